Background: an optimization exercise with open tools, aiming at small area and a short achievable clock period. Do not read the settings as production practice. At most, simulation tests tie the RTL to the original design; equivalence was not proved. The runs stand in the order in which they began. Some may have run side by side, so a run need not build on the results above it, and the first need not be the original design. Not every run is shown, and edits may drop behaviour that the tests do not exercise. The RTL of runs 5 to 8 and 10 to 13 was laid out without a check of its function. Power is estimated from default activity; no workload was simulated.

## flow/design.v

```verilog
module riscv_core_ref (
input clk,
input rstn,
output [31:0] instr_mem_addr,
input  [31:0] instr_mem_rdata,
output [31:0] data_mem_addr,
output        data_mem_write,
output [31:0] data_mem_wdata,
input  [31:0] data_mem_rdata
);
localparam BEQ   = 6'h00;
localparam BNE   = 6'h01;
localparam BLT   = 6'h02;
localparam BGE   = 6'h03;
localparam BLTU  = 6'h04;
localparam BGEU  = 6'h05;
localparam JALR  = 6'h06;
localparam JAL   = 6'h07;
localparam LUI   = 6'h08;
localparam AUIPC = 6'h09;
localparam ADDI  = 6'h0A;
localparam SLTI  = 6'h0B;
localparam SLTIU = 6'h0C;
localparam XORI  = 6'h0D;
localparam ORI   = 6'h0E;
localparam ANDI  = 6'h0F;
localparam SLLI  = 6'h10;
localparam SRLI  = 6'h11;
localparam SRAI  = 6'h12;
localparam ADD   = 6'h13;
localparam SUB   = 6'h14;
localparam OR    = 6'h15;
localparam XOR   = 6'h16;
localparam AND   = 6'h17;
localparam SLT   = 6'h18;
localparam SLTU  = 6'h19;
localparam SLL   = 6'h1A;
localparam SRL   = 6'h1B;
localparam SRA   = 6'h1C;
localparam LB    = 6'h1D;
localparam LH    = 6'h1E;
localparam LW    = 6'h1F;
localparam LBU   = 6'h20;
localparam LHU   = 6'h21;
localparam SB    = 6'h22;
localparam SH    = 6'h23;
localparam SW    = 6'h24;
localparam ILLEGAL = 6'h3F;
reg [31:0] rf [0:31];
reg [31:0] pc_ff;
reg [31:0] data_mem_wdata_l;
wire [31:0] instr_raw;
reg  [5:0] instr_e;
reg        illegal_instr;
wire [31:0] i_im;
wire [31:0] s_im;
wire [31:0] b_im;
wire [31:0] u_im;
wire [31:0] j_im;
wire        sign;
wire [4:0]  rsj_sel;
wire [4:0]  rsk_sel;
wire [4:0]  rsd_sel;
wire [31:0] rsj; 
wire [31:0] rsk;
reg  [31:0] pc_nxt;
reg  [31:0] rf_wdata;
reg  [31:0] d_addr;
reg  [31:0] d_wdata;
reg  [3:0]  d_wmask;
reg         d_write;
reg         take_branch;
reg         alu_op;
reg         load_op;
wire [31:0] ld_wsh;
wire [7:0]  ld_byte;
wire [15:0] ld_half;
assign rsd_sel = instr_raw[11:7];
assign rsj_sel = instr_raw[19:15];
assign rsk_sel = instr_raw[24:20];
assign sign    = instr_raw[31];
assign i_im = {{21{sign}}, instr_raw[30:20]};
assign s_im = {{21{sign}}, instr_raw[30:25], instr_raw[11:7]};
assign b_im = {{20{sign}}, instr_raw[7], instr_raw[30:25], instr_raw[11:8], 1'b0};
assign u_im = {sign, instr_raw[30:12], 12'b0};
assign j_im = {{12{sign}}, instr_raw[19:12], instr_raw[20], instr_raw[30:21], 1'b0};
assign rsj = (rsj_sel == 5'd0) ? 32'b0 : rf[rsj_sel];
assign rsk = (rsk_sel == 5'd0) ? 32'b0 : rf[rsk_sel];
assign instr_mem_addr = pc_ff;
assign instr_raw = instr_mem_rdata;
always @ (*) begin
    illegal_instr = 1'b0;
    instr_e = ILLEGAL;
    casez (instr_raw) 
        32'b?????????????????000?????1100011: instr_e = BEQ;
        32'b?????????????????001?????1100011: instr_e = BNE;
        32'b?????????????????100?????1100011: instr_e = BLT;
        32'b?????????????????101?????1100011: instr_e = BGE;
        32'b?????????????????110?????1100011: instr_e = BLTU;
        32'b?????????????????111?????1100011: instr_e = BGEU;
        32'b?????????????????000?????1100111: instr_e = JALR;
        32'b?????????????????????????1101111: instr_e = JAL;
        32'b?????????????????????????0110111: instr_e = LUI;
        32'b?????????????????????????0010111: instr_e = AUIPC;
        32'b?????????????????000?????0010011: instr_e = ADDI;
        32'b?????????????????010?????0010011: instr_e = SLTI;
        32'b?????????????????011?????0010011: instr_e = SLTIU;
        32'b?????????????????100?????0010011: instr_e = XORI;
        32'b?????????????????110?????0010011: instr_e = ORI;
        32'b?????????????????111?????0010011: instr_e = ANDI;
        32'b000000???????????001?????0010011: instr_e = SLLI;
        32'b000000???????????101?????0010011: instr_e = SRLI;
        32'b010000???????????101?????0010011: instr_e = SRAI;
        32'b0000000??????????000?????0110011: instr_e = ADD;
        32'b0100000??????????000?????0110011: instr_e = SUB;
        32'b0000000??????????110?????0110011: instr_e = OR;
        32'b0000000??????????100?????0110011: instr_e = XOR;
        32'b0000000??????????111?????0110011: instr_e = AND;
        32'b0000000??????????010?????0110011: instr_e = SLT;
        32'b0000000??????????011?????0110011: instr_e = SLTU;
        32'b0000000??????????001?????0110011: instr_e = SLL;
        32'b0000000??????????101?????0110011: instr_e = SRL;
        32'b0100000??????????101?????0110011: instr_e = SRA;
        32'b?????????????????000?????0000011: instr_e = LB;
        32'b?????????????????001?????0000011: instr_e = LH;
        32'b?????????????????010?????0000011: instr_e = LW;
        32'b?????????????????100?????0000011: instr_e = LBU;
        32'b?????????????????101?????0000011: instr_e = LHU;
        32'b?????????????????000?????0100011: instr_e = SB;
        32'b?????????????????001?????0100011: instr_e = SH;
        32'b?????????????????010?????0100011: instr_e = SW;
        default                               illegal_instr = 1'b1;
    endcase
end
always @ (*) begin
    case (instr_e) 
        BEQ:     take_branch = (rsj == rsk) ? 1'b1 : 1'b0;
        BNE:     take_branch = (rsj != rsk) ? 1'b1 : 1'b0;
        BLT:     take_branch = ($signed(rsj) < $signed(rsk)) ? 1'b1 : 1'b0;
        BGE:     take_branch = ($signed(rsj) >= $signed(rsk)) ? 1'b1 : 1'b0;
        BLTU:    take_branch = (rsj < rsk) ? 1'b1 : 1'b0;
        BGEU:    take_branch = (rsj >= rsk) ? 1'b1 : 1'b0;
        JALR,    
        JAL:     take_branch = 1'b1;
        default  take_branch = 1'b0;
    endcase 
end
always @ (*) begin
    if (take_branch) begin
        case (instr_e) 
            BEQ,
            BNE,
            BLT,
            BGE,
            BLTU,
            BGEU:    pc_nxt = pc_ff + b_im;
            JALR:    pc_nxt = (rsj + i_im) & 32'hFFFFFFFE;
            JAL:     pc_nxt = pc_ff + j_im;
            default  pc_nxt = pc_ff + 4;
        endcase
    end
    else begin
        pc_nxt = pc_ff + 4;
    end
end
always @ (*) begin
    alu_op = 1'b1;
    load_op = 1'b0;
    rf_wdata = 32'b0;
    case (instr_e) 
        JALR,    
        JAL:   rf_wdata = pc_ff + 4;
        LUI:   rf_wdata = {u_im[31:12], 12'b0};
        AUIPC: rf_wdata = pc_ff + u_im;
        ADDI:  rf_wdata = rsj + i_im;
        SLTI:  rf_wdata = ($signed(rsj) < $signed(i_im)) ? 1 : 0;
        SLTIU: rf_wdata = (rsj < i_im) ? 1 : 0;
        XORI:  rf_wdata = rsj ^ i_im;
        ORI:   rf_wdata = rsj | i_im;
        ANDI:  rf_wdata = rsj & i_im;
        SLLI:  rf_wdata = rsj << (i_im & 'h1F);
        SRLI:  rf_wdata = rsj >> (i_im & 'h1F);
        SRAI:  rf_wdata = $signed(rsj) >>> (i_im & 'h1F);
        ADD:   rf_wdata = rsj + rsk;
        SUB:   rf_wdata = rsj - rsk;
        OR:    rf_wdata = rsj | rsk;
        XOR:   rf_wdata = rsj ^ rsk;
        AND:   rf_wdata = rsj & rsk;
        SLT:   rf_wdata = ($signed(rsj) < $signed(rsk)) ? 1 : 0;
        SLTU:  rf_wdata = (rsj < rsk) ? 1 : 0;
        SLL:   rf_wdata = rsj << (rsk & 'h1F);
        SRL:   rf_wdata = rsj >> (rsk & 'h1F);
        SRA:   rf_wdata = $signed(rsj) >>> (rsk & 'h1F);
        LBU : begin alu_op = 1'b0; load_op = 1'b1; rf_wdata = {24'b0, ld_byte}; end
        LHU : begin alu_op = 1'b0; load_op = 1'b1; rf_wdata = {16'b0, ld_half}; end
        LW  : begin alu_op = 1'b0; load_op = 1'b1; rf_wdata = data_mem_rdata; end
        LB  : begin alu_op = 1'b0; load_op = 1'b1; rf_wdata = {{24{ld_byte[7]}},  ld_byte}; end
        LH  : begin alu_op = 1'b0; load_op = 1'b1; rf_wdata = {{16{ld_half[15]}}, ld_half}; end
        default alu_op = 1'b0;
    endcase
end
assign data_mem_addr = {d_addr[31:2], 2'b00};
assign data_mem_wdata = data_mem_wdata_l;
assign data_mem_write = d_write;
always @ (*) begin
    d_write = 1;
    d_wdata = 0;
    d_wmask = 0;
    d_addr = i_im + rsj;
    case (instr_e) 
        SB: begin
            d_addr  = s_im + rsj;
            d_wdata = {4{rsk[7:0]}};
            d_wmask = 4'h1 << d_addr[1:0];
        end
        SH: begin
            d_addr  = s_im + rsj;
            d_wdata = {2{rsk[15:0]}};
            d_wmask = (d_addr[1]) ? 4'hC : 4'h3;
        end
        SW: begin
            d_addr  = s_im + rsj;
            d_wdata = rsk;
            d_wmask = 4'hF;
        end
        default d_write = 0;
    endcase
end
always @ (*) begin
    begin
      data_mem_wdata_l[7:0]   = (d_wmask[0]) ? d_wdata[7:0]   : data_mem_rdata[7:0]; 
      data_mem_wdata_l[15:8]  = (d_wmask[1]) ? d_wdata[15:8]  : data_mem_rdata[15:8];
      data_mem_wdata_l[23:16] = (d_wmask[2]) ? d_wdata[23:16] : data_mem_rdata[23:16];
      data_mem_wdata_l[31:24] = (d_wmask[3]) ? d_wdata[31:24] : data_mem_rdata[31:24];
    end
end
assign ld_wsh   = data_mem_rdata >> {d_addr[1:0], 3'b000};
assign ld_byte = ld_wsh[7:0];
assign ld_half = (d_addr[1]) ? data_mem_rdata[31:16] : data_mem_rdata[15:0];
integer i;
always @ (posedge clk, negedge rstn) begin
    if (~rstn) begin
        for (i = 0 ; i < 32; i = i + 1) begin
            rf[i] <= 0;
        end
        pc_ff <= 0;
    end
    else begin
        pc_ff <= pc_nxt;
        if ((alu_op || load_op) && (rsd_sel != 5'd0)) begin
            rf[rsd_sel] <= rf_wdata;
        end
    end
end
endmodule
```

## flow/run.sh

```bash
#!/bin/bash
# synth_recipe.tcl (not shown) runs the flow's synth.tcl, then flattens the netlist and writes it again
# the make line also repeats each setting of config.mk as NAME=value (left out here)
make -C /OpenROAD-flow-scripts/flow DESIGN_CONFIG=/design/flow/config.mk WORK_HOME=/design/flow/orfs CLKGATE_MAP_FILE= SYNTH_SCRIPT=/design/flow/synth_recipe.tcl finish
```

## flow/config.mk

```make
export PLATFORM = sky130hd
export DESIGN_NAME = riscv_core_ref
export DESIGN_NICKNAME = riscv_core_ref
export VERILOG_FILES = /design/flow/design.v
export SDC_FILE = /design/flow/constraint.sdc
export NUM_CORES = 4
export LEC_CHECK = 0
export CAP_MARGIN = 20
export CORE_MARGIN = 2
export CORE_UTILIZATION = 30
export PLACE_DENSITY = 0.45
export SLEW_MARGIN = 20
```

## flow/constraint.sdc

```tcl
create_clock -name core_clock -period 12.0 [get_ports {clk}]
set_input_delay 2.4000 -clock core_clock [delete_from_list [all_inputs] [get_ports {clk}]]
set_output_delay 2.4000 -clock core_clock [all_outputs]
set_load 0.01 [all_outputs]
```

==> metrics.md, run 1 <==
| Metric | Value |
|---|---|
| Total congestion overflow | 0 |
| HPWL reported at the end of detailed placement | 442000 um |
| DRC errors left | 0 |
| First-pass detailed-route iteration total | 7 |
| Worst-case setup margin in the final layout | 0.238 ns |
| Area share of and/or/nand/nor cells after synthesis | 21.7% |
| Max H-tree Level | 3 |
| Iteration-0 DRC Markers | 13278 |
| Fraction of registers with async set/reset | 100% |
| Total cell area at the placement stage | 82500 um^2 |
| Vias after detailed routing | 86717 |
| Worst Skew | 0.0739 ns |
| Total of fill cells in the finished design | 24986 |
| Result of the run | no timing/DRC/antenna violations |
| Core area | 240000 um^2 |
| Worst-case setup slack after placement | 0.337 ns |
| Via-to-Cell Ratio | 6.91 |
| Max rail drop VDD | 0.135 mV |
| XOR/XNOR Fraction of Synth Area | 1.96% |
| Area of the die | 245000 um^2 |
| Fraction of the mapped netlist area in compound gates | 28.3% |
| Number of register bits inferred by synthesis | 1023 |
| Total wire length after detailed routing | 603000 um |
| Worst path buffer plus inverter count | 7 |
| Synth unique cells | 117 |
| Actual transition at the worst max-transition pin | 1.41 ns |
| Kind of start point of the critical path | input pin |
| Final non-filler cell area | 86900 um^2 |
| Layout area overhead | 20.0% |
| Number of antenna violations at the first check in global routing | 75 |
| Headroom to the max-slew limit | 5.15% |
| Cell repeated most along the worst path | a21oi_1 |
| Row count | 180 |
| Most common library cell in the layout ignoring fill and taps | a21oi_1 |
| Total negative slack for setup checks | 0 ns |
| CP Capture Type | output port |
| Post-Syn Area per Cell | 8.04 um^2 |
| Worst path top cell family by delay | compound AO/OA/AOI/OAI gates |
| Combinational family with the most area after synthesis | compound AO/OA/AOI/OAI gates |
| Total power consumption of the routed design | 11.5 mW |
| Critical path class | in2out |
| # setup viols final | 0 |
| Share of the core filled with cells in the final layout | 36.2% |
| Final slew viol count | 0 |
| First-pass GRT wire length | 788000 um |
| Die Wd | 495 um |
| Share of the clock period used by the worst path after layout | 98.0% |
| Part of the Yosys area used for sequential elements | 35.3% |
| Net total in the final layout | 9468 |
| Post-synth EDFFs | 0 |
| TritonCTS Sinks | 1023 |
| Multiplexer share of the synthesized area | 3.74% |
| Clock edge transition at the registers on the reported setup and hold paths | 0.06 ns |
| Class of the most critical hold timing path | reg2reg |
| Count of buffers inserted at the top-level ports | 159 |
| Number of global-route vias before repair | 80921 |
| CTS Buffer Depth | 3 |
| Worst endpoint required time | 9.60 ns |
| Clock tree from TritonCTS | done |
| Time the worst path needs with I/O delays and setup | 11.76 ns |
| Root buffer cell | clkbuf_16 |
| Setup repair after global routing missed its margin | false |
| Leak | 37.7 nW |
| All-layer global routing usage | 47.7% |
| Slowest cell on the critical path | a21oi_1 |
| Synthesized instance count | 9006 |
| Final antenna-violating net count | 0 |
| Cell area after synthesis | 72400 um^2 |
| Die span in y | 495 um |
| Detail-routed net length per standard cell | 48.0 um |
| GPL Wtd Cong | 1.07 |
| Most instantiated flip-flop cell in the synthesis netlist | dfrtp_1 |
| Arrival @ worst endpoint | 9.36 ns |
| Delay of the slowest cell on the worst path | 0.83 ns |
| # IOs | 163 |
| Adder-Cell Fraction of Synth Area | 3.34% |
| Maximum net fanout on the critical path | 22 |
| Warnings, synthesis | 2 |
| Number of buffers created by CTS | 120 |
| Max Clock Freq | 85.0 MHz |
| Endpoints failing hold | 0 |
| Share of layout cells above drive strength 1 | 14.2% |
| Max-cap viol count | 0 |
| Maximum number of pins on one net before global-route repair | 157 |
| Clk latency of the worst-skew pair | 0.84 ns |
| Initial core utilization | 30.1% |
| Power density over the cells | 132 nW/um^2 |
| Commonest cells after routing, fill and taps aside | 1328 x a21oi_1, 1261 x nor2_1, 1023 x dfrtp_1, 641 x buf_4, 472 x a22oi_1 |
==> cell type report <==
class	count	area, um^2	area share, %
Clock buffer	173	3480	4.01
Inverter	162	608	0.699
Tap cell	3185	3990	4.58
Timing Repair Buffer	895	8330	9.58
Multi-Input combinational cell	7010	44100	50.7
Clock inverter	49	724	0.833
Antenna cell	52	130	0.150
Sequential cell	1023	25600	29.4
==> what timing repair did <==
item | in CTS | in global routing
buffers inserted | 0 | 0
hold buffers | 0 | 0
setup endpoints to repair | 0 | 2
resized for setup | 0 | 1
==> worst min-delay path, stage by stage, from the launching register on <==
cell and delay (ns):
dfrtp_1 0.37, nand2_1 0.05, o21ai_1 0.07
==> sequential cells by signal, indices dropped and copies added (netlist names) <==
name / flops
pc_ff: 31
rf: 992
==> cells by family after synthesis <==
| family | Yosys count |
|---|---|
| simple gates | 3235 |
| compound gates | 3173 |
| flops | 1023 |
| buf+inv | 975 |
| mux | 247 |
| fa+ha+maj | 190 |
| xor+xnor | 162 |
| other cells | 1 |
==> worst paths after layout <==
check,from,to,slack [ns],cells past startpoint
worst max-delay path,instr_mem_rdata[16],data_mem_addr[28],0.24,26
worst min-delay path,rf[20][10]$_DFFE_PN0P_,rf[20][10]$_DFFE_PN0P_,0.52,2
worst max register to register,rf[13][7]$_DFFE_PN0P_,rf[27][20]$_DFFE_PN0P_,3.82,23
worst min register to register,rf[20][10]$_DFFE_PN0P_,rf[20][10]$_DFFE_PN0P_,0.52,2
max in group asynchronous,rstn,rf[15][17]$_DFFE_PN0P_,7.79,3
min in group asynchronous,rstn,rf[23][6]$_DFFE_PN0P_,1.58,1
==> stage by stage <==
stage | std cells | hold slack, ns
after global placement | 12270 | 0.486
final | 12549 | 0.522
after global routing | 12504 | 0.548
after CTS | 12492 | 0.516
after floorplan | 9008 | 0.464
after detailed placement | 12270 | 0.500
==> cells in the mapped netlist, drive strengths merged (158+ instances only) <==
| master | number | area, um^2 |
|---|---|---|
| mux2i | 163 | 1630 |
| nor3 | 158 | 976 |
| nand3 | 434 | 2180 |
| buf | 310 | 1560 |
| dfrtp | 1023 | 25600 |
| nand4 | 199 | 1260 |
| a22oi | 472 | 3540 |
| o21ai | 332 | 1670 |
| clkbuf | 503 | 1890 |
| nor2 | 1329 | 5010 |
| a21oi | 1371 | 6910 |
| ha | 184 | 2300 |
| nand2 | 439 | 1650 |
| and3 | 262 | 1640 |
==> power by group <==
group / total (mW) / switching (mW) / internal, mW
registers: 4.07 / 0.373 / 3.70
logic: 3.39 / 2.38 / 1.01
clock network: 4.00 / 1.72 / 2.28
==> metal layers <==
metal	vias up	wire length [um]	GRT usage, %
li1	33964	-	-
met1	42911	210000	52.6
met2	7156	257000	71.5
met3	2648	62000	15.0
met4	38	73800	47.5
met5	-	290	0
==> inputs of run 2 (changes only) <==
==> flow/design.v (replaced) <==
module riscv_core_ref (
input clk,
input rstn,
output [31:0] instr_mem_addr,
input  [31:0] instr_mem_rdata,
output [31:0] data_mem_addr,
output        data_mem_write,
output [31:0] data_mem_wdata,
input  [31:0] data_mem_rdata
);
wire [31:0] ins = instr_mem_rdata;
wire [6:0]  op  = ins[6:0];
wire [2:0]  f3  = ins[14:12];
wire [4:0]  rd  = ins[11:7];
wire [4:0]  ra  = ins[19:15];
wire [4:0]  rb  = ins[24:20];
wire        sg  = ins[31];
wire op_lui   = (op == 7'b0110111);
wire op_auipc = (op == 7'b0010111);
wire op_jal   = (op == 7'b1101111);
wire op_jalr  = (op == 7'b1100111) & (f3 == 3'b000);
wire op_br    = (op == 7'b1100011) & (f3[2:1] != 2'b01);
wire op_imm   = (op == 7'b0010011) &
                ((f3 == 3'b001) ? (ins[31:26] == 6'b000000) :
                 (f3 == 3'b101) ? ((ins[31:26] == 6'b000000) | (ins[31:26] == 6'b010000)) :
                 1'b1);
wire op_reg   = (op == 7'b0110011) &
                ((ins[31:25] == 7'b0000000) |
                 ((ins[31:25] == 7'b0100000) & ((f3 == 3'b000) | (f3 == 3'b101))));
wire op_load  = (op == 7'b0000011) & (f3 != 3'b011) & (f3[2:1] != 2'b11);
wire op_store = (op == 7'b0100011) & (f3[2] == 1'b0) & (f3[1:0] != 2'b11);
wire op_link  = op_jal | op_jalr;
wire rf_we    = (op_lui | op_auipc | op_link | op_imm | op_reg | op_load) & (rd != 5'd0);
wire [31:0] i_im = {{21{sg}}, ins[30:20]};
wire [31:0] s_im = {{21{sg}}, ins[30:25], ins[11:7]};
wire [31:0] b_im = {{20{sg}}, ins[7], ins[30:25], ins[11:8], 1'b0};
wire [31:0] u_im = {ins[31:12], 12'b0};
wire [31:0] j_im = {{12{sg}}, ins[19:12], ins[20], ins[30:21], 1'b0};
reg  [31:0] rf [1:31];
reg  [31:1] vld;
wire [31:0] wd;
wire [31:0] sel_a, sel_b;
assign sel_a[0] = 1'b0;
assign sel_b[0] = 1'b0;
genvar gi;
generate
for (gi = 1; gi < 32; gi = gi + 1) begin : g_rf
    assign sel_a[gi] = vld[gi] & (ra == gi);
    assign sel_b[gi] = vld[gi] & (rb == gi);
    always @(posedge clk) begin
        if (rf_we && rd == gi) rf[gi] <= wd;
    end
end
endgenerate
always @(posedge clk or negedge rstn) begin
    if (!rstn) vld <= 31'b0;
    else if (rf_we) vld[rd] <= 1'b1;
end
reg [31:0] rsa, rsb;
integer k;
always @(*) begin
    rsa = 32'b0;
    rsb = 32'b0;
    for (k = 1; k < 32; k = k + 1) begin
        rsa = rsa | ({32{sel_a[k]}} & rf[k]);
        rsb = rsb | ({32{sel_b[k]}} & rf[k]);
    end
end
reg  [31:1] pc;
wire [31:0] pc_w   = {pc, 1'b0};
wire [31:0] pc4    = pc_w + 32'd4;
wire [31:0] pc_imm = ins[3] ? j_im : (ins[2] ? u_im : b_im);
wire [31:0] pc_sum = pc_w + pc_imm;
wire [31:0] ag_im = op_store ? s_im : i_im;
wire [31:0] ag    = rsa + ag_im;
wire        use_imm = ~ins[5];                   
wire [31:0] opb     = use_imm ? i_im : rsb;
wire        do_sub  = ins[6] | (f3[2:1] == 2'b01) | (ins[5] & ins[30] & (f3 == 3'b000));
wire [32:0] diff    = {1'b0, rsa} + {1'b0, opb ^ {32{do_sub}}} + {32'b0, do_sub};
wire [31:0] sum     = diff[31:0];
wire        ltu     = ~diff[32];
wire        lt      = (rsa[31] ^ opb[31]) ? rsa[31] : sum[31];
wire        eq      = (rsa == rsb);
wire [4:0]  shamt   = opb[4:0];
wire        sh_left = ~f3[2];
wire        sh_fill = ins[30] & rsa[31];
reg  [31:0] sh_in;
integer m;
always @(*) for (m = 0; m < 32; m = m + 1) sh_in[m] = sh_left ? rsa[31-m] : rsa[m];
wire [31:0] sh_r    = $signed({sh_fill & ~sh_left, sh_in}) >>> shamt;
reg  [31:0] sh_out;
always @(*) for (m = 0; m < 32; m = m + 1) sh_out[m] = sh_left ? sh_r[31-m] : sh_r[m];
reg [31:0] alu;
always @(*) begin
    case (f3)
        3'b000: alu = sum;
        3'b001: alu = sh_out;
        3'b010: alu = {31'b0, lt};
        3'b011: alu = {31'b0, ltu};
        3'b100: alu = rsa ^ opb;
        3'b101: alu = sh_out;
        3'b110: alu = rsa | opb;
        default: alu = rsa & opb;
    endcase
end
wire br_c  = f3[2] ? (f3[1] ? ltu : lt) : eq;
wire taken = op_jal | (op_br & (br_c ^ f3[0]));
wire [31:1] pc_nxt = op_jalr ? ag[31:1] : taken ? pc_sum[31:1] : pc4[31:1];
always @(posedge clk or negedge rstn) begin
    if (!rstn) pc <= 31'b0;
    else       pc <= pc_nxt;
end
wire [1:0]  ab  = ag[1:0];
wire [15:0] ldh = ab[1] ? data_mem_rdata[31:16] : data_mem_rdata[15:0];
wire [7:0]  ldb = ab[0] ? ldh[15:8] : ldh[7:0];
reg  [31:0] ld;
always @(*) begin
    case (f3[1:0])
        2'b00:   ld = {{24{ldb[7] & ~f3[2]}}, ldb};
        2'b01:   ld = {{16{ldh[15] & ~f3[2]}}, ldh};
        default: ld = data_mem_rdata;
    endcase
end
assign wd = op_load  ? ld :
            op_lui   ? u_im :
            op_auipc ? pc_sum :
            op_link  ? pc4 :
                       alu;
reg [3:0] wm;
always @(*) begin
    wm = 4'b0000;
    if (op_store) begin
        case (f3[1:0])
            2'b00:   wm = 4'b0001 << ab;
            2'b01:   wm = ab[1] ? 4'b1100 : 4'b0011;
            default: wm = 4'b1111;
        endcase
    end
end
wire [31:0] st = f3[1] ? rsb : f3[0] ? {2{rsb[15:0]}} : {4{rsb[7:0]}};
assign data_mem_wdata[7:0]   = wm[0] ? st[7:0]   : data_mem_rdata[7:0];
assign data_mem_wdata[15:8]  = wm[1] ? st[15:8]  : data_mem_rdata[15:8];
assign data_mem_wdata[23:16] = wm[2] ? st[23:16] : data_mem_rdata[23:16];
assign data_mem_wdata[31:24] = wm[3] ? st[31:24] : data_mem_rdata[31:24];
assign data_mem_write = op_store;
assign data_mem_addr  = {ag[31:2], 2'b00};
assign instr_mem_addr = pc_w;
endmodule
==> metrics.md, run 2 <==
| Metric | Value |
|---|---|
| Setup repair after global routing missed its margin | false |
| Total negative slack for setup checks | 0 ns (unchanged) |
| Initial core utilization | 30.2% (+0.034 points) |
| Combinational group share of total power | 19.7% (-9.8 points) |
| Post-cts resize count | 0 (unchanged) |
| Headroom to the max-slew limit | 11.5% (+6.3 points) |
| Fraction of registers with async set/reset | 5.88% (-94 points) |
| Total cell area at the placement stage | 68200 um^2 (-17%) |
| DRC errors left | 0 (unchanged) |
| Library cell with the highest instance count after synthesis | edfxtp_1 |
| Area contributors post-synth | edfxtp_1 49%, nand3_1 7.8%, a22oi_1 3.8% |
| Class of the most critical hold timing path | reg2reg |
| Delay of the slowest cell on the worst path | 0.65 ns (-0.18 ns) |
| Ranking of synthesized cells by instance count | 992 x edfxtp_1, 949 x nand3_1, 340 x clkbuf_1, 312 x a22oi_1, 297 x nor2_1 |
| Core area | 202000 um^2 (-16%) |
| Final non-filler cell area | 72300 um^2 (-17%) |
| Result of the run | no timing/DRC/antenna violations |
| Final antenna-violating net count | 0 (unchanged) |
| Synthesized instance count | 5774 (-36%) |
| Iteration-0 DRC Markers | 12271 (-7.6%) |
| Kind of start point of the critical path | input pin |
| Critical-path cell list | clkdlybuf4s50_1, buf_4, and3b_4, and2_0, a22o_1, nor4_1, nand3_1, ha_1, nor3_1, o21ai_0, a21oi_1, o21a_1, o211ai_1, a221o_1, a2111oi_0, nor3_1, o41ai_1, buf_4, o21ai_0, xor2_1, clkdlybuf4s50_1 |
| Total congestion overflow | 0 (unchanged) |
| Power density over the cells | 140 nW/um^2 (+6.5%) |
| # setup viols final | 0 (unchanged) |
| Area of the die | 207000 um^2 (-16%) |
| Final slew viol count | 0 (unchanged) |
| GPL Wtd Cong | 1.01 (-5.7%) |
| Flip-flop count of the largest register after layout | 992 (unchanged) |
| Post-synth EDFFs | 992 (+992) |
| Max H-tree Level | 3 (unchanged) |
| Synth unique cells | 100 (-15%) |
| Clock tree from TritonCTS | done |
| Commonest cells after routing, fill and taps aside | 992 x edfxtp_1, 948 x nand3_1, 389 x buf_4, 312 x a22oi_1, 274 x nand4_1 |
| Detail-routed net length per standard cell | 47.7 um (-0.70%) |
| Yosys top cell area share | 48.8% (+13 points) |
| Part of the Yosys area used for sequential elements | 51.4% (+16 points) |
| Leak | 25.8 nW (-32%) |
| All-layer global routing usage | 39.3% (-8.4 points) |
| Number of hold-repair buffers added at the cts stage | 0 (unchanged) |
| Endpoints failing hold | 0 (unchanged) |
| First-pass GRT wire length | 548000 um (-30%) |
| R2r worst-path depth | 27 (+17%) |
| Design internal power | 6.93 mW (-0.86%) |
| Number of buffers created by CTS | 119 (-0.83%) |
| Register-to-register path setup slack | 2.68 ns (-1.14 ns) |
| First-pass detailed-route iteration total | 13 (+6) |
| CP Capture Type | output port |
| Share of layout cells above drive strength 1 | 13.9% (-0.24 points) |
| Start of the worst register-to-register path | vld[31]$_DFFE_PN0P_ |
| Number of buffers inserted to repair setup after CTS | 0 (unchanged) |
| Net switching power figure | 3.22 mW (-28%) |
| Number of register bits inferred by synthesis | 1054 (+3.0%) |
| Maximum net fanout on the critical path | 13 (-41%) |
| Vias after detailed routing | 62101 (-28%) |
| Die Wd | 455 um (-8.2%) |
| Via-to-Cell Ratio | 7.06 (+2.1%) |
| Root buffer cell | clkbuf_16 |
| R2r endpoint | pc[26]$_DFF_PN0_ |
| Worst hold slack | 0.566 ns (+0.0431 ns) |
| HPWL reported at the end of detailed placement | 286000 um (-35%) |
| Most common library cell in the layout ignoring fill and taps | edfxtp_1 |
| Share of total power in sequential cells | 42.3% (+6.8 points) |
| Max-cap viol count | 0 (unchanged) |
| Share of the clock period used by the worst path after layout | 98.7% (+0.71 points) |
| # IOs | 163 (unchanged) |
| Critical path class | in2out |
| CTS Buffer Depth | 3 (unchanged) |
| Count of buffers inserted at the top-level ports | 159 (unchanged) |
| Most area-hungry cell type in the Yosys netlist | edfxtp_1 |
| Portion of total power attributed to the clock network | 38.0% (+3.1 points) |
| Number of antenna violations at the first check in global routing | 26 (-65%) |
| Row count | 165 (-8.3%) |
| Warnings, synthesis | 2 (unchanged) |
| Max rail drop VDD | 0.134 mV (-0.31%) |
| Number of global-route vias before repair | 57838 (-29%) |
| Worst endpoint required time | 9.60 ns (about the same) |
| Register bank with the most flops | rf |
| Clk latency of the worst-skew pair | 0.84 ns (about the same) |
| Layout area overhead | 18.5% |
| Arrival @ worst endpoint | 9.45 ns (+0.09 ns) |
| Slowest cell on the critical path | and2_0 |
| TritonCTS Sinks | 1054 (+3.0%) |
| Largest registers in the final layout | rf (992), pc (31), vld (31) |
| Total wire length after detailed routing | 420000 um (-30%) |
| Time the worst path needs with I/O delays and setup | 11.85 ns (+0.0856 ns) |
| Final cell count without fillers | 8802 (-30%) |
| Worst setup path end | data_mem_addr[30] |
| Post-Syn Area per Cell | 10.6 um^2 (+31%) |
| Share of total power consumed by net switching | 31.7% (-7.3 points) |
| Die span in y | 455 um (-8.2%) |
| Worst Skew | 0.0562 ns (-0.0177 ns) |
| Maximum number of pins on one net before global-route repair | 89 (-43%) |
| Crit path launch | instr_mem_rdata[18] |
| Net total in the final layout | 6244 (-34%) |
| Actual transition at the worst max-transition pin | 1.33 ns (-0.0799 ns) |
| Max Clock Freq | 84.4 MHz (-0.72%) |
| Cell area after synthesis | 61000 um^2 (-16%) |
| Cell count after placement | 8556 (-30%) |
| Most instantiated flip-flop cell in the synthesis netlist | edfxtp_1 |
| Clock edge transition at the registers on the reported setup and hold paths | 0.06 ns (about the same) |
[run 2: cell types whose count changed after synthesis, sizes merged, moves of 97 or more]
cell,previous run,this run
a21oi,1371,250
nand3,434,949
dfrtp,1023,62
nor2,1329,297
nor3,158,61
nand2,439,263
a22oi,472,312
o21ai,332,193
buf,310,132
and3,262,134
clkbuf,503,340
edfxtp,0,992
[run 2: per-layer routing]
metal / global-route usage, % / part of all wire [%] / vias to the layer above
li1: - / - / 23283
met1: 48.0 / 36 / 30967
met2: 57.2 / 41 / 5997
met3: 13.6 / 13 / 1826
met4: 29.1 / 9.3 / 28
met5: 0.827 / 0.11 / -
[run 2: power by group through the flow]
stage                     sequential [mW]  clock, mW  combinational (mW)
after floorplan                      4.33          0               0.966
after global placement               4.37          0                1.94
after detailed placement             4.36          0                1.93
after CTS                            4.29       3.85                1.94
after global routing                 4.29       3.99                2.06
final                                4.29       3.85                2.00
[run 2: how the worst min path moves through the flow]
| stage | from | end | slack (ns) | cells past startpoint |
|---|---|---|---|---|
| floorplan | vld[8]$_DFFE_PN0P_ | vld[8]$_DFFE_PN0P_ | 0.45 | 1 |
| global placement | vld[5]$_DFFE_PN0P_ | vld[5]$_DFFE_PN0P_ | 0.56 | 1 |
| detailed placement | vld[5]$_DFFE_PN0P_ | vld[5]$_DFFE_PN0P_ | 0.55 | 1 |
| CTS | vld[5]$_DFFE_PN0P_ | vld[5]$_DFFE_PN0P_ | 0.57 | 1 |
| global route | vld[5]$_DFFE_PN0P_ | vld[5]$_DFFE_PN0P_ | 0.60 | 1 |
| finish | vld[5]$_DFFE_PN0P_ | vld[5]$_DFFE_PN0P_ | 0.57 | 1 |
[run 2: stage by stage]
| step | utilization, % | power [mW] | setup slack, ns |
|---|---|---|---|
| finish | 35.8 | 10.1 | 0.153 |
| global route | 35.7 | 10.3 | 0.0434 |
| CTS | 35.7 | 10.1 | 0.533 |
| detailed placement | 33.7 | 6.30 | 0.561 |
| global placement | 33.7 | 6.30 | 0.441 |
| floorplan | - | 5.29 | 2.27 |
[run 2: kinds of logic (layout without fill, tap and decap cells)]
logic type / Yosys count / after routing / synth area share (%)
compound gates: 1305 / 1305 / 15.3
xor+xnor: 179 / 179 / 2.57
fa+ha+maj: 172 / 172 / 3.57
buf+inv: 571 / 903 / 3.81
flops: 1054 / 1054 / 51.4
mux: 145 / 145 / 3.12
other cells: 1 / 25 / 0.00615
simple gates: 2347 / 2347 / 20.3
[run 2: cell type report]
cell class	instances	area [um^2]
fill	20056	130000
sequential	1054	31300
multi-input combinational	4151	28000
timing repair buffer	581	5140
tap	2672	3340
clock buffer	140	3140
clock inverter	83	881
inverter	99	374
antenna	22	55.1
[run 2: worst max-delay path, delay by kind of cell]
family | cells | cell delay, ns
AO/OA/AOI/OAI | 9 | 2.49
XOR/XNOR | 1 | 0.19
adder cells (fa/ha/maj) | 1 | 0.39
buffers and inverters | 4 | 1.64
AND/OR/NAND/NOR | 6 | 2.31
==> inputs of run 3 (changes only) <==
--- a/flow/design.v
+++ b/flow/design.v
@@ -40,14 +40,25 @@
 reg  [31:1] vld;
 wire [31:0] wd;
-wire [31:0] sel_a, sel_b;
-assign sel_a[0] = 1'b0;
-assign sel_b[0] = 1'b0;
-genvar gi;
+wire [31:0] wdn = ~wd;
+wire [3:0] pa_lo, pb_lo;
+wire [7:0] pa_hi, pb_hi;
+genvar gi, gj;
+generate
+for (gi = 0; gi < 4; gi = gi + 1) begin : g_plo
+    assign pa_lo[gi] = (ra[1:0] == gi);
+    assign pb_lo[gi] = (rb[1:0] == gi);
+end
+for (gi = 0; gi < 8; gi = gi + 1) begin : g_phi
+    assign pa_hi[gi] = (ra[4:2] == gi);
+    assign pb_hi[gi] = (rb[4:2] == gi);
+end
+endgenerate
+wire [31:1] sna, snb;
 generate
 for (gi = 1; gi < 32; gi = gi + 1) begin : g_rf
-    assign sel_a[gi] = vld[gi] & (ra == gi);
-    assign sel_b[gi] = vld[gi] & (rb == gi);
+    c_nand3 u_sa (.a(vld[gi]), .b(pa_lo[gi % 4]), .c(pa_hi[gi / 4]), .y(sna[gi]));
+    c_nand3 u_sb (.a(vld[gi]), .b(pb_lo[gi % 4]), .c(pb_hi[gi / 4]), .y(snb[gi]));
     always @(posedge clk) begin
-        if (rf_we && rd == gi) rf[gi] <= wd;
+        if (rf_we && rd == gi) rf[gi] <= wdn;
     end
 end
@@ -57,14 +68,17 @@
     else if (rf_we) vld[rd] <= 1'b1;
 end
-reg [31:0] rsa, rsb;
-integer k;
-always @(*) begin
-    rsa = 32'b0;
-    rsb = 32'b0;
-    for (k = 1; k < 32; k = k + 1) begin
-        rsa = rsa | ({32{sel_a[k]}} & rf[k]);
-        rsb = rsb | ({32{sel_b[k]}} & rf[k]);
+wire [31:0] rsa_n, rsb_n;
+generate
+for (gj = 0; gj < 32; gj = gj + 1) begin : g_rd
+    wire [31:1] qn;
+    for (gi = 1; gi < 32; gi = gi + 1) begin : g_q
+        assign qn[gi] = rf[gi][gj];
     end
+    rf_rd_bit u_a (.qn(qn), .sn(sna), .yn(rsa_n[gj]));
+    rf_rd_bit u_b (.qn(qn), .sn(snb), .yn(rsb_n[gj]));
 end
+endgenerate
+wire [31:0] rsa = ~rsa_n;
+wire [31:0] rsb = ~rsb_n;
 reg  [31:1] pc;
 wire [31:0] pc_w   = {pc, 1'b0};
@@ -73,5 +87,6 @@
 wire [31:0] pc_sum = pc_w + pc_imm;
 wire [31:0] ag_im = op_store ? s_im : i_im;
-wire [31:0] ag    = rsa + ag_im;
+wire [31:0] ag;
+agu_add u_agu (.an(rsa_n), .bn(~ag_im), .s(ag));
 wire        use_imm = ~ins[5];                   
 wire [31:0] opb     = use_imm ? i_im : rsb;
@@ -127,15 +142,23 @@
             op_link  ? pc4 :
                        alu;
-reg [3:0] wm;
+reg [3:0] wm_tt [0:3];
+integer v, kk;
+reg [1:0] abv;
 always @(*) begin
-    wm = 4'b0000;
-    if (op_store) begin
-        case (f3[1:0])
-            2'b00:   wm = 4'b0001 << ab;
-            2'b01:   wm = ab[1] ? 4'b1100 : 4'b0011;
-            default: wm = 4'b1111;
-        endcase
+    for (kk = 0; kk < 4; kk = kk + 1) begin
+        for (v = 0; v < 4; v = v + 1) begin
+            abv = v[1:0] + s_im[1:0];
+            wm_tt[kk][v] = op_store & (f3[1] | (f3[0] ? (abv[1] == kk[1]) : (abv == kk[1:0])));
+        end
     end
 end
+wire [3:0] wm;
+genvar gk;
+generate
+for (gk = 0; gk < 4; gk = gk + 1) begin : g_wm
+    c_mux4 u_wm (.d0(wm_tt[gk][3]), .d1(wm_tt[gk][2]), .d2(wm_tt[gk][1]), .d3(wm_tt[gk][0]),
+                 .s0(rsa_n[0]), .s1(rsa_n[1]), .y(wm[gk]));
+end
+endgenerate
 wire [31:0] st = f3[1] ? rsb : f3[0] ? {2{rsb[15:0]}} : {4{rsb[7:0]}};
 assign data_mem_wdata[7:0]   = wm[0] ? st[7:0]   : data_mem_rdata[7:0];
@@ -147,2 +170,810 @@
 assign instr_mem_addr = pc_w;
 endmodule
+module rf_rd_bit (input [31:1] qn, input [31:1] sn, output yn);
+wire [15:0] p;
+wire [7:0]  q;
+wire [1:0]  r;
+c_nor2 u_p0 (.a(qn[1]), .b(sn[1]), .y(p[0]));
+genvar i;
+generate
+for (i = 1; i < 16; i = i + 1) begin : g_p
+    c_o22ai u_p (.a1(qn[2*i]), .a2(sn[2*i]), .b1(qn[2*i+1]), .b2(sn[2*i+1]), .y(p[i]));
+end
+for (i = 0; i < 8; i = i + 1) begin : g_q
+    c_nor2 u_q (.a(p[2*i]), .b(p[2*i+1]), .y(q[i]));
+end
+for (i = 0; i < 2; i = i + 1) begin : g_r
+    c_nand4 u_r (.a(q[4*i]), .b(q[4*i+1]), .c(q[4*i+2]), .d(q[4*i+3]), .y(r[i]));
+end
+endgenerate
+c_nor2 u_y (.a(r[0]), .b(r[1]), .y(yn));
+endmodule
+module agu_add (input [31:0] an, input [31:0] bn, output [31:0] s);
+wire n1;
+wire n2;
+wire n3;
+wire n4;
+wire n5;
+wire n6;
+wire n7;
+wire n8;
+wire n9;
+wire n10;
+wire n11;
+wire n12;
+wire n13;
+wire n14;
+wire n15;
+wire n16;
+wire n17;
+wire n18;
+wire n19;
+wire n20;
+wire n21;
+wire n22;
+wire n23;
+wire n24;
+wire n25;
+wire n26;
+wire n27;
+wire n28;
+wire n29;
+wire n30;
+wire n31;
+wire n32;
+wire n33;
+wire n34;
+wire n35;
+wire n36;
+wire n37;
+wire n38;
+wire n39;
+wire n40;
+wire n41;
+wire n42;
+wire n43;
+wire n44;
+wire n45;
+wire n46;
+wire n47;
+wire n48;
+wire n49;
+wire n50;
+wire n51;
+wire n52;
+wire n53;
+wire n54;
+wire n55;
+wire n56;
+wire n57;
+wire n58;
+wire n59;
+wire n60;
+wire n61;
+wire n62;
+wire n63;
+wire n64;
+wire n65;
+wire n66;
+wire n67;
+wire n68;
+wire n69;
+wire n70;
+wire n71;
+wire n72;
+wire n73;
+wire n74;
+wire n75;
+wire n76;
+wire n77;
+wire n78;
+wire n79;
+wire n80;
+wire n81;
+wire n82;
+wire n83;
+wire n84;
+wire n85;
+wire n86;
+wire n87;
+wire n88;
+wire n89;
+wire n90;
+wire n91;
+wire n92;
+wire n93;
+wire n94;
+wire n95;
+wire n96;
+wire n97;
+wire n98;
+wire n99;
+wire n100;
+wire n101;
+wire n102;
+wire n103;
+wire n104;
+wire n105;
+wire n106;
+wire n107;
+wire n108;
+wire n109;
+wire n110;
+wire n111;
+wire n112;
+wire n113;
+wire n114;
+wire n115;
+wire n116;
+wire n117;
+wire n118;
+wire n119;
+wire n120;
+wire n121;
+wire n122;
+wire n123;
+wire n124;
+wire n125;
+wire n126;
+wire n127;
+wire n128;
+wire n129;
+wire n130;
+wire n131;
+wire n132;
+wire n133;
+wire n134;
+wire n135;
+wire n136;
+wire n137;
+wire n138;
+wire n139;
+wire n140;
+wire n141;
+wire n142;
+wire n143;
+wire n144;
+wire n145;
+wire n146;
+wire n147;
+wire n148;
+wire n149;
+wire n150;
+wire n151;
+wire n152;
+wire n153;
+wire n154;
+wire n155;
+wire n156;
+wire n157;
+wire n158;
+wire n159;
+wire n160;
+wire n161;
+wire n162;
+wire n163;
+wire n164;
+wire n165;
+wire n166;
+wire n167;
+wire n168;
+wire n169;
+wire n170;
+wire n171;
+wire n172;
+wire n173;
+wire n174;
+wire n175;
+wire n176;
+wire n177;
+wire n178;
+wire n179;
+wire n180;
+wire n181;
+wire n182;
+wire n183;
+wire n184;
+wire n185;
+wire n186;
+wire n187;
+wire n188;
+wire n189;
+wire n190;
+wire n191;
+wire n192;
+wire n193;
+wire n194;
+wire n195;
+wire n196;
+wire n197;
+wire n198;
+wire n199;
+wire n200;
+wire n201;
+wire n202;
+wire n203;
+wire n204;
+wire n205;
+wire n206;
+wire n207;
+wire n208;
+wire n209;
+wire n210;
+wire n211;
+wire n212;
+wire n213;
+wire n214;
+wire n215;
+wire n216;
+wire n217;
+wire n218;
+wire n219;
+wire n220;
+wire n221;
+wire n222;
+wire n223;
+wire n224;
+wire n225;
+wire n226;
+wire n227;
+wire n228;
+wire n229;
+wire n230;
+wire n231;
+wire n232;
+wire n233;
+wire n234;
+wire n235;
+wire n236;
+wire n237;
+wire n238;
+wire n239;
+wire n240;
+wire n241;
+wire n242;
+wire n243;
+wire n244;
+wire n245;
+wire n246;
+wire n247;
+wire n248;
+wire n249;
+wire n250;
+wire n251;
+wire n252;
+wire n253;
+wire n254;
+wire n255;
+wire n256;
+wire n257;
+wire n258;
+wire n259;
+wire n260;
+wire n261;
+wire n262;
+wire n263;
+wire n264;
+wire n265;
+wire n266;
+wire n267;
+wire n268;
+wire n269;
+wire n270;
+wire n271;
+wire n272;
+wire n273;
+wire n274;
+wire n275;
+wire n276;
+wire n277;
+wire n278;
+wire n279;
+wire n280;
+wire n281;
+wire n282;
+wire n283;
+wire n284;
+wire n285;
+wire n286;
+wire n287;
+wire n288;
+wire n289;
+wire n290;
+wire n291;
+wire n292;
+wire n293;
+wire n294;
+wire n295;
+wire n296;
+wire n297;
+wire n298;
+wire n299;
+wire n300;
+wire n301;
+wire n302;
+wire n303;
+wire n304;
+wire n305;
+wire n306;
+wire n307;
+wire n308;
+wire n309;
+wire n310;
+wire n311;
+wire n312;
+wire n313;
+wire n314;
+wire n315;
+wire n316;
+wire n317;
+wire n318;
+wire n319;
+wire n320;
+wire n321;
+wire n322;
+wire n323;
+wire n324;
+wire n325;
+wire n326;
+wire n327;
+wire n328;
+wire n329;
+wire n330;
+wire s331;
+wire s332;
+wire s333;
+wire s334;
+wire s335;
+wire s336;
+wire s337;
+wire s338;
+wire s339;
+wire s340;
+wire s341;
+wire s342;
+wire s343;
+wire s344;
+wire s345;
+wire s346;
+wire s347;
+wire s348;
+wire s349;
+wire s350;
+wire s351;
+wire s352;
+wire s353;
+wire s354;
+wire s355;
+wire s356;
+wire s357;
+wire s358;
+wire s359;
+wire s360;
+wire s361;
+c_nor2 u0 (.a(an[0]), .b(bn[0]), .y(n1));
+c_xor2 u1 (.a(an[0]), .b(bn[0]), .y(n2));
+c_nor2 u2 (.a(an[1]), .b(bn[1]), .y(n3));
+c_nand2 u3 (.a(an[1]), .b(bn[1]), .y(n4));
+c_xor2 u4 (.a(an[1]), .b(bn[1]), .y(n5));
+c_nor2 u5 (.a(an[2]), .b(bn[2]), .y(n6));
+c_nand2 u6 (.a(an[2]), .b(bn[2]), .y(n7));
+c_xor2 u7 (.a(an[2]), .b(bn[2]), .y(n8));
+c_nor2 u8 (.a(an[3]), .b(bn[3]), .y(n9));
+c_nand2 u9 (.a(an[3]), .b(bn[3]), .y(n10));
+c_xor2 u10 (.a(an[3]), .b(bn[3]), .y(n11));
+c_nor2 u11 (.a(an[4]), .b(bn[4]), .y(n12));
+c_nand2 u12 (.a(an[4]), .b(bn[4]), .y(n13));
+c_xor2 u13 (.a(an[4]), .b(bn[4]), .y(n14));
+c_nor2 u14 (.a(an[5]), .b(bn[5]), .y(n15));
+c_nand2 u15 (.a(an[5]), .b(bn[5]), .y(n16));
+c_xor2 u16 (.a(an[5]), .b(bn[5]), .y(n17));
+c_nor2 u17 (.a(an[6]), .b(bn[6]), .y(n18));
+c_nand2 u18 (.a(an[6]), .b(bn[6]), .y(n19));
+c_xor2 u19 (.a(an[6]), .b(bn[6]), .y(n20));
+c_nor2 u20 (.a(an[7]), .b(bn[7]), .y(n21));
+c_nand2 u21 (.a(an[7]), .b(bn[7]), .y(n22));
+c_xor2 u22 (.a(an[7]), .b(bn[7]), .y(n23));
+c_nor2 u23 (.a(an[8]), .b(bn[8]), .y(n24));
+c_nand2 u24 (.a(an[8]), .b(bn[8]), .y(n25));
+c_xor2 u25 (.a(an[8]), .b(bn[8]), .y(n26));
+c_nor2 u26 (.a(an[9]), .b(bn[9]), .y(n27));
+c_nand2 u27 (.a(an[9]), .b(bn[9]), .y(n28));
+c_xor2 u28 (.a(an[9]), .b(bn[9]), .y(n29));
+c_nor2 u29 (.a(an[10]), .b(bn[10]), .y(n30));
+c_nand2 u30 (.a(an[10]), .b(bn[10]), .y(n31));
+c_xor2 u31 (.a(an[10]), .b(bn[10]), .y(n32));
+c_nor2 u32 (.a(an[11]), .b(bn[11]), .y(n33));
+c_nand2 u33 (.a(an[11]), .b(bn[11]), .y(n34));
+c_xor2 u34 (.a(an[11]), .b(bn[11]), .y(n35));
+c_nor2 u35 (.a(an[12]), .b(bn[12]), .y(n36));
+c_nand2 u36 (.a(an[12]), .b(bn[12]), .y(n37));
+c_xor2 u37 (.a(an[12]), .b(bn[12]), .y(n38));
+c_nor2 u38 (.a(an[13]), .b(bn[13]), .y(n39));
+c_nand2 u39 (.a(an[13]), .b(bn[13]), .y(n40));
+c_xor2 u40 (.a(an[13]), .b(bn[13]), .y(n41));
+c_nor2 u41 (.a(an[14]), .b(bn[14]), .y(n42));
+c_nand2 u42 (.a(an[14]), .b(bn[14]), .y(n43));
+c_xor2 u43 (.a(an[14]), .b(bn[14]), .y(n44));
+c_nor2 u44 (.a(an[15]), .b(bn[15]), .y(n45));
+c_nand2 u45 (.a(an[15]), .b(bn[15]), .y(n46));
+c_xor2 u46 (.a(an[15]), .b(bn[15]), .y(n47));
+c_nor2 u47 (.a(an[16]), .b(bn[16]), .y(n48));
+c_nand2 u48 (.a(an[16]), .b(bn[16]), .y(n49));
+c_xor2 u49 (.a(an[16]), .b(bn[16]), .y(n50));
+c_nor2 u50 (.a(an[17]), .b(bn[17]), .y(n51));
+c_nand2 u51 (.a(an[17]), .b(bn[17]), .y(n52));
+c_xor2 u52 (.a(an[17]), .b(bn[17]), .y(n53));
+c_nor2 u53 (.a(an[18]), .b(bn[18]), .y(n54));
+c_nand2 u54 (.a(an[18]), .b(bn[18]), .y(n55));
+c_xor2 u55 (.a(an[18]), .b(bn[18]), .y(n56));
+c_nor2 u56 (.a(an[19]), .b(bn[19]), .y(n57));
+c_nand2 u57 (.a(an[19]), .b(bn[19]), .y(n58));
+c_xor2 u58 (.a(an[19]), .b(bn[19]), .y(n59));
+c_nor2 u59 (.a(an[20]), .b(bn[20]), .y(n60));
+c_nand2 u60 (.a(an[20]), .b(bn[20]), .y(n61));
+c_xor2 u61 (.a(an[20]), .b(bn[20]), .y(n62));
+c_nor2 u62 (.a(an[21]), .b(bn[21]), .y(n63));
+c_nand2 u63 (.a(an[21]), .b(bn[21]), .y(n64));
+c_xor2 u64 (.a(an[21]), .b(bn[21]), .y(n65));
+c_nor2 u65 (.a(an[22]), .b(bn[22]), .y(n66));
+c_nand2 u66 (.a(an[22]), .b(bn[22]), .y(n67));
+c_xor2 u67 (.a(an[22]), .b(bn[22]), .y(n68));
+c_nor2 u68 (.a(an[23]), .b(bn[23]), .y(n69));
+c_nand2 u69 (.a(an[23]), .b(bn[23]), .y(n70));
+c_xor2 u70 (.a(an[23]), .b(bn[23]), .y(n71));
+c_nor2 u71 (.a(an[24]), .b(bn[24]), .y(n72));
+c_nand2 u72 (.a(an[24]), .b(bn[24]), .y(n73));
+c_xor2 u73 (.a(an[24]), .b(bn[24]), .y(n74));
+c_nor2 u74 (.a(an[25]), .b(bn[25]), .y(n75));
+c_nand2 u75 (.a(an[25]), .b(bn[25]), .y(n76));
+c_xor2 u76 (.a(an[25]), .b(bn[25]), .y(n77));
+c_nor2 u77 (.a(an[26]), .b(bn[26]), .y(n78));
+c_nand2 u78 (.a(an[26]), .b(bn[26]), .y(n79));
+c_xor2 u79 (.a(an[26]), .b(bn[26]), .y(n80));
+c_nor2 u80 (.a(an[27]), .b(bn[27]), .y(n81));
+c_nand2 u81 (.a(an[27]), .b(bn[27]), .y(n82));
+c_xor2 u82 (.a(an[27]), .b(bn[27]), .y(n83));
+c_nor2 u83 (.a(an[28]), .b(bn[28]), .y(n84));
+c_nand2 u84 (.a(an[28]), .b(bn[28]), .y(n85));
+c_xor2 u85 (.a(an[28]), .b(bn[28]), .y(n86));
+c_nor2 u86 (.a(an[29]), .b(bn[29]), .y(n87));
+c_nand2 u87 (.a(an[29]), .b(bn[29]), .y(n88));
+c_xor2 u88 (.a(an[29]), .b(bn[29]), .y(n89));
+c_nor2 u89 (.a(an[30]), .b(bn[30]), .y(n90));
+c_nand2 u90 (.a(an[30]), .b(bn[30]), .y(n91));
+c_xor2 u91 (.a(an[30]), .b(bn[30]), .y(n92));
+c_nor2 u92 (.a(an[31]), .b(bn[31]), .y(n93));
+c_nand2 u93 (.a(an[31]), .b(bn[31]), .y(n94));
+c_xor2 u94 (.a(an[31]), .b(bn[31]), .y(n95));
+c_a21oi u95 (.a1(n4), .a2(n1), .b1(n3), .y(n96));
+c_a21oi u96 (.a1(n7), .a2(n3), .b1(n6), .y(n97));
+c_nand2 u97 (.a(n7), .b(n4), .y(n98));
+c_a21oi u98 (.a1(n10), .a2(n6), .b1(n9), .y(n99));
+c_nand2 u99 (.a(n10), .b(n7), .y(n100));
+c_a21oi u100 (.a1(n13), .a2(n9), .b1(n12), .y(n101));
+c_nand2 u101 (.a(n13), .b(n10), .y(n102));
+c_a21oi u102 (.a1(n16), .a2(n12), .b1(n15), .y(n103));
+c_nand2 u103 (.a(n16), .b(n13), .y(n104));
+c_a21oi u104 (.a1(n19), .a2(n15), .b1(n18), .y(n105));
+c_nand2 u105 (.a(n19), .b(n16), .y(n106));
+c_a21oi u106 (.a1(n22), .a2(n18), .b1(n21), .y(n107));
+c_nand2 u107 (.a(n22), .b(n19), .y(n108));
+c_a21oi u108 (.a1(n25), .a2(n21), .b1(n24), .y(n109));
+c_nand2 u109 (.a(n25), .b(n22), .y(n110));
+c_a21oi u110 (.a1(n28), .a2(n24), .b1(n27), .y(n111));
+c_nand2 u111 (.a(n28), .b(n25), .y(n112));
+c_a21oi u112 (.a1(n31), .a2(n27), .b1(n30), .y(n113));
+c_nand2 u113 (.a(n31), .b(n28), .y(n114));
+c_a21oi u114 (.a1(n34), .a2(n30), .b1(n33), .y(n115));
+c_nand2 u115 (.a(n34), .b(n31), .y(n116));
+c_a21oi u116 (.a1(n37), .a2(n33), .b1(n36), .y(n117));
+c_nand2 u117 (.a(n37), .b(n34), .y(n118));
+c_a21oi u118 (.a1(n40), .a2(n36), .b1(n39), .y(n119));
+c_nand2 u119 (.a(n40), .b(n37), .y(n120));
+c_a21oi u120 (.a1(n43), .a2(n39), .b1(n42), .y(n121));
+c_nand2 u121 (.a(n43), .b(n40), .y(n122));
+c_a21oi u122 (.a1(n46), .a2(n42), .b1(n45), .y(n123));
+c_nand2 u123 (.a(n46), .b(n43), .y(n124));
+c_a21oi u124 (.a1(n49), .a2(n45), .b1(n48), .y(n125));
+c_nand2 u125 (.a(n49), .b(n46), .y(n126));
+c_a21oi u126 (.a1(n52), .a2(n48), .b1(n51), .y(n127));
+c_nand2 u127 (.a(n52), .b(n49), .y(n128));
+c_a21oi u128 (.a1(n55), .a2(n51), .b1(n54), .y(n129));
+c_nand2 u129 (.a(n55), .b(n52), .y(n130));
+c_a21oi u130 (.a1(n58), .a2(n54), .b1(n57), .y(n131));
+c_nand2 u131 (.a(n58), .b(n55), .y(n132));
+c_a21oi u132 (.a1(n61), .a2(n57), .b1(n60), .y(n133));
+c_nand2 u133 (.a(n61), .b(n58), .y(n134));
+c_a21oi u134 (.a1(n64), .a2(n60), .b1(n63), .y(n135));
+c_nand2 u135 (.a(n64), .b(n61), .y(n136));
+c_a21oi u136 (.a1(n67), .a2(n63), .b1(n66), .y(n137));
+c_nand2 u137 (.a(n67), .b(n64), .y(n138));
+c_a21oi u138 (.a1(n70), .a2(n66), .b1(n69), .y(n139));
+c_nand2 u139 (.a(n70), .b(n67), .y(n140));
+c_a21oi u140 (.a1(n73), .a2(n69), .b1(n72), .y(n141));
+c_nand2 u141 (.a(n73), .b(n70), .y(n142));
+c_a21oi u142 (.a1(n76), .a2(n72), .b1(n75), .y(n143));
+c_nand2 u143 (.a(n76), .b(n73), .y(n144));
+c_a21oi u144 (.a1(n79), .a2(n75), .b1(n78), .y(n145));
+c_nand2 u145 (.a(n79), .b(n76), .y(n146));
+c_a21oi u146 (.a1(n82), .a2(n78), .b1(n81), .y(n147));
+c_nand2 u147 (.a(n82), .b(n79), .y(n148));
+c_a21oi u148 (.a1(n85), .a2(n81), .b1(n84), .y(n149));
+c_nand2 u149 (.a(n85), .b(n82), .y(n150));
+c_a21oi u150 (.a1(n88), .a2(n84), .b1(n87), .y(n151));
+c_nand2 u151 (.a(n88), .b(n85), .y(n152));
+c_a21oi u152 (.a1(n91), .a2(n87), .b1(n90), .y(n153));
+c_nand2 u153 (.a(n91), .b(n88), .y(n154));
+c_a21oi u154 (.a1(n94), .a2(n90), .b1(n93), .y(n155));
+c_nand2 u155 (.a(n94), .b(n91), .y(n156));
+c_inv u156 (.a(n1), .y(n157));
+c_o21ai u157 (.a1(n98), .a2(n157), .b1(n97), .y(n158));
+c_o21ai u158 (.a1(n100), .a2(n96), .b1(n99), .y(n159));
+c_o21ai u159 (.a1(n102), .a2(n97), .b1(n101), .y(n160));
+c_nor2 u160 (.a(n102), .b(n98), .y(n161));
+c_o21ai u161 (.a1(n104), .a2(n99), .b1(n103), .y(n162));
+c_nor2 u162 (.a(n104), .b(n100), .y(n163));
+c_o21ai u163 (.a1(n106), .a2(n101), .b1(n105), .y(n164));
+c_nor2 u164 (.a(n106), .b(n102), .y(n165));
+c_o21ai u165 (.a1(n108), .a2(n103), .b1(n107), .y(n166));
+c_nor2 u166 (.a(n108), .b(n104), .y(n167));
+c_o21ai u167 (.a1(n110), .a2(n105), .b1(n109), .y(n168));
+c_nor2 u168 (.a(n110), .b(n106), .y(n169));
+c_o21ai u169 (.a1(n112), .a2(n107), .b1(n111), .y(n170));
+c_nor2 u170 (.a(n112), .b(n108), .y(n171));
+c_o21ai u171 (.a1(n114), .a2(n109), .b1(n113), .y(n172));
+c_nor2 u172 (.a(n114), .b(n110), .y(n173));
+c_o21ai u173 (.a1(n116), .a2(n111), .b1(n115), .y(n174));
+c_nor2 u174 (.a(n116), .b(n112), .y(n175));
+c_o21ai u175 (.a1(n118), .a2(n113), .b1(n117), .y(n176));
+c_nor2 u176 (.a(n118), .b(n114), .y(n177));
+c_o21ai u177 (.a1(n120), .a2(n115), .b1(n119), .y(n178));
+c_nor2 u178 (.a(n120), .b(n116), .y(n179));
+c_o21ai u179 (.a1(n122), .a2(n117), .b1(n121), .y(n180));
+c_nor2 u180 (.a(n122), .b(n118), .y(n181));
+c_o21ai u181 (.a1(n124), .a2(n119), .b1(n123), .y(n182));
+c_nor2 u182 (.a(n124), .b(n120), .y(n183));
+c_o21ai u183 (.a1(n126), .a2(n121), .b1(n125), .y(n184));
+c_nor2 u184 (.a(n126), .b(n122), .y(n185));
+c_o21ai u185 (.a1(n128), .a2(n123), .b1(n127), .y(n186));
+c_nor2 u186 (.a(n128), .b(n124), .y(n187));
+c_o21ai u187 (.a1(n130), .a2(n125), .b1(n129), .y(n188));
+c_nor2 u188 (.a(n130), .b(n126), .y(n189));
+c_o21ai u189 (.a1(n132), .a2(n127), .b1(n131), .y(n190));
+c_nor2 u190 (.a(n132), .b(n128), .y(n191));
+c_o21ai u191 (.a1(n134), .a2(n129), .b1(n133), .y(n192));
+c_nor2 u192 (.a(n134), .b(n130), .y(n193));
+c_o21ai u193 (.a1(n136), .a2(n131), .b1(n135), .y(n194));
+c_nor2 u194 (.a(n136), .b(n132), .y(n195));
+c_o21ai u195 (.a1(n138), .a2(n133), .b1(n137), .y(n196));
+c_nor2 u196 (.a(n138), .b(n134), .y(n197));
+c_o21ai u197 (.a1(n140), .a2(n135), .b1(n139), .y(n198));
+c_nor2 u198 (.a(n140), .b(n136), .y(n199));
+c_o21ai u199 (.a1(n142), .a2(n137), .b1(n141), .y(n200));
+c_nor2 u200 (.a(n142), .b(n138), .y(n201));
+c_o21ai u201 (.a1(n144), .a2(n139), .b1(n143), .y(n202));
+c_nor2 u202 (.a(n144), .b(n140), .y(n203));
+c_o21ai u203 (.a1(n146), .a2(n141), .b1(n145), .y(n204));
+c_nor2 u204 (.a(n146), .b(n142), .y(n205));
+c_o21ai u205 (.a1(n148), .a2(n143), .b1(n147), .y(n206));
+c_nor2 u206 (.a(n148), .b(n144), .y(n207));
+c_o21ai u207 (.a1(n150), .a2(n145), .b1(n149), .y(n208));
+c_nor2 u208 (.a(n150), .b(n146), .y(n209));
+c_o21ai u209 (.a1(n152), .a2(n147), .b1(n151), .y(n210));
+c_nor2 u210 (.a(n152), .b(n148), .y(n211));
+c_o21ai u211 (.a1(n154), .a2(n149), .b1(n153), .y(n212));
+c_nor2 u212 (.a(n154), .b(n150), .y(n213));
+c_o21ai u213 (.a1(n156), .a2(n151), .b1(n155), .y(n214));
+c_nor2 u214 (.a(n156), .b(n152), .y(n215));
+c_a21oi u215 (.a1(n161), .a2(n1), .b1(n160), .y(n216));
+c_inv u216 (.a(n96), .y(n217));
+c_a21oi u217 (.a1(n163), .a2(n217), .b1(n162), .y(n218));
+c_a21oi u218 (.a1(n165), .a2(n158), .b1(n164), .y(n219));
+c_a21oi u219 (.a1(n167), .a2(n159), .b1(n166), .y(n220));
+c_a21oi u220 (.a1(n169), .a2(n160), .b1(n168), .y(n221));
+c_nand2 u221 (.a(n169), .b(n161), .y(n222));
+c_a21oi u222 (.a1(n171), .a2(n162), .b1(n170), .y(n223));
+c_nand2 u223 (.a(n171), .b(n163), .y(n224));
+c_a21oi u224 (.a1(n173), .a2(n164), .b1(n172), .y(n225));
+c_nand2 u225 (.a(n173), .b(n165), .y(n226));
+c_a21oi u226 (.a1(n175), .a2(n166), .b1(n174), .y(n227));
+c_nand2 u227 (.a(n175), .b(n167), .y(n228));
+c_a21oi u228 (.a1(n177), .a2(n168), .b1(n176), .y(n229));
+c_nand2 u229 (.a(n177), .b(n169), .y(n230));
+c_a21oi u230 (.a1(n179), .a2(n170), .b1(n178), .y(n231));
+c_nand2 u231 (.a(n179), .b(n171), .y(n232));
+c_a21oi u232 (.a1(n181), .a2(n172), .b1(n180), .y(n233));
+c_nand2 u233 (.a(n181), .b(n173), .y(n234));
+c_a21oi u234 (.a1(n183), .a2(n174), .b1(n182), .y(n235));
+c_nand2 u235 (.a(n183), .b(n175), .y(n236));
+c_a21oi u236 (.a1(n185), .a2(n176), .b1(n184), .y(n237));
+c_nand2 u237 (.a(n185), .b(n177), .y(n238));
+c_a21oi u238 (.a1(n187), .a2(n178), .b1(n186), .y(n239));
+c_nand2 u239 (.a(n187), .b(n179), .y(n240));
+c_a21oi u240 (.a1(n189), .a2(n180), .b1(n188), .y(n241));
+c_nand2 u241 (.a(n189), .b(n181), .y(n242));
+c_a21oi u242 (.a1(n191), .a2(n182), .b1(n190), .y(n243));
+c_nand2 u243 (.a(n191), .b(n183), .y(n244));
+c_a21oi u244 (.a1(n193), .a2(n184), .b1(n192), .y(n245));
+c_nand2 u245 (.a(n193), .b(n185), .y(n246));
+c_a21oi u246 (.a1(n195), .a2(n186), .b1(n194), .y(n247));
+c_nand2 u247 (.a(n195), .b(n187), .y(n248));
+c_a21oi u248 (.a1(n197), .a2(n188), .b1(n196), .y(n249));
+c_nand2 u249 (.a(n197), .b(n189), .y(n250));
+c_a21oi u250 (.a1(n199), .a2(n190), .b1(n198), .y(n251));
+c_nand2 u251 (.a(n199), .b(n191), .y(n252));
+c_a21oi u252 (.a1(n201), .a2(n192), .b1(n200), .y(n253));
+c_nand2 u253 (.a(n201), .b(n193), .y(n254));
+c_a21oi u254 (.a1(n203), .a2(n194), .b1(n202), .y(n255));
+c_nand2 u255 (.a(n203), .b(n195), .y(n256));
+c_a21oi u256 (.a1(n205), .a2(n196), .b1(n204), .y(n257));
+c_nand2 u257 (.a(n205), .b(n197), .y(n258));
+c_a21oi u258 (.a1(n207), .a2(n198), .b1(n206), .y(n259));
+c_nand2 u259 (.a(n207), .b(n199), .y(n260));
+c_a21oi u260 (.a1(n209), .a2(n200), .b1(n208), .y(n261));
+c_nand2 u261 (.a(n209), .b(n201), .y(n262));
+c_a21oi u262 (.a1(n211), .a2(n202), .b1(n210), .y(n263));
+c_nand2 u263 (.a(n211), .b(n203), .y(n264));
+c_a21oi u264 (.a1(n213), .a2(n204), .b1(n212), .y(n265));
+c_nand2 u265 (.a(n213), .b(n205), .y(n266));
+c_a21oi u266 (.a1(n215), .a2(n206), .b1(n214), .y(n267));
+c_nand2 u267 (.a(n215), .b(n207), .y(n268));
+c_o21ai u268 (.a1(n222), .a2(n157), .b1(n221), .y(n269));
+c_o21ai u269 (.a1(n224), .a2(n96), .b1(n223), .y(n270));
+c_inv u270 (.a(n158), .y(n271));
+c_o21ai u271 (.a1(n226), .a2(n271), .b1(n225), .y(n272));
+c_inv u272 (.a(n159), .y(n273));
+c_o21ai u273 (.a1(n228), .a2(n273), .b1(n227), .y(n274));
+c_o21ai u274 (.a1(n230), .a2(n216), .b1(n229), .y(n275));
+c_o21ai u275 (.a1(n232), .a2(n218), .b1(n231), .y(n276));
+c_o21ai u276 (.a1(n234), .a2(n219), .b1(n233), .y(n277));
+c_o21ai u277 (.a1(n236), .a2(n220), .b1(n235), .y(n278));
+c_o21ai u278 (.a1(n238), .a2(n221), .b1(n237), .y(n279));
+c_nor2 u279 (.a(n238), .b(n222), .y(n280));
+c_o21ai u280 (.a1(n240), .a2(n223), .b1(n239), .y(n281));
+c_nor2 u281 (.a(n240), .b(n224), .y(n282));
+c_o21ai u282 (.a1(n242), .a2(n225), .b1(n241), .y(n283));
+c_nor2 u283 (.a(n242), .b(n226), .y(n284));
+c_o21ai u284 (.a1(n244), .a2(n227), .b1(n243), .y(n285));
+c_nor2 u285 (.a(n244), .b(n228), .y(n286));
+c_o21ai u286 (.a1(n246), .a2(n229), .b1(n245), .y(n287));
+c_nor2 u287 (.a(n246), .b(n230), .y(n288));
+c_o21ai u288 (.a1(n248), .a2(n231), .b1(n247), .y(n289));
+c_nor2 u289 (.a(n248), .b(n232), .y(n290));
+c_o21ai u290 (.a1(n250), .a2(n233), .b1(n249), .y(n291));
+c_nor2 u291 (.a(n250), .b(n234), .y(n292));
+c_o21ai u292 (.a1(n252), .a2(n235), .b1(n251), .y(n293));
+c_nor2 u293 (.a(n252), .b(n236), .y(n294));
+c_o21ai u294 (.a1(n254), .a2(n237), .b1(n253), .y(n295));
+c_nor2 u295 (.a(n254), .b(n238), .y(n296));
+c_o21ai u296 (.a1(n256), .a2(n239), .b1(n255), .y(n297));
+c_nor2 u297 (.a(n256), .b(n240), .y(n298));
+c_o21ai u298 (.a1(n258), .a2(n241), .b1(n257), .y(n299));
+c_nor2 u299 (.a(n258), .b(n242), .y(n300));
+c_o21ai u300 (.a1(n260), .a2(n243), .b1(n259), .y(n301));
+c_nor2 u301 (.a(n260), .b(n244), .y(n302));
+c_o21ai u302 (.a1(n262), .a2(n245), .b1(n261), .y(n303));
+c_nor2 u303 (.a(n262), .b(n246), .y(n304));
+c_o21ai u304 (.a1(n264), .a2(n247), .b1(n263), .y(n305));
+c_nor2 u305 (.a(n264), .b(n248), .y(n306));
+c_o21ai u306 (.a1(n266), .a2(n249), .b1(n265), .y(n307));
+c_nor2 u307 (.a(n266), .b(n250), .y(n308));
+c_o21ai u308 (.a1(n268), .a2(n251), .b1(n267), .y(n309));
+c_nor2 u309 (.a(n268), .b(n252), .y(n310));
+c_a21oi u310 (.a1(n280), .a2(n1), .b1(n279), .y(n311));
+c_a21oi u311 (.a1(n282), .a2(n217), .b1(n281), .y(n312));
+c_a21oi u312 (.a1(n284), .a2(n158), .b1(n283), .y(n313));
+c_a21oi u313 (.a1(n286), .a2(n159), .b1(n285), .y(n314));
+c_inv u314 (.a(n216), .y(n315));
+c_a21oi u315 (.a1(n288), .a2(n315), .b1(n287), .y(n316));
+c_inv u316 (.a(n218), .y(n317));
+c_a21oi u317 (.a1(n290), .a2(n317), .b1(n289), .y(n318));
+c_inv u318 (.a(n219), .y(n319));
+c_a21oi u319 (.a1(n292), .a2(n319), .b1(n291), .y(n320));
+c_inv u320 (.a(n220), .y(n321));
+c_a21oi u321 (.a1(n294), .a2(n321), .b1(n293), .y(n322));
+c_a21oi u322 (.a1(n296), .a2(n269), .b1(n295), .y(n323));
+c_a21oi u323 (.a1(n298), .a2(n270), .b1(n297), .y(n324));
+c_a21oi u324 (.a1(n300), .a2(n272), .b1(n299), .y(n325));
+c_a21oi u325 (.a1(n302), .a2(n274), .b1(n301), .y(n326));
+c_a21oi u326 (.a1(n304), .a2(n275), .b1(n303), .y(n327));
+c_a21oi u327 (.a1(n306), .a2(n276), .b1(n305), .y(n328));
+c_a21oi u328 (.a1(n308), .a2(n277), .b1(n307), .y(n329));
+c_a21oi u329 (.a1(n310), .a2(n278), .b1(n309), .y(n330));
+c_xor2 u330 (.a(n5), .b(n1), .y(s331));
+c_xnor2 u331 (.a(n8), .b(n96), .y(s332));
+c_xor2 u332 (.a(n11), .b(n158), .y(s333));
+c_xor2 u333 (.a(n14), .b(n159), .y(s334));
+c_xnor2 u334 (.a(n17), .b(n216), .y(s335));
+c_xnor2 u335 (.a(n20), .b(n218), .y(s336));
+c_xnor2 u336 (.a(n23), .b(n219), .y(s337));
+c_xnor2 u337 (.a(n26), .b(n220), .y(s338));
+c_xor2 u338 (.a(n29), .b(n269), .y(s339));
+c_xor2 u339 (.a(n32), .b(n270), .y(s340));
+c_xor2 u340 (.a(n35), .b(n272), .y(s341));
+c_xor2 u341 (.a(n38), .b(n274), .y(s342));
+c_xor2 u342 (.a(n41), .b(n275), .y(s343));
+c_xor2 u343 (.a(n44), .b(n276), .y(s344));
+c_xor2 u344 (.a(n47), .b(n277), .y(s345));
+c_xor2 u345 (.a(n50), .b(n278), .y(s346));
+c_xnor2 u346 (.a(n53), .b(n311), .y(s347));
+c_xnor2 u347 (.a(n56), .b(n312), .y(s348));
+c_xnor2 u348 (.a(n59), .b(n313), .y(s349));
+c_xnor2 u349 (.a(n62), .b(n314), .y(s350));
+c_xnor2 u350 (.a(n65), .b(n316), .y(s351));
+c_xnor2 u351 (.a(n68), .b(n318), .y(s352));
+c_xnor2 u352 (.a(n71), .b(n320), .y(s353));
+c_xnor2 u353 (.a(n74), .b(n322), .y(s354));
+c_xnor2 u354 (.a(n77), .b(n323), .y(s355));
+c_xnor2 u355 (.a(n80), .b(n324), .y(s356));
+c_xnor2 u356 (.a(n83), .b(n325), .y(s357));
+c_xnor2 u357 (.a(n86), .b(n326), .y(s358));
+c_xnor2 u358 (.a(n89), .b(n327), .y(s359));
+c_xnor2 u359 (.a(n92), .b(n328), .y(s360));
+c_xnor2 u360 (.a(n95), .b(n329), .y(s361));
+assign s[0] = n2;
+assign s[1] = s331;
+assign s[2] = s332;
+assign s[3] = s333;
+assign s[4] = s334;
+assign s[5] = s335;
+assign s[6] = s336;
+assign s[7] = s337;
+assign s[8] = s338;
+assign s[9] = s339;
+assign s[10] = s340;
+assign s[11] = s341;
+assign s[12] = s342;
+assign s[13] = s343;
+assign s[14] = s344;
+assign s[15] = s345;
+assign s[16] = s346;
+assign s[17] = s347;
+assign s[18] = s348;
+assign s[19] = s349;
+assign s[20] = s350;
+assign s[21] = s351;
+assign s[22] = s352;
+assign s[23] = s353;
+assign s[24] = s354;
+assign s[25] = s355;
+assign s[26] = s356;
+assign s[27] = s357;
+assign s[28] = s358;
+assign s[29] = s359;
+assign s[30] = s360;
+assign s[31] = s361;
+endmodule
+module c_inv (input a, output y);
+assign y = ~a;
+endmodule
+module c_nand2 (input a, input b, output y);
+assign y = ~(a & b);
+endmodule
+module c_nor2 (input a, input b, output y);
+assign y = ~(a | b);
+endmodule
+module c_nand3 (input a, input b, input c, output y);
+assign y = ~(a & b & c);
+endmodule
+module c_nand4 (input a, input b, input c, input d, output y);
+assign y = ~(a & b & c & d);
+endmodule
+module c_a21oi (input a1, input a2, input b1, output y);
+assign y = ~((a1 & a2) | b1);
+endmodule
+module c_o21ai (input a1, input a2, input b1, output y);
+assign y = ~((a1 | a2) & b1);
+endmodule
+module c_o22ai (input a1, input a2, input b1, input b2, output y);
+assign y = ~((a1 | a2) & (b1 | b2));
+endmodule
+module c_xor2 (input a, input b, output y);
+assign y = a ^ b;
+endmodule
+module c_mux4 (input d0, input d1, input d2, input d3, input s0, input s1, output y);
+assign y = s1 ? (s0 ? d3 : d2) : (s0 ? d1 : d0);
+endmodule
+module c_xnor2 (input a, input b, output y);
+assign y = ~(a ^ b);
+endmodule
--- a/flow/config.mk
+++ b/flow/config.mk
@@ -8,5 +8,8 @@
 export CAP_MARGIN = 20
 export CORE_MARGIN = 2
-export CORE_UTILIZATION = 30
-export PLACE_DENSITY = 0.45
+export CORE_UTILIZATION = 55
+export CTS_BUF_LIST = sky130_fd_sc_hd__clkbuf_8
+export PLACE_DENSITY = 0.7
+export SETUP_SLACK_MARGIN = 5
 export SLEW_MARGIN = 20
+export SYNTH_HIERARCHICAL = 1
==> metrics.md, run 3 <==
| Metric | Value |
|---|---|
| CTS Buffer Depth | 3 (unchanged) |
| Most area-hungry cell type in the Yosys netlist | edfxtp_1 |
| GPL Wtd Cong | 1.14 (+13%) |
| Worst-case setup slack after placement | 1.31 ns (+0.750 ns) |
| Cell area after synthesis | 57100 um^2 (-6.5%) |
| Root buffer cell | clkbuf_8 |
| Fraction of registers with async set/reset | 5.88% (unchanged) |
| Initial core utilization | 55.3% (+25 points) |
| HPWL reported at the end of detailed placement | 181000 um (-37%) |
| Total congestion overflow | 9 |
| Exit stage | global routing |
| Most instantiated flip-flop cell in the synthesis netlist | edfxtp_1 |
| Library cell with the highest instance count after synthesis | edfxtp_1 |
| Number of buffers created by CTS | 165 (+39%) |
| Post-Syn Area per Cell | 10.7 um^2 (+0.82%) |
| Max H-tree Level | 4 (+1) |
| TritonCTS Sinks | 1054 (unchanged) |
| Ranking of synthesized cells by instance count | 992 x edfxtp_1, 975 x o22ai_1, 908 x nor2_1, 273 x nand2_1, 219 x a21oi_1 |
| Post-synth EDFFs | 992 (unchanged) |
| All-layer global routing usage | 74.8% |
| Die span in y | 326 um (-28%) |
| Maximum number of pins on one net before global-route repair | 63 |
| Row count | 118 (-28%) |
| Tool error | [ERROR GRT-0232] Routing congestion too high. Check the congestion heatmap in the GUI. |
| Synthesized instance count | 5357 (-7.2%) |
| Synth unique cells | 83 (-17%) |
| Area contributors post-synth | edfxtp_1 52%, o22ai_1 11%, nor2_1 6.0% |
| Result of the run | did not finish |
| Total cell area at the placement stage | 63200 um^2 (-7.3%) |
| Warnings, synthesis | 11 (+9) |
| Number of register bits inferred by synthesis | 1054 (unchanged) |
| Yosys top cell area share | 52.2% (+3.4 points) |
| Part of the Yosys area used for sequential elements | 54.9% (+3.5 points) |
| Die Wd | 326 um (-28%) |
| # IOs | 163 (unchanged) |
| Cell count after placement | 6881 (-20%) |
| Count of buffers inserted at the top-level ports | 159 (unchanged) |
## run 3: cell families after synthesis
family	share of synthesized area [%]
AND/OR/NAND/NOR	12.5
XOR/XNOR	3.27
multiplexers	3.58
buffers and inverters	2.38
AO/OA/AOI/OAI	20.3
other	0.00657
adder cells (fa/ha/maj)	3.12
flip-flops	54.9
## run 3: per-layer routing
layer | overflow | track usage, %
met1 | 1 | 76.2
met2 | 2 | 87.4
met3 | 0 | 64.2
met4 | 6 | 69.0
met5 | 0 | 41.9
## run 3: through the flow
| step | hold slack [ns] | power [mW] |
|---|---|---|
| floorplan | 0.575 | 5.36 |
| global placement | 0.595 | 6.14 |
| detailed placement | 0.604 | 6.15 |
| CTS | 0.658 | 9.34 |
## run 3: worst max-delay path by stage
stage                                       to
after detailed placement      pc[12]$_DFF_PN0_
after global placement        pc[12]$_DFF_PN0_
after floorplan           rf[10][26]$_DFFE_PP_
after CTS                    data_mem_addr[23]
## run 3: power groups by stage
| stage | Combinational, mW | Sequential [mW] | Clock [mW] |
|---|---|---|---|
| after floorplan | 1.02 | 4.33 | 0 |
| after global placement | 1.79 | 4.35 | 0 |
| after detailed placement | 1.80 | 4.36 | 0 |
| after CTS | 2.16 | 4.29 | 2.89 |
## run 3: what timing repair did
item                       in CTS
setup endpoints to repair    1086
pin swaps                     341
buffers inserted              674
hold buffers                    0
cloned                         90
resized for setup             995
## run 3: modules after synthesis, one instance, submodules excluded, a selection
module / times used / flip-flops and latches
agu_add: 1 / 0
c_inv: 8 / 0
c_xor2: 43 / 0
c_nand3: 62 / 0
riscv_core_ref: 1 / 1054
c_nand2: 82 / 0
c_o22ai: 960 / 0
c_nand4: 128 / 0
c_xnor2: 20 / 0
c_a21oi: 72 / 0
c_mux4: 4 / 0
==> inputs of run 4 (changes only) <==
--- a/flow/config.mk
+++ b/flow/config.mk
@@ -11,5 +11,5 @@
 export CTS_BUF_LIST = sky130_fd_sc_hd__clkbuf_8
 export PLACE_DENSITY = 0.7
-export SETUP_SLACK_MARGIN = 5
+export SETUP_SLACK_MARGIN = 3.5
 export SLEW_MARGIN = 20
 export SYNTH_HIERARCHICAL = 1
==> metrics.md, run 4 <==
| Metric | Value |
|---|---|
| All-layer global routing usage | 51.0% |
| R2r endpoint | rf[22][29]$_DFFE_PP_ |
| Actual transition at the worst max-transition pin | 1.46 ns |
| Vias after detailed routing | 56035 |
| Result of the run | no timing/DRC/antenna violations |
| Die Wd | 326 um (unchanged) |
| Max H-tree Level | 4 (unchanged) |
| Final cell count without fillers | 7461 |
| DRC errors left | 0 |
| Headroom to the max-slew limit | 2.63% |
| HPWL reported at the end of detailed placement | 184000 um (+1.9%) |
| Layout area overhead | 22.1% |
| Power density over the cells | 133 nW/um^2 |
| Clock tree from TritonCTS | done |
| Clk latency of the worst-skew pair | 0.94 ns |
| CP Capture Type | output port |
| Yosys top cell area share | 52.2% (unchanged) |
| Leak | 24.9 nW |
| Worst endpoint required time | 9.60 ns |
| Most instantiated flip-flop cell in the synthesis netlist | edfxtp_1 |
| Total wire length after detailed routing | 286000 um |
| Number of register bits inferred by synthesis | 1054 (unchanged) |
| # IOs | 163 (unchanged) |
| Net total in the final layout | 6150 |
| Most area-hungry cell type in the Yosys netlist | edfxtp_1 |
| Worst Skew | 0.0895 ns |
| Register bank with the most flops | rf |
| Arrival @ worst endpoint | 6.42 ns |
| Post-synth EDFFs | 992 (unchanged) |
| Synthesized instance count | 5357 (unchanged) |
| Ranking of synthesized cells by instance count | 992 x edfxtp_1, 975 x o22ai_1, 908 x nor2_1, 273 x nand2_1, 219 x a21oi_1 |
| Number of global-route vias before repair | 51181 |
| Worst setup path end | data_mem_wdata[25] |
| Fraction of registers with async set/reset | 5.88% (unchanged) |
| Final slew viol count | 0 |
| Share of layout cells above drive strength 1 | 18.5% |
| Iteration-0 DRC Markers | 10256 |
| Worst hold slack | 0.562 ns |
| Final antenna-violating net count | 0 |
| Initial core utilization | 55.3% (unchanged) |
| Max-cap viol count | 0 |
| Number of antenna violations at the first check in global routing | 17 |
| Total congestion overflow | 0 |
| Die span in y | 326 um (unchanged) |
| Max Clock Freq | 113 MHz |
| Part of the Yosys area used for sequential elements | 54.9% (unchanged) |
| Kind of start point of the critical path | input pin |
| Count of buffers inserted at the top-level ports | 159 (unchanged) |
| Commonest cells after routing, fill and taps aside | 992 x edfxtp_1, 972 x o22ai_1, 797 x nor2_1, 302 x buf_4, 265 x nand2_1 |
| Crit path launch | instr_mem_rdata[21] |
| Class of the most critical hold timing path | reg2reg |
| Library cell with the highest instance count after synthesis | edfxtp_1 |
| Total negative slack for setup checks | 0 ns |
| Number of hold-repair buffers added at the cts stage | 0 (unchanged) |
| Flip-flop count of the largest register after layout | 992 |
| Via-to-Cell Ratio | 7.51 |
| Total of fill cells in the finished design | 7759 |
| Detail-routed net length per standard cell | 38.3 um |
| Worst-case setup margin in the final layout | 3.18 ns |
| Time the worst path needs with I/O delays and setup | 8.82 ns |
| Core area | 103000 um^2 |
| Register-to-register path setup slack | 4.90 ns |
| First-pass detailed-route iteration total | 9 |
| Row count | 118 (unchanged) |
| Number of buffers created by CTS | 167 (+1.2%) |
| Cell area after synthesis | 57100 um^2 (unchanged) |
| Maximum number of pins on one net before global-route repair | 63 |
| Share of the clock period used by the worst path after layout | 73.5% |
| Area of the die | 106000 um^2 |
| Maximum net fanout on the critical path | 31 |
| Setup repair after global routing missed its margin | true |
| Warnings, synthesis | 11 (unchanged) |
| Max rail drop VDD | 0.150 mV |
| Post-Syn Area per Cell | 10.7 um^2 (unchanged) |
| CTS Buffer Depth | 3 (unchanged) |
| Synth unique cells | 83 (unchanged) |
| Worst-case setup slack after placement | 1.33 ns (+0.0220 ns) |
| Area contributors post-synth | edfxtp_1 52%, o22ai_1 11%, nor2_1 6.0% |
| TritonCTS Sinks | 1054 (unchanged) |
| Clock edge transition at the registers on the reported setup and hold paths | 0.07 ns |
| Most common library cell in the layout ignoring fill and taps | edfxtp_1 |
| Start of the worst register-to-register path | vld[8]$_DFFE_PN0P_ |
| Share of the core filled with cells in the final layout | 67.5% |
| Endpoints failing hold | 0 |
| R2r worst-path depth | 18 |
| # setup viols final | 0 |
| Root buffer cell | clkbuf_8 |
| Cell count after placement | 6952 (+1.0%) |
| First-pass GRT wire length | 382000 um |
| Largest registers in the final layout | rf (992), pc (31), vld (31) |
| GPL Wtd Cong | 1.15 (+1.1%) |
| Critical path class | in2out |
run 4: cell counts after synthesis:
No cell type changed its count.
run 4: repair_timing:
| item | in CTS | in global routing |
|---|---|---|
| buffers inserted | 82 | 86 |
| endpoints found under the setup margin | 930 | 665 |
| cloned | 10 | 20 |
| pin swaps | 56 | 74 |
| gates resized for setup | 318 | 192 |
run 4: power breakdown:
| part | total (mW) | switching, mW | internal, mW |
|---|---|---|---|
| clock | 2.93 | 1.52 | 1.41 |
| sequential | 4.29 | 0.122 | 4.17 |
| combinational | 2.03 | 1.38 | 0.654 |
| total | 9.25 | 3.02 | 6.24 |
run 4: critical path, cell delays in order:
cell and delay [ns]:
clkdlybuf4s50_1 0.41, buf_4 0.21, nor2_4 0.63, nand3_2 0.26, buf_8 0.29, o22ai_1 0.21, nor2_1 0.08, nand4_1 0.29
nor2_1 0.12, buf_4 0.23, mux2i_1 0.14, o21ai_0 0.14, a21oi_4 0.34, clkdlybuf4s50_1 0.60
run 4: final cells by class:
type | count | area [um^2] | area share, %
multi-input combinational | 4002 | 26900 | 38.7
sequential | 1054 | 31300 | 45.0
clock inverter | 127 | 738 | 1.06
tap | 1380 | 1730 | 2.48
clock buffer | 171 | 2350 | 3.38
inverter | 130 | 502 | 0.720
timing repair buffer | 587 | 6030 | 8.65
timing repair inverter | 1 | 7.51 | 0.0108
antenna | 9 | 22.5 | 0.0323
run 4: worst min path at each step:
stage,cells past startpoint,slack (ns),start,end
finish,1,0.56,vld[30]$_DFFE_PN0P_,vld[30]$_DFFE_PN0P_
global route,1,0.60,vld[30]$_DFFE_PN0P_,vld[30]$_DFFE_PN0P_
CTS,1,0.56,vld[30]$_DFFE_PN0P_,vld[30]$_DFFE_PN0P_
detailed placement,1,0.54,vld[24]$_DFFE_PN0P_,vld[24]$_DFFE_PN0P_
global placement,1,0.54,vld[20]$_DFFE_PN0P_,vld[20]$_DFFE_PN0P_
floorplan,1,0.47,vld[10]$_DFFE_PN0P_,vld[10]$_DFFE_PN0P_
run 4: Yosys stat by module, one instance, submodules excluded, a selection:
module / cells / times used
c_nand4: 1 / 128
riscv_core_ref: 3181 / 1
c_xnor2: 1 / 20
agu_add: 32 / 1
c_a21oi: 1 / 72
c_nor2: 1 / 713
c_o21ai: 1 / 52
c_mux4: 1 / 4
c_nand3: 1 / 62
c_inv: 1 / 8
c_nand2: 1 / 82
c_xor2: 1 / 43
c_o22ai: 1 / 960
run 4: cell families after synthesis:
family | count (synthesis) | synth area share [%]
AND/OR/NAND/NOR | 1634 | 12.5
AO/OA/AOI/OAI | 1823 | 20.3
flip-flops | 1054 | 54.9
multiplexers | 174 | 3.58
adder cells (fa/ha/maj) | 141 | 3.12
XOR/XNOR | 213 | 3.27
other | 1 | 0.00657
buffers and inverters | 317 | 2.38
run 4: per-layer routing:
metal | vias to the layer above | GRT usage [%] | wire length (um)
li1 | 22311 | - | -
met1 | 26434 | 59.9 | 88500
met2 | 5626 | 75.0 | 118000
met3 | 1640 | 19.1 | 46600
met4 | 24 | 41.2 | 32500
met5 | - | 0 | 301
run 4: metrics by stage:
| stage | instance area, um^2 | power [mW] |
|---|---|---|
| 2_1_floorplan | 57100 | 5.28 |
| 3_3_place_gp | 62200 | 6.13 |
| 3_5_place_dp | 62200 | 6.13 |
| 4_1_cts | 67600 | 9.02 |
| 5_1_grt | 69600 | 9.43 |
| 6_report | 69700 | 9.25 |
==> inputs of run 5 (changes only) <==
--- a/flow/design.v
+++ b/flow/design.v
@@ -85,5 +85,7 @@
 wire [31:0] pc4    = pc_w + 32'd4;
 wire [31:0] pc_imm = ins[3] ? j_im : (ins[2] ? u_im : b_im);
-wire [31:0] pc_sum = pc_w + pc_imm;
+wire [31:0] pc_sum;
+assign pc_sum[0] = 1'b0;
+pc_add u_pca (.a(pc), .b(pc_imm[31:1]), .s(pc_sum[31:1]));
 wire [31:0] ag_im = op_store ? s_im : i_im;
 wire [31:0] ag;
@@ -92,7 +94,16 @@
 wire [31:0] opb     = use_imm ? i_im : rsb;
 wire        do_sub  = ins[6] | (f3[2:1] == 2'b01) | (ins[5] & ins[30] & (f3 == 3'b000));
-wire [32:0] diff    = {1'b0, rsa} + {1'b0, opb ^ {32{do_sub}}} + {32'b0, do_sub};
-wire [31:0] sum     = diff[31:0];
-wire        ltu     = ~diff[32];
+wire [31:0] sum;
+wire        alu_co;
+wire [31:0] bn_imm = ~(i_im ^ {32{do_sub}});
+wire [31:0] bn_reg, alu_bn;
+generate
+for (gj = 0; gj < 32; gj = gj + 1) begin : g_bn
+    c_xor2 u_x (.a(rsb_n[gj]), .b(do_sub), .y(bn_reg[gj]));
+    c_mux2 u_m (.d0(bn_reg[gj]), .d1(bn_imm[gj]), .s(use_imm), .y(alu_bn[gj]));
+end
+endgenerate
+alu_add u_alu (.an(rsa_n), .bn(alu_bn), .ci(do_sub), .s(sum), .co(alu_co));
+wire        ltu     = ~alu_co;
 wire        lt      = (rsa[31] ^ opb[31]) ? rsa[31] : sum[31];
 wire        eq      = (rsa == rsb);
@@ -945,4 +956,1228 @@
 assign s[31] = s361;
 endmodule
+module alu_add (input [31:0] an, input [31:0] bn, input ci, output [31:0] s, output co);
+wire n1;
+wire n2;
+wire n3;
+wire n4;
+wire n5;
+wire n6;
+wire n7;
+wire n8;
+wire n9;
+wire n10;
+wire n11;
+wire n12;
+wire n13;
+wire n14;
+wire n15;
+wire n16;
+wire n17;
+wire n18;
+wire n19;
+wire n20;
+wire n21;
+wire n22;
+wire n23;
+wire n24;
+wire n25;
+wire n26;
+wire n27;
+wire n28;
+wire n29;
+wire n30;
+wire n31;
+wire n32;
+wire n33;
+wire n34;
+wire n35;
+wire n36;
+wire n37;
+wire n38;
+wire n39;
+wire n40;
+wire n41;
+wire n42;
+wire n43;
+wire n44;
+wire n45;
+wire n46;
+wire n47;
+wire n48;
+wire n49;
+wire n50;
+wire n51;
+wire n52;
+wire n53;
+wire n54;
+wire n55;
+wire n56;
+wire n57;
+wire n58;
+wire n59;
+wire n60;
+wire n61;
+wire n62;
+wire n63;
+wire n64;
+wire n65;
+wire n66;
+wire n67;
+wire n68;
+wire n69;
+wire n70;
+wire n71;
+wire n72;
+wire n73;
+wire n74;
+wire n75;
+wire n76;
+wire n77;
+wire n78;
+wire n79;
+wire n80;
+wire n81;
+wire n82;
+wire n83;
+wire n84;
+wire n85;
+wire n86;
+wire n87;
+wire n88;
+wire n89;
+wire n90;
+wire n91;
+wire n92;
+wire n93;
+wire n94;
+wire n95;
+wire n96;
+wire n97;
+wire n98;
+wire n99;
+wire n100;
+wire n101;
+wire n102;
+wire n103;
+wire n104;
+wire n105;
+wire n106;
+wire n107;
+wire n108;
+wire n109;
+wire n110;
+wire n111;
+wire n112;
+wire n113;
+wire n114;
+wire n115;
+wire n116;
+wire n117;
+wire n118;
+wire n119;
+wire n120;
+wire n121;
+wire n122;
+wire n123;
+wire n124;
+wire n125;
+wire n126;
+wire n127;
+wire n128;
+wire n129;
+wire n130;
+wire n131;
+wire n132;
+wire n133;
+wire n134;
+wire n135;
+wire n136;
+wire n137;
+wire n138;
+wire n139;
+wire n140;
+wire n141;
+wire n142;
+wire n143;
+wire n144;
+wire n145;
+wire n146;
+wire n147;
+wire n148;
+wire n149;
+wire n150;
+wire n151;
+wire n152;
+wire n153;
+wire n154;
+wire n155;
+wire n156;
+wire n157;
+wire n158;
+wire n159;
+wire n160;
+wire n161;
+wire n162;
+wire n163;
+wire n164;
+wire n165;
+wire n166;
+wire n167;
+wire n168;
+wire n169;
+wire n170;
+wire n171;
+wire n172;
+wire n173;
+wire n174;
+wire n175;
+wire n176;
+wire n177;
+wire n178;
+wire n179;
+wire n180;
+wire n181;
+wire n182;
+wire n183;
+wire n184;
+wire n185;
+wire n186;
+wire n187;
+wire n188;
+wire n189;
+wire n190;
+wire n191;
+wire n192;
+wire n193;
+wire n194;
+wire n195;
+wire n196;
+wire n197;
+wire n198;
+wire n199;
+wire n200;
+wire n201;
+wire n202;
+wire n203;
+wire n204;
+wire n205;
+wire n206;
+wire n207;
+wire n208;
+wire n209;
+wire n210;
+wire n211;
+wire n212;
+wire n213;
+wire n214;
+wire n215;
+wire n216;
+wire n217;
+wire n218;
+wire n219;
+wire n220;
+wire n221;
+wire n222;
+wire n223;
+wire n224;
+wire n225;
+wire n226;
+wire n227;
+wire n228;
+wire n229;
+wire n230;
+wire n231;
+wire n232;
+wire n233;
+wire n234;
+wire n235;
+wire n236;
+wire n237;
+wire n238;
+wire n239;
+wire n240;
+wire n241;
+wire n242;
+wire n243;
+wire n244;
+wire n245;
+wire n246;
+wire n247;
+wire n248;
+wire n249;
+wire n250;
+wire n251;
+wire n252;
+wire n253;
+wire n254;
+wire n255;
+wire n256;
+wire n257;
+wire n258;
+wire n259;
+wire n260;
+wire n261;
+wire n262;
+wire n263;
+wire n264;
+wire n265;
+wire n266;
+wire n267;
+wire n268;
+wire n269;
+wire n270;
+wire n271;
+wire n272;
+wire n273;
+wire n274;
+wire n275;
+wire n276;
+wire n277;
+wire n278;
+wire n279;
+wire n280;
+wire n281;
+wire n282;
+wire n283;
+wire n284;
+wire n285;
+wire n286;
+wire n287;
+wire n288;
+wire n289;
+wire n290;
+wire n291;
+wire n292;
+wire n293;
+wire n294;
+wire n295;
+wire n296;
+wire n297;
+wire n298;
+wire n299;
+wire n300;
+wire n301;
+wire n302;
+wire n303;
+wire n304;
+wire n305;
+wire n306;
+wire n307;
+wire n308;
+wire n309;
+wire n310;
+wire n311;
+wire n312;
+wire n313;
+wire n314;
+wire n315;
+wire n316;
+wire n317;
+wire n318;
+wire n319;
+wire n320;
+wire n321;
+wire n322;
+wire n323;
+wire n324;
+wire n325;
+wire n326;
+wire n327;
+wire n328;
+wire n329;
+wire n330;
+wire n331;
+wire n332;
+wire n333;
+wire n334;
+wire n335;
+wire n336;
+wire n337;
+wire n338;
+wire n339;
+wire n340;
+wire n341;
+wire n342;
+wire s343;
+wire s344;
+wire s345;
+wire s346;
+wire s347;
+wire s348;
+wire s349;
+wire s350;
+wire s351;
+wire s352;
+wire s353;
+wire s354;
+wire s355;
+wire s356;
+wire s357;
+wire s358;
+wire s359;
+wire s360;
+wire s361;
+wire s362;
+wire s363;
+wire s364;
+wire s365;
+wire s366;
+wire s367;
+wire s368;
+wire s369;
+wire s370;
+wire s371;
+wire s372;
+wire s373;
+wire s374;
+c_nor2 u0 (.a(an[0]), .b(bn[0]), .y(n1));
+c_nand2 u1 (.a(an[0]), .b(bn[0]), .y(n2));
+c_xor2 u2 (.a(an[0]), .b(bn[0]), .y(n3));
+c_nor2 u3 (.a(an[1]), .b(bn[1]), .y(n4));
+c_nand2 u4 (.a(an[1]), .b(bn[1]), .y(n5));
+c_xor2 u5 (.a(an[1]), .b(bn[1]), .y(n6));
+c_nor2 u6 (.a(an[2]), .b(bn[2]), .y(n7));
+c_nand2 u7 (.a(an[2]), .b(bn[2]), .y(n8));
+c_xor2 u8 (.a(an[2]), .b(bn[2]), .y(n9));
+c_nor2 u9 (.a(an[3]), .b(bn[3]), .y(n10));
+c_nand2 u10 (.a(an[3]), .b(bn[3]), .y(n11));
+c_xor2 u11 (.a(an[3]), .b(bn[3]), .y(n12));
+c_nor2 u12 (.a(an[4]), .b(bn[4]), .y(n13));
+c_nand2 u13 (.a(an[4]), .b(bn[4]), .y(n14));
+c_xor2 u14 (.a(an[4]), .b(bn[4]), .y(n15));
+c_nor2 u15 (.a(an[5]), .b(bn[5]), .y(n16));
+c_nand2 u16 (.a(an[5]), .b(bn[5]), .y(n17));
+c_xor2 u17 (.a(an[5]), .b(bn[5]), .y(n18));
+c_nor2 u18 (.a(an[6]), .b(bn[6]), .y(n19));
+c_nand2 u19 (.a(an[6]), .b(bn[6]), .y(n20));
+c_xor2 u20 (.a(an[6]), .b(bn[6]), .y(n21));
+c_nor2 u21 (.a(an[7]), .b(bn[7]), .y(n22));
+c_nand2 u22 (.a(an[7]), .b(bn[7]), .y(n23));
+c_xor2 u23 (.a(an[7]), .b(bn[7]), .y(n24));
+c_nor2 u24 (.a(an[8]), .b(bn[8]), .y(n25));
+c_nand2 u25 (.a(an[8]), .b(bn[8]), .y(n26));
+c_xor2 u26 (.a(an[8]), .b(bn[8]), .y(n27));
+c_nor2 u27 (.a(an[9]), .b(bn[9]), .y(n28));
+c_nand2 u28 (.a(an[9]), .b(bn[9]), .y(n29));
+c_xor2 u29 (.a(an[9]), .b(bn[9]), .y(n30));
+c_nor2 u30 (.a(an[10]), .b(bn[10]), .y(n31));
+c_nand2 u31 (.a(an[10]), .b(bn[10]), .y(n32));
+c_xor2 u32 (.a(an[10]), .b(bn[10]), .y(n33));
+c_nor2 u33 (.a(an[11]), .b(bn[11]), .y(n34));
+c_nand2 u34 (.a(an[11]), .b(bn[11]), .y(n35));
+c_xor2 u35 (.a(an[11]), .b(bn[11]), .y(n36));
+c_nor2 u36 (.a(an[12]), .b(bn[12]), .y(n37));
+c_nand2 u37 (.a(an[12]), .b(bn[12]), .y(n38));
+c_xor2 u38 (.a(an[12]), .b(bn[12]), .y(n39));
+c_nor2 u39 (.a(an[13]), .b(bn[13]), .y(n40));
+c_nand2 u40 (.a(an[13]), .b(bn[13]), .y(n41));
+c_xor2 u41 (.a(an[13]), .b(bn[13]), .y(n42));
+c_nor2 u42 (.a(an[14]), .b(bn[14]), .y(n43));
+c_nand2 u43 (.a(an[14]), .b(bn[14]), .y(n44));
+c_xor2 u44 (.a(an[14]), .b(bn[14]), .y(n45));
+c_nor2 u45 (.a(an[15]), .b(bn[15]), .y(n46));
+c_nand2 u46 (.a(an[15]), .b(bn[15]), .y(n47));
+c_xor2 u47 (.a(an[15]), .b(bn[15]), .y(n48));
+c_nor2 u48 (.a(an[16]), .b(bn[16]), .y(n49));
+c_nand2 u49 (.a(an[16]), .b(bn[16]), .y(n50));
+c_xor2 u50 (.a(an[16]), .b(bn[16]), .y(n51));
+c_nor2 u51 (.a(an[17]), .b(bn[17]), .y(n52));
+c_nand2 u52 (.a(an[17]), .b(bn[17]), .y(n53));
+c_xor2 u53 (.a(an[17]), .b(bn[17]), .y(n54));
+c_nor2 u54 (.a(an[18]), .b(bn[18]), .y(n55));
+c_nand2 u55 (.a(an[18]), .b(bn[18]), .y(n56));
+c_xor2 u56 (.a(an[18]), .b(bn[18]), .y(n57));
+c_nor2 u57 (.a(an[19]), .b(bn[19]), .y(n58));
+c_nand2 u58 (.a(an[19]), .b(bn[19]), .y(n59));
+c_xor2 u59 (.a(an[19]), .b(bn[19]), .y(n60));
+c_nor2 u60 (.a(an[20]), .b(bn[20]), .y(n61));
+c_nand2 u61 (.a(an[20]), .b(bn[20]), .y(n62));
+c_xor2 u62 (.a(an[20]), .b(bn[20]), .y(n63));
+c_nor2 u63 (.a(an[21]), .b(bn[21]), .y(n64));
+c_nand2 u64 (.a(an[21]), .b(bn[21]), .y(n65));
+c_xor2 u65 (.a(an[21]), .b(bn[21]), .y(n66));
+c_nor2 u66 (.a(an[22]), .b(bn[22]), .y(n67));
+c_nand2 u67 (.a(an[22]), .b(bn[22]), .y(n68));
+c_xor2 u68 (.a(an[22]), .b(bn[22]), .y(n69));
+c_nor2 u69 (.a(an[23]), .b(bn[23]), .y(n70));
+c_nand2 u70 (.a(an[23]), .b(bn[23]), .y(n71));
+c_xor2 u71 (.a(an[23]), .b(bn[23]), .y(n72));
+c_nor2 u72 (.a(an[24]), .b(bn[24]), .y(n73));
+c_nand2 u73 (.a(an[24]), .b(bn[24]), .y(n74));
+c_xor2 u74 (.a(an[24]), .b(bn[24]), .y(n75));
+c_nor2 u75 (.a(an[25]), .b(bn[25]), .y(n76));
+c_nand2 u76 (.a(an[25]), .b(bn[25]), .y(n77));
+c_xor2 u77 (.a(an[25]), .b(bn[25]), .y(n78));
+c_nor2 u78 (.a(an[26]), .b(bn[26]), .y(n79));
+c_nand2 u79 (.a(an[26]), .b(bn[26]), .y(n80));
+c_xor2 u80 (.a(an[26]), .b(bn[26]), .y(n81));
+c_nor2 u81 (.a(an[27]), .b(bn[27]), .y(n82));
+c_nand2 u82 (.a(an[27]), .b(bn[27]), .y(n83));
+c_xor2 u83 (.a(an[27]), .b(bn[27]), .y(n84));
+c_nor2 u84 (.a(an[28]), .b(bn[28]), .y(n85));
+c_nand2 u85 (.a(an[28]), .b(bn[28]), .y(n86));
+c_xor2 u86 (.a(an[28]), .b(bn[28]), .y(n87));
+c_nor2 u87 (.a(an[29]), .b(bn[29]), .y(n88));
+c_nand2 u88 (.a(an[29]), .b(bn[29]), .y(n89));
+c_xor2 u89 (.a(an[29]), .b(bn[29]), .y(n90));
+c_nor2 u90 (.a(an[30]), .b(bn[30]), .y(n91));
+c_nand2 u91 (.a(an[30]), .b(bn[30]), .y(n92));
+c_xor2 u92 (.a(an[30]), .b(bn[30]), .y(n93));
+c_nor2 u93 (.a(an[31]), .b(bn[31]), .y(n94));
+c_nand2 u94 (.a(an[31]), .b(bn[31]), .y(n95));
+c_xor2 u95 (.a(an[31]), .b(bn[31]), .y(n96));
+c_a21oi u96 (.a1(n2), .a2(ci), .b1(n1), .y(n97));
+c_a21oi u97 (.a1(n5), .a2(n1), .b1(n4), .y(n98));
+c_nand2 u98 (.a(n5), .b(n2), .y(n99));
+c_a21oi u99 (.a1(n8), .a2(n4), .b1(n7), .y(n100));
+c_nand2 u100 (.a(n8), .b(n5), .y(n101));
+c_a21oi u101 (.a1(n11), .a2(n7), .b1(n10), .y(n102));
+c_nand2 u102 (.a(n11), .b(n8), .y(n103));
+c_a21oi u103 (.a1(n14), .a2(n10), .b1(n13), .y(n104));
+c_nand2 u104 (.a(n14), .b(n11), .y(n105));
+c_a21oi u105 (.a1(n17), .a2(n13), .b1(n16), .y(n106));
+c_nand2 u106 (.a(n17), .b(n14), .y(n107));
+c_a21oi u107 (.a1(n20), .a2(n16), .b1(n19), .y(n108));
+c_nand2 u108 (.a(n20), .b(n17), .y(n109));
+c_a21oi u109 (.a1(n23), .a2(n19), .b1(n22), .y(n110));
+c_nand2 u110 (.a(n23), .b(n20), .y(n111));
+c_a21oi u111 (.a1(n26), .a2(n22), .b1(n25), .y(n112));
+c_nand2 u112 (.a(n26), .b(n23), .y(n113));
+c_a21oi u113 (.a1(n29), .a2(n25), .b1(n28), .y(n114));
+c_nand2 u114 (.a(n29), .b(n26), .y(n115));
+c_a21oi u115 (.a1(n32), .a2(n28), .b1(n31), .y(n116));
+c_nand2 u116 (.a(n32), .b(n29), .y(n117));
+c_a21oi u117 (.a1(n35), .a2(n31), .b1(n34), .y(n118));
+c_nand2 u118 (.a(n35), .b(n32), .y(n119));
+c_a21oi u119 (.a1(n38), .a2(n34), .b1(n37), .y(n120));
+c_nand2 u120 (.a(n38), .b(n35), .y(n121));
+c_a21oi u121 (.a1(n41), .a2(n37), .b1(n40), .y(n122));
+c_nand2 u122 (.a(n41), .b(n38), .y(n123));
+c_a21oi u123 (.a1(n44), .a2(n40), .b1(n43), .y(n124));
+c_nand2 u124 (.a(n44), .b(n41), .y(n125));
+c_a21oi u125 (.a1(n47), .a2(n43), .b1(n46), .y(n126));
+c_nand2 u126 (.a(n47), .b(n44), .y(n127));
+c_a21oi u127 (.a1(n50), .a2(n46), .b1(n49), .y(n128));
+c_nand2 u128 (.a(n50), .b(n47), .y(n129));
+c_a21oi u129 (.a1(n53), .a2(n49), .b1(n52), .y(n130));
+c_nand2 u130 (.a(n53), .b(n50), .y(n131));
+c_a21oi u131 (.a1(n56), .a2(n52), .b1(n55), .y(n132));
+c_nand2 u132 (.a(n56), .b(n53), .y(n133));
+c_a21oi u133 (.a1(n59), .a2(n55), .b1(n58), .y(n134));
+c_nand2 u134 (.a(n59), .b(n56), .y(n135));
+c_a21oi u135 (.a1(n62), .a2(n58), .b1(n61), .y(n136));
+c_nand2 u136 (.a(n62), .b(n59), .y(n137));
+c_a21oi u137 (.a1(n65), .a2(n61), .b1(n64), .y(n138));
+c_nand2 u138 (.a(n65), .b(n62), .y(n139));
+c_a21oi u139 (.a1(n68), .a2(n64), .b1(n67), .y(n140));
+c_nand2 u140 (.a(n68), .b(n65), .y(n141));
+c_a21oi u141 (.a1(n71), .a2(n67), .b1(n70), .y(n142));
+c_nand2 u142 (.a(n71), .b(n68), .y(n143));
+c_a21oi u143 (.a1(n74), .a2(n70), .b1(n73), .y(n144));
+c_nand2 u144 (.a(n74), .b(n71), .y(n145));
+c_a21oi u145 (.a1(n77), .a2(n73), .b1(n76), .y(n146));
+c_nand2 u146 (.a(n77), .b(n74), .y(n147));
+c_a21oi u147 (.a1(n80), .a2(n76), .b1(n79), .y(n148));
+c_nand2 u148 (.a(n80), .b(n77), .y(n149));
+c_a21oi u149 (.a1(n83), .a2(n79), .b1(n82), .y(n150));
+c_nand2 u150 (.a(n83), .b(n80), .y(n151));
+c_a21oi u151 (.a1(n86), .a2(n82), .b1(n85), .y(n152));
+c_nand2 u152 (.a(n86), .b(n83), .y(n153));
+c_a21oi u153 (.a1(n89), .a2(n85), .b1(n88), .y(n154));
+c_nand2 u154 (.a(n89), .b(n86), .y(n155));
+c_a21oi u155 (.a1(n92), .a2(n88), .b1(n91), .y(n156));
+c_nand2 u156 (.a(n92), .b(n89), .y(n157));
+c_a21oi u157 (.a1(n95), .a2(n91), .b1(n94), .y(n158));
+c_nand2 u158 (.a(n95), .b(n92), .y(n159));
+c_inv u159 (.a(ci), .y(n160));
+c_o21ai u160 (.a1(n99), .a2(n160), .b1(n98), .y(n161));
+c_o21ai u161 (.a1(n101), .a2(n97), .b1(n100), .y(n162));
+c_o21ai u162 (.a1(n103), .a2(n98), .b1(n102), .y(n163));
+c_nor2 u163 (.a(n103), .b(n99), .y(n164));
+c_o21ai u164 (.a1(n105), .a2(n100), .b1(n104), .y(n165));
+c_nor2 u165 (.a(n105), .b(n101), .y(n166));
+c_o21ai u166 (.a1(n107), .a2(n102), .b1(n106), .y(n167));
+c_nor2 u167 (.a(n107), .b(n103), .y(n168));
+c_o21ai u168 (.a1(n109), .a2(n104), .b1(n108), .y(n169));
+c_nor2 u169 (.a(n109), .b(n105), .y(n170));
+c_o21ai u170 (.a1(n111), .a2(n106), .b1(n110), .y(n171));
+c_nor2 u171 (.a(n111), .b(n107), .y(n172));
+c_o21ai u172 (.a1(n113), .a2(n108), .b1(n112), .y(n173));
+c_nor2 u173 (.a(n113), .b(n109), .y(n174));
+c_o21ai u174 (.a1(n115), .a2(n110), .b1(n114), .y(n175));
+c_nor2 u175 (.a(n115), .b(n111), .y(n176));
+c_o21ai u176 (.a1(n117), .a2(n112), .b1(n116), .y(n177));
+c_nor2 u177 (.a(n117), .b(n113), .y(n178));
+c_o21ai u178 (.a1(n119), .a2(n114), .b1(n118), .y(n179));
+c_nor2 u179 (.a(n119), .b(n115), .y(n180));
+c_o21ai u180 (.a1(n121), .a2(n116), .b1(n120), .y(n181));
+c_nor2 u181 (.a(n121), .b(n117), .y(n182));
+c_o21ai u182 (.a1(n123), .a2(n118), .b1(n122), .y(n183));
+c_nor2 u183 (.a(n123), .b(n119), .y(n184));
+c_o21ai u184 (.a1(n125), .a2(n120), .b1(n124), .y(n185));
+c_nor2 u185 (.a(n125), .b(n121), .y(n186));
+c_o21ai u186 (.a1(n127), .a2(n122), .b1(n126), .y(n187));
+c_nor2 u187 (.a(n127), .b(n123), .y(n188));
+c_o21ai u188 (.a1(n129), .a2(n124), .b1(n128), .y(n189));
+c_nor2 u189 (.a(n129), .b(n125), .y(n190));
+c_o21ai u190 (.a1(n131), .a2(n126), .b1(n130), .y(n191));
+c_nor2 u191 (.a(n131), .b(n127), .y(n192));
+c_o21ai u192 (.a1(n133), .a2(n128), .b1(n132), .y(n193));
+c_nor2 u193 (.a(n133), .b(n129), .y(n194));
+c_o21ai u194 (.a1(n135), .a2(n130), .b1(n134), .y(n195));
+c_nor2 u195 (.a(n135), .b(n131), .y(n196));
+c_o21ai u196 (.a1(n137), .a2(n132), .b1(n136), .y(n197));
+c_nor2 u197 (.a(n137), .b(n133), .y(n198));
+c_o21ai u198 (.a1(n139), .a2(n134), .b1(n138), .y(n199));
+c_nor2 u199 (.a(n139), .b(n135), .y(n200));
+c_o21ai u200 (.a1(n141), .a2(n136), .b1(n140), .y(n201));
+c_nor2 u201 (.a(n141), .b(n137), .y(n202));
+c_o21ai u202 (.a1(n143), .a2(n138), .b1(n142), .y(n203));
+c_nor2 u203 (.a(n143), .b(n139), .y(n204));
+c_o21ai u204 (.a1(n145), .a2(n140), .b1(n144), .y(n205));
+c_nor2 u205 (.a(n145), .b(n141), .y(n206));
+c_o21ai u206 (.a1(n147), .a2(n142), .b1(n146), .y(n207));
+c_nor2 u207 (.a(n147), .b(n143), .y(n208));
+c_o21ai u208 (.a1(n149), .a2(n144), .b1(n148), .y(n209));
+c_nor2 u209 (.a(n149), .b(n145), .y(n210));
+c_o21ai u210 (.a1(n151), .a2(n146), .b1(n150), .y(n211));
+c_nor2 u211 (.a(n151), .b(n147), .y(n212));
+c_o21ai u212 (.a1(n153), .a2(n148), .b1(n152), .y(n213));
+c_nor2 u213 (.a(n153), .b(n149), .y(n214));
+c_o21ai u214 (.a1(n155), .a2(n150), .b1(n154), .y(n215));
+c_nor2 u215 (.a(n155), .b(n151), .y(n216));
+c_o21ai u216 (.a1(n157), .a2(n152), .b1(n156), .y(n217));
+c_nor2 u217 (.a(n157), .b(n153), .y(n218));
+c_o21ai u218 (.a1(n159), .a2(n154), .b1(n158), .y(n219));
+c_nor2 u219 (.a(n159), .b(n155), .y(n220));
+c_a21oi u220 (.a1(n164), .a2(ci), .b1(n163), .y(n221));
+c_inv u221 (.a(n97), .y(n222));
+c_a21oi u222 (.a1(n166), .a2(n222), .b1(n165), .y(n223));
+c_a21oi u223 (.a1(n168), .a2(n161), .b1(n167), .y(n224));
+c_a21oi u224 (.a1(n170), .a2(n162), .b1(n169), .y(n225));
+c_a21oi u225 (.a1(n172), .a2(n163), .b1(n171), .y(n226));
+c_nand2 u226 (.a(n172), .b(n164), .y(n227));
+c_a21oi u227 (.a1(n174), .a2(n165), .b1(n173), .y(n228));
+c_nand2 u228 (.a(n174), .b(n166), .y(n229));
+c_a21oi u229 (.a1(n176), .a2(n167), .b1(n175), .y(n230));
+c_nand2 u230 (.a(n176), .b(n168), .y(n231));
+c_a21oi u231 (.a1(n178), .a2(n169), .b1(n177), .y(n232));
+c_nand2 u232 (.a(n178), .b(n170), .y(n233));
+c_a21oi u233 (.a1(n180), .a2(n171), .b1(n179), .y(n234));
+c_nand2 u234 (.a(n180), .b(n172), .y(n235));
+c_a21oi u235 (.a1(n182), .a2(n173), .b1(n181), .y(n236));
+c_nand2 u236 (.a(n182), .b(n174), .y(n237));
+c_a21oi u237 (.a1(n184), .a2(n175), .b1(n183), .y(n238));
+c_nand2 u238 (.a(n184), .b(n176), .y(n239));
+c_a21oi u239 (.a1(n186), .a2(n177), .b1(n185), .y(n240));
+c_nand2 u240 (.a(n186), .b(n178), .y(n241));
+c_a21oi u241 (.a1(n188), .a2(n179), .b1(n187), .y(n242));
+c_nand2 u242 (.a(n188), .b(n180), .y(n243));
+c_a21oi u243 (.a1(n190), .a2(n181), .b1(n189), .y(n244));
+c_nand2 u244 (.a(n190), .b(n182), .y(n245));
+c_a21oi u245 (.a1(n192), .a2(n183), .b1(n191), .y(n246));
+c_nand2 u246 (.a(n192), .b(n184), .y(n247));
+c_a21oi u247 (.a1(n194), .a2(n185), .b1(n193), .y(n248));
+c_nand2 u248 (.a(n194), .b(n186), .y(n249));
+c_a21oi u249 (.a1(n196), .a2(n187), .b1(n195), .y(n250));
+c_nand2 u250 (.a(n196), .b(n188), .y(n251));
+c_a21oi u251 (.a1(n198), .a2(n189), .b1(n197), .y(n252));
+c_nand2 u252 (.a(n198), .b(n190), .y(n253));
+c_a21oi u253 (.a1(n200), .a2(n191), .b1(n199), .y(n254));
+c_nand2 u254 (.a(n200), .b(n192), .y(n255));
+c_a21oi u255 (.a1(n202), .a2(n193), .b1(n201), .y(n256));
+c_nand2 u256 (.a(n202), .b(n194), .y(n257));
+c_a21oi u257 (.a1(n204), .a2(n195), .b1(n203), .y(n258));
+c_nand2 u258 (.a(n204), .b(n196), .y(n259));
+c_a21oi u259 (.a1(n206), .a2(n197), .b1(n205), .y(n260));
+c_nand2 u260 (.a(n206), .b(n198), .y(n261));
+c_a21oi u261 (.a1(n208), .a2(n199), .b1(n207), .y(n262));
+c_nand2 u262 (.a(n208), .b(n200), .y(n263));
+c_a21oi u263 (.a1(n210), .a2(n201), .b1(n209), .y(n264));
+c_nand2 u264 (.a(n210), .b(n202), .y(n265));
+c_a21oi u265 (.a1(n212), .a2(n203), .b1(n211), .y(n266));
+c_nand2 u266 (.a(n212), .b(n204), .y(n267));
+c_a21oi u267 (.a1(n214), .a2(n205), .b1(n213), .y(n268));
+c_nand2 u268 (.a(n214), .b(n206), .y(n269));
+c_a21oi u269 (.a1(n216), .a2(n207), .b1(n215), .y(n270));
+c_nand2 u270 (.a(n216), .b(n208), .y(n271));
+c_a21oi u271 (.a1(n218), .a2(n209), .b1(n217), .y(n272));
+c_nand2 u272 (.a(n218), .b(n210), .y(n273));
+c_a21oi u273 (.a1(n220), .a2(n211), .b1(n219), .y(n274));
+c_nand2 u274 (.a(n220), .b(n212), .y(n275));
+c_o21ai u275 (.a1(n227), .a2(n160), .b1(n226), .y(n276));
+c_o21ai u276 (.a1(n229), .a2(n97), .b1(n228), .y(n277));
+c_inv u277 (.a(n161), .y(n278));
+c_o21ai u278 (.a1(n231), .a2(n278), .b1(n230), .y(n279));
+c_inv u279 (.a(n162), .y(n280));
+c_o21ai u280 (.a1(n233), .a2(n280), .b1(n232), .y(n281));
+c_o21ai u281 (.a1(n235), .a2(n221), .b1(n234), .y(n282));
+c_o21ai u282 (.a1(n237), .a2(n223), .b1(n236), .y(n283));
+c_o21ai u283 (.a1(n239), .a2(n224), .b1(n238), .y(n284));
+c_o21ai u284 (.a1(n241), .a2(n225), .b1(n240), .y(n285));
+c_o21ai u285 (.a1(n243), .a2(n226), .b1(n242), .y(n286));
+c_nor2 u286 (.a(n243), .b(n227), .y(n287));
+c_o21ai u287 (.a1(n245), .a2(n228), .b1(n244), .y(n288));
+c_nor2 u288 (.a(n245), .b(n229), .y(n289));
+c_o21ai u289 (.a1(n247), .a2(n230), .b1(n246), .y(n290));
+c_nor2 u290 (.a(n247), .b(n231), .y(n291));
+c_o21ai u291 (.a1(n249), .a2(n232), .b1(n248), .y(n292));
+c_nor2 u292 (.a(n249), .b(n233), .y(n293));
+c_o21ai u293 (.a1(n251), .a2(n234), .b1(n250), .y(n294));
+c_nor2 u294 (.a(n251), .b(n235), .y(n295));
+c_o21ai u295 (.a1(n253), .a2(n236), .b1(n252), .y(n296));
+c_nor2 u296 (.a(n253), .b(n237), .y(n297));
+c_o21ai u297 (.a1(n255), .a2(n238), .b1(n254), .y(n298));
+c_nor2 u298 (.a(n255), .b(n239), .y(n299));
+c_o21ai u299 (.a1(n257), .a2(n240), .b1(n256), .y(n300));
+c_nor2 u300 (.a(n257), .b(n241), .y(n301));
+c_o21ai u301 (.a1(n259), .a2(n242), .b1(n258), .y(n302));
+c_nor2 u302 (.a(n259), .b(n243), .y(n303));
+c_o21ai u303 (.a1(n261), .a2(n244), .b1(n260), .y(n304));
+c_nor2 u304 (.a(n261), .b(n245), .y(n305));
+c_o21ai u305 (.a1(n263), .a2(n246), .b1(n262), .y(n306));
+c_nor2 u306 (.a(n263), .b(n247), .y(n307));
+c_o21ai u307 (.a1(n265), .a2(n248), .b1(n264), .y(n308));
+c_nor2 u308 (.a(n265), .b(n249), .y(n309));
+c_o21ai u309 (.a1(n267), .a2(n250), .b1(n266), .y(n310));
+c_nor2 u310 (.a(n267), .b(n251), .y(n311));
+c_o21ai u311 (.a1(n269), .a2(n252), .b1(n268), .y(n312));
+c_nor2 u312 (.a(n269), .b(n253), .y(n313));
+c_o21ai u313 (.a1(n271), .a2(n254), .b1(n270), .y(n314));
+c_nor2 u314 (.a(n271), .b(n255), .y(n315));
+c_o21ai u315 (.a1(n273), .a2(n256), .b1(n272), .y(n316));
+c_nor2 u316 (.a(n273), .b(n257), .y(n317));
+c_o21ai u317 (.a1(n275), .a2(n258), .b1(n274), .y(n318));
+c_nor2 u318 (.a(n275), .b(n259), .y(n319));
+c_a21oi u319 (.a1(n287), .a2(ci), .b1(n286), .y(n320));
+c_a21oi u320 (.a1(n289), .a2(n222), .b1(n288), .y(n321));
+c_a21oi u321 (.a1(n291), .a2(n161), .b1(n290), .y(n322));
+c_a21oi u322 (.a1(n293), .a2(n162), .b1(n292), .y(n323));
+c_inv u323 (.a(n221), .y(n324));
+c_a21oi u324 (.a1(n295), .a2(n324), .b1(n294), .y(n325));
+c_inv u325 (.a(n223), .y(n326));
+c_a21oi u326 (.a1(n297), .a2(n326), .b1(n296), .y(n327));
+c_inv u327 (.a(n224), .y(n328));
+c_a21oi u328 (.a1(n299), .a2(n328), .b1(n298), .y(n329));
+c_inv u329 (.a(n225), .y(n330));
+c_a21oi u330 (.a1(n301), .a2(n330), .b1(n300), .y(n331));
+c_a21oi u331 (.a1(n303), .a2(n276), .b1(n302), .y(n332));
+c_a21oi u332 (.a1(n305), .a2(n277), .b1(n304), .y(n333));
+c_a21oi u333 (.a1(n307), .a2(n279), .b1(n306), .y(n334));
+c_a21oi u334 (.a1(n309), .a2(n281), .b1(n308), .y(n335));
+c_a21oi u335 (.a1(n311), .a2(n282), .b1(n310), .y(n336));
+c_a21oi u336 (.a1(n313), .a2(n283), .b1(n312), .y(n337));
+c_a21oi u337 (.a1(n315), .a2(n284), .b1(n314), .y(n338));
+c_a21oi u338 (.a1(n317), .a2(n285), .b1(n316), .y(n339));
+c_a21oi u339 (.a1(n319), .a2(n286), .b1(n318), .y(n340));
+c_nand2 u340 (.a(n319), .b(n287), .y(n341));
+c_o21ai u341 (.a1(n341), .a2(n160), .b1(n340), .y(n342));
+c_xor2 u342 (.a(n3), .b(ci), .y(s343));
+c_xnor2 u343 (.a(n6), .b(n97), .y(s344));
+c_xor2 u344 (.a(n9), .b(n161), .y(s345));
+c_xor2 u345 (.a(n12), .b(n162), .y(s346));
+c_xnor2 u346 (.a(n15), .b(n221), .y(s347));
+c_xnor2 u347 (.a(n18), .b(n223), .y(s348));
+c_xnor2 u348 (.a(n21), .b(n224), .y(s349));
+c_xnor2 u349 (.a(n24), .b(n225), .y(s350));
+c_xor2 u350 (.a(n27), .b(n276), .y(s351));
+c_xor2 u351 (.a(n30), .b(n277), .y(s352));
+c_xor2 u352 (.a(n33), .b(n279), .y(s353));
+c_xor2 u353 (.a(n36), .b(n281), .y(s354));
+c_xor2 u354 (.a(n39), .b(n282), .y(s355));
+c_xor2 u355 (.a(n42), .b(n283), .y(s356));
+c_xor2 u356 (.a(n45), .b(n284), .y(s357));
+c_xor2 u357 (.a(n48), .b(n285), .y(s358));
+c_xnor2 u358 (.a(n51), .b(n320), .y(s359));
+c_xnor2 u359 (.a(n54), .b(n321), .y(s360));
+c_xnor2 u360 (.a(n57), .b(n322), .y(s361));
+c_xnor2 u361 (.a(n60), .b(n323), .y(s362));
+c_xnor2 u362 (.a(n63), .b(n325), .y(s363));
+c_xnor2 u363 (.a(n66), .b(n327), .y(s364));
+c_xnor2 u364 (.a(n69), .b(n329), .y(s365));
+c_xnor2 u365 (.a(n72), .b(n331), .y(s366));
+c_xnor2 u366 (.a(n75), .b(n332), .y(s367));
+c_xnor2 u367 (.a(n78), .b(n333), .y(s368));
+c_xnor2 u368 (.a(n81), .b(n334), .y(s369));
+c_xnor2 u369 (.a(n84), .b(n335), .y(s370));
+c_xnor2 u370 (.a(n87), .b(n336), .y(s371));
+c_xnor2 u371 (.a(n90), .b(n337), .y(s372));
+c_xnor2 u372 (.a(n93), .b(n338), .y(s373));
+c_xnor2 u373 (.a(n96), .b(n339), .y(s374));
+assign s[0] = s343;
+assign s[1] = s344;
+assign s[2] = s345;
+assign s[3] = s346;
+assign s[4] = s347;
+assign s[5] = s348;
+assign s[6] = s349;
+assign s[7] = s350;
+assign s[8] = s351;
+assign s[9] = s352;
+assign s[10] = s353;
+assign s[11] = s354;
+assign s[12] = s355;
+assign s[13] = s356;
+assign s[14] = s357;
+assign s[15] = s358;
+assign s[16] = s359;
+assign s[17] = s360;
+assign s[18] = s361;
+assign s[19] = s362;
+assign s[20] = s363;
+assign s[21] = s364;
+assign s[22] = s365;
+assign s[23] = s366;
+assign s[24] = s367;
+assign s[25] = s368;
+assign s[26] = s369;
+assign s[27] = s370;
+assign s[28] = s371;
+assign s[29] = s372;
+assign s[30] = s373;
+assign s[31] = s374;
+assign co = n342;
+endmodule
+module pc_add (input [30:0] a, input [30:0] b, output [30:0] s);
+wire n1;
+wire n2;
+wire n3;
+wire n4;
+wire n5;
+wire n6;
+wire n7;
+wire n8;
+wire n9;
+wire n10;
+wire n11;
+wire n12;
+wire n13;
+wire n14;
+wire n15;
+wire n16;
+wire n17;
+wire n18;
+wire n19;
+wire n20;
+wire n21;
+wire n22;
+wire n23;
+wire n24;
+wire n25;
+wire n26;
+wire n27;
+wire n28;
+wire n29;
+wire n30;
+wire n31;
+wire n32;
+wire n33;
+wire n34;
+wire n35;
+wire n36;
+wire n37;
+wire n38;
+wire n39;
+wire n40;
+wire n41;
+wire n42;
+wire n43;
+wire n44;
+wire n45;
+wire n46;
+wire n47;
+wire n48;
+wire n49;
+wire n50;
+wire n51;
+wire n52;
+wire n53;
+wire n54;
+wire n55;
+wire n56;
+wire n57;
+wire n58;
+wire n59;
+wire n60;
+wire n61;
+wire n62;
+wire n63;
+wire n64;
+wire n65;
+wire n66;
+wire n67;
+wire n68;
+wire n69;
+wire n70;
+wire n71;
+wire n72;
+wire n73;
+wire n74;
+wire n75;
+wire n76;
+wire n77;
+wire n78;
+wire n79;
+wire n80;
+wire n81;
+wire n82;
+wire n83;
+wire n84;
+wire n85;
+wire n86;
+wire n87;
+wire n88;
+wire n89;
+wire n90;
+wire n91;
+wire n92;
+wire n93;
+wire n94;
+wire n95;
+wire n96;
+wire n97;
+wire n98;
+wire n99;
+wire n100;
+wire n101;
+wire n102;
+wire n103;
+wire n104;
+wire n105;
+wire n106;
+wire n107;
+wire n108;
+wire n109;
+wire n110;
+wire n111;
+wire n112;
+wire n113;
+wire n114;
+wire n115;
+wire n116;
+wire n117;
+wire n118;
+wire n119;
+wire n120;
+wire n121;
+wire n122;
+wire n123;
+wire n124;
+wire n125;
+wire n126;
+wire n127;
+wire n128;
+wire n129;
+wire n130;
+wire n131;
+wire n132;
+wire n133;
+wire n134;
+wire n135;
+wire n136;
+wire n137;
+wire n138;
+wire n139;
+wire n140;
+wire n141;
+wire n142;
+wire n143;
+wire n144;
+wire n145;
+wire n146;
+wire n147;
+wire n148;
+wire n149;
+wire n150;
+wire n151;
+wire n152;
+wire n153;
+wire n154;
+wire n155;
+wire n156;
+wire n157;
+wire n158;
+wire n159;
+wire n160;
+wire n161;
+wire n162;
+wire n163;
+wire n164;
+wire n165;
+wire n166;
+wire n167;
+wire n168;
+wire n169;
+wire n170;
+wire n171;
+wire n172;
+wire n173;
+wire n174;
+wire s175;
+wire s176;
+wire s177;
+wire s178;
+wire s179;
+wire s180;
+wire s181;
+wire s182;
+wire s183;
+wire s184;
+wire s185;
+wire s186;
+wire s187;
+wire s188;
+wire s189;
+wire s190;
+wire s191;
+wire s192;
+wire s193;
+wire s194;
+wire s195;
+wire s196;
+wire s197;
+wire s198;
+wire s199;
+wire s200;
+wire s201;
+wire s202;
+wire s203;
+wire s204;
+c_nand2 u0 (.a(a[0]), .b(b[0]), .y(n1));
+c_xor2 u1 (.a(a[0]), .b(b[0]), .y(n2));
+c_nand2 u2 (.a(a[1]), .b(b[1]), .y(n3));
+c_nor2 u3 (.a(a[1]), .b(b[1]), .y(n4));
+c_xor2 u4 (.a(a[1]), .b(b[1]), .y(n5));
+c_nand2 u5 (.a(a[2]), .b(b[2]), .y(n6));
+c_nor2 u6 (.a(a[2]), .b(b[2]), .y(n7));
+c_xor2 u7 (.a(a[2]), .b(b[2]), .y(n8));
+c_nand2 u8 (.a(a[3]), .b(b[3]), .y(n9));
+c_nor2 u9 (.a(a[3]), .b(b[3]), .y(n10));
+c_xor2 u10 (.a(a[3]), .b(b[3]), .y(n11));
+c_nand2 u11 (.a(a[4]), .b(b[4]), .y(n12));
+c_nor2 u12 (.a(a[4]), .b(b[4]), .y(n13));
+c_xor2 u13 (.a(a[4]), .b(b[4]), .y(n14));
+c_nand2 u14 (.a(a[5]), .b(b[5]), .y(n15));
+c_nor2 u15 (.a(a[5]), .b(b[5]), .y(n16));
+c_xor2 u16 (.a(a[5]), .b(b[5]), .y(n17));
+c_nand2 u17 (.a(a[6]), .b(b[6]), .y(n18));
+c_nor2 u18 (.a(a[6]), .b(b[6]), .y(n19));
+c_xor2 u19 (.a(a[6]), .b(b[6]), .y(n20));
+c_nand2 u20 (.a(a[7]), .b(b[7]), .y(n21));
+c_nor2 u21 (.a(a[7]), .b(b[7]), .y(n22));
+c_xor2 u22 (.a(a[7]), .b(b[7]), .y(n23));
+c_nand2 u23 (.a(a[8]), .b(b[8]), .y(n24));
+c_nor2 u24 (.a(a[8]), .b(b[8]), .y(n25));
+c_xor2 u25 (.a(a[8]), .b(b[8]), .y(n26));
+c_nand2 u26 (.a(a[9]), .b(b[9]), .y(n27));
+c_nor2 u27 (.a(a[9]), .b(b[9]), .y(n28));
+c_xor2 u28 (.a(a[9]), .b(b[9]), .y(n29));
+c_nand2 u29 (.a(a[10]), .b(b[10]), .y(n30));
+c_nor2 u30 (.a(a[10]), .b(b[10]), .y(n31));
+c_xor2 u31 (.a(a[10]), .b(b[10]), .y(n32));
+c_nand2 u32 (.a(a[11]), .b(b[11]), .y(n33));
+c_nor2 u33 (.a(a[11]), .b(b[11]), .y(n34));
+c_xor2 u34 (.a(a[11]), .b(b[11]), .y(n35));
+c_nand2 u35 (.a(a[12]), .b(b[12]), .y(n36));
+c_nor2 u36 (.a(a[12]), .b(b[12]), .y(n37));
+c_xor2 u37 (.a(a[12]), .b(b[12]), .y(n38));
+c_nand2 u38 (.a(a[13]), .b(b[13]), .y(n39));
+c_nor2 u39 (.a(a[13]), .b(b[13]), .y(n40));
+c_xor2 u40 (.a(a[13]), .b(b[13]), .y(n41));
+c_nand2 u41 (.a(a[14]), .b(b[14]), .y(n42));
+c_nor2 u42 (.a(a[14]), .b(b[14]), .y(n43));
+c_xor2 u43 (.a(a[14]), .b(b[14]), .y(n44));
+c_nand2 u44 (.a(a[15]), .b(b[15]), .y(n45));
+c_nor2 u45 (.a(a[15]), .b(b[15]), .y(n46));
+c_xor2 u46 (.a(a[15]), .b(b[15]), .y(n47));
+c_nand2 u47 (.a(a[16]), .b(b[16]), .y(n48));
+c_nor2 u48 (.a(a[16]), .b(b[16]), .y(n49));
+c_xor2 u49 (.a(a[16]), .b(b[16]), .y(n50));
+c_nand2 u50 (.a(a[17]), .b(b[17]), .y(n51));
+c_nor2 u51 (.a(a[17]), .b(b[17]), .y(n52));
+c_xor2 u52 (.a(a[17]), .b(b[17]), .y(n53));
+c_nand2 u53 (.a(a[18]), .b(b[18]), .y(n54));
+c_nor2 u54 (.a(a[18]), .b(b[18]), .y(n55));
+c_xor2 u55 (.a(a[18]), .b(b[18]), .y(n56));
+c_nand2 u56 (.a(a[19]), .b(b[19]), .y(n57));
+c_nor2 u57 (.a(a[19]), .b(b[19]), .y(n58));
+c_xor2 u58 (.a(a[19]), .b(b[19]), .y(n59));
+c_nand2 u59 (.a(a[20]), .b(b[20]), .y(n60));
+c_nor2 u60 (.a(a[20]), .b(b[20]), .y(n61));
+c_xor2 u61 (.a(a[20]), .b(b[20]), .y(n62));
+c_nand2 u62 (.a(a[21]), .b(b[21]), .y(n63));
+c_nor2 u63 (.a(a[21]), .b(b[21]), .y(n64));
+c_xor2 u64 (.a(a[21]), .b(b[21]), .y(n65));
+c_nand2 u65 (.a(a[22]), .b(b[22]), .y(n66));
+c_nor2 u66 (.a(a[22]), .b(b[22]), .y(n67));
+c_xor2 u67 (.a(a[22]), .b(b[22]), .y(n68));
+c_nand2 u68 (.a(a[23]), .b(b[23]), .y(n69));
+c_nor2 u69 (.a(a[23]), .b(b[23]), .y(n70));
+c_xor2 u70 (.a(a[23]), .b(b[23]), .y(n71));
+c_nand2 u71 (.a(a[24]), .b(b[24]), .y(n72));
+c_nor2 u72 (.a(a[24]), .b(b[24]), .y(n73));
+c_xor2 u73 (.a(a[24]), .b(b[24]), .y(n74));
+c_nand2 u74 (.a(a[25]), .b(b[25]), .y(n75));
+c_nor2 u75 (.a(a[25]), .b(b[25]), .y(n76));
+c_xor2 u76 (.a(a[25]), .b(b[25]), .y(n77));
+c_nand2 u77 (.a(a[26]), .b(b[26]), .y(n78));
+c_nor2 u78 (.a(a[26]), .b(b[26]), .y(n79));
+c_xor2 u79 (.a(a[26]), .b(b[26]), .y(n80));
+c_nand2 u80 (.a(a[27]), .b(b[27]), .y(n81));
+c_nor2 u81 (.a(a[27]), .b(b[27]), .y(n82));
+c_xor2 u82 (.a(a[27]), .b(b[27]), .y(n83));
+c_nand2 u83 (.a(a[28]), .b(b[28]), .y(n84));
+c_nor2 u84 (.a(a[28]), .b(b[28]), .y(n85));
+c_xor2 u85 (.a(a[28]), .b(b[28]), .y(n86));
+c_nand2 u86 (.a(a[29]), .b(b[29]), .y(n87));
+c_nor2 u87 (.a(a[29]), .b(b[29]), .y(n88));
+c_xor2 u88 (.a(a[29]), .b(b[29]), .y(n89));
+c_nand2 u89 (.a(a[30]), .b(b[30]), .y(n90));
+c_nor2 u90 (.a(a[30]), .b(b[30]), .y(n91));
+c_xor2 u91 (.a(a[30]), .b(b[30]), .y(n92));
+c_o21ai u92 (.a1(n4), .a2(n1), .b1(n3), .y(n93));
+c_o21ai u93 (.a1(n10), .a2(n6), .b1(n9), .y(n94));
+c_nor2 u94 (.a(n10), .b(n7), .y(n95));
+c_o21ai u95 (.a1(n16), .a2(n12), .b1(n15), .y(n96));
+c_nor2 u96 (.a(n16), .b(n13), .y(n97));
+c_o21ai u97 (.a1(n22), .a2(n18), .b1(n21), .y(n98));
+c_nor2 u98 (.a(n22), .b(n19), .y(n99));
+c_o21ai u99 (.a1(n28), .a2(n24), .b1(n27), .y(n100));
+c_nor2 u100 (.a(n28), .b(n25), .y(n101));
+c_o21ai u101 (.a1(n34), .a2(n30), .b1(n33), .y(n102));
+c_nor2 u102 (.a(n34), .b(n31), .y(n103));
+c_o21ai u103 (.a1(n40), .a2(n36), .b1(n39), .y(n104));
+c_nor2 u104 (.a(n40), .b(n37), .y(n105));
+c_o21ai u105 (.a1(n46), .a2(n42), .b1(n45), .y(n106));
+c_nor2 u106 (.a(n46), .b(n43), .y(n107));
+c_o21ai u107 (.a1(n52), .a2(n48), .b1(n51), .y(n108));
+c_nor2 u108 (.a(n52), .b(n49), .y(n109));
+c_o21ai u109 (.a1(n58), .a2(n54), .b1(n57), .y(n110));
+c_nor2 u110 (.a(n58), .b(n55), .y(n111));
+c_o21ai u111 (.a1(n64), .a2(n60), .b1(n63), .y(n112));
+c_nor2 u112 (.a(n64), .b(n61), .y(n113));
+c_o21ai u113 (.a1(n70), .a2(n66), .b1(n69), .y(n114));
+c_nor2 u114 (.a(n70), .b(n67), .y(n115));
+c_o21ai u115 (.a1(n76), .a2(n72), .b1(n75), .y(n116));
+c_nor2 u116 (.a(n76), .b(n73), .y(n117));
+c_o21ai u117 (.a1(n82), .a2(n78), .b1(n81), .y(n118));
+c_nor2 u118 (.a(n82), .b(n79), .y(n119));
+c_o21ai u119 (.a1(n88), .a2(n84), .b1(n87), .y(n120));
+c_nor2 u120 (.a(n88), .b(n85), .y(n121));
+c_a21oi u121 (.a1(n95), .a2(n93), .b1(n94), .y(n122));
+c_a21oi u122 (.a1(n99), .a2(n96), .b1(n98), .y(n123));
+c_nand2 u123 (.a(n99), .b(n97), .y(n124));
+c_a21oi u124 (.a1(n103), .a2(n100), .b1(n102), .y(n125));
+c_nand2 u125 (.a(n103), .b(n101), .y(n126));
+c_a21oi u126 (.a1(n107), .a2(n104), .b1(n106), .y(n127));
+c_nand2 u127 (.a(n107), .b(n105), .y(n128));
+c_a21oi u128 (.a1(n111), .a2(n108), .b1(n110), .y(n129));
+c_nand2 u129 (.a(n111), .b(n109), .y(n130));
+c_a21oi u130 (.a1(n115), .a2(n112), .b1(n114), .y(n131));
+c_nand2 u131 (.a(n115), .b(n113), .y(n132));
+c_a21oi u132 (.a1(n119), .a2(n116), .b1(n118), .y(n133));
+c_nand2 u133 (.a(n119), .b(n117), .y(n134));
+c_o21ai u134 (.a1(n124), .a2(n122), .b1(n123), .y(n135));
+c_o21ai u135 (.a1(n128), .a2(n125), .b1(n127), .y(n136));
+c_nor2 u136 (.a(n128), .b(n126), .y(n137));
+c_o21ai u137 (.a1(n132), .a2(n129), .b1(n131), .y(n138));
+c_nor2 u138 (.a(n132), .b(n130), .y(n139));
+c_a21oi u139 (.a1(n137), .a2(n135), .b1(n136), .y(n140));
+c_inv u140 (.a(n140), .y(n141));
+c_a21oi u141 (.a1(n139), .a2(n141), .b1(n138), .y(n142));
+c_inv u142 (.a(n135), .y(n143));
+c_o21ai u143 (.a1(n126), .a2(n143), .b1(n125), .y(n144));
+c_o21ai u144 (.a1(n130), .a2(n140), .b1(n129), .y(n145));
+c_o21ai u145 (.a1(n134), .a2(n142), .b1(n133), .y(n146));
+c_inv u146 (.a(n122), .y(n147));
+c_a21oi u147 (.a1(n97), .a2(n147), .b1(n96), .y(n148));
+c_a21oi u148 (.a1(n101), .a2(n135), .b1(n100), .y(n149));
+c_a21oi u149 (.a1(n105), .a2(n144), .b1(n104), .y(n150));
+c_a21oi u150 (.a1(n109), .a2(n141), .b1(n108), .y(n151));
+c_a21oi u151 (.a1(n113), .a2(n145), .b1(n112), .y(n152));
+c_inv u152 (.a(n142), .y(n153));
+c_a21oi u153 (.a1(n117), .a2(n153), .b1(n116), .y(n154));
+c_a21oi u154 (.a1(n121), .a2(n146), .b1(n120), .y(n155));
+c_inv u155 (.a(n93), .y(n156));
+c_o21ai u156 (.a1(n7), .a2(n156), .b1(n6), .y(n157));
+c_o21ai u157 (.a1(n13), .a2(n122), .b1(n12), .y(n158));
+c_o21ai u158 (.a1(n19), .a2(n148), .b1(n18), .y(n159));
+c_o21ai u159 (.a1(n25), .a2(n143), .b1(n24), .y(n160));
+c_o21ai u160 (.a1(n31), .a2(n149), .b1(n30), .y(n161));
+c_inv u161 (.a(n144), .y(n162));
+c_o21ai u162 (.a1(n37), .a2(n162), .b1(n36), .y(n163));
+c_o21ai u163 (.a1(n43), .a2(n150), .b1(n42), .y(n164));
+c_o21ai u164 (.a1(n49), .a2(n140), .b1(n48), .y(n165));
+c_o21ai u165 (.a1(n55), .a2(n151), .b1(n54), .y(n166));
+c_inv u166 (.a(n145), .y(n167));
+c_o21ai u167 (.a1(n61), .a2(n167), .b1(n60), .y(n168));
+c_o21ai u168 (.a1(n67), .a2(n152), .b1(n66), .y(n169));
+c_o21ai u169 (.a1(n73), .a2(n142), .b1(n72), .y(n170));
+c_o21ai u170 (.a1(n79), .a2(n154), .b1(n78), .y(n171));
+c_inv u171 (.a(n146), .y(n172));
+c_o21ai u172 (.a1(n85), .a2(n172), .b1(n84), .y(n173));
+c_o21ai u173 (.a1(n91), .a2(n155), .b1(n90), .y(n174));
+c_xnor2 u174 (.a(n5), .b(n1), .y(s175));
+c_xor2 u175 (.a(n8), .b(n93), .y(s176));
+c_xor2 u176 (.a(n11), .b(n157), .y(s177));
+c_xnor2 u177 (.a(n14), .b(n122), .y(s178));
+c_xor2 u178 (.a(n17), .b(n158), .y(s179));
+c_xnor2 u179 (.a(n20), .b(n148), .y(s180));
+c_xor2 u180 (.a(n23), .b(n159), .y(s181));
+c_xor2 u181 (.a(n26), .b(n135), .y(s182));
+c_xor2 u182 (.a(n29), .b(n160), .y(s183));
+c_xnor2 u183 (.a(n32), .b(n149), .y(s184));
+c_xor2 u184 (.a(n35), .b(n161), .y(s185));
+c_xor2 u185 (.a(n38), .b(n144), .y(s186));
+c_xor2 u186 (.a(n41), .b(n163), .y(s187));
+c_xnor2 u187 (.a(n44), .b(n150), .y(s188));
+c_xor2 u188 (.a(n47), .b(n164), .y(s189));
+c_xnor2 u189 (.a(n50), .b(n140), .y(s190));
+c_xor2 u190 (.a(n53), .b(n165), .y(s191));
+c_xnor2 u191 (.a(n56), .b(n151), .y(s192));
+c_xor2 u192 (.a(n59), .b(n166), .y(s193));
+c_xor2 u193 (.a(n62), .b(n145), .y(s194));
+c_xor2 u194 (.a(n65), .b(n168), .y(s195));
+c_xnor2 u195 (.a(n68), .b(n152), .y(s196));
+c_xor2 u196 (.a(n71), .b(n169), .y(s197));
+c_xnor2 u197 (.a(n74), .b(n142), .y(s198));
+c_xor2 u198 (.a(n77), .b(n170), .y(s199));
+c_xnor2 u199 (.a(n80), .b(n154), .y(s200));
+c_xor2 u200 (.a(n83), .b(n171), .y(s201));
+c_xor2 u201 (.a(n86), .b(n146), .y(s202));
+c_xor2 u202 (.a(n89), .b(n173), .y(s203));
+c_xnor2 u203 (.a(n92), .b(n155), .y(s204));
+assign s[0] = n2;
+assign s[1] = s175;
+assign s[2] = s176;
+assign s[3] = s177;
+assign s[4] = s178;
+assign s[5] = s179;
+assign s[6] = s180;
+assign s[7] = s181;
+assign s[8] = s182;
+assign s[9] = s183;
+assign s[10] = s184;
+assign s[11] = s185;
+assign s[12] = s186;
+assign s[13] = s187;
+assign s[14] = s188;
+assign s[15] = s189;
+assign s[16] = s190;
+assign s[17] = s191;
+assign s[18] = s192;
+assign s[19] = s193;
+assign s[20] = s194;
+assign s[21] = s195;
+assign s[22] = s196;
+assign s[23] = s197;
+assign s[24] = s198;
+assign s[25] = s199;
+assign s[26] = s200;
+assign s[27] = s201;
+assign s[28] = s202;
+assign s[29] = s203;
+assign s[30] = s204;
+endmodule
 module c_inv (input a, output y);
 assign y = ~a;
@@ -972,4 +2207,7 @@
 assign y = a ^ b;
 endmodule
+module c_mux2 (input d0, input d1, input s, output y);
+assign y = s ? d1 : d0;
+endmodule
 module c_mux4 (input d0, input d1, input d2, input d3, input s0, input s1, output y);
 assign y = s1 ? (s0 ? d3 : d2) : (s0 ? d1 : d0);
==> flow/flow/run.sh (new file) <==
#!/bin/bash
# Own layout flow: the standard synthesis unchanged, then the standard ORFS
# layout with the I/O port buffers made from buf_4 and the delay cells kept
# out of the resizer's choices.  Each step's output goes to its own log here.
set -euo pipefail
DU="sky130_fd_sc_hd__probe_p_8 sky130_fd_sc_hd__probec_p_8 sky130_fd_sc_hd__lpflow_bleeder_1 sky130_fd_sc_hd__lpflow_clkbufkapwr_1 sky130_fd_sc_hd__lpflow_clkbufkapwr_16 sky130_fd_sc_hd__lpflow_clkbufkapwr_2 sky130_fd_sc_hd__lpflow_clkbufkapwr_4 sky130_fd_sc_hd__lpflow_clkbufkapwr_8 sky130_fd_sc_hd__lpflow_clkinvkapwr_1 sky130_fd_sc_hd__lpflow_clkinvkapwr_16 sky130_fd_sc_hd__lpflow_clkinvkapwr_2 sky130_fd_sc_hd__lpflow_clkinvkapwr_4 sky130_fd_sc_hd__lpflow_clkinvkapwr_8 sky130_fd_sc_hd__lpflow_decapkapwr_12 sky130_fd_sc_hd__lpflow_decapkapwr_3 sky130_fd_sc_hd__lpflow_decapkapwr_4 sky130_fd_sc_hd__lpflow_decapkapwr_6 sky130_fd_sc_hd__lpflow_decapkapwr_8 sky130_fd_sc_hd__lpflow_inputiso0n_1 sky130_fd_sc_hd__lpflow_inputiso0p_1 sky130_fd_sc_hd__lpflow_inputiso1n_1 sky130_fd_sc_hd__lpflow_inputiso1p_1 sky130_fd_sc_hd__lpflow_inputisolatch_1 sky130_fd_sc_hd__lpflow_isobufsrc_1 sky130_fd_sc_hd__lpflow_isobufsrc_16 sky130_fd_sc_hd__lpflow_isobufsrc_2 sky130_fd_sc_hd__lpflow_isobufsrc_4 sky130_fd_sc_hd__lpflow_isobufsrc_8 sky130_fd_sc_hd__lpflow_isobufsrckapwr_16 sky130_fd_sc_hd__lpflow_lsbuf_lh_hl_isowell_tap_1 sky130_fd_sc_hd__lpflow_lsbuf_lh_hl_isowell_tap_2 sky130_fd_sc_hd__lpflow_lsbuf_lh_hl_isowell_tap_4 sky130_fd_sc_hd__lpflow_lsbuf_lh_isowell_4 sky130_fd_sc_hd__lpflow_lsbuf_lh_isowell_tap_1 sky130_fd_sc_hd__lpflow_lsbuf_lh_isowell_tap_2 sky130_fd_sc_hd__lpflow_lsbuf_lh_isowell_tap_4"
DU="$DU sky130_fd_sc_hd__clkdlybuf4s15_1 sky130_fd_sc_hd__clkdlybuf4s15_2 sky130_fd_sc_hd__clkdlybuf4s18_1 sky130_fd_sc_hd__clkdlybuf4s18_2 sky130_fd_sc_hd__clkdlybuf4s25_1 sky130_fd_sc_hd__clkdlybuf4s25_2 sky130_fd_sc_hd__clkdlybuf4s50_1 sky130_fd_sc_hd__clkdlybuf4s50_2 sky130_fd_sc_hd__dlygate4sd1_1 sky130_fd_sc_hd__dlygate4sd2_1 sky130_fd_sc_hd__dlygate4sd3_1 sky130_fd_sc_hd__dlymetal6s2s_1 sky130_fd_sc_hd__dlymetal6s4s_1 sky130_fd_sc_hd__dlymetal6s6s_1"
bash standard.sh synth > std_synth.log 2>&1
bash standard.sh "DONT_USE_CELLS=$DU" "BUFFER_PORTS_ARGS=-buffer_cell sky130_fd_sc_hd__buf_4" finish > std_layout.log 2>&1
==> flow/standard.sh (new file) <==
#!/bin/bash
# synth_recipe.tcl (not shown) runs the flow's synth.tcl, then flattens the netlist and writes it again
# the make line also repeats each setting of config.mk as NAME=value (left out here)
make -C /OpenROAD-flow-scripts/flow DESIGN_CONFIG=/design/flow/config.mk WORK_HOME=/design/flow/orfs CLKGATE_MAP_FILE= SYNTH_SCRIPT=/design/flow/synth_recipe.tcl "${@:-finish}"
--- a/flow/config.mk
+++ b/flow/config.mk
@@ -8,7 +8,6 @@
 export CAP_MARGIN = 20
 export CORE_MARGIN = 2
-export CORE_UTILIZATION = 55
-export CTS_BUF_LIST = sky130_fd_sc_hd__clkbuf_8
-export PLACE_DENSITY = 0.7
+export CORE_UTILIZATION = 45
+export PLACE_DENSITY = 0.6
 export SETUP_SLACK_MARGIN = 3.5
 export SLEW_MARGIN = 20
removed: flow/run.sh
==> metrics.md, run 5 <==
| Metric | Value |
|---|---|
| Worst hold slack | 0.590 ns (+0.0285 ns) |
| Post-synth EDFFs | 992 (unchanged) |
| Most instantiated flip-flop cell in the synthesis netlist | edfxtp_1 |
| Total of fill cells in the finished design | 11488 (+48%) |
| Critical-path cell list | buf_4, and3_1, nand3_2, buf_2, o22ai_1, nor2_1, nand4_1, nor2_1, buf_1, mux2i_1, o21ai_0, a21oi_4, buf_4 |
| Post-Syn Area per Cell | 10.3 um^2 (-2.9%) |
| Number of hold-repair buffers added at the cts stage | 0 (unchanged) |
| Warnings, synthesis | 11 (unchanged) |
| Count of buffers inserted at the top-level ports | 159 (unchanged) |
| Register-to-register path setup slack | 4.91 ns (about the same) |
| Max-cap viol count | 0 (unchanged) |
| Yosys top cell area share | 50.1% (-2.1 points) |
| Net total in the final layout | 6428 (+4.5%) |
| All-layer global routing usage | 43.7% (-7.3 points) |
| CTS Buffer Depth | 3 (unchanged) |
| Max H-tree Level | 3 (-1) |
| Commonest cells after routing, fill and taps aside | 992 x edfxtp_1, 973 x o22ai_1, 922 x nor2_1, 374 x nand2_1, 206 x xor2_1 |
| Share of layout cells above drive strength 1 | 18.8% (+0.30 points) |
| Area of the die | 135000 um^2 (+27%) |
| R2r worst-path depth | 20 (+2) |
| Row count | 133 (+13%) |
| Total congestion overflow | 0 (unchanged) |
| Max rail drop VDD | 0.125 mV (-17%) |
| Clk latency of the worst-skew pair | 0.79 ns (-0.15 ns) |
| Area contributors post-synth | edfxtp_1 50%, o22ai_1 10%, nor2_1 6.4% |
| Headroom to the max-slew limit | 16.6% (+14 points) |
| TritonCTS Sinks | 1054 (unchanged) |
| Power density over the cells | 140 nW/um^2 (+5.1%) |
| Leak | 24.6 nW (-0.97%) |
| Total power consumption of the routed design | 9.84 mW (+6.3%) |
| Synth unique cells | 100 (+20%) |
| Most area-hungry cell type in the Yosys netlist | edfxtp_1 |
| Synthesized instance count | 5752 (+7.4%) |
| Number of register bits inferred by synthesis | 1054 (unchanged) |
| Endpoints failing hold | 0 (unchanged) |
| Maximum number of pins on one net before global-route repair | 68 (+7.9%) |
| First-pass detailed-route iteration total | 14 (+5) |
| Cell area after synthesis | 59500 um^2 (+4.3%) |
| HPWL reported at the end of detailed placement | 203000 um (+10%) |
| Final antenna-violating net count | 0 (unchanged) |
| Ranking of synthesized cells by instance count | 1009 x nor2_1, 992 x edfxtp_1, 980 x o22ai_1, 378 x nand2_1, 216 x xor2_1 |
| Final slew viol count | 0 (unchanged) |
| DRC errors left | 0 (unchanged) |
| Die Wd | 368 um (+13%) |
| Fraction of registers with async set/reset | 5.88% (unchanged) |
| Flip-flop count of the largest register after layout | 992 (unchanged) |
| Min-Delay Startpoint | vld[25]$_DFFE_PN0P_ |
| GPL Wtd Cong | 1.10 (-4.4%) |
| Class of the most critical hold timing path | reg2reg |
| # IOs | 163 (unchanged) |
| Kind of start point of the critical path | input pin |
| Worst Skew | 0.0701 ns (-0.0195 ns) |
| Slowest cell on the critical path | nand3_2 |
| Part of the Yosys area used for sequential elements | 52.7% (-2.2 points) |
| Layout area overhead | 18.5% |
| Core area | 131000 um^2 (+27%) |
| Start of the worst register-to-register path | vld[26]$_DFFE_PN0P_ |
| Root buffer cell | clkbuf_16 |
| Register bank with the most flops | rf |
| Number of global-route vias before repair | 52462 (+2.5%) |
| CP Capture Type | output port |
| Most common library cell in the layout ignoring fill and taps | edfxtp_1 |
| Number of antenna violations at the first check in global routing | 12 (-5) |
| Critical path class | in2out |
| Delay of the slowest cell on the worst path | 0.58 ns (-0.05 ns) |
| Actual transition at the worst max-transition pin | 1.24 ns (-0.223 ns) |
| Setup repair after global routing missed its margin | true |
| Clock edge transition at the registers on the reported setup and hold paths | 0.07 ns (about the same) |
| R2r endpoint | rf[9][13]$_DFFE_PP_ |
| Total wire length after detailed routing | 307000 um (+7.3%) |
| # setup viols final | 0 (unchanged) |
| Worst endpoint required time | 9.60 ns (about the same) |
| Number of cells on the worst hold path | 1 (unchanged) |
| Share of the clock period used by the worst path after layout | 72.8% (-0.63 points) |
| Via-to-Cell Ratio | 7.16 (-4.7%) |
| Time the worst path needs with I/O delays and setup | 8.74 ns (-0.0752 ns) |
| Initial core utilization | 45.3% (-10 points) |
| Maximum net fanout on the critical path | 16 (-48%) |
| Clock tree from TritonCTS | done |
| Hold path endpoint | vld[25]$_DFFE_PN0P_ |
| Library cell with the highest instance count after synthesis | nor2_1 |
| Max Clock Freq | 114 MHz (+0.86%) |
| Detail-routed net length per standard cell | 37.7 um (-1.6%) |
| Arrival @ worst endpoint | 6.34 ns (-0.08 ns) |
| Iteration-0 DRC Markers | 11025 (+7.5%) |
| Number of buffers created by CTS | 109 (-35%) |
| Vias after detailed routing | 58185 (+3.8%) |
| Die span in y | 368 um (+13%) |
| Result of the run | no timing/DRC/antenna violations |
| Largest registers in the final layout | rf (992), pc (31), vld (31) |
| First-pass GRT wire length | 414000 um (+8.3%) |
| Total negative slack for setup checks | 0 ns (unchanged) |
| Share of the core filled with cells in the final layout | 53.7% (-14 points) |
run 5: cell types whose count changed after synthesis, moves of 60 or more:
cell     change
xor2_1     +112
buf_4       +67
a21oi_2     +95
ha_1        -60
a21oi_1     -74
nand2_1    +105
o21ai_1    +104
nor2_1     +101
run 5: repair_timing:
item | 4_1_cts | 5_1_grt
resized for setup | 224 | 177
pin swaps | 58 | 71
setup buffers | 124 | 131
setup endpoints to repair | 1003 | 456
cloned | 25 | 2
run 5: layout make-up:
type / instances / area (um^2) / share of cell area (%)
Clock inverter: 71 / 714 / 1.01
Sequential cell: 1054 / 31300 / 44.5
Clock buffer: 130 / 2830 / 4.01
Multi-Input combinational cell: 4349 / 28600 / 40.6
Antenna cell: 3 / 7.51 / 0.0107
Timing Repair Buffer: 647 / 4310 / 6.12
Inverter: 122 / 464 / 0.659
Tap cell: 1755 / 2200 / 3.12
run 5: worst max-delay path by stage:
stage / start / to / slack [ns] / cells after the start
6_report: instr_mem_rdata[23] / data_mem_wdata[29] / 3.26 / 13
3_3_place_gp: instr_mem_rdata[16] / rf[4][21]$_DFFE_PP_ / 1.82 / 18
5_1_grt: instr_mem_rdata[15] / data_mem_addr[29] / 3.35 / 19
2_1_floorplan: instr_mem_rdata[12] / rf[10][16]$_DFFE_PP_ / 3.53 / 24
4_1_cts: instr_mem_rdata[15] / data_mem_addr[31] / 3.38 / 19
3_5_place_dp: instr_mem_rdata[16] / rf[26][29]$_DFFE_PP_ / 1.72 / 19
run 5: logic make-up after synthesis:
| kind of cell | Yosys count | synth area share, % |
|---|---|---|
| AOI/OAI and AO/OA | 1946 | 21.4 |
| buffers and inverters | 377 | 3.22 |
| other | 1 | 0.00630 |
| and+or+nand+nor | 1873 | 13.8 |
| adders and majority gates | 79 | 1.66 |
| muxes | 125 | 2.87 |
| DFF | 1054 | 52.7 |
| xor gates and xnor gates | 297 | 4.39 |
run 5: power breakdown:
part / internal [mW] / switching (mW)
logic: 0.621 / 1.49
registers: 4.18 / 0.139
clock network: 1.89 / 1.52
run 5: critical path: cells and delay by family:
kind            cells  cell delay, ns
simple gates        5            1.60
buf+inv             4            1.26
compound gates      3            0.81
mux                 1            0.22
run 5: metal layers:
layer  track usage (%)  share of wire, %  vias up
met5                 0             0.052        -
met4              35.1                10       12
met3              15.8                16     1375
met2              61.6                40     5366
met1              53.7                34    28011
li1                  -                 -    23421
run 5: Yosys stat by module, one instance, submodules excluded, excerpt:
module / copies in the design / area (um^2)
c_nand4: 128 / 6.26
agu_add: 1 / 240
c_o21ai: 144 / 5.00
c_a21oi: 166 / 8.76
pc_add: 1 / 233
c_xor2: 168 / 8.76
c_nand3: 62 / 5.00
run 5: per-stage QoR:
stage               cells  cell area [um^2]  setup slack (ns)
finish               8131             70500              3.26
CTS                  7991             69000              3.38
global route         8128             70500              3.35
floorplan            5754             59500              3.53
detailed placement   7641             63300              1.72
global placement     7639             63300              1.82
==> inputs of run 6 (changes only) <==
--- a/flow/design.v
+++ b/flow/design.v
@@ -69,4 +69,5 @@
 end
 wire [31:0] rsa_n, rsb_n;
+wire [31:0] rsa_r0, rsa_r1;
 generate
 for (gj = 0; gj < 32; gj = gj + 1) begin : g_rd
@@ -75,6 +76,6 @@
         assign qn[gi] = rf[gi][gj];
     end
-    rf_rd_bit u_a (.qn(qn), .sn(sna), .yn(rsa_n[gj]));
-    rf_rd_bit u_b (.qn(qn), .sn(snb), .yn(rsb_n[gj]));
+    rf_rd_bit u_a (.qn(qn), .sn(sna), .yn(rsa_n[gj]), .r({rsa_r1[gj], rsa_r0[gj]}));
+    rf_rd_bit u_b (.qn(qn), .sn(snb), .yn(rsb_n[gj]), .r());
 end
 endgenerate
@@ -90,5 +91,5 @@
 wire [31:0] ag_im = op_store ? s_im : i_im;
 wire [31:0] ag;
-agu_add u_agu (.an(rsa_n), .bn(~ag_im), .s(ag));
+agu_add u_agu (.an(rsa_n), .bn(~ag_im), .r0(rsa_r0), .r1(rsa_r1), .b(ag_im), .s(ag));
 wire        use_imm = ~ins[5];                   
 wire [31:0] opb     = use_imm ? i_im : rsb;
@@ -104,8 +105,10 @@
 end
 endgenerate
-alu_add u_alu (.an(rsa_n), .bn(alu_bn), .ci(do_sub), .s(sum), .co(alu_co));
+wire [31:0] x_and, x_or, x_xor;
+alu_add u_alu (.an(rsa_n), .bn(alu_bn), .ci(do_sub), .s(sum), .co(alu_co),
+               .xg(x_and), .xt(x_or), .xp(x_xor));
 wire        ltu     = ~alu_co;
 wire        lt      = (rsa[31] ^ opb[31]) ? rsa[31] : sum[31];
-wire        eq      = (rsa == rsb);
+wire        eq      = &x_xor;
 wire [4:0]  shamt   = opb[4:0];
 wire        sh_left = ~f3[2];
@@ -124,8 +127,8 @@
         3'b010: alu = {31'b0, lt};
         3'b011: alu = {31'b0, ltu};
-        3'b100: alu = rsa ^ opb;
+        3'b100: alu = x_xor;
         3'b101: alu = sh_out;
-        3'b110: alu = rsa | opb;
-        default: alu = rsa & opb;
+        3'b110: alu = x_or;
+        default: alu = x_and;
     endcase
 end
@@ -181,8 +184,7 @@
 assign instr_mem_addr = pc_w;
 endmodule
-module rf_rd_bit (input [31:1] qn, input [31:1] sn, output yn);
+module rf_rd_bit (input [31:1] qn, input [31:1] sn, output yn, output [1:0] r);
 wire [15:0] p;
 wire [7:0]  q;
-wire [1:0]  r;
 c_nor2 u_p0 (.a(qn[1]), .b(sn[1]), .y(p[0]));
 genvar i;
@@ -200,5 +202,5 @@
 c_nor2 u_y (.a(r[0]), .b(r[1]), .y(yn));
 endmodule
-module agu_add (input [31:0] an, input [31:0] bn, output [31:0] s);
+module agu_add (input [31:0] an, input [31:0] bn, input [31:0] r0, input [31:0] r1, input [31:0] b, output [31:0] s);
 wire n1;
 wire n2;
@@ -562,365 +564,365 @@
 wire s360;
 wire s361;
-c_nor2 u0 (.a(an[0]), .b(bn[0]), .y(n1));
+c_o21ai u0 (.a1(r0[0]), .a2(r1[0]), .b1(b[0]), .y(n1));
 c_xor2 u1 (.a(an[0]), .b(bn[0]), .y(n2));
-c_nor2 u2 (.a(an[1]), .b(bn[1]), .y(n3));
-c_nand2 u3 (.a(an[1]), .b(bn[1]), .y(n4));
+c_o21ai u2 (.a1(r0[1]), .a2(r1[1]), .b1(b[1]), .y(n3));
+c_nor3 u3 (.a(r0[1]), .b(r1[1]), .c(b[1]), .y(n4));
 c_xor2 u4 (.a(an[1]), .b(bn[1]), .y(n5));
-c_nor2 u5 (.a(an[2]), .b(bn[2]), .y(n6));
-c_nand2 u6 (.a(an[2]), .b(bn[2]), .y(n7));
+c_o21ai u5 (.a1(r0[2]), .a2(r1[2]), .b1(b[2]), .y(n6));
+c_nor3 u6 (.a(r0[2]), .b(r1[2]), .c(b[2]), .y(n7));
 c_xor2 u7 (.a(an[2]), .b(bn[2]), .y(n8));
-c_nor2 u8 (.a(an[3]), .b(bn[3]), .y(n9));
-c_nand2 u9 (.a(an[3]), .b(bn[3]), .y(n10));
+c_o21ai u8 (.a1(r0[3]), .a2(r1[3]), .b1(b[3]), .y(n9));
+c_nor3 u9 (.a(r0[3]), .b(r1[3]), .c(b[3]), .y(n10));
 c_xor2 u10 (.a(an[3]), .b(bn[3]), .y(n11));
-c_nor2 u11 (.a(an[4]), .b(bn[4]), .y(n12));
-c_nand2 u12 (.a(an[4]), .b(bn[4]), .y(n13));
+c_o21ai u11 (.a1(r0[4]), .a2(r1[4]), .b1(b[4]), .y(n12));
+c_nor3 u12 (.a(r0[4]), .b(r1[4]), .c(b[4]), .y(n13));
 c_xor2 u13 (.a(an[4]), .b(bn[4]), .y(n14));
-c_nor2 u14 (.a(an[5]), .b(bn[5]), .y(n15));
-c_nand2 u15 (.a(an[5]), .b(bn[5]), .y(n16));
+c_o21ai u14 (.a1(r0[5]), .a2(r1[5]), .b1(b[5]), .y(n15));
+c_nor3 u15 (.a(r0[5]), .b(r1[5]), .c(b[5]), .y(n16));
 c_xor2 u16 (.a(an[5]), .b(bn[5]), .y(n17));
-c_nor2 u17 (.a(an[6]), .b(bn[6]), .y(n18));
-c_nand2 u18 (.a(an[6]), .b(bn[6]), .y(n19));
+c_o21ai u17 (.a1(r0[6]), .a2(r1[6]), .b1(b[6]), .y(n18));
+c_nor3 u18 (.a(r0[6]), .b(r1[6]), .c(b[6]), .y(n19));
 c_xor2 u19 (.a(an[6]), .b(bn[6]), .y(n20));
-c_nor2 u20 (.a(an[7]), .b(bn[7]), .y(n21));
-c_nand2 u21 (.a(an[7]), .b(bn[7]), .y(n22));
+c_o21ai u20 (.a1(r0[7]), .a2(r1[7]), .b1(b[7]), .y(n21));
+c_nor3 u21 (.a(r0[7]), .b(r1[7]), .c(b[7]), .y(n22));
 c_xor2 u22 (.a(an[7]), .b(bn[7]), .y(n23));
-c_nor2 u23 (.a(an[8]), .b(bn[8]), .y(n24));
-c_nand2 u24 (.a(an[8]), .b(bn[8]), .y(n25));
+c_o21ai u23 (.a1(r0[8]), .a2(r1[8]), .b1(b[8]), .y(n24));
+c_nor3 u24 (.a(r0[8]), .b(r1[8]), .c(b[8]), .y(n25));
 c_xor2 u25 (.a(an[8]), .b(bn[8]), .y(n26));
-c_nor2 u26 (.a(an[9]), .b(bn[9]), .y(n27));
-c_nand2 u27 (.a(an[9]), .b(bn[9]), .y(n28));
+c_o21ai u26 (.a1(r0[9]), .a2(r1[9]), .b1(b[9]), .y(n27));
+c_nor3 u27 (.a(r0[9]), .b(r1[9]), .c(b[9]), .y(n28));
 c_xor2 u28 (.a(an[9]), .b(bn[9]), .y(n29));
-c_nor2 u29 (.a(an[10]), .b(bn[10]), .y(n30));
-c_nand2 u30 (.a(an[10]), .b(bn[10]), .y(n31));
+c_o21ai u29 (.a1(r0[10]), .a2(r1[10]), .b1(b[10]), .y(n30));
+c_nor3 u30 (.a(r0[10]), .b(r1[10]), .c(b[10]), .y(n31));
 c_xor2 u31 (.a(an[10]), .b(bn[10]), .y(n32));
-c_nor2 u32 (.a(an[11]), .b(bn[11]), .y(n33));
-c_nand2 u33 (.a(an[11]), .b(bn[11]), .y(n34));
+c_o21ai u32 (.a1(r0[11]), .a2(r1[11]), .b1(b[11]), .y(n33));
+c_nor3 u33 (.a(r0[11]), .b(r1[11]), .c(b[11]), .y(n34));
 c_xor2 u34 (.a(an[11]), .b(bn[11]), .y(n35));
-c_nor2 u35 (.a(an[12]), .b(bn[12]), .y(n36));
-c_nand2 u36 (.a(an[12]), .b(bn[12]), .y(n37));
+c_o21ai u35 (.a1(r0[12]), .a2(r1[12]), .b1(b[12]), .y(n36));
+c_nor3 u36 (.a(r0[12]), .b(r1[12]), .c(b[12]), .y(n37));
 c_xor2 u37 (.a(an[12]), .b(bn[12]), .y(n38));
-c_nor2 u38 (.a(an[13]), .b(bn[13]), .y(n39));
-c_nand2 u39 (.a(an[13]), .b(bn[13]), .y(n40));
+c_o21ai u38 (.a1(r0[13]), .a2(r1[13]), .b1(b[13]), .y(n39));
+c_nor3 u39 (.a(r0[13]), .b(r1[13]), .c(b[13]), .y(n40));
 c_xor2 u40 (.a(an[13]), .b(bn[13]), .y(n41));
-c_nor2 u41 (.a(an[14]), .b(bn[14]), .y(n42));
-c_nand2 u42 (.a(an[14]), .b(bn[14]), .y(n43));
+c_o21ai u41 (.a1(r0[14]), .a2(r1[14]), .b1(b[14]), .y(n42));
+c_nor3 u42 (.a(r0[14]), .b(r1[14]), .c(b[14]), .y(n43));
 c_xor2 u43 (.a(an[14]), .b(bn[14]), .y(n44));
-c_nor2 u44 (.a(an[15]), .b(bn[15]), .y(n45));
-c_nand2 u45 (.a(an[15]), .b(bn[15]), .y(n46));
+c_o21ai u44 (.a1(r0[15]), .a2(r1[15]), .b1(b[15]), .y(n45));
+c_nor3 u45 (.a(r0[15]), .b(r1[15]), .c(b[15]), .y(n46));
 c_xor2 u46 (.a(an[15]), .b(bn[15]), .y(n47));
-c_nor2 u47 (.a(an[16]), .b(bn[16]), .y(n48));
-c_nand2 u48 (.a(an[16]), .b(bn[16]), .y(n49));
+c_o21ai u47 (.a1(r0[16]), .a2(r1[16]), .b1(b[16]), .y(n48));
+c_nor3 u48 (.a(r0[16]), .b(r1[16]), .c(b[16]), .y(n49));
 c_xor2 u49 (.a(an[16]), .b(bn[16]), .y(n50));
-c_nor2 u50 (.a(an[17]), .b(bn[17]), .y(n51));
-c_nand2 u51 (.a(an[17]), .b(bn[17]), .y(n52));
+c_o21ai u50 (.a1(r0[17]), .a2(r1[17]), .b1(b[17]), .y(n51));
+c_nor3 u51 (.a(r0[17]), .b(r1[17]), .c(b[17]), .y(n52));
 c_xor2 u52 (.a(an[17]), .b(bn[17]), .y(n53));
-c_nor2 u53 (.a(an[18]), .b(bn[18]), .y(n54));
-c_nand2 u54 (.a(an[18]), .b(bn[18]), .y(n55));
+c_o21ai u53 (.a1(r0[18]), .a2(r1[18]), .b1(b[18]), .y(n54));
+c_nor3 u54 (.a(r0[18]), .b(r1[18]), .c(b[18]), .y(n55));
 c_xor2 u55 (.a(an[18]), .b(bn[18]), .y(n56));
-c_nor2 u56 (.a(an[19]), .b(bn[19]), .y(n57));
-c_nand2 u57 (.a(an[19]), .b(bn[19]), .y(n58));
+c_o21ai u56 (.a1(r0[19]), .a2(r1[19]), .b1(b[19]), .y(n57));
+c_nor3 u57 (.a(r0[19]), .b(r1[19]), .c(b[19]), .y(n58));
 c_xor2 u58 (.a(an[19]), .b(bn[19]), .y(n59));
-c_nor2 u59 (.a(an[20]), .b(bn[20]), .y(n60));
-c_nand2 u60 (.a(an[20]), .b(bn[20]), .y(n61));
+c_o21ai u59 (.a1(r0[20]), .a2(r1[20]), .b1(b[20]), .y(n60));
+c_nor3 u60 (.a(r0[20]), .b(r1[20]), .c(b[20]), .y(n61));
 c_xor2 u61 (.a(an[20]), .b(bn[20]), .y(n62));
-c_nor2 u62 (.a(an[21]), .b(bn[21]), .y(n63));
-c_nand2 u63 (.a(an[21]), .b(bn[21]), .y(n64));
+c_o21ai u62 (.a1(r0[21]), .a2(r1[21]), .b1(b[21]), .y(n63));
+c_nor3 u63 (.a(r0[21]), .b(r1[21]), .c(b[21]), .y(n64));
 c_xor2 u64 (.a(an[21]), .b(bn[21]), .y(n65));
-c_nor2 u65 (.a(an[22]), .b(bn[22]), .y(n66));
-c_nand2 u66 (.a(an[22]), .b(bn[22]), .y(n67));
+c_o21ai u65 (.a1(r0[22]), .a2(r1[22]), .b1(b[22]), .y(n66));
+c_nor3 u66 (.a(r0[22]), .b(r1[22]), .c(b[22]), .y(n67));
 c_xor2 u67 (.a(an[22]), .b(bn[22]), .y(n68));
-c_nor2 u68 (.a(an[23]), .b(bn[23]), .y(n69));
-c_nand2 u69 (.a(an[23]), .b(bn[23]), .y(n70));
+c_o21ai u68 (.a1(r0[23]), .a2(r1[23]), .b1(b[23]), .y(n69));
+c_nor3 u69 (.a(r0[23]), .b(r1[23]), .c(b[23]), .y(n70));
 c_xor2 u70 (.a(an[23]), .b(bn[23]), .y(n71));
-c_nor2 u71 (.a(an[24]), .b(bn[24]), .y(n72));
-c_nand2 u72 (.a(an[24]), .b(bn[24]), .y(n73));
+c_o21ai u71 (.a1(r0[24]), .a2(r1[24]), .b1(b[24]), .y(n72));
+c_nor3 u72 (.a(r0[24]), .b(r1[24]), .c(b[24]), .y(n73));
 c_xor2 u73 (.a(an[24]), .b(bn[24]), .y(n74));
-c_nor2 u74 (.a(an[25]), .b(bn[25]), .y(n75));
-c_nand2 u75 (.a(an[25]), .b(bn[25]), .y(n76));
+c_o21ai u74 (.a1(r0[25]), .a2(r1[25]), .b1(b[25]), .y(n75));
+c_nor3 u75 (.a(r0[25]), .b(r1[25]), .c(b[25]), .y(n76));
 c_xor2 u76 (.a(an[25]), .b(bn[25]), .y(n77));
-c_nor2 u77 (.a(an[26]), .b(bn[26]), .y(n78));
-c_nand2 u78 (.a(an[26]), .b(bn[26]), .y(n79));
+c_o21ai u77 (.a1(r0[26]), .a2(r1[26]), .b1(b[26]), .y(n78));
+c_nor3 u78 (.a(r0[26]), .b(r1[26]), .c(b[26]), .y(n79));
 c_xor2 u79 (.a(an[26]), .b(bn[26]), .y(n80));
-c_nor2 u80 (.a(an[27]), .b(bn[27]), .y(n81));
-c_nand2 u81 (.a(an[27]), .b(bn[27]), .y(n82));
+c_o21ai u80 (.a1(r0[27]), .a2(r1[27]), .b1(b[27]), .y(n81));
+c_nor3 u81 (.a(r0[27]), .b(r1[27]), .c(b[27]), .y(n82));
 c_xor2 u82 (.a(an[27]), .b(bn[27]), .y(n83));
-c_nor2 u83 (.a(an[28]), .b(bn[28]), .y(n84));
-c_nand2 u84 (.a(an[28]), .b(bn[28]), .y(n85));
+c_o21ai u83 (.a1(r0[28]), .a2(r1[28]), .b1(b[28]), .y(n84));
+c_nor3 u84 (.a(r0[28]), .b(r1[28]), .c(b[28]), .y(n85));
 c_xor2 u85 (.a(an[28]), .b(bn[28]), .y(n86));
-c_nor2 u86 (.a(an[29]), .b(bn[29]), .y(n87));
-c_nand2 u87 (.a(an[29]), .b(bn[29]), .y(n88));
+c_o21ai u86 (.a1(r0[29]), .a2(r1[29]), .b1(b[29]), .y(n87));
+c_nor3 u87 (.a(r0[29]), .b(r1[29]), .c(b[29]), .y(n88));
 c_xor2 u88 (.a(an[29]), .b(bn[29]), .y(n89));
-c_nor2 u89 (.a(an[30]), .b(bn[30]), .y(n90));
-c_nand2 u90 (.a(an[30]), .b(bn[30]), .y(n91));
+c_o21ai u89 (.a1(r0[30]), .a2(r1[30]), .b1(b[30]), .y(n90));
+c_nor3 u90 (.a(r0[30]), .b(r1[30]), .c(b[30]), .y(n91));
 c_xor2 u91 (.a(an[30]), .b(bn[30]), .y(n92));
-c_nor2 u92 (.a(an[31]), .b(bn[31]), .y(n93));
-c_nand2 u93 (.a(an[31]), .b(bn[31]), .y(n94));
+c_o21ai u92 (.a1(r0[31]), .a2(r1[31]), .b1(b[31]), .y(n93));
+c_nor3 u93 (.a(r0[31]), .b(r1[31]), .c(b[31]), .y(n94));
 c_xor2 u94 (.a(an[31]), .b(bn[31]), .y(n95));
-c_a21oi u95 (.a1(n4), .a2(n1), .b1(n3), .y(n96));
-c_a21oi u96 (.a1(n7), .a2(n3), .b1(n6), .y(n97));
-c_nand2 u97 (.a(n7), .b(n4), .y(n98));
-c_a21oi u98 (.a1(n10), .a2(n6), .b1(n9), .y(n99));
-c_nand2 u99 (.a(n10), .b(n7), .y(n100));
-c_a21oi u100 (.a1(n13), .a2(n9), .b1(n12), .y(n101));
-c_nand2 u101 (.a(n13), .b(n10), .y(n102));
-c_a21oi u102 (.a1(n16), .a2(n12), .b1(n15), .y(n103));
-c_nand2 u103 (.a(n16), .b(n13), .y(n104));
-c_a21oi u104 (.a1(n19), .a2(n15), .b1(n18), .y(n105));
-c_nand2 u105 (.a(n19), .b(n16), .y(n106));
-c_a21oi u106 (.a1(n22), .a2(n18), .b1(n21), .y(n107));
-c_nand2 u107 (.a(n22), .b(n19), .y(n108));
-c_a21oi u108 (.a1(n25), .a2(n21), .b1(n24), .y(n109));
-c_nand2 u109 (.a(n25), .b(n22), .y(n110));
-c_a21oi u110 (.a1(n28), .a2(n24), .b1(n27), .y(n111));
-c_nand2 u111 (.a(n28), .b(n25), .y(n112));
-c_a21oi u112 (.a1(n31), .a2(n27), .b1(n30), .y(n113));
-c_nand2 u113 (.a(n31), .b(n28), .y(n114));
-c_a21oi u114 (.a1(n34), .a2(n30), .b1(n33), .y(n115));
-c_nand2 u115 (.a(n34), .b(n31), .y(n116));
-c_a21oi u116 (.a1(n37), .a2(n33), .b1(n36), .y(n117));
-c_nand2 u117 (.a(n37), .b(n34), .y(n118));
-c_a21oi u118 (.a1(n40), .a2(n36), .b1(n39), .y(n119));
-c_nand2 u119 (.a(n40), .b(n37), .y(n120));
-c_a21oi u120 (.a1(n43), .a2(n39), .b1(n42), .y(n121));
-c_nand2 u121 (.a(n43), .b(n40), .y(n122));
-c_a21oi u122 (.a1(n46), .a2(n42), .b1(n45), .y(n123));
-c_nand2 u123 (.a(n46), .b(n43), .y(n124));
-c_a21oi u124 (.a1(n49), .a2(n45), .b1(n48), .y(n125));
-c_nand2 u125 (.a(n49), .b(n46), .y(n126));
-c_a21oi u126 (.a1(n52), .a2(n48), .b1(n51), .y(n127));
-c_nand2 u127 (.a(n52), .b(n49), .y(n128));
-c_a21oi u128 (.a1(n55), .a2(n51), .b1(n54), .y(n129));
-c_nand2 u129 (.a(n55), .b(n52), .y(n130));
-c_a21oi u130 (.a1(n58), .a2(n54), .b1(n57), .y(n131));
-c_nand2 u131 (.a(n58), .b(n55), .y(n132));
-c_a21oi u132 (.a1(n61), .a2(n57), .b1(n60), .y(n133));
-c_nand2 u133 (.a(n61), .b(n58), .y(n134));
-c_a21oi u134 (.a1(n64), .a2(n60), .b1(n63), .y(n135));
-c_nand2 u135 (.a(n64), .b(n61), .y(n136));
-c_a21oi u136 (.a1(n67), .a2(n63), .b1(n66), .y(n137));
-c_nand2 u137 (.a(n67), .b(n64), .y(n138));
-c_a21oi u138 (.a1(n70), .a2(n66), .b1(n69), .y(n139));
-c_nand2 u139 (.a(n70), .b(n67), .y(n140));
-c_a21oi u140 (.a1(n73), .a2(n69), .b1(n72), .y(n141));
-c_nand2 u141 (.a(n73), .b(n70), .y(n142));
-c_a21oi u142 (.a1(n76), .a2(n72), .b1(n75), .y(n143));
-c_nand2 u143 (.a(n76), .b(n73), .y(n144));
-c_a21oi u144 (.a1(n79), .a2(n75), .b1(n78), .y(n145));
-c_nand2 u145 (.a(n79), .b(n76), .y(n146));
-c_a21oi u146 (.a1(n82), .a2(n78), .b1(n81), .y(n147));
-c_nand2 u147 (.a(n82), .b(n79), .y(n148));
-c_a21oi u148 (.a1(n85), .a2(n81), .b1(n84), .y(n149));
-c_nand2 u149 (.a(n85), .b(n82), .y(n150));
-c_a21oi u150 (.a1(n88), .a2(n84), .b1(n87), .y(n151));
-c_nand2 u151 (.a(n88), .b(n85), .y(n152));
-c_a21oi u152 (.a1(n91), .a2(n87), .b1(n90), .y(n153));
-c_nand2 u153 (.a(n91), .b(n88), .y(n154));
-c_a21oi u154 (.a1(n94), .a2(n90), .b1(n93), .y(n155));
-c_nand2 u155 (.a(n94), .b(n91), .y(n156));
+c_o21ai u95 (.a1(n4), .a2(n1), .b1(n3), .y(n96));
+c_o21ai u96 (.a1(n7), .a2(n3), .b1(n6), .y(n97));
+c_nor2 u97 (.a(n7), .b(n4), .y(n98));
+c_o21ai u98 (.a1(n10), .a2(n6), .b1(n9), .y(n99));
+c_nor2 u99 (.a(n10), .b(n7), .y(n100));
+c_o21ai u100 (.a1(n13), .a2(n9), .b1(n12), .y(n101));
+c_nor2 u101 (.a(n13), .b(n10), .y(n102));
+c_o21ai u102 (.a1(n16), .a2(n12), .b1(n15), .y(n103));
+c_nor2 u103 (.a(n16), .b(n13), .y(n104));
+c_o21ai u104 (.a1(n19), .a2(n15), .b1(n18), .y(n105));
+c_nor2 u105 (.a(n19), .b(n16), .y(n106));
+c_o21ai u106 (.a1(n22), .a2(n18), .b1(n21), .y(n107));
+c_nor2 u107 (.a(n22), .b(n19), .y(n108));
+c_o21ai u108 (.a1(n25), .a2(n21), .b1(n24), .y(n109));
+c_nor2 u109 (.a(n25), .b(n22), .y(n110));
+c_o21ai u110 (.a1(n28), .a2(n24), .b1(n27), .y(n111));
+c_nor2 u111 (.a(n28), .b(n25), .y(n112));
+c_o21ai u112 (.a1(n31), .a2(n27), .b1(n30), .y(n113));
+c_nor2 u113 (.a(n31), .b(n28), .y(n114));
+c_o21ai u114 (.a1(n34), .a2(n30), .b1(n33), .y(n115));
+c_nor2 u115 (.a(n34), .b(n31), .y(n116));
+c_o21ai u116 (.a1(n37), .a2(n33), .b1(n36), .y(n117));
+c_nor2 u117 (.a(n37), .b(n34), .y(n118));
+c_o21ai u118 (.a1(n40), .a2(n36), .b1(n39), .y(n119));
+c_nor2 u119 (.a(n40), .b(n37), .y(n120));
+c_o21ai u120 (.a1(n43), .a2(n39), .b1(n42), .y(n121));
+c_nor2 u121 (.a(n43), .b(n40), .y(n122));
+c_o21ai u122 (.a1(n46), .a2(n42), .b1(n45), .y(n123));
+c_nor2 u123 (.a(n46), .b(n43), .y(n124));
+c_o21ai u124 (.a1(n49), .a2(n45), .b1(n48), .y(n125));
+c_nor2 u125 (.a(n49), .b(n46), .y(n126));
+c_o21ai u126 (.a1(n52), .a2(n48), .b1(n51), .y(n127));
+c_nor2 u127 (.a(n52), .b(n49), .y(n128));
+c_o21ai u128 (.a1(n55), .a2(n51), .b1(n54), .y(n129));
+c_nor2 u129 (.a(n55), .b(n52), .y(n130));
+c_o21ai u130 (.a1(n58), .a2(n54), .b1(n57), .y(n131));
+c_nor2 u131 (.a(n58), .b(n55), .y(n132));
+c_o21ai u132 (.a1(n61), .a2(n57), .b1(n60), .y(n133));
+c_nor2 u133 (.a(n61), .b(n58), .y(n134));
+c_o21ai u134 (.a1(n64), .a2(n60), .b1(n63), .y(n135));
+c_nor2 u135 (.a(n64), .b(n61), .y(n136));
+c_o21ai u136 (.a1(n67), .a2(n63), .b1(n66), .y(n137));
+c_nor2 u137 (.a(n67), .b(n64), .y(n138));
+c_o21ai u138 (.a1(n70), .a2(n66), .b1(n69), .y(n139));
+c_nor2 u139 (.a(n70), .b(n67), .y(n140));
+c_o21ai u140 (.a1(n73), .a2(n69), .b1(n72), .y(n141));
+c_nor2 u141 (.a(n73), .b(n70), .y(n142));
+c_o21ai u142 (.a1(n76), .a2(n72), .b1(n75), .y(n143));
+c_nor2 u143 (.a(n76), .b(n73), .y(n144));
+c_o21ai u144 (.a1(n79), .a2(n75), .b1(n78), .y(n145));
+c_nor2 u145 (.a(n79), .b(n76), .y(n146));
+c_o21ai u146 (.a1(n82), .a2(n78), .b1(n81), .y(n147));
+c_nor2 u147 (.a(n82), .b(n79), .y(n148));
+c_o21ai u148 (.a1(n85), .a2(n81), .b1(n84), .y(n149));
+c_nor2 u149 (.a(n85), .b(n82), .y(n150));
+c_o21ai u150 (.a1(n88), .a2(n84), .b1(n87), .y(n151));
+c_nor2 u151 (.a(n88), .b(n85), .y(n152));
+c_o21ai u152 (.a1(n91), .a2(n87), .b1(n90), .y(n153));
+c_nor2 u153 (.a(n91), .b(n88), .y(n154));
+c_o21ai u154 (.a1(n94), .a2(n90), .b1(n93), .y(n155));
+c_nor2 u155 (.a(n94), .b(n91), .y(n156));
 c_inv u156 (.a(n1), .y(n157));
-c_o21ai u157 (.a1(n98), .a2(n157), .b1(n97), .y(n158));
-c_o21ai u158 (.a1(n100), .a2(n96), .b1(n99), .y(n159));
-c_o21ai u159 (.a1(n102), .a2(n97), .b1(n101), .y(n160));
-c_nor2 u160 (.a(n102), .b(n98), .y(n161));
-c_o21ai u161 (.a1(n104), .a2(n99), .b1(n103), .y(n162));
-c_nor2 u162 (.a(n104), .b(n100), .y(n163));
-c_o21ai u163 (.a1(n106), .a2(n101), .b1(n105), .y(n164));
-c_nor2 u164 (.a(n106), .b(n102), .y(n165));
-c_o21ai u165 (.a1(n108), .a2(n103), .b1(n107), .y(n166));
-c_nor2 u166 (.a(n108), .b(n104), .y(n167));
-c_o21ai u167 (.a1(n110), .a2(n105), .b1(n109), .y(n168));
-c_nor2 u168 (.a(n110), .b(n106), .y(n169));
-c_o21ai u169 (.a1(n112), .a2(n107), .b1(n111), .y(n170));
-c_nor2 u170 (.a(n112), .b(n108), .y(n171));
-c_o21ai u171 (.a1(n114), .a2(n109), .b1(n113), .y(n172));
-c_nor2 u172 (.a(n114), .b(n110), .y(n173));
-c_o21ai u173 (.a1(n116), .a2(n111), .b1(n115), .y(n174));
-c_nor2 u174 (.a(n116), .b(n112), .y(n175));
-c_o21ai u175 (.a1(n118), .a2(n113), .b1(n117), .y(n176));
-c_nor2 u176 (.a(n118), .b(n114), .y(n177));
-c_o21ai u177 (.a1(n120), .a2(n115), .b1(n119), .y(n178));
-c_nor2 u178 (.a(n120), .b(n116), .y(n179));
-c_o21ai u179 (.a1(n122), .a2(n117), .b1(n121), .y(n180));
-c_nor2 u180 (.a(n122), .b(n118), .y(n181));
-c_o21ai u181 (.a1(n124), .a2(n119), .b1(n123), .y(n182));
-c_nor2 u182 (.a(n124), .b(n120), .y(n183));
-c_o21ai u183 (.a1(n126), .a2(n121), .b1(n125), .y(n184));
-c_nor2 u184 (.a(n126), .b(n122), .y(n185));
-c_o21ai u185 (.a1(n128), .a2(n123), .b1(n127), .y(n186));
-c_nor2 u186 (.a(n128), .b(n124), .y(n187));
-c_o21ai u187 (.a1(n130), .a2(n125), .b1(n129), .y(n188));
-c_nor2 u188 (.a(n130), .b(n126), .y(n189));
-c_o21ai u189 (.a1(n132), .a2(n127), .b1(n131), .y(n190));
-c_nor2 u190 (.a(n132), .b(n128), .y(n191));
-c_o21ai u191 (.a1(n134), .a2(n129), .b1(n133), .y(n192));
-c_nor2 u192 (.a(n134), .b(n130), .y(n193));
-c_o21ai u193 (.a1(n136), .a2(n131), .b1(n135), .y(n194));
-c_nor2 u194 (.a(n136), .b(n132), .y(n195));
-c_o21ai u195 (.a1(n138), .a2(n133), .b1(n137), .y(n196));
-c_nor2 u196 (.a(n138), .b(n134), .y(n197));
-c_o21ai u197 (.a1(n140), .a2(n135), .b1(n139), .y(n198));
-c_nor2 u198 (.a(n140), .b(n136), .y(n199));
-c_o21ai u199 (.a1(n142), .a2(n137), .b1(n141), .y(n200));
-c_nor2 u200 (.a(n142), .b(n138), .y(n201));
-c_o21ai u201 (.a1(n144), .a2(n139), .b1(n143), .y(n202));
-c_nor2 u202 (.a(n144), .b(n140), .y(n203));
-c_o21ai u203 (.a1(n146), .a2(n141), .b1(n145), .y(n204));
-c_nor2 u204 (.a(n146), .b(n142), .y(n205));
-c_o21ai u205 (.a1(n148), .a2(n143), .b1(n147), .y(n206));
-c_nor2 u206 (.a(n148), .b(n144), .y(n207));
-c_o21ai u207 (.a1(n150), .a2(n145), .b1(n149), .y(n208));
-c_nor2 u208 (.a(n150), .b(n146), .y(n209));
-c_o21ai u209 (.a1(n152), .a2(n147), .b1(n151), .y(n210));
-c_nor2 u210 (.a(n152), .b(n148), .y(n211));
-c_o21ai u211 (.a1(n154), .a2(n149), .b1(n153), .y(n212));
-c_nor2 u212 (.a(n154), .b(n150), .y(n213));
-c_o21ai u213 (.a1(n156), .a2(n151), .b1(n155), .y(n214));
-c_nor2 u214 (.a(n156), .b(n152), .y(n215));
-c_a21oi u215 (.a1(n161), .a2(n1), .b1(n160), .y(n216));
+c_a21oi u157 (.a1(n98), .a2(n157), .b1(n97), .y(n158));
+c_a21oi u158 (.a1(n100), .a2(n96), .b1(n99), .y(n159));
+c_a21oi u159 (.a1(n102), .a2(n97), .b1(n101), .y(n160));
+c_nand2 u160 (.a(n102), .b(n98), .y(n161));
+c_a21oi u161 (.a1(n104), .a2(n99), .b1(n103), .y(n162));
+c_nand2 u162 (.a(n104), .b(n100), .y(n163));
+c_a21oi u163 (.a1(n106), .a2(n101), .b1(n105), .y(n164));
+c_nand2 u164 (.a(n106), .b(n102), .y(n165));
+c_a21oi u165 (.a1(n108), .a2(n103), .b1(n107), .y(n166));
+c_nand2 u166 (.a(n108), .b(n104), .y(n167));
+c_a21oi u167 (.a1(n110), .a2(n105), .b1(n109), .y(n168));
+c_nand2 u168 (.a(n110), .b(n106), .y(n169));
+c_a21oi u169 (.a1(n112), .a2(n107), .b1(n111), .y(n170));
+c_nand2 u170 (.a(n112), .b(n108), .y(n171));
+c_a21oi u171 (.a1(n114), .a2(n109), .b1(n113), .y(n172));
+c_nand2 u172 (.a(n114), .b(n110), .y(n173));
+c_a21oi u173 (.a1(n116), .a2(n111), .b1(n115), .y(n174));
+c_nand2 u174 (.a(n116), .b(n112), .y(n175));
+c_a21oi u175 (.a1(n118), .a2(n113), .b1(n117), .y(n176));
+c_nand2 u176 (.a(n118), .b(n114), .y(n177));
+c_a21oi u177 (.a1(n120), .a2(n115), .b1(n119), .y(n178));
+c_nand2 u178 (.a(n120), .b(n116), .y(n179));
+c_a21oi u179 (.a1(n122), .a2(n117), .b1(n121), .y(n180));
+c_nand2 u180 (.a(n122), .b(n118), .y(n181));
+c_a21oi u181 (.a1(n124), .a2(n119), .b1(n123), .y(n182));
+c_nand2 u182 (.a(n124), .b(n120), .y(n183));
+c_a21oi u183 (.a1(n126), .a2(n121), .b1(n125), .y(n184));
+c_nand2 u184 (.a(n126), .b(n122), .y(n185));
+c_a21oi u185 (.a1(n128), .a2(n123), .b1(n127), .y(n186));
+c_nand2 u186 (.a(n128), .b(n124), .y(n187));
+c_a21oi u187 (.a1(n130), .a2(n125), .b1(n129), .y(n188));
+c_nand2 u188 (.a(n130), .b(n126), .y(n189));
+c_a21oi u189 (.a1(n132), .a2(n127), .b1(n131), .y(n190));
+c_nand2 u190 (.a(n132), .b(n128), .y(n191));
+c_a21oi u191 (.a1(n134), .a2(n129), .b1(n133), .y(n192));
+c_nand2 u192 (.a(n134), .b(n130), .y(n193));
+c_a21oi u193 (.a1(n136), .a2(n131), .b1(n135), .y(n194));
+c_nand2 u194 (.a(n136), .b(n132), .y(n195));
+c_a21oi u195 (.a1(n138), .a2(n133), .b1(n137), .y(n196));
+c_nand2 u196 (.a(n138), .b(n134), .y(n197));
+c_a21oi u197 (.a1(n140), .a2(n135), .b1(n139), .y(n198));
+c_nand2 u198 (.a(n140), .b(n136), .y(n199));
+c_a21oi u199 (.a1(n142), .a2(n137), .b1(n141), .y(n200));
+c_nand2 u200 (.a(n142), .b(n138), .y(n201));
+c_a21oi u201 (.a1(n144), .a2(n139), .b1(n143), .y(n202));
+c_nand2 u202 (.a(n144), .b(n140), .y(n203));
+c_a21oi u203 (.a1(n146), .a2(n141), .b1(n145), .y(n204));
+c_nand2 u204 (.a(n146), .b(n142), .y(n205));
+c_a21oi u205 (.a1(n148), .a2(n143), .b1(n147), .y(n206));
+c_nand2 u206 (.a(n148), .b(n144), .y(n207));
+c_a21oi u207 (.a1(n150), .a2(n145), .b1(n149), .y(n208));
+c_nand2 u208 (.a(n150), .b(n146), .y(n209));
+c_a21oi u209 (.a1(n152), .a2(n147), .b1(n151), .y(n210));
+c_nand2 u210 (.a(n152), .b(n148), .y(n211));
+c_a21oi u211 (.a1(n154), .a2(n149), .b1(n153), .y(n212));
+c_nand2 u212 (.a(n154), .b(n150), .y(n213));
+c_a21oi u213 (.a1(n156), .a2(n151), .b1(n155), .y(n214));
+c_nand2 u214 (.a(n156), .b(n152), .y(n215));
+c_o21ai u215 (.a1(n161), .a2(n1), .b1(n160), .y(n216));
 c_inv u216 (.a(n96), .y(n217));
-c_a21oi u217 (.a1(n163), .a2(n217), .b1(n162), .y(n218));
-c_a21oi u218 (.a1(n165), .a2(n158), .b1(n164), .y(n219));
-c_a21oi u219 (.a1(n167), .a2(n159), .b1(n166), .y(n220));
-c_a21oi u220 (.a1(n169), .a2(n160), .b1(n168), .y(n221));
-c_nand2 u221 (.a(n169), .b(n161), .y(n222));
-c_a21oi u222 (.a1(n171), .a2(n162), .b1(n170), .y(n223));
-c_nand2 u223 (.a(n171), .b(n163), .y(n224));
-c_a21oi u224 (.a1(n173), .a2(n164), .b1(n172), .y(n225));
-c_nand2 u225 (.a(n173), .b(n165), .y(n226));
-c_a21oi u226 (.a1(n175), .a2(n166), .b1(n174), .y(n227));
-c_nand2 u227 (.a(n175), .b(n167), .y(n228));
-c_a21oi u228 (.a1(n177), .a2(n168), .b1(n176), .y(n229));
-c_nand2 u229 (.a(n177), .b(n169), .y(n230));
-c_a21oi u230 (.a1(n179), .a2(n170), .b1(n178), .y(n231));
-c_nand2 u231 (.a(n179), .b(n171), .y(n232));
-c_a21oi u232 (.a1(n181), .a2(n172), .b1(n180), .y(n233));
-c_nand2 u233 (.a(n181), .b(n173), .y(n234));
-c_a21oi u234 (.a1(n183), .a2(n174), .b1(n182), .y(n235));
-c_nand2 u235 (.a(n183), .b(n175), .y(n236));
-c_a21oi u236 (.a1(n185), .a2(n176), .b1(n184), .y(n237));
-c_nand2 u237 (.a(n185), .b(n177), .y(n238));
-c_a21oi u238 (.a1(n187), .a2(n178), .b1(n186), .y(n239));
-c_nand2 u239 (.a(n187), .b(n179), .y(n240));
-c_a21oi u240 (.a1(n189), .a2(n180), .b1(n188), .y(n241));
-c_nand2 u241 (.a(n189), .b(n181), .y(n242));
-c_a21oi u242 (.a1(n191), .a2(n182), .b1(n190), .y(n243));
-c_nand2 u243 (.a(n191), .b(n183), .y(n244));
-c_a21oi u244 (.a1(n193), .a2(n184), .b1(n192), .y(n245));
-c_nand2 u245 (.a(n193), .b(n185), .y(n246));
-c_a21oi u246 (.a1(n195), .a2(n186), .b1(n194), .y(n247));
-c_nand2 u247 (.a(n195), .b(n187), .y(n248));
-c_a21oi u248 (.a1(n197), .a2(n188), .b1(n196), .y(n249));
-c_nand2 u249 (.a(n197), .b(n189), .y(n250));
-c_a21oi u250 (.a1(n199), .a2(n190), .b1(n198), .y(n251));
-c_nand2 u251 (.a(n199), .b(n191), .y(n252));
-c_a21oi u252 (.a1(n201), .a2(n192), .b1(n200), .y(n253));
-c_nand2 u253 (.a(n201), .b(n193), .y(n254));
-c_a21oi u254 (.a1(n203), .a2(n194), .b1(n202), .y(n255));
-c_nand2 u255 (.a(n203), .b(n195), .y(n256));
-c_a21oi u256 (.a1(n205), .a2(n196), .b1(n204), .y(n257));
-c_nand2 u257 (.a(n205), .b(n197), .y(n258));
-c_a21oi u258 (.a1(n207), .a2(n198), .b1(n206), .y(n259));
-c_nand2 u259 (.a(n207), .b(n199), .y(n260));
-c_a21oi u260 (.a1(n209), .a2(n200), .b1(n208), .y(n261));
-c_nand2 u261 (.a(n209), .b(n201), .y(n262));
-c_a21oi u262 (.a1(n211), .a2(n202), .b1(n210), .y(n263));
-c_nand2 u263 (.a(n211), .b(n203), .y(n264));
-c_a21oi u264 (.a1(n213), .a2(n204), .b1(n212), .y(n265));
-c_nand2 u265 (.a(n213), .b(n205), .y(n266));
-c_a21oi u266 (.a1(n215), .a2(n206), .b1(n214), .y(n267));
-c_nand2 u267 (.a(n215), .b(n207), .y(n268));
-c_o21ai u268 (.a1(n222), .a2(n157), .b1(n221), .y(n269));
-c_o21ai u269 (.a1(n224), .a2(n96), .b1(n223), .y(n270));
+c_o21ai u217 (.a1(n163), .a2(n217), .b1(n162), .y(n218));
+c_o21ai u218 (.a1(n165), .a2(n158), .b1(n164), .y(n219));
+c_o21ai u219 (.a1(n167), .a2(n159), .b1(n166), .y(n220));
+c_o21ai u220 (.a1(n169), .a2(n160), .b1(n168), .y(n221));
+c_nor2 u221 (.a(n169), .b(n161), .y(n222));
+c_o21ai u222 (.a1(n171), .a2(n162), .b1(n170), .y(n223));
+c_nor2 u223 (.a(n171), .b(n163), .y(n224));
+c_o21ai u224 (.a1(n173), .a2(n164), .b1(n172), .y(n225));
+c_nor2 u225 (.a(n173), .b(n165), .y(n226));
+c_o21ai u226 (.a1(n175), .a2(n166), .b1(n174), .y(n227));
+c_nor2 u227 (.a(n175), .b(n167), .y(n228));
+c_o21ai u228 (.a1(n177), .a2(n168), .b1(n176), .y(n229));
+c_nor2 u229 (.a(n177), .b(n169), .y(n230));
+c_o21ai u230 (.a1(n179), .a2(n170), .b1(n178), .y(n231));
+c_nor2 u231 (.a(n179), .b(n171), .y(n232));
+c_o21ai u232 (.a1(n181), .a2(n172), .b1(n180), .y(n233));
+c_nor2 u233 (.a(n181), .b(n173), .y(n234));
+c_o21ai u234 (.a1(n183), .a2(n174), .b1(n182), .y(n235));
+c_nor2 u235 (.a(n183), .b(n175), .y(n236));
+c_o21ai u236 (.a1(n185), .a2(n176), .b1(n184), .y(n237));
+c_nor2 u237 (.a(n185), .b(n177), .y(n238));
+c_o21ai u238 (.a1(n187), .a2(n178), .b1(n186), .y(n239));
+c_nor2 u239 (.a(n187), .b(n179), .y(n240));
+c_o21ai u240 (.a1(n189), .a2(n180), .b1(n188), .y(n241));
+c_nor2 u241 (.a(n189), .b(n181), .y(n242));
+c_o21ai u242 (.a1(n191), .a2(n182), .b1(n190), .y(n243));
+c_nor2 u243 (.a(n191), .b(n183), .y(n244));
+c_o21ai u244 (.a1(n193), .a2(n184), .b1(n192), .y(n245));
+c_nor2 u245 (.a(n193), .b(n185), .y(n246));
+c_o21ai u246 (.a1(n195), .a2(n186), .b1(n194), .y(n247));
+c_nor2 u247 (.a(n195), .b(n187), .y(n248));
+c_o21ai u248 (.a1(n197), .a2(n188), .b1(n196), .y(n249));
+c_nor2 u249 (.a(n197), .b(n189), .y(n250));
+c_o21ai u250 (.a1(n199), .a2(n190), .b1(n198), .y(n251));
+c_nor2 u251 (.a(n199), .b(n191), .y(n252));
+c_o21ai u252 (.a1(n201), .a2(n192), .b1(n200), .y(n253));
+c_nor2 u253 (.a(n201), .b(n193), .y(n254));
+c_o21ai u254 (.a1(n203), .a2(n194), .b1(n202), .y(n255));
+c_nor2 u255 (.a(n203), .b(n195), .y(n256));
+c_o21ai u256 (.a1(n205), .a2(n196), .b1(n204), .y(n257));
+c_nor2 u257 (.a(n205), .b(n197), .y(n258));
+c_o21ai u258 (.a1(n207), .a2(n198), .b1(n206), .y(n259));
+c_nor2 u259 (.a(n207), .b(n199), .y(n260));
+c_o21ai u260 (.a1(n209), .a2(n200), .b1(n208), .y(n261));
+c_nor2 u261 (.a(n209), .b(n201), .y(n262));
+c_o21ai u262 (.a1(n211), .a2(n202), .b1(n210), .y(n263));
+c_nor2 u263 (.a(n211), .b(n203), .y(n264));
+c_o21ai u264 (.a1(n213), .a2(n204), .b1(n212), .y(n265));
+c_nor2 u265 (.a(n213), .b(n205), .y(n266));
+c_o21ai u266 (.a1(n215), .a2(n206), .b1(n214), .y(n267));
+c_nor2 u267 (.a(n215), .b(n207), .y(n268));
+c_a21oi u268 (.a1(n222), .a2(n157), .b1(n221), .y(n269));
+c_a21oi u269 (.a1(n224), .a2(n96), .b1(n223), .y(n270));
 c_inv u270 (.a(n158), .y(n271));
-c_o21ai u271 (.a1(n226), .a2(n271), .b1(n225), .y(n272));
+c_a21oi u271 (.a1(n226), .a2(n271), .b1(n225), .y(n272));
 c_inv u272 (.a(n159), .y(n273));
-c_o21ai u273 (.a1(n228), .a2(n273), .b1(n227), .y(n274));
-c_o21ai u274 (.a1(n230), .a2(n216), .b1(n229), .y(n275));
-c_o21ai u275 (.a1(n232), .a2(n218), .b1(n231), .y(n276));
-c_o21ai u276 (.a1(n234), .a2(n219), .b1(n233), .y(n277));
-c_o21ai u277 (.a1(n236), .a2(n220), .b1(n235), .y(n278));
-c_o21ai u278 (.a1(n238), .a2(n221), .b1(n237), .y(n279));
-c_nor2 u279 (.a(n238), .b(n222), .y(n280));
-c_o21ai u280 (.a1(n240), .a2(n223), .b1(n239), .y(n281));
-c_nor2 u281 (.a(n240), .b(n224), .y(n282));
-c_o21ai u282 (.a1(n242), .a2(n225), .b1(n241), .y(n283));
-c_nor2 u283 (.a(n242), .b(n226), .y(n284));
-c_o21ai u284 (.a1(n244), .a2(n227), .b1(n243), .y(n285));
-c_nor2 u285 (.a(n244), .b(n228), .y(n286));
-c_o21ai u286 (.a1(n246), .a2(n229), .b1(n245), .y(n287));
-c_nor2 u287 (.a(n246), .b(n230), .y(n288));
-c_o21ai u288 (.a1(n248), .a2(n231), .b1(n247), .y(n289));
-c_nor2 u289 (.a(n248), .b(n232), .y(n290));
-c_o21ai u290 (.a1(n250), .a2(n233), .b1(n249), .y(n291));
-c_nor2 u291 (.a(n250), .b(n234), .y(n292));
-c_o21ai u292 (.a1(n252), .a2(n235), .b1(n251), .y(n293));
-c_nor2 u293 (.a(n252), .b(n236), .y(n294));
-c_o21ai u294 (.a1(n254), .a2(n237), .b1(n253), .y(n295));
-c_nor2 u295 (.a(n254), .b(n238), .y(n296));
-c_o21ai u296 (.a1(n256), .a2(n239), .b1(n255), .y(n297));
-c_nor2 u297 (.a(n256), .b(n240), .y(n298));
-c_o21ai u298 (.a1(n258), .a2(n241), .b1(n257), .y(n299));
-c_nor2 u299 (.a(n258), .b(n242), .y(n300));
-c_o21ai u300 (.a1(n260), .a2(n243), .b1(n259), .y(n301));
-c_nor2 u301 (.a(n260), .b(n244), .y(n302));
-c_o21ai u302 (.a1(n262), .a2(n245), .b1(n261), .y(n303));
-c_nor2 u303 (.a(n262), .b(n246), .y(n304));
-c_o21ai u304 (.a1(n264), .a2(n247), .b1(n263), .y(n305));
-c_nor2 u305 (.a(n264), .b(n248), .y(n306));
-c_o21ai u306 (.a1(n266), .a2(n249), .b1(n265), .y(n307));
-c_nor2 u307 (.a(n266), .b(n250), .y(n308));
-c_o21ai u308 (.a1(n268), .a2(n251), .b1(n267), .y(n309));
-c_nor2 u309 (.a(n268), .b(n252), .y(n310));
-c_a21oi u310 (.a1(n280), .a2(n1), .b1(n279), .y(n311));
-c_a21oi u311 (.a1(n282), .a2(n217), .b1(n281), .y(n312));
-c_a21oi u312 (.a1(n284), .a2(n158), .b1(n283), .y(n313));
-c_a21oi u313 (.a1(n286), .a2(n159), .b1(n285), .y(n314));
+c_a21oi u273 (.a1(n228), .a2(n273), .b1(n227), .y(n274));
+c_a21oi u274 (.a1(n230), .a2(n216), .b1(n229), .y(n275));
+c_a21oi u275 (.a1(n232), .a2(n218), .b1(n231), .y(n276));
+c_a21oi u276 (.a1(n234), .a2(n219), .b1(n233), .y(n277));
+c_a21oi u277 (.a1(n236), .a2(n220), .b1(n235), .y(n278));
+c_a21oi u278 (.a1(n238), .a2(n221), .b1(n237), .y(n279));
+c_nand2 u279 (.a(n238), .b(n222), .y(n280));
+c_a21oi u280 (.a1(n240), .a2(n223), .b1(n239), .y(n281));
+c_nand2 u281 (.a(n240), .b(n224), .y(n282));
+c_a21oi u282 (.a1(n242), .a2(n225), .b1(n241), .y(n283));
+c_nand2 u283 (.a(n242), .b(n226), .y(n284));
+c_a21oi u284 (.a1(n244), .a2(n227), .b1(n243), .y(n285));
+c_nand2 u285 (.a(n244), .b(n228), .y(n286));
+c_a21oi u286 (.a1(n246), .a2(n229), .b1(n245), .y(n287));
+c_nand2 u287 (.a(n246), .b(n230), .y(n288));
+c_a21oi u288 (.a1(n248), .a2(n231), .b1(n247), .y(n289));
+c_nand2 u289 (.a(n248), .b(n232), .y(n290));
+c_a21oi u290 (.a1(n250), .a2(n233), .b1(n249), .y(n291));
+c_nand2 u291 (.a(n250), .b(n234), .y(n292));
+c_a21oi u292 (.a1(n252), .a2(n235), .b1(n251), .y(n293));
+c_nand2 u293 (.a(n252), .b(n236), .y(n294));
+c_a21oi u294 (.a1(n254), .a2(n237), .b1(n253), .y(n295));
+c_nand2 u295 (.a(n254), .b(n238), .y(n296));
+c_a21oi u296 (.a1(n256), .a2(n239), .b1(n255), .y(n297));
+c_nand2 u297 (.a(n256), .b(n240), .y(n298));
+c_a21oi u298 (.a1(n258), .a2(n241), .b1(n257), .y(n299));
+c_nand2 u299 (.a(n258), .b(n242), .y(n300));
+c_a21oi u300 (.a1(n260), .a2(n243), .b1(n259), .y(n301));
+c_nand2 u301 (.a(n260), .b(n244), .y(n302));
+c_a21oi u302 (.a1(n262), .a2(n245), .b1(n261), .y(n303));
+c_nand2 u303 (.a(n262), .b(n246), .y(n304));
+c_a21oi u304 (.a1(n264), .a2(n247), .b1(n263), .y(n305));
+c_nand2 u305 (.a(n264), .b(n248), .y(n306));
+c_a21oi u306 (.a1(n266), .a2(n249), .b1(n265), .y(n307));
+c_nand2 u307 (.a(n266), .b(n250), .y(n308));
+c_a21oi u308 (.a1(n268), .a2(n251), .b1(n267), .y(n309));
+c_nand2 u309 (.a(n268), .b(n252), .y(n310));
+c_o21ai u310 (.a1(n280), .a2(n1), .b1(n279), .y(n311));
+c_o21ai u311 (.a1(n282), .a2(n217), .b1(n281), .y(n312));
+c_o21ai u312 (.a1(n284), .a2(n158), .b1(n283), .y(n313));
+c_o21ai u313 (.a1(n286), .a2(n159), .b1(n285), .y(n314));
 c_inv u314 (.a(n216), .y(n315));
-c_a21oi u315 (.a1(n288), .a2(n315), .b1(n287), .y(n316));
+c_o21ai u315 (.a1(n288), .a2(n315), .b1(n287), .y(n316));
 c_inv u316 (.a(n218), .y(n317));
-c_a21oi u317 (.a1(n290), .a2(n317), .b1(n289), .y(n318));
+c_o21ai u317 (.a1(n290), .a2(n317), .b1(n289), .y(n318));
 c_inv u318 (.a(n219), .y(n319));
-c_a21oi u319 (.a1(n292), .a2(n319), .b1(n291), .y(n320));
+c_o21ai u319 (.a1(n292), .a2(n319), .b1(n291), .y(n320));
 c_inv u320 (.a(n220), .y(n321));
-c_a21oi u321 (.a1(n294), .a2(n321), .b1(n293), .y(n322));
-c_a21oi u322 (.a1(n296), .a2(n269), .b1(n295), .y(n323));
-c_a21oi u323 (.a1(n298), .a2(n270), .b1(n297), .y(n324));
-c_a21oi u324 (.a1(n300), .a2(n272), .b1(n299), .y(n325));
-c_a21oi u325 (.a1(n302), .a2(n274), .b1(n301), .y(n326));
-c_a21oi u326 (.a1(n304), .a2(n275), .b1(n303), .y(n327));
-c_a21oi u327 (.a1(n306), .a2(n276), .b1(n305), .y(n328));
-c_a21oi u328 (.a1(n308), .a2(n277), .b1(n307), .y(n329));
-c_a21oi u329 (.a1(n310), .a2(n278), .b1(n309), .y(n330));
-c_xor2 u330 (.a(n5), .b(n1), .y(s331));
-c_xnor2 u331 (.a(n8), .b(n96), .y(s332));
-c_xor2 u332 (.a(n11), .b(n158), .y(s333));
-c_xor2 u333 (.a(n14), .b(n159), .y(s334));
-c_xnor2 u334 (.a(n17), .b(n216), .y(s335));
-c_xnor2 u335 (.a(n20), .b(n218), .y(s336));
-c_xnor2 u336 (.a(n23), .b(n219), .y(s337));
-c_xnor2 u337 (.a(n26), .b(n220), .y(s338));
-c_xor2 u338 (.a(n29), .b(n269), .y(s339));
-c_xor2 u339 (.a(n32), .b(n270), .y(s340));
-c_xor2 u340 (.a(n35), .b(n272), .y(s341));
-c_xor2 u341 (.a(n38), .b(n274), .y(s342));
-c_xor2 u342 (.a(n41), .b(n275), .y(s343));
-c_xor2 u343 (.a(n44), .b(n276), .y(s344));
-c_xor2 u344 (.a(n47), .b(n277), .y(s345));
-c_xor2 u345 (.a(n50), .b(n278), .y(s346));
-c_xnor2 u346 (.a(n53), .b(n311), .y(s347));
-c_xnor2 u347 (.a(n56), .b(n312), .y(s348));
-c_xnor2 u348 (.a(n59), .b(n313), .y(s349));
-c_xnor2 u349 (.a(n62), .b(n314), .y(s350));
-c_xnor2 u350 (.a(n65), .b(n316), .y(s351));
-c_xnor2 u351 (.a(n68), .b(n318), .y(s352));
-c_xnor2 u352 (.a(n71), .b(n320), .y(s353));
-c_xnor2 u353 (.a(n74), .b(n322), .y(s354));
-c_xnor2 u354 (.a(n77), .b(n323), .y(s355));
-c_xnor2 u355 (.a(n80), .b(n324), .y(s356));
-c_xnor2 u356 (.a(n83), .b(n325), .y(s357));
-c_xnor2 u357 (.a(n86), .b(n326), .y(s358));
-c_xnor2 u358 (.a(n89), .b(n327), .y(s359));
-c_xnor2 u359 (.a(n92), .b(n328), .y(s360));
-c_xnor2 u360 (.a(n95), .b(n329), .y(s361));
+c_o21ai u321 (.a1(n294), .a2(n321), .b1(n293), .y(n322));
+c_o21ai u322 (.a1(n296), .a2(n269), .b1(n295), .y(n323));
+c_o21ai u323 (.a1(n298), .a2(n270), .b1(n297), .y(n324));
+c_o21ai u324 (.a1(n300), .a2(n272), .b1(n299), .y(n325));
+c_o21ai u325 (.a1(n302), .a2(n274), .b1(n301), .y(n326));
+c_o21ai u326 (.a1(n304), .a2(n275), .b1(n303), .y(n327));
+c_o21ai u327 (.a1(n306), .a2(n276), .b1(n305), .y(n328));
+c_o21ai u328 (.a1(n308), .a2(n277), .b1(n307), .y(n329));
+c_o21ai u329 (.a1(n310), .a2(n278), .b1(n309), .y(n330));
+c_xnor2 u330 (.a(n5), .b(n1), .y(s331));
+c_xor2 u331 (.a(n8), .b(n96), .y(s332));
+c_xnor2 u332 (.a(n11), .b(n158), .y(s333));
+c_xnor2 u333 (.a(n14), .b(n159), .y(s334));
+c_xor2 u334 (.a(n17), .b(n216), .y(s335));
+c_xor2 u335 (.a(n20), .b(n218), .y(s336));
+c_xor2 u336 (.a(n23), .b(n219), .y(s337));
+c_xor2 u337 (.a(n26), .b(n220), .y(s338));
+c_xnor2 u338 (.a(n29), .b(n269), .y(s339));
+c_xnor2 u339 (.a(n32), .b(n270), .y(s340));
+c_xnor2 u340 (.a(n35), .b(n272), .y(s341));
+c_xnor2 u341 (.a(n38), .b(n274), .y(s342));
+c_xnor2 u342 (.a(n41), .b(n275), .y(s343));
+c_xnor2 u343 (.a(n44), .b(n276), .y(s344));
+c_xnor2 u344 (.a(n47), .b(n277), .y(s345));
+c_xnor2 u345 (.a(n50), .b(n278), .y(s346));
+c_xor2 u346 (.a(n53), .b(n311), .y(s347));
+c_xor2 u347 (.a(n56), .b(n312), .y(s348));
+c_xor2 u348 (.a(n59), .b(n313), .y(s349));
+c_xor2 u349 (.a(n62), .b(n314), .y(s350));
+c_xor2 u350 (.a(n65), .b(n316), .y(s351));
+c_xor2 u351 (.a(n68), .b(n318), .y(s352));
+c_xor2 u352 (.a(n71), .b(n320), .y(s353));
+c_xor2 u353 (.a(n74), .b(n322), .y(s354));
+c_xor2 u354 (.a(n77), .b(n323), .y(s355));
+c_xor2 u355 (.a(n80), .b(n324), .y(s356));
+c_xor2 u356 (.a(n83), .b(n325), .y(s357));
+c_xor2 u357 (.a(n86), .b(n326), .y(s358));
+c_xor2 u358 (.a(n89), .b(n327), .y(s359));
+c_xor2 u359 (.a(n92), .b(n328), .y(s360));
+c_xor2 u360 (.a(n95), .b(n329), .y(s361));
 assign s[0] = n2;
 assign s[1] = s331;
@@ -956,5 +958,5 @@
 assign s[31] = s361;
 endmodule
-module alu_add (input [31:0] an, input [31:0] bn, input ci, output [31:0] s, output co);
+module alu_add (input [31:0] an, input [31:0] bn, input ci, output [31:0] s, output co, output [31:0] xg, output [31:0] xt, output [31:0] xp);
 wire n1;
 wire n2;
@@ -1738,4 +1740,100 @@
 assign s[31] = s374;
 assign co = n342;
+assign xg[0] = n1;
+assign xt[0] = n2;
+assign xp[0] = n3;
+assign xg[1] = n4;
+assign xt[1] = n5;
+assign xp[1] = n6;
+assign xg[2] = n7;
+assign xt[2] = n8;
+assign xp[2] = n9;
+assign xg[3] = n10;
+assign xt[3] = n11;
+assign xp[3] = n12;
+assign xg[4] = n13;
+assign xt[4] = n14;
+assign xp[4] = n15;
+assign xg[5] = n16;
+assign xt[5] = n17;
+assign xp[5] = n18;
+assign xg[6] = n19;
+assign xt[6] = n20;
+assign xp[6] = n21;
+assign xg[7] = n22;
+assign xt[7] = n23;
+assign xp[7] = n24;
+assign xg[8] = n25;
+assign xt[8] = n26;
+assign xp[8] = n27;
+assign xg[9] = n28;
+assign xt[9] = n29;
+assign xp[9] = n30;
+assign xg[10] = n31;
+assign xt[10] = n32;
+assign xp[10] = n33;
+assign xg[11] = n34;
+assign xt[11] = n35;
+assign xp[11] = n36;
+assign xg[12] = n37;
+assign xt[12] = n38;
+assign xp[12] = n39;
+assign xg[13] = n40;
+assign xt[13] = n41;
+assign xp[13] = n42;
+assign xg[14] = n43;
+assign xt[14] = n44;
+assign xp[14] = n45;
+assign xg[15] = n46;
+assign xt[15] = n47;
+assign xp[15] = n48;
+assign xg[16] = n49;
+assign xt[16] = n50;
+assign xp[16] = n51;
+assign xg[17] = n52;
+assign xt[17] = n53;
+assign xp[17] = n54;
+assign xg[18] = n55;
+assign xt[18] = n56;
+assign xp[18] = n57;
+assign xg[19] = n58;
+assign xt[19] = n59;
+assign xp[19] = n60;
+assign xg[20] = n61;
+assign xt[20] = n62;
+assign xp[20] = n63;
+assign xg[21] = n64;
+assign xt[21] = n65;
+assign xp[21] = n66;
+assign xg[22] = n67;
+assign xt[22] = n68;
+assign xp[22] = n69;
+assign xg[23] = n70;
+assign xt[23] = n71;
+assign xp[23] = n72;
+assign xg[24] = n73;
+assign xt[24] = n74;
+assign xp[24] = n75;
+assign xg[25] = n76;
+assign xt[25] = n77;
+assign xp[25] = n78;
+assign xg[26] = n79;
+assign xt[26] = n80;
+assign xp[26] = n81;
+assign xg[27] = n82;
+assign xt[27] = n83;
+assign xp[27] = n84;
+assign xg[28] = n85;
+assign xt[28] = n86;
+assign xp[28] = n87;
+assign xg[29] = n88;
+assign xt[29] = n89;
+assign xp[29] = n90;
+assign xg[30] = n91;
+assign xt[30] = n92;
+assign xp[30] = n93;
+assign xg[31] = n94;
+assign xt[31] = n95;
+assign xp[31] = n96;
 endmodule
 module pc_add (input [30:0] a, input [30:0] b, output [30:0] s);
@@ -2189,4 +2287,7 @@
 assign y = ~(a | b);
 endmodule
+module c_nor3 (input a, input b, input c, output y);
+assign y = ~(a | b | c);
+endmodule
 module c_nand3 (input a, input b, input c, output y);
 assign y = ~(a & b & c);
--- a/flow/config.mk
+++ b/flow/config.mk
@@ -9,4 +9,6 @@
 export CORE_MARGIN = 2
 export CORE_UTILIZATION = 45
+export CTS_CLUSTER_DIAMETER = 80
+export CTS_CLUSTER_SIZE = 20
 export PLACE_DENSITY = 0.6
 export SETUP_SLACK_MARGIN = 3.5
==> metrics.md, run 6 <==
| Metric | Value |
|---|---|
| Clock tree from TritonCTS | done |
| Share of layout cells above drive strength 1 | 17.7% (-1.1 points) |
| Worst-case setup slack after placement | 1.90 ns (+0.178 ns) |
| Maximum net fanout on the critical path | 32 (+16) |
| Power density over the cells | 130 nW/um^2 (-7.2%) |
| Most instantiated flip-flop cell in the synthesis netlist | edfxtp_1 |
| XOR/XNOR Fraction of Synth Area | 3.92% (-0.46 points) |
| Total wire length after detailed routing | 301000 um (-1.9%) |
| Endpoints failing hold | 0 (unchanged) |
| First-pass detailed-route iteration total | 10 (-4) |
| Die Wd | 366 um (-0.47%) |
| Total negative slack for setup checks | 0 ns (unchanged) |
| Clk latency of the worst-skew pair | 0.72 ns (-0.07 ns) |
| Die span in y | 366 um (-0.47%) |
| Synth unique cells | 96 (-4.0%) |
| Result of the run | no timing/DRC/antenna violations |
| Core area | 130000 um^2 (-1.1%) |
| Iteration-0 DRC Markers | 9792 (-11%) |
| Share of the core filled with cells in the final layout | 51.3% (-2.4 points) |
| Max-cap viol count | 0 (unchanged) |
| CP Capture Type | output port |
| Slowest cell on the critical path | nor2_1 |
| All-layer global routing usage | 43.2% (-0.47 points) |
| Arrival @ worst endpoint | 6.25 ns (-0.09 ns) |
| Headroom to the max-slew limit | 16.9% (+0.32 points) |
| Ranking of synthesized cells by instance count | 1009 x nor2_1, 992 x edfxtp_1, 970 x o22ai_1, 378 x nand2_1, 235 x o21ai_1 |
| Area share of and/or/nand/nor cells after synthesis | 14.4% (+0.61 points) |
| Combinational family with the most area after synthesis | compound AO/OA/AOI/OAI gates |
| Area contributors post-synth | edfxtp_1 51%, o22ai_1 10%, nor2_1 6.4% |
| Kind of start point of the critical path | input pin |
| Worst endpoint required time | 9.60 ns (about the same) |
| Area of the die | 134000 um^2 (-0.93%) |
| Post-Syn Area per Cell | 10.3 um^2 (-0.33%) |
| Post-synth EDFFs | 992 (unchanged) |
| Synthesized instance count | 5717 (-0.61%) |
| Initial core utilization | 45.4% (+0.088 points) |
| Worst hold slack | 0.547 ns (-0.0433 ns) |
| Final slew viol count | 0 (unchanged) |
| Total congestion overflow | 0 (unchanged) |
| Share of the clock period used by the worst path after layout | 72.1% (-0.72 points) |
| Adder-Cell Fraction of Synth Area | 0.318% (-1.3 points) |
| Setup repair after global routing missed its margin | true |
| DRC errors left | 0 (unchanged) |
| Delay of the slowest cell on the worst path | 0.61 ns (+0.03 ns) |
| TritonCTS Sinks | 1054 (unchanged) |
| Total of fill cells in the finished design | 11748 (+2.3%) |
| Via-to-Cell Ratio | 7.14 (-0.20%) |
| Critical path class | in2out |
| Final antenna-violating net count | 0 (unchanged) |
| Worst-case setup margin in the final layout | 3.35 ns (+0.0869 ns) |
| Max Clock Freq | 116 MHz (+1.0%) |
| Multiplexer share of the synthesized area | 3.29% (+0.42 points) |
| Number of global-route vias before repair | 49916 (-4.9%) |
| Worst Skew | 0.0570 ns (-0.0131 ns) |
| Part of the Yosys area used for sequential elements | 53.2% (+0.50 points) |
| Final cell count without fillers | 7771 (-4.4%) |
| Number of antenna violations at the first check in global routing | 13 (+1) |
| Register bank with the most flops | rf |
| Cell area after synthesis | 58900 um^2 (-0.94%) |
| Total power consumption of the routed design | 8.63 mW (-12%) |
| Critical-path cell list | buf_4, and3b_2, nand3_2, clkbuf_8, o22ai_1, nor2_1, nand4_1, buf_6, nor2_1, buf_2, xor2_1, xnor2_1, buf_4 |
| Leak | 22.7 nW (-7.7%) |
| # IOs | 163 (unchanged) |
| Warnings, synthesis | 11 (unchanged) |
| # setup viols final | 0 (unchanged) |
| Number of register bits inferred by synthesis | 1054 (unchanged) |
| Time the worst path needs with I/O delays and setup | 8.65 ns (-0.0869 ns) |
| Clock edge transition at the registers on the reported setup and hold paths | 0.08 ns (about the same) |
| Row count | 132 (-0.75%) |
| Yosys top cell area share | 50.5% (+0.47 points) |
| Most common library cell in the layout ignoring fill and taps | edfxtp_1 |
| Fraction of registers with async set/reset | 5.88% (unchanged) |
| Net total in the final layout | 6065 (-5.6%) |
| Flip-flop count of the largest register after layout | 992 (unchanged) |
| Class of the most critical hold timing path | reg2reg |
| Fraction of the mapped netlist area in compound gates | 20.9% (-0.53 points) |
| Count of buffers inserted at the top-level ports | 159 (unchanged) |
| Detail-routed net length per standard cell | 38.7 um (+2.6%) |
| Largest registers in the final layout | rf (992), pc (31), vld (31) |
| Final non-filler cell area | 66600 um^2 (-5.5%) |
| Cell count after placement | 7488 (-2.0%) |
| Actual transition at the worst max-transition pin | 1.23 ns (-0.00472 ns) |
| HPWL reported at the end of detailed placement | 213000 um (+5.0%) |
| Library cell with the highest instance count after synthesis | nor2_1 |
| First-pass GRT wire length | 407000 um (-1.7%) |
| Vias after detailed routing | 55495 (-4.6%) |
| Layout area overhead | 13.1% |
| Maximum number of pins on one net before global-route repair | 70 (+2.9%) |
| Commonest cells after routing, fill and taps aside | 992 x edfxtp_1, 970 x o22ai_1, 917 x nor2_1, 378 x nand2_1, 211 x o21ai_1 |
| GPL Wtd Cong | 1.10 (-0.25%) |
| Root buffer cell | clkbuf_16 |
| Max rail drop VDD | 0.138 mV (+11%) |
| Total cell area at the placement stage | 62100 um^2 (-1.9%) |
| Most area-hungry cell type in the Yosys netlist | edfxtp_1 |
| Number of buffers created by CTS | 67 (-39%) |
| Max H-tree Level | 3 (unchanged) |
| CTS Buffer Depth | 3 (unchanged) |
-- run 6: cell count changes in the layout (fill, tap and decap cells not counted), sizes merged, moves of 33 or more --
cell	previous run	this run
clkinv	56	8
ha	79	15
clkbuf	158	104
a21oi	313	280
inv	124	62
o21ai	306	369
buf	619	514
-- run 6: routing by layer --
metal	vias to the layer above	global-route usage, %	share of wire, %
met5	-	0	0.022
met1	27296	58.7	38
li1	22601	-	-
met3	882	11.9	14
met4	12	27.0	7.9
met2	4704	61.0	41
-- run 6: cells by family (layout without fill, tap and decap cells) --
group	count (synthesis)	in the layout
flip-flops	1054	1054
other	1	11
AO/OA/AOI/OAI	1919	1919
adder cells (fa/ha/maj)	15	15
multiplexers	151	151
buffers and inverters	402	690
AND/OR/NAND/NOR	1911	1925
XOR/XNOR	264	264
-- run 6: path summary, 6_finish.rpt --
path                                      from              endpoint  slack [ns]  cells past startpoint
max                        instr_mem_rdata[18]      data_mem_addr[4]        3.35                     13
min                        vld[14]$_DFFE_PN0P_   vld[14]$_DFFE_PN0P_        0.55                      1
max reg2reg                vld[15]$_DFFE_PN0P_  rf[12][28]$_DFFE_PP_        5.10                     21
min reg2reg                vld[14]$_DFFE_PN0P_   vld[14]$_DFFE_PN0P_        0.55                      1
max in group asynchronous                 rstn   vld[14]$_DFFE_PN0P_        9.53                      1
min in group asynchronous                 rstn      pc[20]$_DFF_PN0_        1.83                      1
-- run 6: timing repair --
item / 4_1_cts / 5_1_grt
setup buffers: 89 / 63
setup endpoints to repair: 928 / 478
gates resized for setup: 154 / 112
pin swaps: 51 / 33
hold buffers: 0 / 0
cloned: 12 / 2
-- run 6: critical path: cells and delay by family --
| family | cells | cell delay [ns] |
|---|---|---|
| AND/OR/NAND/NOR | 5 | 1.52 |
| AO/OA/AOI/OAI | 1 | 0.15 |
| buffers and inverters | 5 | 1.47 |
| XOR/XNOR | 2 | 0.64 |
-- run 6: modules after synthesis (local to each module, per instance), a selection --
| module | cells inside | times used | cell area, um^2 | flops+latches |
|---|---|---|---|---|
| agu_add | 32 | 1 | 240 | 0 |
| pc_add | 31 | 1 | 233 | 0 |
| c_o22ai | 1 | 960 | 6.26 | 0 |
| c_xor2 | 1 | 177 | 8.76 | 0 |
| riscv_core_ref | 2743 | 1 | 41600 | 1054 |
| c_nand4 | 1 | 128 | 6.26 | 0 |
| c_mux4 | 1 | 4 | 22.5 | 0 |
| c_nor2 | 1 | 815 | 3.75 | 0 |
| c_o21ai | 1 | 195 | 5.00 | 0 |
| c_xnor2 | 1 | 43 | 8.76 | 0 |
| c_nand2 | 1 | 167 | 3.75 | 0 |
| c_inv | 1 | 24 | 3.75 | 0 |
| c_a21oi | 1 | 146 | 8.76 | 0 |
-- run 6: cell type report --
type	count	area, um^2	area share, %
Inverter	55	208	0.312
Timing Repair Buffer	529	3660	5.49
Tap cell	1742	2180	3.27
Antenna cell	8	20.0	0.0300
Clock inverter	17	181	0.272
Multi-Input combinational cell	4277	27200	40.8
Sequential cell	1054	31300	47.0
Clock buffer	89	1880	2.82
-- run 6: report_power, final --
part	leakage, nW	switching, mW	total (mW)	internal, mW
logic	11.8	1.37	1.90	0.530
clock network	0.995	1.29	2.42	1.13
registers	9.89	0.131	4.31	4.18
total	22.7	2.80	8.63	5.83
==> inputs of run 7 (changes only) <==
--- a/flow/config.mk
+++ b/flow/config.mk
@@ -12,5 +12,5 @@
 export CTS_CLUSTER_SIZE = 20
 export PLACE_DENSITY = 0.6
-export SETUP_SLACK_MARGIN = 3.5
+export SETUP_SLACK_MARGIN = 4.2
 export SLEW_MARGIN = 20
 export SYNTH_HIERARCHICAL = 1
==> metrics.md, run 7 <==
| Metric | Value |
|---|---|
| Result of the run | complete, but fails checks |
| Set of violated layout checks | capacitance limit, slew limit |
| Final antenna-violating net count | 0 (unchanged) |
| Headroom to the max-slew limit | -11.8% (-29 points) |
| Layout area overhead | 23.8% |
| Fraction of registers with async set/reset | 5.88% (unchanged) |
| Net total in the final layout | 6516 (+7.4%) |
| GPL Wtd Cong | 1.15 (+4.5%) |
| Maximum number of pins on one net before global-route repair | 66 (-5.7%) |
| Row count | 132 (unchanged) |
| Total wire length after detailed routing | 322000 um (+7.1%) |
| Max Clock Freq | 123 MHz (+6.2%) |
| Register bank with the most flops | rf |
| Max-cap viol count | 2 (+2) |
| Total power consumption of the routed design | 8.72 mW (+1.1%) |
| Total congestion overflow | 0 (unchanged) |
| Post-synth EDFFs | 992 (unchanged) |
| Leak | 25.3 nW (+11%) |
| Total negative slack for setup checks | 0 ns (unchanged) |
| Max rail drop VDD | 0.137 mV (-0.19%) |
| Maximum net fanout on the critical path | 6 (-81%) |
| Detail-routed net length per standard cell | 39.3 um (+1.4%) |
| Worst-case setup margin in the final layout | 3.85 ns (+0.505 ns) |
| Part of the Yosys area used for sequential elements | 53.2% (unchanged) |
| Synthesized instance count | 5717 (unchanged) |
| Critical path class | in2out |
| Cell area after synthesis | 58900 um^2 (unchanged) |
| Yosys top cell area share | 50.5% (unchanged) |
| Flip-flop count of the largest register after layout | 992 (unchanged) |
| Area contributors post-synth | edfxtp_1 51%, o22ai_1 10%, nor2_1 6.4% |
| Post-Syn Area per Cell | 10.3 um^2 (unchanged) |
| Time the worst path needs with I/O delays and setup | 8.15 ns (-0.505 ns) |
| Vias after detailed routing | 59324 (+6.9%) |
| Commonest cells after routing, fill and taps aside | 992 x edfxtp_1, 955 x o22ai_1, 818 x nor2_1, 353 x nand2_1, 227 x buf_4 |
| First-pass GRT wire length | 424000 um (+4.3%) |
| Area of the die | 134000 um^2 (unchanged) |
| Kind of start point of the critical path | input pin |
| Share of the core filled with cells in the final layout | 56.2% (+4.9 points) |
| Die span in y | 366 um (unchanged) |
| CTS Buffer Depth | 3 (unchanged) |
| Worst endpoint required time | 9.60 ns (about the same) |
| DRC errors left | 0 (unchanged) |
| Most common library cell in the layout ignoring fill and taps | edfxtp_1 |
| Max H-tree Level | 3 (unchanged) |
| Arrival @ worst endpoint | 5.75 ns (-0.50 ns) |
| Class of the most critical hold timing path | reg2reg |
| HPWL reported at the end of detailed placement | 214000 um (+0.45%) |
| # setup viols final | 0 (unchanged) |
| Root buffer cell | clkbuf_16 |
| Number of antenna violations at the first check in global routing | 24 (+11) |
| Worst Skew | 0.0935 ns (+0.0365 ns) |
| Number of hold-repair buffers added at the cts stage | 0 (unchanged) |
| Most area-hungry cell type in the Yosys netlist | edfxtp_1 |
| Endpoints failing hold | 0 (unchanged) |
| Final slew viol count | 3 (+3) |
| First-pass detailed-route iteration total | 12 (+2) |
| Worst-case setup slack after placement | 1.90 ns (-0.00480 ns) |
| Core area | 130000 um^2 (unchanged) |
| Count of buffers inserted at the top-level ports | 159 (unchanged) |
| Clock tree from TritonCTS | done |
| Setup repair after global routing missed its margin | true |
| Library cell with the highest instance count after synthesis | nor2_1 |
| Share of the clock period used by the worst path after layout | 67.9% (-4.2 points) |
| Warnings, synthesis | 11 (unchanged) |
| Number of register bits inferred by synthesis | 1054 (unchanged) |
| All-layer global routing usage | 45.2% (+1.9 points) |
| Number of buffers created by CTS | 66 (-1.5%) |
| Final cell count without fillers | 8210 (+5.6%) |
| Die Wd | 366 um (unchanged) |
| CP Capture Type | output port |
| Ranking of synthesized cells by instance count | 1009 x nor2_1, 992 x edfxtp_1, 970 x o22ai_1, 378 x nand2_1, 235 x o21ai_1 |
| Initial core utilization | 45.4% (unchanged) |
| Largest registers in the final layout | rf (992), pc (31), vld (31) |
| Most instantiated flip-flop cell in the synthesis netlist | edfxtp_1 |
| Iteration-0 DRC Markers | 11653 (+19%) |
| Clk latency of the worst-skew pair | 0.72 ns (about the same) |
| Synth unique cells | 96 (unchanged) |
| Via-to-Cell Ratio | 7.23 (+1.2%) |
| Cell count after placement | 7520 (+0.43%) |
| Share of layout cells above drive strength 1 | 25.2% (+7.5 points) |
| Clock edge transition at the registers on the reported setup and hold paths | 0.09 ns (about the same) |
| TritonCTS Sinks | 1054 (unchanged) |
| Number of global-route vias before repair | 52429 (+5.0%) |
| Actual transition at the worst max-transition pin | 1.66 ns (+0.427 ns) |
| # IOs | 163 (unchanged) |
| Power density over the cells | 120 nW/um^2 (-7.7%) |
[run 7: cell counts after synthesis]
Identical to the previous run, type by type.
[run 7: repair_timing]
item / 4_1_cts / 5_1_grt
gates resized for setup: 685 / 351
gates cloned: 21 / 12
setup buffers: 359 / 193
endpoints found under the setup margin: 1085 / 1034
pin swaps: 228 / 151
endpoints found under the hold margin: 0 / 0
[run 7: layer usage]
metal  vias to the layer above  global-route usage [%]  part of all wire [%]
met3                      1339                    17.3                    17
li1                      23491                       -                     -
met5                         -                       0                 0.083
met4                        24                    31.2                   9.7
met2                      5520                    61.5                    39
met1                     28950                    58.9                    35
[run 7: logic make-up after synthesis]
kind of cell | count (synthesis) | synth area share, %
xor+xnor | 264 | 3.92
flops | 1054 | 53.2
fa+ha+maj | 15 | 0.318
other cells | 1 | 0.00636
mux | 151 | 3.29
buf+inv | 402 | 4.03
simple gates | 1911 | 14.4
compound gates | 1919 | 20.9
[run 7: critical path, cell delays in order]
cell and delay (ns):
buf_16 0.13, nor3b_4 0.15, buf_6 0.13, buf_8 0.13
nand3_4 0.19, buf_4 0.22, o22ai_1 0.11, nor2_2 0.30
nand4_1 0.18, buf_6 0.18, nor3_4 0.33, o21ai_2 0.18
a21oi_4 0.19, o21ai_2 0.10, a21oi_2 0.26, o21ai_2 0.11
xor2_2 0.15, buf_6 0.15, buf_6 0.12
[run 7: layout make-up]
class | instances | area (um^2)
Fill cell | 11116 | 56900
Sequential cell | 1054 | 31300
Multi-Input combinational cell | 4285 | 29300
Timing Repair Buffer | 973 | 7990
Tap cell | 1742 | 2180
Clock buffer | 78 | 1710
Inverter | 55 | 226
Clock inverter | 12 | 174
Antenna cell | 11 | 27.5
[run 7: final timing paths]
kind	slack, ns	endpoint	startpoint	cells after the start
hold / removal	0.62	vld[15]$_DFFE_PN0P_	vld[15]$_DFFE_PN0P_	1
min in group asynchronous	1.80	pc[24]$_DFF_PN0_	rstn	1
hold reg to reg	0.62	vld[15]$_DFFE_PN0P_	vld[15]$_DFFE_PN0P_	1
setup / recovery	3.85	data_mem_addr[26]	instr_mem_rdata[18]	19
setup reg to reg	5.37	rf[30][21]$_DFFE_PP_	vld[31]$_DFFE_PN0P_	23
max in group asynchronous	9.51	pc[8]$_DFF_PN0_	rstn	1
[run 7: where the power goes]
part / internal, mW / switching (mW) / total [mW]
clock network: 1.03 / 1.27 / 2.30
registers: 4.17 / 0.138 / 4.31
logic: 0.632 / 1.48 / 2.11
[run 7: metrics by stage]
stage               hold slack (ns)  area [um^2]
global route                  0.625        72900
detailed placement            0.509        62300
floorplan                     0.451        59100
finish                        0.615        72900
CTS                           0.559        70000
global placement              0.500        62100
[run 7: modules after synthesis (local to each module, per instance), excerpt]
module   flops+latches  cells inside  times used
c_mux2               0             1          32
c_xnor2              0             1          43
c_xor2               0             1         177
c_o22ai              0             1         960
c_nand3              0             1          62
c_inv                0             1          24
==> inputs of run 8 (changes only) <==
--- a/flow/design.v
+++ b/flow/design.v
@@ -39,6 +39,5 @@
 reg  [31:0] rf [1:31];
 reg  [31:1] vld;
-wire [31:0] wd;
-wire [31:0] wdn = ~wd;
+wire [31:0] wdn;
 wire [3:0] pa_lo, pb_lo;
 wire [7:0] pa_hi, pb_hi;
@@ -106,34 +105,46 @@
 endgenerate
 wire [31:0] x_and, x_or, x_xor;
-alu_add u_alu (.an(rsa_n), .bn(alu_bn), .ci(do_sub), .s(sum), .co(alu_co),
+wire        c31;
+alu_add u_alu (.an(rsa_n), .bn(alu_bn), .ci(do_sub), .s(sum), .co(alu_co), .c31(c31),
                .xg(x_and), .xt(x_or), .xp(x_xor));
-wire        ltu     = ~alu_co;
-wire        lt      = (rsa[31] ^ opb[31]) ? rsa[31] : sum[31];
+wire        lt1     = ~x_xor[31] & rsa[31];
+wire        lt0     = x_xor[31] | rsa[31];
+wire        ltu1    = ~x_or[31];
+wire        ltu0    = ~x_and[31];
+wire        lt      = c31 ? lt1 : lt0;
+wire        ltu     = c31 ? ltu1 : ltu0;
 wire        eq      = &x_xor;
 wire [4:0]  shamt   = opb[4:0];
 wire        sh_left = ~f3[2];
 wire        sh_fill = ins[30] & rsa[31];
-reg  [31:0] sh_in;
-integer m;
-always @(*) for (m = 0; m < 32; m = m + 1) sh_in[m] = sh_left ? rsa[31-m] : rsa[m];
-wire [31:0] sh_r    = $signed({sh_fill & ~sh_left, sh_in}) >>> shamt;
-reg  [31:0] sh_out;
-always @(*) for (m = 0; m < 32; m = m + 1) sh_out[m] = sh_left ? sh_r[31-m] : sh_r[m];
-reg [31:0] alu;
-always @(*) begin
-    case (f3)
-        3'b000: alu = sum;
-        3'b001: alu = sh_out;
-        3'b010: alu = {31'b0, lt};
-        3'b011: alu = {31'b0, ltu};
-        3'b100: alu = x_xor;
-        3'b101: alu = sh_out;
-        3'b110: alu = x_or;
-        default: alu = x_and;
-    endcase
+wire        sh_fp   = sh_fill & ~sh_left;        
+wire [31:0] sh_st [0:6];
+generate
+for (gj = 0; gj < 32; gj = gj + 1) begin : g_sh
+    c_mux2i u_r0 (.d0(rsa_n[gj]), .d1(rsa_n[31-gj]), .s(sh_left), .y(sh_st[0][gj]));
+    for (gi = 0; gi < 5; gi = gi + 1) begin : g_k
+        if (gj + (1 << gi) < 32) begin : g_in
+            c_mux2i u_s (.d0(sh_st[gi][gj]), .d1(sh_st[gi][gj + (1 << gi)]), .s(shamt[gi]), .y(sh_st[gi+1][gj]));
+        end else begin : g_fill
+            c_mux2i u_s (.d0(sh_st[gi][gj]), .d1((gi % 2 == 0) ? sh_fp : ~sh_fp), .s(shamt[gi]), .y(sh_st[gi+1][gj]));
+        end
+    end
+    c_mux2i u_r1 (.d0(sh_st[5][gj]), .d1(sh_st[5][31-gj]), .s(sh_left), .y(sh_st[6][gj]));
 end
-wire br_c  = f3[2] ? (f3[1] ? ltu : lt) : eq;
-wire taken = op_jal | (op_br & (br_c ^ f3[0]));
-wire [31:1] pc_nxt = op_jalr ? ag[31:1] : taken ? pc_sum[31:1] : pc4[31:1];
+endgenerate
+wire [31:0] sh_out = sh_st[6];
+wire br_c1  = f3[2] ? (f3[1] ? ltu1 : lt1) : eq;
+wire br_c0  = f3[2] ? (f3[1] ? ltu0 : lt0) : eq;
+wire taken1 = op_jal | (op_br & (br_c1 ^ f3[0]));
+wire taken0 = op_jal | (op_br & (br_c0 ^ f3[0]));
+wire [31:1] pc_oth = op_jalr ? ag[31:1] : pc4[31:1];
+wire [31:1] pc_n1  = taken1 ? pc_sum[31:1] : pc_oth;
+wire [31:1] pc_n0  = taken0 ? pc_sum[31:1] : pc_oth;
+wire [31:1] pc_nxt;
+generate
+for (gj = 1; gj < 32; gj = gj + 1) begin : g_pcn
+    c_mux2 u_m (.d0(pc_n0[gj]), .d1(pc_n1[gj]), .s(c31), .y(pc_nxt[gj]));
+end
+endgenerate
 always @(posedge clk or negedge rstn) begin
     if (!rstn) pc <= 31'b0;
@@ -151,9 +162,28 @@
     endcase
 end
-assign wd = op_load  ? ld :
-            op_lui   ? u_im :
-            op_auipc ? pc_sum :
-            op_link  ? pc4 :
-                       alu;
+wire        wb_alu  = ~(op_load | op_lui | op_auipc | op_link);
+wire        s_sum   = wb_alu & (f3 == 3'b000);
+wire        s_sh    = wb_alu & (f3[1:0] == 2'b01);
+reg  [31:0] alu_rest;
+always @(*) begin
+    case (f3)
+        3'b010:  alu_rest = {31'b0, lt};
+        3'b011:  alu_rest = {31'b0, ltu};
+        3'b100:  alu_rest = x_xor;
+        3'b110:  alu_rest = x_or;
+        3'b111:  alu_rest = x_and;
+        default: alu_rest = 32'b0;
+    endcase
+end
+wire [31:0] wb_rest = op_load  ? ld :
+                      op_lui   ? u_im :
+                      op_auipc ? pc_sum :
+                      op_link  ? pc4 :
+                                 alu_rest;
+generate
+for (gj = 0; gj < 32; gj = gj + 1) begin : g_wb
+    c_a221oi u_w (.a1(sum[gj]), .a2(s_sum), .b1(sh_out[gj]), .b2(s_sh), .c1(wb_rest[gj]), .y(wdn[gj]));
+end
+endgenerate
 reg [3:0] wm_tt [0:3];
 integer v, kk;
@@ -958,5 +988,5 @@
 assign s[31] = s361;
 endmodule
-module alu_add (input [31:0] an, input [31:0] bn, input ci, output [31:0] s, output co, output [31:0] xg, output [31:0] xt, output [31:0] xp);
+module alu_add (input [31:0] an, input [31:0] bn, input ci, output [31:0] s, output co, output c31, output [31:0] xg, output [31:0] xt, output [31:0] xp);
 wire n1;
 wire n2;
@@ -1333,4 +1363,5 @@
 wire s373;
 wire s374;
+wire n375;
 c_nor2 u0 (.a(an[0]), .b(bn[0]), .y(n1));
 c_nand2 u1 (.a(an[0]), .b(bn[0]), .y(n2));
@@ -1707,4 +1738,5 @@
 c_xnor2 u372 (.a(n93), .b(n338), .y(s373));
 c_xnor2 u373 (.a(n96), .b(n339), .y(s374));
+c_inv u374 (.a(n339), .y(n375));
 assign s[0] = s343;
 assign s[1] = s344;
@@ -1740,4 +1772,5 @@
 assign s[31] = s374;
 assign co = n342;
+assign c31 = n375;
 assign xg[0] = n1;
 assign xt[0] = n2;
@@ -2308,4 +2341,10 @@
 assign y = a ^ b;
 endmodule
+module c_a221oi (input a1, input a2, input b1, input b2, input c1, output y);
+assign y = ~((a1 & a2) | (b1 & b2) | c1);
+endmodule
+module c_mux2i (input d0, input d1, input s, output y);
+assign y = ~(s ? d1 : d0);
+endmodule
 module c_mux2 (input d0, input d1, input s, output y);
 assign y = s ? d1 : d0;
--- a/flow/config.mk
+++ b/flow/config.mk
@@ -12,5 +12,5 @@
 export CTS_CLUSTER_SIZE = 20
 export PLACE_DENSITY = 0.6
-export SETUP_SLACK_MARGIN = 4.2
+export SETUP_SLACK_MARGIN = 3.0
 export SLEW_MARGIN = 20
 export SYNTH_HIERARCHICAL = 1
==> metrics.md, run 8 <==
| Metric | Value |
|---|---|
| Max Clock Freq | 108 MHz (-12%) |
| Leak | 22.2 nW (-12%) |
| Register bank with the most flops | rf |
| Area of the die | 134000 um^2 (about the same) |
| Final antenna-violating net count | 0 (unchanged) |
| Clock tree from TritonCTS | done |
| GPL Wtd Cong | 1.10 (-4.6%) |
| Initial core utilization | 45.4% (about the same) |
| HPWL reported at the end of detailed placement | 192000 um (-10%) |
| Root buffer cell | clkbuf_16 |
| CP Capture Type | output port |
| Design internal power | 5.96 mW (+2.1%) |
| Worst endpoint required time | 9.60 ns (about the same) |
| Slowest cell on the critical path | nor2_1 |
| Share of layout cells above drive strength 1 | 16.5% (-8.7 points) |
| Delay of the slowest cell on the worst path | 0.98 ns (+0.65 ns) |
| Largest registers in the final layout | rf (992), pc (31), vld (31) |
| Clk latency of the worst-skew pair | 0.74 ns (+0.02 ns) |
| Flip-flop count of the largest register after layout | 992 (unchanged) |
| All-layer global routing usage | 39.2% (-6.0 points) |
| Die span in y | 366 um (about the same) |
| Final slew viol count | 0 (-3) |
| Cell area after synthesis | 58900 um^2 (about the same) |
| Share of total power consumed by net switching | 31.5% (-1.6 points) |
| Total wire length after detailed routing | 274000 um (-15%) |
| First-pass detailed-route iteration total | 8 (-4) |
| Class of the most critical hold timing path | reg2reg |
| Endpoints failing hold | 0 (unchanged) |
| Combinational group share of total power | 21.7% (-2.5 points) |
| Post-Syn Area per Cell | 10.8 um^2 (+5.2%) |
| Total negative slack for setup checks | 0 ns (unchanged) |
| Max H-tree Level | 3 (unchanged) |
| Result of the run | no timing/DRC/antenna violations |
| Total of fill cells in the finished design | 11757 (+5.8%) |
| Iteration-0 DRC Markers | 8647 (-26%) |
| Layout area overhead | 11.6% |
| Commonest cells after routing, fill and taps aside | 992 x edfxtp_1, 971 x o22ai_1, 893 x nor2_1, 279 x mux2i_1, 267 x nand2_1 |
| Share of total power in sequential cells | 49.2% (-0.2 points) |
| Worst hold slack | 0.545 ns (-0.0699 ns) |
| Max rail drop VDD | 0.130 mV (-5.4%) |
| Cell repeated most along the worst path | buf_4 |
| Count of buffers inserted at the top-level ports | 159 (unchanged) |
| Detail-routed net length per standard cell | 37.1 um (-5.6%) |
| Setup repair after global routing missed its margin | true |
| Worst path buffer plus inverter count | 3 (-4) |
| Share of the clock period used by the worst path after layout | 77.3% (+9.4 points) |
| Die Wd | 366 um (about the same) |
| Net total in the final layout | 5697 (-13%) |
| Vias after detailed routing | 51834 (-13%) |
| Number of global-route vias before repair | 47230 (-9.9%) |
| # setup viols final | 0 (unchanged) |
| DRC errors left | 0 (unchanged) |
| Portion of total power attributed to the clock network | 29.0% (+2.6 points) |
| Time the worst path needs with I/O delays and setup | 9.28 ns (+1.13 ns) |
| CTS Buffer Depth | 3 (unchanged) |
| Headroom to the max-slew limit | 15.6% (+27 points) |
| Maximum net fanout on the critical path | 19 (+13) |
| Total congestion overflow | 0 (unchanged) |
| Warnings, synthesis | 11 (unchanged) |
| Kind of start point of the critical path | input pin |
| Number of buffers created by CTS | 70 (+6.1%) |
| Via-to-Cell Ratio | 7.01 (-3.0%) |
| TritonCTS Sinks | 1054 (unchanged) |
| Net switching power figure | 2.74 mW (-4.9%) |
| Max-cap viol count | 0 (-2) |
| Number of antenna violations at the first check in global routing | 11 (-54%) |
| Critical path class | in2out |
| Maximum number of pins on one net before global-route repair | 58 (-12%) |
| Row count | 132 (unchanged) |
| Arrival @ worst endpoint | 6.88 ns (+1.13 ns) |
| Core area | 130000 um^2 (unchanged) |
| Synthesized instance count | 5436 (-4.9%) |
| First-pass GRT wire length | 371000 um (-13%) |
| Worst Skew | 0.0547 ns (-0.0388 ns) |
| Most common library cell in the layout ignoring fill and taps | edfxtp_1 |
| Critical-path cell list | buf_4, and3b_1, nand3_4, buf_4, o22ai_1, nor2_1, nand4_1, nor2_1, xor2_1, xor2_1, buf_4 |
| Clock edge transition at the registers on the reported setup and hold paths | 0.08 ns (about the same) |
| Worst path top cell family by delay | simple AND/OR/NAND/NOR gates |
| Power density over the cells | 132 nW/um^2 (+11%) |
| Actual transition at the worst max-transition pin | 1.27 ns (-0.394 ns) |
| # IOs | 163 (unchanged) |
-- run 8: cell count changes in the layout (fill, tap and decap cells not counted), sizes merged, moves of 22 or more --
cell    previous run  this run
a211oi            41         6
a21oi            280       257
a221oi            12        48
a31oi             28         6
buf              924       380
clkbuf           127        96
mux2              54       142
mux2i             78       280
nand2            379       267
nand3            149       110
nor2            1015       954
nor3              73        44
o21ai            369       280
or3               26         3
-- run 8: final timing paths --
path	end	startpoint	slack (ns)	depth (start not counted)
max in group asynchronous	pc[19]$_DFF_PN0_	rstn	8.90	2
worst min-delay path	vld[29]$_DFFE_PN0P_	vld[29]$_DFFE_PN0P_	0.55	1
worst max-delay path	data_mem_addr[22]	instr_mem_rdata[18]	2.72	11
min in group asynchronous	pc[18]$_DFF_PN0_	rstn	1.75	1
worst min register to register	vld[29]$_DFFE_PN0P_	vld[29]$_DFFE_PN0P_	0.55	1
worst max register to register	rf[17][9]$_DFFE_PP_	vld[20]$_DFFE_PN0P_	4.83	17
-- run 8: power by group through the flow --
stage,logic (mW),clock network [mW],registers (mW)
after global routing,1.98,2.66,4.30
after floorplan,1.31,0,4.35
after global placement,1.77,0,4.36
final,1.89,2.53,4.29
after CTS,1.81,2.53,4.28
after detailed placement,1.80,0,4.36
-- run 8: area by class of cell --
| cell class | instances | area, um^2 | share of cell area (%) |
|---|---|---|---|
| diodes | 2 | 5.00 | 0.00761 |
| clock buffers | 84 | 1840 | 2.79 |
| clock inverters | 23 | 368 | 0.560 |
| inverters | 67 | 258 | 0.392 |
| multi-input cells | 4030 | 27100 | 41.2 |
| flip-flops and latches | 1054 | 31300 | 47.7 |
| well taps | 1742 | 2180 | 3.32 |
| repair buffers | 392 | 2660 | 4.05 |
-- run 8: per-stage QoR --
stage	power, mW	util, %	setup slack, ns	area, um^2	cells
3_5_place_dp	6.16	48.1	1.85	62400	7230
4_1_cts	8.63	50.2	3.01	65100	7349
3_3_place_gp	6.13	48.0	1.72	62300	7224
2_1_floorplan	5.65	-	3.03	58900	5438
5_1_grt	8.94	50.6	2.96	65700	7392
6_report	8.71	50.6	2.72	65700	7394
-- run 8: repair_timing --
item,CTS,global route
hold buffers,0,0
setup endpoints to repair,605,179
setup buffers,7,33
gates cloned,5,4
gates resized for setup,91,39
pin swaps,8,18
-- run 8: layer usage --
metal  vias up  share of wire [%]  global-route usage [%]
li1      21452                  -                       -
met1     25631                 37                    51.1
met2      3917                 42                    57.2
met3       828                 13                    10.8
met4         6                8.3                    25.6
met5         -              0.015                       0
-- run 8: worst reg2reg max path, stage by stage (launching register included) --
cell and delay [ns]:
dfrtp_1 0.50, nand3_2 0.45, buf_2 0.62, o22ai_1 0.19, nor2_1 0.20, nand4_1 0.76
nor2_4 0.31, buf_6 0.17, xor2_1 0.08, mux2_4 0.34, nand2_1 0.19, nand2_1 0.13
nor2_1 0.35, nand2_1 0.13, o21ai_1 0.49, xor2_1 0.29, a221oi_4 0.95, buf_1 0.66
==> inputs of run 9 (changes only) <==
--- a/flow/design.v
+++ b/flow/design.v
@@ -118,20 +118,10 @@
 wire        sh_left = ~f3[2];
 wire        sh_fill = ins[30] & rsa[31];
-wire        sh_fp   = sh_fill & ~sh_left;        
-wire [31:0] sh_st [0:6];
-generate
-for (gj = 0; gj < 32; gj = gj + 1) begin : g_sh
-    c_mux2i u_r0 (.d0(rsa_n[gj]), .d1(rsa_n[31-gj]), .s(sh_left), .y(sh_st[0][gj]));
-    for (gi = 0; gi < 5; gi = gi + 1) begin : g_k
-        if (gj + (1 << gi) < 32) begin : g_in
-            c_mux2i u_s (.d0(sh_st[gi][gj]), .d1(sh_st[gi][gj + (1 << gi)]), .s(shamt[gi]), .y(sh_st[gi+1][gj]));
-        end else begin : g_fill
-            c_mux2i u_s (.d0(sh_st[gi][gj]), .d1((gi % 2 == 0) ? sh_fp : ~sh_fp), .s(shamt[gi]), .y(sh_st[gi+1][gj]));
-        end
-    end
-    c_mux2i u_r1 (.d0(sh_st[5][gj]), .d1(sh_st[5][31-gj]), .s(sh_left), .y(sh_st[6][gj]));
-end
-endgenerate
-wire [31:0] sh_out = sh_st[6];
+reg  [31:0] sh_in;
+integer m;
+always @(*) for (m = 0; m < 32; m = m + 1) sh_in[m] = sh_left ? rsa[31-m] : rsa[m];
+wire [31:0] sh_r    = $signed({sh_fill & ~sh_left, sh_in}) >>> shamt;
+reg  [31:0] sh_out;
+always @(*) for (m = 0; m < 32; m = m + 1) sh_out[m] = sh_left ? sh_r[31-m] : sh_r[m];
 wire br_c1  = f3[2] ? (f3[1] ? ltu1 : lt1) : eq;
 wire br_c0  = f3[2] ? (f3[1] ? ltu0 : lt0) : eq;
@@ -2344,7 +2334,4 @@
 assign y = ~((a1 & a2) | (b1 & b2) | c1);
 endmodule
-module c_mux2i (input d0, input d1, input s, output y);
-assign y = ~(s ? d1 : d0);
-endmodule
 module c_mux2 (input d0, input d1, input s, output y);
 assign y = s ? d1 : d0;
--- a/flow/config.mk
+++ b/flow/config.mk
@@ -12,5 +12,5 @@
 export CTS_CLUSTER_SIZE = 20
 export PLACE_DENSITY = 0.6
-export SETUP_SLACK_MARGIN = 3.0
+export SETUP_SLACK_MARGIN = 3.5
 export SLEW_MARGIN = 20
 export SYNTH_HIERARCHICAL = 1
==> metrics.md, run 9 <==
| Metric | Value |
|---|---|
| Worst Skew | 0.0745 ns (+0.0198 ns) |
| R2r worst-path depth | 25 (+8) |
| Arrival @ worst endpoint | 6.27 ns (-0.61 ns) |
| Row count | 132 (unchanged) |
| Flip-flop count of the largest register after layout | 992 (unchanged) |
| Final slew viol count | 0 (unchanged) |
| Worst endpoint required time | 9.60 ns (about the same) |
| DRC errors left | 0 (unchanged) |
| Die span in y | 366 um (+0.12%) |
| Start of the worst register-to-register path | vld[2]$_DFFE_PN0P_ |
| Post-Syn Area per Cell | 10.6 um^2 (-2.3%) |
| Iteration-0 DRC Markers | 9161 (+5.9%) |
| GPL Wtd Cong | 1.08 (-1.1%) |
| Clock edge transition at the registers on the reported setup and hold paths | 0.09 ns (about the same) |
| Worst path top cell family by delay | simple AND/OR/NAND/NOR gates |
| Worst setup path end | data_mem_wdata[24] |
| Cell area after synthesis | 59100 um^2 (+0.24%) |
| Delay of the slowest cell on the worst path | 0.59 ns (-0.39 ns) |
| Layout area overhead | 13.5% |
| Core area | 130000 um^2 (unchanged) |
| Max rail drop VDD | 0.115 mV (-11%) |
| Share of layout cells above drive strength 1 | 19.1% (+2.5 points) |
| Number of global-route vias before repair | 49332 (+4.5%) |
| First-pass detailed-route iteration total | 10 (+2) |
| Time the worst path needs with I/O delays and setup | 8.67 ns (-0.606 ns) |
| TritonCTS Sinks | 1054 (unchanged) |
| Total congestion overflow | 0 (unchanged) |
| Maximum net fanout on the critical path | 21 (+2) |
| Detail-routed net length per standard cell | 38.8 um (+4.6%) |
| Share of the clock period used by the worst path after layout | 72.3% (-5.0 points) |
| Total wire length after detailed routing | 296000 um (+8.1%) |
| Cell repeated most along the worst path | buf_4 |
| Net total in the final layout | 5946 (+4.4%) |
| Result of the run | no timing/DRC/antenna violations |
| Kind of start point of the critical path | input pin |
| Vias after detailed routing | 54396 (+4.9%) |
| Clock tree from TritonCTS | done |
| Number of buffers created by CTS | 68 (-2.9%) |
| Via-to-Cell Ratio | 7.12 (+1.6%) |
| Initial core utilization | 45.5% (+0.11 points) |
| Root buffer cell | clkbuf_16 |
| Max Clock Freq | 115 MHz (+7.0%) |
| Synthesized instance count | 5576 (+2.6%) |
| Register bank with the most flops | rf |
| First-pass GRT wire length | 397000 um (+6.9%) |
| Total negative slack for setup checks | 0 ns (unchanged) |
| Endpoints failing hold | 0 (unchanged) |
| Actual transition at the worst max-transition pin | 1.22 ns (-0.0502 ns) |
| Slowest cell on the critical path | o21ai_0 |
| Commonest cells after routing, fill and taps aside | 1009 x o22ai_1, 992 x edfxtp_1, 938 x nor2_1, 279 x nand2_1, 190 x buf_4 |
| Setup repair after global routing missed its margin | true |
| Crit path launch | instr_mem_rdata[23] |
| Warnings, synthesis | 11 (unchanged) |
| Area of the die | 134000 um^2 (+0.24%) |
| Power density over the cells | 135 nW/um^2 (+1.9%) |
| HPWL reported at the end of detailed placement | 206000 um (+7.2%) |
| Headroom to the max-slew limit | 18.1% (+2.5 points) |
| Leak | 22.4 nW (+0.77%) |
| Largest registers in the final layout | rf (992), pc (31), vld (31) |
| Number of antenna violations at the first check in global routing | 17 (+6) |
| Total power consumption of the routed design | 9.05 mW (+3.9%) |
| Clk latency of the worst-skew pair | 0.73 ns (about the same) |
| Critical path class | in2out |
| Final antenna-violating net count | 0 (unchanged) |
| Register-to-register path setup slack | 5.24 ns (+0.41 ns) |
| Total cell area at the placement stage | 62500 um^2 (+0.11%) |
| Worst path buffer plus inverter count | 4 (+1) |
| Critical-path cell list | buf_4, nor3b_4, buf_6, nand3_4, buf_2, o22ai_1, nor2_1, nand4_1, nor2_2, mux2i_1, o21ai_0, a21oi_1, buf_4 |
| All-layer global routing usage | 42.1% (+2.9 points) |
| CP Capture Type | output port |
| Most common library cell in the layout ignoring fill and taps | o22ai_1 |
| # setup viols final | 0 (unchanged) |
| Class of the most critical hold timing path | reg2reg |
| CTS Buffer Depth | 3 (unchanged) |
| Count of buffers inserted at the top-level ports | 159 (unchanged) |
| Logic depth of the worst setup path including buffers | 13 (+2) |
| Die Wd | 366 um (+0.12%) |
| # IOs | 163 (unchanged) |
| Final non-filler cell area | 67000 um^2 (+2.0%) |
| Max-cap viol count | 0 (unchanged) |
| Maximum number of pins on one net before global-route repair | 63 (+8.6%) |
| Max H-tree Level | 3 (unchanged) |
| Number of hold-repair buffers added at the cts stage | 0 (unchanged) |
| R2r endpoint | rf[28][0]$_DFFE_PP_ |
[run 9: power by group]
part	switching, mW	leakage [nW]	total (mW)	internal, mW
Sequential	0.177	9.75	4.37	4.19
Combinational	1.52	11.6	2.28	0.759
Clock	1.31	0.979	2.40	1.09
Total	3.01	22.4	9.05	6.04
[run 9: worst reg2reg max path, delay by kind of cell (launching register included)]
kind            cells  cell delay (ns)
compound gates     12             2.55
buf+inv             6             1.50
mux                 1             0.26
xor+xnor            1             0.23
simple gates        5             1.37
flops               1             0.58
[run 9: metal layers]
layer	vias up	GRT usage, %	share of wire (%)
met5	-	0	0.043
met4	16	28.1	8.8
met3	959	12.2	13
met2	4472	62.8	42
met1	26720	53.0	36
li1	22229	-	-
[run 9: worst min-delay path by stage]
| stage | endpoint | start | depth (start not counted) | slack [ns] |
|---|---|---|---|---|
| floorplan | vld[18]$_DFFE_PN0P_ | vld[18]$_DFFE_PN0P_ | 1 | 0.45 |
| finish | vld[21]$_DFFE_PN0P_ | vld[21]$_DFFE_PN0P_ | 1 | 0.55 |
| CTS | vld[21]$_DFFE_PN0P_ | vld[21]$_DFFE_PN0P_ | 1 | 0.55 |
| global placement | vld[22]$_DFFE_PN0P_ | vld[22]$_DFFE_PN0P_ | 1 | 0.50 |
| global route | vld[21]$_DFFE_PN0P_ | vld[21]$_DFFE_PN0P_ | 1 | 0.57 |
| detailed placement | vld[22]$_DFFE_PN0P_ | vld[22]$_DFFE_PN0P_ | 1 | 0.51 |
[run 9: cell type report]
type,instances,area [um^2]
Multi-Input combinational cell,4142,27400
Inverter,66,255
Timing Repair Buffer,533,3790
Clock buffer,82,1780
Tap cell,1742,2180
Fill cell,11544,62800
Clock inverter,17,239
Sequential cell,1054,31300
Antenna cell,5,12.5
[run 9: timing repair]
item | in CTS | in global routing
resized for setup | 183 | 85
endpoints found under the hold margin | 0 | 0
endpoints found under the setup margin | 1067 | 275
cloned | 7 | 8
pin swaps | 44 | 37
setup buffers | 64 | 85
[run 9: per-stage QoR]
step | utilization (%) | hold slack [ns] | setup WS, ns | cells
5_1_grt | 51.6 | 0.575 | 3.49 | 7638
3_3_place_gp | 48.0 | 0.499 | 1.66 | 7359
6_report | 51.6 | 0.553 | 3.33 | 7641
4_1_cts | 50.8 | 0.551 | 3.45 | 7539
2_1_floorplan | - | 0.451 | 3.58 | 5578
3_5_place_dp | 48.1 | 0.511 | 1.67 | 7369
==> inputs of run 10 (changes only) <==
--- a/flow/design.v
+++ b/flow/design.v
@@ -112,16 +112,24 @@
 wire        ltu1    = ~x_or[31];
 wire        ltu0    = ~x_and[31];
-wire        lt      = c31 ? lt1 : lt0;
-wire        ltu     = c31 ? ltu1 : ltu0;
-wire        eq      = &x_xor;
+wire        eq      = (rsa_n == rsb_n);
 wire [4:0]  shamt   = opb[4:0];
 wire        sh_left = ~f3[2];
 wire        sh_fill = ins[30] & rsa[31];
-reg  [31:0] sh_in;
-integer m;
-always @(*) for (m = 0; m < 32; m = m + 1) sh_in[m] = sh_left ? rsa[31-m] : rsa[m];
-wire [31:0] sh_r    = $signed({sh_fill & ~sh_left, sh_in}) >>> shamt;
-reg  [31:0] sh_out;
-always @(*) for (m = 0; m < 32; m = m + 1) sh_out[m] = sh_left ? sh_r[31-m] : sh_r[m];
+wire        sh_fp   = sh_fill & ~sh_left;        
+wire [31:0] sh_st [0:6];
+generate
+for (gj = 0; gj < 32; gj = gj + 1) begin : g_sh
+    c_mux2i u_r0 (.d0(rsa_n[gj]), .d1(rsa_n[31-gj]), .s(sh_left), .y(sh_st[0][gj]));
+    for (gi = 0; gi < 5; gi = gi + 1) begin : g_k
+        if (gj + (1 << gi) < 32) begin : g_in
+            c_mux2i u_s (.d0(sh_st[gi][gj]), .d1(sh_st[gi][gj + (1 << gi)]), .s(shamt[gi]), .y(sh_st[gi+1][gj]));
+        end else begin : g_fill
+            c_mux2i u_s (.d0(sh_st[gi][gj]), .d1((gi % 2 == 0) ? sh_fp : ~sh_fp), .s(shamt[gi]), .y(sh_st[gi+1][gj]));
+        end
+    end
+    c_mux2i u_r1 (.d0(sh_st[5][gj]), .d1(sh_st[5][31-gj]), .s(sh_left), .y(sh_st[6][gj]));
+end
+endgenerate
+wire [31:0] sh_out = sh_st[6];
 wire br_c1  = f3[2] ? (f3[1] ? ltu1 : lt1) : eq;
 wire br_c0  = f3[2] ? (f3[1] ? ltu0 : lt0) : eq;
@@ -158,6 +166,4 @@
 always @(*) begin
     case (f3)
-        3'b010:  alu_rest = {31'b0, lt};
-        3'b011:  alu_rest = {31'b0, ltu};
         3'b100:  alu_rest = x_xor;
         3'b110:  alu_rest = x_or;
@@ -171,7 +177,17 @@
                       op_link  ? pc4 :
                                  alu_rest;
+wire        s_lt    = wb_alu & (f3 == 3'b010);
+wire        s_ltu   = wb_alu & (f3 == 3'b011);
+wire        rest0_1 = wb_rest[0] | (s_lt & lt1) | (s_ltu & ltu1);
+wire        rest0_0 = wb_rest[0] | (s_lt & lt0) | (s_ltu & ltu0);
+wire        rest0;
+c_mux2 u_r0 (.d0(rest0_0), .d1(rest0_1), .s(c31), .y(rest0));
 generate
 for (gj = 0; gj < 32; gj = gj + 1) begin : g_wb
-    c_a221oi u_w (.a1(sum[gj]), .a2(s_sum), .b1(sh_out[gj]), .b2(s_sh), .c1(wb_rest[gj]), .y(wdn[gj]));
+    if (gj == 0) begin : g_b0
+        c_a221oi u_w (.a1(sum[gj]), .a2(s_sum), .b1(sh_out[gj]), .b2(s_sh), .c1(rest0), .y(wdn[gj]));
+    end else begin : g_bn
+        c_a221oi u_w (.a1(sum[gj]), .a2(s_sum), .b1(sh_out[gj]), .b2(s_sh), .c1(wb_rest[gj]), .y(wdn[gj]));
+    end
 end
 endgenerate
@@ -196,8 +212,9 @@
 endgenerate
 wire [31:0] st = f3[1] ? rsb : f3[0] ? {2{rsb[15:0]}} : {4{rsb[7:0]}};
-assign data_mem_wdata[7:0]   = wm[0] ? st[7:0]   : data_mem_rdata[7:0];
-assign data_mem_wdata[15:8]  = wm[1] ? st[15:8]  : data_mem_rdata[15:8];
-assign data_mem_wdata[23:16] = wm[2] ? st[23:16] : data_mem_rdata[23:16];
-assign data_mem_wdata[31:24] = wm[3] ? st[31:24] : data_mem_rdata[31:24];
+generate
+for (gj = 0; gj < 32; gj = gj + 1) begin : g_wdat
+    c_mux2 u_m (.d0(data_mem_rdata[gj]), .d1(st[gj]), .s(wm[gj / 8]), .y(data_mem_wdata[gj]));
+end
+endgenerate
 assign data_mem_write = op_store;
 assign data_mem_addr  = {ag[31:2], 2'b00};
@@ -2334,4 +2351,7 @@
 assign y = ~((a1 & a2) | (b1 & b2) | c1);
 endmodule
+module c_mux2i (input d0, input d1, input s, output y);
+assign y = ~(s ? d1 : d0);
+endmodule
 module c_mux2 (input d0, input d1, input s, output y);
 assign y = s ? d1 : d0;
==> metrics.md, run 10 <==
| Metric | Value |
|---|---|
| DRC errors left | 0 (unchanged) |
| All-layer global routing usage | 38.6% (-3.4 points) |
| Total of fill cells in the finished design | 11455 (-0.77%) |
| Via-to-Cell Ratio | 7.01 (-1.5%) |
| Area of all sequential standard cells | 31300 um^2 (unchanged) |
| Most common library cell in the layout ignoring fill and taps | edfxtp_1 |
| Endpoints failing hold | 0 (unchanged) |
| Core area | 131000 um^2 (+1.1%) |
| Slowest cell on the critical path | nor2_1 |
| Class of the most critical hold timing path | reg2reg |
| Clock tree from TritonCTS | done |
| Iteration-0 DRC Markers | 8558 (-6.6%) |
| Time the worst path needs with I/O delays and setup | 8.70 ns (+0.0218 ns) |
| Die Wd | 367 um (+0.28%) |
| Post-Syn Area per Cell | 11.0 um^2 (+3.8%) |
| Layout area overhead | 13.8% |
| Max Clock Freq | 115 MHz (-0.25%) |
| Actual transition at the worst max-transition pin | 1.23 ns (+0.0153 ns) |
| # IOs | 163 (unchanged) |
| Net switching power figure | 2.73 mW (-9.3%) |
| Number of antenna violations at the first check in global routing | 4 (-13) |
| Net total in the final layout | 5801 (-2.4%) |
| Final cell count without fillers | 7509 (-1.7%) |
| Warnings, synthesis | 11 (unchanged) |
| Maximum net fanout on the critical path | 25 (+19%) |
| # setup viols final | 0 (unchanged) |
| Power density over the cells | 130 nW/um^2 (-3.8%) |
| Headroom to the max-slew limit | 17.9% (-0.16 points) |
| Register bank with the most flops | rf |
| Area of the die | 135000 um^2 (+0.57%) |
| Critical path class | in2out |
| First-pass GRT wire length | 368000 um (-7.2%) |
| HPWL reported at the end of detailed placement | 186000 um (-9.7%) |
| Clk latency of the worst-skew pair | 0.72 ns (about the same) |
| Critical-path cell list | buf_4, nor2b_4, buf_6, buf_6, nand3_4, buf_1, o22ai_1, nor2_1, nand4_1, nor2_1, mux2i_1, mux2_4, buf_4 |
| Final antenna-violating net count | 0 (unchanged) |
| Setup repair after global routing missed its margin | true |
| Commonest cells after routing, fill and taps aside | 992 x edfxtp_1, 984 x o22ai_1, 890 x nor2_1, 255 x mux2i_1, 250 x nand2_1 |
| Number of buffers created by CTS | 70 (+2.9%) |
| CTS Buffer Depth | 3 (unchanged) |
| Total negative slack for setup checks | 0 ns (unchanged) |
| Share of total power in sequential cells | 48.9% (+0.6 points) |
| Result of the run | no timing/DRC/antenna violations |
| Delay of the slowest cell on the worst path | 0.59 ns (about the same) |
| Flip-flop count of the largest register after layout | 992 (unchanged) |
| Number of global-route vias before repair | 48182 (-2.3%) |
| Count of buffers inserted at the top-level ports | 159 (unchanged) |
| Die span in y | 367 um (+0.28%) |
| Max rail drop VDD | 0.126 mV (+9.0%) |
| Combinational group share of total power | 22.5% (-2.7 points) |
| Start of the worst register-to-register path | vld[9]$_DFFE_PN0P_ |
| Final slew viol count | 0 (unchanged) |
| Number of cells on the worst hold path | 1 (unchanged) |
| Share of layout cells above drive strength 1 | 19.6% (+0.60 points) |
| Vias after detailed routing | 52663 (-3.2%) |
| GPL Wtd Cong | 1.11 (+2.4%) |
| Design internal power | 6.06 mW (+0.24%) |
| Row count | 133 (+0.76%) |
| Area occupied by multi-input gates | 28000 um^2 (+2.2%) |
| Synthesized instance count | 5405 (-3.1%) |
| Share of the clock period used by the worst path after layout | 72.5% (+0.18 points) |
| Register-to-register path setup slack | 5.36 ns (+0.12 ns) |
| Detail-routed net length per standard cell | 36.2 um (-6.7%) |
| Min-Delay Startpoint | vld[26]$_DFFE_PN0P_ |
| Hold path endpoint | vld[26]$_DFFE_PN0P_ |
| CP Capture Type | output port |
| Clock edge transition at the registers on the reported setup and hold paths | 0.09 ns (about the same) |
| Number of hold-repair buffers added at the cts stage | 0 (unchanged) |
| Kind of start point of the critical path | input pin |
| Arrival @ worst endpoint | 6.30 ns (+0.03 ns) |
| Leak | 24.5 nW (+9.6%) |
| Share of total power consumed by net switching | 31.0% (-2.2 points) |
| Root buffer cell | clkbuf_16 |
| Cell count after placement | 7246 (-1.7%) |
| Worst endpoint required time | 9.60 ns (about the same) |
| Largest registers in the final layout | rf (992), pc (31), vld (31) |
| Maximum number of pins on one net before global-route repair | 45 (-29%) |
| First-pass detailed-route iteration total | 7 (-3) |
| Worst Skew | 0.0484 ns (-0.0261 ns) |
| R2r worst-path depth | 15 (-40%) |
| Max H-tree Level | 3 (unchanged) |
| Total congestion overflow | 0 (unchanged) |
| Max-cap viol count | 0 (unchanged) |
| R2r endpoint | rf[11][16]$_DFFE_PP_ |
| Total wire length after detailed routing | 272000 um (-8.3%) |
| Cell area after synthesis | 59400 um^2 (+0.57%) |
| TritonCTS Sinks | 1054 (unchanged) |
| Initial core utilization | 45.2% (-0.26 points) |
| Portion of total power attributed to the clock network | 28.6% (+2.1 points) |
==> run 10: layout make-up <==
cell class | instances | area share [%]
Antenna cell | 3 | 0.0111
Clock buffer | 81 | 2.71
Multi-Input combinational cell | 4017 | 41.4
Inverter | 64 | 0.387
Tap cell | 1755 | 3.25
Clock inverter | 23 | 0.507
Timing Repair Buffer | 512 | 5.36
Sequential cell | 1054 | 46.3
==> run 10: critical path: cells and delay by family <==
family                 cells  cell delay (ns)
muxes                      2             0.73
AOI/OAI and AO/OA          1             0.18
buffers and inverters      5             1.16
and+or+nand+nor            5             1.76
==> run 10: how the worst max path moves through the flow <==
stage / start / endpoint / slack [ns] / depth (start not counted)
after floorplan: instr_mem_rdata[5] / rf[10][0]$_DFFE_PP_ / 3.55 / 19
after global placement: instr_mem_rdata[16] / rf[13][30]$_DFFE_PP_ / 2.20 / 17
after detailed placement: instr_mem_rdata[16] / rf[11][31]$_DFFE_PP_ / 2.03 / 17
after CTS: instr_mem_rdata[18] / data_mem_addr[24] / 3.42 / 17
after global routing: instr_mem_rdata[19] / data_mem_addr[31] / 3.36 / 18
final: instr_mem_rdata[21] / data_mem_wdata[16] / 3.30 / 13
==> run 10: power groups by stage <==
stage	logic, mW	clock network, mW	registers, mW
3_5_place_dp	1.85	0	4.36
4_1_cts	1.89	2.52	4.28
3_3_place_gp	1.82	0	4.36
5_1_grt	2.04	2.64	4.30
2_1_floorplan	1.38	0	4.34
6_report	1.98	2.51	4.29
==> run 10: metrics by stage <==
stage                     util (%)  hold slack (ns)  setup slack, ns  area, um^2  power, mW
final                         51.5            0.617             3.30       67600       8.78
after global routing          51.5            0.615             3.36       67600       8.99
after CTS                     50.9            0.579             3.42       66800       8.69
after detailed placement      48.0            0.532             2.03       63000       6.21
after global placement        47.9            0.530             2.20       62900       6.18
after floorplan                  -            0.460             3.55       59400       5.72
==> run 10: what timing repair did <==
item	in CTS	in global routing
setup buffers	77	58
pin swaps	44	19
gates cloned	10	4
resized for setup	181	71
setup endpoints to repair	739	563
==> run 10: metal layers <==
layer  track usage, %  vias up  part of all wire, %
li1                 -    21594                    -
met1             48.8    25741                   35
met2             55.7     4365                   42
met3             13.2      959                   14
met4             26.7        4                  8.8
met5                0        -                0.053
==> inputs of run 11 (changes only) <==
--- a/flow/config.mk
+++ b/flow/config.mk
@@ -12,5 +12,5 @@
 export CTS_CLUSTER_SIZE = 20
 export PLACE_DENSITY = 0.6
-export SETUP_SLACK_MARGIN = 3.5
+export SETUP_SLACK_MARGIN = 3.8
 export SLEW_MARGIN = 20
 export SYNTH_HIERARCHICAL = 1
==> metrics.md, run 11 <==
| Metric | Value |
|---|---|
| Die span in y | 367 um (unchanged) |
| Maximum net fanout on the critical path | 12 (-52%) |
| Root buffer cell | clkbuf_16 |
| Leak | 25.0 nW (+2.0%) |
| Most common library cell in the layout ignoring fill and taps | edfxtp_1 |
| Post-Syn Area per Cell | 11.0 um^2 (unchanged) |
| Kind of start point of the critical path | input pin |
| Clk latency of the worst-skew pair | 0.72 ns (about the same) |
| # IOs | 163 (unchanged) |
| Endpoints failing hold | 0 (unchanged) |
| Flip-flop count of the largest register after layout | 992 (unchanged) |
| Clock edge transition at the registers on the reported setup and hold paths | 0.08 ns (about the same) |
| Worst setup path end | data_mem_wdata[24] |
| Final antenna-violating net count | 0 (unchanged) |
| Vias after detailed routing | 53557 (+1.7%) |
| Setup repair after global routing missed its margin | true |
| Total wire length after detailed routing | 278000 um (+2.4%) |
| R2r worst-path depth | 17 (+2) |
| Largest registers in the final layout | rf (992), pc (31), vld (31) |
| Net total in the final layout | 5920 (+2.1%) |
| Crit path launch | instr_mem_rdata[21] |
| Share of layout cells above drive strength 1 | 21.9% (+2.2 points) |
| Commonest cells after routing, fill and taps aside | 992 x edfxtp_1, 982 x o22ai_1, 852 x nor2_1, 251 x mux2i_1, 250 x nand2_1 |
| Final cell count without fillers | 7628 (+1.6%) |
| Max rail drop VDD | 0.143 mV (+14%) |
| Via-to-Cell Ratio | 7.02 (+0.11%) |
| Clock tree from TritonCTS | done |
| Class of the most critical hold timing path | reg2reg |
| Row count | 133 (unchanged) |
| TritonCTS Sinks | 1054 (unchanged) |
| Core area | 131000 um^2 (unchanged) |
| Critical-path cell list | buf_4, and2_4, nand3_2, o22ai_1, nor2_1, nand4_1, nor2_1, buf_2, mux2i_1, nor2_1, a21oi_2, mux2_4, buf_4 |
| Die Wd | 367 um (unchanged) |
| GPL Wtd Cong | 1.07 (-3.3%) |
| DRC errors left | 0 (unchanged) |
| Max-cap viol count | 0 (unchanged) |
| Result of the run | no timing/DRC/antenna violations |
| First-pass GRT wire length | 378000 um (+2.7%) |
| Cell count after placement | 7240 (-0.083%) |
| Cell repeated most along the worst path | nor2_1 |
| Maximum number of pins on one net before global-route repair | 63 (+40%) |
| Register bank with the most flops | rf |
| Layout area overhead | 15.9% |
| Area occupied by multi-input gates | 28400 um^2 (+1.4%) |
| Headroom to the max-slew limit | 15.3% (-2.7 points) |
| CP Capture Type | output port |
| # setup viols final | 0 (unchanged) |
| Area of the die | 135000 um^2 (unchanged) |
| Share of the clock period used by the worst path after layout | 70.1% (-2.4 points) |
| Total congestion overflow | 0 (unchanged) |
| Start of the worst register-to-register path | vld[29]$_DFFE_PN0P_ |
| Detail-routed net length per standard cell | 36.5 um (+0.78%) |
| Number of antenna violations at the first check in global routing | 16 (+12) |
| Time the worst path needs with I/O delays and setup | 8.41 ns (-0.289 ns) |
| Delay of the slowest cell on the worst path | 0.65 ns (+0.06 ns) |
| Final slew viol count | 0 (unchanged) |
| Worst endpoint required time | 9.60 ns (about the same) |
| Area of all sequential standard cells | 31300 um^2 (unchanged) |
| Critical path class | in2out |
| Power density over the cells | 127 nW/um^2 (-2.4%) |
| Number of global-route vias before repair | 48554 (+0.77%) |
| Worst Skew | 0.0508 ns (+0.00243 ns) |
| Max Clock Freq | 119 MHz (+3.4%) |
| Initial core utilization | 45.2% (unchanged) |
| Count of buffers inserted at the top-level ports | 159 (unchanged) |
| Arrival @ worst endpoint | 6.01 ns (-0.29 ns) |
| R2r endpoint | rf[23][28]$_DFFE_PP_ |
| HPWL reported at the end of detailed placement | 186000 um (-0.32%) |
| Actual transition at the worst max-transition pin | 1.27 ns (+0.0403 ns) |
| Number of hold-repair buffers added at the cts stage | 0 (unchanged) |
| Number of buffers created by CTS | 70 (unchanged) |
| Total of fill cells in the finished design | 11472 (+0.15%) |
| Cell area after synthesis | 59400 um^2 (unchanged) |
| Slowest cell on the critical path | nand3_2 |
| Warnings, synthesis | 11 (unchanged) |
| Worst hold slack | 0.588 ns (-0.0283 ns) |
| Total negative slack for setup checks | 0 ns (unchanged) |
| Iteration-0 DRC Markers | 8779 (+2.6%) |
| CTS Buffer Depth | 3 (unchanged) |
| Max H-tree Level | 3 (unchanged) |
| All-layer global routing usage | 39.8% (+1.1 points) |
| Register-to-register path setup slack | 5.41 ns (+0.05 ns) |
| Synthesized instance count | 5405 (unchanged) |
| First-pass detailed-route iteration total | 8 (+1) |
[run 11: power by group]
part | switching (mW) | leakage, nW | internal [mW]
logic | 1.23 | 13.3 | 0.756
clock network | 1.31 | 1.00 | 1.13
registers | 0.167 | 10.7 | 4.13
total | 2.71 | 25.0 | 6.02
[run 11: per-stage QoR]
| stage | power, mW | setup WS (ns) | area (um^2) | utilization (%) |
|---|---|---|---|---|
| 6_report | 8.73 | 3.59 | 68900 | 52.4 |
| 5_1_grt | 8.92 | 3.75 | 68800 | 52.4 |
| 4_1_cts | 8.62 | 3.73 | 67500 | 51.4 |
| 3_5_place_dp | 6.20 | 2.03 | 62900 | 47.9 |
| 3_3_place_gp | 6.17 | 2.05 | 62900 | 47.9 |
| 2_1_floorplan | 5.72 | 3.69 | 59500 | - |
[run 11: how the worst min path moves through the flow]
stage                                    from             endpoint  slack, ns  cells after the start
after floorplan            vld[1]$_DFFE_PN0P_   vld[1]$_DFFE_PN0P_       0.46                      1
after global placement    vld[27]$_DFFE_PN0P_  vld[27]$_DFFE_PN0P_       0.52                      1
after detailed placement  vld[19]$_DFFE_PN0P_  vld[19]$_DFFE_PN0P_       0.53                      1
after CTS                 vld[24]$_DFFE_PN0P_  vld[24]$_DFFE_PN0P_       0.59                      1
after global routing       vld[1]$_DFFE_PN0P_   vld[1]$_DFFE_PN0P_       0.62                      1
final                      vld[2]$_DFFE_PN0P_   vld[2]$_DFFE_PN0P_       0.59                      1
[run 11: routing by layer]
metal | up-vias | track usage, % | wire length (um)
li1 | 21841 | - | -
met1 | 26114 | 50.4 | 98900
met2 | 4533 | 56.9 | 114000
met3 | 1053 | 13.5 | 39900
met4 | 16 | 28.3 | 25000
met5 | - | 0 | 100
[run 11: repair_timing]
action                                  in CTS  in global routing
buffers inserted                           143                111
pin swaps                                   74                 36
gates resized for setup                    254                155
gates cloned                                20                  1
endpoints found under the setup margin    1083                695
[run 11: area by class of cell]
type	instances	share of cell area, %
Sequential cell	1054	45.5
Multi-Input combinational cell	4023	41.3
Timing Repair Buffer	624	6.58
Tap cell	1755	3.19
Clock buffer	85	2.66
Inverter	64	0.400
Clock inverter	17	0.353
Antenna cell	5	0.0182
Timing Repair inverter	1	0.0164
[run 11: worst max-delay path, delay by kind of cell]
family          cells  cell delay [ns]
compound gates      2             0.71
buf+inv             3             0.72
mux                 2             0.45
simple gates        6             1.67
==> inputs of run 12 (changes only) <==
--- a/flow/design.v
+++ b/flow/design.v
@@ -100,6 +100,6 @@
 generate
 for (gj = 0; gj < 32; gj = gj + 1) begin : g_bn
-    c_xor2 u_x (.a(rsb_n[gj]), .b(do_sub), .y(bn_reg[gj]));
-    c_mux2 u_m (.d0(bn_reg[gj]), .d1(bn_imm[gj]), .s(use_imm), .y(alu_bn[gj]));
+    c_xnor2 u_x (.a(rsb_n[gj]), .b(do_sub), .y(bn_reg[gj]));       
+    c_mux2i u_m (.d0(bn_reg[gj]), .d1(~bn_imm[gj]), .s(use_imm), .y(alu_bn[gj]));
 end
 endgenerate
@@ -112,5 +112,5 @@
 wire        ltu1    = ~x_or[31];
 wire        ltu0    = ~x_and[31];
-wire        eq      = (rsa_n == rsb_n);
+wire        eq      = &x_xor;
 wire [4:0]  shamt   = opb[4:0];
 wire        sh_left = ~f3[2];
@@ -136,11 +136,11 @@
 wire taken1 = op_jal | (op_br & (br_c1 ^ f3[0]));
 wire taken0 = op_jal | (op_br & (br_c0 ^ f3[0]));
+wire taken;
+c_mux2 u_tk (.d0(taken0), .d1(taken1), .s(c31), .y(taken));
 wire [31:1] pc_oth = op_jalr ? ag[31:1] : pc4[31:1];
-wire [31:1] pc_n1  = taken1 ? pc_sum[31:1] : pc_oth;
-wire [31:1] pc_n0  = taken0 ? pc_sum[31:1] : pc_oth;
 wire [31:1] pc_nxt;
 generate
 for (gj = 1; gj < 32; gj = gj + 1) begin : g_pcn
-    c_mux2 u_m (.d0(pc_n0[gj]), .d1(pc_n1[gj]), .s(c31), .y(pc_nxt[gj]));
+    c_mux2i u_m (.d0(~pc_oth[gj]), .d1(~pc_sum[gj]), .s(taken), .y(pc_nxt[gj]));
 end
 endgenerate
@@ -212,9 +212,8 @@
 endgenerate
 wire [31:0] st = f3[1] ? rsb : f3[0] ? {2{rsb[15:0]}} : {4{rsb[7:0]}};
-generate
-for (gj = 0; gj < 32; gj = gj + 1) begin : g_wdat
-    c_mux2 u_m (.d0(data_mem_rdata[gj]), .d1(st[gj]), .s(wm[gj / 8]), .y(data_mem_wdata[gj]));
-end
-endgenerate
+assign data_mem_wdata[7:0]   = wm[0] ? st[7:0]   : data_mem_rdata[7:0];
+assign data_mem_wdata[15:8]  = wm[1] ? st[15:8]  : data_mem_rdata[15:8];
+assign data_mem_wdata[23:16] = wm[2] ? st[23:16] : data_mem_rdata[23:16];
+assign data_mem_wdata[31:24] = wm[3] ? st[31:24] : data_mem_rdata[31:24];
 assign data_mem_write = op_store;
 assign data_mem_addr  = {ag[31:2], 2'b00};
--- a/flow/config.mk
+++ b/flow/config.mk
@@ -12,5 +12,5 @@
 export CTS_CLUSTER_SIZE = 20
 export PLACE_DENSITY = 0.6
-export SETUP_SLACK_MARGIN = 3.8
+export SETUP_SLACK_MARGIN = 3.5
 export SLEW_MARGIN = 20
 export SYNTH_HIERARCHICAL = 1
==> metrics.md, run 12 <==
| Metric | Value |
|---|---|
| Result of the run | no timing/DRC/antenna violations |
| Register-to-register path setup slack | 4.88 ns (-0.53 ns) |
| Number of cells on the worst hold path | 1 (unchanged) |
| Final cell count without fillers | 7355 (-3.6%) |
| Total of fill cells in the finished design | 11319 (-1.3%) |
| Most common library cell in the layout ignoring fill and taps | edfxtp_1 |
| Time the worst path needs with I/O delays and setup | 8.90 ns (+0.489 ns) |
| Total cell area at the placement stage | 61300 um^2 (-2.6%) |
| Arrival @ worst endpoint | 9.22 ns (+3.21 ns) |
| Number of buffers created by CTS | 69 (-1.4%) |
| Core area | 128000 um^2 (-2.8%) |
| Die Wd | 363 um (-1.3%) |
| Worst endpoint required time | 12.32 ns (+2.72 ns) |
| Share of layout cells above drive strength 1 | 17.9% (-4.0 points) |
| Maximum net fanout on the critical path | 31 (+19) |
| # IOs | 163 (unchanged) |
| R2r worst-path depth | 16 (-1) |
| Clk latency of the worst-skew pair | 0.72 ns (about the same) |
| Layout area overhead | 13.9% |
| Worst path top cell family by delay | compound AO/OA/AOI/OAI gates |
| Largest registers in the final layout | rf (992), pc (31), vld (31) |
| Number of hold-repair buffers added at the cts stage | 0 (unchanged) |
| Logic depth of the worst setup path including buffers | 20 (+7) |
| Flip-flop count of the largest register after layout | 992 (unchanged) |
| DRC errors left | 0 (unchanged) |
| Critical-path cell list | buf_4, inv_1, nor2_2, buf_1, nand3_2, buf_4, o22ai_1, nor2_1, nand4_1, nor2_2, xnor2_1, mux2i_1, xor2_1, mux2i_1, o21ai_0, a21oi_1, o22a_1, o22ai_1, a221oi_4, buf_2 |
| First-pass GRT wire length | 365000 um (-3.5%) |
| Headroom to the max-slew limit | 15.3% (about the same) |
| Area of the die | 132000 um^2 (-2.5%) |
| Total negative slack for setup checks | 0 ns (unchanged) |
| Endpoints failing hold | 0 (unchanged) |
| Max Clock Freq | 112 MHz (-5.5%) |
| Worst hold slack | 0.573 ns (-0.0152 ns) |
| CP Capture Type | flop |
| Initial core utilization | 45.3% (+0.094 points) |
| Max rail drop VDD | 0.128 mV (-10%) |
| Power density over the cells | 129 nW/um^2 (+1.9%) |
| Clock edge transition at the registers on the reported setup and hold paths | 0.08 ns (about the same) |
| Vias after detailed routing | 51469 (-3.9%) |
| HPWL reported at the end of detailed placement | 188000 um (+1.2%) |
| Row count | 131 (-1.5%) |
| Actual transition at the worst max-transition pin | 1.27 ns (-0.00463 ns) |
| Warnings, synthesis | 11 (unchanged) |
| Class of the most critical hold timing path | reg2reg |
| Worst Skew | 0.0403 ns (-0.0105 ns) |
| CTS Buffer Depth | 3 (unchanged) |
| Critical path class | in2reg |
| All-layer global routing usage | 39.6% (-0.16 points) |
| Share of the clock period used by the worst path after layout | 74.1% (+4.1 points) |
| Setup repair after global routing missed its margin | true |
| Final antenna-violating net count | 0 (unchanged) |
| Maximum number of pins on one net before global-route repair | 63 (unchanged) |
| Worst path buffer plus inverter count | 5 (+2) |
| Cell area after synthesis | 57900 um^2 (-2.6%) |
| Post-Syn Area per Cell | 10.8 um^2 (-1.5%) |
| Clock tree from TritonCTS | done |
| Cell count after placement | 7079 (-2.2%) |
| Leak | 22.7 nW (-9.4%) |
| Slowest cell on the critical path | o21ai_0 |
| Root buffer cell | clkbuf_16 |
| Final slew viol count | 0 (unchanged) |
| Max-cap viol count | 0 (unchanged) |
| # setup viols final | 0 (unchanged) |
| Max H-tree Level | 3 (unchanged) |
| Total congestion overflow | 0 (unchanged) |
| Final non-filler cell area | 65900 um^2 (-4.2%) |
| Number of global-route vias before repair | 46534 (-4.2%) |
| Commonest cells after routing, fill and taps aside | 992 x edfxtp_1, 976 x o22ai_1, 831 x nor2_1, 346 x mux2i_1, 273 x nand2_1 |
| Share of the core filled with cells in the final layout | 51.6% (-0.80 points) |
| Count of buffers inserted at the top-level ports | 159 (unchanged) |
| GPL Wtd Cong | 1.07 (-0.77%) |
| Synthesized instance count | 5349 (-1.0%) |
| Number of antenna violations at the first check in global routing | 16 (unchanged) |
| Delay of the slowest cell on the worst path | 0.89 ns (+0.24 ns) |
| Total wire length after detailed routing | 270000 um (-2.9%) |
| Kind of start point of the critical path | input pin |
| Register bank with the most flops | rf |
| Via-to-Cell Ratio | 7.00 (-0.33%) |
| Detail-routed net length per standard cell | 36.8 um (+0.76%) |
| Net total in the final layout | 5746 (-2.9%) |
| Die span in y | 363 um (-1.3%) |
| First-pass detailed-route iteration total | 8 (unchanged) |
| TritonCTS Sinks | 1054 (unchanged) |
| Iteration-0 DRC Markers | 9123 (+3.9%) |
==> run 12: cell types whose count changed in the layout (fill, tap and decap cells not counted), sizes merged, moves of 15 or more <==
cell	before	now
xor2	232	159
buf	600	503
xnor2	66	109
mux2i	256	350
o21ai	248	300
a21oi	249	227
mux2	191	24
nor2	959	926
a22oi	33	5
nand3	117	102
clkbuf	109	92
nand2	251	273
inv	67	98
==> run 12: per-stage QoR <==
| stage | total power [mW] | setup slack, ns |
|---|---|---|
| final | 8.52 | 3.10 |
| after CTS | 8.43 | 3.37 |
| after global placement | 6.01 | 1.45 |
| after global routing | 8.73 | 3.38 |
| after detailed placement | 6.02 | 1.44 |
| after floorplan | 5.51 | 3.44 |
==> run 12: worst paths after layout <==
check,start,end
max,instr_mem_rdata[20],rf[24][30]$_DFFE_PP_
min,vld[29]$_DFFE_PN0P_,vld[29]$_DFFE_PN0P_
max reg2reg,vld[24]$_DFFE_PN0P_,rf[24][30]$_DFFE_PP_
min reg2reg,vld[29]$_DFFE_PN0P_,vld[29]$_DFFE_PN0P_
max in group asynchronous,rstn,pc[22]$_DFF_PN0_
min in group asynchronous,rstn,vld[1]$_DFFE_PN0P_
==> run 12: report_power, final <==
group / total [mW] / switching [mW] / internal [mW] / leakage (nW)
registers: 4.31 / 0.167 / 4.14 / 10.0
clock network: 2.43 / 1.30 / 1.13 / 1.01
logic: 1.78 / 1.22 / 0.559 / 11.6
total: 8.52 / 2.69 / 5.83 / 22.7
==> run 12: layout make-up <==
type | instances | area (um^2) | area share [%]
Sequential cell | 1054 | 31300 | 47.5
Multi-Input combinational cell | 3928 | 26300 | 39.9
Timing Repair Buffer | 517 | 3740 | 5.68
Tap cell | 1662 | 2080 | 3.15
Clock buffer | 78 | 1810 | 2.75
Inverter | 94 | 354 | 0.537
Clock inverter | 20 | 269 | 0.408
Antenna cell | 2 | 5.00 | 0.00759
==> run 12: metal layers <==
metal | vias to the layer above | part of all wire [%] | GRT usage, %
li1 | 21311 | - | -
met1 | 25384 | 38 | 54.6
met2 | 4068 | 40 | 54.9
met3 | 686 | 15 | 12.6
met4 | 20 | 6.9 | 22.2
met5 | - | 0.070 | 0
==> run 12: timing repair <==
item                                    in CTS  in global routing
buffers inserted                            74                 84
endpoints found under the setup margin     779                314
pin swaps                                   37                 35
gates resized for setup                    155                 87
cloned                                      11                  3
==> inputs of run 13 (changes only) <==
--- a/flow/config.mk
+++ b/flow/config.mk
@@ -12,5 +12,5 @@
 export CTS_CLUSTER_SIZE = 20
 export PLACE_DENSITY = 0.6
-export SETUP_SLACK_MARGIN = 3.5
+export SETUP_SLACK_MARGIN = 3.8
 export SLEW_MARGIN = 20
 export SYNTH_HIERARCHICAL = 1
==> metrics.md, run 13 <==
| Metric | Value |
|---|---|
| Via-to-Cell Ratio | 7.07 (+0.98%) |
| Delay of the slowest cell on the worst path | 0.44 ns (-0.45 ns) |
| Clk latency of the worst-skew pair | 0.70 ns (-0.02 ns) |
| Vias after detailed routing | 53457 (+3.9%) |
| Result of the run | no timing/DRC/antenna violations |
| Clock edge transition at the registers on the reported setup and hold paths | 0.09 ns (about the same) |
| Critical path class | in2out |
| Initial core utilization | 45.3% (unchanged) |
| Commonest cells after routing, fill and taps aside | 992 x edfxtp_1, 976 x o22ai_1, 796 x nor2_1, 346 x mux2i_1, 269 x nand2_1 |
| Layout area overhead | 17.7% |
| Worst Skew | 0.0347 ns (-0.00560 ns) |
| Headroom to the max-slew limit | 11.6% (-3.6 points) |
| Register bank with the most flops | rf |
| Max H-tree Level | 3 (unchanged) |
| Detail-routed net length per standard cell | 37.2 um (+1.2%) |
| Post-Syn Area per Cell | 10.8 um^2 (unchanged) |
| Maximum number of pins on one net before global-route repair | 65 (+3.2%) |
| Cell count after placement | 7086 (+0.099%) |
| Number of hold-repair buffers added at the cts stage | 0 (unchanged) |
| Final antenna-violating net count | 0 (unchanged) |
| CP Capture Type | output port |
| Core area | 128000 um^2 (unchanged) |
| Row count | 131 (unchanged) |
| GPL Wtd Cong | 1.07 (+0.13%) |
| Kind of start point of the critical path | input pin |
| Max Clock Freq | 117 MHz (+4.3%) |
| Warnings, synthesis | 11 (unchanged) |
| Worst endpoint required time | 9.60 ns (-2.72 ns) |
| Total cell area at the placement stage | 61400 um^2 (about the same) |
| DRC errors left | 0 (unchanged) |
| Arrival @ worst endpoint | 6.13 ns (-3.09 ns) |
| Root buffer cell | clkbuf_16 |
| Total negative slack for setup checks | 0 ns (unchanged) |
| Net total in the final layout | 5954 (+3.6%) |
| Time the worst path needs with I/O delays and setup | 8.53 ns (-0.370 ns) |
| Total wire length after detailed routing | 281000 um (+4.1%) |
| All-layer global routing usage | 41.0% (+1.4 points) |
| R2r endpoint | rf[16][24]$_DFFE_PP_ |
| Clock tree from TritonCTS | done |
| HPWL reported at the end of detailed placement | 192000 um (+2.3%) |
| Count of buffers inserted at the top-level ports | 159 (unchanged) |
| Power density over the cells | 125 nW/um^2 (-2.9%) |
| Most common library cell in the layout ignoring fill and taps | edfxtp_1 |
| Setup repair after global routing missed its margin | true |
| Total power consumption of the routed design | 8.55 mW (+0.41%) |
| Hold path endpoint | vld[2]$_DFFE_PN0P_ |
| Number of buffers created by CTS | 68 (-1.4%) |
| TritonCTS Sinks | 1054 (unchanged) |
| Final slew viol count | 0 (unchanged) |
| # IOs | 163 (unchanged) |
| R2r worst-path depth | 15 (-1) |
| CTS Buffer Depth | 3 (unchanged) |
| Synthesized instance count | 5349 (unchanged) |
| Slowest cell on the critical path | nor2_1 |
| Largest registers in the final layout | rf (992), pc (31), vld (31) |
| Total congestion overflow | 0 (unchanged) |
| Min-Delay Startpoint | vld[2]$_DFFE_PN0P_ |
| First-pass detailed-route iteration total | 10 (+2) |
| Iteration-0 DRC Markers | 9924 (+8.8%) |
| Maximum net fanout on the critical path | 22 (-29%) |
| Share of the clock period used by the worst path after layout | 71.1% (-3.1 points) |
| Register-to-register path setup slack | 5.34 ns (+0.46 ns) |
| Max rail drop VDD | 0.111 mV (-13%) |
| Die span in y | 363 um (unchanged) |
| Area of the die | 132000 um^2 (unchanged) |
| Die Wd | 363 um (unchanged) |
| Final cell count without fillers | 7565 (+2.9%) |
| Max-cap viol count | 0 (unchanged) |
| Flip-flop count of the largest register after layout | 992 (unchanged) |
| Number of cells on the worst hold path | 1 (unchanged) |
| Final non-filler cell area | 68200 um^2 (+3.4%) |
| Leak | 23.5 nW (+3.7%) |
| Number of antenna violations at the first check in global routing | 9 (-7) |
| Number of global-route vias before repair | 47522 (+2.1%) |
| Cell area after synthesis | 57900 um^2 (unchanged) |
| Share of layout cells above drive strength 1 | 21.1% (+3.2 points) |
| Start of the worst register-to-register path | vld[16]$_DFFE_PN0P_ |
| Class of the most critical hold timing path | reg2reg |
| Endpoints failing hold | 0 (unchanged) |
| Actual transition at the worst max-transition pin | 1.31 ns (+0.0452 ns) |
| # setup viols final | 0 (unchanged) |
| First-pass GRT wire length | 378000 um (+3.5%) |
| Critical-path cell list | buf_4, inv_1, nor2_1, buf_2, nand3_2, buf_6, o22ai_1, nor2_1, nand4_1, nor2_2, nand2_1, o21ai_0, a21oi_2, buf_4 |
## run 13: report_power, final
group | switching (mW) | leakage, nW | internal (mW)
sequential | 0.167 | 10.0 | 4.14
combinational | 1.26 | 12.5 | 0.576
clock | 1.32 | 0.982 | 1.09
## run 13: critical path, delay by kind of cell
family,cells,cell delay [ns]
AOI/OAI and AO/OA,3,0.62
and+or+nand+nor,6,1.66
buffers and inverters,5,1.38
## run 13: worst max-delay path by stage
stage,to,from
2_1_floorplan,rf[1][0]$_DFFE_PP_,instr_mem_rdata[14]
6_report,data_mem_wdata[25],instr_mem_rdata[21]
3_5_place_dp,data_mem_addr[27],instr_mem_rdata[15]
5_1_grt,data_mem_wdata[25],instr_mem_rdata[23]
4_1_cts,data_mem_wdata[25],instr_mem_rdata[20]
3_3_place_gp,data_mem_addr[27],instr_mem_rdata[16]
## run 13: per-stage QoR
step           hold slack [ns]  utilization, %  setup WS [ns]
2_1_floorplan            0.454               -           3.44
3_3_place_gp             0.530            48.0           1.84
3_5_place_dp             0.531            48.0           1.76
4_1_cts                  0.592            51.6           3.52
5_1_grt                  0.625            53.4           3.61
6_report                 0.592            53.4           3.47
## run 13: cell type report
| type | count | area, um^2 |
|---|---|---|
| Antenna cell | 4 | 10.0 |
| Clock buffer | 71 | 1710 |
| Inverter | 94 | 357 |
| Tap cell | 1662 | 2080 |
| Sequential cell | 1054 | 31300 |
| Timing Repair Buffer | 723 | 5280 |
| Clock inverter | 26 | 295 |
| Fill cell | 11159 | 59500 |
| Multi-Input combinational cell | 3931 | 27100 |
## run 13: what timing repair did
item	4_1_cts	5_1_grt
gates resized for setup	258	194
endpoints found under the setup margin	1058	641
hold endpoints to repair	0	0
cloned	16	3
pin swaps	74	57
buffers inserted	147	209
## run 13: routing by layer
layer  vias up  global-route usage (%)  share of wire, %
met4        11                    24.7               7.5
met1     26264                    55.9                38
li1      21768                       -                 -
met2      4543                    57.0                40
met3       871                    12.8                15
met5         -                       0             0.090
==> inputs of run 14 (changes only) <==
--- a/flow/design.v
+++ b/flow/design.v
@@ -163,18 +163,18 @@
 wire        s_sum   = wb_alu & (f3 == 3'b000);
 wire        s_sh    = wb_alu & (f3[1:0] == 2'b01);
-reg  [31:0] alu_rest;
-always @(*) begin
-    case (f3)
-        3'b100:  alu_rest = x_xor;
-        3'b110:  alu_rest = x_or;
-        3'b111:  alu_rest = x_and;
-        default: alu_rest = 32'b0;
-    endcase
+wire        s_xor   = wb_alu & (f3 == 3'b100);
+wire        s_or    = wb_alu & (f3 == 3'b110);
+wire        s_and   = wb_alu & (f3 == 3'b111);
+wire [31:0] wb_early = op_lui   ? u_im :
+                       op_auipc ? pc_sum :
+                       op_link  ? pc4 : 32'b0;
+wire [31:0] wb_l1n, wb_l2n, wb_rest;
+generate
+for (gj = 0; gj < 32; gj = gj + 1) begin : g_wr
+    c_a222oi u_l1 (.a1(x_xor[gj]), .a2(s_xor), .b1(x_or[gj]), .b2(s_or), .c1(x_and[gj]), .c2(s_and), .y(wb_l1n[gj]));
+    c_a21oi  u_l2 (.a1(ld[gj]), .a2(op_load), .b1(wb_early[gj]), .y(wb_l2n[gj]));
+    c_nand2  u_r  (.a(wb_l1n[gj]), .b(wb_l2n[gj]), .y(wb_rest[gj]));
 end
-wire [31:0] wb_rest = op_load  ? ld :
-                      op_lui   ? u_im :
-                      op_auipc ? pc_sum :
-                      op_link  ? pc4 :
-                                 alu_rest;
+endgenerate
 wire        s_lt    = wb_alu & (f3 == 3'b010);
 wire        s_ltu   = wb_alu & (f3 == 3'b011);
@@ -2347,4 +2347,7 @@
 assign y = a ^ b;
 endmodule
+module c_a222oi (input a1, input a2, input b1, input b2, input c1, input c2, output y);
+assign y = ~((a1 & a2) | (b1 & b2) | (c1 & c2));
+endmodule
 module c_a221oi (input a1, input a2, input b1, input b2, input c1, output y);
 assign y = ~((a1 & a2) | (b1 & b2) | c1);
==> metrics.md, run 14 <==
| Metric | Value |
|---|---|
| Total wire length after detailed routing | 289000 um (+2.9%) |
| Actual transition at the worst max-transition pin | 1.27 ns (-0.0440 ns) |
| Synthesized instance count | 5341 (-0.15%) |
| Row count | 131 (unchanged) |
| First-pass detailed-route iteration total | 9 (-1) |
| Post-Syn Area per Cell | 10.8 um^2 (about the same) |
| Clk latency of the worst-skew pair | 0.74 ns (+0.04 ns) |
| Flip-flop count of the largest register after layout | 992 (unchanged) |
| Initial core utilization | 45.4% (about the same) |
| GPL Wtd Cong | 1.08 (+1.5%) |
| Number of global-route vias before repair | 47969 (+0.94%) |
| Count of buffers inserted at the top-level ports | 159 (unchanged) |
| Number of antenna violations at the first check in global routing | 20 (+11) |
| Worst endpoint required time | 9.60 ns (about the same) |
| Cell repeated most along the worst path | buf_4 |
| DRC errors left | 0 (unchanged) |
| CP Capture Type | output port |
| Die Wd | 363 um (about the same) |
| Register bank with the most flops | rf |
| Share of the core filled with cells in the final layout | 53.4% (about the same) |
| Iteration-0 DRC Markers | 10010 (+0.87%) |
| Max H-tree Level | 3 (unchanged) |
| Area of the die | 131000 um^2 (about the same) |
| Vias after detailed routing | 54075 (+1.2%) |
| Most common library cell in the layout ignoring fill and taps | edfxtp_1 |
| Detail-routed net length per standard cell | 38.4 um (+3.3%) |
| Share of layout cells above drive strength 1 | 20.5% (-0.63 points) |
| Max rail drop VDD | 0.123 mV (+11%) |
| Total negative slack for setup checks | 0 ns (unchanged) |
| Clock tree from TritonCTS | done |
| Power density over the cells | 124 nW/um^2 (-1.3%) |
| Worst-case setup slack after placement | 2.16 ns (+0.402 ns) |
| Number of buffers created by CTS | 68 (unchanged) |
| Delay of the slowest cell on the worst path | 0.41 ns (-0.03 ns) |
| Commonest cells after routing, fill and taps aside | 992 x edfxtp_1, 972 x o22ai_1, 776 x nor2_1, 342 x nand2_1, 317 x mux2i_1 |
| Net total in the final layout | 5911 (-0.72%) |
| Kind of start point of the critical path | input pin |
| TritonCTS Sinks | 1054 (unchanged) |
| Class of the most critical hold timing path | reg2reg |
| # setup viols final | 0 (unchanged) |
| Endpoints failing hold | 0 (unchanged) |
| Slowest cell on the critical path | mux2i_1 |
| Final cell count without fillers | 7532 (-0.44%) |
| Critical path class | in2out |
| Time the worst path needs with I/O delays and setup | 8.54 ns (+0.0140 ns) |
| Worst Skew | 0.0636 ns (+0.0289 ns) |
| Max Clock Freq | 117 MHz (-0.16%) |
| # IOs | 163 (unchanged) |
| All-layer global routing usage | 41.5% (+0.45 points) |
| Critical-path cell list | buf_4, clkinvlp_4, nor2_4, buf_8, buf_1, nand3_4, o22ai_1, nor2_1, nand4_1, nor2_2, buf_2, mux2i_1, o21ai_0, a21oi_4, buf_4 |
| HPWL reported at the end of detailed placement | 181000 um (-5.9%) |
| Result of the run | no timing/DRC/antenna violations |
| Headroom to the max-slew limit | 15.5% (+3.9 points) |
| Final antenna-violating net count | 0 (unchanged) |
| Maximum net fanout on the critical path | 16 (-27%) |
| Arrival @ worst endpoint | 6.14 ns (about the same) |
| Total of fill cells in the finished design | 11056 (-0.92%) |
| Maximum number of pins on one net before global-route repair | 63 (-3.1%) |
| Cell area after synthesis | 57900 um^2 (about the same) |
| Worst-case setup margin in the final layout | 3.46 ns (-0.0140 ns) |
| Core area | 128000 um^2 (-0.13%) |
| Setup repair after global routing missed its margin | true |
| Worst path top cell family by delay | buffers and inverters |
| Clock edge transition at the registers on the reported setup and hold paths | 0.09 ns (about the same) |
| Warnings, synthesis | 11 (unchanged) |
| Via-to-Cell Ratio | 7.18 (+1.6%) |
| Die span in y | 363 um (about the same) |
| Root buffer cell | clkbuf_16 |
| Total congestion overflow | 0 (unchanged) |
| CTS Buffer Depth | 3 (unchanged) |
| Largest registers in the final layout | rf (992), pc (31), vld (31) |
| Share of the clock period used by the worst path after layout | 71.2% (+0.12 points) |
| First-pass GRT wire length | 380000 um (+0.52%) |
| Max-cap viol count | 0 (unchanged) |
| Final slew viol count | 0 (unchanged) |
| Layout area overhead | 17.7% (about the same) |
| Cell count after placement | 7099 (+0.18%) |
| Leak | 23.9 nW (+1.8%) |
| Worst path buffer plus inverter count | 6 (+1) |
run 14: metrics by stage:
| step | hold slack [ns] | power (mW) | instance area (um^2) |
|---|---|---|---|
| after floorplan | 0.487 | 5.50 | 58400 |
| after global placement | 0.521 | 5.89 | 61600 |
| after detailed placement | 0.535 | 5.92 | 61800 |
| after CTS | 0.585 | 8.32 | 66400 |
| after global routing | 0.647 | 8.64 | 68100 |
| final | 0.639 | 8.44 | 68100 |
run 14: cell type report:
class	count	area, um^2	share of cell area, %
Clock buffer	82	1800	2.64
Timing Repair Buffer	647	4920	7.22
Inverter	103	400	0.588
Sequential cell	1054	31300	46.0
Tap cell	1662	2080	3.05
Multi-Input combinational cell	3957	27300	40.1
Antenna cell	9	22.5	0.0331
Clock inverter	18	233	0.342
run 14: worst reg2reg max path, delay by kind of cell, from the launching register on:
family | cells | cell delay [ns]
AOI/OAI and AO/OA | 5 | 1.71
buffers and inverters | 6 | 1.64
and+or+nand+nor | 7 | 1.10
xor gates and xnor gates | 2 | 0.99
DFF | 1 | 0.83
run 14: worst paths after layout:
path / slack (ns) / endpoint / depth (start not counted) / startpoint
max: 3.46 / data_mem_wdata[25] / 15 / instr_mem_rdata[20]
min: 0.64 / vld[20]$_DFFE_PN0P_ / 1 / vld[20]$_DFFE_PN0P_
max reg2reg: 5.58 / rf[7][3]$_DFFE_PP_ / 20 / vld[3]$_DFFE_PN0P_
min reg2reg: 0.64 / vld[20]$_DFFE_PN0P_ / 1 / vld[20]$_DFFE_PN0P_
max in group asynchronous: 9.51 / vld[7]$_DFFE_PN0P_ / 1 / rstn
min in group asynchronous: 1.83 / pc[23]$_DFF_PN0_ / 1 / rstn
run 14: layer usage:
| metal | global-route usage, % | routed length (um) | vias to the layer above |
|---|---|---|---|
| met5 | 1.55 | 679 | - |
| met4 | 28.4 | 24800 | 28 |
| met3 | 15.9 | 47200 | 1052 |
| met2 | 56.8 | 115000 | 4835 |
| met1 | 53.8 | 102000 | 26346 |
| li1 | - | - | 21814 |
run 14: what timing repair did:
item                                    4_1_cts  5_1_grt
pin swaps                                    96       51
hold endpoints to repair                      0        0
gates cloned                                 24       12
resized for setup                           217      163
endpoints found under the setup margin      745      276
buffers inserted                            163      120
hold buffers                                  0        0
run 14: where the power goes:
part	switching [mW]	total, mW	internal, mW
clock	1.31	2.40	1.09
combinational	1.15	1.72	0.574
sequential	0.168	4.31	4.14
total	2.63	8.44	5.81
==> inputs of run 15 (changes only) <==
==> flow/flow/run.sh (replaced) <==
#!/bin/bash
set -euo pipefail
DU="sky130_fd_sc_hd__probe_p_8 sky130_fd_sc_hd__probec_p_8 sky130_fd_sc_hd__lpflow_bleeder_1 sky130_fd_sc_hd__lpflow_clkbufkapwr_1 sky130_fd_sc_hd__lpflow_clkbufkapwr_16 sky130_fd_sc_hd__lpflow_clkbufkapwr_2 sky130_fd_sc_hd__lpflow_clkbufkapwr_4 sky130_fd_sc_hd__lpflow_clkbufkapwr_8 sky130_fd_sc_hd__lpflow_clkinvkapwr_1 sky130_fd_sc_hd__lpflow_clkinvkapwr_16 sky130_fd_sc_hd__lpflow_clkinvkapwr_2 sky130_fd_sc_hd__lpflow_clkinvkapwr_4 sky130_fd_sc_hd__lpflow_clkinvkapwr_8 sky130_fd_sc_hd__lpflow_decapkapwr_12 sky130_fd_sc_hd__lpflow_decapkapwr_3 sky130_fd_sc_hd__lpflow_decapkapwr_4 sky130_fd_sc_hd__lpflow_decapkapwr_6 sky130_fd_sc_hd__lpflow_decapkapwr_8 sky130_fd_sc_hd__lpflow_inputiso0n_1 sky130_fd_sc_hd__lpflow_inputiso0p_1 sky130_fd_sc_hd__lpflow_inputiso1n_1 sky130_fd_sc_hd__lpflow_inputiso1p_1 sky130_fd_sc_hd__lpflow_inputisolatch_1 sky130_fd_sc_hd__lpflow_isobufsrc_1 sky130_fd_sc_hd__lpflow_isobufsrc_16 sky130_fd_sc_hd__lpflow_isobufsrc_2 sky130_fd_sc_hd__lpflow_isobufsrc_4 sky130_fd_sc_hd__lpflow_isobufsrc_8 sky130_fd_sc_hd__lpflow_isobufsrckapwr_16 sky130_fd_sc_hd__lpflow_lsbuf_lh_hl_isowell_tap_1 sky130_fd_sc_hd__lpflow_lsbuf_lh_hl_isowell_tap_2 sky130_fd_sc_hd__lpflow_lsbuf_lh_hl_isowell_tap_4 sky130_fd_sc_hd__lpflow_lsbuf_lh_isowell_4 sky130_fd_sc_hd__lpflow_lsbuf_lh_isowell_tap_1 sky130_fd_sc_hd__lpflow_lsbuf_lh_isowell_tap_2 sky130_fd_sc_hd__lpflow_lsbuf_lh_isowell_tap_4"
DU="$DU sky130_fd_sc_hd__clkdlybuf4s15_1 sky130_fd_sc_hd__clkdlybuf4s15_2 sky130_fd_sc_hd__clkdlybuf4s18_1 sky130_fd_sc_hd__clkdlybuf4s18_2 sky130_fd_sc_hd__clkdlybuf4s25_1 sky130_fd_sc_hd__clkdlybuf4s25_2 sky130_fd_sc_hd__clkdlybuf4s50_1 sky130_fd_sc_hd__clkdlybuf4s50_2 sky130_fd_sc_hd__dlygate4sd1_1 sky130_fd_sc_hd__dlygate4sd2_1 sky130_fd_sc_hd__dlygate4sd3_1 sky130_fd_sc_hd__dlymetal6s2s_1 sky130_fd_sc_hd__dlymetal6s4s_1 sky130_fd_sc_hd__dlymetal6s6s_1"
bash standard.sh synth > std_synth.log 2>&1
bash standard.sh "DONT_USE_CELLS=$DU" "BUFFER_PORTS_ARGS=-buffer_cell sky130_fd_sc_hd__buf_4" "LAYER_PARASITICS_FILE=$PWD/flow/setRC_pess.tcl" finish > std_layout.log 2>&1
==> flow/flow/setRC_pess.tcl (new file) <==
# The platform's setRC.tcl with every layer's wire resistance and capacitance
# raised by 20%, so that the resizer's estimates before detailed routing lean
# pessimistic on long wires.
set_layer_rc -layer li1 -capacitance 1.799e-04 -resistance 8.611e-02
set_layer_rc -layer met1 -capacitance 2.0685E-04 -resistance 1.0715e-03
set_layer_rc -layer met2 -capacitance 1.6348E-04 -resistance 1.0715e-03
set_layer_rc -layer met3 -capacitance 2.57954E-04 -resistance 1.8804e-04
set_layer_rc -layer met4 -capacitance 1.77754E-04 -resistance 1.8804e-04
set_layer_rc -layer met5 -capacitance 1.84904E-04 -resistance 2.1372e-05

set_layer_rc -via mcon -resistance 9.249146E-3
set_layer_rc -via via -resistance 4.5E-3
set_layer_rc -via via2 -resistance 3.368786E-3
set_layer_rc -via via3 -resistance 0.376635E-3
set_layer_rc -via via4 -resistance 0.00580E-3

set_wire_rc -signal -layer met1
set_wire_rc -clock -layer met3
--- a/flow/config.mk
+++ b/flow/config.mk
@@ -12,5 +12,5 @@
 export CTS_CLUSTER_SIZE = 20
 export PLACE_DENSITY = 0.6
-export SETUP_SLACK_MARGIN = 3.8
+export SETUP_SLACK_MARGIN = 3.5
 export SLEW_MARGIN = 20
 export SYNTH_HIERARCHICAL = 1
==> metrics.md, run 15 <==
| Metric | Value |
|---|---|
| Max rail drop VDD | 0.138 mV (+12%) |
| Number of hold-repair buffers added at the cts stage | 0 (unchanged) |
| Detail-routed net length per standard cell | 36.8 um (-4.1%) |
| Critical path class | in2out |
| Iteration-0 DRC Markers | 8404 (-16%) |
| Actual transition at the worst max-transition pin | 1.04 ns (-0.227 ns) |
| Post-Syn Area per Cell | 10.8 um^2 (unchanged) |
| Number of antenna violations at the first check in global routing | 5 (-75%) |
| # IOs | 163 (unchanged) |
| Final antenna-violating net count | 0 (unchanged) |
| Vias after detailed routing | 52149 (-3.6%) |
| Class of the most critical hold timing path | reg2reg |
| DRC errors left | 0 (unchanged) |
| Headroom to the max-slew limit | 28.6% (+13 points) |
| Max Clock Freq | 120 MHz (+2.3%) |
| Total congestion overflow | 0 (unchanged) |
| Total of fill cells in the finished design | 11115 (+0.53%) |
| Die Wd | 363 um (unchanged) |
| Share of layout cells above drive strength 1 | 19.0% (-1.5 points) |
| Via-to-Cell Ratio | 7.02 (-2.2%) |
| Kind of start point of the critical path | input pin |
| Warnings, synthesis | 11 (unchanged) |
| Total cell area at the placement stage | 62100 um^2 (+0.53%) |
| GPL Wtd Cong | 1.13 (+4.6%) |
| CTS Buffer Depth | 3 (unchanged) |
| Delay of the slowest cell on the worst path | 0.44 ns (+0.03 ns) |
| Net total in the final layout | 5823 (-1.5%) |
| Most common library cell in the layout ignoring fill and taps | edfxtp_1 |
| Critical-path cell list | buf_4, inv_1, and3_4, nand3_4, buf_2, o22ai_1, nor2_1, nand4_1, nor2_4, buf_6, mux2i_1, o21ai_0, a21oi_4, buf_4 |
| HPWL reported at the end of detailed placement | 188000 um (+3.6%) |
| # setup viols final | 0 (unchanged) |
| Cell repeated most along the worst path | buf_4 |
| Time the worst path needs with I/O delays and setup | 8.35 ns (-0.195 ns) |
| Worst endpoint required time | 9.60 ns (about the same) |
| Share of the clock period used by the worst path after layout | 69.5% (-1.6 points) |
| Power density over the cells | 125 nW/um^2 (+0.80%) |
| Clk latency of the worst-skew pair | 0.71 ns (-0.03 ns) |
| Result of the run | no timing/DRC/antenna violations |
| Initial core utilization | 45.4% (unchanged) |
| Area of the die | 131000 um^2 (unchanged) |
| Clock edge transition at the registers on the reported setup and hold paths | 0.08 ns (about the same) |
| Commonest cells after routing, fill and taps aside | 992 x edfxtp_1, 971 x o22ai_1, 808 x nor2_1, 346 x nand2_1, 319 x mux2i_1 |
| Core area | 128000 um^2 (unchanged) |
| TritonCTS Sinks | 1054 (unchanged) |
| Cell area after synthesis | 57900 um^2 (unchanged) |
| Total negative slack for setup checks | 0 ns (unchanged) |
| Largest registers in the final layout | rf (992), pc (31), vld (31) |
| Leak | 23.6 nW (-1.5%) |
| Final non-filler cell area | 66800 um^2 (-1.9%) |
| Slowest cell on the critical path | and3_4 |
| Endpoints failing hold | 0 (unchanged) |
| Max-cap viol count | 0 (unchanged) |
| Layout area overhead | 15.4% |
| Maximum net fanout on the critical path | 22 (+6) |
| Number of global-route vias before repair | 48139 (+0.35%) |
| Final slew viol count | 0 (unchanged) |
| Worst path buffer plus inverter count | 5 (-1) |
| First-pass GRT wire length | 374000 um (-1.5%) |
| All-layer global routing usage | 40.5% (-1.0 points) |
| Die span in y | 363 um (unchanged) |
| Register bank with the most flops | rf |
| Setup repair after global routing missed its margin | true |
| Max H-tree Level | 3 (unchanged) |
| CP Capture Type | output port |
| Worst Skew | 0.0371 ns (-0.0265 ns) |
| Flip-flop count of the largest register after layout | 992 (unchanged) |
| Worst path top cell family by delay | simple AND/OR/NAND/NOR gates |
| Number of buffers created by CTS | 68 (unchanged) |
| Row count | 131 (unchanged) |
| Root buffer cell | clkbuf_16 |
| Clock tree from TritonCTS | done |
| Total wire length after detailed routing | 274000 um (-5.4%) |
| Synthesized instance count | 5341 (unchanged) |
| Maximum number of pins on one net before global-route repair | 63 (unchanged) |
| Count of buffers inserted at the top-level ports | 159 (unchanged) |
| First-pass detailed-route iteration total | 9 (unchanged) |
| Arrival @ worst endpoint | 5.95 ns (-0.19 ns) |
run 15: cell count changes in the layout (fill, tap and decap cells not counted), sizes merged, moves of 4 or more:
cell	delta
clkbuf	-17
nand3	-23
inv	+5
buf	-58
diode	-4
run 15: report_power, final:
group	internal [mW]	total (mW)	switching (mW)
clock network	1.07	2.36	1.29
logic	0.558	1.68	1.12
registers	4.14	4.30	0.159
total	5.77	8.34	2.57
run 15: layer usage:
| layer | global-route usage [%] | vias up | part of all wire [%] |
|---|---|---|---|
| met5 | 0.925 | - | 0.064 |
| met3 | 12.7 | 779 | 14 |
| met1 | 53.0 | 25708 | 37 |
| li1 | - | 21513 | - |
| met2 | 57.5 | 4147 | 42 |
| met4 | 26.6 | 2 | 7.7 |
run 15: repair_timing:
item	in CTS	in global routing
gates cloned	9	1
pin swaps	61	27
gates resized for setup	157	83
buffers inserted	112	73
endpoints found under the setup margin	693	345
run 15: metrics by stage:
stage / total power, mW / cells / setup WS [ns] / utilization (%) / hold WS [ns]
after floorplan: 5.50 / 5344 / 3.61 / - / 0.487
after global placement: 6.01 / 7123 / 1.65 / 48.5 / 0.568
after detailed placement: 5.93 / 7136 / 2.08 / 48.7 / 0.542
after CTS: 8.49 / 7345 / 3.45 / 51.7 / 0.601
after global routing: 8.85 / 7424 / 3.38 / 52.4 / 0.630
final: 8.34 / 7428 / 3.65 / 52.4 / 0.589
run 15: cell type report:
| class | instances | area [um^2] | area share [%] |
|---|---|---|---|
| clock buffers | 70 | 1730 | 2.59 |
| clock inverters | 18 | 246 | 0.369 |
| diodes | 5 | 12.5 | 0.0187 |
| repair buffers | 584 | 4350 | 6.51 |
| multi-input cells | 3932 | 26600 | 39.9 |
| flip-flops and latches | 1054 | 31300 | 46.9 |
| well taps | 1662 | 2080 | 3.11 |
| inverters | 103 | 394 | 0.590 |
run 15: final timing paths:
path | startpoint | end | slack [ns] | depth (start not counted)
max in group asynchronous | rstn | pc[11]$_DFF_PN0_ | 9.56 | 1
max reg2reg | vld[27]$_DFFE_PN0P_ | rf[2][0]$_DFFE_PP_ | 5.58 | 20
min reg2reg | vld[28]$_DFFE_PN0P_ | vld[28]$_DFFE_PN0P_ | 0.59 | 1
min | vld[28]$_DFFE_PN0P_ | vld[28]$_DFFE_PN0P_ | 0.59 | 1
min in group asynchronous | rstn | vld[1]$_DFFE_PN0P_ | 1.81 | 1
max | instr_mem_rdata[23] | data_mem_wdata[31] | 3.65 | 14
==> inputs of run 16 (changes only) <==
==> flow/flow/setRC_pess.tcl (replaced) <==
# The platform's setRC.tcl with every layer's wire resistance and capacitance
# raised by 10%, so that the resizer's estimates before detailed routing lean
# pessimistic on long wires.
set_layer_rc -layer li1 -capacitance 1.648900e-04 -resistance 7.893600e-02
set_layer_rc -layer met1 -capacitance 1.896125e-04 -resistance 9.821900e-04
set_layer_rc -layer met2 -capacitance 1.498563e-04 -resistance 9.821900e-04
set_layer_rc -layer met3 -capacitance 2.364582e-04 -resistance 1.723700e-04
set_layer_rc -layer met4 -capacitance 1.629408e-04 -resistance 1.723700e-04
set_layer_rc -layer met5 -capacitance 1.694957e-04 -resistance 1.959100e-05

set_layer_rc -via mcon -resistance 9.249146E-3
set_layer_rc -via via -resistance 4.5E-3
set_layer_rc -via via2 -resistance 3.368786E-3
set_layer_rc -via via3 -resistance 0.376635E-3
set_layer_rc -via via4 -resistance 0.00580E-3

set_wire_rc -signal -layer met1
set_wire_rc -clock -layer met3
==> metrics.md, run 16 <==
| Metric | Value |
|---|---|
| First-pass GRT wire length | 383000 um (+2.6%) |
| Worst Skew | 0.0494 ns (+0.0123 ns) |
| Maximum number of pins on one net before global-route repair | 63 (unchanged) |
| Flip-flop count of the largest register after layout | 992 (unchanged) |
| TritonCTS Sinks | 1054 (unchanged) |
| Initial core utilization | 45.4% (unchanged) |
| Die span in y | 363 um (unchanged) |
| Number of buffers created by CTS | 68 (unchanged) |
| Result of the run | no timing/DRC/antenna violations |
| Most common library cell in the layout ignoring fill and taps | edfxtp_1 |
| Iteration-0 DRC Markers | 10161 (+21%) |
| Max rail drop VDD | 0.122 mV (-12%) |
| Total negative slack for setup checks | 0 ns (unchanged) |
| Net total in the final layout | 5803 (-0.34%) |
| Commonest cells after routing, fill and taps aside | 992 x edfxtp_1, 972 x o22ai_1, 812 x nor2_1, 346 x nand2_1, 319 x mux2i_1 |
| Via-to-Cell Ratio | 7.23 (+2.9%) |
| Class of the most critical hold timing path | reg2reg |
| Number of global-route vias before repair | 48013 (-0.26%) |
| Critical path class | in2out |
| Headroom to the max-slew limit | 17.9% (-11 points) |
| Power density over the cells | 127 nW/um^2 (+2.1%) |
| Vias after detailed routing | 53572 (+2.7%) |
| Share of layout cells above drive strength 1 | 18.2% (-0.75 points) |
| Clock edge transition at the registers on the reported setup and hold paths | 0.07 ns (about the same) |
| Post-Syn Area per Cell | 10.8 um^2 (unchanged) |
| Register-to-register path setup slack | 5.22 ns (-0.36 ns) |
| Number of antenna violations at the first check in global routing | 10 (+5) |
| Layout area overhead | 15.2% |
| # setup viols final | 0 (unchanged) |
| Worst path buffer plus inverter count | 3 (-2) |
| Max-cap viol count | 0 (unchanged) |
| Register bank with the most flops | rf |
| Max H-tree Level | 3 (unchanged) |
| GPL Wtd Cong | 1.07 (-5.2%) |
| Final antenna-violating net count | 0 (unchanged) |
| Max Clock Freq | 116 MHz (-3.0%) |
| Time the worst path needs with I/O delays and setup | 8.60 ns (+0.256 ns) |
| HPWL reported at the end of detailed placement | 185000 um (-1.2%) |
| Clk latency of the worst-skew pair | 0.72 ns (about the same) |
| Root buffer cell | clkbuf_16 |
| Critical-path cell list | buf_4, nand2_1, nor2_4, nand3_4, o22ai_1, nor2_1, nand4_1, nor2_2, buf_2, mux2i_1, o21ai_0, a21oi_4, buf_4 |
| Synthesized instance count | 5341 (unchanged) |
| First-pass detailed-route iteration total | 10 (+1) |
| Share of the clock period used by the worst path after layout | 71.7% (+2.1 points) |
| Largest registers in the final layout | rf (992), pc (31), vld (31) |
| Met3 Usage GRT | 15.4% (+2.6 points) |
| All-layer global routing usage | 41.9% (+1.4 points) |
| Cell repeated most along the worst path | buf_4 |
| Clock tree from TritonCTS | done |
| Count of buffers inserted at the top-level ports | 159 (unchanged) |
| Total congestion overflow | 0 (unchanged) |
| Arrival @ worst endpoint | 6.20 ns (+0.25 ns) |
| Setup repair after global routing missed its margin | true |
| CP Capture Type | output port |
| Met1 Track Usage GR | 55.2% (+2.2 points) |
| Most congested layer reported by global routing | met2 |
| Area of the die | 131000 um^2 (unchanged) |
| Slowest cell on the critical path | nor2_4 |
| Core area | 128000 um^2 (unchanged) |
| DRC errors left | 0 (unchanged) |
| # IOs | 163 (unchanged) |
| Cell area after synthesis | 57900 um^2 (unchanged) |
| Final slew viol count | 0 (unchanged) |
| Die Wd | 363 um (unchanged) |
| Total wire length after detailed routing | 286000 um (+4.5%) |
| Share of the core filled with cells in the final layout | 52.3% (-0.10 points) |
| Leak | 23.4 nW (-0.48%) |
| Kind of start point of the critical path | input pin |
| Met2 demand-to-capacity share in global routing | 58.0% (+0.51 points) |
| Worst endpoint required time | 9.60 ns (about the same) |
| Row count | 131 (unchanged) |
| Warnings, synthesis | 11 (unchanged) |
| Detail-routed net length per standard cell | 38.6 um (+4.8%) |
| CTS Buffer Depth | 3 (unchanged) |
| Number of hold-repair buffers added at the cts stage | 0 (unchanged) |
| Worst path top cell family by delay | simple AND/OR/NAND/NOR gates |
| Actual transition at the worst max-transition pin | 1.20 ns (+0.157 ns) |
| Delay of the slowest cell on the worst path | 0.58 ns (+0.14 ns) |
| Maximum net fanout on the critical path | 15 (-32%) |
| Endpoints failing hold | 0 (unchanged) |
## run 16: repair_timing
action                                  CTS  global route
buffers inserted                        126            48
pin swaps                                69            27
endpoints found under the setup margin  911           120
gates resized for setup                 136            65
cloned                                   21             2
## run 16: per-layer routing
metal / part of all wire (%) / routed length [um] / up-vias
met4: 7.8 / 22300 / 16
li1: - / - / 21542
met1: 36 / 103000 / 26284
met5: 0.16 / 471 / -
met3: 16 / 45400 / 939
met2: 40 / 115000 / 4791
## run 16: per-stage QoR
step | instances | area, um^2 | hold WS [ns] | setup WS, ns | power, mW
after floorplan | 5344 | 58400 | 0.487 | 3.61 | 5.50
after global placement | 7099 | 61700 | 0.530 | 1.60 | 6.00
after CTS | 7355 | 65900 | 0.604 | 3.45 | 8.51
final | 7413 | 66700 | 0.602 | 3.40 | 8.50
after detailed placement | 7114 | 61900 | 0.536 | 1.88 | 5.96
after global routing | 7410 | 66700 | 0.630 | 3.32 | 8.83
## run 16: path summary, 6_finish.rpt
| path | from | end | depth (start not counted) |
|---|---|---|---|
| worst max-delay path | instr_mem_rdata[24] | data_mem_wdata[31] | 13 |
| worst min-delay path | vld[14]$_DFFE_PN0P_ | vld[14]$_DFFE_PN0P_ | 1 |
| worst max register to register | vld[25]$_DFFE_PN0P_ | rf[22][25]$_DFFE_PP_ | 20 |
| worst min register to register | vld[14]$_DFFE_PN0P_ | vld[14]$_DFFE_PN0P_ | 1 |
| max in group asynchronous | rstn | pc[6]$_DFF_PN0_ | 1 |
| min in group asynchronous | rstn | pc[26]$_DFF_PN0_ | 1 |
## run 16: area by class of cell
type / count / area (um^2)
Fill cell: 11155 / 60900
Sequential cell: 1054 / 31300
Clock inverter: 25 / 395
Timing Repair Buffer: 551 / 4090
Multi-Input combinational cell: 3945 / 26700
Tap cell: 1662 / 2080
Clock buffer: 69 / 1710
Inverter: 103 / 394
Antenna cell: 4 / 10.0
## run 16: power breakdown
part | total (mW) | internal (mW) | switching, mW
registers | 4.32 | 4.14 | 0.172
clock network | 2.46 | 1.15 | 1.32
logic | 1.72 | 0.555 | 1.16
total | 8.50 | 5.84 | 2.65
==> inputs of run 17 (changes only) <==
==> flow/flow/setRC_pess.tcl (replaced) <==
# The platform's setRC.tcl with every layer's wire resistance and capacitance
# raised by 20%, so that the resizer's estimates before detailed routing lean
# pessimistic on long wires.
set_layer_rc -layer li1 -capacitance 1.798800e-04 -resistance 8.611200e-02
set_layer_rc -layer met1 -capacitance 2.068500e-04 -resistance 1.071480e-03
set_layer_rc -layer met2 -capacitance 1.634796e-04 -resistance 1.071480e-03
set_layer_rc -layer met3 -capacitance 2.579544e-04 -resistance 1.880400e-04
set_layer_rc -layer met4 -capacitance 1.777536e-04 -resistance 1.880400e-04
set_layer_rc -layer met5 -capacitance 1.849044e-04 -resistance 2.137200e-05

set_layer_rc -via mcon -resistance 9.249146E-3
set_layer_rc -via via -resistance 4.5E-3
set_layer_rc -via via2 -resistance 3.368786E-3
set_layer_rc -via via3 -resistance 0.376635E-3
set_layer_rc -via via4 -resistance 0.00580E-3

set_wire_rc -signal -layer met1
set_wire_rc -clock -layer met3
--- a/flow/config.mk
+++ b/flow/config.mk
@@ -12,5 +12,5 @@
 export CTS_CLUSTER_SIZE = 20
 export PLACE_DENSITY = 0.6
-export SETUP_SLACK_MARGIN = 3.5
+export SETUP_SLACK_MARGIN = 3.3
 export SLEW_MARGIN = 20
 export SYNTH_HIERARCHICAL = 1
==> metrics.md, run 17 <==
| Metric | Value |
|---|---|
| Result of the run | no timing/DRC/antenna violations |
| Number of buffers created by CTS | 71 (+4.4%) |
| Start of the worst register-to-register path | vld[30]$_DFFE_PN0P_ |
| Cell count after placement | 7136 (+0.31%) |
| All-layer global routing usage | 40.9% (-0.96 points) |
| Max rail drop VDD | 0.167 mV (+37%) |
| Met3 Usage GRT | 13.0% (-2.4 points) |
| Final slew viol count | 0 (unchanged) |
| Die span in y | 363 um (unchanged) |
| Max H-tree Level | 3 (unchanged) |
| Critical path class | in2out |
| Synthesized instance count | 5341 (unchanged) |
| Met1 Track Usage GR | 53.7% (-1.6 points) |
| Initial core utilization | 45.4% (unchanged) |
| Crit path launch | instr_mem_rdata[21] |
| Layout area overhead | 15.7% |
| Vias after detailed routing | 53084 (-0.91%) |
| Setup repair after global routing missed its margin | true |
| Worst-case setup margin in the final layout | 3.36 ns (-0.0428 ns) |
| Flip-flop count of the largest register after layout | 992 (unchanged) |
| Number of antenna violations at the first check in global routing | 5 (-5) |
| Share of total power in sequential cells | 50.7% (about the same) |
| First-pass GRT wire length | 376000 um (-2.0%) |
| Total cell area at the placement stage | 62200 um^2 (+0.36%) |
| Worst endpoint required time | 9.60 ns (about the same) |
| GPL Wtd Cong | 1.09 (+1.4%) |
| R2r worst-path depth | 19 (-5.0%) |
| Share of layout cells above drive strength 1 | 18.6% (+0.38 points) |
| Via-to-Cell Ratio | 7.11 (-1.6%) |
| Net switching power figure | 2.62 mW (-1.3%) |
| Share of the core filled with cells in the final layout | 52.5% (+0.20 points) |
| Iteration-0 DRC Markers | 9582 (-5.7%) |
| Actual transition at the worst max-transition pin | 1.11 ns (-0.0926 ns) |
| Kind of start point of the critical path | input pin |
| Power density over the cells | 127 nW/um^2 (-0.54%) |
| Total of fill cells in the finished design | 11314 (+1.4%) |
| Arrival @ worst endpoint | 6.24 ns (+0.04 ns) |
| Core area | 128000 um^2 (unchanged) |
| Total negative slack for setup checks | 0 ns (unchanged) |
| Row count | 131 (unchanged) |
| Commonest cells after routing, fill and taps aside | 992 x edfxtp_1, 970 x o22ai_1, 820 x nor2_1, 346 x nand2_1, 316 x mux2i_1 |
| Min-Delay Startpoint | vld[13]$_DFFE_PN0P_ |
| Net total in the final layout | 5852 (+0.84%) |
| Combinational group share of total power | 19.7% (-0.5 points) |
| Worst-case setup slack after placement | 2.22 ns (+0.340 ns) |
| Max-cap viol count | 0 (unchanged) |
| Endpoints failing hold | 0 (unchanged) |
| Number of global-route vias before repair | 47727 (-0.60%) |
| Total wire length after detailed routing | 281000 um (-1.9%) |
| Area of the die | 131000 um^2 (unchanged) |
| Clock tree from TritonCTS | done |
| Final non-filler cell area | 66900 um^2 (+0.39%) |
| Detail-routed net length per standard cell | 37.6 um (-2.6%) |
| # setup viols final | 0 (unchanged) |
| Post-Syn Area per Cell | 10.8 um^2 (unchanged) |
| Share of total power consumed by net switching | 30.9% (-0.36 points) |
| DRC errors left | 0 (unchanged) |
| Number of cells on the worst hold path | 1 (unchanged) |
| Hold path endpoint | vld[13]$_DFFE_PN0P_ |
| Root buffer cell | clkbuf_16 |
| Class of the most critical hold timing path | reg2reg |
| Total congestion overflow | 0 (unchanged) |
| Portion of total power attributed to the clock network | 29.5% (+0.5 points) |
| Maximum number of pins on one net before global-route repair | 63 (unchanged) |
| Worst Skew | 0.0793 ns (+0.0298 ns) |
| First-pass detailed-route iteration total | 10 (unchanged) |
| TritonCTS Sinks | 1054 (unchanged) |
| Warnings, synthesis | 11 (unchanged) |
| Max Clock Freq | 116 MHz (-0.49%) |
| Cell area after synthesis | 57900 um^2 (unchanged) |
| Most congested layer reported by global routing | met2 |
| Most common library cell in the layout ignoring fill and taps | edfxtp_1 |
| Headroom to the max-slew limit | 26.2% (+8.4 points) |
| Die Wd | 363 um (unchanged) |
| Time the worst path needs with I/O delays and setup | 8.64 ns (+0.0428 ns) |
| Register bank with the most flops | rf |
| Largest registers in the final layout | rf (992), pc (31), vld (31) |
| Register-to-register path setup slack | 5.77 ns (+0.55 ns) |
| Share of the clock period used by the worst path after layout | 72.0% (+0.36 points) |
| Met2 demand-to-capacity share in global routing | 59.5% (+1.5 points) |
| CP Capture Type | output port |
| Maximum net fanout on the critical path | 17 (+2) |
| # IOs | 163 (unchanged) |
| Clk latency of the worst-skew pair | 0.73 ns (about the same) |
| Count of buffers inserted at the top-level ports | 159 (unchanged) |
| Final cell count without fillers | 7467 (+0.73%) |
| R2r endpoint | rf[21][19]$_DFFE_PP_ |
| Design internal power | 5.87 mW (+0.37%) |
| HPWL reported at the end of detailed placement | 187000 um (+0.81%) |
| CTS Buffer Depth | 3 (unchanged) |
| Final antenna-violating net count | 0 (unchanged) |
| Leak | 23.6 nW (+0.54%) |
| Clock edge transition at the registers on the reported setup and hold paths | 0.05 ns (-0.02 ns) |
## run 17: changes by cell type in the layout (fill, tap and decap cells not counted), sizes merged, moves of 2 or more
cell | previous run | this run
clkinvlp | 5 | 2
buf | 542 | 585
clkbuf | 78 | 95
inv | 103 | 108
nand3 | 109 | 107
bufinv | 4 | 2
## run 17: metrics by stage
stage | hold WS [ns] | power [mW]
floorplan | 0.487 | 5.50
global placement | 0.554 | 6.01
detailed placement | 0.547 | 5.94
CTS | 0.574 | 8.63
global route | 0.622 | 8.97
finish | 0.595 | 8.48
## run 17: how the worst max path moves through the flow
stage | to | slack (ns) | depth (start not counted)
after floorplan | rf[10][0]$_DFFE_PP_ | 3.39 | 14
after global placement | rf[24][18]$_DFFE_PP_ | 1.62 | 19
after detailed placement | data_mem_addr[24] | 2.22 | 15
after CTS | data_mem_addr[26] | 3.28 | 18
after global routing | data_mem_wdata[31] | 3.24 | 12
final | data_mem_wdata[31] | 3.36 | 14
## run 17: layer usage
layer  vias up  part of all wire, %
li1      21624                    -
met1     26153                   36
met2      4456                   41
met3       851                   15
met4         0                  7.5
met5         -                    0
## run 17: layout make-up
class                      count  area [um^2]  share of cell area, %
tap                         1662         2080                   3.11
clock inverter                24          345                  0.516
sequential                  1054        31300                   46.8
clock buffer                  79         1830                   2.73
multi-input combinational   3941        26500                   39.6
timing repair buffer         601         4410                   6.59
inverter                     103          395                  0.591
antenna                        3         7.51                 0.0112
## run 17: power groups by stage
stage / registers, mW / clock network (mW) / logic [mW]
after global routing: 4.33 / 2.77 / 1.88
after global placement: 4.38 / 0 / 1.62
after detailed placement: 4.37 / 0 / 1.57
after floorplan: 4.35 / 0 / 1.15
after CTS: 4.30 / 2.63 / 1.70
final: 4.30 / 2.51 / 1.67
## run 17: repair_timing
item	CTS	global route
pin swaps	64	33
hold buffers	0	0
resized for setup	113	66
endpoints found under the setup margin	914	248
setup buffers	128	74
cloned	14	5
## run 17: critical path, stage by stage
cell	delay, ns
buf_4	0.18
inv_1	0.30
nor2_4	0.12
buf_6	0.16
nand3_4	0.32
buf_2	0.34
o22ai_1	0.12
nor2_1	0.15
nand4_1	0.46
nor2_4	0.46
mux2i_1	0.20
o21ai_0	0.51
a21oi_1	0.25
buf_4	0.21
==> inputs of run 18 (changes only) <==
==> flow/flow/setRC_pess.tcl (replaced) <==
# The platform's setRC.tcl with every layer's wire resistance and capacitance
# raised by 25%, so that the resizer's estimates before detailed routing lean
# pessimistic on long wires.
set_layer_rc -layer li1 -capacitance 1.873750e-04 -resistance 8.970000e-02
set_layer_rc -layer met1 -capacitance 2.154688e-04 -resistance 1.116125e-03
set_layer_rc -layer met2 -capacitance 1.702913e-04 -resistance 1.116125e-03
set_layer_rc -layer met3 -capacitance 2.687025e-04 -resistance 1.958750e-04
set_layer_rc -layer met4 -capacitance 1.851600e-04 -resistance 1.958750e-04
set_layer_rc -layer met5 -capacitance 1.926087e-04 -resistance 2.226250e-05

set_layer_rc -via mcon -resistance 9.249146E-3
set_layer_rc -via via -resistance 4.5E-3
set_layer_rc -via via2 -resistance 3.368786E-3
set_layer_rc -via via3 -resistance 0.376635E-3
set_layer_rc -via via4 -resistance 0.00580E-3

set_wire_rc -signal -layer met1
set_wire_rc -clock -layer met3
--- a/flow/config.mk
+++ b/flow/config.mk
@@ -12,5 +12,5 @@
 export CTS_CLUSTER_SIZE = 20
 export PLACE_DENSITY = 0.6
-export SETUP_SLACK_MARGIN = 3.3
+export SETUP_SLACK_MARGIN = 3.5
 export SLEW_MARGIN = 20
 export SYNTH_HIERARCHICAL = 1
==> metrics.md, run 18 <==
| Metric | Value |
|---|---|
| Result of the run | no timing/DRC/antenna violations |
| Initial core utilization | 45.4% (unchanged) |
| Largest registers in the final layout | rf (992), pc (31), vld (31) |
| Total power consumption of the routed design | 8.56 mW (+0.95%) |
| Layout area overhead | 19.3% |
| Number of antenna violations at the first check in global routing | 11 (+6) |
| Class of the most critical hold timing path | reg2reg |
| First-pass detailed-route iteration total | 12 (+2) |
| Net total in the final layout | 6012 (+2.7%) |
| Max Clock Freq | 120 MHz (+3.9%) |
| First-pass GRT wire length | 384000 um (+2.2%) |
| Critical path class | in2out |
| Commonest cells after routing, fill and taps aside | 992 x edfxtp_1, 965 x o22ai_1, 790 x nor2_1, 343 x nand2_1, 318 x mux2i_1 |
| Share of the core filled with cells in the final layout | 54.1% (+1.7 points) |
| Core area | 128000 um^2 (unchanged) |
| Share of the clock period used by the worst path after layout | 69.3% (-2.7 points) |
| Register-to-register path setup slack | 5.90 ns (+0.13 ns) |
| DRC errors left | 0 (unchanged) |
| Headroom to the max-slew limit | 28.5% (+2.3 points) |
| Clock edge transition at the registers on the reported setup and hold paths | 0.07 ns (+0.02 ns) |
| Most common library cell in the layout ignoring fill and taps | edfxtp_1 |
| Detail-routed net length per standard cell | 37.2 um (-0.91%) |
| GPL Wtd Cong | 1.06 (-2.5%) |
| Setup repair after global routing missed its margin | true |
| CP Capture Type | output port |
| Max H-tree Level | 3 (unchanged) |
| Maximum net fanout on the critical path | 10 (-7) |
| Worst Skew | 0.0738 ns (-0.00545 ns) |
| Warnings, synthesis | 11 (unchanged) |
| Power density over the cells | 124 nW/um^2 (-2.1%) |
| Kind of start point of the critical path | input pin |
| Final non-filler cell area | 69000 um^2 (+3.2%) |
| Cell count after placement | 7153 (+0.24%) |
| Arrival @ worst endpoint | 5.92 ns (-0.32 ns) |
| Total negative slack for setup checks | 0 ns (unchanged) |
| Share of layout cells above drive strength 1 | 21.5% (+2.9 points) |
| Met3 WL | 42100 um (+2.1%) |
| Total cell area at the placement stage | 62100 um^2 (about the same) |
| Count of buffers inserted at the top-level ports | 159 (unchanged) |
| Topmost layer with routed signal wires | met5 |
| Final slew viol count | 0 (unchanged) |
| Actual transition at the worst max-transition pin | 1.07 ns (-0.0345 ns) |
| Total congestion overflow | 0 (unchanged) |
| Row count | 131 (unchanged) |
| Endpoints failing hold | 0 (unchanged) |
| TritonCTS Sinks | 1054 (unchanged) |
| Leak | 24.3 nW (+3.3%) |
| Worst-case setup slack after placement | 2.16 ns (-0.0523 ns) |
| Via-to-Cell Ratio | 7.07 (-0.52%) |
| Max-cap viol count | 0 (unchanged) |
| Post-Syn Area per Cell | 10.8 um^2 (unchanged) |
| Die span in y | 363 um (unchanged) |
| Root buffer cell | clkbuf_16 |
| Flip-flop count of the largest register after layout | 992 (unchanged) |
| Cell area after synthesis | 57900 um^2 (unchanged) |
| Clock tree from TritonCTS | done |
| Worst hold slack | 0.607 ns (+0.0122 ns) |
| CTS Buffer Depth | 3 (unchanged) |
| Area of the die | 131000 um^2 (unchanged) |
| Number of buffers created by CTS | 70 (-1.4%) |
| Synthesized instance count | 5341 (unchanged) |
| Routed met1 length | 104000 um (+1.7%) |
| Iteration-0 DRC Markers | 9450 (-1.4%) |
| Final cell count without fillers | 7638 (+2.3%) |
| Final antenna-violating net count | 0 (unchanged) |
| Die Wd | 363 um (unchanged) |
| Maximum number of pins on one net before global-route repair | 63 (unchanged) |
| HPWL reported at the end of detailed placement | 191000 um (+2.2%) |
| # IOs | 163 (unchanged) |
| Total of fill cells in the finished design | 11117 (-1.7%) |
| Total wire length after detailed routing | 284000 um (+1.4%) |
| Detailed route wirelength on metal2 | 116000 um (-0.14%) |
| Clk latency of the worst-skew pair | 0.74 ns (about the same) |
| # setup viols final | 0 (unchanged) |
| Worst endpoint required time | 9.60 ns (about the same) |
| Worst-case setup margin in the final layout | 3.68 ns (+0.326 ns) |
| Time the worst path needs with I/O delays and setup | 8.32 ns (-0.326 ns) |
| All-layer global routing usage | 41.8% (+0.87 points) |
| Register bank with the most flops | rf |
| Max rail drop VDD | 0.137 mV (-18%) |
| Number of global-route vias before repair | 48909 (+2.5%) |
| Vias after detailed routing | 54017 (+1.8%) |
run 18: layer usage:
metal / global-route usage [%] / vias to the layer above
met5: 0 / -
met4: 26.5 / 8
met3: 14.3 / 947
met2: 59.4 / 4559
met1: 54.5 / 26534
li1: - / 21969
run 18: cell type report:
class	count	area, um^2	share of cell area [%]
antenna	5	12.5	0.0181
clock inverter	26	384	0.556
tap	1662	2080	3.01
timing repair buffer	758	5610	8.12
multi-input combinational	3945	27400	39.7
clock buffer	85	1830	2.65
sequential	1054	31300	45.4
inverter	103	409	0.593
run 18: final timing paths:
path	start	cells after the start	endpoint
setup / recovery	instr_mem_rdata[19]	19	data_mem_addr[25]
hold / removal	vld[3]$_DFFE_PN0P_	1	vld[3]$_DFFE_PN0P_
setup reg to reg	vld[7]$_DFFE_PN0P_	18	rf[4][24]$_DFFE_PP_
hold reg to reg	vld[3]$_DFFE_PN0P_	1	vld[3]$_DFFE_PN0P_
max in group asynchronous	rstn	1	vld[9]$_DFFE_PN0P_
min in group asynchronous	rstn	1	vld[18]$_DFFE_PN0P_
run 18: report_power, final:
group          switching (mW)  internal, mW  leakage, nW  total, mW
sequential              0.166          4.14         10.2       4.31
clock                    1.35          1.17         1.06       2.52
combinational            1.16         0.572         13.1       1.73
total                    2.68          5.89         24.3       8.56
run 18: worst max-delay path: stages:
cell and delay (ns):
buf_16 0.14, nor3b_4 0.20, buf_6 0.17, nand3_4 0.20, buf_2 0.21, buf_4 0.21, buf_2 0.20, o22ai_1 0.14
nor2_1 0.07, nand4_1 0.12, buf_6 0.20, o21ai_1 0.12, o21ai_1 0.44, a21oi_2 0.19, o21ai_1 0.30, a21oi_2 0.12
o21ai_4 0.12, xor2_4 0.23, buf_6 0.13
run 18: timing repair:
| item | CTS | global route |
|---|---|---|
| cloned | 23 | 1 |
| setup endpoints to repair | 941 | 647 |
| resized for setup | 254 | 144 |
| buffers inserted | 222 | 120 |
| pin swaps | 121 | 73 |
| endpoints found under the hold margin | 0 | 0 |
| hold buffers | 0 | 0 |

## separate check: timing with driven ports
Ports are ideal in the flow. The routed layouts listed here were re-timed in OpenROAD.
Step 1 (the two cells are an assumption about what drives the block):
set clk [get_ports {clk}]
set_driving_cell -lib_cell sky130_fd_sc_hd__clkbuf_16 $clk
set_driving_cell -lib_cell sky130_fd_sc_hd__buf_2 [delete_from_list [all_inputs] $clk]
Step 2, shift: input delay + t, output delay - t, t = (earliest + latest rising clock arrival at the registers) / 2. This alone moves slack from input paths to output paths.
Slacks: ideal ports / drivers / drivers and shift; pairs: ideal ports / drivers.
run | t, ns | setup WS [ns] | worst setup path at the end | latest minus earliest clock arrival (ns) | cell pins on the clock port's net
run 1 | 0.901 | 0.238 / 0.215 / 0.215 | input to output | 0.074 / 0.074 | 1
run 2 | 0.896 | 0.153 / 0.133 / 0.133 | input to output | 0.056 / 0.056 | 1
run 4 | 0.970 | 3.183 / 3.160 / 2.441 | input to register | 0.089 / 0.089 | 1
run 5 | 0.844 | 3.258 / 3.180 / 2.439 | input to register | 0.070 / 0.070 | 1
run 6 | 0.766 | 3.345 / 3.318 / 2.707 | input to register | 0.057 / 0.057 | 1
run 7 | 0.752 | 3.850 / 3.694 / 3.088 | input to register | 0.094 / 0.093 | 1
run 8 | 0.790 | 2.720 / 2.692 / 2.170 | input to register | 0.055 / 0.055 | 1
run 9 | 0.781 | 3.326 / 3.300 / 2.713 | input to register | 0.075 / 0.074 | 1
run 10 | 0.776 | 3.304 / 3.274 / 2.835 | input to register | 0.049 / 0.048 | 1
run 11 | 0.780 | 3.593 / 3.569 / 2.919 | input to register | 0.050 / 0.051 | 1
run 12 | 0.767 | 3.104 / 3.147 / 2.380 | input to register | 0.040 / 0.040 | 1
run 13 | 0.766 | 3.474 / 3.443 / 2.999 | input to register | 0.035 / 0.035 | 1
run 14 | 0.790 | 3.460 / 3.425 / 3.159 | input to register | 0.064 / 0.064 | 1
run 15 | 0.778 | 3.655 / 3.628 / 3.345 | input to register | 0.037 / 0.037 | 1
run 16 | 0.782 | 3.399 / 3.368 / 2.950 | input to register | 0.050 / 0.049 | 1
run 17 | 0.770 | 3.356 / 3.330 / 3.104 | input to register | 0.079 / 0.079 | 1
run 18 | 0.786 | 3.682 / 3.528 / 3.221 | input to register | 0.074 / 0.074 | 1
For run 5, which loses most, drivers alone change the setup slack by -0.078 ns; drivers and shift together by -0.819 ns.
